Background: an optimization exercise with open tools, aiming at small area, a short achievable clock period and few clock cycles per item. Do not read the settings as production practice. RTL that was checked went through simulation tests only; none was proved equivalent to the original. The runs stand in the order in which they began. Some may have run side by side, so a run need not build on the results above it, and the first need not be the original design. The series may have gaps, and a smaller design here may also do less where the tests do not look. Only the layout flow was run in runs 3 to 8 and 21; the RTL was not checked for function there.

==> flow/config.mk <==
export PLATFORM = sky130hd
export DESIGN_NAME = filter
export DESIGN_NICKNAME = filter
export VERILOG_FILES = /design/flow/design.v
export SDC_FILE = /design/flow/constraint.sdc
export NUM_CORES = 4
export LEC_CHECK = 0
export CAP_MARGIN = 20
export CORE_MARGIN = 2
export CORE_UTILIZATION = 40
export SLEW_MARGIN = 20
==> flow/constraint.sdc <==
create_clock -name core_clock -period 10.0 [get_ports {clock}]
set_input_delay 2.0000 -clock core_clock [delete_from_list [all_inputs] [get_ports {clock}]]
set_output_delay 2.0000 -clock core_clock [all_outputs]
set_load 0.01 [all_outputs]
==> flow/design.v <==
module filter(
        input clock,
        input reset,
        input start,
        output reg done,
        input  [15:0] data_in,
        output reg [15:0] data_out
    );
    reg signed [15:0] x0, x1, x2, x3, x4, x5, x6, x7;
    always @(posedge clock) begin
        if (reset) begin
            x0 <= 16'sd0; x1 <= 16'sd0; x2 <= 16'sd0; x3 <= 16'sd0;
            x4 <= 16'sd0; x5 <= 16'sd0; x6 <= 16'sd0; x7 <= 16'sd0;
        end else if (start) begin
            x0 <= data_in; x1 <= x0; x2 <= x1; x3 <= x2;
            x4 <= x3; x5 <= x4; x6 <= x5; x7 <= x6;
        end
    end
    wire signed [16:0] a = x0 + x7;
    wire signed [16:0] b = x1 + x6;
    wire signed [16:0] c = x2 + x5;
    wire signed [16:0] d = x3 + x4;
    wire signed [23:0] y = 2*a + 12*b + 42*c + 71*d;
    always @(posedge clock) begin
        if (reset) begin
            done <= 1'b0;
            data_out <= 16'd0;
        end else begin
            done <= start;
            data_out <= y[23:8];
        end
    end
endmodule
==> flow/run.sh <==
#!/bin/bash
# synth_recipe.tcl (not shown) runs the flow's synth.tcl, then flattens the netlist and writes it again
# the make line also repeats each setting of config.mk as NAME=value (left out here)
make -C /OpenROAD-flow-scripts/flow DESIGN_CONFIG=/design/flow/config.mk WORK_HOME=/design/flow/orfs CLKGATE_MAP_FILE= SYNTH_SCRIPT=/design/flow/synth_recipe.tcl finish
==> results of run 1 <==
[metal layers]
layer / routed length, um / vias up
met5: 0 / -
met4: 368 / 0
met3: 717 / 30
met2: 11870 / 105
met1: 15330 / 4546
li1: - / 4929
[through the flow]
stage	setup WS [ns]	util [%]
floorplan	1.862	-
CTS	1.021	44.65
finish	1.091	44.65
detailed placement	1.052	42.94
global route	0.4060	44.65
global placement	1.218	42.94
[layout make-up]
type                            count  area [um2]
Fill cell                        3219       18510
Multi-Input combinational cell   1061        9649
Sequential cell                   145        2903
Inverter                          236       885.9
Tap cell                          448       560.5
Clock buffer                       22       474.2
Timing Repair Buffer               37       364.1
Clock inverter                     10       98.84
[path summary, 6_finish.rpt]
check	startpoint	endpoint	slack, ns	depth (start not counted)
worst max-delay path	x2[1]$_SDFFE_PP0P_	data_out[15]$_SDFF_PP0_	1.09	36
worst min-delay path	x7[9]$_SDFFE_PP0P_	x7[9]$_SDFFE_PP0P_	0.50	2
worst max register to register	x2[1]$_SDFFE_PP0P_	data_out[15]$_SDFF_PP0_	1.09	36
worst min register to register	x7[9]$_SDFFE_PP0P_	x7[9]$_SDFFE_PP0P_	0.50	2
[logic make-up (layout without fill, tap and decap cells)]
logic type      count (synthesis)  count (layout)  synth area share [%]
fa+ha+maj                     316             316                 35.32
simple gates                  321             321                 10.28
mux                           128             128                 9.453
xor+xnor                       98              98                 6.536
buf+inv                       267             305                 7.394
compound gates                198             198                 9.600
flops                         145             145                 21.42
[Yosys cell counts, types with 2 or more instances]
library cell,instances
inv_1,236
ha_1,205
nor2_1,196
dfxtp_1,145
mux2i_1,128
fa_1,111
xnor2_1,69
a21oi_1,61
o21ai_0,37
nand2_1,33
xor2_1,27
nand3_1,26
a21o_1,23
nor3_1,20
clkbuf_1,19
buf_1,12
nor2b_1,11
o21bai_1,11
and3_1,10
o21a_1,8
nand2b_1,7
o21ai_1,7
o41ai_1,6
or3_1,6
a211oi_1,5
o211ai_1,5
o31ai_1,5
a41oi_1,4
o2111ai_1,4
a21boi_0,3
a31oi_1,3
nor3b_1,3
a2111oi_0,2
a211o_1,2
a22oi_1,2
o22ai_2,2
xnor3_1,2
[tightest hold or removal path, cell delays in order, from the launching register on]
cell and delay [ns]:
dfxtp_1 0.33, mux2i_1 0.07, nor2_1 0.07
[cell usage in the layout, fill, tap and decap left out, types with 6 or more instances in the layout]
| cell | count |
|---|---|
| a21o_1 | 23 |
| nor3_1 | 20 |
| clkdlybuf4s50_1 | 33 |
| nand3_1 | 26 |
| o41ai_1 | 6 |
| o21ai_0 | 37 |
| inv_1 | 236 |
| clkbuf_16 | 17 |
| o21bai_1 | 11 |
| nor2_1 | 196 |
| or3_1 | 6 |
| dfxtp_1 | 145 |
| xor2_1 | 27 |
| nand2_1 | 33 |
| ha_1 | 205 |
| fa_1 | 111 |
| nor2b_1 | 11 |
| and3_1 | 10 |
| o21a_1 | 8 |
| xnor2_1 | 69 |
| mux2i_1 | 128 |
| o21ai_1 | 7 |
| nand2b_1 | 7 |
| a21oi_1 | 61 |
[registers in the layout, indices dropped and copies added (netlist names)]
signal and flops:
x6 16, x1 16, done 1, x5 16, x4 16, x7 16, x0 16, x3 16
x2 16, data_out 16
==> results.sh, run 1 <==
export IMPL_status="complete, no violations"
export IMPL_period_minus_slack_ns=8.909
export IMPL_busiest_layer="met1"
export IMPL_synth_edf_count=0
export IMPL_placed_cells=1927
export IMPL_firstDrtPassIters=5
export IMPL_clk_pin_slew_worst_paths_ns=0.07
export IMPL_hpwlAfterDp_mm=22.73
export IMPL_cts_sinks=145
export IMPL_die_area_um2=35370
export IMPL_clock_fmax_ghz=0.1122
export IMPL_avgSynthCellArea_um2=9.202
export IMPL_hold_viol=0
export IMPL_place_area_um2=14360
export IMPL_nets=1833
export IMPL_drt_first_iter_violations=465
export IMPL_post_cts_buffers=0
export IMPL_tightest_slew_ns=1.005
export IMPL_fp_row_count=67
export IMPL_clock_tree_root_cell="clkbuf_16"
export IMPL_io_buffers=35
export IMPL_dr_total_vias=9610
export IMPL_yosysWarnings=1
export IMPL_required_ns=10.38
export IMPL_fin_area_um2=14940
export IMPL_cts_resized=0
export IMPL_cts_hold_buf=0
export IMPL_synth_async_reset_ratio_pct=0
export IMPL_worst_setup_path_start_kind="flip-flop"
export IMPL_finalSetupViolCount=0
export IMPL_antenna_cells=0
export IMPL_grt_max_degree=78
export IMPL_final_cells=1959
export IMPL_synth_cell_type_count=54
export IMPL_gp_congestion=0.8169
export IMPL_finalCritPeriodShare_pct=89.09
export IMPL_dieHeight_um=188.1
export IMPL_hold_slack_ns=0.4959
export IMPL_avgViaCountPerCell=4.906
export IMPL_synthFlopType="dfxtp_1"
export IMPL_antenna_found_initial=0
export IMPL_max_slew_margin_pct=33.01
export IMPL_cp_max_fo=5
export IMPL_drive_gt1_share_pct=2.912
export IMPL_cp_top_family="compound AO/OA/AOI/OAI gates"
export IMPL_grt_pass1_vias=9451
export IMPL_syn_area_um2=13550
export IMPL_die_w_um=188.1
export IMPL_wl_per_cell_um=14.44
export IMPL_grt_usage_pct=16.77
export IMPL_rsz0062_at_grt="no"
export IMPL_maxCapViolations=0
export IMPL_synth_top_cell_area_share_pct=21.42
export IMPL_clkLatencyLatePin_ns=0.44
export IMPL_setup_tns_ns=0
export IMPL_crit_slowest_cell="fa_1"
export IMPL_syn_to_final_growth_pct=10.19
export IMPL_cp_end_kind="flip-flop"
export IMPL_numCtsBuffers=17
export IMPL_io_pins=36
export IMPL_htreeDepth=4
export IMPL_overflow=0
export IMPL_ys_ff_latch=145
export IMPL_met3_usage_pct=2.227
export IMPL_core_um2=33450
export IMPL_yosys_area_top_type="dfxtp_1"
export IMPL_clockBufferDepth=2
export IMPL_drc=0
export IMPL_max_stage_delay_ns=0.54
export IMPL_hold_class="reg -> reg"
export IMPL_grt_first_pass_wirelength_mm=47.58
export IMPL_initial_core_util_pct=40.52
export IMPL_use_met2_pct=24.98
export IMPL_ys_top_cells_by_area="dfxtp_1 (21%), ha_1 (19%), fa_1 (16%)"
export IMPL_drv_slew=0
export IMPL_arrival_ns=9.29
export IMPL_cts_tree="done"
export IMPL_use_met1_pct=25.28
export IMPL_clock_skew_ns=0.01139
export IMPL_syn_inst=1473
export IMPL_crit_type="reg -> reg"
export IMPL_postRouteAntennaNets=0
export IMPL_critPathBufInv=4
export IMPL_seq_area_frac_synth_pct=21.42
export IMPL_routed_wl_mm=28.29
Testbench counts, summed over its fixed seeds: cycles 2,064, samples 2,048.
Power of run 1 is not shown: the default activity estimate is doubtful for this run.
==> run 2: changes to the inputs <==
==> flow/design.v (replaced) <==
module filter(
        input clock,
        input reset,
        input start,
        output reg done,
        input  [15:0] data_in,
        output reg [15:0] data_out
    );
    reg [15:0] h0, h1, h2, h3, h4, h5, h6;
    reg [23:0] p0;
    reg [23:0] p1;
    always @(posedge clock) begin
        if (reset) begin
            h0 <= 16'd0; h1 <= 16'd0; h2 <= 16'd0; h3 <= 16'd0;
            h4 <= 16'd0; h5 <= 16'd0; h6 <= 16'd0;
        end else if (start) begin
            h0 <= data_in; h1 <= h0; h2 <= h1; h3 <= h2;
            h4 <= h3; h5 <= h4; h6 <= h5;
        end
    end
    wire s0, c0;
    fa u0 (h0[2], h0[3], h1[0], s0, c0);
    wire s1, c1;
    fa u1 (h0[3], h0[4], h1[1], s1, c1);
    wire s2, c2;
    fa u2 (h1[3], h1[5], h2[0], s2, c2);
    wire s3, c3;
    ha u3 (h2[3], h3[0], s3, c3);
    wire s4, c4;
    fa u4 (h0[4], h0[5], h1[2], s4, c4);
    wire s5, c5;
    fa u5 (h1[4], h1[6], h2[1], s5, c5);
    wire s6, c6;
    fa u6 (h2[4], h3[1], h3[4], s6, c6);
    wire s7, c7;
    ha u7 (h4[2], h4[4], s7, c7);
    wire s8, c8;
    fa u8 (h0[5], h0[6], h1[3], s8, c8);
    wire s9, c9;
    fa u9 (h1[5], h1[7], h2[2], s9, c9);
    wire s10, c10;
    fa u10 (h2[5], h3[2], h3[5], s10, c10);
    wire s11, c11;
    fa u11 (h4[3], h4[5], h4[7], s11, c11);
    wire s12, c12;
    fa u12 (h0[6], h0[7], h1[4], s12, c12);
    wire s13, c13;
    fa u13 (h1[6], h1[8], h2[3], s13, c13);
    wire s14, c14;
    fa u14 (h2[6], h3[3], h3[6], s14, c14);
    wire s15, c15;
    fa u15 (h4[4], h4[6], h4[8], s15, c15);
    wire s16, c16;
    fa u16 (h0[7], h0[8], h1[5], s16, c16);
    wire s17, c17;
    fa u17 (h1[7], h1[9], h2[4], s17, c17);
    wire s18, c18;
    fa u18 (h2[7], h3[4], h3[7], s18, c18);
    wire s19, c19;
    fa u19 (h4[5], h4[7], h4[9], s19, c19);
    wire s20, c20;
    fa u20 (h0[8], h0[9], h1[10], s20, c20);
    wire s21, c21;
    fa u21 (h1[6], h1[8], h2[5], s21, c21);
    wire s22, c22;
    fa u22 (h2[8], h3[5], h3[8], s22, c22);
    wire s23, c23;
    fa u23 (h4[10], h4[6], h4[8], s23, c23);
    wire s24, c24;
    fa u24 (h0[10], h0[9], h1[11], s24, c24);
    wire s25, c25;
    fa u25 (h1[7], h1[9], h2[6], s25, c25);
    wire s26, c26;
    fa u26 (h2[9], h3[6], h3[9], s26, c26);
    wire s27, c27;
    fa u27 (h4[11], h4[7], h4[9], s27, c27);
    wire s28, c28;
    fa u28 (h0[10], h0[11], h1[10], s28, c28);
    wire s29, c29;
    fa u29 (h1[12], h1[8], h2[10], s29, c29);
    wire s30, c30;
    fa u30 (h2[7], h3[10], h3[7], s30, c30);
    wire s31, c31;
    fa u31 (h4[10], h4[12], h4[8], s31, c31);
    wire s32, c32;
    fa u32 (h0[11], h0[12], h1[11], s32, c32);
    wire s33, c33;
    fa u33 (h1[13], h1[9], h2[11], s33, c33);
    wire s34, c34;
    fa u34 (h2[8], h3[11], h3[8], s34, c34);
    wire s35, c35;
    fa u35 (h4[11], h4[13], h4[9], s35, c35);
    wire s36, c36;
    fa u36 (h0[12], h0[13], h1[10], s36, c36);
    wire s37, c37;
    fa u37 (h1[12], h1[14], h2[12], s37, c37);
    wire s38, c38;
    fa u38 (h2[15], h2[9], h3[12], s38, c38);
    wire s39, c39;
    fa u39 (h3[15], h3[9], h4[10], s39, c39);
    wire s40, c40;
    fa u40 (1'b1, h0[13], h0[14], s40, c40);
    wire s41, c41;
    fa u41 (h1[11], h1[13], h2[10], s41, c41);
    wire s42, c42;
    fa u42 (h2[13], h3[10], h3[13], s42, c42);
    wire s43, c43;
    ha u43 (h4[11], h4[13], s43, c43);
    wire s44, c44;
    fa u44 (1'b1, h0[14], h1[12], s44, c44);
    wire s45, c45;
    fa u45 (h1[14], h2[11], h2[14], s45, c45);
    wire s46, c46;
    fa u46 (h0[0], h0[1], h1[0], s46, c46);
    wire s47, c47;
    fa u47 (h1[2], h2[0], h3[0], s47, c47);
    wire s48, c48;
    fa u48 (h0[1], h0[2], h1[1], s48, c48);
    wire s49, c49;
    fa u49 (h1[3], h2[1], h3[1], s49, c49);
    wire s50, c50;
    fa u50 (h4[1], h4[3], h5[1], s50, c50);
    wire s51, c51;
    fa u51 (h1[2], h1[4], h2[2], s51, c51);
    wire s52, c52;
    fa u52 (h3[2], h4[0], h4[2], s52, c52);
    wire s53, c53;
    fa u53 (h4[4], h5[2], h5[3], s53, c53);
    wire s54, c54;
    ha u54 (h6[4], ~h2[5], s54, c54);
    wire s55, c55;
    fa u55 (h3[3], h4[1], h4[3], s55, c55);
    wire s56, c56;
    fa u56 (h4[5], h5[3], h5[4], s56, c56);
    wire s57, c57;
    fa u57 (h6[5], ~h2[6], ~h3[6], s57, c57);
    wire s58, c58;
    fa u58 (s3, c0, s1, s58, c58);
    wire s59, c59;
    fa u59 (h4[6], h5[4], h5[5], s59, c59);
    wire s60, c60;
    fa u60 (h6[6], ~h2[7], ~h3[7], s60, c60);
    wire s61, c61;
    fa u61 (c3, s7, c1, s61, c61);
    wire s62, c62;
    fa u62 (c2, s4, s5, s62, c62);
    wire s63, c63;
    fa u63 (h5[5], h5[6], h6[7], s63, c63);
    wire s64, c64;
    fa u64 (~h2[8], ~h3[8], c7, s64, c64);
    wire s65, c65;
    fa u65 (c4, c5, c6, s65, c65);
    wire s66, c66;
    fa u66 (s10, s11, s8, s66, c66);
    wire s67, c67;
    fa u67 (h5[6], h5[7], h6[8], s67, c67);
    wire s68, c68;
    fa u68 (~h2[9], ~h3[9], c10, s68, c68);
    wire s69, c69;
    fa u69 (c11, c8, c9, s69, c69);
    wire s70, c70;
    fa u70 (s12, s13, s14, s70, c70);
    wire s71, c71;
    fa u71 (h5[7], h5[8], h6[9], s71, c71);
    wire s72, c72;
    fa u72 (~h2[10], ~h3[10], c12, s72, c72);
    wire s73, c73;
    fa u73 (c13, c14, c15, s73, c73);
    wire s74, c74;
    fa u74 (s16, s17, s18, s74, c74);
    wire s75, c75;
    fa u75 (h5[8], h5[9], h6[10], s75, c75);
    wire s76, c76;
    fa u76 (~h2[11], ~h3[11], c16, s76, c76);
    wire s77, c77;
    fa u77 (c17, c18, c19, s77, c77);
    wire s78, c78;
    fa u78 (s20, s21, s22, s78, c78);
    wire s79, c79;
    fa u79 (h5[10], h5[9], h6[11], s79, c79);
    wire s80, c80;
    fa u80 (~h2[12], ~h3[12], c20, s80, c80);
    wire s81, c81;
    fa u81 (c21, c22, c23, s81, c81);
    wire s82, c82;
    fa u82 (s24, s25, s26, s82, c82);
    wire s83, c83;
    fa u83 (h5[10], h5[11], h6[12], s83, c83);
    wire s84, c84;
    fa u84 (~h2[13], ~h3[13], c24, s84, c84);
    wire s85, c85;
    fa u85 (c25, c26, c27, s85, c85);
    wire s86, c86;
    fa u86 (s28, s29, s30, s86, c86);
    wire s87, c87;
    fa u87 (h5[11], h5[12], h6[13], s87, c87);
    wire s88, c88;
    fa u88 (~h2[14], ~h3[14], c28, s88, c88);
    wire s89, c89;
    fa u89 (c29, c30, c31, s89, c89);
    wire s90, c90;
    fa u90 (s32, s33, s34, s90, c90);
    wire s91, c91;
    fa u91 (h4[12], h4[14], h5[12], s91, c91);
    wire s92, c92;
    fa u92 (h5[13], h6[14], c32, s92, c92);
    wire s93, c93;
    fa u93 (c33, c34, c35, s93, c93);
    wire s94, c94;
    fa u94 (s36, s37, s38, s94, c94);
    wire s95, c95;
    fa u95 (h5[13], h5[14], ~h1[15], s95, c95);
    wire s96, c96;
    fa u96 (~h4[15], ~h6[15], s43, s96, c96);
    wire s97, c97;
    fa u97 (c36, c37, c38, s97, c97);
    wire s98, c98;
    fa u98 (c39, s40, s41, s98, c98);
    wire s99, c99;
    fa u99 (h3[11], h3[14], h4[12], s99, c99);
    wire s100, c100;
    fa u100 (h4[14], h5[14], ~h0[15], s100, c100);
    wire s101, c101;
    fa u101 (~h5[15], c43, c40, s101, c101);
    wire s102, c102;
    fa u102 (c41, c42, s44, s102, c102);
    wire s103, c103;
    fa u103 (1'b1, h1[13], h2[12], s103, c103);
    wire s104, c104;
    fa u104 (h3[12], h4[13], ~h0[15], s104, c104);
    wire s105, c105;
    fa u105 (~h1[15], ~h2[15], ~h3[15], s105, c105);
    wire s106, c106;
    fa u106 (~h4[15], ~h5[15], c44, s106, c106);
    wire s107, c107;
    ha u107 (h0[0], h1[1], s107, c107);
    wire s108, c108;
    fa u108 (h4[0], h4[2], h5[0], s108, c108);
    wire s109, c109;
    fa u109 (h5[1], h6[2], ~h2[3], s109, c109);
    wire s110, c110;
    fa u110 (h5[2], h6[3], ~h2[4], s110, c110);
    wire s111, c111;
    fa u111 (~h3[4], c46, c47, s111, c111);
    wire s112, c112;
    ha u112 (s48, s49, s112, c112);
    wire s113, c113;
    fa u113 (~h3[5], s54, c48, s113, c113);
    wire s114, c114;
    fa u114 (c49, c50, s0, s114, c114);
    wire s115, c115;
    fa u115 (s51, s52, s53, s115, c115);
    wire s116, c116;
    fa u116 (c54, c51, c52, s116, c116);
    wire s117, c117;
    fa u117 (c53, s2, s55, s117, c117);
    wire s118, c118;
    fa u118 (s56, s57, s58, s118, c118);
    wire s119, c119;
    fa u119 (c55, c56, c57, s119, c119);
    wire s120, c120;
    fa u120 (s59, s6, s60, s120, c120);
    wire s121, c121;
    fa u121 (c58, s61, s62, s121, c121);
    wire s122, c122;
    fa u122 (c59, c60, s63, s122, c122);
    wire s123, c123;
    fa u123 (s9, s64, c61, s123, c123);
    wire s124, c124;
    fa u124 (c62, s65, s66, s124, c124);
    wire s125, c125;
    fa u125 (c63, s15, s67, s125, c125);
    wire s126, c126;
    fa u126 (c64, c65, c66, s126, c126);
    wire s127, c127;
    fa u127 (s68, s69, s70, s127, c127);
    wire s128, c128;
    fa u128 (c67, s19, s71, s128, c128);
    wire s129, c129;
    fa u129 (c68, c69, c70, s129, c129);
    wire s130, c130;
    fa u130 (s72, s73, s74, s130, c130);
    wire s131, c131;
    fa u131 (c71, s23, s75, s131, c131);
    wire s132, c132;
    fa u132 (c72, c73, c74, s132, c132);
    wire s133, c133;
    fa u133 (s76, s77, s78, s133, c133);
    wire s134, c134;
    fa u134 (c75, s27, s79, s134, c134);
    wire s135, c135;
    fa u135 (c76, c77, c78, s135, c135);
    wire s136, c136;
    fa u136 (s80, s81, s82, s136, c136);
    wire s137, c137;
    fa u137 (c79, s31, s83, s137, c137);
    wire s138, c138;
    fa u138 (c80, c81, c82, s138, c138);
    wire s139, c139;
    fa u139 (s84, s85, s86, s139, c139);
    wire s140, c140;
    fa u140 (c83, s35, s87, s140, c140);
    wire s141, c141;
    fa u141 (c84, c85, c86, s141, c141);
    wire s142, c142;
    fa u142 (s88, s89, s90, s142, c142);
    wire s143, c143;
    fa u143 (c87, s39, s91, s143, c143);
    wire s144, c144;
    fa u144 (c88, c89, c90, s144, c144);
    wire s145, c145;
    fa u145 (s92, s93, s94, s145, c145);
    wire s146, c146;
    fa u146 (c91, s42, s95, s146, c146);
    wire s147, c147;
    fa u147 (c92, c93, s96, s147, c147);
    wire s148, c148;
    fa u148 (c94, s97, s98, s148, c148);
    wire s149, c149;
    fa u149 (c95, s100, s45, s149, c149);
    wire s150, c150;
    fa u150 (s99, c96, c97, s150, c150);
    wire s151, c151;
    fa u151 (c98, s101, s102, s151, c151);
    wire s152, c152;
    fa u152 (c100, c45, c99, s152, c152);
    wire s153, c153;
    fa u153 (s103, s104, s105, s153, c153);
    wire s154, c154;
    fa u154 (c101, c102, s106, s154, c154);
    wire s155, c155;
    fa u155 (1'b1, h1[14], h2[13], s155, c155);
    wire s156, c156;
    fa u156 (h3[13], h4[14], c103, s156, c156);
    wire s157, c157;
    fa u157 (c104, c105, c106, s157, c157);
    wire s158, c158;
    fa u158 (1'b1, h2[14], h3[14], s158, c158);
    wire s159, c159;
    fa u159 (1'b1, h1[0], h4[0], s159, c159);
    wire s160, c160;
    fa u160 (h4[1], h5[0], h6[1], s160, c160);
    wire s161, c161;
    ha u161 (~h2[2], ~h3[2], s161, c161);
    wire s162, c162;
    fa u162 (~h3[3], c107, s108, s162, c162);
    wire s163, c163;
    fa u163 (s109, s46, s47, s163, c163);
    wire s164, c164;
    fa u164 (c108, c109, s110, s164, c164);
    wire s165, c165;
    fa u165 (s50, s112, s111, s165, c165);
    wire s166, c166;
    fa u166 (c110, c112, c111, s166, c166);
    wire s167, c167;
    fa u167 (s113, s114, s115, s167, c167);
    wire s168, c168;
    fa u168 (c113, c114, c115, s168, c168);
    wire s169, c169;
    fa u169 (s116, s117, s118, s169, c169);
    wire s170, c170;
    fa u170 (c116, c117, s119, s170, c170);
    wire s171, c171;
    fa u171 (s120, c118, s121, s171, c171);
    wire s172, c172;
    fa u172 (c119, c120, s122, s172, c172);
    wire s173, c173;
    fa u173 (s123, c121, s124, s173, c173);
    wire s174, c174;
    fa u174 (c122, s125, c123, s174, c174);
    wire s175, c175;
    fa u175 (c124, s126, s127, s175, c175);
    wire s176, c176;
    fa u176 (c125, s128, c126, s176, c176);
    wire s177, c177;
    fa u177 (c127, s129, s130, s177, c177);
    wire s178, c178;
    fa u178 (c128, s131, c129, s178, c178);
    wire s179, c179;
    fa u179 (c130, s132, s133, s179, c179);
    wire s180, c180;
    fa u180 (c131, s134, c132, s180, c180);
    wire s181, c181;
    fa u181 (c133, s135, s136, s181, c181);
    wire s182, c182;
    fa u182 (c134, s137, c135, s182, c182);
    wire s183, c183;
    fa u183 (c136, s138, s139, s183, c183);
    wire s184, c184;
    fa u184 (c137, s140, c138, s184, c184);
    wire s185, c185;
    fa u185 (c139, s141, s142, s185, c185);
    wire s186, c186;
    fa u186 (c140, s143, c141, s186, c186);
    wire s187, c187;
    fa u187 (c142, s144, s145, s187, c187);
    wire s188, c188;
    fa u188 (c143, s146, c144, s188, c188);
    wire s189, c189;
    fa u189 (s147, c145, s148, s189, c189);
    wire s190, c190;
    fa u190 (c146, s149, c147, s190, c190);
    wire s191, c191;
    fa u191 (s150, c148, s151, s191, c191);
    wire s192, c192;
    fa u192 (c149, s152, s153, s192, c192);
    wire s193, c193;
    fa u193 (c150, c151, s154, s193, c193);
    wire s194, c194;
    fa u194 (s155, c152, c153, s194, c194);
    wire s195, c195;
    fa u195 (s156, c154, s157, s195, c195);
    wire s196, c196;
    fa u196 (~h1[15], ~h4[15], c155, s196, c196);
    wire s197, c197;
    fa u197 (s158, c156, c157, s197, c197);
    wire s198, c198;
    fa u198 (1'b1, ~h2[15], ~h3[15], s198, c198);
    wire s199, c199;
    ha u199 (h6[0], ~h2[1], s199, c199);
    wire s200, c200;
    fa u200 (s107, s161, c159, s200, c200);
    wire s201, c201;
    fa u201 (c161, c160, s162, s201, c201);
    wire s202, c202;
    fa u202 (c162, c163, s164, s202, c202);
    wire s203, c203;
    fa u203 (c164, c165, s166, s203, c203);
    wire s204, c204;
    fa u204 (c166, c167, s168, s204, c204);
    wire s205, c205;
    fa u205 (c168, s170, c169, s205, c205);
    wire s206, c206;
    fa u206 (c170, s172, c171, s206, c206);
    wire s207, c207;
    fa u207 (c172, s174, c173, s207, c207);
    wire s208, c208;
    fa u208 (c174, s176, c175, s208, c208);
    wire s209, c209;
    fa u209 (c176, s178, c177, s209, c209);
    wire s210, c210;
    fa u210 (c178, s180, c179, s210, c210);
    wire s211, c211;
    fa u211 (c180, s182, c181, s211, c211);
    wire s212, c212;
    fa u212 (c182, s184, c183, s212, c212);
    wire s213, c213;
    fa u213 (c184, s186, c185, s213, c213);
    wire s214, c214;
    fa u214 (c186, s188, c187, s214, c214);
    wire s215, c215;
    fa u215 (c188, s190, c189, s215, c215);
    wire s216, c216;
    fa u216 (s192, c190, c191, s216, c216);
    wire s217, c217;
    fa u217 (c192, s194, c193, s217, c217);
    wire s218, c218;
    fa u218 (s196, c194, c195, s218, c218);
    wire s219, c219;
    fa u219 (c158, s198, c196, s219, c219);
    wire s220, c220;
    ha u220 (~h3[1], s199, s220, c220);
    wire s221, c221;
    fa u221 (c199, s160, s200, s221, c221);
    wire s222, c222;
    fa u222 (c200, s163, s201, s222, c222);
    wire s223, c223;
    fa u223 (c201, s165, s202, s223, c223);
    wire s224, c224;
    fa u224 (c202, s167, s203, s224, c224);
    wire s225, c225;
    fa u225 (c203, s204, s169, s225, c225);
    wire s226, c226;
    fa u226 (c204, s171, s205, s226, c226);
    wire s227, c227;
    fa u227 (s173, c205, s206, s227, c227);
    wire s228, c228;
    fa u228 (s175, c206, s207, s228, c228);
    wire s229, c229;
    fa u229 (s177, c207, s208, s229, c229);
    wire s230, c230;
    fa u230 (s179, c208, s209, s230, c230);
    wire s231, c231;
    fa u231 (s181, c209, s210, s231, c231);
    wire s232, c232;
    fa u232 (s183, c210, s211, s232, c232);
    wire s233, c233;
    fa u233 (s185, c211, s212, s233, c233);
    wire s234, c234;
    fa u234 (s187, c212, s213, s234, c234);
    wire s235, c235;
    fa u235 (s189, c213, s214, s235, c235);
    wire s236, c236;
    fa u236 (s191, c214, s215, s236, c236);
    wire s237, c237;
    fa u237 (s193, c215, s216, s237, c237);
    wire s238, c238;
    fa u238 (s195, c216, s217, s238, c238);
    wire s239, c239;
    fa u239 (s197, c217, s218, s239, c239);
    wire s240, c240;
    fa u240 (s219, c197, c218, s240, c240);
    wire s241, c241;
    fa u241 (1'b1, c198, c219, s241, c241);
    wire [23:0] pn0 = {c241, s241, c239, c238, c237, c236, c235, c234, c233, c232, c231, c230, c229, c228, c227, c226, c225, c224, c223, c222, c221, c220, s159, ~h2[0]};
    wire [23:0] pn1 = {1'b0, c240, s240, s239, s238, s237, s236, s235, s234, s233, s232, s231, s230, s229, s228, s227, s226, s225, s224, s223, s222, s221, s220, ~h3[0]};
    wire s242, c242;
    ha u242 (h0[0], p0[1], s242, c242);
    wire s243, c243;
    fa u243 (h0[1], p0[2], p1[2], s243, c243);
    wire s244, c244;
    fa u244 (h0[2], p0[3], p1[3], s244, c244);
    wire s245, c245;
    fa u245 (h0[3], p0[4], p1[4], s245, c245);
    wire s246, c246;
    fa u246 (h0[4], p0[5], p1[5], s246, c246);
    wire s247, c247;
    fa u247 (h0[5], p0[6], p1[6], s247, c247);
    wire s248, c248;
    fa u248 (h0[6], p0[7], p1[7], s248, c248);
    wire s249, c249;
    fa u249 (h0[7], p0[8], p1[8], s249, c249);
    wire s250, c250;
    fa u250 (h0[8], p0[9], p1[9], s250, c250);
    wire s251, c251;
    fa u251 (h0[9], p0[10], p1[10], s251, c251);
    wire s252, c252;
    fa u252 (h0[10], p0[11], p1[11], s252, c252);
    wire s253, c253;
    fa u253 (h0[11], p0[12], p1[12], s253, c253);
    wire s254, c254;
    fa u254 (h0[12], p0[13], p1[13], s254, c254);
    wire s255, c255;
    fa u255 (h0[13], p0[14], p1[14], s255, c255);
    wire s256, c256;
    fa u256 (h0[14], p0[15], p1[15], s256, c256);
    wire s257, c257;
    fa u257 (p0[16], p1[16], ~h0[15], s257, c257);
    wire s258, c258;
    ha u258 (p0[17], p1[17], s258, c258);
    wire s259, c259;
    ha u259 (p0[18], p1[18], s259, c259);
    wire s260, c260;
    ha u260 (p0[19], p1[19], s260, c260);
    wire s261, c261;
    ha u261 (p0[20], p1[20], s261, c261);
    wire s262, c262;
    ha u262 (p0[21], p1[21], s262, c262);
    wire s263, c263;
    ha u263 (p0[22], p1[22], s263, c263);
    wire [23:0] r0 = {p0[23], c262, c261, c260, c259, c258, s258, c256, c255, c254, c253, c252, c251, c250, c249, c248, c247, c246, c245, c244, c243, c242, p1[1], p0[0]};
    wire [23:0] r1 = {c263, s263, s262, s261, s260, s259, c257, s257, s256, s255, s254, s253, s252, s251, s250, s249, s248, s247, s246, s245, s244, s243, s242, p1[0]};
    wire [23:0] y = r0 + r1;
    always @(posedge clock) begin
        p0 <= pn0;
        p1 <= pn1;
    end
    always @(posedge clock) begin
        if (reset) begin
            done <= 1'b0;
            data_out <= 16'd0;
        end else begin
            done <= start;
            if (done)
                data_out <= y[23:8];
        end
    end
endmodule
module fa(input a, input b, input c, output s, output co);
    assign s  = a ^ b ^ c;
    assign co = (a & b) | (a & c) | (b & c);
endmodule
module ha(input a, input b, output s, output co);
    assign s  = a ^ b;
    assign co = a & b;
endmodule
--- a/flow/config.mk
+++ b/flow/config.mk
@@ -9,3 +9,4 @@
 export CORE_MARGIN = 2
 export CORE_UTILIZATION = 40
 export SLEW_MARGIN = 20
+export SYNTH_HIERARCHICAL = 1
==> run 2 against run 1 <==
  * Still clean
  * First-iteration DRC count grew 15%
  * Worst hold slack lost 0.025 ns
  * Non-clock buffer count stayed put
  * Register-to-register slack improved by 5.4 ns
  * Fmax up 150%
  * Design area fell by 12%
  * Final cell count fell by 31%
  * Via count down 29%
  * Clock skew up 0.0040 ns
  * Core utilization grew 0.77 points
  * Area after synthesis shrank 13%
  * Wire length is 11% lower
  * Critical path type is now reg -> out
  * Critical endpoint is now done
==> results.sh, run 2 <==
export IMPL_clkLatencyLatePin_ns=0.44
export IMPL_required_ns=8.00
export IMPL_hpwlAfterDp_mm=20.03
export IMPL_initial_core_util_pct=40.85
export IMPL_cts_sinks=176
export IMPL_mostFrequentLayoutCells="fa_1 (248), dfxtp_1 (176), nor2_1 (123)"
export IMPL_finalSetupViolCount=0
export IMPL_path_cells="clkdlybuf4s50_1"
export IMPL_hold_class="reg -> reg"
export IMPL_finalCritPeriodShare_pct=35.95
export IMPL_crit_slowest_cell="clkdlybuf4s50_1"
export IMPL_synth_top_cell_area_share_pct=42.01
export IMPL_cp_max_fo=12
export IMPL_clk_pin_slew_worst_paths_ns=0.07
export IMPL_avgViaCountPerCell=5.050
export IMPL_dr_total_vias=6787
export IMPL_grt_pass1_vias=7506
export IMPL_grt_usage_pct=18.01
export IMPL_period_minus_slack_ns=3.595
export IMPL_synth_async_reset_ratio_pct=0
export IMPL_setup_tns_ns=0
export IMPL_synth_cell_type_count=50
export IMPL_postRouteAntennaNets=0
export IMPL_nets=1253
export IMPL_crit_type="reg -> out"
export IMPL_top_register="p0"
export IMPL_firstDrtPassIters=7
export IMPL_post_cts_buffers=0
export IMPL_top_regs="p0 (24), p1 (23)"
export IMPL_busiest_layer="met2"
export IMPL_drt_first_iter_violations=534
export IMPL_fp_row_count=62
export IMPL_io_pins=36
export IMPL_routed_wl_mm=25.11
export IMPL_gp_congestion=0.8305
export IMPL_core_um2=28940
export IMPL_htreeDepth=4
export IMPL_cts_hold_buf=0
export IMPL_synthFlopType="dfxtp_1"
export IMPL_tightest_slew_ns=0.9084
export IMPL_cp_top_family="buffers and inverters"
export IMPL_ys_top_cells_by_area="fa_1 (42%), dfxtp_1 (30%), mux2i_1 (9.7%)"
export IMPL_clockBufferDepth=2
export IMPL_rsz0062_at_grt="no"
export IMPL_io_buffers=35
export IMPL_clock_fmax_ghz=0.2782
export IMPL_arrival_ns=1.59
export IMPL_syn_area_um2=11820
export IMPL_cp_end_kind="primary output"
export IMPL_hold_viol=0
export IMPL_clock_tree_root_cell="clkbuf_16"
export IMPL_yosys_area_top_type="fa_1"
export IMPL_syn_to_final_growth_pct=11.20
export IMPL_met3_usage_pct=3.247
export IMPL_dieHeight_um=175.9
export IMPL_cts_tree="done"
export IMPL_largest_reg_flops=24
export IMPL_max_stage_delay_ns=0.61
export IMPL_syn_inst=919
export IMPL_yosysWarnings=7
export IMPL_use_met2_pct=31.45
export IMPL_status="complete, no violations"
export IMPL_antenna_cells=0
export IMPL_ys_ff_latch=176
export IMPL_layout_commonest_cell="fa_1"
export IMPL_drv_slew=0
export IMPL_seq_area_frac_synth_pct=29.81
export IMPL_grt_first_pass_wirelength_mm=41.86
export IMPL_cts_resized=0
export IMPL_clock_skew_ns=0.01543
export IMPL_grt_max_degree=103
export IMPL_antenna_found_initial=0
export IMPL_maxCapViolations=0
export IMPL_synth_most_common_cell="fa_1"
export IMPL_numCtsBuffers=17
export IMPL_worst_setup_path_start_kind="flip-flop"
export IMPL_die_w_um=175.9
export IMPL_overflow=0
export IMPL_die_area_um2=30940
export IMPL_avgSynthCellArea_um2=12.86
export IMPL_wl_per_cell_um=18.68
export IMPL_synth_common_cells="fa_1 (248), dfxtp_1 (176), nor2_1 (123)"
export IMPL_use_met1_pct=23.34
export IMPL_drive_gt1_share_pct=4.583
export IMPL_drc=0
export IMPL_max_slew_margin_pct=39.44
export IMPL_synth_edf_count=0
export IMPL_critPathBufInv=1
[run 2: changes by cell type after synthesis, moves of 15 or more]
cell     change
a21oi_1     -43
ha_1       -167
nor3_1      -19
xor2_1      -25
nand3_1     -15
inv_1      -196
o21ai_0     -21
xnor2_1     -63
nor2_1      -73
fa_1       +137
dfxtp_1     +31
nand2_1     -15
a21o_1      -19
[run 2: final timing paths]
kind         slack, ns                        to  cells past startpoint                startpoint
max               6.41                      done                      1           done$_SDFF_PP0_
min               0.47  data_out[8]$_SDFFE_PP0P_                      1  data_out[8]$_SDFFE_PP0P_
max reg2reg       6.46            p1[16]$_DFF_P_                      6       h0[13]$_SDFFE_PP0P_
min reg2reg       0.47  data_out[8]$_SDFFE_PP0P_                      1  data_out[8]$_SDFFE_PP0P_
[run 2: layout make-up]
type,count,area [um2]
clock buffer,21,460.4
clock inverter,10,127.6
fill,2613,15790
inverter,40,150.1
multi-input combinational,676,8033
sequential,176,3523
tap,384,480.5
timing repair buffer,37,367.9
[run 2: routing by layer]
layer  share of wire, %  vias up
li1                   -     3092
met1                 43     3539
met2                 53      127
met3                3.1       29
met4                1.5        0
met5                  0        -
[run 2: modules after synthesis (local to each module, per instance)]
| module | cell area, um2 | times used | cells |
|---|---|---|---|
| filter | 6654 | 1 | 655 |
| ha | 12.51 | 16 | 1 |
| fa | 20.02 | 248 | 1 |
[run 2: through the flow]
step                utilization (%)  hold slack [ns]  cells  cell area, um2  setup slack, ns
floorplan                         -           0.4037    926           11850            6.715
global placement              43.38           0.4551   1313           12550            5.784
detailed placement            43.38           0.4580   1313           12550            5.761
CTS                           45.41           0.4737   1344           13140            6.223
global route                  45.42           0.4807   1344           13140            6.312
finish                        45.42           0.4705   1344           13140            6.405
[run 2: kinds of logic (layout without fill, tap and decap cells)]
group	after synthesis	after routing	synth area share, %
adders and majority gates	286	286	46.03
and+or+nand+nor	181	181	6.849
DFF	176	176	29.81
muxes	114	114	9.655
AOI/OAI and AO/OA	79	79	4.584
buffers and inverters	74	108	2.445
xor gates and xnor gates	8	8	0.5929
other	1	8	0.03173
Testbench counts for the RTL of run 2, summed over its fixed seeds: cycles 2,064, samples 2,048.
Power of run 2 is not shown: the default activity estimate is doubtful for this run.
==> run 3: changes to the inputs <==
--- a/flow/design.v
+++ b/flow/design.v
@@ -9,15 +9,19 @@
     reg [15:0] h0, h1, h2, h3, h4, h5, h6;
     reg [23:0] p0;
     reg [23:0] p1;
-    always @(posedge clock) begin
-        if (reset) begin
-            h0 <= 16'd0; h1 <= 16'd0; h2 <= 16'd0; h3 <= 16'd0;
-            h4 <= 16'd0; h5 <= 16'd0; h6 <= 16'd0;
-        end else if (start) begin
-            h0 <= data_in; h1 <= h0; h2 <= h1; h3 <= h2;
-            h4 <= h3; h5 <= h4; h6 <= h5;
+    wire ld   = start & ~reset;
+    wire hold = ~start & ~reset;
+    wire [111:0] hq = {h6, h5, h4, h3, h2, h1, h0};
+    wire [111:0] hn = {h5, h4, h3, h2, h1, h0, data_in};
+    wire [111:0] hd;
+    genvar gi;
+    generate
+        for (gi = 0; gi < 112; gi = gi + 1) begin : hsel
+            ao22 m (ld, hn[gi], hold, hq[gi], hd[gi]);
         end
-    end
+    endgenerate
+    always @(posedge clock)
+        {h6, h5, h4, h3, h2, h1, h0} <= hd;
     wire s0, c0;
     fa u0 (h0[2], h0[3], h1[0], s0, c0);
     wire s1, c1;
@@ -555,21 +559,28 @@
         p0 <= pn0;
         p1 <= pn1;
     end
-    always @(posedge clock) begin
-        if (reset) begin
-            done <= 1'b0;
-            data_out <= 16'd0;
-        end else begin
-            done <= start;
-            if (done)
-                data_out <= y[23:8];
+    reg dn;
+    wire ldo   = dn & ~reset;
+    wire holdo = ~dn & ~reset;
+    wire [15:0] od;
+    generate
+        for (gi = 0; gi < 16; gi = gi + 1) begin : osel
+            ao22 m (ldo, y[gi + 8], holdo, data_out[gi], od[gi]);
         end
+    endgenerate
+    always @(posedge clock) begin
+        done <= start & ~reset;
+        dn <= start & ~reset;
+        data_out <= od;
     end
 endmodule
 module fa(input a, input b, input c, output s, output co);
     assign s  = a ^ b ^ c;
     assign co = (a & b) | (a & c) | (b & c);
 endmodule
+module ao22(input a1, input a2, input b1, input b2, output y);
+    assign y = (a1 & a2) | (b1 & b2);
+endmodule
 module ha(input a, input b, output s, output co);
     assign s  = a ^ b;
     assign co = a & b;
==> run 3 against run 2 <==
  * Fmax decreased by 10%
  * Worst hold slack improved by 0.0040 ns
  * Wire length decreased by 6.5%
  * First-iteration DRC count shrank 30%
==> results.sh, run 3 <==
export IMPL_hold_slack_ns=0.4745
export IMPL_fillCellCount=2378
export IMPL_io_buffers=35
export IMPL_syn_inst=742
export IMPL_layout_commonest_cell="fa_1"
export IMPL_dr_total_vias=6126
export IMPL_synth_cell_type_count=40
export IMPL_arrival_ns=4.37
export IMPL_finalCritPeriodShare_pct=39.98
export IMPL_tightest_slew_ns=0.9789
export IMPL_syn_area_um2=10950
export IMPL_yosys_area_top_type="fa_1"
export IMPL_post_cts_buffers=0
export IMPL_avgSynthCellArea_um2=14.76
export IMPL_antenna_cells=0
export IMPL_fp_row_count=60
export IMPL_grt_max_degree=92
export IMPL_top_register="p0"
export IMPL_clockBufferDepth=2
export IMPL_hpwlAfterDp_mm=18.49
export IMPL_clock_skew_ns=0.01134
export IMPL_synth_common_cells="fa_1 (248), dfxtp_1 (176), a22o_1 (128)"
export IMPL_cts_hold_buf=0
export IMPL_clk_pin_slew_worst_paths_ns=0.07
export IMPL_grt_pass1_vias=6866
export IMPL_htreeDepth=4
export IMPL_syn_to_final_growth_pct=12.77
export IMPL_drc=0
export IMPL_die_w_um=169.5
export IMPL_die_area_um2=28720
export IMPL_hold_viol=0
export IMPL_seqCellArea_um2=3523
export IMPL_synthFlopType="dfxtp_1"
export IMPL_numCtsBuffers=17
export IMPL_firstDrtPassIters=5
export IMPL_yosysWarnings=7
export IMPL_gp_congestion=0.8373
export IMPL_placed_cells=1125
export IMPL_maxCapViolations=0
export IMPL_drt_first_iter_violations=374
export IMPL_ys_ff_latch=176
export IMPL_routed_wl_mm=23.48
export IMPL_timing_final_ws_setup_ns=6.002
export IMPL_setup_tns_ns=0
export IMPL_synth_edf_count=0
export IMPL_top_regs="p0 (24), p1 (23)"
export IMPL_final_cells=1157
export IMPL_clock_fmax_ghz=0.2501
export IMPL_initial_core_util_pct=40.64
export IMPL_wl_per_cell_um=20.30
export IMPL_cp_end_kind="flip-flop"
export IMPL_multi_input_area_um2=7312
export IMPL_overflow=0
export IMPL_postRouteAntennaNets=0
export IMPL_ys_top_cells_by_area="fa_1 (45%), dfxtp_1 (32%), a22o_1 (10%)"
export IMPL_cp_max_fo=88
export IMPL_period_minus_slack_ns=3.998
export IMPL_dp_slack_ns=5.660
export IMPL_clock_tree_root_cell="clkbuf_16"
export IMPL_synth_most_common_cell="fa_1"
export IMPL_mostFrequentLayoutCells="fa_1 (248), dfxtp_1 (176), a22o_1 (128)"
export IMPL_synth_top_cell_area_share_pct=45.33
export IMPL_worst_setup_path_start_kind="input pin"
export IMPL_rsz0062_at_grt="no"
export IMPL_grt_usage_pct=17.87
export IMPL_io_pins=36
export IMPL_antenna_found_initial=0
export IMPL_max_slew_margin_pct=34.74
export IMPL_core_um2=26950
export IMPL_dieHeight_um=169.5
export IMPL_grt_first_pass_wirelength_mm=38.24
export IMPL_status="complete, no violations"
export IMPL_crit_type="in -> reg"
export IMPL_clkLatencyLatePin_ns=0.44
export IMPL_largest_reg_flops=24
export IMPL_drive_gt1_share_pct=5.270
export IMPL_seq_area_frac_synth_pct=32.17
export IMPL_hold_class="reg -> reg"
export IMPL_finalSetupViolCount=0
export IMPL_synth_async_reset_ratio_pct=0
export IMPL_drv_slew=0
export IMPL_nets=1108
export IMPL_cts_sinks=176
export IMPL_cts_tree="done"
export IMPL_required_ns=10.38
export IMPL_cts_resized=0
export IMPL_avgViaCountPerCell=5.295
[run 3: changes by cell type in the layout (fill, tap and decap cells not counted), moves of 5 or more]
cell,previous run,this run
a22o_1,0,128
a32o_1,6,0
mux2i_1,114,1
nand2_1,18,9
nand2b_1,6,0
nand3_1,11,4
nor2_1,123,10
o21ai_0,16,7
o21bai_1,1,6
or3_1,6,0
xor2_1,2,7
[run 3: worst max-delay path: stages]
cell and delay [ns]:
clkdlybuf4s50_1 0.55, nor2b_4 0.61, buf_4 0.79, a22o_1 0.27
[run 3: final cells by class]
| class | instances | share of cell area, % |
|---|---|---|
| Clock buffer | 17 | 3.444 |
| Timing Repair Buffer | 37 | 2.958 |
| Multi-Input combinational cell | 530 | 59.20 |
| Sequential cell | 176 | 28.53 |
| Tap cell | 341 | 3.454 |
| Inverter | 41 | 1.246 |
| Clock inverter | 15 | 1.175 |
[run 3: routing by layer]
| metal | vias to the layer above | share of wire, % | global-route usage (%) | routed length (um) |
|---|---|---|---|---|
| li1 | 2731 | - | - | - |
| met1 | 3292 | 42 | 22.21 | 9825 |
| met2 | 79 | 54 | 31.71 | 12680 |
| met3 | 24 | 2.4 | 3.335 | 574 |
| met4 | 0 | 1.7 | 5.425 | 403 |
| met5 | - | 0 | 0 | 0 |
[run 3: path summary, 6_finish.rpt]
kind	from	endpoint	slack [ns]	cells after the start
worst max-delay path	reset	h3[9]$_DFF_P_	6.00	4
worst min-delay path	h3[0]$_DFF_P_	p1[0]$_DFF_P_	0.47	1
worst max register to register	h0[5]$_DFF_P_	p1[8]$_DFF_P_	6.35	6
worst min register to register	h3[0]$_DFF_P_	p1[0]$_DFF_P_	0.47	1
[run 3: metrics by stage]
| stage | cell area [um2] | utilization [%] |
|---|---|---|
| after floorplan | 10980 | - |
| after global placement | 11780 | 43.70 |
| after detailed placement | 11780 | 43.70 |
| after CTS | 12350 | 45.81 |
| after global routing | 12350 | 45.83 |
| final | 12350 | 45.83 |
[run 3: cells by family after synthesis]
logic type	count (synthesis)	share of synthesized area (%)
xor+xnor	14	1.120
other cells	1	0.03424
flops	176	32.17
simple gates	41	1.896
compound gates	180	13.53
fa+ha+maj	286	49.67
buf+inv	43	1.496
mux	1	0.09139
[run 3: per-module statistics from Yosys (local to each module, per instance)]
module	cells inside	area, um2	times used	flops+latches
ao22	1	8.758	128	0
filter	350	4667	1	176
fa	1	20.02	248	0
ha	1	12.51	16	0
Power of run 3 is not shown: the default activity estimate is doubtful for this run.
==> run 4: changes to the inputs <==
--- a/flow/design.v
+++ b/flow/design.v
@@ -9,6 +9,7 @@
     reg [15:0] h0, h1, h2, h3, h4, h5, h6;
     reg [23:0] p0;
     reg [23:0] p1;
+    reg [23:0] p2;
     wire ld   = start & ~reset;
     wire hold = ~start & ~reset;
     wire [111:0] hq = {h6, h5, h4, h3, h2, h1, h0};
@@ -462,102 +463,104 @@
     fa u218 (s196, c194, c195, s218, c218);
     wire s219, c219;
     fa u219 (c158, s198, c196, s219, c219);
+    wire [23:0] pn0 = {1'b0, 1'b1, s219, s197, s195, s193, s191, s189, s187, s185, s183, s181, s179, s177, s175, s173, c204, c203, c202, c201, c200, c199, ~h3[1], ~h2[0]};
+    wire [23:0] pn1 = {1'b0, c198, c197, c217, c216, c215, c214, c213, c212, c211, c210, c209, c208, c207, c206, c205, s171, s204, s167, s165, s163, s160, s199, ~h3[0]};
+    wire [23:0] pn2 = {1'b0, c219, c218, s218, s217, s216, s215, s214, s213, s212, s211, s210, s209, s208, s207, s206, s205, s169, s203, s202, s201, s200, s159, 1'b0};
     wire s220, c220;
-    ha u220 (~h3[1], s199, s220, c220);
+    ha u220 (h0[0], p0[1], s220, c220);
     wire s221, c221;
-    fa u221 (c199, s160, s200, s221, c221);
+    fa u221 (h0[1], p0[2], p1[2], s221, c221);
     wire s222, c222;
-    fa u222 (c200, s163, s201, s222, c222);
+    fa u222 (h0[2], p0[3], p1[3], s222, c222);
     wire s223, c223;
-    fa u223 (c201, s165, s202, s223, c223);
+    fa u223 (h0[3], p0[4], p1[4], s223, c223);
     wire s224, c224;
-    fa u224 (c202, s167, s203, s224, c224);
+    fa u224 (h0[4], p0[5], p1[5], s224, c224);
     wire s225, c225;
-    fa u225 (c203, s204, s169, s225, c225);
+    fa u225 (h0[5], p0[6], p1[6], s225, c225);
     wire s226, c226;
-    fa u226 (c204, s171, s205, s226, c226);
+    fa u226 (h0[6], p0[7], p1[7], s226, c226);
     wire s227, c227;
-    fa u227 (s173, c205, s206, s227, c227);
+    fa u227 (h0[7], p0[8], p1[8], s227, c227);
     wire s228, c228;
-    fa u228 (s175, c206, s207, s228, c228);
+    fa u228 (h0[8], p0[9], p1[9], s228, c228);
     wire s229, c229;
-    fa u229 (s177, c207, s208, s229, c229);
+    fa u229 (h0[9], p0[10], p1[10], s229, c229);
     wire s230, c230;
-    fa u230 (s179, c208, s209, s230, c230);
+    fa u230 (h0[10], p0[11], p1[11], s230, c230);
     wire s231, c231;
-    fa u231 (s181, c209, s210, s231, c231);
+    fa u231 (h0[11], p0[12], p1[12], s231, c231);
     wire s232, c232;
-    fa u232 (s183, c210, s211, s232, c232);
+    fa u232 (h0[12], p0[13], p1[13], s232, c232);
     wire s233, c233;
-    fa u233 (s185, c211, s212, s233, c233);
+    fa u233 (h0[13], p0[14], p1[14], s233, c233);
     wire s234, c234;
-    fa u234 (s187, c212, s213, s234, c234);
+    fa u234 (h0[14], p0[15], p1[15], s234, c234);
     wire s235, c235;
-    fa u235 (s189, c213, s214, s235, c235);
+    fa u235 (p0[16], p1[16], p2[16], s235, c235);
     wire s236, c236;
-    fa u236 (s191, c214, s215, s236, c236);
+    ha u236 (p0[17], p1[17], s236, c236);
     wire s237, c237;
-    fa u237 (s193, c215, s216, s237, c237);
+    ha u237 (p0[18], p1[18], s237, c237);
     wire s238, c238;
-    fa u238 (s195, c216, s217, s238, c238);
+    ha u238 (p0[19], p1[19], s238, c238);
     wire s239, c239;
-    fa u239 (s197, c217, s218, s239, c239);
+    ha u239 (p0[20], p1[20], s239, c239);
     wire s240, c240;
-    fa u240 (s219, c197, c218, s240, c240);
+    ha u240 (p0[21], p1[21], s240, c240);
     wire s241, c241;
-    fa u241 (1'b1, c198, c219, s241, c241);
-    wire [23:0] pn0 = {c241, s241, c239, c238, c237, c236, c235, c234, c233, c232, c231, c230, c229, c228, c227, c226, c225, c224, c223, c222, c221, c220, s159, ~h2[0]};
-    wire [23:0] pn1 = {1'b0, c240, s240, s239, s238, s237, s236, s235, s234, s233, s232, s231, s230, s229, s228, s227, s226, s225, s224, s223, s222, s221, s220, ~h3[0]};
+    ha u241 (p0[22], p1[22], s241, c241);
     wire s242, c242;
-    ha u242 (h0[0], p0[1], s242, c242);
+    ha u242 (p1[1], p2[1], s242, c242);
     wire s243, c243;
-    fa u243 (h0[1], p0[2], p1[2], s243, c243);
+    fa u243 (p2[2], c220, s221, s243, c243);
     wire s244, c244;
-    fa u244 (h0[2], p0[3], p1[3], s244, c244);
+    fa u244 (p2[3], c221, s222, s244, c244);
     wire s245, c245;
-    fa u245 (h0[3], p0[4], p1[4], s245, c245);
+    fa u245 (p2[4], c222, s223, s245, c245);
     wire s246, c246;
-    fa u246 (h0[4], p0[5], p1[5], s246, c246);
+    fa u246 (p2[5], c223, s224, s246, c246);
     wire s247, c247;
-    fa u247 (h0[5], p0[6], p1[6], s247, c247);
+    fa u247 (p2[6], c224, s225, s247, c247);
     wire s248, c248;
-    fa u248 (h0[6], p0[7], p1[7], s248, c248);
+    fa u248 (p2[7], c225, s226, s248, c248);
     wire s249, c249;
-    fa u249 (h0[7], p0[8], p1[8], s249, c249);
+    fa u249 (p2[8], c226, s227, s249, c249);
     wire s250, c250;
-    fa u250 (h0[8], p0[9], p1[9], s250, c250);
+    fa u250 (p2[9], c227, s228, s250, c250);
     wire s251, c251;
-    fa u251 (h0[9], p0[10], p1[10], s251, c251);
+    fa u251 (p2[10], c228, s229, s251, c251);
     wire s252, c252;
-    fa u252 (h0[10], p0[11], p1[11], s252, c252);
+    fa u252 (p2[11], c229, s230, s252, c252);
     wire s253, c253;
-    fa u253 (h0[11], p0[12], p1[12], s253, c253);
+    fa u253 (p2[12], c230, s231, s253, c253);
     wire s254, c254;
-    fa u254 (h0[12], p0[13], p1[13], s254, c254);
+    fa u254 (p2[13], c231, s232, s254, c254);
     wire s255, c255;
-    fa u255 (h0[13], p0[14], p1[14], s255, c255);
+    fa u255 (p2[14], c232, s233, s255, c255);
     wire s256, c256;
-    fa u256 (h0[14], p0[15], p1[15], s256, c256);
+    fa u256 (p2[15], c233, s234, s256, c256);
     wire s257, c257;
-    fa u257 (p0[16], p1[16], ~h0[15], s257, c257);
+    fa u257 (~h0[15], c234, s235, s257, c257);
     wire s258, c258;
-    ha u258 (p0[17], p1[17], s258, c258);
+    fa u258 (p2[17], s236, c235, s258, c258);
     wire s259, c259;
-    ha u259 (p0[18], p1[18], s259, c259);
+    fa u259 (p2[18], c236, s237, s259, c259);
     wire s260, c260;
-    ha u260 (p0[19], p1[19], s260, c260);
+    fa u260 (p2[19], c237, s238, s260, c260);
     wire s261, c261;
-    ha u261 (p0[20], p1[20], s261, c261);
+    fa u261 (p2[20], c238, s239, s261, c261);
     wire s262, c262;
-    ha u262 (p0[21], p1[21], s262, c262);
+    fa u262 (p2[21], c239, s240, s262, c262);
     wire s263, c263;
-    ha u263 (p0[22], p1[22], s263, c263);
-    wire [23:0] r0 = {p0[23], c262, c261, c260, c259, c258, s258, c256, c255, c254, c253, c252, c251, c250, c249, c248, c247, c246, c245, c244, c243, c242, p1[1], p0[0]};
-    wire [23:0] r1 = {c263, s263, s262, s261, s260, s259, c257, s257, s256, s255, s254, s253, s252, s251, s250, s249, s248, s247, s246, s245, s244, s243, s242, p1[0]};
+    fa u263 (p2[22], c240, s241, s263, c263);
+    wire [23:0] r0 = {c241, c262, c261, c260, c259, c258, c257, c256, c255, c254, c253, c252, c251, c250, c249, c248, c247, c246, c245, c244, c243, c242, s220, p0[0]};
+    wire [23:0] r1 = {c263, s263, s262, s261, s260, s259, s258, s257, s256, s255, s254, s253, s252, s251, s250, s249, s248, s247, s246, s245, s244, s243, s242, p1[0]};
     wire [23:0] y = r0 + r1;
     always @(posedge clock) begin
         p0 <= pn0;
         p1 <= pn1;
+        p2 <= pn2;
     end
     reg dn;
     wire ldo   = dn & ~reset;
==> run 4 against run 3 <==
  * Still clean on timing, DRC and antenna
  * Worst hold slack lost 0.024 ns
  * Flip-flop and latch count is 20 higher
  * Wire length increased by 5.2%
  * Critical path depth stayed put
  * Non-clock buffer count unchanged
  * Count of clock-buffer cells in the layout is 2 higher
  * Core utilization rose by 0.11 points
  * Setup slack improved by 0.0082 ns
  * Synthesized cell count increased by 2.7%
  * Design area is 3.6% higher
  * Critical endpoint is now h6[2]$_DFF_P_
  * Highest routed layer unchanged
==> results.sh, run 4 <==
export IMPL_r2r_cells=10
export IMPL_hold_class="reg -> reg"
export IMPL_clk_pin_slew_worst_paths_ns=0.07
export IMPL_yosys_area_top_type="fa_1"
export IMPL_crit_type="in -> reg"
export IMPL_yosysWarnings=7
export IMPL_cts_sinks=196
export IMPL_antenna_cells=0
export IMPL_crit_slowest_cell="buf_4"
export IMPL_max_stage_delay_ns=0.84
export IMPL_cts_tree="done"
export IMPL_layout_commonest_cell="fa_1"
export IMPL_hpwlAfterDp_mm=19.23
export IMPL_required_ns=10.38
export IMPL_top_register="p1"
export IMPL_tightest_slew_ns=0.9151
export IMPL_clkLatencyLatePin_ns=0.44
export IMPL_clock_fmax_ghz=0.2507
export IMPL_firstDrtPassIters=4
export IMPL_holdPathStages=1
export IMPL_path_cells="clkdlybuf4s50_1 > nor2b_4 > buf_4 > a22o_1"
export IMPL_avgViaCountPerCell=5.186
export IMPL_cp_max_fo=84
export IMPL_postRouteAntennaNets=0
export IMPL_ys_ff_latch=196
export IMPL_overflow=0
export IMPL_grt_max_degree=85
export IMPL_seq_area_frac_synth_pct=34.55
export IMPL_drv_slew=0
export IMPL_cp_end_kind="flip-flop"
export IMPL_drc=0
export IMPL_finalCritPeriodShare_pct=39.90
export IMPL_wl_per_cell_um=20.34
export IMPL_clock_tree_root_cell="clkbuf_16"
export IMPL_gp_congestion=0.8321
export IMPL_setup_tns_ns=0
export IMPL_dieHeight_um=172.5
export IMPL_die_w_um=172.5
export IMPL_syn_area_um2=11360
export IMPL_largest_reg_flops=23
export IMPL_top_regs="p1 (23), p0 (22), p2 (22)"
export IMPL_drive_gt1_share_pct=5.144
export IMPL_initial_core_util_pct=40.77
export IMPL_clockBufferDepth=2
export IMPL_htreeDepth=4
export IMPL_grt_usage_pct=17.71
export IMPL_clock_skew_ns=0.01159
export IMPL_synth_top_cell_area_share_pct=43.71
export IMPL_core_um2=27860
export IMPL_antenna_found_initial=0
export IMPL_status="complete, no violations"
export IMPL_finalSetupViolCount=0
export IMPL_routed_wl_mm=24.70
export IMPL_max_slew_margin_pct=38.99
export IMPL_avgSynthCellArea_um2=14.90
export IMPL_arrival_ns=4.37
export IMPL_drt_first_iter_violations=356
export IMPL_cts_resized=0
export IMPL_synth_cell_type_count=41
export IMPL_synthFlopType="dfxtp_1"
export IMPL_rsz0062_at_grt="no"
export IMPL_syn_inst=762
export IMPL_nets=1128
export IMPL_grt_first_pass_wirelength_mm=39.76
export IMPL_grt_pass1_vias=7099
export IMPL_synth_common_cells="fa_1 (248), dfxtp_1 (196), a22o_1 (128)"
export IMPL_worst_setup_path_start_kind="input pin"
export IMPL_fp_row_count=61
export IMPL_synth_edf_count=0
export IMPL_syn_to_final_growth_pct=12.69
export IMPL_hold_viol=0
export IMPL_cts_hold_buf=0
export IMPL_mostFrequentLayoutCells="fa_1 (248), dfxtp_1 (196), a22o_1 (128)"
export IMPL_numCtsBuffers=17
export IMPL_dr_total_vias=6296
export IMPL_die_area_um2=29760
export IMPL_synth_async_reset_ratio_pct=0
export IMPL_io_pins=36
export IMPL_period_minus_slack_ns=3.990
export IMPL_synth_most_common_cell="fa_1"
export IMPL_io_buffers=35
export IMPL_maxCapViolations=0
export IMPL_ys_top_cells_by_area="fa_1 (44%), dfxtp_1 (35%), a22o_1 (9.9%)"
export IMPL_post_cts_buffers=0
==> run 4: area by class of cell <==
cell class,instances,area (um2)
Fill cell,2466,15060
Timing Repair Buffer,37,365.4
Clock buffer,19,442.9
Sequential cell,196,3924
Multi-Input combinational cell,530,7316
Clock inverter,13,123.9
Inverter,41,153.9
Tap cell,378,473.0
==> run 4: final timing paths <==
path,slack (ns),start,endpoint
min,0.45,h3[0]$_DFF_P_,p1[0]$_DFF_P_
max reg2reg,6.23,h0[1]$_DFF_P_,data_out[14]$_DFF_P_
min reg2reg,0.45,h3[0]$_DFF_P_,p1[0]$_DFF_P_
max,6.01,reset,h6[2]$_DFF_P_
==> run 4: worst max-delay path: cells and delay by family <==
kind / cells / cell delay, ns
and+or+nand+nor: 1 / 0.66
AOI/OAI and AO/OA: 1 / 0.26
buffers and inverters: 2 / 1.40
==> run 4: cells by family (layout without fill, tap and decap cells) <==
| logic type | count (synthesis) | after routing | synth area share [%] |
|---|---|---|---|
| AOI/OAI and AO/OA | 180 | 180 | 13.08 |
| xor gates and xnor gates | 14 | 14 | 1.080 |
| adders and majority gates | 286 | 286 | 47.90 |
| buffers and inverters | 43 | 110 | 1.443 |
| DFF | 196 | 196 | 34.55 |
| muxes | 1 | 1 | 0.08814 |
| other | 1 | 8 | 0.03302 |
| and+or+nand+nor | 41 | 41 | 1.829 |
==> run 4: stage by stage <==
step | util [%] | setup WS (ns) | cell area, um2 | cells | hold WS [ns]
5_1_grt | 45.94 | 5.896 | 12800 | 1214 | 0.4705
3_3_place_gp | 43.89 | 5.609 | 12230 | 1182 | 0.4325
3_5_place_dp | 43.90 | 5.576 | 12230 | 1182 | 0.4320
6_report | 45.94 | 6.010 | 12800 | 1214 | 0.4503
2_1_floorplan | - | 3.710 | 11380 | 769 | 0.4049
4_1_cts | 45.93 | 6.049 | 12800 | 1214 | 0.4480
==> run 4: routing by layer <==
metal	track usage, %	up-vias	part of all wire, %
met2	30.97	102	53
met5	0	-	0
li1	-	2802	-
met3	3.161	26	2.8
met4	5.556	0	2.0
met1	22.35	3366	42
==> run 4: per-module statistics from Yosys (local to each module, per instance) <==
module	cells	flops+latches
ha	1	0
fa	1	0
filter	370	196
ao22	1	0
Power of run 4 is not shown: the default activity estimate is doubtful for this run.
==> run 5: changes to the inputs <==
==> flow/design.v: back to that of run 3 <==
==> flow/flow/run.sh (new file) <==
#!/bin/bash
# Standard ORFS layout (standard.sh), asking the timing repair for more
# setup margin than the 10 ns clock needs, so it optimises the achieved period.
set -euo pipefail
bash standard.sh SETUP_SLACK_MARGIN=6.5 finish > orfs_make.log 2>&1
==> flow/standard.sh (new file) <==
#!/bin/bash
# synth_recipe.tcl (not shown) runs the flow's synth.tcl, then flattens the netlist and writes it again
# the make line also repeats each setting of config.mk as NAME=value (left out here)
make -C /OpenROAD-flow-scripts/flow DESIGN_CONFIG=/design/flow/config.mk WORK_HOME=/design/flow/orfs CLKGATE_MAP_FILE= SYNTH_SCRIPT=/design/flow/synth_recipe.tcl "${@:-finish}"
removed: flow/run.sh
==> run 5 against run 4 <==
  * Still clean
  * Register-to-register slack improved by 0.32 ns
  * Final cell count shrank 4.5%
  * Setup slack better by 0.54 ns
  * Flip-flop and latch count decreased by 20
  * Critical path type is now reg -> reg
==> results.sh, run 5 <==
export IMPL_overflow=0
export IMPL_mostFrequentLayoutCells="fa_1 (248), dfxtp_1 (129), a22o_1 (128)"
export IMPL_period_minus_slack_ns=3.447
export IMPL_largest_reg_flops=24
export IMPL_postRouteAntennaNets=0
export IMPL_required_ns=10.30
export IMPL_layout_commonest_cell="fa_1"
export IMPL_hpwlAfterDp_mm=18.48
export IMPL_die_w_um=169.5
export IMPL_io_buffers=35
export IMPL_clockBufferDepth=2
export IMPL_syn_area_um2=10950
export IMPL_cp_end_kind="flip-flop"
export IMPL_rsz0062_at_grt="no"
export IMPL_avgViaCountPerCell=5.318
export IMPL_path_common_cell="fa_1"
export IMPL_drt_first_iter_violations=361
export IMPL_hold_viol=0
export IMPL_max_stage_delay_ns=0.59
export IMPL_cts_sinks=176
export IMPL_fp_row_count=60
export IMPL_numCtsBuffers=17
export IMPL_antenna_found_initial=0
export IMPL_grt_first_pass_wirelength_mm=38.63
export IMPL_ys_ff_latch=176
export IMPL_htreeDepth=4
export IMPL_maxCapViolations=0
export IMPL_drive_gt1_share_pct=11.25
export IMPL_setup_tns_ns=0
export IMPL_clock_skew_ns=0.01496
export IMPL_dieHeight_um=169.5
export IMPL_fillCellCount=2353
export IMPL_syn_to_final_growth_pct=14.30
export IMPL_cts_tree="done"
export IMPL_hold_slack_ns=0.4753
export IMPL_synthFlopType="dfxtp_1"
export IMPL_yosysWarnings=7
export IMPL_die_area_um2=28720
export IMPL_avgSynthCellArea_um2=14.76
export IMPL_firstDrtPassIters=4
export IMPL_clock_fmax_ghz=0.2901
export IMPL_status="complete, no violations"
export IMPL_drc=0
export IMPL_worst_setup_path_start_kind="flip-flop"
export IMPL_path_cells="fa_1 > fa_1 > fa_1 > fa_1 > fa_1 > fa_1"
export IMPL_wl_per_cell_um=20.67
export IMPL_critPathBufInv=0
export IMPL_grt_pass1_vias=6857
export IMPL_arrival_ns=3.75
export IMPL_grt_usage_pct=18.21
export IMPL_clock_tree_root_cell="clkbuf_16"
export IMPL_top_register="p0"
export IMPL_io_pins=36
export IMPL_post_cts_buffers=0
export IMPL_gp_congestion=0.8091
export IMPL_top_regs="p0 (24), p1 (23)"
export IMPL_synth_edf_count=0
export IMPL_crit_type="reg -> reg"
export IMPL_dr_total_vias=6163
export IMPL_cp_top_family="adder cells"
export IMPL_finalCritPeriodShare_pct=34.47
export IMPL_synth_top_cell_area_share_pct=45.33
export IMPL_max_slew_margin_pct=54.47
export IMPL_crit_slowest_cell="fa_1"
export IMPL_drv_slew=0
export IMPL_syn_inst=742
export IMPL_routed_wl_mm=23.95
export IMPL_clkLatencyLatePin_ns=0.44
export IMPL_clk_pin_slew_worst_paths_ns=0.07
export IMPL_synth_most_common_cell="fa_1"
export IMPL_nets=1110
export IMPL_core_um2=26950
export IMPL_seq_area_frac_synth_pct=32.17
export IMPL_finalSetupViolCount=0
export IMPL_tightest_slew_ns=0.6799
export IMPL_hold_class="reg -> reg"
export IMPL_synth_async_reset_ratio_pct=0
export IMPL_grt_max_degree=93
export IMPL_ys_top_cells_by_area="fa_1 (45%), dfxtp_1 (32%), a22o_1 (10%)"
export IMPL_antenna_cells=0
export IMPL_cp_max_fo=5
export IMPL_synth_common_cells="fa_1 (248), dfxtp_1 (176), a22o_1 (128)"
export IMPL_synth_cell_type_count=40
export IMPL_initial_core_util_pct=40.64
export IMPL_yosys_area_top_type="fa_1"
==> run 5: worst paths after layout <==
check,startpoint,end,slack [ns],cells after the start
max reg2reg,h0[6]$_DFF_P_,p1[10]$_DFF_P_,6.55,6
min reg2reg,data_out[10]$_DFF_P_,data_out[10]$_DFF_P_,0.48,1
max,h0[6]$_DFF_P_,p1[10]$_DFF_P_,6.55,6
min,data_out[10]$_DFF_P_,data_out[10]$_DFF_P_,0.48,1
==> run 5: logic make-up (layout without fill, tap and decap cells) <==
| kind of cell | after synthesis | after routing | share of synthesized area (%) |
|---|---|---|---|
| simple gates | 41 | 43 | 1.896 |
| other cells | 1 | 8 | 0.03424 |
| compound gates | 180 | 180 | 13.53 |
| fa+ha+maj | 286 | 286 | 49.67 |
| mux | 1 | 1 | 0.09139 |
| flops | 176 | 176 | 32.17 |
| xor+xnor | 14 | 14 | 1.120 |
| buf+inv | 43 | 110 | 1.496 |
==> run 5: Yosys stat by module (local to each module, per instance) <==
module / flip-flops and latches / area (um2) / cells / times used
filter: 176 / 4667 / 350 / 1
fa: 0 / 20.02 / 1 / 248
ha: 0 / 12.51 / 1 / 16
ao22: 0 / 8.758 / 1 / 128
==> run 5: final cells by class <==
cell class / count / area (um2) / area share, %
clock buffers: 18 / 439.2 / 3.508
flip-flops and latches: 176 / 3585 / 28.63
well taps: 341 / 426.7 / 3.408
multi-input cells: 532 / 7327 / 58.52
repair buffers: 37 / 390.4 / 3.118
inverters: 41 / 153.9 / 1.229
clock inverters: 14 / 197.7 / 1.579
==> run 5: layer usage <==
metal  vias to the layer above  track usage (%)  share of wire (%)
li1                       2736                -                  -
met1                      3305            22.51                 41
met2                        97            32.58                 54
met3                        25            3.148                3.1
met4                         0            5.648                1.9
met5                         -                0                  0
==> run 5: metrics by stage <==
step                std cells  worst slack, ns  utilization [%]  area [um2]
finish                   1159            6.553            46.45       12520
global route             1159            6.502            46.45       12520
CTS                      1159            6.503            46.27       12470
detailed placement       1125            5.688            43.70       11780
global placement         1125            5.710            43.70       11780
floorplan                 749            6.365                -       10990
==> run 5: repair_timing <==
| action | CTS | global route |
|---|---|---|
| gates resized for setup | 26 | 28 |
| hold buffers | 0 | 0 |
| pin swaps | 1 | 0 |
| gates cloned | 2 | 0 |
| endpoints found under the setup margin | 106 | 109 |
| hold endpoints to repair | 0 | 0 |
Power of run 5 is not shown: the default activity estimate is doubtful for this run.
==> run 6: changes to the inputs <==
==> flow/flow/run.sh (replaced) <==
#!/bin/bash
# Standard ORFS layout (standard.sh), asking the timing repair for more
# setup margin than the 10 ns clock needs, so it optimises the achieved period.
set -euo pipefail
bash standard.sh SETUP_SLACK_MARGIN=7.2 finish > orfs_make.log 2>&1
==> run 6 against run 5 <==
  * Critical endpoint is now p1[15]$_DFF_P_
  * Final cell count rose by 4.7%
  * Global-route usage rose by 1.4 points
  * Wire length is 10% higher
  * Area after synthesis is the same
  * Core utilization grew 4.2 points
  * Die area did not move
  * First-iteration DRC count increased by 18%
  * Critical path type unchanged
==> results.sh, run 6 <==
export IMPL_clock_tree_root_cell="clkbuf_16"
export IMPL_worst_setup_path_start_kind="flip-flop"
export IMPL_seqCellArea_um2=3725
export IMPL_antenna_cells=0
export IMPL_htreeDepth=4
export IMPL_dieHeight_um=169.5
export IMPL_hpwlAfterDp_mm=18.36
export IMPL_endpoint="p1[15]$_DFF_P_"
export IMPL_period_minus_slack_ns=3.424
export IMPL_cp_end_kind="flip-flop"
export IMPL_reg2reg_to="p1[15]$_DFF_P_"
export IMPL_top_regs="p0 (24), p1 (23)"
export IMPL_firstDrtPassIters=4
export IMPL_yosys_area_top_type="fa_1"
export IMPL_finalSetupViolCount=0
export IMPL_yosysWarnings=7
export IMPL_clkLatencyLatePin_ns=0.44
export IMPL_synthFlopType="dfxtp_1"
export IMPL_die_w_um=169.5
export IMPL_synth_cell_type_count=40
export IMPL_postRouteAntennaNets=0
export IMPL_clock_skew_ns=0.01380
export IMPL_cts_tree="done"
export IMPL_hold_viol=0
export IMPL_top_register="p0"
export IMPL_clk_pin_slew_worst_paths_ns=0.07
export IMPL_drt_first_iter_violations=425
export IMPL_tightest_slew_ns=0.6709
export IMPL_rsz0062_at_grt="yes"
export IMPL_utilization_pct=50.65
export IMPL_r2r_cells=6
export IMPL_reg2reg_slack_ns=6.58
export IMPL_crit_start="h3[8]$_DFF_P_"
export IMPL_layout_commonest_cell="fa_1"
export IMPL_overflow=0
export IMPL_wl_per_cell_um=21.76
export IMPL_io_buffers=35
export IMPL_die_area_um2=28720
export IMPL_ys_ff_latch=176
export IMPL_crit_type="reg -> reg"
export IMPL_io_pins=36
export IMPL_avgSynthCellArea_um2=14.76
export IMPL_ys_top_cells_by_area="fa_1 (45%), dfxtp_1 (32%), a22o_1 (10%)"
export IMPL_hold_class="reg -> reg"
export IMPL_arrival_ns=3.74
export IMPL_drive_gt1_share_pct=36.20
export IMPL_min_delay_start="h2[0]$_DFF_P_"
export IMPL_drv_slew=0
export IMPL_finalCritPeriodShare_pct=34.24
export IMPL_core_um2=26950
export IMPL_gp_congestion=0.8153
export IMPL_cts_sinks=176
export IMPL_multi_input_area_um2=7835
export IMPL_mostFrequentLayoutCells="fa_1 (170), a22o_1 (128), dfxtp_1 (93)"
export IMPL_avgViaCountPerCell=5.336
export IMPL_cp_max_fo=2
export IMPL_grt_usage_pct=19.64
export IMPL_grt_max_degree=71
export IMPL_synth_async_reset_ratio_pct=0
export IMPL_synth_top_cell_area_share_pct=45.33
export IMPL_syn_inst=742
export IMPL_worstReg2RegStart="h3[8]$_DFF_P_"
export IMPL_clock_fmax_ghz=0.2920
export IMPL_synth_common_cells="fa_1 (248), dfxtp_1 (176), a22o_1 (128)"
export IMPL_maxCapViolations=0
export IMPL_syn_to_final_growth_pct=24.64
export IMPL_synth_most_common_cell="fa_1"
export IMPL_grt_first_pass_wirelength_mm=41.50
export IMPL_setup_tns_ns=0
export IMPL_drc=0
export IMPL_synth_edf_count=0
export IMPL_largest_reg_flops=24
export IMPL_routed_wl_mm=26.42
export IMPL_fp_row_count=60
export IMPL_max_slew_margin_pct=55.07
export IMPL_seq_area_frac_synth_pct=32.17
export IMPL_fillCellCount=2224
export IMPL_antenna_found_initial=0
export IMPL_grt_pass1_vias=7190
export IMPL_syn_area_um2=10950
export IMPL_required_ns=10.32
export IMPL_numCtsBuffers=17
export IMPL_status="complete, no violations"
export IMPL_dr_total_vias=6478
export IMPL_clockBufferDepth=2
export IMPL_nets=1166
export IMPL_initial_core_util_pct=40.64
## run 6: cell counts after synthesis
No cell type changed its count.
## run 6: per-module statistics from Yosys, one instance, submodules excluded
module,copies in the design,cells,flip-flops and latches
fa,248,1,0
filter,1,350,176
ha,16,1,0
ao22,128,1,0
## run 6: area by class of cell
class / count / share of cell area [%]
Sequential cell: 176 / 27.28
Multi-Input combinational cell: 533 / 57.39
Timing Repair Buffer: 92 / 6.480
Clock inverter: 14 / 1.476
Tap cell: 341 / 3.125
Inverter: 41 / 1.127
Clock buffer: 17 / 3.116
## run 6: logic make-up (layout without fill, tap and decap cells)
logic type      Yosys count  in the layout  share of synthesized area (%)
mux                       1              1                        0.09139
fa+ha+maj               286            286                          49.67
xor+xnor                 14             14                          1.120
buf+inv                  43            164                          1.496
compound gates          180            180                          13.53
flops                   176            176                          32.17
simple gates             41             44                          1.896
other cells               1              8                        0.03424
## run 6: how the worst min path moves through the flow
stage,endpoint,cells past startpoint
floorplan,p1[0]$_DFF_P_,1
global placement,data_out[12]$_DFF_P_,1
detailed placement,data_out[12]$_DFF_P_,1
CTS,p0[0]$_DFF_P_,1
global route,p0[0]$_DFF_P_,1
finish,p0[0]$_DFF_P_,1
## run 6: critical path: stages (launching register included)
cell and delay [ns]:
dfxtp_4 0.36, fa_1 0.52, fa_1 0.59, fa_2 0.44, fa_2 0.37, fa_2 0.56, fa_2 0.45
## run 6: per-layer routing
layer,routed length [um],up-vias,track usage (%)
li1,-,2853,-
met1,10720,3465,24.56
met2,14170,127,34.69
met3,889,33,3.521
met4,637,0,6.169
met5,0,-,0
## run 6: repair_timing
action	in CTS	in global routing
hold buffers	0	0
pin swaps	49	29
gates resized for setup	317	51
hold endpoints to repair	0	0
gates cloned	4	0
buffers inserted	40	14
setup endpoints to repair	180	116
## run 6: metrics by stage
stage | instance area [um2] | cells | hold WS (ns) | setup slack [ns]
4_1_cts | 13330 | 1200 | 0.4610 | 6.593
2_1_floorplan | 11000 | 749 | 0.4049 | 6.365
3_3_place_gp | 11780 | 1125 | 0.4534 | 5.481
3_5_place_dp | 11780 | 1125 | 0.4524 | 5.464
5_1_grt | 13650 | 1214 | 0.4755 | 6.517
6_report | 13650 | 1214 | 0.4528 | 6.576
Power of run 6 is not shown: the default activity estimate is doubtful for this run.
==> run 7: changes to the inputs <==
==> flow/design.v (replaced) <==
module filter(
        input clock,
        input reset,
        input start,
        output reg done,
        input  [15:0] data_in,
        output reg [15:0] data_out
    );
    reg [15:0] h0, h1, h2, h3, h4, h5, h6;
    reg [23:0] p0;
    reg [23:0] p1;
    wire ld   = start & ~reset;
    wire hold = ~start & ~reset;
    wire [111:0] hq = {h6, h5, h4, h3, h2, h1, h0};
    wire [111:0] hn = {h5, h4, h3, h2, h1, h0, data_in};
    wire [111:0] hd;
    genvar gi;
    generate
        for (gi = 0; gi < 112; gi = gi + 1) begin : hsel
            ao22 m (ld, hn[gi], hold, hq[gi], hd[gi]);
        end
    endgenerate
    always @(posedge clock)
        {h6, h5, h4, h3, h2, h1, h0} <= hd;
    reg  [16:0] pc;    
    wire [16:0] pc_n = {h0[15], h0} + {h3[15], h3};
    wire [16:0] pc_d;
    generate
        for (gi = 0; gi < 17; gi = gi + 1) begin : pcsel
            ao22 m (ld, pc_n[gi], hold, pc[gi], pc_d[gi]);
        end
    endgenerate
    always @(posedge clock)
        pc <= pc_d;
    reg  [16:0] pd;    
    wire [16:0] pd_n = {h1[15], h1} + {h2[15], h2};
    wire [16:0] pd_d;
    generate
        for (gi = 0; gi < 17; gi = gi + 1) begin : pdsel
            ao22 m (ld, pd_n[gi], hold, pd[gi], pd_d[gi]);
        end
    endgenerate
    always @(posedge clock)
        pd <= pd_d;
    wire s0, c0;
    ha u0 (h0[2], h0[3], s0, c0);
    wire s1, c1;
    fa u1 (h0[3], h0[4], h5[3], s1, c1);
    wire s2, c2;
    ha u2 (h5[4], h6[5], s2, c2);
    wire s3, c3;
    fa u3 (h0[4], h0[5], h5[4], s3, c3);
    wire s4, c4;
    fa u4 (h5[5], h6[6], pc[2], s4, c4);
    wire s5, c5;
    fa u5 (h0[5], h0[6], h5[5], s5, c5);
    wire s6, c6;
    fa u6 (h5[6], h6[7], pc[3], s6, c6);
    wire s7, c7;
    fa u7 (h0[6], h0[7], h5[6], s7, c7);
    wire s8, c8;
    fa u8 (h5[7], h6[8], pc[4], s8, c8);
    wire s9, c9;
    fa u9 (h0[7], h0[8], h5[7], s9, c9);
    wire s10, c10;
    fa u10 (h5[8], h6[9], pc[5], s10, c10);
    wire s11, c11;
    fa u11 (h0[8], h0[9], h5[8], s11, c11);
    wire s12, c12;
    fa u12 (h5[9], h6[10], pc[10], s12, c12);
    wire s13, c13;
    fa u13 (h0[10], h0[9], h5[10], s13, c13);
    wire s14, c14;
    fa u14 (h5[9], h6[11], pc[11], s14, c14);
    wire s15, c15;
    fa u15 (h0[10], h0[11], h5[10], s15, c15);
    wire s16, c16;
    fa u16 (h5[11], h6[12], pc[10], s16, c16);
    wire s17, c17;
    fa u17 (h0[11], h0[12], h5[11], s17, c17);
    wire s18, c18;
    fa u18 (h5[12], h6[13], pc[11], s18, c18);
    wire s19, c19;
    fa u19 (h0[12], h0[13], h5[12], s19, c19);
    wire s20, c20;
    fa u20 (h5[13], h6[14], pc[10], s20, c20);
    wire s21, c21;
    fa u21 (1'b1, h0[13], h0[14], s21, c21);
    wire s22, c22;
    fa u22 (h5[13], h5[14], pc[11], s22, c22);
    wire s23, c23;
    ha u23 (pc[13], pc[15], s23, c23);
    wire s24, c24;
    fa u24 (1'b1, h0[14], h5[14], s24, c24);
    wire s25, c25;
    fa u25 (pc[12], pc[14], pd[11], s25, c25);
    wire s26, c26;
    fa u26 (h0[0], h0[1], h5[0], s26, c26);
    wire s27, c27;
    ha u27 (h5[1], h6[2], s27, c27);
    wire s28, c28;
    fa u28 (h0[1], h0[2], h5[1], s28, c28);
    wire s29, c29;
    fa u29 (h5[2], h6[3], pc[1], s29, c29);
    wire s30, c30;
    ha u30 (pc[3], pd[1], s30, c30);
    wire s31, c31;
    fa u31 (h5[2], h5[3], h6[4], s31, c31);
    wire s32, c32;
    fa u32 (pc[0], pc[2], pc[4], s32, c32);
    wire s33, c33;
    fa u33 (pd[2], ~pd[5], s0, s33, c33);
    wire s34, c34;
    fa u34 (pc[1], pc[3], pc[5], s34, c34);
    wire s35, c35;
    fa u35 (pd[0], pd[3], ~pd[6], s35, c35);
    wire s36, c36;
    fa u36 (c0, s2, s1, s36, c36);
    wire s37, c37;
    fa u37 (pc[4], pc[6], pd[1], s37, c37);
    wire s38, c38;
    fa u38 (pd[4], ~pd[7], c2, s38, c38);
    wire s39, c39;
    fa u39 (c1, s3, s4, s39, c39);
    wire s40, c40;
    fa u40 (pc[5], pc[7], pd[2], s40, c40);
    wire s41, c41;
    fa u41 (pd[5], ~pd[8], c3, s41, c41);
    wire s42, c42;
    fa u42 (c4, s5, s6, s42, c42);
    wire s43, c43;
    fa u43 (pc[6], pc[8], pd[3], s43, c43);
    wire s44, c44;
    fa u44 (pd[6], ~pd[9], c5, s44, c44);
    wire s45, c45;
    fa u45 (c6, s7, s8, s45, c45);
    wire s46, c46;
    fa u46 (pc[7], pc[9], pd[4], s46, c46);
    wire s47, c47;
    fa u47 (pd[7], ~pd[10], c7, s47, c47);
    wire s48, c48;
    fa u48 (c8, s10, s9, s48, c48);
    wire s49, c49;
    fa u49 (pc[6], pc[8], pd[5], s49, c49);
    wire s50, c50;
    fa u50 (pd[8], ~pd[11], c10, s50, c50);
    wire s51, c51;
    fa u51 (c9, s11, s12, s51, c51);
    wire s52, c52;
    fa u52 (pc[7], pc[9], pd[6], s52, c52);
    wire s53, c53;
    fa u53 (pd[9], ~pd[12], c11, s53, c53);
    wire s54, c54;
    fa u54 (c12, s13, s14, s54, c54);
    wire s55, c55;
    fa u55 (pc[12], pc[8], pd[10], s55, c55);
    wire s56, c56;
    fa u56 (pd[7], ~pd[13], c13, s56, c56);
    wire s57, c57;
    fa u57 (c14, s15, s16, s57, c57);
    wire s58, c58;
    fa u58 (pc[13], pc[9], pd[11], s58, c58);
    wire s59, c59;
    fa u59 (pd[8], ~pd[14], c15, s59, c59);
    wire s60, c60;
    fa u60 (c16, s17, s18, s60, c60);
    wire s61, c61;
    fa u61 (pc[12], pc[14], pd[12], s61, c61);
    wire s62, c62;
    fa u62 (pd[9], ~pd[15], c17, s62, c62);
    wire s63, c63;
    fa u63 (c18, s19, s20, s63, c63);
    wire s64, c64;
    fa u64 (pd[10], pd[13], pd[16], s64, c64);
    wire s65, c65;
    fa u65 (~h6[15], s23, c19, s65, c65);
    wire s66, c66;
    fa u66 (c20, s21, s22, s66, c66);
    wire s67, c67;
    fa u67 (pd[14], ~h0[15], ~h5[15], s67, c67);
    wire s68, c68;
    fa u68 (~pc[16], c23, c21, s68, c68);
    wire s69, c69;
    fa u69 (c22, s24, s25, s69, c69);
    wire s70, c70;
    fa u70 (1'b1, pc[13], pc[15], s70, c70);
    wire s71, c71;
    fa u71 (pd[12], pd[15], ~h0[15], s71, c71);
    wire s72, c72;
    fa u72 (~h5[15], c24, c25, s72, c72);
    wire s73, c73;
    fa u73 (1'b1, pc[14], pd[13], s73, c73);
    wire s74, c74;
    ha u74 (h0[0], h5[0], s74, c74);
    wire s75, c75;
    fa u75 (pc[0], pc[2], pd[0], s75, c75);
    wire s76, c76;
    ha u76 (~pd[3], s27, s76, c76);
    wire s77, c77;
    fa u77 (~pd[4], c27, s30, s77, c77);
    wire s78, c78;
    fa u78 (c26, s28, s29, s78, c78);
    wire s79, c79;
    fa u79 (c30, c28, c29, s79, c79);
    wire s80, c80;
    fa u80 (s31, s32, s33, s80, c80);
    wire s81, c81;
    fa u81 (c31, c32, s34, s81, c81);
    wire s82, c82;
    fa u82 (s35, c33, s36, s82, c82);
    wire s83, c83;
    fa u83 (c34, c35, s37, s83, c83);
    wire s84, c84;
    fa u84 (s38, c36, s39, s84, c84);
    wire s85, c85;
    fa u85 (c37, s40, c38, s85, c85);
    wire s86, c86;
    fa u86 (c39, s41, s42, s86, c86);
    wire s87, c87;
    fa u87 (c40, s43, c41, s87, c87);
    wire s88, c88;
    fa u88 (c42, s44, s45, s88, c88);
    wire s89, c89;
    fa u89 (c43, s46, c44, s89, c89);
    wire s90, c90;
    fa u90 (c45, s47, s48, s90, c90);
    wire s91, c91;
    fa u91 (c46, s49, c47, s91, c91);
    wire s92, c92;
    fa u92 (c48, s50, s51, s92, c92);
    wire s93, c93;
    fa u93 (c49, s52, c50, s93, c93);
    wire s94, c94;
    fa u94 (c51, s53, s54, s94, c94);
    wire s95, c95;
    fa u95 (c52, s55, c53, s95, c95);
    wire s96, c96;
    fa u96 (c54, s56, s57, s96, c96);
    wire s97, c97;
    fa u97 (c55, s58, c56, s97, c97);
    wire s98, c98;
    fa u98 (c57, s59, s60, s98, c98);
    wire s99, c99;
    fa u99 (c58, s61, c59, s99, c99);
    wire s100, c100;
    fa u100 (c60, s62, s63, s100, c100);
    wire s101, c101;
    fa u101 (c61, s64, c62, s101, c101);
    wire s102, c102;
    fa u102 (c63, s65, s66, s102, c102);
    wire s103, c103;
    fa u103 (c64, s67, c65, s103, c103);
    wire s104, c104;
    fa u104 (c66, s68, s69, s104, c104);
    wire s105, c105;
    fa u105 (c67, s70, s71, s105, c105);
    wire s106, c106;
    fa u106 (c68, c69, s72, s106, c106);
    wire s107, c107;
    fa u107 (~pc[16], ~pd[16], c70, s107, c107);
    wire s108, c108;
    fa u108 (c71, s73, c72, s108, c108);
    wire s109, c109;
    fa u109 (1'b1, pc[15], pd[14], s109, c109);
    wire s110, c110;
    ha u110 (h6[1], pc[1], s110, c110);
    wire s111, c111;
    fa u111 (c74, s26, s75, s111, c111);
    wire s112, c112;
    fa u112 (c75, c76, s77, s112, c112);
    wire s113, c113;
    fa u113 (c77, c78, s79, s113, c113);
    wire s114, c114;
    fa u114 (c79, s81, c80, s114, c114);
    wire s115, c115;
    fa u115 (c81, s83, c82, s115, c115);
    wire s116, c116;
    fa u116 (c83, s85, c84, s116, c116);
    wire s117, c117;
    fa u117 (c85, s87, c86, s117, c117);
    wire s118, c118;
    fa u118 (c87, s89, c88, s118, c118);
    wire s119, c119;
    fa u119 (c89, s91, c90, s119, c119);
    wire s120, c120;
    fa u120 (c91, s93, c92, s120, c120);
    wire s121, c121;
    fa u121 (c93, s95, c94, s121, c121);
    wire s122, c122;
    fa u122 (c95, s97, c96, s122, c122);
    wire s123, c123;
    fa u123 (c97, s99, c98, s123, c123);
    wire s124, c124;
    fa u124 (c99, s101, c100, s124, c124);
    wire s125, c125;
    fa u125 (c101, s103, c102, s125, c125);
    wire s126, c126;
    fa u126 (s105, c103, c104, s126, c126);
    wire s127, c127;
    fa u127 (c105, s107, c106, s127, c127);
    wire s128, c128;
    fa u128 (c73, s109, c107, s128, c128);
    wire s129, c129;
    fa u129 (1'b1, pd[15], ~pc[16], s129, c129);
    wire s130, c130;
    ha u130 (h6[0], pc[0], s130, c130);
    wire s131, c131;
    fa u131 (~pd[2], s110, s74, s131, c131);
    wire s132, c132;
    fa u132 (c110, s76, s111, s132, c132);
    wire s133, c133;
    fa u133 (c111, s78, s112, s133, c133);
    wire s134, c134;
    fa u134 (c112, s80, s113, s134, c134);
    wire s135, c135;
    fa u135 (c113, s82, s114, s135, c135);
    wire s136, c136;
    fa u136 (s84, c114, s115, s136, c136);
    wire s137, c137;
    fa u137 (s86, c115, s116, s137, c137);
    wire s138, c138;
    fa u138 (s88, c116, s117, s138, c138);
    wire s139, c139;
    fa u139 (s90, c117, s118, s139, c139);
    wire s140, c140;
    fa u140 (s92, c118, s119, s140, c140);
    wire s141, c141;
    fa u141 (s94, c119, s120, s141, c141);
    wire s142, c142;
    fa u142 (s96, c120, s121, s142, c142);
    wire s143, c143;
    fa u143 (s98, c121, s122, s143, c143);
    wire s144, c144;
    fa u144 (s100, c122, s123, s144, c144);
    wire s145, c145;
    fa u145 (s102, c123, s124, s145, c145);
    wire s146, c146;
    fa u146 (s104, c124, s125, s146, c146);
    wire s147, c147;
    fa u147 (s106, c125, s126, s147, c147);
    wire s148, c148;
    fa u148 (s108, c126, s127, s148, c148);
    wire s149, c149;
    fa u149 (c108, s128, c127, s149, c149);
    wire s150, c150;
    fa u150 (c109, s129, c128, s150, c150);
    wire s151, c151;
    fa u151 (1'b1, ~pd[16], c129, s151, c151);
    wire [23:0] pn0 = {c151, s151, s150, c148, c147, c146, c145, c144, c143, c142, c141, c140, c139, c138, c137, c136, c135, c134, c133, c132, c131, c130, ~pd[1], 1'b1};
    wire [23:0] pn1 = {1'b0, c150, c149, s149, s148, s147, s146, s145, s144, s143, s142, s141, s140, s139, s138, s137, s136, s135, s134, s133, s132, s131, s130, ~pd[0]};
    wire s152, c152;
    ha u152 (h0[0], p0[1], s152, c152);
    wire s153, c153;
    fa u153 (h0[1], p0[2], p1[2], s153, c153);
    wire s154, c154;
    fa u154 (h0[2], p0[3], p1[3], s154, c154);
    wire s155, c155;
    fa u155 (h0[3], p0[4], p1[4], s155, c155);
    wire s156, c156;
    fa u156 (h0[4], p0[5], p1[5], s156, c156);
    wire s157, c157;
    fa u157 (h0[5], p0[6], p1[6], s157, c157);
    wire s158, c158;
    fa u158 (h0[6], p0[7], p1[7], s158, c158);
    wire s159, c159;
    fa u159 (h0[7], p0[8], p1[8], s159, c159);
    wire s160, c160;
    fa u160 (h0[8], p0[9], p1[9], s160, c160);
    wire s161, c161;
    fa u161 (h0[9], p0[10], p1[10], s161, c161);
    wire s162, c162;
    fa u162 (h0[10], p0[11], p1[11], s162, c162);
    wire s163, c163;
    fa u163 (h0[11], p0[12], p1[12], s163, c163);
    wire s164, c164;
    fa u164 (h0[12], p0[13], p1[13], s164, c164);
    wire s165, c165;
    fa u165 (h0[13], p0[14], p1[14], s165, c165);
    wire s166, c166;
    fa u166 (h0[14], p0[15], p1[15], s166, c166);
    wire s167, c167;
    fa u167 (p0[16], p1[16], ~h0[15], s167, c167);
    wire s168, c168;
    ha u168 (p0[17], p1[17], s168, c168);
    wire s169, c169;
    ha u169 (p0[18], p1[18], s169, c169);
    wire s170, c170;
    ha u170 (p0[19], p1[19], s170, c170);
    wire s171, c171;
    ha u171 (p0[20], p1[20], s171, c171);
    wire s172, c172;
    ha u172 (p0[21], p1[21], s172, c172);
    wire s173, c173;
    ha u173 (p0[22], p1[22], s173, c173);
    wire [23:0] r0 = {p0[23], c172, c171, c170, c169, c168, s168, c166, c165, c164, c163, c162, c161, c160, c159, c158, c157, c156, c155, c154, c153, c152, p1[1], p0[0]};
    wire [23:0] r1 = {c173, s173, s172, s171, s170, s169, c167, s167, s166, s165, s164, s163, s162, s161, s160, s159, s158, s157, s156, s155, s154, s153, s152, p1[0]};
    wire [23:0] y = r0 + r1;
    always @(posedge clock) begin
        p0 <= pn0;
        p1 <= pn1;
    end
    reg dn;
    wire ldo   = dn & ~reset;
    wire holdo = ~dn & ~reset;
    wire [15:0] od;
    generate
        for (gi = 0; gi < 16; gi = gi + 1) begin : osel
            ao22 m (ldo, y[gi + 8], holdo, data_out[gi], od[gi]);
        end
    endgenerate
    always @(posedge clock) begin
        done <= start & ~reset;
        dn <= start & ~reset;
        data_out <= od;
    end
endmodule
module fa(input a, input b, input c, output s, output co);
    assign s  = a ^ b ^ c;
    assign co = (a & b) | (a & c) | (b & c);
endmodule
module ao22(input a1, input a2, input b1, input b2, output y);
    assign y = (a1 & a2) | (b1 & b2);
endmodule
module ha(input a, input b, output s, output co);
    assign s  = a ^ b;
    assign co = a & b;
endmodule
==> flow/flow/run.sh (replaced) <==
#!/bin/bash
# Standard ORFS layout (standard.sh) with two changes to how it is
# optimised: ports are buffered with a plain buffer instead of the default
# delay-buffer cell, and timing repair is asked for more setup margin than the
# 10 ns clock needs, so that it works on the achieved period.
set -euo pipefail
bash standard.sh SETUP_SLACK_MARGIN=6.8 "BUFFER_PORTS_ARGS=-buffer_cell sky130_fd_sc_hd__buf_2" finish > orfs_make.log 2>&1
==> run 7 against run 6 <==
  * Wire length fell by 11%
  * First-iteration DRC count rose by 8.0%
  * Final cell count rose by 12%
  * Fmax rose by 11%
  * Flip-flop and latch count rose by 33
  * Setup slack improved by 0.34 ns
  * Highest routed layer unchanged
  * Worst hold slack improved by 0.0099 ns
  * Die area rose by 4.4%
==> results.sh, run 7 <==
export IMPL_endpoint="h0[0]$_DFF_P_"
export IMPL_seqCellArea_um2=4214
export IMPL_drv_slew=0
export IMPL_max_slew_margin_pct=30.45
export IMPL_rsz0062_at_grt="no"
export IMPL_multi_input_area_um2=7177
export IMPL_grt_usage_pct=15.83
export IMPL_synth_cell_type_count=56
export IMPL_clockBufferDepth=3
export IMPL_setup_tns_ns=0
export IMPL_cp_top_family="buffers and inverters"
export IMPL_mostFrequentLayoutCells="dfxtp_1 (195), a22o_1 (163), fa_1 (160)"
export IMPL_fillCellCount=2494
export IMPL_io_buffers=35
export IMPL_synth_top_cell_area_share_pct=36.54
export IMPL_hold_slack_ns=0.4627
export IMPL_synth_common_cells="dfxtp_1 (209), a22o_1 (163), fa_1 (160)"
export IMPL_dr_total_vias=7190
export IMPL_seq_area_frac_synth_pct=36.54
export IMPL_nets=1217
export IMPL_arrival_ns=3.54
export IMPL_syn_to_final_growth_pct=15.35
export IMPL_htreeDepth=1
export IMPL_maxCapViolations=0
export IMPL_clock_tree_root_cell="clkbuf_16"
export IMPL_core_um2=28010
export IMPL_synthFlopType="dfxtp_1"
export IMPL_firstDrtPassIters=5
export IMPL_avgSynthCellArea_um2=12.75
export IMPL_syn_area_um2=11450
export IMPL_layout_commonest_cell="dfxtp_1"
export IMPL_hold_class="reg -> reg"
export IMPL_reg2reg_slack_ns=6.95
export IMPL_tightest_slew_ns=1.041
export IMPL_yosysWarnings=7
export IMPL_wl_per_cell_um=17.21
export IMPL_drive_gt1_share_pct=11.66
export IMPL_path_common_cell="buf_6"
export IMPL_worst_path_stages=5
export IMPL_status="complete, no violations"
export IMPL_io_pins=36
export IMPL_synth_async_reset_ratio_pct=0
export IMPL_syn_inst=898
export IMPL_max_stage_delay_ns=0.53
export IMPL_hold_viol=0
export IMPL_dieHeight_um=173.2
export IMPL_crit_type="in -> reg"
export IMPL_routed_wl_mm=23.47
export IMPL_hpwlAfterDp_mm=17.91
export IMPL_worst_setup_path_start_kind="input pin"
export IMPL_cp_end_kind="flip-flop"
export IMPL_clock_fmax_ghz=0.3242
export IMPL_place_area_um2=12160
export IMPL_antenna_found_initial=0
export IMPL_die_w_um=173.2
export IMPL_grt_pass1_vias=7428
export IMPL_antenna_cells=0
export IMPL_avgViaCountPerCell=5.271
export IMPL_required_ns=10.46
export IMPL_cts_tree="done"
export IMPL_ys_ff_latch=209
export IMPL_clkLatencyLatePin_ns=0.53
export IMPL_finalSetupViolCount=0
export IMPL_reg2reg_to="data_out[15]$_DFF_P_"
export IMPL_clock_skew_ns=0.02156
export IMPL_fin_area_um2=13210
export IMPL_grt_first_pass_wirelength_mm=38.79
export IMPL_path_cells="buf_2 > nor2b_4 > buf_6 > buf_6 > a22o_1"
export IMPL_period_minus_slack_ns=3.084
export IMPL_synth_edf_count=0
export IMPL_cts_sinks=209
export IMPL_crit_start="start"
export IMPL_clk_pin_slew_worst_paths_ns=0.06
export IMPL_synth_most_common_cell="dfxtp_1"
export IMPL_die_area_um2=30000
export IMPL_yosys_area_top_type="dfxtp_1"
export IMPL_r2r_cells=10
export IMPL_drc=0
export IMPL_drt_first_iter_violations=459
export IMPL_gp_congestion=0.8127
export IMPL_numCtsBuffers=24
export IMPL_critPathBufInv=3
export IMPL_finalCritPeriodShare_pct=30.84
export IMPL_initial_core_util_pct=40.88
export IMPL_crit_slowest_cell="buf_6"
export IMPL_ys_top_cells_by_area="dfxtp_1 (37%), fa_1 (28%), a22o_1 (12%)"
export IMPL_grt_max_degree=77
export IMPL_fp_row_count=61
export IMPL_overflow=0
export IMPL_postRouteAntennaNets=0
export IMPL_cp_max_fo=76
export IMPL_worstReg2RegStart="h0[7]$_DFF_P_"
export IMPL_cts_hold_buf=0
export IMPL_top_regs="p0 (23), p1 (23)"
## run 7: per-stage QoR
stage | utilization [%] | std cells | setup slack (ns)
3_3_place_gp | 43.40 | 1319 | 6.048
6_report | 47.16 | 1364 | 6.916
5_1_grt | 47.16 | 1364 | 6.805
3_5_place_dp | 43.40 | 1319 | 6.023
4_1_cts | 47.02 | 1363 | 6.797
2_1_floorplan | - | 904 | 5.977
## run 7: Yosys stat by module (local to each module, per instance)
module  copies in the design  flip-flops and latches  cells
filter                     1                     209    562
ha                        16                       0      1
ao22                     162                       0      1
fa                       158                       0      1
## run 7: worst min-delay path by stage
stage | start | end | slack (ns) | depth (start not counted)
2_1_floorplan | pd[1]$_DFF_P_ | p0[1]$_DFF_P_ | 0.39 | 1
3_3_place_gp | data_out[0]$_DFF_P_ | data_out[0]$_DFF_P_ | 0.45 | 1
3_5_place_dp | data_out[0]$_DFF_P_ | data_out[0]$_DFF_P_ | 0.45 | 1
4_1_cts | data_out[10]$_DFF_P_ | data_out[10]$_DFF_P_ | 0.47 | 1
5_1_grt | data_out[8]$_DFF_P_ | data_out[8]$_DFF_P_ | 0.48 | 1
6_report | data_out[6]$_DFF_P_ | data_out[6]$_DFF_P_ | 0.46 | 1
## run 7: what timing repair did
item | 4_1_cts | 5_1_grt
pin swaps | 0 | 1
setup buffers | 0 | 1
endpoints found under the setup margin | 79 | 83
gates cloned | 0 | 0
gates resized for setup | 12 | 14
## run 7: layout make-up
cell class              count  share of cell area (%)
multi-input cells         659                   54.33
flip-flops and latches    209                   31.90
clock buffers              25                   4.651
well taps                 378                   3.581
clock inverters            19                   2.842
repair buffers             40                   1.724
inverters                  34                  0.9662
## run 7: cell families after synthesis
logic type               after synthesis  share of synthesized area [%]
AO/OA/AOI/OAI                        287                          19.84
adder cells (fa/ha/maj)              230                          35.62
flip-flops                           209                          36.54
AND/OR/NAND/NOR                      102                          4.250
buffers and inverters                 36                          1.191
XOR/XNOR                              33                          2.524
other                                  1                        0.03275
## run 7: per-layer routing
| layer | vias up | routed length (um) | global-route usage (%) |
|---|---|---|---|
| met3 | 30 | 926 | 2.287 |
| li1 | 3465 | - | - |
| met2 | 131 | 10290 | 24.27 |
| met5 | - | 0 | 0 |
| met4 | 0 | 402 | 3.884 |
| met1 | 3564 | 11850 | 23.60 |
Power of run 7 is not shown: the default activity estimate is doubtful for this run.
==> run 8: changes to the inputs <==
==> flow/design.v: back to that of run 3 <==
==> run 8 against run 7 <==
  * Final cell count decreased by 13%
  * Flip-flop and latch count is 33 lower
  * Design area decreased by 2.7%
  * Count of clock-buffer cells in the layout down 7
  * Synthesized cell count decreased by 17%
  * Register-to-register slack worse by 0.32 ns
  * Setup slack got worse by 0.29 ns
  * Die area shrank 4.2%
==> results.sh, run 8 <==
export IMPL_initial_core_util_pct=40.64
export IMPL_arrival_ns=3.68
export IMPL_period_minus_slack_ns=3.374
export IMPL_tightest_slew_ns=0.7539
export IMPL_required_ns=10.31
export IMPL_synth_most_common_cell="fa_1"
export IMPL_synth_edf_count=0
export IMPL_synth_top_cell_area_share_pct=45.33
export IMPL_avgSynthCellArea_um2=14.76
export IMPL_reg2reg_slack_ns=6.63
export IMPL_io_pins=36
export IMPL_cts_tree="done"
export IMPL_syn_to_final_growth_pct=17.28
export IMPL_status="complete, no violations"
export IMPL_clockBufferDepth=2
export IMPL_cts_sinks=176
export IMPL_cts_hold_buf=0
export IMPL_holdPathStages=1
export IMPL_min_delay_start="h2[0]$_DFF_P_"
export IMPL_multi_input_area_um2=7503
export IMPL_ys_top_cells_by_area="fa_1 (45%), dfxtp_1 (32%), a22o_1 (10%)"
export IMPL_synthFlopType="dfxtp_1"
export IMPL_setup_tns_ns=0
export IMPL_crit_type="reg -> reg"
export IMPL_drc=0
export IMPL_synth_cell_type_count=40
export IMPL_maxCapViolations=0
export IMPL_core_um2=26950
export IMPL_die_w_um=169.5
export IMPL_worstReg2RegStart="h0[6]$_DFF_P_"
export IMPL_drt_first_iter_violations=398
export IMPL_dr_total_vias=6315
export IMPL_hold_viol=0
export IMPL_mostFrequentLayoutCells="fa_1 (189), a22o_1 (128), dfxtp_1 (112)"
export IMPL_syn_inst=742
export IMPL_fp_row_count=60
export IMPL_clock_tree_root_cell="clkbuf_16"
export IMPL_synth_async_reset_ratio_pct=0
export IMPL_hold_class="reg -> reg"
export IMPL_dieHeight_um=169.5
export IMPL_rsz0062_at_grt="yes"
export IMPL_postRouteAntennaNets=0
export IMPL_synth_common_cells="fa_1 (248), dfxtp_1 (176), a22o_1 (128)"
export IMPL_syn_area_um2=10950
export IMPL_clock_fmax_ghz=0.2964
export IMPL_reg2reg_to="p1[9]$_DFF_P_"
export IMPL_worst_setup_path_start_kind="flip-flop"
export IMPL_min_to="p0[0]$_DFF_P_"
export IMPL_avgViaCountPerCell=5.334
export IMPL_gp_congestion=0.8404
export IMPL_hpwlAfterDp_mm=18.45
export IMPL_top_register="p0"
export IMPL_seqCellArea_um2=3721
export IMPL_grt_max_degree=89
export IMPL_clock_skew_ns=0.01416
export IMPL_overflow=0
export IMPL_layout_commonest_cell="fa_1"
export IMPL_finalCritPeriodShare_pct=33.74
export IMPL_largest_reg_flops=24
export IMPL_htreeDepth=4
export IMPL_firstDrtPassIters=4
export IMPL_die_area_um2=28720
export IMPL_clkLatencyLatePin_ns=0.44
export IMPL_ys_ff_latch=176
export IMPL_numCtsBuffers=17
export IMPL_io_buffers=35
export IMPL_grt_usage_pct=18.30
export IMPL_antenna_found_initial=0
export IMPL_cp_end_kind="flip-flop"
export IMPL_clk_pin_slew_worst_paths_ns=0.08
export IMPL_yosys_area_top_type="fa_1"
export IMPL_antenna_cells=0
export IMPL_grt_pass1_vias=7071
export IMPL_nets=1135
export IMPL_max_slew_margin_pct=49.69
export IMPL_drive_gt1_share_pct=27.64
export IMPL_r2r_cells=6
export IMPL_drv_slew=0
export IMPL_wl_per_cell_um=20.83
export IMPL_yosysWarnings=7
export IMPL_routed_wl_mm=24.67
export IMPL_finalSetupViolCount=0
export IMPL_top_regs="p0 (24), p1 (23)"
export IMPL_cp_max_fo=4
export IMPL_fillCellCount=2316
export IMPL_seq_area_frac_synth_pct=32.17
export IMPL_grt_first_pass_wirelength_mm=39.09
run 8: stage by stage:
step	setup slack (ns)	cell area (um2)	instances	hold WS [ns]	utilization, %
6_report	6.626	12850	1184	0.4508	47.66
5_1_grt	6.548	12850	1184	0.4683	47.66
4_1_cts	6.607	12660	1173	0.4745	46.96
3_5_place_dp	6.077	11600	1125	0.4506	43.05
3_3_place_gp	6.094	11600	1125	0.4492	43.05
2_1_floorplan	6.365	10990	749	0.4049	-
run 8: worst max-delay path by stage:
stage,start,end,slack [ns],depth (start not counted)
after floorplan,start,h0[0]$_DFF_P_,6.36,2
after global placement,start,h6[3]$_DFF_P_,6.09,4
after detailed placement,start,h5[14]$_DFF_P_,6.08,4
after CTS,h1[4]$_DFF_P_,p1[10]$_DFF_P_,6.61,6
after global routing,h4[5]$_DFF_P_,p1[12]$_DFF_P_,6.55,7
final,h0[6]$_DFF_P_,p1[9]$_DFF_P_,6.63,6
run 8: final cells by class:
class,instances,share of cell area [%]
clock buffer,18,3.419
multi-input combinational,532,58.41
timing repair buffer,62,3.156
clock inverter,14,1.529
tap,341,3.321
sequential,176,28.97
inverter,41,1.198
run 8: critical path, cell delays in order (launching register included):
cell and delay [ns]:
dfxtp_4 0.38, fa_1 0.52, fa_1 0.55, fa_2 0.46
fa_2 0.35, fa_1 0.54, fa_2 0.45
run 8: per-module statistics from Yosys, one instance, submodules excluded:
module | flops+latches | cell area (um2) | copies in the design
ao22 | 0 | 8.758 | 128
filter | 176 | 4667 | 1
fa | 0 | 20.02 | 248
ha | 0 | 12.51 | 16
run 8: cell families (layout without fill, tap and decap cells):
group / after synthesis / count (layout) / synth area share, %
AO/OA/AOI/OAI: 180 / 180 / 13.53
XOR/XNOR: 14 / 14 / 1.120
adder cells (fa/ha/maj): 286 / 286 / 49.67
buffers and inverters: 43 / 135 / 1.496
flip-flops: 176 / 176 / 32.17
multiplexers: 1 / 1 / 0.09139
other: 1 / 8 / 0.03424
AND/OR/NAND/NOR: 41 / 43 / 1.896
run 8: timing repair:
action	4_1_cts	5_1_grt
cloned	0	2
setup buffers	16	9
setup endpoints to repair	117	117
pin swaps	25	25
resized for setup	142	38
run 8: layer usage:
layer | GRT usage [%] | wire length, um | up-vias
li1 | - | - | 2798
met1 | 23.08 | 10180 | 3370
met2 | 32.19 | 13110 | 120
met3 | 3.265 | 823 | 27
met4 | 5.537 | 554 | 0
met5 | 0 | 0 | -
Power of run 8 is not shown: the default activity estimate is doubtful for this run.
==> run 9: changes to the inputs <==
==> flow/design.v (replaced) <==
module filter(
        input clock,
        input reset,
        input start,
        output reg done,
        input  [15:0] data_in,
        output reg [15:0] data_out
    );
    reg [15:0] h0, h1, h2, h3, h4, h5, h6;
    reg [23:0] p0;
    reg [23:0] p1;
    wire [8:0] ld, hold;
    wire [111:0] hq = {h6, h5, h4, h3, h2, h1, h0};
    wire [111:0] hn = {h5, h4, h3, h2, h1, h0, data_in};
    wire [111:0] hd;
    genvar gi;
    generate
        for (gi = 0; gi < 9; gi = gi + 1) begin : sel
            selgen g (start, reset, ld[gi], hold[gi]);
        end
        for (gi = 0; gi < 112; gi = gi + 1) begin : hsel
            ao22 m (ld[gi / 16], hn[gi], hold[gi / 16], hq[gi], hd[gi]);
        end
    endgenerate
    always @(posedge clock)
        {h6, h5, h4, h3, h2, h1, h0} <= hd;
    reg  [16:0] pc;    
    wire [16:0] pc_n = {h0[15], h0} + {h3[15], h3};
    wire [16:0] pc_d;
    generate
        for (gi = 0; gi < 17; gi = gi + 1) begin : pcsel
            ao22 m (ld[7], pc_n[gi], hold[7], pc[gi], pc_d[gi]);
        end
    endgenerate
    always @(posedge clock)
        pc <= pc_d;
    reg  [16:0] pd;    
    wire [16:0] pd_n = {h1[15], h1} + {h2[15], h2};
    wire [16:0] pd_d;
    generate
        for (gi = 0; gi < 17; gi = gi + 1) begin : pdsel
            ao22 m (ld[8], pd_n[gi], hold[8], pd[gi], pd_d[gi]);
        end
    endgenerate
    always @(posedge clock)
        pd <= pd_d;
    wire s0, c0;
    ha u0 (h0[2], h0[3], s0, c0);
    wire s1, c1;
    fa u1 (h0[3], h0[4], h5[3], s1, c1);
    wire s2, c2;
    ha u2 (h5[4], h6[5], s2, c2);
    wire s3, c3;
    fa u3 (h0[4], h0[5], h5[4], s3, c3);
    wire s4, c4;
    fa u4 (h5[5], h6[6], pc[2], s4, c4);
    wire s5, c5;
    fa u5 (h0[5], h0[6], h5[5], s5, c5);
    wire s6, c6;
    fa u6 (h5[6], h6[7], pc[3], s6, c6);
    wire s7, c7;
    fa u7 (h0[6], h0[7], h5[6], s7, c7);
    wire s8, c8;
    fa u8 (h5[7], h6[8], pc[4], s8, c8);
    wire s9, c9;
    fa u9 (h0[7], h0[8], h5[7], s9, c9);
    wire s10, c10;
    fa u10 (h5[8], h6[9], pc[5], s10, c10);
    wire s11, c11;
    fa u11 (h0[8], h0[9], h5[8], s11, c11);
    wire s12, c12;
    fa u12 (h5[9], h6[10], pc[10], s12, c12);
    wire s13, c13;
    fa u13 (h0[10], h0[9], h5[10], s13, c13);
    wire s14, c14;
    fa u14 (h5[9], h6[11], pc[11], s14, c14);
    wire s15, c15;
    fa u15 (h0[10], h0[11], h5[10], s15, c15);
    wire s16, c16;
    fa u16 (h5[11], h6[12], pc[10], s16, c16);
    wire s17, c17;
    fa u17 (h0[11], h0[12], h5[11], s17, c17);
    wire s18, c18;
    fa u18 (h5[12], h6[13], pc[11], s18, c18);
    wire s19, c19;
    fa u19 (h0[12], h0[13], h5[12], s19, c19);
    wire s20, c20;
    fa u20 (h5[13], h6[14], pc[10], s20, c20);
    wire s21, c21;
    fa u21 (1'b1, h0[13], h0[14], s21, c21);
    wire s22, c22;
    fa u22 (h5[13], h5[14], pc[11], s22, c22);
    wire s23, c23;
    ha u23 (pc[13], pc[15], s23, c23);
    wire s24, c24;
    fa u24 (1'b1, h0[14], h5[14], s24, c24);
    wire s25, c25;
    fa u25 (pc[12], pc[14], pd[11], s25, c25);
    wire s26, c26;
    fa u26 (h0[0], h0[1], h5[0], s26, c26);
    wire s27, c27;
    ha u27 (h5[1], h6[2], s27, c27);
    wire s28, c28;
    fa u28 (h0[1], h0[2], h5[1], s28, c28);
    wire s29, c29;
    fa u29 (h5[2], h6[3], pc[1], s29, c29);
    wire s30, c30;
    ha u30 (pc[3], pd[1], s30, c30);
    wire s31, c31;
    fa u31 (h5[2], h5[3], h6[4], s31, c31);
    wire s32, c32;
    fa u32 (pc[0], pc[2], pc[4], s32, c32);
    wire s33, c33;
    fa u33 (pd[2], ~pd[5], s0, s33, c33);
    wire s34, c34;
    fa u34 (pc[1], pc[3], pc[5], s34, c34);
    wire s35, c35;
    fa u35 (pd[0], pd[3], ~pd[6], s35, c35);
    wire s36, c36;
    fa u36 (c0, s2, s1, s36, c36);
    wire s37, c37;
    fa u37 (pc[4], pc[6], pd[1], s37, c37);
    wire s38, c38;
    fa u38 (pd[4], ~pd[7], c2, s38, c38);
    wire s39, c39;
    fa u39 (c1, s3, s4, s39, c39);
    wire s40, c40;
    fa u40 (pc[5], pc[7], pd[2], s40, c40);
    wire s41, c41;
    fa u41 (pd[5], ~pd[8], c3, s41, c41);
    wire s42, c42;
    fa u42 (c4, s5, s6, s42, c42);
    wire s43, c43;
    fa u43 (pc[6], pc[8], pd[3], s43, c43);
    wire s44, c44;
    fa u44 (pd[6], ~pd[9], c5, s44, c44);
    wire s45, c45;
    fa u45 (c6, s7, s8, s45, c45);
    wire s46, c46;
    fa u46 (pc[7], pc[9], pd[4], s46, c46);
    wire s47, c47;
    fa u47 (pd[7], ~pd[10], c7, s47, c47);
    wire s48, c48;
    fa u48 (c8, s10, s9, s48, c48);
    wire s49, c49;
    fa u49 (pc[6], pc[8], pd[5], s49, c49);
    wire s50, c50;
    fa u50 (pd[8], ~pd[11], c10, s50, c50);
    wire s51, c51;
    fa u51 (c9, s11, s12, s51, c51);
    wire s52, c52;
    fa u52 (pc[7], pc[9], pd[6], s52, c52);
    wire s53, c53;
    fa u53 (pd[9], ~pd[12], c11, s53, c53);
    wire s54, c54;
    fa u54 (c12, s13, s14, s54, c54);
    wire s55, c55;
    fa u55 (pc[12], pc[8], pd[10], s55, c55);
    wire s56, c56;
    fa u56 (pd[7], ~pd[13], c13, s56, c56);
    wire s57, c57;
    fa u57 (c14, s15, s16, s57, c57);
    wire s58, c58;
    fa u58 (pc[13], pc[9], pd[11], s58, c58);
    wire s59, c59;
    fa u59 (pd[8], ~pd[14], c15, s59, c59);
    wire s60, c60;
    fa u60 (c16, s17, s18, s60, c60);
    wire s61, c61;
    fa u61 (pc[12], pc[14], pd[12], s61, c61);
    wire s62, c62;
    fa u62 (pd[9], ~pd[15], c17, s62, c62);
    wire s63, c63;
    fa u63 (c18, s19, s20, s63, c63);
    wire s64, c64;
    fa u64 (pd[10], pd[13], pd[16], s64, c64);
    wire s65, c65;
    fa u65 (~h6[15], s23, c19, s65, c65);
    wire s66, c66;
    fa u66 (c20, s21, s22, s66, c66);
    wire s67, c67;
    fa u67 (pd[14], ~h0[15], ~h5[15], s67, c67);
    wire s68, c68;
    fa u68 (~pc[16], c23, c21, s68, c68);
    wire s69, c69;
    fa u69 (c22, s24, s25, s69, c69);
    wire s70, c70;
    fa u70 (1'b1, pc[13], pc[15], s70, c70);
    wire s71, c71;
    fa u71 (pd[12], pd[15], ~h0[15], s71, c71);
    wire s72, c72;
    fa u72 (~h5[15], c24, c25, s72, c72);
    wire s73, c73;
    fa u73 (1'b1, pc[14], pd[13], s73, c73);
    wire s74, c74;
    ha u74 (h0[0], h5[0], s74, c74);
    wire s75, c75;
    fa u75 (pc[0], pc[2], pd[0], s75, c75);
    wire s76, c76;
    ha u76 (~pd[3], s27, s76, c76);
    wire s77, c77;
    fa u77 (~pd[4], c27, s30, s77, c77);
    wire s78, c78;
    fa u78 (c26, s28, s29, s78, c78);
    wire s79, c79;
    fa u79 (c30, c28, c29, s79, c79);
    wire s80, c80;
    fa u80 (s31, s32, s33, s80, c80);
    wire s81, c81;
    fa u81 (c31, c32, s34, s81, c81);
    wire s82, c82;
    fa u82 (s35, c33, s36, s82, c82);
    wire s83, c83;
    fa u83 (c34, c35, s37, s83, c83);
    wire s84, c84;
    fa u84 (s38, c36, s39, s84, c84);
    wire s85, c85;
    fa u85 (c37, s40, c38, s85, c85);
    wire s86, c86;
    fa u86 (c39, s41, s42, s86, c86);
    wire s87, c87;
    fa u87 (c40, s43, c41, s87, c87);
    wire s88, c88;
    fa u88 (c42, s44, s45, s88, c88);
    wire s89, c89;
    fa u89 (c43, s46, c44, s89, c89);
    wire s90, c90;
    fa u90 (c45, s47, s48, s90, c90);
    wire s91, c91;
    fa u91 (c46, s49, c47, s91, c91);
    wire s92, c92;
    fa u92 (c48, s50, s51, s92, c92);
    wire s93, c93;
    fa u93 (c49, s52, c50, s93, c93);
    wire s94, c94;
    fa u94 (c51, s53, s54, s94, c94);
    wire s95, c95;
    fa u95 (c52, s55, c53, s95, c95);
    wire s96, c96;
    fa u96 (c54, s56, s57, s96, c96);
    wire s97, c97;
    fa u97 (c55, s58, c56, s97, c97);
    wire s98, c98;
    fa u98 (c57, s59, s60, s98, c98);
    wire s99, c99;
    fa u99 (c58, s61, c59, s99, c99);
    wire s100, c100;
    fa u100 (c60, s62, s63, s100, c100);
    wire s101, c101;
    fa u101 (c61, s64, c62, s101, c101);
    wire s102, c102;
    fa u102 (c63, s65, s66, s102, c102);
    wire s103, c103;
    fa u103 (c64, s67, c65, s103, c103);
    wire s104, c104;
    fa u104 (c66, s68, s69, s104, c104);
    wire s105, c105;
    fa u105 (c67, s70, s71, s105, c105);
    wire s106, c106;
    fa u106 (c68, c69, s72, s106, c106);
    wire s107, c107;
    fa u107 (~pc[16], ~pd[16], c70, s107, c107);
    wire s108, c108;
    fa u108 (c71, s73, c72, s108, c108);
    wire s109, c109;
    fa u109 (1'b1, pc[15], pd[14], s109, c109);
    wire s110, c110;
    ha u110 (h6[1], pc[1], s110, c110);
    wire s111, c111;
    fa u111 (c74, s26, s75, s111, c111);
    wire s112, c112;
    fa u112 (c75, c76, s77, s112, c112);
    wire s113, c113;
    fa u113 (c77, c78, s79, s113, c113);
    wire s114, c114;
    fa u114 (c79, s81, c80, s114, c114);
    wire s115, c115;
    fa u115 (c81, s83, c82, s115, c115);
    wire s116, c116;
    fa u116 (c83, s85, c84, s116, c116);
    wire s117, c117;
    fa u117 (c85, s87, c86, s117, c117);
    wire s118, c118;
    fa u118 (c87, s89, c88, s118, c118);
    wire s119, c119;
    fa u119 (c89, s91, c90, s119, c119);
    wire s120, c120;
    fa u120 (c91, s93, c92, s120, c120);
    wire s121, c121;
    fa u121 (c93, s95, c94, s121, c121);
    wire s122, c122;
    fa u122 (c95, s97, c96, s122, c122);
    wire s123, c123;
    fa u123 (c97, s99, c98, s123, c123);
    wire s124, c124;
    fa u124 (c99, s101, c100, s124, c124);
    wire s125, c125;
    fa u125 (c101, s103, c102, s125, c125);
    wire s126, c126;
    fa u126 (s105, c103, c104, s126, c126);
    wire s127, c127;
    fa u127 (c105, s107, c106, s127, c127);
    wire s128, c128;
    fa u128 (c73, s109, c107, s128, c128);
    wire s129, c129;
    fa u129 (1'b1, pd[15], ~pc[16], s129, c129);
    wire s130, c130;
    ha u130 (h6[0], pc[0], s130, c130);
    wire s131, c131;
    fa u131 (~pd[2], s110, s74, s131, c131);
    wire s132, c132;
    fa u132 (c110, s76, s111, s132, c132);
    wire s133, c133;
    fa u133 (c111, s78, s112, s133, c133);
    wire s134, c134;
    fa u134 (c112, s80, s113, s134, c134);
    wire s135, c135;
    fa u135 (c113, s82, s114, s135, c135);
    wire s136, c136;
    fa u136 (s84, c114, s115, s136, c136);
    wire s137, c137;
    fa u137 (s86, c115, s116, s137, c137);
    wire s138, c138;
    fa u138 (s88, c116, s117, s138, c138);
    wire s139, c139;
    fa u139 (s90, c117, s118, s139, c139);
    wire s140, c140;
    fa u140 (s92, c118, s119, s140, c140);
    wire s141, c141;
    fa u141 (s94, c119, s120, s141, c141);
    wire s142, c142;
    fa u142 (s96, c120, s121, s142, c142);
    wire s143, c143;
    fa u143 (s98, c121, s122, s143, c143);
    wire s144, c144;
    fa u144 (s100, c122, s123, s144, c144);
    wire s145, c145;
    fa u145 (s102, c123, s124, s145, c145);
    wire s146, c146;
    fa u146 (s104, c124, s125, s146, c146);
    wire s147, c147;
    fa u147 (s106, c125, s126, s147, c147);
    wire s148, c148;
    fa u148 (s108, c126, s127, s148, c148);
    wire s149, c149;
    fa u149 (c108, s128, c127, s149, c149);
    wire s150, c150;
    fa u150 (c109, s129, c128, s150, c150);
    wire s151, c151;
    fa u151 (1'b1, ~pd[16], c129, s151, c151);
    wire [23:0] pn0 = {c151, s151, s150, c148, c147, c146, c145, c144, c143, c142, c141, c140, c139, c138, c137, c136, c135, c134, c133, c132, c131, c130, ~pd[1], 1'b1};
    wire [23:0] pn1 = {1'b0, c150, c149, s149, s148, s147, s146, s145, s144, s143, s142, s141, s140, s139, s138, s137, s136, s135, s134, s133, s132, s131, s130, ~pd[0]};
    wire s152, c152;
    ha u152 (h0[0], p0[1], s152, c152);
    wire s153, c153;
    fa u153 (h0[1], p0[2], p1[2], s153, c153);
    wire s154, c154;
    fa u154 (h0[2], p0[3], p1[3], s154, c154);
    wire s155, c155;
    fa u155 (h0[3], p0[4], p1[4], s155, c155);
    wire s156, c156;
    fa u156 (h0[4], p0[5], p1[5], s156, c156);
    wire s157, c157;
    fa u157 (h0[5], p0[6], p1[6], s157, c157);
    wire s158, c158;
    fa u158 (h0[6], p0[7], p1[7], s158, c158);
    wire s159, c159;
    fa u159 (h0[7], p0[8], p1[8], s159, c159);
    wire s160, c160;
    fa u160 (h0[8], p0[9], p1[9], s160, c160);
    wire s161, c161;
    fa u161 (h0[9], p0[10], p1[10], s161, c161);
    wire s162, c162;
    fa u162 (h0[10], p0[11], p1[11], s162, c162);
    wire s163, c163;
    fa u163 (h0[11], p0[12], p1[12], s163, c163);
    wire s164, c164;
    fa u164 (h0[12], p0[13], p1[13], s164, c164);
    wire s165, c165;
    fa u165 (h0[13], p0[14], p1[14], s165, c165);
    wire s166, c166;
    fa u166 (h0[14], p0[15], p1[15], s166, c166);
    wire s167, c167;
    fa u167 (p0[16], p1[16], ~h0[15], s167, c167);
    wire s168, c168;
    ha u168 (p0[17], p1[17], s168, c168);
    wire s169, c169;
    ha u169 (p0[18], p1[18], s169, c169);
    wire s170, c170;
    ha u170 (p0[19], p1[19], s170, c170);
    wire s171, c171;
    ha u171 (p0[20], p1[20], s171, c171);
    wire s172, c172;
    ha u172 (p0[21], p1[21], s172, c172);
    wire s173, c173;
    ha u173 (p0[22], p1[22], s173, c173);
    wire [23:0] r0 = {p0[23], c172, c171, c170, c169, c168, s168, c166, c165, c164, c163, c162, c161, c160, c159, c158, c157, c156, c155, c154, c153, c152, p1[1], p0[0]};
    wire [23:0] r1 = {c173, s173, s172, s171, s170, s169, c167, s167, s166, s165, s164, s163, s162, s161, s160, s159, s158, s157, s156, s155, s154, s153, s152, p1[0]};
    wire [23:0] y = r0 + r1;
    always @(posedge clock) begin
        p0 <= pn0;
        p1 <= pn1;
    end
    reg dn;
    wire ldo   = dn & ~reset;
    wire holdo = ~dn & ~reset;
    wire [15:0] od;
    generate
        for (gi = 0; gi < 16; gi = gi + 1) begin : osel
            ao22 m (ldo, y[gi + 8], holdo, data_out[gi], od[gi]);
        end
    endgenerate
    always @(posedge clock) begin
        done <= start & ~reset;
        dn <= start & ~reset;
        data_out <= od;
    end
endmodule
module fa(input a, input b, input c, output s, output co);
    assign s  = a ^ b ^ c;
    assign co = (a & b) | (a & c) | (b & c);
endmodule
module selgen(input start, input reset, output ld, output hold);
    assign ld   = start & ~reset;
    assign hold = ~start & ~reset;
endmodule
module ao22(input a1, input a2, input b1, input b2, output y);
    assign y = (a1 & a2) | (b1 & b2);
endmodule
module ha(input a, input b, output s, output co);
    assign s  = a ^ b;
    assign co = a & b;
endmodule
==> flow/flow/run.sh (replaced) <==
#!/bin/bash
# Standard ORFS layout (standard.sh) with two changes to how it is
# optimised: ports are buffered with a plain buffer instead of the default
# delay-buffer cell, and timing repair is asked for more setup margin than the
# 10 ns clock needs, so that it works on the achieved period.
set -euo pipefail
bash standard.sh SETUP_SLACK_MARGIN=7.1 "BUFFER_PORTS_ARGS=-buffer_cell sky130_fd_sc_hd__buf_2" finish > orfs_make.log 2>&1
==> run 9 against run 8 <==
  * Still clean
  * Final cell count up 19%
  * Via count up 20%
  * Critical path depth down 2
  * Critical path type is now in -> reg
  * Largest cell class unchanged
==> results.sh, run 9 <==
export IMPL_status="complete, no violations"
export IMPL_grt_pass1_vias=7861
export IMPL_core_um2=28780
export IMPL_hold_class="reg -> reg"
export IMPL_yosys_area_top_type="dfxtp_1"
export IMPL_cts_tree="done"
export IMPL_clock_fmax_ghz=0.3324
export IMPL_maxCapViolations=0
export IMPL_max_slew_margin_pct=48.03
export IMPL_drv_slew=0
export IMPL_wl_per_cell_um=18.67
export IMPL_clock_skew_ns=0.02179
export IMPL_synth_edf_count=0
export IMPL_hold_viol=0
export IMPL_grt_first_pass_wirelength_mm=42.91
export IMPL_dr_total_vias=7585
export IMPL_ys_ff_latch=209
export IMPL_avgSynthCellArea_um2=12.65
export IMPL_nets=1260
export IMPL_die_area_um2=30630
export IMPL_overflow=0
export IMPL_synth_common_cells="dfxtp_1 (209), a22o_1 (162), fa_1 (160)"
export IMPL_antenna_found_initial=0
export IMPL_grt_max_degree=22
export IMPL_cp_end_kind="flip-flop"
export IMPL_seq_area_frac_synth_pct=35.76
export IMPL_synth_top_cell_area_share_pct=35.76
export IMPL_ys_top_cells_by_area="dfxtp_1 (36%), fa_1 (27%), a22o_1 (12%)"
export IMPL_drive_gt1_share_pct=18.81
export IMPL_routed_wl_mm=26.32
export IMPL_clock_tree_root_cell="clkbuf_16"
export IMPL_hpwlAfterDp_mm=20.95
export IMPL_clockBufferDepth=3
export IMPL_synthFlopType="dfxtp_1"
export IMPL_tightest_slew_ns=0.7795
export IMPL_synth_async_reset_ratio_pct=0
export IMPL_synth_cell_type_count=53
export IMPL_io_buffers=35
export IMPL_top_regs="p0 (23), p1 (23)"
export IMPL_syn_inst=925
export IMPL_yosysWarnings=7
export IMPL_gp_congestion=0.8338
export IMPL_period_minus_slack_ns=3.009
export IMPL_grt_usage_pct=17.77
export IMPL_worst_setup_path_start_kind="input pin"
export IMPL_clkLatencyLatePin_ns=0.53
export IMPL_setup_tns_ns=0
export IMPL_dieHeight_um=175.0
export IMPL_numCtsBuffers=23
export IMPL_syn_area_um2=11700
export IMPL_utilization_pct=47.52
export IMPL_antenna_cells=0
export IMPL_placed_cells=1346
export IMPL_fp_row_count=62
export IMPL_cts_hold_buf=0
export IMPL_htreeDepth=1
export IMPL_clk_pin_slew_worst_paths_ns=0.06
export IMPL_synth_most_common_cell="dfxtp_1"
export IMPL_required_ns=10.40
export IMPL_rsz0062_at_grt="yes"
export IMPL_io_pins=36
export IMPL_drc=0
export IMPL_layout_commonest_cell="a22o_1"
export IMPL_die_w_um=175.0
export IMPL_arrival_ns=3.41
export IMPL_drt_first_iter_violations=479
export IMPL_postRouteAntennaNets=0
export IMPL_final_cells=1410
export IMPL_initial_core_util_pct=40.65
export IMPL_crit_type="in -> reg"
export IMPL_avgViaCountPerCell=5.379
export IMPL_finalSetupViolCount=0
export IMPL_cts_sinks=209
export IMPL_mostFrequentLayoutCells="a22o_1 (162), dfxtp_1 (161), fa_1 (147)"
export IMPL_finalCritPeriodShare_pct=30.09
export IMPL_firstDrtPassIters=5
export IMPL_syn_to_final_growth_pct=16.90
export IMPL_cp_max_fo=21
==> run 9: cell types whose count changed after synthesis, moves of 24 or more <==
cell / change
fa_1: -88
a22o_1: +34
dfxtp_1: +33
ha_1: +32
a21oi_1: +24
==> run 9: metrics by stage <==
step           setup WS, ns  cell area, um2  hold WS [ns]
3_5_place_dp          6.422           12370        0.4531
4_1_cts               6.974           13430        0.4713
3_3_place_gp          6.445           12370        0.4471
5_1_grt               6.951           13680        0.4808
6_report              6.991           13680        0.4683
2_1_floorplan         7.135           11720        0.3936
==> run 9: Yosys stat by module, one instance, submodules excluded <==
| module | cells | flops+latches |
|---|---|---|
| filter | 571 | 209 |
| fa | 1 | 0 |
| ha | 1 | 0 |
| selgen | 2 | 0 |
| ao22 | 1 | 0 |
==> run 9: repair_timing <==
item | in CTS | in global routing
cloned | 0 | 0
gates resized for setup | 57 | 52
setup buffers | 13 | 10
endpoints found under the setup margin | 175 | 127
pin swaps | 0 | 10
==> run 9: area by class of cell <==
cell class | instances | area [um2]
Fill cell | 2576 | 15100
Multi-Input combinational cell | 687 | 7523
Sequential cell | 209 | 4277
Clock buffer | 33 | 673.1
Timing Repair Buffer | 61 | 483.0
Tap cell | 384 | 480.5
Clock inverter | 7 | 131.4
Inverter | 29 | 108.9
==> run 9: cell families after synthesis <==
family | count (synthesis) | synth area share, %
compound gates | 294 | 19.59
fa+ha+maj | 230 | 34.86
flops | 209 | 35.76
simple gates | 113 | 5.368
xor+xnor | 41 | 3.069
buf+inv | 35 | 1.144
mux | 2 | 0.1711
other cells | 1 | 0.03205
==> run 9: layer usage <==
layer | track usage, % | vias to the layer above | wire length (um)
met4 | 4.826 | 0 | 550
li1 | - | 3599 | -
met5 | 0 | - | 0
met3 | 2.611 | 45 | 916
met2 | 27.87 | 134 | 11680
met1 | 25.74 | 3807 | 13170
==> run 9: worst paths after layout <==
check,to,startpoint,depth (start not counted),slack (ns)
max,h0[11]$_DFF_P_,reset,4,6.99
min,data_out[0]$_DFF_P_,data_out[0]$_DFF_P_,1,0.47
min reg2reg,data_out[0]$_DFF_P_,data_out[0]$_DFF_P_,1,0.47
max reg2reg,p1[17]$_DFF_P_,h0[13]$_DFF_P_,6,7.10
==> run 9: critical path, stage by stage <==
cell and delay (ns):
buf_2 0.59, nor2_1 0.28, buf_4 0.29, a22o_1 0.22
Testbench counts for the RTL of run 9, summed over its fixed seeds: cycles 2,064, samples 2,048.
Power of run 9 is not shown: the default activity estimate is doubtful for this run.
==> run 10: changes to the inputs <==
==> flow/flow/run.sh (replaced) <==
#!/bin/bash
# Standard ORFS layout (standard.sh) with two changes to how it is
# optimised: ports are buffered with a plain buffer instead of the default
# delay-buffer cell, and timing repair is asked for more setup margin than the
# 10 ns clock needs, so that it works on the achieved period.
set -euo pipefail
bash standard.sh SETUP_SLACK_MARGIN=6.8 "BUFFER_PORTS_ARGS=-buffer_cell sky130_fd_sc_hd__buf_2" finish > orfs_make.log 2>&1
==> run 10 against run 9 <==
  * Worst hold slack lost 0.0069 ns
  * Clock skew fell by 0.0016 ns
  * Synthesized cell count unchanged
  * Core utilization is 1.6 points lower
  * Critical path depth up 5
  * Critical endpoint is now data_out[15]$_DFF_P_
==> results.sh, run 10 <==
export IMPL_layout_commonest_cell="dfxtp_1"
export IMPL_synth_cell_type_count=53
export IMPL_max_slew_margin_pct=24.09
export IMPL_overflow=0
export IMPL_antenna_cells=0
export IMPL_holdPathStages=1
export IMPL_cp_end_kind="flip-flop"
export IMPL_routed_wl_mm=25.99
export IMPL_cts_hold_buf=0
export IMPL_reg2reg_to="data_out[15]$_DFF_P_"
export IMPL_status="complete, no violations"
export IMPL_drive_gt1_share_pct=10.07
export IMPL_yosysWarnings=7
export IMPL_fin_area_um2=13210
export IMPL_die_area_um2=30630
export IMPL_place_area_um2=12370
export IMPL_min_delay_start="data_out[7]$_DFF_P_"
export IMPL_finalCritPeriodShare_pct=30.98
export IMPL_gp_congestion=0.8338
export IMPL_drt_first_iter_violations=471
export IMPL_yosys_area_top_type="dfxtp_1"
export IMPL_tightest_slew_ns=1.134
export IMPL_clock_fmax_ghz=0.3228
export IMPL_cts_tree="done"
export IMPL_crit_type="reg -> reg"
export IMPL_clkLatencyLatePin_ns=0.53
export IMPL_drv_slew=0
export IMPL_period_minus_slack_ns=3.098
export IMPL_fillCellCount=2647
export IMPL_clk_pin_slew_worst_paths_ns=0.06
export IMPL_grt_max_degree=22
export IMPL_avgViaCountPerCell=5.373
export IMPL_critPathBufInv=0
export IMPL_mostFrequentLayoutCells="dfxtp_1 (201), a22o_1 (162), fa_1 (160)"
export IMPL_setup_tns_ns=0
export IMPL_clock_tree_root_cell="clkbuf_16"
export IMPL_syn_to_final_growth_pct=12.87
export IMPL_synth_common_cells="dfxtp_1 (209), a22o_1 (162), fa_1 (160)"
export IMPL_synth_edf_count=0
export IMPL_grt_pass1_vias=7789
export IMPL_synth_async_reset_ratio_pct=0
export IMPL_clock_skew_ns=0.02014
export IMPL_worst_setup_path_start_kind="flip-flop"
export IMPL_avgSynthCellArea_um2=12.65
export IMPL_postRouteAntennaNets=0
export IMPL_synth_most_common_cell="dfxtp_1"
export IMPL_cts_sinks=209
export IMPL_die_w_um=175.0
export IMPL_max_stage_delay_ns=0.62
export IMPL_initial_core_util_pct=40.65
export IMPL_cp_max_fo=7
export IMPL_use_met1_pct=25.70
export IMPL_worstReg2RegStart="h0[11]$_DFF_P_"
export IMPL_finalSetupViolCount=0
export IMPL_grt_first_pass_wirelength_mm=42.63
export IMPL_hold_class="reg -> reg"
export IMPL_grt_usage_pct=17.65
export IMPL_firstDrtPassIters=8
export IMPL_required_ns=10.40
export IMPL_min_to="data_out[7]$_DFF_P_"
export IMPL_rsz0062_at_grt="yes"
export IMPL_cp_top_family="adder cells"
export IMPL_clockBufferDepth=3
export IMPL_top_regs="p0 (23), p1 (23)"
export IMPL_io_buffers=35
export IMPL_path_cells="fa_1 > ha_1 > a21oi_1 > o21ai_0 > or3b_2 > a2bb2oi_1 > a31oi_1 > xnor2_1 > a22o_1"
export IMPL_htreeDepth=1
export IMPL_crit_slowest_cell="dfxtp_1"
export IMPL_hold_viol=0
export IMPL_syn_area_um2=11700
export IMPL_seq_area_frac_synth_pct=35.76
export IMPL_hold_slack_ns=0.4613
export IMPL_io_pins=36
export IMPL_use_met2_pct=27.45
export IMPL_wl_per_cell_um=18.74
export IMPL_core_um2=28780
export IMPL_synth_top_cell_area_share_pct=35.76
export IMPL_maxCapViolations=0
export IMPL_drc=0
export IMPL_post_cts_buffers=0
export IMPL_ys_top_cells_by_area="dfxtp_1 (36%), fa_1 (27%), a22o_1 (12%)"
export IMPL_crit_start="h0[11]$_DFF_P_"
export IMPL_utilization_pct=45.88
export IMPL_antenna_found_initial=0
export IMPL_hpwlAfterDp_mm=20.95
export IMPL_arrival_ns=3.50
export IMPL_met3_usage_pct=2.633
export IMPL_ys_ff_latch=209
export IMPL_nets=1237
export IMPL_reg2reg_slack_ns=6.90
export IMPL_dr_total_vias=7453
export IMPL_fp_row_count=62
export IMPL_busiest_layer="met2"
export IMPL_syn_inst=925
export IMPL_synthFlopType="dfxtp_1"
export IMPL_dieHeight_um=175.0
export IMPL_numCtsBuffers=23
export IMPL_r2r_cells=9
run 10: cell counts after synthesis:
No cell type changed its count.
run 10: worst reg2reg max path: stages (launching register included):
cell and delay (ns):
dfxtp_1 0.62, fa_1 0.48, ha_1 0.43, a21oi_1 0.11, o21ai_0 0.28, or3b_2 0.48
a2bb2oi_1 0.15, a31oi_1 0.07, xnor2_1 0.15, a22o_1 0.21
run 10: cell type report:
class | instances | area (um2) | share of cell area [%]
multi-input cells | 687 | 7417 | 56.17
flip-flops and latches | 209 | 4197 | 31.78
clock buffers | 33 | 673.1 | 5.098
well taps | 384 | 480.5 | 3.638
repair buffers | 38 | 197.7 | 1.497
clock inverters | 7 | 131.4 | 0.9949
inverters | 29 | 108.9 | 0.8243
run 10: kinds of logic after synthesis:
family          Yosys count  share of synthesized area (%)
mux                       2                         0.1711
fa+ha+maj               230                          34.86
xor+xnor                 41                          3.069
other cells               1                        0.03205
buf+inv                  35                          1.144
compound gates          294                          19.59
flops                   209                          35.76
simple gates            113                          5.368
run 10: repair_timing:
item	CTS	global route
cloned	0	0
endpoints found under the setup margin	10	14
resized for setup	2	8
run 10: stage by stage:
step,std cells,setup slack (ns)
finish,1387,6.902
global route,1387,6.731
CTS,1386,6.814
detailed placement,1346,6.422
global placement,1346,6.445
floorplan,931,7.135
run 10: how the worst max path moves through the flow:
stage,to,slack (ns),cells past startpoint
6_report,data_out[15]$_DFF_P_,6.90,9
4_1_cts,data_out[14]$_DFF_P_,6.81,9
2_1_floorplan,data_out[0]$_DFF_P_,7.14,2
5_1_grt,data_out[15]$_DFF_P_,6.73,9
3_3_place_gp,pc[15]$_DFF_P_,6.44,3
3_5_place_dp,h1[15]$_DFF_P_,6.42,3
run 10: routing by layer:
metal / share of wire (%) / up-vias
li1: - / 3550
met1: 50 / 3720
met2: 44 / 139
met3: 3.9 / 44
met4: 2.2 / 0
met5: 0 / -
run 10: per-module statistics from Yosys, one instance, submodules excluded:
| module | times used | flip-flops and latches | cells inside |
|---|---|---|---|
| filter | 1 | 209 | 571 |
| ao22 | 162 | 0 | 1 |
| fa | 158 | 0 | 1 |
| ha | 16 | 0 | 1 |
| selgen | 9 | 0 | 2 |
Power of run 10 is not shown: the default activity estimate is doubtful for this run.
==> run 11: changes to the inputs <==
==> flow/flow/run.sh (replaced) <==
#!/bin/bash
# Standard ORFS layout (standard.sh) with changes only to how it is
# optimised: ports are buffered with a plain buffer instead of the default
# delay-buffer cell, and timing repair is asked for more setup margin than the
# 10 ns clock needs, so that it works on the achieved period.
set -euo pipefail
bash standard.sh SETUP_SLACK_MARGIN=7.1 "BUFFER_PORTS_ARGS=-buffer_cell sky130_fd_sc_hd__buf_4" "MATCH_CELL_FOOTPRINT=0" finish > orfs_make.log 2>&1
==> run 11 against run 10 <==
  * Still clean on timing, DRC and antenna
  * Final cell count is 1.5% higher
  * Die area stayed put
  * Wire length is 4.3% higher
  * Design area is 3.9% higher
  * Core utilization is 1.8 points higher
  * Clock skew is 0.0088 ns lower
  * Largest cell class unchanged
==> results.sh, run 11 <==
export IMPL_status="complete, no violations"
export IMPL_min_delay_start="h4[10]$_DFF_P_"
export IMPL_synth_async_reset_ratio_pct=0
export IMPL_io_pins=36
export IMPL_cp_max_fo=3
export IMPL_grt_first_pass_wirelength_mm=43.56
export IMPL_hpwlAfterDp_mm=21.50
export IMPL_clockBufferDepth=3
export IMPL_reg2reg_slack_ns=7.14
export IMPL_max_slew_margin_pct=33.86
export IMPL_fillCellCount=2558
export IMPL_overflow=0
export IMPL_routed_wl_mm=27.10
export IMPL_clock_fmax_ghz=0.3394
export IMPL_setup_tns_ns=0
export IMPL_firstDrtPassIters=5
export IMPL_cts_tree="done"
export IMPL_crit_type="reg -> out"
export IMPL_worst_setup_path_start_kind="flip-flop"
export IMPL_synth_top_cell_area_share_pct=35.76
export IMPL_fp_row_count=62
export IMPL_synthFlopType="dfxtp_1"
export IMPL_drc=0
export IMPL_cts_sinks=209
export IMPL_tightest_slew_ns=0.9884
export IMPL_drive_gt1_share_pct=19.73
export IMPL_clock_skew_ns=0.01138
export IMPL_dr_total_vias=7552
export IMPL_holdPathStages=1
export IMPL_min_to="h4[10]$_DFF_P_"
export IMPL_avgViaCountPerCell=5.364
export IMPL_maxCapViolations=0
export IMPL_dieHeight_um=175.0
export IMPL_cp_top_family="flip-flops"
export IMPL_required_ns=8.00
export IMPL_arrival_ns=0.95
export IMPL_gp_congestion=0.8799
export IMPL_htreeDepth=1
export IMPL_mostFrequentLayoutCells="a22o_1 (162), dfxtp_1 (159), fa_1 (150)"
export IMPL_path_cells="buf_6"
export IMPL_antenna_cells=0
export IMPL_max_stage_delay_ns=0.34
export IMPL_die_w_um=175.0
export IMPL_grt_usage_pct=18.02
export IMPL_clk_pin_slew_worst_paths_ns=0.06
export IMPL_yosysWarnings=7
export IMPL_hold_viol=0
export IMPL_io_buffers=35
export IMPL_avgSynthCellArea_um2=12.65
export IMPL_yosys_area_top_type="dfxtp_1"
export IMPL_period_minus_slack_ns=2.946
export IMPL_reg2reg_to="p1[15]$_DFF_P_"
export IMPL_cp_end_kind="primary output"
export IMPL_clkLatencyLatePin_ns=0.51
export IMPL_grt_pass1_vias=7920
export IMPL_r2r_cells=5
export IMPL_synth_common_cells="dfxtp_1 (209), a22o_1 (162), fa_1 (160)"
export IMPL_wl_per_cell_um=19.25
export IMPL_synth_edf_count=0
export IMPL_clock_tree_root_cell="clkbuf_16"
export IMPL_critPathBufInv=1
export IMPL_finalCritPeriodShare_pct=29.46
export IMPL_ys_top_cells_by_area="dfxtp_1 (36%), fa_1 (27%), a22o_1 (12%)"
export IMPL_crit_slowest_cell="dfxtp_2"
export IMPL_drv_slew=0
export IMPL_syn_to_final_growth_pct=17.25
export IMPL_ys_ff_latch=209
export IMPL_seq_area_frac_synth_pct=35.76
export IMPL_grt_max_degree=22
export IMPL_postRouteAntennaNets=0
export IMPL_synth_cell_type_count=53
export IMPL_core_um2=28780
export IMPL_finalSetupViolCount=0
export IMPL_antenna_found_initial=0
export IMPL_die_area_um2=30630
export IMPL_rsz0062_at_grt="yes"
export IMPL_numCtsBuffers=23
export IMPL_worstReg2RegStart="h0[12]$_DFF_P_"
export IMPL_synth_most_common_cell="dfxtp_1"
export IMPL_nets=1261
export IMPL_syn_area_um2=11700
export IMPL_drt_first_iter_violations=570
export IMPL_hold_class="reg -> reg"
export IMPL_top_regs="p0 (23), p1 (23)"
export IMPL_syn_inst=925
export IMPL_layout_commonest_cell="a22o_1"
export IMPL_initial_core_util_pct=40.65
## run 11: layout make-up
| cell class | instances | area, um2 | share of cell area, % |
|---|---|---|---|
| clock buffer | 29 | 648.1 | 4.725 |
| sequential | 209 | 4279 | 31.19 |
| multi-input combinational | 687 | 7571 | 55.19 |
| inverter | 29 | 108.9 | 0.7935 |
| tap | 384 | 480.5 | 3.502 |
| timing repair buffer | 62 | 529.3 | 3.858 |
| clock inverter | 8 | 101.3 | 0.7388 |
## run 11: timing repair
| item | in CTS | in global routing |
|---|---|---|
| hold buffers | 0 | 0 |
| setup endpoints to repair | 108 | 68 |
| gates resized for setup | 74 | 47 |
| pin swaps | 1 | 10 |
| buffers inserted | 15 | 10 |
## run 11: logic make-up (layout without fill, tap and decap cells)
group / count (synthesis) / count (layout) / synth area share (%)
adders and majority gates: 230 / 230 / 34.86
and+or+nand+nor: 113 / 113 / 5.368
buffers and inverters: 35 / 128 / 1.144
muxes: 2 / 2 / 0.1711
other: 1 / 7 / 0.03205
xor gates and xnor gates: 41 / 41 / 3.069
DFF: 209 / 209 / 35.76
AOI/OAI and AO/OA: 294 / 294 / 19.59
## run 11: modules after synthesis (local to each module, per instance)
| module | area (um2) | flip-flops and latches | cells | times used |
|---|---|---|---|---|
| ao22 | 8.758 | 0 | 1 | 162 |
| fa | 20.02 | 0 | 1 | 158 |
| filter | 6760 | 209 | 571 | 1 |
| ha | 12.51 | 0 | 1 | 16 |
| selgen | 17.52 | 0 | 2 | 9 |
## run 11: per-layer routing
metal  wire length (um)  track usage (%)  up-vias
li1                   -                -     3599
met1              13500            26.19     3767
met2              12090            28.38      153
met3               1055            2.698       33
met4                457            4.271        0
met5                  0                0        -
## run 11: how the worst max path moves through the flow
stage               slack (ns)                 from                   to  cells past startpoint
finish                    7.05           dn$_DFF_P_                 done                      1
global route              7.02  data_out[3]$_DFF_P_          data_out[3]                      1
detailed placement        6.52                reset       h6[15]$_DFF_P_                      3
global placement          6.48                reset       h1[14]$_DFF_P_                      3
CTS                       7.03           dn$_DFF_P_                 done                      1
floorplan                 7.14                reset  data_out[0]$_DFF_P_                      2
## run 11: through the flow
| step | area, um2 | hold WS (ns) | setup slack, ns | std cells | util, % |
|---|---|---|---|---|---|
| finish | 13720 | 0.4707 | 7.054 | 1408 | 47.67 |
| global route | 13720 | 0.4795 | 7.021 | 1408 | 47.67 |
| CTS | 13510 | 0.4734 | 7.034 | 1398 | 46.96 |
| detailed placement | 12460 | 0.4578 | 6.518 | 1346 | 43.29 |
| global placement | 12460 | 0.4534 | 6.479 | 1346 | 43.28 |
| floorplan | 11720 | 0.3936 | 7.135 | 931 | - |
Power of run 11 is not shown: the default activity estimate is doubtful for this run.
==> run 12: changes to the inputs <==
==> flow/flow/run.sh (replaced) <==
#!/bin/bash
# Standard ORFS layout (standard.sh) with changes only to how it is
# optimised: ports are buffered with a plain buffer instead of the default
# delay-buffer cell, and timing repair is asked for more setup margin than the
# 10 ns clock needs, so that it works on the achieved period.
set -euo pipefail
bash standard.sh SETUP_SLACK_MARGIN=7.1 "BUFFER_PORTS_ARGS=-buffer_cell sky130_fd_sc_hd__buf_4" finish > orfs_make.log 2>&1
--- a/flow/config.mk
+++ b/flow/config.mk
@@ -8,5 +8,7 @@
 export CAP_MARGIN = 20
 export CORE_MARGIN = 2
 export CORE_UTILIZATION = 40
+export CTS_CLUSTER_DIAMETER = 60
+export CTS_CLUSTER_SIZE = 40
 export SLEW_MARGIN = 20
 export SYNTH_HIERARCHICAL = 1
==> run 12 against run 11 <==
  * Still clean on timing, DRC and antenna
  * Via count is essentially flat
  * Register-to-register slack lost 0.06 ns
  * Synthesized cell count is the same
  * Design area shrank 0.72%
  * Die area is the same
  * Sequential share of layout area grew 0.28 points
  * Global-route usage shrank 0.078 points
  * Critical path depth is the same
  * Count of clock-buffer cells in the layout shrank 11
  * Core utilization shrank 0.34 points
  * Largest cell class unchanged
  * Highest routed layer unchanged
==> results.sh, run 12 <==
export IMPL_io_pins=36
export IMPL_hold_slack_ns=0.4785
export IMPL_fp_row_count=62
export IMPL_finalCritPeriodShare_pct=29.64
export IMPL_hpwlAfterDp_mm=21.50
export IMPL_clock_tree_root_cell="clkbuf_16"
export IMPL_critPathBufInv=1
export IMPL_seq_area_frac_synth_pct=35.76
export IMPL_required_ns=8.00
export IMPL_firstDrtPassIters=5
export IMPL_clkLatencyLatePin_ns=0.50
export IMPL_grt_pass1_vias=7879
export IMPL_clock_skew_ns=0.03500
export IMPL_nets=1259
export IMPL_grt_usage_pct=17.94
export IMPL_cp_end_kind="primary output"
export IMPL_synth_cell_type_count=53
export IMPL_synth_most_common_cell="dfxtp_1"
export IMPL_yosys_area_top_type="dfxtp_1"
export IMPL_status="complete, no violations"
export IMPL_routed_wl_mm=26.94
export IMPL_crit_slowest_cell="dfxtp_2"
export IMPL_antenna_cells=0
export IMPL_drt_first_iter_violations=524
export IMPL_overflow=0
export IMPL_clockBufferDepth=3
export IMPL_avgSynthCellArea_um2=12.65
export IMPL_synth_common_cells="dfxtp_1 (209), a22o_1 (162), fa_1 (160)"
export IMPL_drv_slew=0
export IMPL_placed_cells=1346
export IMPL_yosysWarnings=7
export IMPL_io_buffers=35
export IMPL_die_w_um=175.0
export IMPL_gp_congestion=0.8799
export IMPL_top_regs="p0 (23), p1 (23)"
export IMPL_drc=0
export IMPL_grt_first_pass_wirelength_mm=43.35
export IMPL_synth_edf_count=0
export IMPL_period_minus_slack_ns=2.964
export IMPL_hold_viol=0
export IMPL_wl_per_cell_um=19.19
export IMPL_finalSetupViolCount=0
export IMPL_syn_to_final_growth_pct=16.40
export IMPL_syn_area_um2=11700
export IMPL_clk_pin_slew_worst_paths_ns=0.09
export IMPL_grt_max_degree=26
export IMPL_htreeDepth=1
export IMPL_layout_commonest_cell="a22o_1"
export IMPL_cts_sinks=209
export IMPL_crit_type="reg -> out"
export IMPL_initial_core_util_pct=40.65
export IMPL_dp_slack_ns=6.518
export IMPL_max_stage_delay_ns=0.36
export IMPL_core_um2=28780
export IMPL_cp_max_fo=3
export IMPL_ys_top_cells_by_area="dfxtp_1 (36%), fa_1 (27%), a22o_1 (12%)"
export IMPL_arrival_ns=0.96
export IMPL_hold_class="reg -> reg"
export IMPL_dr_total_vias=7553
export IMPL_worst_setup_path_start_kind="flip-flop"
export IMPL_clock_fmax_ghz=0.3373
export IMPL_rsz0062_at_grt="yes"
export IMPL_cts_tree="done"
export IMPL_setup_tns_ns=0
export IMPL_max_slew_margin_pct=49.81
export IMPL_synthFlopType="dfxtp_1"
export IMPL_synth_top_cell_area_share_pct=35.76
export IMPL_timing_final_ws_setup_ns=7.036
export IMPL_drive_gt1_share_pct=20.00
export IMPL_avgViaCountPerCell=5.380
export IMPL_syn_inst=925
export IMPL_final_cells=1404
export IMPL_dieHeight_um=175.0
export IMPL_die_area_um2=30630
export IMPL_ys_ff_latch=209
export IMPL_mostFrequentLayoutCells="a22o_1 (162), dfxtp_1 (157), fa_1 (148)"
export IMPL_numCtsBuffers=16
export IMPL_cp_top_family="flip-flops"
export IMPL_antenna_found_initial=0
export IMPL_path_cells="buf_6"
export IMPL_postRouteAntennaNets=0
export IMPL_tightest_slew_ns=0.7521
export IMPL_cts_hold_buf=0
export IMPL_synth_async_reset_ratio_pct=0
export IMPL_maxCapViolations=0
## run 12: per-stage QoR
step | utilization [%] | instance area [um2]
floorplan | - | 11720
global placement | 43.28 | 12460
detailed placement | 43.29 | 12460
CTS | 46.45 | 13370
global route | 47.32 | 13620
finish | 47.32 | 13620
## run 12: layout make-up
class / instances / area [um2]
clock buffer: 18 / 439.2
clock inverter: 10 / 123.9
fill: 2557 / 15160
inverter: 29 / 108.9
multi-input combinational: 687 / 7589
sequential: 209 / 4287
tap: 384 / 480.5
timing repair buffer: 67 / 591.8
## run 12: Yosys stat by module, one instance, submodules excluded
module / cells inside / area (um2) / flip-flops and latches / copies in the design
ao22: 1 / 8.758 / 0 / 162
fa: 1 / 20.02 / 0 / 158
ha: 1 / 12.51 / 0 / 16
filter: 571 / 6760 / 209 / 1
selgen: 2 / 17.52 / 0 / 9
## run 12: path summary, 6_finish.rpt
path / slack (ns) / cells past startpoint / endpoint / from
max: 7.04 / 1 / done / dn$_DFF_P_
min reg2reg: 0.48 / 1 / h4[10]$_DFF_P_ / h4[10]$_DFF_P_
min: 0.48 / 1 / h4[10]$_DFF_P_ / h4[10]$_DFF_P_
max reg2reg: 7.08 / 6 / p1[7]$_DFF_P_ / h0[4]$_DFF_P_
## run 12: per-layer routing
layer  wire (um)  track usage, %
met2       12020           28.34
met5           0               0
met3        1201           2.154
met4         476           4.444
met1       13240           26.27
## run 12: repair_timing
action                                  4_1_cts  5_1_grt
gates resized for setup                      78       51
pin swaps                                     1       11
buffers inserted                             17       13
endpoints found under the setup margin      116       88
## run 12: kinds of logic (layout without fill, tap and decap cells)
| logic type | after synthesis | in the layout | synth area share, % |
|---|---|---|---|
| other cells | 1 | 7 | 0.03205 |
| simple gates | 113 | 113 | 5.368 |
| xor+xnor | 41 | 41 | 3.069 |
| buf+inv | 35 | 124 | 1.144 |
| mux | 2 | 2 | 0.1711 |
| flops | 209 | 209 | 35.76 |
| fa+ha+maj | 230 | 230 | 34.86 |
| compound gates | 294 | 294 | 19.59 |
Power of run 12 is not shown: the default activity estimate is doubtful for this run.
==> run 13: changes to the inputs <==
--- a/flow/config.mk
+++ b/flow/config.mk
@@ -8,7 +8,5 @@
 export CAP_MARGIN = 20
 export CORE_MARGIN = 2
 export CORE_UTILIZATION = 40
-export CTS_CLUSTER_DIAMETER = 60
-export CTS_CLUSTER_SIZE = 40
 export SLEW_MARGIN = 20
 export SYNTH_HIERARCHICAL = 1
==> run 13 against run 12 <==
  * Clock skew shrank 0.024 ns
  * Wire length grew 0.58%
  * Core utilization grew 0.34 points
  * Synthesized cell count is the same
  * Count of clock-buffer cells in the layout grew 11
  * First-iteration DRC count grew 8.8%
  * Fmax grew 0.62%
==> results.sh, run 13 <==
export IMPL_max_stage_delay_ns=0.34
export IMPL_crit_slowest_cell="dfxtp_2"
export IMPL_postRouteAntennaNets=0
export IMPL_antenna_cells=0
export IMPL_seq_area_frac_synth_pct=35.76
export IMPL_io_pins=36
export IMPL_core_um2=28780
export IMPL_yosysWarnings=7
export IMPL_grt_first_pass_wirelength_mm=43.56
export IMPL_dr_total_vias=7552
export IMPL_clock_tree_root_cell="clkbuf_16"
export IMPL_synth_edf_count=0
export IMPL_cp_top_family="flip-flops"
export IMPL_hold_class="reg -> reg"
export IMPL_use_met1_pct=26.19
export IMPL_clkLatencyLatePin_ns=0.51
export IMPL_cts_hold_buf=0
export IMPL_cts_tree="done"
export IMPL_cts_sinks=209
export IMPL_htreeDepth=1
export IMPL_clockBufferDepth=3
export IMPL_hpwlAfterDp_mm=21.50
export IMPL_avgViaCountPerCell=5.364
export IMPL_utilization_pct=47.67
export IMPL_antenna_found_initial=0
export IMPL_required_ns=8.00
export IMPL_grt_pass1_vias=7920
export IMPL_die_area_um2=30630
export IMPL_clock_skew_ns=0.01138
export IMPL_fillCellCount=2558
export IMPL_dieHeight_um=175.0
export IMPL_top_regs="p0 (23), p1 (23)"
export IMPL_use_met2_pct=28.38
export IMPL_timing_final_ws_setup_ns=7.054
export IMPL_synth_most_common_cell="dfxtp_1"
export IMPL_gp_congestion=0.8799
export IMPL_overflow=0
export IMPL_cp_end_kind="primary output"
export IMPL_ys_ff_latch=209
export IMPL_period_minus_slack_ns=2.946
export IMPL_fp_row_count=62
export IMPL_wl_per_cell_um=19.25
export IMPL_critPathBufInv=1
export IMPL_maxCapViolations=0
export IMPL_mostFrequentLayoutCells="a22o_1 (162), dfxtp_1 (159), fa_1 (150)"
export IMPL_finalSetupViolCount=0
export IMPL_synth_cell_type_count=53
export IMPL_synth_async_reset_ratio_pct=0
export IMPL_syn_area_um2=11700
export IMPL_io_buffers=35
export IMPL_die_w_um=175.0
export IMPL_max_slew_margin_pct=33.86
export IMPL_drive_gt1_share_pct=19.73
export IMPL_routed_wl_mm=27.10
export IMPL_status="complete, no violations"
export IMPL_tightest_slew_ns=0.9884
export IMPL_drt_first_iter_violations=570
export IMPL_layout_commonest_cell="a22o_1"
export IMPL_grt_max_degree=22
export IMPL_numCtsBuffers=23
export IMPL_avgSynthCellArea_um2=12.65
export IMPL_synth_common_cells="dfxtp_1 (209), a22o_1 (162), fa_1 (160)"
export IMPL_arrival_ns=0.95
export IMPL_syn_to_final_growth_pct=17.25
export IMPL_fin_area_um2=13720
export IMPL_synthFlopType="dfxtp_1"
export IMPL_busiest_layer="met2"
export IMPL_worst_setup_path_start_kind="flip-flop"
export IMPL_firstDrtPassIters=5
export IMPL_met3_usage_pct=2.698
export IMPL_finalCritPeriodShare_pct=29.46
export IMPL_syn_inst=925
export IMPL_path_cells="buf_6"
export IMPL_cp_max_fo=3
export IMPL_place_area_um2=12460
export IMPL_setup_tns_ns=0
export IMPL_drc=0
export IMPL_ys_top_cells_by_area="dfxtp_1 (36%), fa_1 (27%), a22o_1 (12%)"
export IMPL_drv_slew=0
export IMPL_grt_usage_pct=18.02
export IMPL_rsz0062_at_grt="yes"
export IMPL_initial_core_util_pct=40.65
export IMPL_clk_pin_slew_worst_paths_ns=0.06
export IMPL_crit_type="reg -> out"
export IMPL_hold_viol=0
export IMPL_dp_slack_ns=6.518
export IMPL_nets=1261
export IMPL_yosys_area_top_type="dfxtp_1"
export IMPL_clock_fmax_ghz=0.3394
export IMPL_synth_top_cell_area_share_pct=35.76
==> run 13: cell types whose count changed in the layout (fill, tap and decap cells not counted), moves of 2 or more <==
cell	delta
buf_12	-2
buf_4	-3
clkbuf_16	+6
clkbuf_8	+4
dfxtp_1	+2
dfxtp_4	-2
fa_1	+2
fa_2	-2
inv_8	-4
==> run 13: routing by layer <==
layer	vias up	share of wire, %
met5	-	0
met3	33	3.9
met2	153	45
met1	3767	50
met4	0	1.7
li1	3599	-
==> run 13: cell type report <==
cell class	instances	area (um2)	share of cell area, %
inverters	29	108.9	0.7935
clock buffers	29	648.1	4.725
well taps	384	480.5	3.502
repair buffers	62	529.3	3.858
multi-input cells	687	7571	55.19
flip-flops and latches	209	4279	31.19
clock inverters	8	101.3	0.7388
==> run 13: Yosys stat by module (local to each module, per instance) <==
module  area (um2)  flip-flops and latches
filter        6760                     209
ha           12.51                       0
fa           20.02                       0
ao22         8.758                       0
selgen       17.52                       0
==> run 13: cells by family after synthesis <==
family	synth area share [%]
buffers and inverters	1.144
other	0.03205
XOR/XNOR	3.069
AO/OA/AOI/OAI	19.59
adder cells (fa/ha/maj)	34.86
multiplexers	0.1711
AND/OR/NAND/NOR	5.368
flip-flops	35.76
==> run 13: stage by stage <==
step / hold slack (ns) / instances
floorplan: 0.3936 / 931
global placement: 0.4534 / 1346
global route: 0.4795 / 1408
CTS: 0.4734 / 1398
finish: 0.4707 / 1408
detailed placement: 0.4578 / 1346
==> run 13: final timing paths <==
check | from | endpoint | slack, ns | depth (start not counted)
setup / recovery | dn$_DFF_P_ | done | 7.05 | 1
hold / removal | h4[10]$_DFF_P_ | h4[10]$_DFF_P_ | 0.47 | 1
setup reg to reg | h0[12]$_DFF_P_ | p1[15]$_DFF_P_ | 7.14 | 5
hold reg to reg | h4[10]$_DFF_P_ | h4[10]$_DFF_P_ | 0.47 | 1
==> run 13: timing repair <==
action	in CTS	in global routing
pin swaps	1	10
buffers inserted	15	10
gates resized for setup	74	47
setup endpoints to repair	108	68
Power of run 13 is not shown: the default activity estimate is doubtful for this run.
==> run 14: changes to the inputs <==
--- a/flow/config.mk
+++ b/flow/config.mk
@@ -8,5 +8,7 @@
 export CAP_MARGIN = 20
 export CORE_MARGIN = 2
 export CORE_UTILIZATION = 40
+export CTS_CLUSTER_DIAMETER = 100
+export CTS_CLUSTER_SIZE = 24
 export SLEW_MARGIN = 20
 export SYNTH_HIERARCHICAL = 1
==> run 14 against run 13 <==
  * Design area decreased by 3.1%
  * Setup slack improved by 0.021 ns
  * Highest routed layer unchanged
  * Via count about the same
  * Still clean
  * Final cell count decreased by 1.5%
  * Largest cell class unchanged
  * Critical path type unchanged
  * Wire length decreased by 1.0%
  * Die area unchanged
  * Flip-flop and latch count unchanged
==> results.sh, run 14 <==
export IMPL_status="complete, no violations"
export IMPL_finalCritPeriodShare_pct=29.26
export IMPL_arrival_ns=0.93
export IMPL_crit_slowest_cell="dfxtp_2"
export IMPL_cp_top_family="flip-flops"
export IMPL_path_cells="buf_6"
export IMPL_io_pins=36
export IMPL_dr_total_vias=7556
export IMPL_synth_common_cells="dfxtp_1 (209), a22o_1 (162), fa_1 (160)"
export IMPL_cp_max_fo=3
export IMPL_clock_tree_root_cell="clkbuf_16"
export IMPL_grt_max_degree=25
export IMPL_clkLatencyLatePin_ns=0.48
export IMPL_drc=0
export IMPL_synth_async_reset_ratio_pct=0
export IMPL_avgSynthCellArea_um2=12.65
export IMPL_avgViaCountPerCell=5.448
export IMPL_grt_pass1_vias=7798
export IMPL_top_regs="p0 (23), p1 (23)"
export IMPL_required_ns=8.00
export IMPL_hold_slack_ns=0.4790
export IMPL_synth_top_cell_area_share_pct=35.76
export IMPL_antenna_found_initial=0
export IMPL_mostFrequentLayoutCells="a22o_1 (162), dfxtp_1 (158), fa_1 (151)"
export IMPL_clock_fmax_ghz=0.3418
export IMPL_placed_cells=1346
export IMPL_ys_ff_latch=209
export IMPL_yosysWarnings=7
export IMPL_htreeDepth=1
export IMPL_setup_tns_ns=0
export IMPL_fillCellCount=2597
export IMPL_critPathBufInv=1
export IMPL_die_w_um=175.0
export IMPL_drv_slew=0
export IMPL_hold_class="reg -> reg"
export IMPL_cts_tree="done"
export IMPL_grt_usage_pct=17.87
export IMPL_cts_hold_buf=0
export IMPL_clk_pin_slew_worst_paths_ns=0.09
export IMPL_crit_type="reg -> out"
export IMPL_drive_gt1_share_pct=17.75
export IMPL_seqCellArea_um2=4283
export IMPL_overflow=0
export IMPL_numCtsBuffers=12
export IMPL_nets=1251
export IMPL_tightest_slew_ns=0.7604
export IMPL_io_buffers=35
export IMPL_yosys_area_top_type="dfxtp_1"
export IMPL_clock_skew_ns=0.01429
export IMPL_layout_commonest_cell="a22o_1"
export IMPL_utilization_pct=46.20
export IMPL_maxCapViolations=0
export IMPL_die_area_um2=30630
export IMPL_hpwlAfterDp_mm=21.50
export IMPL_synth_edf_count=0
export IMPL_max_stage_delay_ns=0.36
export IMPL_hold_viol=0
export IMPL_cp_end_kind="primary output"
export IMPL_rsz0062_at_grt="yes"
export IMPL_synthFlopType="dfxtp_1"
export IMPL_period_minus_slack_ns=2.926
export IMPL_syn_to_final_growth_pct=13.66
export IMPL_synth_most_common_cell="dfxtp_1"
export IMPL_initial_core_util_pct=40.65
export IMPL_finalSetupViolCount=0
export IMPL_max_slew_margin_pct=49.25
export IMPL_postRouteAntennaNets=0
export IMPL_seq_area_frac_synth_pct=35.76
export IMPL_syn_area_um2=11700
export IMPL_dieHeight_um=175.0
export IMPL_clockBufferDepth=3
export IMPL_routed_wl_mm=26.82
export IMPL_final_cells=1387
export IMPL_grt_first_pass_wirelength_mm=43.15
export IMPL_wl_per_cell_um=19.34
export IMPL_cts_sinks=209
export IMPL_fp_row_count=62
export IMPL_synth_cell_type_count=53
export IMPL_core_um2=28780
export IMPL_drt_first_iter_violations=462
export IMPL_syn_inst=925
export IMPL_gp_congestion=0.8799
export IMPL_worst_setup_path_start_kind="flip-flop"
export IMPL_antenna_cells=0
export IMPL_ys_top_cells_by_area="dfxtp_1 (36%), fa_1 (27%), a22o_1 (12%)"
export IMPL_multi_input_area_um2=7528
export IMPL_firstDrtPassIters=5
-- run 14: cell counts after synthesis --
Identical to the previous run, type by type.
-- run 14: worst paths after layout --
kind	startpoint	end	slack [ns]	cells past startpoint
max	dn$_DFF_P_	done	7.07	1
min	data_out[14]$_DFF_P_	data_out[14]$_DFF_P_	0.48	1
max reg2reg	pc[3]$_DFF_P_	p1[9]$_DFF_P_	7.15	5
min reg2reg	data_out[14]$_DFF_P_	data_out[14]$_DFF_P_	0.48	1
-- run 14: layout make-up --
type                            instances  share of cell area, %
Timing Repair Buffer                   63                  4.036
Inverter                               29                 0.8186
Multi-Input combinational cell        687                  56.61
Tap cell                              384                  3.613
Clock inverter                          2                 0.2635
Sequential cell                       209                  32.21
Clock buffer                           13                  2.446
-- run 14: per-module statistics from Yosys (local to each module, per instance) --
module  cells inside  cell area, um2  flops+latches  copies in the design
ao22               1           8.758              0                   162
fa                 1           20.02              0                   158
filter           571            6760            209                     1
ha                 1           12.51              0                    16
selgen             2           17.52              0                     9
-- run 14: cells by family after synthesis --
family | Yosys count | synth area share (%)
flops | 209 | 35.76
mux | 2 | 0.1711
simple gates | 113 | 5.368
xor+xnor | 41 | 3.069
fa+ha+maj | 230 | 34.86
other cells | 1 | 0.03205
compound gates | 294 | 19.59
buf+inv | 35 | 1.144
-- run 14: what timing repair did --
action / CTS / global route
buffers inserted: 13 / 13
setup endpoints to repair: 144 / 70
pin swaps: 1 / 12
gates resized for setup: 70 / 42
-- run 14: per-layer routing --
metal	global-route usage [%]	share of wire [%]	up-vias
met3	2.306	3.8	42
met5	0	0	-
li1	-	-	3560
met1	26.06	50	3789
met2	28.39	45	165
met4	4.097	2.0	0
-- run 14: per-stage QoR --
| step | worst slack, ns | cell area [um2] |
|---|---|---|
| 2_1_floorplan | 7.135 | 11720 |
| 3_3_place_gp | 6.479 | 12460 |
| 5_1_grt | 7.032 | 13300 |
| 6_report | 7.074 | 13300 |
| 4_1_cts | 7.051 | 13090 |
| 3_5_place_dp | 6.518 | 12460 |
Power of run 14 is not shown: the default activity estimate is doubtful for this run.
==> run 15: changes to the inputs <==
--- a/flow/config.mk
+++ b/flow/config.mk
@@ -9,6 +9,6 @@
 export CORE_MARGIN = 2
 export CORE_UTILIZATION = 40
 export CTS_CLUSTER_DIAMETER = 100
-export CTS_CLUSTER_SIZE = 24
+export CTS_CLUSTER_SIZE = 20
 export SLEW_MARGIN = 20
 export SYNTH_HIERARCHICAL = 1
==> run 15 against run 14 <==
  * Still clean
  * Final cell count grew 0.14%
  * Synthesized cell count is the same
  * Clock skew grew 0.012 ns
  * Critical path type unchanged
  * Critical endpoint unchanged
  * Largest cell class unchanged
==> results.sh, run 15 <==
export IMPL_synth_async_reset_ratio_pct=0
export IMPL_clock_tree_root_cell="clkbuf_16"
export IMPL_grt_first_pass_wirelength_mm=43.17
export IMPL_r2r_cells=5
export IMPL_cp_top_family="flip-flops"
export IMPL_routed_wl_mm=26.84
export IMPL_syn_inst=925
export IMPL_avgSynthCellArea_um2=12.65
export IMPL_place_area_um2=12460
export IMPL_syn_to_final_growth_pct=14.44
export IMPL_syn_area_um2=11700
export IMPL_setup_tns_ns=0
export IMPL_cp_max_fo=3
export IMPL_use_met1_pct=26.24
export IMPL_crit_slowest_cell="dfxtp_2"
export IMPL_path_cells="buf_6"
export IMPL_clock_skew_ns=0.02608
export IMPL_initial_core_util_pct=40.65
export IMPL_status="complete, no violations"
export IMPL_tightest_slew_ns=0.7437
export IMPL_cts_tree="done"
export IMPL_numCtsBuffers=14
export IMPL_hold_class="reg -> reg"
export IMPL_dp_slack_ns=6.518
export IMPL_antenna_found_initial=0
export IMPL_hpwlAfterDp_mm=21.50
export IMPL_crit_type="reg -> out"
export IMPL_drt_first_iter_violations=565
export IMPL_finalCritPeriodShare_pct=29.47
export IMPL_gp_congestion=0.8799
export IMPL_synth_simple_area_share_pct=5.368
export IMPL_wl_per_cell_um=19.32
export IMPL_dr_total_vias=7529
export IMPL_drv_slew=0
export IMPL_required_ns=8.00
export IMPL_clkLatencyLatePin_ns=0.49
export IMPL_clock_fmax_ghz=0.3394
export IMPL_period_minus_slack_ns=2.947
export IMPL_synth_most_common_cell="dfxtp_1"
export IMPL_max_slew_margin_pct=50.37
export IMPL_fin_area_um2=13390
export IMPL_timing_final_ws_setup_ns=7.053
export IMPL_nets=1254
export IMPL_synth_area_mux_share_pct=0.1711
export IMPL_layout_commonest_cell="a22o_1"
export IMPL_postRouteAntennaNets=0
export IMPL_max_stage_delay_ns=0.36
export IMPL_yosysWarnings=7
export IMPL_core_um2=28780
export IMPL_top_regs="p0 (23), p1 (23)"
export IMPL_crit_start="dn$_DFF_P_"
export IMPL_met3_usage_pct=2.154
export IMPL_use_met2_pct=28.26
export IMPL_synth_edf_count=0
export IMPL_avgViaCountPerCell=5.420
export IMPL_finalSetupViolCount=0
export IMPL_holdPathStages=1
export IMPL_synth_compound_area_share_pct=19.59
export IMPL_antenna_cells=0
export IMPL_synthFlopType="dfxtp_1"
export IMPL_seq_area_frac_synth_pct=35.76
export IMPL_ys_top_cells_by_area="dfxtp_1 (36%), fa_1 (27%), a22o_1 (12%)"
export IMPL_io_pins=36
export IMPL_die_area_um2=30630
export IMPL_min_delay_start="h4[10]$_DFF_P_"
export IMPL_drive_gt1_share_pct=18.91
export IMPL_maxCapViolations=0
export IMPL_grt_pass1_vias=7744
export IMPL_cts_sinks=209
export IMPL_cp_end_kind="primary output"
export IMPL_dieHeight_um=175.0
export IMPL_worstReg2RegStart="h0[12]$_DFF_P_"
export IMPL_ys_ff_latch=209
export IMPL_synth_fa_ha_area_share_pct=34.86
export IMPL_overflow=0
export IMPL_arrival_ns=0.95
export IMPL_hold_viol=0
export IMPL_yosys_area_share_xor_xnor_pct=3.069
export IMPL_clockBufferDepth=3
export IMPL_synth_cell_type_count=53
export IMPL_mostFrequentLayoutCells="a22o_1 (162), dfxtp_1 (156), fa_1 (148)"
export IMPL_synth_common_cells="dfxtp_1 (209), a22o_1 (162), fa_1 (160)"
export IMPL_grt_usage_pct=17.86
export IMPL_worst_path_stages=1
export IMPL_fp_row_count=62
export IMPL_rsz0062_at_grt="yes"
export IMPL_synth_top_family_by_area="adder cells"
export IMPL_io_buffers=35
export IMPL_worst_setup_path_start_kind="flip-flop"
export IMPL_yosys_area_top_type="dfxtp_1"
export IMPL_grt_max_degree=22
export IMPL_busiest_layer="met2"
export IMPL_die_w_um=175.0
export IMPL_clk_pin_slew_worst_paths_ns=0.08
export IMPL_critPathBufInv=1
export IMPL_synth_top_cell_area_share_pct=35.76
export IMPL_htreeDepth=1
export IMPL_firstDrtPassIters=6
export IMPL_drc=0
[run 15: routing by layer]
| layer | vias up | part of all wire [%] |
|---|---|---|
| met5 | - | 0 |
| met4 | 0 | 1.9 |
| met3 | 34 | 4.2 |
| met2 | 172 | 45 |
| met1 | 3764 | 49 |
| li1 | 3559 | - |
[run 15: repair_timing]
item / in CTS / in global routing
hold buffers: 0 / 0
pin swaps: 1 / 13
setup buffers: 15 / 12
endpoints found under the setup margin: 136 / 69
gates resized for setup: 78 / 53
[run 15: cell type report]
type | count | area (um2)
inverters | 29 | 108.9
multi-input cells | 687 | 7582
clock inverters | 2 | 32.53
flip-flops and latches | 209 | 4290
well taps | 384 | 480.5
clock buffers | 14 | 350.3
repair buffers | 64 | 544.3
fillers | 2570 | 15390
[run 15: final timing paths]
path                          to  slack (ns)
hold reg to reg   h4[10]$_DFF_P_        0.48
hold / removal    h4[10]$_DFF_P_        0.48
setup / recovery            done        7.05
setup reg to reg  p1[15]$_DFF_P_        7.14
[run 15: Yosys stat by module (local to each module, per instance)]
module / cells / area, um2 / flip-flops and latches
ao22: 1 / 8.758 / 0
ha: 1 / 12.51 / 0
selgen: 2 / 17.52 / 0
fa: 1 / 20.02 / 0
filter: 571 / 6760 / 209
[run 15: cell families (layout without fill, tap and decap cells)]
logic type                 after synthesis  count (layout)
AOI/OAI and AO/OA                      294             294
adders and majority gates              230             230
DFF                                    209             209
and+or+nand+nor                        113             113
xor gates and xnor gates                41              41
buffers and inverters                   35             109
muxes                                    2               2
other                                    1               7
[run 15: per-stage QoR]
stage          util [%]  hold WS, ns  instances
3_5_place_dp      43.29       0.4578       1346
2_1_floorplan         -       0.3936        931
5_1_grt           46.52       0.4876       1389
4_1_cts           45.71       0.4803       1377
3_3_place_gp      43.28       0.4534       1346
6_report          46.52       0.4789       1389
Power of run 15 is not shown: the default activity estimate is doubtful for this run.
==> run 16: changes to the inputs <==
--- a/flow/config.mk
+++ b/flow/config.mk
@@ -9,6 +9,6 @@
 export CORE_MARGIN = 2
 export CORE_UTILIZATION = 40
 export CTS_CLUSTER_DIAMETER = 100
-export CTS_CLUSTER_SIZE = 20
+export CTS_CLUSTER_SIZE = 28
 export SLEW_MARGIN = 20
 export SYNTH_HIERARCHICAL = 1
==> run 16 against run 15 <==
  * Flip-flop and latch count stayed put
  * Largest cell class unchanged
  * Critical path type unchanged
  * Worst hold slack better by 0.0014 ns
  * Die area did not move
  * Still clean on timing, DRC and antenna
==> results.sh, run 16 <==
export IMPL_status="complete, no violations"
export IMPL_worst_path_stages=1
export IMPL_nets=1253
export IMPL_grt_pass1_vias=7733
export IMPL_clockBufferDepth=3
export IMPL_setup_tns_ns=0
export IMPL_drv_slew=0
export IMPL_grt_usage_pct=17.74
export IMPL_core_um2=28780
export IMPL_dieHeight_um=175.0
export IMPL_drc=0
export IMPL_arrival_ns=0.93
export IMPL_synthFlopType="dfxtp_1"
export IMPL_grt_max_degree=29
export IMPL_crit_type="reg -> out"
export IMPL_dp_slack_ns=6.518
export IMPL_worst_setup_path_start_kind="flip-flop"
export IMPL_cts_sinks=209
export IMPL_hold_class="reg -> reg"
export IMPL_synth_cell_type_count=53
export IMPL_top_regs="p0 (23), p1 (23)"
export IMPL_synth_simple_area_share_pct=5.368
export IMPL_cts_tree="done"
export IMPL_yosysWarnings=7
export IMPL_fillCellCount=2596
export IMPL_gp_congestion=0.8799
export IMPL_mostFrequentLayoutCells="a22o_1 (162), dfxtp_1 (162), fa_1 (153)"
export IMPL_ys_ff_latch=209
export IMPL_tightest_slew_ns=0.7889
export IMPL_finalSetupViolCount=0
export IMPL_synth_top_family_by_area="adder cells"
export IMPL_syn_to_final_growth_pct=13.37
export IMPL_clkLatencyLatePin_ns=0.47
export IMPL_hold_slack_ns=0.4802
export IMPL_timing_final_ws_setup_ns=7.071
export IMPL_antenna_found_initial=0
export IMPL_synth_compound_area_share_pct=19.59
export IMPL_endpoint="done"
export IMPL_drt_first_iter_violations=543
export IMPL_maxCapViolations=0
export IMPL_crit_start="dn$_DFF_P_"
export IMPL_wl_per_cell_um=19.29
export IMPL_initial_core_util_pct=40.65
export IMPL_die_w_um=175.0
export IMPL_max_stage_delay_ns=0.36
export IMPL_rsz0062_at_grt="yes"
export IMPL_io_buffers=35
export IMPL_max_slew_margin_pct=47.35
export IMPL_hpwlAfterDp_mm=21.50
export IMPL_firstDrtPassIters=5
export IMPL_avgSynthCellArea_um2=12.65
export IMPL_synth_edf_count=0
export IMPL_synth_top_cell_area_share_pct=35.76
export IMPL_postRouteAntennaNets=0
export IMPL_finalCritPeriodShare_pct=29.29
export IMPL_drive_gt1_share_pct=17.41
export IMPL_antenna_cells=0
export IMPL_r2r_cells=6
export IMPL_critPathBufInv=1
export IMPL_worstReg2RegStart="h0[4]$_DFF_P_"
export IMPL_clock_fmax_ghz=0.3414
export IMPL_clock_tree_root_cell="clkbuf_16"
export IMPL_path_cells="buf_6"
export IMPL_synth_async_reset_ratio_pct=0
export IMPL_reg2reg_slack_ns=7.10
export IMPL_crit_slowest_cell="dfxtp_2"
export IMPL_synth_common_cells="dfxtp_1 (209), a22o_1 (162), fa_1 (160)"
export IMPL_cp_end_kind="primary output"
export IMPL_clk_pin_slew_worst_paths_ns=0.10
export IMPL_period_minus_slack_ns=2.930
export IMPL_grt_first_pass_wirelength_mm=42.83
export IMPL_hold_viol=0
export IMPL_avgViaCountPerCell=5.434
export IMPL_cp_top_family="flip-flops"
export IMPL_required_ns=8.00
export IMPL_yosys_area_top_type="dfxtp_1"
export IMPL_ys_top_cells_by_area="dfxtp_1 (36%), fa_1 (27%), a22o_1 (12%)"
export IMPL_syn_area_um2=11700
export IMPL_dr_total_vias=7548
export IMPL_seq_area_frac_synth_pct=35.76
export IMPL_die_area_um2=30630
export IMPL_yosys_area_share_xor_xnor_pct=3.069
export IMPL_synth_fa_ha_area_share_pct=34.86
export IMPL_routed_wl_mm=26.79
export IMPL_synth_area_mux_share_pct=0.1711
export IMPL_syn_inst=925
export IMPL_cp_max_fo=3
export IMPL_htreeDepth=1
export IMPL_clock_skew_ns=0.01547
export IMPL_overflow=0
export IMPL_io_pins=36
export IMPL_reg2reg_to="p1[9]$_DFF_P_"
export IMPL_synth_most_common_cell="dfxtp_1"
export IMPL_fp_row_count=62
export IMPL_numCtsBuffers=11
run 16: changes by cell type in the layout (fill, tap and decap cells not counted), moves of 3 or more:
cell | before | now
fa_1 | 148 | 153
dfxtp_2 | 37 | 33
fa_2 | 12 | 7
buf_4 | 47 | 50
dfxtp_1 | 156 | 162
clkbuf_16 | 14 | 11
run 16: how the worst min path moves through the flow:
| stage | startpoint | cells after the start | slack (ns) | to |
|---|---|---|---|---|
| 4_1_cts | data_out[13]$_DFF_P_ | 1 | 0.48 | data_out[13]$_DFF_P_ |
| 2_1_floorplan | pd[1]$_DFF_P_ | 1 | 0.39 | p0[1]$_DFF_P_ |
| 5_1_grt | h4[10]$_DFF_P_ | 1 | 0.49 | h4[10]$_DFF_P_ |
| 3_3_place_gp | h4[10]$_DFF_P_ | 1 | 0.45 | h4[10]$_DFF_P_ |
| 3_5_place_dp | data_out[0]$_DFF_P_ | 1 | 0.46 | data_out[0]$_DFF_P_ |
| 6_report | data_out[14]$_DFF_P_ | 1 | 0.48 | data_out[14]$_DFF_P_ |
run 16: kinds of logic (layout without fill, tap and decap cells):
group                    Yosys count  count (layout)
AO/OA/AOI/OAI                    294             294
XOR/XNOR                          41              41
adder cells (fa/ha/maj)          230             230
buffers and inverters             35             109
flip-flops                       209             209
multiplexers                       2               2
other                              1               7
AND/OR/NAND/NOR                  113             113
run 16: cell type report:
class | instances | area [um2] | area share [%]
clock inverter | 1 | 16.27 | 0.1226
timing repair buffer | 66 | 555.5 | 4.188
tap | 384 | 480.5 | 3.622
inverter | 29 | 108.9 | 0.8207
sequential | 209 | 4278 | 32.25
multi-input combinational | 687 | 7522 | 56.71
clock buffer | 13 | 302.8 | 2.283
run 16: repair_timing:
item,CTS,global route
buffers inserted,13,16
hold buffers,0,0
pin swaps,1,8
setup endpoints to repair,143,70
gates resized for setup,68,38
run 16: layer usage:
metal  up-vias  global-route usage, %  wire [um]
li1       3554                      -          -
met1      3825                  26.30      13480
met2       138                  28.03      11970
met3        31                  1.849        877
met4         0                  3.993        471
met5         -                      0          0
run 16: per-module statistics from Yosys (local to each module, per instance):
module / copies in the design / cells / cell area (um2) / flip-flops and latches
fa: 158 / 1 / 20.02 / 0
ha: 16 / 1 / 12.51 / 0
selgen: 9 / 2 / 17.52 / 0
ao22: 162 / 1 / 8.758 / 0
filter: 1 / 571 / 6760 / 209
run 16: per-stage QoR:
stage / std cells / utilization (%) / instance area [um2]
2_1_floorplan: 931 / - / 11720
6_report: 1389 / 46.09 / 13260
3_3_place_gp: 1346 / 43.28 / 12460
3_5_place_dp: 1346 / 43.29 / 12460
4_1_cts: 1373 / 45.34 / 13050
5_1_grt: 1389 / 46.09 / 13260
Power of run 16 is not shown: the default activity estimate is doubtful for this run.
==> run 17: changes to the inputs <==
--- a/flow/config.mk
+++ b/flow/config.mk
@@ -7,8 +7,8 @@
 export LEC_CHECK = 0
 export CAP_MARGIN = 20
 export CORE_MARGIN = 2
-export CORE_UTILIZATION = 40
+export CORE_UTILIZATION = 60
 export CTS_CLUSTER_DIAMETER = 100
-export CTS_CLUSTER_SIZE = 28
+export CTS_CLUSTER_SIZE = 24
 export SLEW_MARGIN = 20
 export SYNTH_HIERARCHICAL = 1
==> run 17 against run 16 <==
  * Critical path type unchanged
  * Design area fell by 0.80%
  * Core utilization up 22 points
  * Fmax increased by 0.30%
  * Still clean
  * Wire length up 0.29%
  * Setup slack better by 0.0088 ns
  * Critical path depth did not move
==> results.sh, run 17 <==
export IMPL_avgViaCountPerCell=6.080
export IMPL_grt_pass1_vias=8018
export IMPL_cp_top_family="flip-flops"
export IMPL_clock_skew_ns=0.009773
export IMPL_io_pins=36
export IMPL_tightest_slew_ns=0.7886
export IMPL_gp_congestion=0.8973
export IMPL_syn_area_um2=11700
export IMPL_numCtsBuffers=12
export IMPL_crit_slowest_cell="dfxtp_2"
export IMPL_ys_top_cells_by_area="dfxtp_1 (36%), fa_1 (27%), a22o_1 (12%)"
export IMPL_grt_first_pass_wirelength_mm=42.66
export IMPL_clkLatencyLatePin_ns=0.47
export IMPL_fp_row_count=51
export IMPL_synth_async_reset_ratio_pct=0
export IMPL_clockBufferDepth=3
export IMPL_htreeDepth=1
export IMPL_synth_edf_count=0
export IMPL_overflow=0
export IMPL_grt_max_degree=25
export IMPL_syn_inst=925
export IMPL_max_slew_margin_pct=47.37
export IMPL_cts_hold_buf=0
export IMPL_synth_common_cells="dfxtp_1 (209), a22o_1 (162), fa_1 (160)"
export IMPL_synthFlopType="dfxtp_1"
export IMPL_clk_pin_slew_worst_paths_ns=0.09
export IMPL_ys_ff_latch=209
export IMPL_top_regs="p0 (23), p1 (23)"
export IMPL_firstDrtPassIters=4
export IMPL_avgSynthCellArea_um2=12.65
export IMPL_drc=0
export IMPL_rsz0062_at_grt="yes"
export IMPL_postRouteAntennaNets=0
export IMPL_arrival_ns=0.92
export IMPL_layout_commonest_cell="a22o_1"
export IMPL_max_stage_delay_ns=0.34
export IMPL_drv_slew=0
export IMPL_critPathBufInv=1
export IMPL_synth_cell_type_count=53
export IMPL_die_w_um=143.6
export IMPL_cp_max_fo=2
export IMPL_cp_end_kind="primary output"
export IMPL_finalCritPeriodShare_pct=29.21
export IMPL_dieHeight_um=143.6
export IMPL_io_buffers=35
export IMPL_clock_tree_root_cell="clkbuf_16"
export IMPL_seq_area_frac_synth_pct=35.76
export IMPL_yosysWarnings=7
export IMPL_cts_sinks=209
export IMPL_syn_to_final_growth_pct=12.46
export IMPL_grt_usage_pct=26.88
export IMPL_period_minus_slack_ns=2.921
export IMPL_hold_class="reg -> reg"
export IMPL_clock_fmax_ghz=0.3424
export IMPL_hold_viol=0
export IMPL_drive_gt1_share_pct=18.22
export IMPL_path_cells="buf_6"
export IMPL_core_um2=19270
export IMPL_cts_tree="done"
export IMPL_yosys_area_top_type="dfxtp_1"
export IMPL_status="complete, no violations"
export IMPL_hpwlAfterDp_mm=21.38
export IMPL_dr_total_vias=7685
export IMPL_required_ns=8.00
export IMPL_drt_first_iter_violations=421
export IMPL_initial_core_util_pct=60.71
export IMPL_mostFrequentLayoutCells="a22o_1 (162), dfxtp_1 (157), fa_1 (149)"
export IMPL_nets=1247
export IMPL_worst_setup_path_start_kind="flip-flop"
export IMPL_routed_wl_mm=26.87
export IMPL_wl_per_cell_um=21.26
export IMPL_antenna_found_initial=0
export IMPL_antenna_cells=0
export IMPL_crit_type="reg -> out"
export IMPL_synth_top_cell_area_share_pct=35.76
export IMPL_setup_tns_ns=0
export IMPL_die_area_um2=20630
export IMPL_finalSetupViolCount=0
export IMPL_maxCapViolations=0
export IMPL_synth_most_common_cell="dfxtp_1"
==> run 17: through the flow <==
step | worst slack [ns] | cells | hold WS, ns | util (%) | instance area, um2
after CTS | 7.058 | 1252 | 0.4785 | 66.94 | 12900
after global routing | 7.054 | 1264 | 0.4993 | 68.28 | 13160
final | 7.079 | 1264 | 0.4763 | 68.28 | 13160
after floorplan | 7.135 | 931 | 0.3936 | - | 11720
after global placement | 6.485 | 1226 | 0.4529 | 63.82 | 12300
after detailed placement | 6.489 | 1226 | 0.4592 | 63.85 | 12300
==> run 17: modules after synthesis (local to each module, per instance) <==
module,times used,flops+latches
fa,158,0
selgen,9,0
ao22,162,0
filter,1,209
ha,16,0
==> run 17: final cells by class <==
class                   count  area, um2
multi-input cells         687       7594
clock buffers              14      329.1
fillers                  1434       6113
repair buffers             59      506.7
flip-flops and latches    209       4279
inverters                  29      108.9
well taps                 265      331.6
clock inverters             1      8.758
==> run 17: final timing paths <==
path         cells past startpoint  slack, ns                 start              endpoint
min reg2reg                      1       0.48  data_out[12]$_DFF_P_  data_out[12]$_DFF_P_
min                              1       0.48  data_out[12]$_DFF_P_  data_out[12]$_DFF_P_
max reg2reg                      5       7.15         h0[8]$_DFF_P_        p1[12]$_DFF_P_
max                              1       7.08            dn$_DFF_P_                  done
==> run 17: cell families after synthesis <==
| logic type | Yosys count | synth area share (%) |
|---|---|---|
| muxes | 2 | 0.1711 |
| xor gates and xnor gates | 41 | 3.069 |
| other | 1 | 0.03205 |
| adders and majority gates | 230 | 34.86 |
| DFF | 209 | 35.76 |
| and+or+nand+nor | 113 | 5.368 |
| AOI/OAI and AO/OA | 294 | 19.59 |
| buffers and inverters | 35 | 1.144 |
==> run 17: routing by layer <==
metal | share of wire [%] | vias to the layer above | track usage, %
met1 | 46 | 3915 | 38.34
met3 | 4.8 | 36 | 2.766
met4 | 1.8 | 0 | 6.760
met2 | 48 | 188 | 44.54
li1 | - | 3546 | -
met5 | 0 | - | 0
==> run 17: repair_timing <==
action | 4_1_cts | 5_1_grt
hold endpoints to repair | 0 | 0
setup buffers | 11 | 12
resized for setup | 70 | 57
endpoints found under the setup margin | 128 | 67
pin swaps | 2 | 6
Power of run 17 is not shown: the default activity estimate is doubtful for this run.
==> run 18: changes to the inputs <==
==> flow/flow/run.sh (replaced) <==
#!/bin/bash
# Standard ORFS layout (standard.sh) with changes only to how it is
# optimised: ports are buffered with a plain buffer instead of the default
# delay-buffer cell, and timing repair is asked for more setup margin than the
# 10 ns clock needs, so that it works on the achieved period.
set -euo pipefail
bash standard.sh SETUP_SLACK_MARGIN=7.25 "BUFFER_PORTS_ARGS=-buffer_cell sky130_fd_sc_hd__buf_4" finish > orfs_make.log 2>&1
--- a/flow/config.mk
+++ b/flow/config.mk
@@ -7,7 +7,7 @@
 export LEC_CHECK = 0
 export CAP_MARGIN = 20
 export CORE_MARGIN = 2
-export CORE_UTILIZATION = 60
+export CORE_UTILIZATION = 40
 export CTS_CLUSTER_DIAMETER = 100
 export CTS_CLUSTER_SIZE = 24
 export SLEW_MARGIN = 20
==> run 18 against run 17 <==
  * Global-route usage shrank 9.3 points
  * Wire length shrank 2.9%
  * Count of clock-buffer cells in the layout shrank 1
  * Area after synthesis is the same
==> results.sh, run 18 <==
export IMPL_status="complete, no violations"
export IMPL_numCtsBuffers=12
export IMPL_ys_top_cells_by_area="dfxtp_1 (36%), fa_1 (27%), a22o_1 (12%)"
export IMPL_wl_per_cell_um=18.70
export IMPL_firstDrtPassIters=6
export IMPL_max_stage_delay_ns=0.33
export IMPL_grt_usage_pct=17.58
export IMPL_clock_fmax_ghz=0.3429
export IMPL_ys_ff_latch=209
export IMPL_synth_cell_type_count=53
export IMPL_avgSynthCellArea_um2=12.65
export IMPL_synth_common_cells="dfxtp_1 (209), a22o_1 (162), fa_1 (160)"
export IMPL_clock_tree_root_cell="clkbuf_16"
export IMPL_top_regs="p0 (23), p1 (23)"
export IMPL_dieHeight_um=175.0
export IMPL_drc=0
export IMPL_clkLatencyLatePin_ns=0.47
export IMPL_hold_class="reg -> reg"
export IMPL_crit_type="reg -> out"
export IMPL_cp_end_kind="primary output"
export IMPL_drv_slew=0
export IMPL_synth_top_cell_area_share_pct=35.76
export IMPL_fin_area_um2=13600
export IMPL_synth_edf_count=0
export IMPL_seq_area_frac_synth_pct=35.76
export IMPL_drt_first_iter_violations=529
export IMPL_syn_inst=925
export IMPL_synth_most_common_cell="dfxtp_1"
export IMPL_synth_async_reset_ratio_pct=0
export IMPL_htreeDepth=1
export IMPL_cp_max_fo=2
export IMPL_overflow=0
export IMPL_final_cells=1395
export IMPL_cp_top_family="flip-flops"
export IMPL_maxCapViolations=0
export IMPL_tightest_slew_ns=0.6848
export IMPL_grt_pass1_vias=7828
export IMPL_path_cells="buf_6"
export IMPL_synthFlopType="dfxtp_1"
export IMPL_max_slew_margin_pct=54.30
export IMPL_nets=1260
export IMPL_rsz0062_at_grt="yes"
export IMPL_grt_max_degree=25
export IMPL_hold_viol=0
export IMPL_arrival_ns=0.92
export IMPL_clockBufferDepth=3
export IMPL_mostFrequentLayoutCells="a22o_1 (162), dfxtp_1 (157), fa_1 (121)"
export IMPL_dr_total_vias=7466
export IMPL_antenna_found_initial=0
export IMPL_placed_cells=1344
export IMPL_finalSetupViolCount=0
export IMPL_cts_sinks=209
export IMPL_die_area_um2=30630
export IMPL_avgViaCountPerCell=5.352
export IMPL_setup_tns_ns=0
export IMPL_gp_congestion=0.8585
export IMPL_finalCritPeriodShare_pct=29.16
export IMPL_layout_commonest_cell="a22o_1"
export IMPL_io_pins=36
export IMPL_yosys_area_top_type="dfxtp_1"
export IMPL_initial_core_util_pct=40.65
export IMPL_required_ns=8.00
export IMPL_hpwlAfterDp_mm=20.97
export IMPL_syn_area_um2=11700
export IMPL_hold_slack_ns=0.4746
export IMPL_die_w_um=175.0
export IMPL_period_minus_slack_ns=2.916
export IMPL_yosysWarnings=7
export IMPL_antenna_cells=0
export IMPL_core_um2=28780
export IMPL_crit_slowest_cell="dfxtp_2"
export IMPL_grt_first_pass_wirelength_mm=42.56
export IMPL_syn_to_final_growth_pct=16.23
export IMPL_place_area_um2=12480
export IMPL_clk_pin_slew_worst_paths_ns=0.09
export IMPL_worst_setup_path_start_kind="flip-flop"
export IMPL_postRouteAntennaNets=0
export IMPL_routed_wl_mm=26.08
export IMPL_clock_skew_ns=0.01508
export IMPL_io_buffers=35
export IMPL_cts_tree="done"
export IMPL_critPathBufInv=1
export IMPL_fp_row_count=62
export IMPL_drive_gt1_share_pct=22.85
==> run 18: cell counts after synthesis <==
No cell type changed its count.
==> run 18: layer usage <==
layer	share of wire, %	GRT usage (%)	wire, um
met2	45	27.88	11650
met5	0	0	0
met1	50	25.92	12970
met3	3.6	1.915	949
met4	1.9	4.063	507
==> run 18: final timing paths <==
kind | depth (start not counted) | startpoint | end | slack, ns
hold / removal | 1 | data_out[7]$_DFF_P_ | data_out[7]$_DFF_P_ | 0.47
setup reg to reg | 5 | h0[10]$_DFF_P_ | p1[14]$_DFF_P_ | 7.16
hold reg to reg | 1 | data_out[7]$_DFF_P_ | data_out[7]$_DFF_P_ | 0.47
setup / recovery | 1 | data_out[14]$_DFF_P_ | data_out[14] | 7.08
==> run 18: cell type report <==
type                            instances  area [um2]
Clock buffer                           13       325.3
Clock inverter                          1       8.758
Fill cell                            2575       15180
Inverter                               29       108.9
Multi-Input combinational cell        687        7775
Sequential cell                       209        4297
Tap cell                              384       480.5
Timing Repair Buffer                   72       604.3
==> run 18: repair_timing <==
item                       CTS  global route
buffers inserted            31             6
hold endpoints to repair     0             0
gates resized for setup    128            34
setup endpoints to repair   65           105
pin swaps                   16            12
cloned                       0             0
hold buffers                 0             0
==> run 18: kinds of logic after synthesis <==
group | share of synthesized area (%)
other cells | 0.03205
buf+inv | 1.144
flops | 35.76
xor+xnor | 3.069
simple gates | 5.368
compound gates | 19.59
mux | 0.1711
fa+ha+maj | 34.86
==> run 18: Yosys stat by module (local to each module, per instance) <==
module / cells / times used
filter: 571 / 1
fa: 1 / 158
selgen: 2 / 9
ha: 1 / 16
ao22: 1 / 162
==> run 18: stage by stage <==
step	utilization, %	setup WS (ns)
after floorplan	-	7.262
after global placement	43.37	6.788
after detailed placement	43.37	6.753
after CTS	46.59	7.071
after global routing	47.25	7.051
final	47.25	7.084
Power of run 18 is not shown: the default activity estimate is doubtful for this run.
==> run 19: changes to the inputs <==
==> flow/flow/run.sh (replaced) <==
#!/bin/bash
# Standard ORFS layout (standard.sh) with changes only to how it is
# optimised: ports are buffered with a plain buffer instead of the default
# delay-buffer cell, and timing repair is asked for more setup margin than the
# 10 ns clock needs, so that it works on the achieved period.
set -euo pipefail
bash standard.sh SETUP_SLACK_MARGIN=6.95 "BUFFER_PORTS_ARGS=-buffer_cell sky130_fd_sc_hd__buf_4" finish > orfs_make.log 2>&1
--- a/flow/config.mk
+++ b/flow/config.mk
@@ -7,7 +7,7 @@
 export LEC_CHECK = 0
 export CAP_MARGIN = 20
 export CORE_MARGIN = 2
-export CORE_UTILIZATION = 40
+export CORE_UTILIZATION = 60
 export CTS_CLUSTER_DIAMETER = 100
 export CTS_CLUSTER_SIZE = 24
 export SLEW_MARGIN = 20
==> run 19 against run 18 <==
  * Flip-flop and latch count unchanged
  * First-iteration DRC count down 9.8%
  * Non-clock buffer count shrank 35
  * Sequential share of layout area up 1.5 points
  * Critical path type is now in -> reg
  * Largest cell class unchanged
==> results.sh, run 19 <==
export IMPL_status="complete, no violations"
export IMPL_crit_type="in -> reg"
export IMPL_r2r_cells=5
export IMPL_reg2reg_to="p1[12]$_DFF_P_"
export IMPL_numCtsBuffers=12
export IMPL_htreeDepth=1
export IMPL_synth_top_cell_area_share_pct=35.76
export IMPL_cts_tree="done"
export IMPL_avgViaCountPerCell=6.091
export IMPL_routed_wl_mm=26.29
export IMPL_dieHeight_um=143.6
export IMPL_fp_row_count=51
export IMPL_hpwlAfterDp_mm=21.38
export IMPL_worst_setup_path_start_kind="input pin"
export IMPL_die_area_um2=20630
export IMPL_min_to="data_out[12]$_DFF_P_"
export IMPL_drv_slew=0
export IMPL_synth_simple_area_share_pct=5.368
export IMPL_cts_sinks=209
export IMPL_grt_first_pass_wirelength_mm=42.43
export IMPL_overflow=0
export IMPL_avgSynthCellArea_um2=12.65
export IMPL_yosys_area_share_xor_xnor_pct=3.069
export IMPL_finalCritPeriodShare_pct=29.56
export IMPL_wl_per_cell_um=21.17
export IMPL_layout_commonest_cell="dfxtp_1"
export IMPL_synthFlopType="dfxtp_1"
export IMPL_holdPathStages=1
export IMPL_postRouteAntennaNets=0
export IMPL_grt_pass1_vias=7964
export IMPL_synth_cell_type_count=53
export IMPL_synth_top_family_by_area="adder cells"
export IMPL_rsz0062_at_grt="yes"
export IMPL_required_ns=10.42
export IMPL_drc=0
export IMPL_syn_area_um2=11700
export IMPL_clock_fmax_ghz=0.3383
export IMPL_gp_congestion=0.8973
export IMPL_syn_to_final_growth_pct=8.962
export IMPL_drt_first_iter_violations=477
export IMPL_period_minus_slack_ns=2.956
export IMPL_synth_edf_count=0
export IMPL_grt_max_degree=25
export IMPL_min_delay_start="data_out[12]$_DFF_P_"
export IMPL_fillCellCount=1480
export IMPL_drive_gt1_share_pct=10.03
export IMPL_maxCapViolations=0
export IMPL_initial_core_util_pct=60.71
export IMPL_synth_fa_ha_area_share_pct=34.86
export IMPL_grt_usage_pct=26.74
export IMPL_top_regs="p0 (23), p1 (23)"
export IMPL_cts_hold_buf=0
export IMPL_clockBufferDepth=3
export IMPL_cp_max_fo=21
export IMPL_tightest_slew_ns=1.074
export IMPL_io_pins=36
export IMPL_clock_tree_root_cell="clkbuf_16"
export IMPL_hold_viol=0
export IMPL_die_w_um=143.6
export IMPL_firstDrtPassIters=5
export IMPL_setup_tns_ns=0
export IMPL_arrival_ns=3.37
export IMPL_dr_total_vias=7565
export IMPL_syn_inst=925
export IMPL_clkLatencyLatePin_ns=0.47
export IMPL_synth_most_common_cell="dfxtp_1"
export IMPL_core_um2=19270
export IMPL_worstReg2RegStart="h0[9]$_DFF_P_"
export IMPL_max_slew_margin_pct=28.14
export IMPL_reg2reg_slack_ns=7.05
export IMPL_seq_area_frac_synth_pct=35.76
export IMPL_synth_async_reset_ratio_pct=0
export IMPL_seqCellArea_um2=4215
export IMPL_synth_compound_area_share_pct=19.59
export IMPL_nets=1225
export IMPL_antenna_cells=0
export IMPL_synth_common_cells="dfxtp_1 (209), a22o_1 (162), fa_1 (160)"
export IMPL_io_buffers=35
export IMPL_ys_ff_latch=209
export IMPL_mostFrequentLayoutCells="dfxtp_1 (194), a22o_1 (162), fa_1 (160)"
export IMPL_multi_input_area_um2=7477
export IMPL_ys_top_cells_by_area="dfxtp_1 (36%), fa_1 (27%), a22o_1 (12%)"
export IMPL_hold_class="reg -> reg"
export IMPL_clock_skew_ns=0.009410
export IMPL_yosysWarnings=7
export IMPL_finalSetupViolCount=0
export IMPL_antenna_found_initial=0
export IMPL_cp_end_kind="flip-flop"
export IMPL_clk_pin_slew_worst_paths_ns=0.09
export IMPL_synth_area_mux_share_pct=0.1711
export IMPL_yosys_area_top_type="dfxtp_1"
==> run 19: layout make-up <==
cell class                 count  share of cell area (%)
tap                          265                   2.601
sequential                   209                   33.06
inverter                      29                  0.8539
clock buffer                  14                   2.581
multi-input combinational    687                   58.65
clock inverter                 1                 0.06870
timing repair buffer          37                   2.179
==> run 19: worst max-delay path, cell delays in order <==
cell and delay (ns):
buf_4 0.24, nor2_1 0.86, a22o_1 0.25
==> run 19: how the worst max path moves through the flow <==
stage / startpoint / to / slack, ns / cells after the start
2_1_floorplan: reset / data_out[0]$_DFF_P_ / 7.14 / 2
3_3_place_gp: reset / h0[0]$_DFF_P_ / 6.49 / 3
3_5_place_dp: reset / pd[15]$_DFF_P_ / 6.49 / 3
4_1_cts: h0[1]$_DFF_P_ / data_out[15]$_DFF_P_ / 6.96 / 9
5_1_grt: h0[11]$_DFF_P_ / data_out[15]$_DFF_P_ / 6.93 / 9
6_report: reset / h1[1]$_DFF_P_ / 7.04 / 3
==> run 19: cells by family after synthesis <==
family / Yosys count
XOR/XNOR: 41
flip-flops: 209
AND/OR/NAND/NOR: 113
adder cells (fa/ha/maj): 230
multiplexers: 2
buffers and inverters: 35
other: 1
AO/OA/AOI/OAI: 294
==> run 19: per-stage QoR <==
step	hold WS [ns]	std cells	setup slack [ns]	instance area [um2]	util (%)
finish	0.4757	1242	7.044	12750	66.15
global route	0.4917	1242	6.935	12750	66.15
CTS	0.4805	1241	6.962	12680	65.78
detailed placement	0.4592	1226	6.489	12300	63.85
global placement	0.4529	1226	6.485	12300	63.82
floorplan	0.3936	931	7.135	11720	-
==> run 19: routing by layer <==
metal / part of all wire, % / global-route usage, %
met1: 47 / 38.26
met2: 47 / 44.14
met3: 4.4 / 2.766
met4: 2.0 / 6.760
met5: 0 / 0
==> run 19: modules after synthesis, one instance, submodules excluded <==
module	cells inside	flip-flops and latches	cell area, um2	times used
fa	1	0	20.02	158
selgen	2	0	17.52	9
ha	1	0	12.51	16
ao22	1	0	8.758	162
filter	571	209	6760	1
==> run 19: repair_timing <==
item | 4_1_cts | 5_1_grt
buffers inserted | 0 | 1
resized for setup | 16 | 16
pin swaps | 0 | 1
endpoints found under the setup margin | 25 | 11
Power of run 19 is not shown: the default activity estimate is doubtful for this run.
==> run 20: changes to the inputs <==
==> flow/flow/run.sh (replaced) <==
#!/bin/bash
# Standard ORFS layout (standard.sh) with changes only to how it is
# optimised: ports are buffered with a plain buffer instead of the default
# delay-buffer cell, and timing repair is asked for more setup margin than the
# 10 ns clock needs, so that it works on the achieved period.
set -euo pipefail
bash standard.sh SETUP_SLACK_MARGIN=7.05 "BUFFER_PORTS_ARGS=-buffer_cell sky130_fd_sc_hd__buf_4" finish > orfs_make.log 2>&1
==> run 20 against run 19 <==
  * Still clean on timing, DRC and antenna
  * Sequential share of layout area shrank 0.22 points
  * Wire length grew 1.1%
  * Global-route usage is essentially flat
  * Register-to-register slack gained 0.05 ns
  * Die area is the same
  * Synthesized cell count is the same
  * Critical path type is now reg -> out
  * Largest cell class unchanged
==> results.sh, run 20 <==
export IMPL_die_area_um2=20630
export IMPL_final_cells=1249
export IMPL_setup_tns_ns=0
export IMPL_overflow=0
export IMPL_dr_total_vias=7601
export IMPL_path_cells="buf_6"
export IMPL_cp_max_fo=2
export IMPL_hpwlAfterDp_mm=21.38
export IMPL_hold_viol=0
export IMPL_cts_sinks=209
export IMPL_worst_setup_path_start_kind="flip-flop"
export IMPL_initial_core_util_pct=60.71
export IMPL_drv_slew=0
export IMPL_yosysWarnings=7
export IMPL_critPathBufInv=1
export IMPL_ys_ff_latch=209
export IMPL_drt_first_iter_violations=443
export IMPL_htreeDepth=1
export IMPL_clock_fmax_ghz=0.3426
export IMPL_die_w_um=143.6
export IMPL_antenna_found_initial=0
export IMPL_drc=0
export IMPL_rsz0062_at_grt="yes"
export IMPL_tightest_slew_ns=0.7770
export IMPL_maxCapViolations=0
export IMPL_synth_most_common_cell="dfxtp_1"
export IMPL_clock_skew_ns=0.008169
export IMPL_placed_cells=1226
export IMPL_hold_slack_ns=0.4763
export IMPL_synth_cell_type_count=53
export IMPL_avgViaCountPerCell=6.086
export IMPL_cts_tree="done"
export IMPL_top_regs="p0 (23), p1 (23)"
export IMPL_finalSetupViolCount=0
export IMPL_crit_slowest_cell="dfxtp_2"
export IMPL_max_stage_delay_ns=0.34
export IMPL_syn_inst=925
export IMPL_grt_first_pass_wirelength_mm=42.46
export IMPL_syn_area_um2=11700
export IMPL_nets=1232
export IMPL_antenna_cells=0
export IMPL_synth_async_reset_ratio_pct=0
export IMPL_max_slew_margin_pct=48.15
export IMPL_core_um2=19270
export IMPL_holdPathStages=1
export IMPL_clock_tree_root_cell="clkbuf_16"
export IMPL_fp_row_count=51
export IMPL_fin_area_um2=12970
export IMPL_numCtsBuffers=12
export IMPL_hold_class="reg -> reg"
export IMPL_drive_gt1_share_pct=14.43
export IMPL_io_pins=36
export IMPL_synth_edf_count=0
export IMPL_clk_pin_slew_worst_paths_ns=0.09
export IMPL_synthFlopType="dfxtp_1"
export IMPL_grt_pass1_vias=7974
export IMPL_crit_type="reg -> out"
export IMPL_arrival_ns=0.92
export IMPL_postRouteAntennaNets=0
export IMPL_clockBufferDepth=3
export IMPL_r2r_cells=5
export IMPL_seq_area_frac_synth_pct=35.76
export IMPL_cp_end_kind="primary output"
export IMPL_clkLatencyLatePin_ns=0.47
export IMPL_gp_congestion=0.8973
export IMPL_mostFrequentLayoutCells="dfxtp_1 (170), a22o_1 (162), fa_1 (158)"
export IMPL_dieHeight_um=143.6
export IMPL_io_buffers=35
export IMPL_synth_top_cell_area_share_pct=35.76
export IMPL_cp_top_family="flip-flops"
export IMPL_synth_common_cells="dfxtp_1 (209), a22o_1 (162), fa_1 (160)"
export IMPL_firstDrtPassIters=5
export IMPL_worst_path_stages=1
export IMPL_place_area_um2=12300
export IMPL_syn_to_final_growth_pct=10.88
export IMPL_grt_usage_pct=26.77
export IMPL_wl_per_cell_um=21.28
export IMPL_period_minus_slack_ns=2.919
export IMPL_yosys_area_top_type="dfxtp_1"
export IMPL_routed_wl_mm=26.58
export IMPL_avgSynthCellArea_um2=12.65
export IMPL_finalCritPeriodShare_pct=29.19
export IMPL_cts_hold_buf=0
export IMPL_reg2reg_slack_ns=7.10
export IMPL_layout_commonest_cell="dfxtp_1"
export IMPL_ys_top_cells_by_area="dfxtp_1 (36%), fa_1 (27%), a22o_1 (12%)"
export IMPL_required_ns=8.00
export IMPL_grt_max_degree=25
export IMPL_status="complete, no violations"
==> run 20: repair_timing <==
action,CTS,global route
resized for setup,38,61
buffers inserted,5,3
pin swaps,1,4
setup endpoints to repair,95,91
==> run 20: per-layer routing <==
layer / track usage (%) / vias up / wire, um
met3: 2.766 / 40 / 1179
met5: 0 / - / 0
met2: 44.19 / 188 / 12550
met4: 6.760 / 0 / 522
li1: - / 3516 / -
met1: 38.30 / 3857 / 12330
==> run 20: worst paths after layout <==
check / from / to
max: data_out[3]$_DFF_P_ / data_out[3]
min: data_out[12]$_DFF_P_ / data_out[12]$_DFF_P_
max reg2reg: h0[8]$_DFF_P_ / p1[12]$_DFF_P_
min reg2reg: data_out[12]$_DFF_P_ / data_out[12]$_DFF_P_
==> run 20: Yosys stat by module (local to each module, per instance) <==
module	cells inside	area [um2]
ao22	1	8.758
fa	1	20.02
filter	571	6760
ha	1	12.51
selgen	2	17.52
==> run 20: cell families (layout without fill, tap and decap cells) <==
kind of cell,after synthesis,count (layout),share of synthesized area (%)
compound gates,294,294,19.59
fa+ha+maj,230,230,34.86
flops,209,209,35.76
simple gates,113,113,5.368
xor+xnor,41,41,3.069
buf+inv,35,88,1.144
mux,2,2,0.1711
other cells,1,7,0.03205
==> run 20: through the flow <==
stage / setup WS, ns / utilization [%]
after global routing: 7.032 / 67.32
after CTS: 7.051 / 66.26
after detailed placement: 6.489 / 63.85
after floorplan: 7.135 / -
after global placement: 6.485 / 63.82
final: 7.081 / 67.32
==> run 20: layout make-up <==
| cell class | instances | area (um2) |
|---|---|---|
| clock buffer | 14 | 329.1 |
| clock inverter | 1 | 8.758 |
| fill | 1449 | 6299 |
| inverter | 29 | 108.9 |
| multi-input combinational | 687 | 7540 |
| sequential | 209 | 4260 |
| tap | 265 | 331.6 |
| timing repair buffer | 44 | 394.1 |
Power of run 20 is not shown: the default activity estimate is doubtful for this run.
==> run 21: changes to the inputs <==
--- a/flow/design.v
+++ b/flow/design.v
@@ -25,7 +25,125 @@
     always @(posedge clock)
         {h6, h5, h4, h3, h2, h1, h0} <= hd;
     reg  [16:0] pc;    
-    wire [16:0] pc_n = {h0[15], h0} + {h3[15], h3};
+    wire pca_g0, pca_p0;
+    ha pca_h0 (h0[0], h3[0], pca_p0, pca_g0);
+    wire pca_g1, pca_p1;
+    ha pca_h1 (h0[1], h3[1], pca_p1, pca_g1);
+    wire pca_g2, pca_p2;
+    ha pca_h2 (h0[2], h3[2], pca_p2, pca_g2);
+    wire pca_g3, pca_p3;
+    ha pca_h3 (h0[3], h3[3], pca_p3, pca_g3);
+    wire pca_g4, pca_p4;
+    ha pca_h4 (h0[4], h3[4], pca_p4, pca_g4);
+    wire pca_g5, pca_p5;
+    ha pca_h5 (h0[5], h3[5], pca_p5, pca_g5);
+    wire pca_g6, pca_p6;
+    ha pca_h6 (h0[6], h3[6], pca_p6, pca_g6);
+    wire pca_g7, pca_p7;
+    ha pca_h7 (h0[7], h3[7], pca_p7, pca_g7);
+    wire pca_g8, pca_p8;
+    ha pca_h8 (h0[8], h3[8], pca_p8, pca_g8);
+    wire pca_g9, pca_p9;
+    ha pca_h9 (h0[9], h3[9], pca_p9, pca_g9);
+    wire pca_g10, pca_p10;
+    ha pca_h10 (h0[10], h3[10], pca_p10, pca_g10);
+    wire pca_g11, pca_p11;
+    ha pca_h11 (h0[11], h3[11], pca_p11, pca_g11);
+    wire pca_g12, pca_p12;
+    ha pca_h12 (h0[12], h3[12], pca_p12, pca_g12);
+    wire pca_g13, pca_p13;
+    ha pca_h13 (h0[13], h3[13], pca_p13, pca_g13);
+    wire pca_g14, pca_p14;
+    ha pca_h14 (h0[14], h3[14], pca_p14, pca_g14);
+    wire pca_g15, pca_p15;
+    ha pca_h15 (h0[15], h3[15], pca_p15, pca_g15);
+    wire pca_g16, pca_p16;
+    ha pca_h16 (h0[15], h3[15], pca_p16, pca_g16);
+    wire pca_G0;
+    gc pca_c0 (pca_g1, pca_p1, pca_g0, pca_G0);
+    wire pca_G1, pca_P1;
+    pgc pca_c1 (pca_g3, pca_p3, pca_g2, pca_p2, pca_G1, pca_P1);
+    wire pca_G2, pca_P2;
+    pgc pca_c2 (pca_g5, pca_p5, pca_g4, pca_p4, pca_G2, pca_P2);
+    wire pca_G3, pca_P3;
+    pgc pca_c3 (pca_g7, pca_p7, pca_g6, pca_p6, pca_G3, pca_P3);
+    wire pca_G4, pca_P4;
+    pgc pca_c4 (pca_g9, pca_p9, pca_g8, pca_p8, pca_G4, pca_P4);
+    wire pca_G5, pca_P5;
+    pgc pca_c5 (pca_g11, pca_p11, pca_g10, pca_p10, pca_G5, pca_P5);
+    wire pca_G6, pca_P6;
+    pgc pca_c6 (pca_g13, pca_p13, pca_g12, pca_p12, pca_G6, pca_P6);
+    wire pca_G7, pca_P7;
+    pgc pca_c7 (pca_g15, pca_p15, pca_g14, pca_p14, pca_G7, pca_P7);
+    wire pca_G8;
+    gc pca_c8 (pca_G1, pca_P1, pca_G0, pca_G8);
+    wire pca_G9, pca_P9;
+    pgc pca_c9 (pca_G3, pca_P3, pca_G2, pca_P2, pca_G9, pca_P9);
+    wire pca_G10, pca_P10;
+    pgc pca_c10 (pca_G5, pca_P5, pca_G4, pca_P4, pca_G10, pca_P10);
+    wire pca_G11, pca_P11;
+    pgc pca_c11 (pca_G7, pca_P7, pca_G6, pca_P6, pca_G11, pca_P11);
+    wire pca_G12;
+    gc pca_c12 (pca_G9, pca_P9, pca_G8, pca_G12);
+    wire pca_G13, pca_P13;
+    pgc pca_c13 (pca_G11, pca_P11, pca_G10, pca_P10, pca_G13, pca_P13);
+    wire pca_G14;
+    gc pca_c14 (pca_G13, pca_P13, pca_G12, pca_G14);
+    wire pca_G15;
+    gc pca_c15 (pca_G10, pca_P10, pca_G12, pca_G15);
+    wire pca_G16;
+    gc pca_c16 (pca_G2, pca_P2, pca_G8, pca_G16);
+    wire pca_G17;
+    gc pca_c17 (pca_G4, pca_P4, pca_G12, pca_G17);
+    wire pca_G18;
+    gc pca_c18 (pca_G6, pca_P6, pca_G15, pca_G18);
+    wire pca_G19;
+    gc pca_c19 (pca_g2, pca_p2, pca_G0, pca_G19);
+    wire pca_G20;
+    gc pca_c20 (pca_g4, pca_p4, pca_G8, pca_G20);
+    wire pca_G21;
+    gc pca_c21 (pca_g6, pca_p6, pca_G16, pca_G21);
+    wire pca_G22;
+    gc pca_c22 (pca_g8, pca_p8, pca_G12, pca_G22);
+    wire pca_G23;
+    gc pca_c23 (pca_g10, pca_p10, pca_G17, pca_G23);
+    wire pca_G24;
+    gc pca_c24 (pca_g12, pca_p12, pca_G15, pca_G24);
+    wire pca_G25;
+    gc pca_c25 (pca_g14, pca_p14, pca_G18, pca_G25);
+    wire pca_s1;
+    xo pca_x1 (pca_p1, pca_g0, pca_s1);
+    wire pca_s2;
+    xo pca_x2 (pca_p2, pca_G0, pca_s2);
+    wire pca_s3;
+    xo pca_x3 (pca_p3, pca_G19, pca_s3);
+    wire pca_s4;
+    xo pca_x4 (pca_p4, pca_G8, pca_s4);
+    wire pca_s5;
+    xo pca_x5 (pca_p5, pca_G20, pca_s5);
+    wire pca_s6;
+    xo pca_x6 (pca_p6, pca_G16, pca_s6);
+    wire pca_s7;
+    xo pca_x7 (pca_p7, pca_G21, pca_s7);
+    wire pca_s8;
+    xo pca_x8 (pca_p8, pca_G12, pca_s8);
+    wire pca_s9;
+    xo pca_x9 (pca_p9, pca_G22, pca_s9);
+    wire pca_s10;
+    xo pca_x10 (pca_p10, pca_G17, pca_s10);
+    wire pca_s11;
+    xo pca_x11 (pca_p11, pca_G23, pca_s11);
+    wire pca_s12;
+    xo pca_x12 (pca_p12, pca_G15, pca_s12);
+    wire pca_s13;
+    xo pca_x13 (pca_p13, pca_G24, pca_s13);
+    wire pca_s14;
+    xo pca_x14 (pca_p14, pca_G18, pca_s14);
+    wire pca_s15;
+    xo pca_x15 (pca_p15, pca_G25, pca_s15);
+    wire pca_s16;
+    xo pca_x16 (pca_p16, pca_G14, pca_s16);
+    wire [16:0] pc_n = {pca_s16, pca_s15, pca_s14, pca_s13, pca_s12, pca_s11, pca_s10, pca_s9, pca_s8, pca_s7, pca_s6, pca_s5, pca_s4, pca_s3, pca_s2, pca_s1, pca_p0};
     wire [16:0] pc_d;
     generate
         for (gi = 0; gi < 17; gi = gi + 1) begin : pcsel
@@ -35,7 +153,125 @@
     always @(posedge clock)
         pc <= pc_d;
     reg  [16:0] pd;    
-    wire [16:0] pd_n = {h1[15], h1} + {h2[15], h2};
+    wire pda_g0, pda_p0;
+    ha pda_h0 (h1[0], h2[0], pda_p0, pda_g0);
+    wire pda_g1, pda_p1;
+    ha pda_h1 (h1[1], h2[1], pda_p1, pda_g1);
+    wire pda_g2, pda_p2;
+    ha pda_h2 (h1[2], h2[2], pda_p2, pda_g2);
+    wire pda_g3, pda_p3;
+    ha pda_h3 (h1[3], h2[3], pda_p3, pda_g3);
+    wire pda_g4, pda_p4;
+    ha pda_h4 (h1[4], h2[4], pda_p4, pda_g4);
+    wire pda_g5, pda_p5;
+    ha pda_h5 (h1[5], h2[5], pda_p5, pda_g5);
+    wire pda_g6, pda_p6;
+    ha pda_h6 (h1[6], h2[6], pda_p6, pda_g6);
+    wire pda_g7, pda_p7;
+    ha pda_h7 (h1[7], h2[7], pda_p7, pda_g7);
+    wire pda_g8, pda_p8;
+    ha pda_h8 (h1[8], h2[8], pda_p8, pda_g8);
+    wire pda_g9, pda_p9;
+    ha pda_h9 (h1[9], h2[9], pda_p9, pda_g9);
+    wire pda_g10, pda_p10;
+    ha pda_h10 (h1[10], h2[10], pda_p10, pda_g10);
+    wire pda_g11, pda_p11;
+    ha pda_h11 (h1[11], h2[11], pda_p11, pda_g11);
+    wire pda_g12, pda_p12;
+    ha pda_h12 (h1[12], h2[12], pda_p12, pda_g12);
+    wire pda_g13, pda_p13;
+    ha pda_h13 (h1[13], h2[13], pda_p13, pda_g13);
+    wire pda_g14, pda_p14;
+    ha pda_h14 (h1[14], h2[14], pda_p14, pda_g14);
+    wire pda_g15, pda_p15;
+    ha pda_h15 (h1[15], h2[15], pda_p15, pda_g15);
+    wire pda_g16, pda_p16;
+    ha pda_h16 (h1[15], h2[15], pda_p16, pda_g16);
+    wire pda_G0;
+    gc pda_c0 (pda_g1, pda_p1, pda_g0, pda_G0);
+    wire pda_G1, pda_P1;
+    pgc pda_c1 (pda_g3, pda_p3, pda_g2, pda_p2, pda_G1, pda_P1);
+    wire pda_G2, pda_P2;
+    pgc pda_c2 (pda_g5, pda_p5, pda_g4, pda_p4, pda_G2, pda_P2);
+    wire pda_G3, pda_P3;
+    pgc pda_c3 (pda_g7, pda_p7, pda_g6, pda_p6, pda_G3, pda_P3);
+    wire pda_G4, pda_P4;
+    pgc pda_c4 (pda_g9, pda_p9, pda_g8, pda_p8, pda_G4, pda_P4);
+    wire pda_G5, pda_P5;
+    pgc pda_c5 (pda_g11, pda_p11, pda_g10, pda_p10, pda_G5, pda_P5);
+    wire pda_G6, pda_P6;
+    pgc pda_c6 (pda_g13, pda_p13, pda_g12, pda_p12, pda_G6, pda_P6);
+    wire pda_G7, pda_P7;
+    pgc pda_c7 (pda_g15, pda_p15, pda_g14, pda_p14, pda_G7, pda_P7);
+    wire pda_G8;
+    gc pda_c8 (pda_G1, pda_P1, pda_G0, pda_G8);
+    wire pda_G9, pda_P9;
+    pgc pda_c9 (pda_G3, pda_P3, pda_G2, pda_P2, pda_G9, pda_P9);
+    wire pda_G10, pda_P10;
+    pgc pda_c10 (pda_G5, pda_P5, pda_G4, pda_P4, pda_G10, pda_P10);
+    wire pda_G11, pda_P11;
+    pgc pda_c11 (pda_G7, pda_P7, pda_G6, pda_P6, pda_G11, pda_P11);
+    wire pda_G12;
+    gc pda_c12 (pda_G9, pda_P9, pda_G8, pda_G12);
+    wire pda_G13, pda_P13;
+    pgc pda_c13 (pda_G11, pda_P11, pda_G10, pda_P10, pda_G13, pda_P13);
+    wire pda_G14;
+    gc pda_c14 (pda_G13, pda_P13, pda_G12, pda_G14);
+    wire pda_G15;
+    gc pda_c15 (pda_G10, pda_P10, pda_G12, pda_G15);
+    wire pda_G16;
+    gc pda_c16 (pda_G2, pda_P2, pda_G8, pda_G16);
+    wire pda_G17;
+    gc pda_c17 (pda_G4, pda_P4, pda_G12, pda_G17);
+    wire pda_G18;
+    gc pda_c18 (pda_G6, pda_P6, pda_G15, pda_G18);
+    wire pda_G19;
+    gc pda_c19 (pda_g2, pda_p2, pda_G0, pda_G19);
+    wire pda_G20;
+    gc pda_c20 (pda_g4, pda_p4, pda_G8, pda_G20);
+    wire pda_G21;
+    gc pda_c21 (pda_g6, pda_p6, pda_G16, pda_G21);
+    wire pda_G22;
+    gc pda_c22 (pda_g8, pda_p8, pda_G12, pda_G22);
+    wire pda_G23;
+    gc pda_c23 (pda_g10, pda_p10, pda_G17, pda_G23);
+    wire pda_G24;
+    gc pda_c24 (pda_g12, pda_p12, pda_G15, pda_G24);
+    wire pda_G25;
+    gc pda_c25 (pda_g14, pda_p14, pda_G18, pda_G25);
+    wire pda_s1;
+    xo pda_x1 (pda_p1, pda_g0, pda_s1);
+    wire pda_s2;
+    xo pda_x2 (pda_p2, pda_G0, pda_s2);
+    wire pda_s3;
+    xo pda_x3 (pda_p3, pda_G19, pda_s3);
+    wire pda_s4;
+    xo pda_x4 (pda_p4, pda_G8, pda_s4);
+    wire pda_s5;
+    xo pda_x5 (pda_p5, pda_G20, pda_s5);
+    wire pda_s6;
+    xo pda_x6 (pda_p6, pda_G16, pda_s6);
+    wire pda_s7;
+    xo pda_x7 (pda_p7, pda_G21, pda_s7);
+    wire pda_s8;
+    xo pda_x8 (pda_p8, pda_G12, pda_s8);
+    wire pda_s9;
+    xo pda_x9 (pda_p9, pda_G22, pda_s9);
+    wire pda_s10;
+    xo pda_x10 (pda_p10, pda_G17, pda_s10);
+    wire pda_s11;
+    xo pda_x11 (pda_p11, pda_G23, pda_s11);
+    wire pda_s12;
+    xo pda_x12 (pda_p12, pda_G15, pda_s12);
+    wire pda_s13;
+    xo pda_x13 (pda_p13, pda_G24, pda_s13);
+    wire pda_s14;
+    xo pda_x14 (pda_p14, pda_G18, pda_s14);
+    wire pda_s15;
+    xo pda_x15 (pda_p15, pda_G25, pda_s15);
+    wire pda_s16;
+    xo pda_x16 (pda_p16, pda_G14, pda_s16);
+    wire [16:0] pd_n = {pda_s16, pda_s15, pda_s14, pda_s13, pda_s12, pda_s11, pda_s10, pda_s9, pda_s8, pda_s7, pda_s6, pda_s5, pda_s4, pda_s3, pda_s2, pda_s1, pda_p0};
     wire [16:0] pd_d;
     generate
         for (gi = 0; gi < 17; gi = gi + 1) begin : pdsel
@@ -424,6 +660,16 @@
     assign ld   = start & ~reset;
     assign hold = ~start & ~reset;
 endmodule
+module gc(input g1, input p1, input g0, output g);
+    assign g = g1 | (p1 & g0);
+endmodule
+module pgc(input g1, input p1, input g0, input p0, output g, output p);
+    assign g = g1 | (p1 & g0);
+    assign p = p1 & p0;
+endmodule
+module xo(input a, input b, output y);
+    assign y = a ^ b;
+endmodule
 module ao22(input a1, input a2, input b1, input b2, output y);
     assign y = (a1 & a2) | (b1 & b2);
 endmodule
==> flow/flow/run.sh (replaced) <==
#!/bin/bash
# Standard ORFS layout (standard.sh) with changes only to how it is
# optimised: ports are buffered with a plain buffer instead of the default
# delay-buffer cell, and timing repair is asked for more setup margin than the
# 10 ns clock needs, so that it works on the achieved period.
set -euo pipefail
bash standard.sh SETUP_SLACK_MARGIN=7.1 "BUFFER_PORTS_ARGS=-buffer_cell sky130_fd_sc_hd__buf_4" finish > orfs_make.log 2>&1
==> run 21 against run 20 <==
  * Still clean
  * Core utilization up 0.68 points
  * Synthesized cell count down 5.7%
  * Non-clock buffer count up 7
  * Design area down 1.6%
  * Fmax down 1.2%
  * Wire length down 6.3%
==> results.sh, run 21 <==
export IMPL_status="complete, no violations"
export IMPL_antenna_found_initial=0
export IMPL_grt_pass1_vias=7769
export IMPL_max_slew_margin_pct=29.39
export IMPL_dieHeight_um=142.5
export IMPL_cp_max_fo=21
export IMPL_avgSynthCellArea_um2=13.20
export IMPL_clockBufferDepth=3
export IMPL_tightest_slew_ns=1.055
export IMPL_cp_end_kind="flip-flop"
export IMPL_io_pins=36
export IMPL_r2r_cells=5
export IMPL_syn_inst=872
export IMPL_period_minus_slack_ns=2.955
export IMPL_grt_usage_pct=25.62
export IMPL_antenna_cells=0
export IMPL_synth_edf_count=0
export IMPL_layout_commonest_cell="dfxtp_1"
export IMPL_cts_sinks=209
export IMPL_clock_tree_root_cell="clkbuf_16"
export IMPL_avgViaCountPerCell=6.115
export IMPL_worst_path_stages=3
export IMPL_cts_tree="done"
export IMPL_die_area_um2=20310
export IMPL_crit_slowest_cell="nor2_1"
export IMPL_postRouteAntennaNets=0
export IMPL_ys_ff_latch=209
export IMPL_grt_max_degree=25
export IMPL_drv_slew=0
export IMPL_drive_gt1_share_pct=16.31
export IMPL_dr_total_vias=7167
export IMPL_io_buffers=35
export IMPL_firstDrtPassIters=5
export IMPL_ys_top_cells_by_area="dfxtp_1 (36%), fa_1 (27%), a22o_1 (12%)"
export IMPL_rsz0062_at_grt="yes"
export IMPL_initial_core_util_pct=61.33
export IMPL_grt_first_pass_wirelength_mm=40.39
export IMPL_overflow=0
export IMPL_clk_pin_slew_worst_paths_ns=0.09
export IMPL_wl_per_cell_um=21.26
export IMPL_busiest_layer="met2"
export IMPL_required_ns=10.40
export IMPL_seq_area_frac_synth_pct=36.35
export IMPL_clock_skew_ns=0.02426
export IMPL_drc=0
export IMPL_fp_row_count=50
export IMPL_numCtsBuffers=12
export IMPL_nets=1187
export IMPL_maxCapViolations=0
export IMPL_use_met2_pct=43.35
export IMPL_synth_async_reset_ratio_pct=0
export IMPL_yosysWarnings=7
export IMPL_drt_first_iter_violations=353
export IMPL_htreeDepth=1
export IMPL_yosys_area_top_type="dfxtp_1"
export IMPL_path_cells="buf_4 > nor2_1 > a22o_1"
export IMPL_clkLatencyLatePin_ns=0.48
export IMPL_synth_common_cells="dfxtp_1 (209), a22o_1 (162), fa_1 (158)"
export IMPL_max_stage_delay_ns=0.85
export IMPL_core_um2=18770
export IMPL_synth_most_common_cell="dfxtp_1"
export IMPL_clock_fmax_ghz=0.3384
export IMPL_top_regs="p0 (23), p1 (23)"
export IMPL_holdPathStages=1
export IMPL_cp_top_family="simple AND/OR/NAND/NOR gates"
export IMPL_critPathBufInv=1
export IMPL_finalCritPeriodShare_pct=29.55
export IMPL_syn_area_um2=11510
export IMPL_fillCellCount=1401
export IMPL_hpwlAfterDp_mm=20.17
export IMPL_worst_setup_path_start_kind="input pin"
export IMPL_routed_wl_mm=24.91
export IMPL_finalSetupViolCount=0
export IMPL_use_met1_pct=35.71
export IMPL_setup_tns_ns=0
export IMPL_synthFlopType="dfxtp_1"
export IMPL_mostFrequentLayoutCells="dfxtp_1 (163), a22o_1 (162), fa_1 (150)"
export IMPL_arrival_ns=3.36
export IMPL_met3_usage_pct=3.331
export IMPL_synth_top_cell_area_share_pct=36.35
export IMPL_gp_congestion=0.8874
export IMPL_die_w_um=142.5
export IMPL_crit_type="in -> reg"
export IMPL_synth_cell_type_count=43
export IMPL_hold_class="reg -> reg"
export IMPL_syn_to_final_growth_pct=10.87
export IMPL_hold_viol=0
[run 21: logic make-up after synthesis]
group	count (synthesis)	share of synthesized area, %
AOI/OAI and AO/OA	276	19.34
and+or+nand+nor	82	4.544
other	1	0.03258
xor gates and xnor gates	46	3.500
buffers and inverters	28	0.9239
DFF	209	36.35
adders and majority gates	230	35.31
[run 21: layer usage]
metal  wire (um)  vias up  share of wire, %
li1            -     3319                 -
met3        1078       35               4.3
met2       11750      165                47
met1       11690     3648                47
met4         392        0               1.6
met5           0        -                 0
[run 21: final timing paths]
kind / from / to / slack [ns]
min: data_out[0]$_DFF_P_ / data_out[0]$_DFF_P_ / 0.47
max reg2reg: pc[2]$_DFF_P_ / p1[8]$_DFF_P_ / 7.10
max: reset / h5[4]$_DFF_P_ / 7.05
min reg2reg: data_out[0]$_DFF_P_ / data_out[0]$_DFF_P_ / 0.47
[run 21: cell type report]
cell class,count,area [um2],area share (%)
inverter,23,90.09,0.7060
timing repair buffer,51,446.7,3.500
sequential,209,4274,33.49
multi-input combinational,641,7323,57.39
clock buffer,13,325.3,2.549
clock inverter,1,8.758,0.06863
tap,234,292.8,2.294
[run 21: repair_timing]
| item | in CTS | in global routing |
|---|---|---|
| hold buffers | 0 | 0 |
| pin swaps | 0 | 1 |
| endpoints found under the setup margin | 137 | 100 |
| gates resized for setup | 62 | 36 |
| buffers inserted | 7 | 8 |
[run 21: metrics by stage]
stage | hold WS (ns) | instance area [um2] | setup WS (ns) | cells | util (%)
6_report | 0.4730 | 12760 | 7.045 | 1172 | 67.99
5_1_grt | 0.4858 | 12760 | 6.959 | 1172 | 67.99
4_1_cts | 0.4799 | 12600 | 7.046 | 1163 | 67.15
3_5_place_dp | 0.4562 | 12070 | 6.504 | 1142 | 64.33
3_3_place_gp | 0.4527 | 12070 | 6.455 | 1142 | 64.30
2_1_floorplan | 0.3936 | 11530 | 7.135 | 878 | -
[run 21: worst reg2reg max path: cells and delay by family, from the launching register on]
family                   cells  cell delay, ns
adder cells (fa/ha/maj)      5            2.28
flip-flops                   1            0.51
[run 21: modules after synthesis, one instance, submodules excluded]
module,area [um2],times used,cells
ao22,8.758,162,1
fa,20.02,158,1
filter,5336,1,378
gc,7.507,30,1
ha,12.51,50,1
pgc,13.76,22,2
selgen,17.52,9,2
xo,8.758,32,1
Power of run 21 is not shown: the default activity estimate is doubtful for this run.
==> run 22: changes to the inputs <==
==> flow/design.v (replaced) <==
module filter(
        input clock,
        input reset,
        input start,
        output reg done,
        input  [15:0] data_in,
        output reg [15:0] data_out
    );
    reg [15:0] h0, h1, h2, h3, h4, h5, h6;
    reg [23:0] p0, p1;
    genvar gi;
    wire [8:0] ld, hold;
    wire [111:0] hq = {h6, h5, h4, h3, h2, h1, h0};
    wire [111:0] hn = {h5, h4, h3, h2, h1, h0, data_in};
    wire [111:0] hd;
    generate
        for (gi = 0; gi < 9; gi = gi + 1) begin : sel
            selgen g (start, reset, ld[gi], hold[gi]);
        end
        for (gi = 0; gi < 112; gi = gi + 1) begin : hsel
            ao22 m (ld[gi / 16], hn[gi], hold[gi / 16], hq[gi], hd[gi]);
        end
    endgenerate
    always @(posedge clock)
        {h6, h5, h4, h3, h2, h1, h0} <= hd;
    reg  [16:0] pc;    
    wire pca_1, pca_2;
    ha pca_1_c (h0[0], h3[0], pca_1, pca_2);
    wire pca_3, pca_4;
    ha pca_3_c (h0[1], h3[1], pca_3, pca_4);
    wire pca_5, pca_6;
    ha pca_5_c (h0[2], h3[2], pca_5, pca_6);
    wire pca_7, pca_8;
    ha pca_7_c (h0[3], h3[3], pca_7, pca_8);
    wire pca_9, pca_10;
    ha pca_9_c (h0[4], h3[4], pca_9, pca_10);
    wire pca_11, pca_12;
    ha pca_11_c (h0[5], h3[5], pca_11, pca_12);
    wire pca_13, pca_14;
    ha pca_13_c (h0[6], h3[6], pca_13, pca_14);
    wire pca_15, pca_16;
    ha pca_15_c (h0[7], h3[7], pca_15, pca_16);
    wire pca_17, pca_18;
    ha pca_17_c (h0[8], h3[8], pca_17, pca_18);
    wire pca_19, pca_20;
    ha pca_19_c (h0[9], h3[9], pca_19, pca_20);
    wire pca_21, pca_22;
    ha pca_21_c (h0[10], h3[10], pca_21, pca_22);
    wire pca_23, pca_24;
    ha pca_23_c (h0[11], h3[11], pca_23, pca_24);
    wire pca_25, pca_26;
    ha pca_25_c (h0[12], h3[12], pca_25, pca_26);
    wire pca_27, pca_28;
    ha pca_27_c (h0[13], h3[13], pca_27, pca_28);
    wire pca_29, pca_30;
    ha pca_29_c (h0[14], h3[14], pca_29, pca_30);
    wire pca_31, pca_32;
    ha pca_31_c (h0[15], h3[15], pca_31, pca_32);
    wire pca_33, pca_34;
    ha pca_33_c (h0[15], h3[15], pca_33, pca_34);
    wire pca_35;
    gc pca_35_c (pca_4, pca_3, pca_2, pca_35);
    wire pca_36;
    gc pca_36_c (pca_8, pca_7, pca_6, pca_36);
    wire pca_37;
    an pca_37_c (pca_7, pca_5, pca_37);
    wire pca_38;
    gc pca_38_c (pca_12, pca_11, pca_10, pca_38);
    wire pca_39;
    an pca_39_c (pca_11, pca_9, pca_39);
    wire pca_40;
    gc pca_40_c (pca_16, pca_15, pca_14, pca_40);
    wire pca_41;
    an pca_41_c (pca_15, pca_13, pca_41);
    wire pca_42;
    gc pca_42_c (pca_20, pca_19, pca_18, pca_42);
    wire pca_43;
    an pca_43_c (pca_19, pca_17, pca_43);
    wire pca_44;
    gc pca_44_c (pca_24, pca_23, pca_22, pca_44);
    wire pca_45;
    an pca_45_c (pca_23, pca_21, pca_45);
    wire pca_46;
    gc pca_46_c (pca_28, pca_27, pca_26, pca_46);
    wire pca_47;
    an pca_47_c (pca_27, pca_25, pca_47);
    wire pca_48;
    gc pca_48_c (pca_32, pca_31, pca_30, pca_48);
    wire pca_49;
    an pca_49_c (pca_31, pca_29, pca_49);
    wire pca_50;
    gc pca_50_c (pca_36, pca_37, pca_35, pca_50);
    wire pca_51;
    gc pca_51_c (pca_40, pca_41, pca_38, pca_51);
    wire pca_52;
    an pca_52_c (pca_41, pca_39, pca_52);
    wire pca_53;
    gc pca_53_c (pca_44, pca_45, pca_42, pca_53);
    wire pca_54;
    an pca_54_c (pca_45, pca_43, pca_54);
    wire pca_55;
    gc pca_55_c (pca_48, pca_49, pca_46, pca_55);
    wire pca_56;
    an pca_56_c (pca_49, pca_47, pca_56);
    wire pca_57;
    gc pca_57_c (pca_51, pca_52, pca_50, pca_57);
    wire pca_58;
    gc pca_58_c (pca_55, pca_56, pca_53, pca_58);
    wire pca_59;
    an pca_59_c (pca_56, pca_54, pca_59);
    wire pca_60;
    gc pca_60_c (pca_58, pca_59, pca_57, pca_60);
    wire pca_61;
    gc pca_61_c (pca_53, pca_54, pca_57, pca_61);
    wire pca_62;
    gc pca_62_c (pca_38, pca_39, pca_50, pca_62);
    wire pca_63;
    gc pca_63_c (pca_42, pca_43, pca_57, pca_63);
    wire pca_64;
    gc pca_64_c (pca_46, pca_47, pca_61, pca_64);
    wire pca_65;
    gc pca_65_c (pca_6, pca_5, pca_35, pca_65);
    wire pca_66;
    gc pca_66_c (pca_10, pca_9, pca_50, pca_66);
    wire pca_67;
    gc pca_67_c (pca_14, pca_13, pca_62, pca_67);
    wire pca_68;
    gc pca_68_c (pca_18, pca_17, pca_57, pca_68);
    wire pca_69;
    gc pca_69_c (pca_22, pca_21, pca_63, pca_69);
    wire pca_70;
    gc pca_70_c (pca_26, pca_25, pca_61, pca_70);
    wire pca_71;
    gc pca_71_c (pca_30, pca_29, pca_64, pca_71);
    wire pca_72;
    xo pca_72_c (pca_3, pca_2, pca_72);
    wire pca_73;
    xo pca_73_c (pca_5, pca_35, pca_73);
    wire pca_74;
    xo pca_74_c (pca_7, pca_65, pca_74);
    wire pca_75;
    xo pca_75_c (pca_9, pca_50, pca_75);
    wire pca_76;
    xo pca_76_c (pca_11, pca_66, pca_76);
    wire pca_77;
    xo pca_77_c (pca_13, pca_62, pca_77);
    wire pca_78;
    xo pca_78_c (pca_15, pca_67, pca_78);
    wire pca_79;
    xo pca_79_c (pca_17, pca_57, pca_79);
    wire pca_80;
    xo pca_80_c (pca_19, pca_68, pca_80);
    wire pca_81;
    xo pca_81_c (pca_21, pca_63, pca_81);
    wire pca_82;
    xo pca_82_c (pca_23, pca_69, pca_82);
    wire pca_83;
    xo pca_83_c (pca_25, pca_61, pca_83);
    wire pca_84;
    xo pca_84_c (pca_27, pca_70, pca_84);
    wire pca_85;
    xo pca_85_c (pca_29, pca_64, pca_85);
    wire pca_86;
    xo pca_86_c (pca_31, pca_71, pca_86);
    wire pca_87;
    xo pca_87_c (pca_33, pca_60, pca_87);
    wire [16:0] pc_n = {pca_87, pca_86, pca_85, pca_84, pca_83, pca_82, pca_81, pca_80, pca_79, pca_78, pca_77, pca_76, pca_75, pca_74, pca_73, pca_72, pca_1};
    wire [16:0] pc_d;
    generate
        for (gi = 0; gi < 17; gi = gi + 1) begin : pcsel
            ao22 m (ld[7], pc_n[gi], hold[7], pc[gi], pc_d[gi]);
        end
    endgenerate
    always @(posedge clock)
        pc <= pc_d;
    reg  [16:0] pd;    
    wire pda_1, pda_2;
    ha pda_1_c (h1[0], h2[0], pda_1, pda_2);
    wire pda_3, pda_4;
    ha pda_3_c (h1[1], h2[1], pda_3, pda_4);
    wire pda_5, pda_6;
    ha pda_5_c (h1[2], h2[2], pda_5, pda_6);
    wire pda_7, pda_8;
    ha pda_7_c (h1[3], h2[3], pda_7, pda_8);
    wire pda_9, pda_10;
    ha pda_9_c (h1[4], h2[4], pda_9, pda_10);
    wire pda_11, pda_12;
    ha pda_11_c (h1[5], h2[5], pda_11, pda_12);
    wire pda_13, pda_14;
    ha pda_13_c (h1[6], h2[6], pda_13, pda_14);
    wire pda_15, pda_16;
    ha pda_15_c (h1[7], h2[7], pda_15, pda_16);
    wire pda_17, pda_18;
    ha pda_17_c (h1[8], h2[8], pda_17, pda_18);
    wire pda_19, pda_20;
    ha pda_19_c (h1[9], h2[9], pda_19, pda_20);
    wire pda_21, pda_22;
    ha pda_21_c (h1[10], h2[10], pda_21, pda_22);
    wire pda_23, pda_24;
    ha pda_23_c (h1[11], h2[11], pda_23, pda_24);
    wire pda_25, pda_26;
    ha pda_25_c (h1[12], h2[12], pda_25, pda_26);
    wire pda_27, pda_28;
    ha pda_27_c (h1[13], h2[13], pda_27, pda_28);
    wire pda_29, pda_30;
    ha pda_29_c (h1[14], h2[14], pda_29, pda_30);
    wire pda_31, pda_32;
    ha pda_31_c (h1[15], h2[15], pda_31, pda_32);
    wire pda_33, pda_34;
    ha pda_33_c (h1[15], h2[15], pda_33, pda_34);
    wire pda_35;
    gc pda_35_c (pda_4, pda_3, pda_2, pda_35);
    wire pda_36;
    gc pda_36_c (pda_8, pda_7, pda_6, pda_36);
    wire pda_37;
    an pda_37_c (pda_7, pda_5, pda_37);
    wire pda_38;
    gc pda_38_c (pda_12, pda_11, pda_10, pda_38);
    wire pda_39;
    an pda_39_c (pda_11, pda_9, pda_39);
    wire pda_40;
    gc pda_40_c (pda_16, pda_15, pda_14, pda_40);
    wire pda_41;
    an pda_41_c (pda_15, pda_13, pda_41);
    wire pda_42;
    gc pda_42_c (pda_20, pda_19, pda_18, pda_42);
    wire pda_43;
    an pda_43_c (pda_19, pda_17, pda_43);
    wire pda_44;
    gc pda_44_c (pda_24, pda_23, pda_22, pda_44);
    wire pda_45;
    an pda_45_c (pda_23, pda_21, pda_45);
    wire pda_46;
    gc pda_46_c (pda_28, pda_27, pda_26, pda_46);
    wire pda_47;
    an pda_47_c (pda_27, pda_25, pda_47);
    wire pda_48;
    gc pda_48_c (pda_32, pda_31, pda_30, pda_48);
    wire pda_49;
    an pda_49_c (pda_31, pda_29, pda_49);
    wire pda_50;
    gc pda_50_c (pda_36, pda_37, pda_35, pda_50);
    wire pda_51;
    gc pda_51_c (pda_40, pda_41, pda_38, pda_51);
    wire pda_52;
    an pda_52_c (pda_41, pda_39, pda_52);
    wire pda_53;
    gc pda_53_c (pda_44, pda_45, pda_42, pda_53);
    wire pda_54;
    an pda_54_c (pda_45, pda_43, pda_54);
    wire pda_55;
    gc pda_55_c (pda_48, pda_49, pda_46, pda_55);
    wire pda_56;
    an pda_56_c (pda_49, pda_47, pda_56);
    wire pda_57;
    gc pda_57_c (pda_51, pda_52, pda_50, pda_57);
    wire pda_58;
    gc pda_58_c (pda_55, pda_56, pda_53, pda_58);
    wire pda_59;
    an pda_59_c (pda_56, pda_54, pda_59);
    wire pda_60;
    gc pda_60_c (pda_58, pda_59, pda_57, pda_60);
    wire pda_61;
    gc pda_61_c (pda_53, pda_54, pda_57, pda_61);
    wire pda_62;
    gc pda_62_c (pda_38, pda_39, pda_50, pda_62);
    wire pda_63;
    gc pda_63_c (pda_42, pda_43, pda_57, pda_63);
    wire pda_64;
    gc pda_64_c (pda_46, pda_47, pda_61, pda_64);
    wire pda_65;
    gc pda_65_c (pda_6, pda_5, pda_35, pda_65);
    wire pda_66;
    gc pda_66_c (pda_10, pda_9, pda_50, pda_66);
    wire pda_67;
    gc pda_67_c (pda_14, pda_13, pda_62, pda_67);
    wire pda_68;
    gc pda_68_c (pda_18, pda_17, pda_57, pda_68);
    wire pda_69;
    gc pda_69_c (pda_22, pda_21, pda_63, pda_69);
    wire pda_70;
    gc pda_70_c (pda_26, pda_25, pda_61, pda_70);
    wire pda_71;
    gc pda_71_c (pda_30, pda_29, pda_64, pda_71);
    wire pda_72;
    xo pda_72_c (pda_3, pda_2, pda_72);
    wire pda_73;
    xo pda_73_c (pda_5, pda_35, pda_73);
    wire pda_74;
    xo pda_74_c (pda_7, pda_65, pda_74);
    wire pda_75;
    xo pda_75_c (pda_9, pda_50, pda_75);
    wire pda_76;
    xo pda_76_c (pda_11, pda_66, pda_76);
    wire pda_77;
    xo pda_77_c (pda_13, pda_62, pda_77);
    wire pda_78;
    xo pda_78_c (pda_15, pda_67, pda_78);
    wire pda_79;
    xo pda_79_c (pda_17, pda_57, pda_79);
    wire pda_80;
    xo pda_80_c (pda_19, pda_68, pda_80);
    wire pda_81;
    xo pda_81_c (pda_21, pda_63, pda_81);
    wire pda_82;
    xo pda_82_c (pda_23, pda_69, pda_82);
    wire pda_83;
    xo pda_83_c (pda_25, pda_61, pda_83);
    wire pda_84;
    xo pda_84_c (pda_27, pda_70, pda_84);
    wire pda_85;
    xo pda_85_c (pda_29, pda_64, pda_85);
    wire pda_86;
    xo pda_86_c (pda_31, pda_71, pda_86);
    wire pda_87;
    xo pda_87_c (pda_33, pda_60, pda_87);
    wire [16:0] pd_n = {pda_87, pda_86, pda_85, pda_84, pda_83, pda_82, pda_81, pda_80, pda_79, pda_78, pda_77, pda_76, pda_75, pda_74, pda_73, pda_72, pda_1};
    wire [16:0] pd_d;
    generate
        for (gi = 0; gi < 17; gi = gi + 1) begin : pdsel
            ao22 m (ld[8], pd_n[gi], hold[8], pd[gi], pd_d[gi]);
        end
    endgenerate
    always @(posedge clock)
        pd <= pd_d;
    wire s0, c0;
    ha u0 (h0[2], h0[3], s0, c0);
    wire s1, c1;
    fa u1 (h0[3], h0[4], h5[3], s1, c1);
    wire s2, c2;
    ha u2 (h5[4], pc[1], s2, c2);
    wire s3, c3;
    fa u3 (h0[4], h0[5], h5[4], s3, c3);
    wire s4, c4;
    fa u4 (h5[5], pc[2], pc[4], s4, c4);
    wire s5, c5;
    fa u5 (h0[5], h0[6], h5[5], s5, c5);
    wire s6, c6;
    fa u6 (h5[6], pc[3], pc[5], s6, c6);
    wire s7, c7;
    fa u7 (h0[6], h0[7], h5[6], s7, c7);
    wire s8, c8;
    fa u8 (h5[7], pc[4], pc[6], s8, c8);
    wire s9, c9;
    fa u9 (h0[7], h0[8], h5[7], s9, c9);
    wire s10, c10;
    fa u10 (h5[8], pc[5], pc[7], s10, c10);
    wire s11, c11;
    fa u11 (h0[8], h0[9], h5[8], s11, c11);
    wire s12, c12;
    fa u12 (h5[9], pc[6], pc[8], s12, c12);
    wire s13, c13;
    fa u13 (h0[9], h0[10], h5[9], s13, c13);
    wire s14, c14;
    fa u14 (h5[10], pc[7], pc[9], s14, c14);
    wire s15, c15;
    fa u15 (h0[10], h0[11], h5[10], s15, c15);
    wire s16, c16;
    fa u16 (h5[11], pc[8], pc[10], s16, c16);
    wire s17, c17;
    fa u17 (h0[11], h0[12], h5[11], s17, c17);
    wire s18, c18;
    fa u18 (h5[12], pc[9], pc[11], s18, c18);
    wire s19, c19;
    fa u19 (h0[12], h0[13], h5[12], s19, c19);
    wire s20, c20;
    fa u20 (h5[13], pc[10], pc[12], s20, c20);
    wire s21, c21;
    fa1 u21 (h0[13], h0[14], s21, c21);
    wire s22, c22;
    fa u22 (h5[13], h5[14], pc[11], s22, c22);
    wire s23, c23;
    ha u23 (pc[13], pc[15], s23, c23);
    wire s24, c24;
    fa1 u24 (h0[14], ~h0[15], s24, c24);
    wire s25, c25;
    fa u25 (h5[14], ~h5[15], pc[12], s25, c25);
    wire s26, c26;
    fa u26 (h0[0], h0[1], h5[0], s26, c26);
    wire s27, c27;
    ha u27 (h5[1], pc[0], s27, c27);
    wire s28, c28;
    fa u28 (h0[1], h0[2], h5[1], s28, c28);
    wire s29, c29;
    fa u29 (h5[2], pc[1], pc[3], s29, c29);
    wire s30, c30;
    ha u30 (pd[1], ~pd[4], s30, c30);
    wire s31, c31;
    fa u31 (h5[2], h5[3], pc[0], s31, c31);
    wire s32, c32;
    fa u32 (pc[2], pc[4], pd[2], s32, c32);
    wire s33, c33;
    fa u33 (~pd[5], h6[4], s0, s33, c33);
    wire s34, c34;
    fa u34 (pc[3], pc[5], pd[0], s34, c34);
    wire s35, c35;
    fa u35 (pd[3], ~pd[6], h6[5], s35, c35);
    wire s36, c36;
    fa u36 (c0, s2, s1, s36, c36);
    wire s37, c37;
    fa u37 (pc[6], pd[1], pd[4], s37, c37);
    wire s38, c38;
    fa u38 (~pd[7], h6[6], c2, s38, c38);
    wire s39, c39;
    fa u39 (c1, s3, s4, s39, c39);
    wire s40, c40;
    fa u40 (pc[7], pd[2], pd[5], s40, c40);
    wire s41, c41;
    fa u41 (~pd[8], h6[7], c3, s41, c41);
    wire s42, c42;
    fa u42 (c4, s5, s6, s42, c42);
    wire s43, c43;
    fa u43 (pc[8], pd[3], pd[6], s43, c43);
    wire s44, c44;
    fa u44 (~pd[9], h6[8], c5, s44, c44);
    wire s45, c45;
    fa u45 (c6, s7, s8, s45, c45);
    wire s46, c46;
    fa u46 (pc[9], pd[4], pd[7], s46, c46);
    wire s47, c47;
    fa u47 (~pd[10], h6[9], c7, s47, c47);
    wire s48, c48;
    fa u48 (c8, s9, s10, s48, c48);
    wire s49, c49;
    fa u49 (pc[10], pd[5], pd[8], s49, c49);
    wire s50, c50;
    fa u50 (~pd[11], h6[10], c9, s50, c50);
    wire s51, c51;
    fa u51 (c10, s11, s12, s51, c51);
    wire s52, c52;
    fa u52 (pc[11], pd[6], pd[9], s52, c52);
    wire s53, c53;
    fa u53 (~pd[12], h6[11], c11, s53, c53);
    wire s54, c54;
    fa u54 (c12, s13, s14, s54, c54);
    wire s55, c55;
    fa u55 (pc[12], pd[7], pd[10], s55, c55);
    wire s56, c56;
    fa u56 (~pd[13], h6[12], c13, s56, c56);
    wire s57, c57;
    fa u57 (c14, s15, s16, s57, c57);
    wire s58, c58;
    fa u58 (pc[13], pd[8], pd[11], s58, c58);
    wire s59, c59;
    fa u59 (~pd[14], h6[13], c15, s59, c59);
    wire s60, c60;
    fa u60 (c16, s17, s18, s60, c60);
    wire s61, c61;
    fa u61 (pc[14], pd[9], pd[12], s61, c61);
    wire s62, c62;
    fa u62 (~pd[15], h6[14], c17, s62, c62);
    wire s63, c63;
    fa u63 (c18, s19, s20, s63, c63);
    wire s64, c64;
    fa u64 (pd[10], pd[13], pd[16], s64, c64);
    wire s65, c65;
    fa u65 (~h6[15], s21, s23, s65, c65);
    wire s66, c66;
    fa u66 (c19, c20, s22, s66, c66);
    wire s67, c67;
    fa u67 (pc[14], ~pc[16], pd[11], s67, c67);
    wire s68, c68;
    fa u68 (pd[14], c21, c23, s68, c68);
    wire s69, c69;
    fa u69 (s24, c22, s25, s69, c69);
    wire s70, c70;
    fa1 u70 (~h0[15], ~h5[15], s70, c70);
    wire s71, c71;
    fa u71 (pc[13], pc[15], pd[12], s71, c71);
    wire s72, c72;
    fa u72 (pd[15], c24, c25, s72, c72);
    wire s73, c73;
    fa1 u73 (pc[14], ~pc[16], s73, c73);
    wire s74, c74;
    ha u74 (h0[0], h5[0], s74, c74);
    wire s75, c75;
    fa u75 (pc[2], pd[0], ~pd[3], s75, c75);
    wire s76, c76;
    ha u76 (h6[2], s27, s76, c76);
    wire s77, c77;
    fa u77 (h6[3], c27, s30, s77, c77);
    wire s78, c78;
    fa u78 (c26, s28, s29, s78, c78);
    wire s79, c79;
    fa u79 (c30, c28, c29, s79, c79);
    wire s80, c80;
    fa u80 (s31, s32, s33, s80, c80);
    wire s81, c81;
    fa u81 (c31, c32, s34, s81, c81);
    wire s82, c82;
    fa u82 (s35, c33, s36, s82, c82);
    wire s83, c83;
    fa u83 (c34, c35, s37, s83, c83);
    wire s84, c84;
    fa u84 (s38, c36, s39, s84, c84);
    wire s85, c85;
    fa u85 (c37, s40, c38, s85, c85);
    wire s86, c86;
    fa u86 (c39, s41, s42, s86, c86);
    wire s87, c87;
    fa u87 (c40, s43, c41, s87, c87);
    wire s88, c88;
    fa u88 (c42, s44, s45, s88, c88);
    wire s89, c89;
    fa u89 (c43, s46, c44, s89, c89);
    wire s90, c90;
    fa u90 (c45, s47, s48, s90, c90);
    wire s91, c91;
    fa u91 (c46, s49, c47, s91, c91);
    wire s92, c92;
    fa u92 (c48, s50, s51, s92, c92);
    wire s93, c93;
    fa u93 (c49, s52, c50, s93, c93);
    wire s94, c94;
    fa u94 (c51, s53, s54, s94, c94);
    wire s95, c95;
    fa u95 (c52, s55, c53, s95, c95);
    wire s96, c96;
    fa u96 (c54, s56, s57, s96, c96);
    wire s97, c97;
    fa u97 (c55, s58, c56, s97, c97);
    wire s98, c98;
    fa u98 (c57, s59, s60, s98, c98);
    wire s99, c99;
    fa u99 (c58, s61, c59, s99, c99);
    wire s100, c100;
    fa u100 (c60, s62, s63, s100, c100);
    wire s101, c101;
    fa u101 (c61, s64, c62, s101, c101);
    wire s102, c102;
    fa u102 (s65, c63, s66, s102, c102);
    wire s103, c103;
    fa u103 (c64, s67, c65, s103, c103);
    wire s104, c104;
    fa u104 (s68, c66, s69, s104, c104);
    wire s105, c105;
    fa u105 (s70, c67, s71, s105, c105);
    wire s106, c106;
    fa u106 (c68, c69, s72, s106, c106);
    wire s107, c107;
    fa u107 (pd[13], ~pd[16], c70, s107, c107);
    wire s108, c108;
    fa u108 (s73, c71, c72, s108, c108);
    wire s109, c109;
    fa1 u109 (pc[15], pd[14], s109, c109);
    wire s110, c110;
    ha u110 (pc[1], ~pd[2], s110, c110);
    wire s111, c111;
    fa u111 (c74, s75, s26, s111, c111);
    wire s112, c112;
    fa u112 (c75, c76, s77, s112, c112);
    wire s113, c113;
    fa u113 (c77, c78, s79, s113, c113);
    wire s114, c114;
    fa u114 (c79, s81, c80, s114, c114);
    wire s115, c115;
    fa u115 (c81, s83, c82, s115, c115);
    wire s116, c116;
    fa u116 (c83, s85, c84, s116, c116);
    wire s117, c117;
    fa u117 (c85, s87, c86, s117, c117);
    wire s118, c118;
    fa u118 (c87, s89, c88, s118, c118);
    wire s119, c119;
    fa u119 (c89, s91, c90, s119, c119);
    wire s120, c120;
    fa u120 (c91, s93, c92, s120, c120);
    wire s121, c121;
    fa u121 (c93, s95, c94, s121, c121);
    wire s122, c122;
    fa u122 (c95, s97, c96, s122, c122);
    wire s123, c123;
    fa u123 (c97, s99, c98, s123, c123);
    wire s124, c124;
    fa u124 (c99, s101, c100, s124, c124);
    wire s125, c125;
    fa u125 (c101, s103, c102, s125, c125);
    wire s126, c126;
    fa u126 (s105, c103, c104, s126, c126);
    wire s127, c127;
    fa u127 (s107, c105, c106, s127, c127);
    wire s128, c128;
    fa u128 (s109, c73, c107, s128, c128);
    wire s129, c129;
    fa1 u129 (~pc[16], pd[15], s129, c129);
    wire s130, c130;
    ha u130 (pc[0], ~pd[1], s130, c130);
    wire s131, c131;
    fa u131 (h6[1], s110, s74, s131, c131);
    wire s132, c132;
    fa u132 (c110, s76, s111, s132, c132);
    wire s133, c133;
    fa u133 (c111, s78, s112, s133, c133);
    wire s134, c134;
    fa u134 (c112, s80, s113, s134, c134);
    wire s135, c135;
    fa u135 (c113, s82, s114, s135, c135);
    wire s136, c136;
    fa u136 (s84, c114, s115, s136, c136);
    wire s137, c137;
    fa u137 (s86, c115, s116, s137, c137);
    wire s138, c138;
    fa u138 (s88, c116, s117, s138, c138);
    wire s139, c139;
    fa u139 (s90, c117, s118, s139, c139);
    wire s140, c140;
    fa u140 (s92, c118, s119, s140, c140);
    wire s141, c141;
    fa u141 (s94, c119, s120, s141, c141);
    wire s142, c142;
    fa u142 (s96, c120, s121, s142, c142);
    wire s143, c143;
    fa u143 (s98, c121, s122, s143, c143);
    wire s144, c144;
    fa u144 (s100, c122, s123, s144, c144);
    wire s145, c145;
    fa u145 (s102, c123, s124, s145, c145);
    wire s146, c146;
    fa u146 (s104, c124, s125, s146, c146);
    wire s147, c147;
    fa u147 (s106, c125, s126, s147, c147);
    wire s148, c148;
    fa u148 (s108, c126, s127, s148, c148);
    wire s149, c149;
    fa u149 (s128, c108, c127, s149, c149);
    wire s150, c150;
    fa u150 (s129, c109, c128, s150, c150);
    wire s151, c151;
    fa1 u151 (~pd[16], c129, s151, c151);
    always @(posedge clock) begin
        p0[1] <= h6[0];
        p0[2] <= c130;
        p0[3] <= c131;
        p0[4] <= c132;
        p0[5] <= c133;
        p0[6] <= c134;
        p0[7] <= c135;
        p0[8] <= c136;
        p0[9] <= c137;
        p0[10] <= c138;
        p0[11] <= c139;
        p0[12] <= c140;
        p0[13] <= c141;
        p0[14] <= c142;
        p0[15] <= c143;
        p0[16] <= c144;
        p0[17] <= c145;
        p0[18] <= c146;
        p0[19] <= c147;
        p0[20] <= c148;
        p0[21] <= s150;
        p0[22] <= s151;
        p0[23] <= c151;
        p1[0] <= ~pd[0];
        p1[1] <= s130;
        p1[2] <= s131;
        p1[3] <= s132;
        p1[4] <= s133;
        p1[5] <= s134;
        p1[6] <= s135;
        p1[7] <= s136;
        p1[8] <= s137;
        p1[9] <= s138;
        p1[10] <= s139;
        p1[11] <= s140;
        p1[12] <= s141;
        p1[13] <= s142;
        p1[14] <= s143;
        p1[15] <= s144;
        p1[16] <= s145;
        p1[17] <= s146;
        p1[18] <= s147;
        p1[19] <= s148;
        p1[20] <= s149;
        p1[21] <= c149;
        p1[22] <= c150;
    end
    wire s152, c152;
    ha u152 (p0[1], p1[1], s152, c152);
    wire s153, c153;
    fa u153 (p0[2], p1[2], h0[1], s153, c153);
    wire s154, c154;
    fa u154 (p0[3], p1[3], h0[2], s154, c154);
    wire s155, c155;
    fa u155 (p0[4], p1[4], h0[3], s155, c155);
    wire s156, c156;
    fa u156 (p0[5], p1[5], h0[4], s156, c156);
    wire s157, c157;
    fa u157 (p0[6], p1[6], h0[5], s157, c157);
    wire s158, c158;
    fa u158 (p0[7], p1[7], h0[6], s158, c158);
    wire s159, c159;
    fa u159 (p0[8], p1[8], h0[7], s159, c159);
    wire s160, c160;
    fa u160 (p0[9], p1[9], h0[8], s160, c160);
    wire s161, c161;
    fa u161 (p0[10], p1[10], h0[9], s161, c161);
    wire s162, c162;
    fa u162 (p0[11], p1[11], h0[10], s162, c162);
    wire s163, c163;
    fa u163 (p0[12], p1[12], h0[11], s163, c163);
    wire s164, c164;
    fa u164 (p0[13], p1[13], h0[12], s164, c164);
    wire s165, c165;
    fa u165 (p0[14], p1[14], h0[13], s165, c165);
    wire s166, c166;
    fa u166 (p0[15], p1[15], h0[14], s166, c166);
    wire s167, c167;
    fa u167 (p0[16], p1[16], ~h0[15], s167, c167);
    wire s168, c168;
    ha u168 (p0[17], p1[17], s168, c168);
    wire s169, c169;
    ha u169 (p0[18], p1[18], s169, c169);
    wire s170, c170;
    ha u170 (p0[19], p1[19], s170, c170);
    wire s171, c171;
    ha u171 (p0[20], p1[20], s171, c171);
    wire s172, c172;
    ha u172 (p0[21], p1[21], s172, c172);
    wire s173, c173;
    ha u173 (p0[22], p1[22], s173, c173);
    wire fy_1, fy_2;
    ha fy_1_c (h0[0], s152, fy_1, fy_2);
    wire fy_3, fy_4;
    ha fy_3_c (c152, s153, fy_3, fy_4);
    wire fy_5, fy_6;
    ha fy_5_c (c153, s154, fy_5, fy_6);
    wire fy_7, fy_8;
    ha fy_7_c (c154, s155, fy_7, fy_8);
    wire fy_9, fy_10;
    ha fy_9_c (c155, s156, fy_9, fy_10);
    wire fy_11, fy_12;
    ha fy_11_c (c156, s157, fy_11, fy_12);
    wire fy_13, fy_14;
    ha fy_13_c (c157, s158, fy_13, fy_14);
    wire fy_15, fy_16;
    ha fy_15_c (c158, s159, fy_15, fy_16);
    wire fy_17, fy_18;
    ha fy_17_c (c159, s160, fy_17, fy_18);
    wire fy_19, fy_20;
    ha fy_19_c (c160, s161, fy_19, fy_20);
    wire fy_21, fy_22;
    ha fy_21_c (c161, s162, fy_21, fy_22);
    wire fy_23, fy_24;
    ha fy_23_c (c162, s163, fy_23, fy_24);
    wire fy_25, fy_26;
    ha fy_25_c (c163, s164, fy_25, fy_26);
    wire fy_27, fy_28;
    ha fy_27_c (c164, s165, fy_27, fy_28);
    wire fy_29, fy_30;
    ha fy_29_c (c165, s166, fy_29, fy_30);
    wire fy_31, fy_32;
    ha fy_31_c (c166, s167, fy_31, fy_32);
    wire fy_33, fy_34;
    ha fy_33_c (s168, c167, fy_33, fy_34);
    wire fy_35, fy_36;
    ha fy_35_c (c168, s169, fy_35, fy_36);
    wire fy_37, fy_38;
    ha fy_37_c (c169, s170, fy_37, fy_38);
    wire fy_39, fy_40;
    ha fy_39_c (c170, s171, fy_39, fy_40);
    wire fy_41, fy_42;
    ha fy_41_c (c171, s172, fy_41, fy_42);
    wire fy_43, fy_44;
    ha fy_43_c (c172, s173, fy_43, fy_44);
    wire fy_45, fy_46;
    ha fy_45_c (p0[23], c173, fy_45, fy_46);
    wire fy_47;
    gc fy_47_c (fy_2, fy_1, p1[0], fy_47);
    wire fy_48;
    gc fy_48_c (fy_6, fy_5, fy_4, fy_48);
    wire fy_49;
    an fy_49_c (fy_5, fy_3, fy_49);
    wire fy_50;
    gc fy_50_c (fy_10, fy_9, fy_8, fy_50);
    wire fy_51;
    an fy_51_c (fy_9, fy_7, fy_51);
    wire fy_52;
    gc fy_52_c (fy_14, fy_13, fy_12, fy_52);
    wire fy_53;
    an fy_53_c (fy_13, fy_11, fy_53);
    wire fy_54;
    gc fy_54_c (fy_18, fy_17, fy_16, fy_54);
    wire fy_55;
    an fy_55_c (fy_17, fy_15, fy_55);
    wire fy_56;
    gc fy_56_c (fy_22, fy_21, fy_20, fy_56);
    wire fy_57;
    an fy_57_c (fy_21, fy_19, fy_57);
    wire fy_58;
    gc fy_58_c (fy_26, fy_25, fy_24, fy_58);
    wire fy_59;
    an fy_59_c (fy_25, fy_23, fy_59);
    wire fy_60;
    gc fy_60_c (fy_30, fy_29, fy_28, fy_60);
    wire fy_61;
    an fy_61_c (fy_29, fy_27, fy_61);
    wire fy_62;
    gc fy_62_c (fy_34, fy_33, fy_32, fy_62);
    wire fy_63;
    an fy_63_c (fy_33, fy_31, fy_63);
    wire fy_64;
    gc fy_64_c (fy_38, fy_37, fy_36, fy_64);
    wire fy_65;
    an fy_65_c (fy_37, fy_35, fy_65);
    wire fy_66;
    gc fy_66_c (fy_42, fy_41, fy_40, fy_66);
    wire fy_67;
    an fy_67_c (fy_41, fy_39, fy_67);
    wire fy_68;
    gc fy_68_c (fy_48, fy_49, fy_47, fy_68);
    wire fy_69;
    gc fy_69_c (fy_52, fy_53, fy_50, fy_69);
    wire fy_70;
    an fy_70_c (fy_53, fy_51, fy_70);
    wire fy_71;
    gc fy_71_c (fy_20, fy_19, fy_54, fy_71);
    wire fy_72;
    an fy_72_c (fy_19, fy_55, fy_72);
    wire fy_73;
    gc fy_73_c (fy_56, fy_57, fy_54, fy_73);
    wire fy_74;
    an fy_74_c (fy_57, fy_55, fy_74);
    wire fy_75;
    gc fy_75_c (fy_28, fy_27, fy_58, fy_75);
    wire fy_76;
    an fy_76_c (fy_27, fy_59, fy_76);
    wire fy_77;
    gc fy_77_c (fy_60, fy_61, fy_58, fy_77);
    wire fy_78;
    an fy_78_c (fy_61, fy_59, fy_78);
    wire fy_79;
    gc fy_79_c (fy_36, fy_35, fy_62, fy_79);
    wire fy_80;
    an fy_80_c (fy_35, fy_63, fy_80);
    wire fy_81;
    gc fy_81_c (fy_64, fy_65, fy_62, fy_81);
    wire fy_82;
    an fy_82_c (fy_65, fy_63, fy_82);
    wire fy_83;
    gc fy_83_c (fy_44, fy_43, fy_66, fy_83);
    wire fy_84;
    an fy_84_c (fy_43, fy_67, fy_84);
    wire fy_85;
    gc fy_85_c (fy_69, fy_70, fy_68, fy_85);
    wire fy_86;
    gc fy_86_c (fy_24, fy_23, fy_73, fy_86);
    wire fy_87;
    an fy_87_c (fy_23, fy_74, fy_87);
    wire fy_88;
    gc fy_88_c (fy_58, fy_59, fy_73, fy_88);
    wire fy_89;
    an fy_89_c (fy_59, fy_74, fy_89);
    wire fy_90;
    gc fy_90_c (fy_75, fy_76, fy_73, fy_90);
    wire fy_91;
    an fy_91_c (fy_76, fy_74, fy_91);
    wire fy_92;
    gc fy_92_c (fy_77, fy_78, fy_73, fy_92);
    wire fy_93;
    an fy_93_c (fy_78, fy_74, fy_93);
    wire fy_94;
    gc fy_94_c (fy_40, fy_39, fy_81, fy_94);
    wire fy_95;
    an fy_95_c (fy_39, fy_82, fy_95);
    wire fy_96;
    gc fy_96_c (fy_66, fy_67, fy_81, fy_96);
    wire fy_97;
    an fy_97_c (fy_67, fy_82, fy_97);
    wire fy_98;
    gc fy_98_c (fy_83, fy_84, fy_81, fy_98);
    wire fy_99;
    an fy_99_c (fy_84, fy_82, fy_99);
    wire fy_100;
    gc fy_100_c (fy_16, fy_15, fy_85, fy_100);
    wire fy_101;
    gc fy_101_c (fy_54, fy_55, fy_85, fy_101);
    wire fy_102;
    gc fy_102_c (fy_71, fy_72, fy_85, fy_102);
    wire fy_103;
    gc fy_103_c (fy_73, fy_74, fy_85, fy_103);
    wire fy_104;
    gc fy_104_c (fy_86, fy_87, fy_85, fy_104);
    wire fy_105;
    gc fy_105_c (fy_88, fy_89, fy_85, fy_105);
    wire fy_106;
    gc fy_106_c (fy_90, fy_91, fy_85, fy_106);
    wire fy_107;
    gc fy_107_c (fy_92, fy_93, fy_85, fy_107);
    wire fy_108;
    gc fy_108_c (fy_32, fy_31, fy_107, fy_108);
    wire fy_109;
    gc fy_109_c (fy_62, fy_63, fy_107, fy_109);
    wire fy_110;
    gc fy_110_c (fy_79, fy_80, fy_107, fy_110);
    wire fy_111;
    gc fy_111_c (fy_81, fy_82, fy_107, fy_111);
    wire fy_112;
    gc fy_112_c (fy_94, fy_95, fy_107, fy_112);
    wire fy_113;
    gc fy_113_c (fy_96, fy_97, fy_107, fy_113);
    wire fy_114;
    gc fy_114_c (fy_98, fy_99, fy_107, fy_114);
    wire fy_115;
    xo fy_115_c (fy_15, fy_85, fy_115);
    wire fy_116;
    xo fy_116_c (fy_17, fy_100, fy_116);
    wire fy_117;
    xo fy_117_c (fy_19, fy_101, fy_117);
    wire fy_118;
    xo fy_118_c (fy_21, fy_102, fy_118);
    wire fy_119;
    xo fy_119_c (fy_23, fy_103, fy_119);
    wire fy_120;
    xo fy_120_c (fy_25, fy_104, fy_120);
    wire fy_121;
    xo fy_121_c (fy_27, fy_105, fy_121);
    wire fy_122;
    xo fy_122_c (fy_29, fy_106, fy_122);
    wire fy_123;
    xo fy_123_c (fy_31, fy_107, fy_123);
    wire fy_124;
    xo fy_124_c (fy_33, fy_108, fy_124);
    wire fy_125;
    xo fy_125_c (fy_35, fy_109, fy_125);
    wire fy_126;
    xo fy_126_c (fy_37, fy_110, fy_126);
    wire fy_127;
    xo fy_127_c (fy_39, fy_111, fy_127);
    wire fy_128;
    xo fy_128_c (fy_41, fy_112, fy_128);
    wire fy_129;
    xo fy_129_c (fy_43, fy_113, fy_129);
    wire fy_130;
    xo fy_130_c (fy_45, fy_114, fy_130);
    wire [15:0] y = {fy_130, fy_129, fy_128, fy_127, fy_126, fy_125, fy_124, fy_123, fy_122, fy_121, fy_120, fy_119, fy_118, fy_117, fy_116, fy_115};
    reg dn;
    wire ldo   = dn & ~reset;
    wire holdo = ~dn & ~reset;
    wire [15:0] od;
    generate
        for (gi = 0; gi < 16; gi = gi + 1) begin : osel
            ao22 m (ldo, y[gi], holdo, data_out[gi], od[gi]);
        end
    endgenerate
    always @(posedge clock) begin
        done <= start & ~reset;
        dn <= start & ~reset;
        data_out <= od;
    end
endmodule
module fa(input a, input b, input c, output s, output co);
    assign s  = a ^ b ^ c;
    assign co = (a & b) | (a & c) | (b & c);
endmodule
module fa1(input a, input b, output s, output co);
    assign s  = ~(a ^ b);
    assign co = a | b;
endmodule
module ha(input a, input b, output s, output co);
    assign s  = a ^ b;
    assign co = a & b;
endmodule
module gc(input g1, input p1, input g0, output g);
    assign g = g1 | (p1 & g0);
endmodule
module an(input a, input b, output y);
    assign y = a & b;
endmodule
module orr(input a, input b, output y);
    assign y = a | b;
endmodule
module xo(input a, input b, output y);
    assign y = a ^ b;
endmodule
module ao22(input a1, input a2, input b1, input b2, output y);
    assign y = (a1 & a2) | (b1 & b2);
endmodule
module selgen(input start, input reset, output ld, output hold);
    assign ld   = start & ~reset;
    assign hold = ~start & ~reset;
endmodule
==> flow/flow/run.sh (replaced) <==
#!/bin/bash
# Standard ORFS layout (standard.sh) with changes only to how it is
# optimised: ports are buffered with a plain buffer instead of the default
# delay-buffer cell, and timing repair is asked for more setup margin than the
# 10 ns clock needs, so that it works on the achieved period.
set -euo pipefail
bash standard.sh SETUP_SLACK_MARGIN=6.95 "BUFFER_PORTS_ARGS=-buffer_cell sky130_fd_sc_hd__buf_4" finish > orfs_make.log 2>&1
==> run 22 against run 21 <==
  * Synthesized cell count shrank 1.1%
  * Final cell count shrank 1.8%
  * Sequential share of layout area increased by 0.52 points
==> results.sh, run 22 <==
export IMPL_cts_sinks=209
export IMPL_clockBufferDepth=3
export IMPL_overflow=0
export IMPL_seq_area_frac_synth_pct=36.66
export IMPL_syn_inst=862
export IMPL_arrival_ns=0.99
export IMPL_top_regs="p0 (23), p1 (23)"
export IMPL_avgSynthCellArea_um2=13.24
export IMPL_synthFlopType="dfxtp_1"
export IMPL_period_minus_slack_ns=2.987
export IMPL_rsz0062_at_grt="no"
export IMPL_syn_to_final_growth_pct=8.420
export IMPL_firstDrtPassIters=4
export IMPL_dieHeight_um=141.9
export IMPL_numCtsBuffers=12
export IMPL_grt_first_pass_wirelength_mm=40.82
export IMPL_grt_max_degree=25
export IMPL_antenna_found_initial=0
export IMPL_drive_gt1_share_pct=9.051
export IMPL_hpwlAfterDp_mm=19.65
export IMPL_clock_fmax_ghz=0.3348
export IMPL_path_cells="buf_4"
export IMPL_grt_usage_pct=26.51
export IMPL_cp_end_kind="primary output"
export IMPL_die_area_um2=20140
export IMPL_synth_top_cell_area_share_pct=36.66
export IMPL_grt_pass1_vias=7576
export IMPL_synth_cell_type_count=11
export IMPL_clkLatencyLatePin_ns=0.47
export IMPL_max_stage_delay_ns=0.38
export IMPL_finalCritPeriodShare_pct=29.87
export IMPL_clk_pin_slew_worst_paths_ns=0.09
export IMPL_cp_top_family="flip-flops"
export IMPL_hold_class="reg -> reg"
export IMPL_maxCapViolations=0
export IMPL_syn_area_um2=11410
export IMPL_synth_edf_count=0
export IMPL_core_um2=18710
export IMPL_drv_slew=0
export IMPL_drc=0
export IMPL_mostFrequentLayoutCells="dfxtp_1 (195), a22o_1 (162), fa_1 (151)"
export IMPL_antenna_cells=0
export IMPL_synth_most_common_cell="dfxtp_1"
export IMPL_ys_top_cells_by_area="dfxtp_1 (37%), fa_1 (26%), a22o_1 (12%)"
export IMPL_avgViaCountPerCell=5.992
export IMPL_nets=1165
export IMPL_crit_slowest_cell="dfxtp_1"
export IMPL_critPathBufInv=1
export IMPL_status="complete, no violations"
export IMPL_utilization_pct=66.15
export IMPL_tightest_slew_ns=1.094
export IMPL_cp_max_fo=3
export IMPL_fp_row_count=50
export IMPL_finalSetupViolCount=0
export IMPL_required_ns=8.00
export IMPL_clock_tree_root_cell="clkbuf_16"
export IMPL_layout_commonest_cell="dfxtp_1"
export IMPL_die_w_um=141.9
export IMPL_yosys_area_top_type="dfxtp_1"
export IMPL_wl_per_cell_um=21.84
export IMPL_postRouteAntennaNets=0
export IMPL_io_buffers=35
export IMPL_clock_skew_ns=0.01100
export IMPL_cts_tree="done"
export IMPL_drt_first_iter_violations=287
export IMPL_htreeDepth=1
export IMPL_yosysWarnings=7
export IMPL_synth_common_cells="dfxtp_1 (209), a22o_1 (162), fa_1 (151)"
export IMPL_ys_ff_latch=209
export IMPL_io_pins=36
export IMPL_crit_type="reg -> out"
export IMPL_gp_congestion=0.8344
export IMPL_hold_viol=0
export IMPL_worst_setup_path_start_kind="flip-flop"
export IMPL_dr_total_vias=6897
export IMPL_reg2reg_slack_ns=7.02
export IMPL_routed_wl_mm=25.13
export IMPL_initial_core_util_pct=61.01
export IMPL_max_slew_margin_pct=26.80
export IMPL_setup_tns_ns=0
export IMPL_synth_async_reset_ratio_pct=0
-- run 22: area by class of cell --
cell class,count,area [um2]
flip-flops and latches,209,4209
clock inverters,2,10.01
fillers,1420,6332
multi-input cells,604,7056
repair buffers,39,292.8
clock buffers,14,329.1
well taps,234,292.8
inverters,49,183.9
-- run 22: worst reg2reg max path, stage by stage, from the launching register on --
cell	delay [ns]
dfxtp_2	0.56
fa_1	0.51
fa_1	0.49
fa_1	0.39
fa_1	0.51
fa_1	0.41
-- run 22: what timing repair did --
action	CTS	global route
endpoints found under the setup margin	40	12
pin swaps	0	0
resized for setup	13	7
endpoints found under the hold margin	0	0
buffers inserted	0	0
hold buffers	0	0
-- run 22: metal layers --
layer | global-route usage, % | up-vias | share of wire (%)
met1 | 33.79 | 3546 | 43
met4 | 10.95 | 0 | 4.5
met3 | 3.172 | 48 | 3.5
met2 | 46.19 | 124 | 49
li1 | - | 3179 | -
met5 | 0 | - | 0
-- run 22: cell families after synthesis --
| kind of cell | after synthesis | synth area share [%] |
|---|---|---|
| XOR/XNOR | 48 | 3.684 |
| buffers and inverters | 49 | 1.612 |
| adder cells (fa/ha/maj) | 231 | 35.26 |
| flip-flops | 209 | 36.66 |
| AO/OA/AOI/OAI | 257 | 18.68 |
| AND/OR/NAND/NOR | 68 | 4.100 |
-- run 22: stage by stage --
| stage | cell area, um2 | hold WS, ns | worst slack, ns | instances |
|---|---|---|---|---|
| 2_1_floorplan | 11410 | 0.3317 | 7.135 | 862 |
| 3_3_place_gp | 11980 | 0.4109 | 6.435 | 1132 |
| 3_5_place_dp | 12000 | 0.4146 | 6.445 | 1135 |
| 4_1_cts | 12360 | 0.4336 | 6.954 | 1151 |
| 5_1_grt | 12370 | 0.4287 | 6.957 | 1151 |
| 6_report | 12370 | 0.4188 | 7.013 | 1151 |
-- run 22: modules after synthesis, one instance, submodules excluded --
module	copies in the design	cell area, um2	cells inside
selgen	9	17.52	2
xo	48	8.758	1
gc	95	7.507	1
fa	151	20.02	1
ha	73	12.51	1
ao22	162	8.758	1
fa1	7	27.53	5
filter	1	4279	233
an	47	6.256	1
-- run 22: final timing paths --
| path | start | end | depth (start not counted) |
|---|---|---|---|
| hold / removal | h6[0]$_DFF_P_ | p0[1]$_DFF_P_ | 0 |
| setup reg to reg | h0[11]$_DFF_P_ | p1[14]$_DFF_P_ | 5 |
| setup / recovery | dn$_DFF_P_ | done | 1 |
| hold reg to reg | h6[0]$_DFF_P_ | p0[1]$_DFF_P_ | 0 |
Testbench counts for the RTL of run 22, summed over its fixed seeds: cycles 2,064, samples 2,048.
Power of run 22 is not shown: the default activity estimate is doubtful for this run.
==> run 23: changes to the inputs <==
==> flow/flow/run.sh (replaced) <==
#!/bin/bash
# Standard ORFS layout (standard.sh) with changes only to how it is
# optimised: ports are buffered with a plain buffer instead of the default
# delay-buffer cell, and timing repair is asked for more setup margin than the
# 10 ns clock needs, so that it works on the achieved period.
set -euo pipefail
bash standard.sh SETUP_SLACK_MARGIN=7.05 "BUFFER_PORTS_ARGS=-buffer_cell sky130_fd_sc_hd__buf_4" finish > orfs_make.log 2>&1
==> run 23 against run 22 <==
  * Still clean on timing, DRC and antenna
  * Area after synthesis unchanged
  * Setup slack better by 0.062 ns
  * Clock skew up 0.0016 ns
  * Die area unchanged
  * Register-to-register slack better by 0.09 ns
  * Sequential share of layout area down 0.088 points
  * Count of clock-buffer cells in the layout unchanged
  * Global-route usage about the same
  * Highest routed layer unchanged
==> results.sh, run 23 <==
export IMPL_clk_pin_slew_worst_paths_ns=0.09
export IMPL_hpwlAfterDp_mm=19.65
export IMPL_synth_edf_count=0
export IMPL_met3_usage_pct=3.172
export IMPL_holdPathStages=0
export IMPL_dp_slack_ns=6.445
export IMPL_dieHeight_um=141.9
export IMPL_clock_skew_ns=0.01260
export IMPL_routed_wl_mm=25.23
export IMPL_yosys_area_share_xor_xnor_pct=3.684
export IMPL_r2r_cells=5
export IMPL_firstDrtPassIters=4
export IMPL_min_delay_start="h6[0]$_DFF_P_"
export IMPL_dr_total_vias=6925
export IMPL_overflow=0
export IMPL_grt_max_degree=25
export IMPL_path_cells="buf_4"
export IMPL_cp_top_family="flip-flops"
export IMPL_grt_usage_pct=26.55
export IMPL_hold_viol=0
export IMPL_drc=0
export IMPL_status="complete, no violations"
export IMPL_synth_top_cell_area_share_pct=36.66
export IMPL_cp_end_kind="primary output"
export IMPL_cts_hold_buf=0
export IMPL_yosysWarnings=7
export IMPL_grt_first_pass_wirelength_mm=40.87
export IMPL_busiest_layer="met2"
export IMPL_synth_cell_type_count=11
export IMPL_synth_area_mux_share_pct=0
export IMPL_syn_area_um2=11410
export IMPL_antenna_found_initial=0
export IMPL_antenna_cells=0
export IMPL_max_slew_margin_pct=46.10
export IMPL_postRouteAntennaNets=0
export IMPL_crit_type="reg -> out"
export IMPL_clkLatencyLatePin_ns=0.47
export IMPL_setup_tns_ns=0
export IMPL_synth_top_family_by_area="adder cells"
export IMPL_clock_fmax_ghz=0.3420
export IMPL_finalSetupViolCount=0
export IMPL_numCtsBuffers=12
export IMPL_seq_area_frac_synth_pct=36.66
export IMPL_initial_core_util_pct=61.01
export IMPL_synthFlopType="dfxtp_1"
export IMPL_synth_async_reset_ratio_pct=0
export IMPL_synth_fa_ha_area_share_pct=35.26
export IMPL_worstReg2RegStart="h0[10]$_DFF_P_"
export IMPL_ys_ff_latch=209
export IMPL_synth_compound_area_share_pct=18.68
export IMPL_hold_slack_ns=0.4226
export IMPL_synth_most_common_cell="dfxtp_1"
export IMPL_maxCapViolations=0
export IMPL_io_pins=36
export IMPL_top_regs="p0 (23), p1 (23)"
export IMPL_die_area_um2=20140
export IMPL_clock_tree_root_cell="clkbuf_16"
export IMPL_gp_congestion=0.8344
export IMPL_core_um2=18710
export IMPL_syn_to_final_growth_pct=10.35
export IMPL_avgSynthCellArea_um2=13.24
export IMPL_yosys_area_top_type="dfxtp_1"
export IMPL_drive_gt1_share_pct=14.02
export IMPL_drt_first_iter_violations=321
export IMPL_use_met1_pct=33.92
export IMPL_period_minus_slack_ns=2.924
export IMPL_hold_class="reg -> reg"
export IMPL_use_met2_pct=46.17
export IMPL_drv_slew=0
export IMPL_timing_final_ws_setup_ns=7.076
export IMPL_avgViaCountPerCell=5.965
export IMPL_mostFrequentLayoutCells="a22o_1 (162), dfxtp_1 (162), fa_1 (151)"
export IMPL_required_ns=8.00
export IMPL_min_to="p0[1]$_DFF_P_"
export IMPL_wl_per_cell_um=21.73
export IMPL_synth_simple_area_share_pct=4.100
export IMPL_grt_pass1_vias=7597
export IMPL_htreeDepth=1
export IMPL_reg2reg_slack_ns=7.11
export IMPL_max_stage_delay_ns=0.33
export IMPL_crit_slowest_cell="dfxtp_2"
export IMPL_reg2reg_to="p1[13]$_DFF_P_"
export IMPL_fp_row_count=50
export IMPL_rsz0062_at_grt="yes"
export IMPL_fillCellCount=1410
export IMPL_arrival_ns=0.92
export IMPL_ys_top_cells_by_area="dfxtp_1 (37%), fa_1 (26%), a22o_1 (12%)"
export IMPL_die_w_um=141.9
export IMPL_io_buffers=35
export IMPL_synth_common_cells="dfxtp_1 (209), a22o_1 (162), fa_1 (151)"
export IMPL_syn_inst=862
export IMPL_clockBufferDepth=3
export IMPL_finalCritPeriodShare_pct=29.24
export IMPL_tightest_slew_ns=0.8076
export IMPL_critPathBufInv=1
export IMPL_worst_setup_path_start_kind="flip-flop"
export IMPL_cp_max_fo=2
export IMPL_nets=1175
export IMPL_cts_sinks=209
export IMPL_cts_tree="done"
==> run 23: cell counts after synthesis <==
Identical to the previous run, type by type.
==> run 23: through the flow <==
step                util (%)  area [um2]  instances
floorplan                  -       11410        862
global placement       64.02       11980       1132
detailed placement     64.15       12000       1135
CTS                    66.66       12470       1160
global route           67.32       12590       1161
finish                 67.32       12590       1161
==> run 23: how the worst max path moves through the flow <==
| stage | start | end | slack, ns | depth (start not counted) |
|---|---|---|---|---|
| CTS | h0[1]$_DFF_P_ | data_out[12]$_DFF_P_ | 6.98 | 9 |
| detailed placement | reset | pc[16]$_DFF_P_ | 6.45 | 3 |
| finish | data_out[12]$_DFF_P_ | data_out[12] | 7.08 | 1 |
| floorplan | reset | data_out[0]$_DFF_P_ | 7.14 | 2 |
| global placement | reset | data_out[7]$_DFF_P_ | 6.43 | 3 |
| global route | h0[10]$_DFF_P_ | p1[13]$_DFF_P_ | 7.01 | 5 |
==> run 23: final cells by class <==
type | instances | area [um2] | area share (%)
multi-input cells | 604 | 7064 | 56.10
flip-flops and latches | 209 | 4273 | 33.93
repair buffers | 49 | 440.4 | 3.497
clock buffers | 14 | 329.1 | 2.613
well taps | 234 | 292.8 | 2.325
inverters | 49 | 183.9 | 1.461
clock inverters | 2 | 10.01 | 0.07948
==> run 23: cell families (layout without fill, tap and decap cells) <==
logic type	count (synthesis)	after routing
simple gates	68	68
flops	209	209
buf+inv	49	114
xor+xnor	48	48
compound gates	257	257
fa+ha+maj	231	231
==> run 23: modules after synthesis (local to each module, per instance) <==
module | flops+latches | cells
filter | 209 | 233
fa1 | 0 | 5
fa | 0 | 1
selgen | 0 | 2
ha | 0 | 1
ao22 | 0 | 1
xo | 0 | 1
gc | 0 | 1
an | 0 | 1
==> run 23: what timing repair did <==
item	CTS	global route
pin swaps	0	1
setup buffers	9	1
endpoints found under the setup margin	82	87
resized for setup	37	46
==> run 23: per-layer routing <==
layer	up-vias	share of wire, %
li1	3197	-
met1	3554	43
met2	129	50
met3	45	3.1
met4	0	4.4
met5	-	0
Power of run 23 is not shown: the default activity estimate is doubtful for this run.
==> run 24: changes to the inputs <==
--- a/flow/config.mk
+++ b/flow/config.mk
@@ -7,7 +7,7 @@
 export LEC_CHECK = 0
 export CAP_MARGIN = 20
 export CORE_MARGIN = 2
-export CORE_UTILIZATION = 60
+export CORE_UTILIZATION = 70
 export CTS_CLUSTER_DIAMETER = 100
 export CTS_CLUSTER_SIZE = 24
 export SLEW_MARGIN = 20
==> run 24 against run 23 <==
  * Design area shrank 0.63%
  * Setup slack worse by 0.045 ns
  * Sequential share of layout area grew 0.24 points
  * Worst hold slack got worse by 0.057 ns
  * Flip-flop and latch count did not move
  * Critical path depth did not move
  * Non-clock buffer count fell by 6
  * First-iteration DRC count grew 45%
  * Register-to-register slack barely moved
  * Core utilization rose by 11 points
  * Synthesized cell count unchanged
  * Critical endpoint is now done
  * Highest routed layer unchanged
==> results.sh, run 24 <==
export IMPL_mostFrequentLayoutCells="a22o_1 (162), dfxtp_1 (159), fa_1 (149)"
export IMPL_crit_slowest_cell="dfxtp_4"
export IMPL_clock_tree_root_cell="clkbuf_16"
export IMPL_grt_max_degree=25
export IMPL_layout_commonest_cell="a22o_1"
export IMPL_required_ns=8.00
export IMPL_finalSetupViolCount=0
export IMPL_syn_to_final_growth_pct=9.659
export IMPL_cts_tree="done"
export IMPL_antenna_cells=0
export IMPL_seq_area_frac_synth_pct=36.66
export IMPL_rsz0062_at_grt="yes"
export IMPL_cp_top_family="flip-flops"
export IMPL_initial_core_util_pct=71.84
export IMPL_max_slew_margin_pct=45.79
export IMPL_arrival_ns=0.97
export IMPL_crit_type="reg -> out"
export IMPL_avgViaCountPerCell=6.195
export IMPL_core_um2=15890
export IMPL_cp_end_kind="primary output"
export IMPL_cp_max_fo=3
export IMPL_path_cells="buf_6"
export IMPL_cts_sinks=209
export IMPL_syn_inst=862
export IMPL_syn_area_um2=11410
export IMPL_max_stage_delay_ns=0.37
export IMPL_postRouteAntennaNets=0
export IMPL_die_w_um=131.7
export IMPL_yosys_area_top_type="dfxtp_1"
export IMPL_avgSynthCellArea_um2=13.24
export IMPL_clkLatencyLatePin_ns=0.47
export IMPL_finalCritPeriodShare_pct=29.69
export IMPL_clock_skew_ns=0.01087
export IMPL_grt_usage_pct=28.88
export IMPL_worst_setup_path_start_kind="flip-flop"
export IMPL_overflow=0
export IMPL_cts_hold_buf=0
export IMPL_critPathBufInv=1
export IMPL_synth_top_cell_area_share_pct=36.66
export IMPL_ys_top_cells_by_area="dfxtp_1 (37%), fa_1 (26%), a22o_1 (12%)"
export IMPL_nets=1169
export IMPL_clock_fmax_ghz=0.3368
export IMPL_clk_pin_slew_worst_paths_ns=0.09
export IMPL_synth_common_cells="dfxtp_1 (209), a22o_1 (162), fa_1 (151)"
export IMPL_synth_cell_type_count=11
export IMPL_status="complete, no violations"
export IMPL_setup_tns_ns=0
export IMPL_numCtsBuffers=12
export IMPL_die_area_um2=17340
export IMPL_drt_first_iter_violations=465
export IMPL_yosysWarnings=7
export IMPL_synth_most_common_cell="dfxtp_1"
export IMPL_clockBufferDepth=3
export IMPL_drc=0
export IMPL_wl_per_cell_um=21.43
export IMPL_fp_row_count=46
export IMPL_synthFlopType="dfxtp_1"
export IMPL_top_regs="p0 (23), p1 (23)"
export IMPL_drv_slew=0
export IMPL_htreeDepth=1
export IMPL_dieHeight_um=131.7
export IMPL_routed_wl_mm=24.33
export IMPL_hpwlAfterDp_mm=19.64
export IMPL_dr_total_vias=7031
export IMPL_ys_ff_latch=209
export IMPL_maxCapViolations=0
export IMPL_hold_class="reg -> reg"
export IMPL_firstDrtPassIters=5
export IMPL_io_pins=36
export IMPL_grt_pass1_vias=7411
export IMPL_tightest_slew_ns=0.8095
export IMPL_synth_edf_count=0
export IMPL_fillCellCount=964
export IMPL_io_buffers=35
export IMPL_hold_viol=0
export IMPL_gp_congestion=0.8982
export IMPL_period_minus_slack_ns=2.969
export IMPL_drive_gt1_share_pct=14.25
export IMPL_synth_async_reset_ratio_pct=0
export IMPL_antenna_found_initial=0
export IMPL_grt_first_pass_wirelength_mm=39.30
run 24: cell counts after synthesis:
No cell type changed its count.
run 24: path summary, 6_finish.rpt:
kind                  start        endpoint  slack (ns)  cells past startpoint
min reg2reg   h6[0]$_DFF_P_   p0[1]$_DFF_P_        0.37                      0
max              dn$_DFF_P_            done        7.03                      1
max reg2reg  h5[14]$_DFF_P_  p1[17]$_DFF_P_        7.10                      5
min           h6[0]$_DFF_P_   p0[1]$_DFF_P_        0.37                      0
run 24: routing by layer:
| metal | GRT usage, % | wire length (um) |
|---|---|---|
| met5 | 0 | 0 |
| met4 | 6.944 | 488 |
| met3 | 3.202 | 1306 |
| met2 | 48.28 | 11750 |
| met1 | 40.99 | 10780 |
run 24: repair_timing:
action / in CTS / in global routing
pin swaps: 0 / 1
hold endpoints to repair: 0 / 0
endpoints found under the setup margin: 74 / 84
resized for setup: 28 / 59
setup buffers: 0 / 8
run 24: through the flow:
stage / instances / hold WS (ns) / util [%] / worst slack, ns / instance area [um2]
2_1_floorplan: 862 / 0.3317 / - / 7.135 / 11410
3_3_place_gp: 1113 / 0.3478 / 75.20 / 6.452 / 11950
3_5_place_dp: 1113 / 0.3556 / 75.21 / 6.438 / 11950
4_1_cts: 1127 / 0.3650 / 77.58 / 7.003 / 12320
5_1_grt: 1135 / 0.3903 / 78.78 / 7.008 / 12510
6_report: 1135 / 0.3658 / 78.78 / 7.031 / 12510
run 24: area by class of cell:
class / instances / area [um2] / share of cell area, %
clock inverters: 1 / 8.758 / 0.06999
flip-flops and latches: 209 / 4277 / 34.17
inverters: 49 / 183.9 / 1.470
clock buffers: 13 / 325.3 / 2.599
multi-input cells: 604 / 7078 / 56.56
well taps: 216 / 270.3 / 2.160
repair buffers: 43 / 371.6 / 2.969
run 24: cells by family (layout without fill, tap and decap cells):
logic type | after synthesis | after routing | synth area share [%]
AOI/OAI and AO/OA | 257 | 257 | 18.68
adders and majority gates | 231 | 231 | 35.26
DFF | 209 | 209 | 36.66
and+or+nand+nor | 68 | 68 | 4.100
buffers and inverters | 49 | 106 | 1.612
xor gates and xnor gates | 48 | 48 | 3.684
run 24: per-module statistics from Yosys (local to each module, per instance):
module  times used  cells  area (um2)
gc              95      1       7.507
fa1              7      5       27.53
fa             151      1       20.02
ha              73      1       12.51
an              47      1       6.256
selgen           9      2       17.52
xo              48      1       8.758
ao22           162      1       8.758
filter           1    233        4279
Power of run 24 is not shown: the default activity estimate is doubtful for this run.
==> run 25: changes to the inputs <==
==> flow/flow/run.sh (replaced) <==
#!/bin/bash
# Standard ORFS layout (standard.sh) with changes only to how it is
# optimised: ports are buffered with a plain buffer instead of the default
# delay-buffer cell, and timing repair is asked for more setup margin than the
# 10 ns clock needs, so that it works on the achieved period.
set -euo pipefail
bash standard.sh SETUP_SLACK_MARGIN=7.0 "BUFFER_PORTS_ARGS=-buffer_cell sky130_fd_sc_hd__buf_4" finish > orfs_make.log 2>&1
--- a/flow/config.mk
+++ b/flow/config.mk
@@ -7,8 +7,9 @@
 export LEC_CHECK = 0
 export CAP_MARGIN = 20
 export CORE_MARGIN = 2
-export CORE_UTILIZATION = 70
+export CORE_UTILIZATION = 60
+export CTS_BUF_LIST = sky130_fd_sc_hd__clkbuf_8
 export CTS_CLUSTER_DIAMETER = 100
-export CTS_CLUSTER_SIZE = 24
+export CTS_CLUSTER_SIZE = 16
 export SLEW_MARGIN = 20
 export SYNTH_HIERARCHICAL = 1
==> run 25 against run 24 <==
  * Count of clock-buffer cells in the layout up 4
  * Die area rose by 16%
  * Flip-flop and latch count did not move
  * First-iteration DRC count decreased by 48%
  * Via count decreased by 1.5%
  * Worst hold slack gained 0.058 ns
  * Register-to-register slack is essentially flat
  * Largest cell class unchanged
==> results.sh, run 25 <==
export IMPL_postRouteAntennaNets=0
export IMPL_overflow=0
export IMPL_layout_commonest_cell="dfxtp_1"
export IMPL_clock_tree_root_cell="clkbuf_8"
export IMPL_synth_cell_type_count=11
export IMPL_synth_top_cell_area_share_pct=36.66
export IMPL_seq_area_frac_synth_pct=36.66
export IMPL_clock_skew_ns=0.02766
export IMPL_crit_type="in -> reg"
export IMPL_yosysWarnings=7
export IMPL_tightest_slew_ns=1.125
export IMPL_clk_pin_slew_worst_paths_ns=0.10
export IMPL_clkLatencyLatePin_ns=0.49
export IMPL_grt_pass1_vias=7603
export IMPL_synth_most_common_cell="dfxtp_1"
export IMPL_seqCellArea_um2=4249
export IMPL_firstDrtPassIters=5
export IMPL_syn_area_um2=11410
export IMPL_hpwlAfterDp_mm=19.65
export IMPL_ys_top_cells_by_area="dfxtp_1 (37%), fa_1 (26%), a22o_1 (12%)"
export IMPL_nets=1175
export IMPL_hold_viol=0
export IMPL_finalSetupViolCount=0
export IMPL_cts_sinks=209
export IMPL_die_area_um2=20140
export IMPL_htreeDepth=1
export IMPL_yosys_area_top_type="dfxtp_1"
export IMPL_synth_async_reset_ratio_pct=0
export IMPL_max_slew_margin_pct=24.72
export IMPL_mostFrequentLayoutCells="dfxtp_1 (175), a22o_1 (162), fa_1 (151)"
export IMPL_syn_to_final_growth_pct=8.716
export IMPL_period_minus_slack_ns=2.964
export IMPL_drc=0
export IMPL_grt_first_pass_wirelength_mm=40.65
export IMPL_rsz0062_at_grt="yes"
export IMPL_maxCapViolations=0
export IMPL_syn_inst=862
export IMPL_worst_setup_path_start_kind="input pin"
export IMPL_dieHeight_um=141.9
export IMPL_hold_slack_ns=0.4235
export IMPL_gp_congestion=0.8344
export IMPL_finalCritPeriodShare_pct=29.64
export IMPL_avgSynthCellArea_um2=13.24
export IMPL_io_pins=36
export IMPL_cts_hold_buf=0
export IMPL_fp_row_count=50
export IMPL_top_regs="p0 (23), p1 (23)"
export IMPL_synth_common_cells="dfxtp_1 (209), a22o_1 (162), fa_1 (151)"
export IMPL_cp_end_kind="flip-flop"
export IMPL_multi_input_area_um2=7056
export IMPL_fillCellCount=1427
export IMPL_grt_max_degree=22
export IMPL_clockBufferDepth=3
export IMPL_drt_first_iter_violations=243
export IMPL_drv_slew=0
export IMPL_initial_core_util_pct=61.01
export IMPL_clock_fmax_ghz=0.3374
export IMPL_routed_wl_mm=25.07
export IMPL_drive_gt1_share_pct=12.00
export IMPL_cp_max_fo=21
export IMPL_status="complete, no violations"
export IMPL_ys_ff_latch=209
export IMPL_antenna_found_initial=0
export IMPL_avgViaCountPerCell=5.977
export IMPL_wl_per_cell_um=21.63
export IMPL_die_w_um=141.9
export IMPL_dr_total_vias=6927
export IMPL_core_um2=18710
export IMPL_cts_tree="done"
export IMPL_antenna_cells=0
export IMPL_numCtsBuffers=17
export IMPL_io_buffers=35
export IMPL_hold_class="reg -> reg"
export IMPL_grt_usage_pct=26.44
export IMPL_synthFlopType="dfxtp_1"
export IMPL_required_ns=10.43
export IMPL_synth_edf_count=0
export IMPL_arrival_ns=3.40
export IMPL_setup_tns_ns=0
run 25: cell counts after synthesis:
Identical to the previous run, type by type.
run 25: path summary, 6_finish.rpt:
| path | from | to | slack (ns) | cells past startpoint |
|---|---|---|---|---|
| max | reset | h3[14]$_DFF_P_ | 7.04 | 3 |
| min | h6[0]$_DFF_P_ | p0[1]$_DFF_P_ | 0.42 | 0 |
| max reg2reg | h0[5]$_DFF_P_ | p1[9]$_DFF_P_ | 7.09 | 5 |
| min reg2reg | h6[0]$_DFF_P_ | p0[1]$_DFF_P_ | 0.42 | 0 |
run 25: repair_timing:
action | in CTS | in global routing
hold endpoints to repair | 0 | 0
endpoints found under the setup margin | 52 | 34
buffers inserted | 1 | 4
resized for setup | 23 | 35
gates cloned | 0 | 0
run 25: cells by family (layout without fill, tap and decap cells):
kind of cell               count (synthesis)  in the layout  share of synthesized area [%]
AOI/OAI and AO/OA                        257            257                          18.68
xor gates and xnor gates                  48             48                          3.684
adders and majority gates                231            231                          35.26
buffers and inverters                     49            112                          1.612
DFF                                      209            209                          36.66
and+or+nand+nor                           68             68                          4.100
run 25: area by class of cell:
cell class / count / area share [%]
Multi-Input combinational cell: 604 / 56.87
Sequential cell: 209 / 34.25
Timing Repair Buffer: 44 / 2.995
Tap cell: 234 / 2.360
Clock buffer: 17 / 1.886
Inverter: 49 / 1.482
Clock inverter: 2 / 0.1614
run 25: per-layer routing:
layer | routed length [um] | global-route usage [%] | part of all wire, % | up-vias
li1 | - | - | - | 3193
met1 | 10810 | 33.57 | 43 | 3554
met2 | 12160 | 45.32 | 49 | 124
met3 | 842 | 3.814 | 3.4 | 56
met4 | 1255 | 11.74 | 5.0 | 0
met5 | 0 | 0 | 0 | -
run 25: stage by stage:
stage / util, % / cells / area [um2] / setup slack [ns]
2_1_floorplan: - / 862 / 11410 / 7.135
3_3_place_gp: 64.02 / 1132 / 11980 / 6.435
3_5_place_dp: 64.15 / 1135 / 12000 / 6.445
4_1_cts: 65.73 / 1155 / 12290 / 7.001
5_1_grt: 66.33 / 1159 / 12410 / 6.980
6_report: 66.33 / 1159 / 12410 / 7.036
run 25: Yosys stat by module, one instance, submodules excluded:
module | area [um2] | times used | flip-flops and latches
selgen | 17.52 | 9 | 0
an | 6.256 | 47 | 0
xo | 8.758 | 48 | 0
fa | 20.02 | 151 | 0
gc | 7.507 | 95 | 0
filter | 4279 | 1 | 209
ha | 12.51 | 73 | 0
ao22 | 8.758 | 162 | 0
fa1 | 27.53 | 7 | 0
run 25: worst max-delay path, cell delays in order:
cell    delay (ns)
buf_4         0.24
nor2_1        0.89
a22o_1        0.26
Power of run 25 is not shown: the default activity estimate is doubtful for this run.
==> run 26: changes to the inputs <==
--- a/flow/config.mk
+++ b/flow/config.mk
@@ -8,8 +8,8 @@
 export CAP_MARGIN = 20
 export CORE_MARGIN = 2
 export CORE_UTILIZATION = 60
-export CTS_BUF_LIST = sky130_fd_sc_hd__clkbuf_8
+export CTS_BUF_LIST = sky130_fd_sc_hd__clkbuf_8 sky130_fd_sc_hd__clkbuf_16
 export CTS_CLUSTER_DIAMETER = 100
-export CTS_CLUSTER_SIZE = 16
+export CTS_CLUSTER_SIZE = 24
 export SLEW_MARGIN = 20
 export SYNTH_HIERARCHICAL = 1
==> run 26 against run 25 <==
  * Design area hardly changed
  * Synthesized cell count stayed put
  * Fmax grew 0.52%
  * Flip-flop and latch count unchanged
  * Core utilization about the same
  * Critical path type is now reg -> out
  * Die area unchanged
  * Via count up 0.17%
  * First-iteration DRC count rose by 7.4%
  * Worst hold slack worse by 0.0063 ns
==> results.sh, run 26 <==
export IMPL_status="complete, no violations"
export IMPL_drc=0
export IMPL_top_regs="p0 (23), p1 (23)"
export IMPL_placed_cells=1135
export IMPL_mostFrequentLayoutCells="dfxtp_1 (190), a22o_1 (162), fa_1 (151)"
export IMPL_synth_common_cells="dfxtp_1 (209), a22o_1 (162), fa_1 (151)"
export IMPL_maxCapViolations=0
export IMPL_tightest_slew_ns=0.7895
export IMPL_hpwlAfterDp_mm=19.65
export IMPL_synth_async_reset_ratio_pct=0
export IMPL_initial_core_util_pct=61.01
export IMPL_arrival_ns=0.95
export IMPL_finalCritPeriodShare_pct=29.48
export IMPL_path_cells="buf_4"
export IMPL_avgSynthCellArea_um2=13.24
export IMPL_utilization_pct=66.31
export IMPL_syn_to_final_growth_pct=8.694
export IMPL_hold_class="reg -> reg"
export IMPL_drv_slew=0
export IMPL_syn_inst=862
export IMPL_period_minus_slack_ns=2.948
export IMPL_hold_viol=0
export IMPL_clkLatencyLatePin_ns=0.47
export IMPL_cts_sinks=209
export IMPL_reg2reg_slack_ns=7.09
export IMPL_overflow=0
export IMPL_endpoint="done"
export IMPL_yosys_area_top_type="dfxtp_1"
export IMPL_dr_total_vias=6939
export IMPL_io_buffers=35
export IMPL_max_stage_delay_ns=0.34
export IMPL_synth_edf_count=0
export IMPL_grt_first_pass_wirelength_mm=40.82
export IMPL_worst_setup_path_start_kind="flip-flop"
export IMPL_clock_skew_ns=0.01188
export IMPL_required_ns=8.00
export IMPL_grt_max_degree=25
export IMPL_firstDrtPassIters=4
export IMPL_setup_tns_ns=0
export IMPL_finalSetupViolCount=0
export IMPL_post_cts_buffers=0
export IMPL_seqCellArea_um2=4233
export IMPL_die_area_um2=20140
export IMPL_critPathBufInv=1
export IMPL_clockBufferDepth=3
export IMPL_dieHeight_um=141.9
export IMPL_antenna_cells=0
export IMPL_r2r_cells=8
export IMPL_holdPathStages=0
export IMPL_clock_tree_root_cell="clkbuf_16"
export IMPL_numCtsBuffers=12
export IMPL_yosysWarnings=7
export IMPL_postRouteAntennaNets=0
export IMPL_ys_ff_latch=209
export IMPL_fillCellCount=1425
export IMPL_rsz0062_at_grt="no"
export IMPL_ys_top_cells_by_area="dfxtp_1 (37%), fa_1 (26%), a22o_1 (12%)"
export IMPL_multi_input_area_um2=7063
export IMPL_clk_pin_slew_worst_paths_ns=0.09
export IMPL_max_slew_margin_pct=47.31
export IMPL_final_cells=1151
export IMPL_synth_cell_type_count=11
export IMPL_drt_first_iter_violations=261
export IMPL_cp_top_family="flip-flops"
export IMPL_clock_fmax_ghz=0.3392
export IMPL_hold_slack_ns=0.4172
export IMPL_die_w_um=141.9
export IMPL_wl_per_cell_um=21.85
export IMPL_avgViaCountPerCell=6.029
export IMPL_syn_area_um2=11410
export IMPL_routed_wl_mm=25.15
export IMPL_htreeDepth=1
export IMPL_grt_pass1_vias=7576
export IMPL_cp_max_fo=3
export IMPL_grt_usage_pct=26.51
export IMPL_reg2reg_to="p1[19]$_DFF_P_"
export IMPL_crit_slowest_cell="dfxtp_2"
export IMPL_nets=1165
export IMPL_synthFlopType="dfxtp_1"
export IMPL_worstReg2RegStart="h0[15]$_DFF_P_"
export IMPL_gp_congestion=0.8344
export IMPL_crit_type="reg -> out"
export IMPL_drive_gt1_share_pct=9.924
export IMPL_cts_tree="done"
export IMPL_antenna_found_initial=0
export IMPL_seq_area_frac_synth_pct=36.66
export IMPL_synth_most_common_cell="dfxtp_1"
export IMPL_layout_commonest_cell="dfxtp_1"
export IMPL_worst_path_stages=1
export IMPL_io_pins=36
export IMPL_cp_end_kind="primary output"
export IMPL_core_um2=18710
export IMPL_fp_row_count=50
export IMPL_synth_top_cell_area_share_pct=36.66
export IMPL_crit_start="dn$_DFF_P_"
run 26: worst register-to-register path, cell delays in order, from the launching register on:
cell and delay (ns):
dfxtp_1 0.41, inv_2 0.16, inv_1 0.06, ha_1 0.27, inv_1 0.06, fa_1 0.46, fa_1 0.44, fa_1 0.53
fa_1 0.41
run 26: Yosys stat by module, one instance, submodules excluded:
module / area [um2] / flip-flops and latches / copies in the design / cells
filter: 4279 / 209 / 1 / 233
fa1: 27.53 / 0 / 7 / 5
fa: 20.02 / 0 / 151 / 1
selgen: 17.52 / 0 / 9 / 2
ha: 12.51 / 0 / 73 / 1
ao22: 8.758 / 0 / 162 / 1
xo: 8.758 / 0 / 48 / 1
gc: 7.507 / 0 / 95 / 1
an: 6.256 / 0 / 47 / 1
run 26: cells by family after synthesis:
group	count (synthesis)	synth area share [%]
buf+inv	49	1.612
flops	209	36.66
fa+ha+maj	231	35.26
compound gates	257	18.68
simple gates	68	4.100
xor+xnor	48	3.684
run 26: metrics by stage:
| stage | cell area [um2] | setup slack (ns) |
|---|---|---|
| after floorplan | 11410 | 7.135 |
| after CTS | 12370 | 7.000 |
| after global routing | 12400 | 6.998 |
| final | 12400 | 7.052 |
| after global placement | 11980 | 6.435 |
| after detailed placement | 12000 | 6.445 |
run 26: layout make-up:
class / instances / share of cell area (%)
Timing Repair Buffer: 39 / 2.360
Sequential cell: 209 / 34.12
Clock inverter: 3 / 0.1110
Multi-Input combinational cell: 604 / 56.94
Tap cell: 234 / 2.360
Inverter: 49 / 1.483
Clock buffer: 13 / 2.623
run 26: how the worst min path moves through the flow:
stage / start / endpoint / slack, ns
2_1_floorplan: h6[0]$_DFF_P_ / p0[1]$_DFF_P_ / 0.33
3_3_place_gp: h6[0]$_DFF_P_ / p0[1]$_DFF_P_ / 0.41
3_5_place_dp: h6[0]$_DFF_P_ / p0[1]$_DFF_P_ / 0.41
4_1_cts: h6[0]$_DFF_P_ / p0[1]$_DFF_P_ / 0.43
5_1_grt: h6[0]$_DFF_P_ / p0[1]$_DFF_P_ / 0.43
6_report: h6[0]$_DFF_P_ / p0[1]$_DFF_P_ / 0.42
run 26: timing repair:
action | 4_1_cts | 5_1_grt
endpoints found under the hold margin | 0 | 0
hold buffers | 0 | 0
setup endpoints to repair | 66 | 39
resized for setup | 18 | 18
gates cloned | 0 | 0
run 26: routing by layer:
metal  global-route usage (%)  wire length [um]  vias up
li1                         -                 -     3183
met1                    33.79             10650     3560
met2                    46.19             12410      143
met3                    3.172               923       53
met4                    10.95              1173        0
met5                        0                 0        -
Power of run 26 is not shown: the default activity estimate is doubtful for this run.
==> run 27: changes to the inputs <==
==> flow/flow/run.sh (replaced) <==
#!/bin/bash
# Standard ORFS layout (standard.sh) with changes only to how it is
# optimised: ports are buffered with a plain buffer instead of the default
# delay-buffer cell, and timing repair is asked for more setup margin than the
# 10 ns clock needs, so that it works on the achieved period.
set -euo pipefail
bash standard.sh SETUP_SLACK_MARGIN=7.0 "BUFFER_PORTS_ARGS=-buffer_cell sky130_fd_sc_hd__buf_4" "CTS_ARGS=-sink_clustering_enable -repair_clock_nets -sink_clustering_size 24 -sink_clustering_max_diameter 100 -distance_between_buffers 1000 -branching_point_buffers_distance 1000" finish > orfs_make.log 2>&1
--- a/flow/config.mk
+++ b/flow/config.mk
@@ -8,8 +8,5 @@
 export CAP_MARGIN = 20
 export CORE_MARGIN = 2
 export CORE_UTILIZATION = 60
-export CTS_BUF_LIST = sky130_fd_sc_hd__clkbuf_8 sky130_fd_sc_hd__clkbuf_16
-export CTS_CLUSTER_DIAMETER = 100
-export CTS_CLUSTER_SIZE = 24
 export SLEW_MARGIN = 20
 export SYNTH_HIERARCHICAL = 1
==> run 27 against run 26 <==
  * Fmax barely moved
  * Design area unchanged
  * Worst hold slack got worse by 0.00077 ns
  * Critical path depth is the same
  * Core utilization is the same
  * Final cell count unchanged
  * Global-route usage unchanged
  * Register-to-register slack about the same
  * Non-clock buffer count unchanged
==> results.sh, run 27 <==
export IMPL_period_minus_slack_ns=2.949
export IMPL_layout_commonest_cell="dfxtp_1"
export IMPL_max_stage_delay_ns=0.34
export IMPL_path_cells="buf_4"
export IMPL_finalSetupViolCount=0
export IMPL_cp_top_family="flip-flops"
export IMPL_fillCellCount=1425
export IMPL_fp_row_count=50
export IMPL_required_ns=8.00
export IMPL_yosysWarnings=7
export IMPL_cp_max_fo=3
export IMPL_hpwlAfterDp_mm=19.65
export IMPL_die_area_um2=20140
export IMPL_post_cts_buffers=0
export IMPL_clock_skew_ns=0.01094
export IMPL_routed_wl_mm=25.17
export IMPL_gp_congestion=0.8344
export IMPL_die_w_um=141.9
export IMPL_seq_area_frac_synth_pct=36.66
export IMPL_io_pins=36
export IMPL_synthFlopType="dfxtp_1"
export IMPL_grt_first_pass_wirelength_mm=40.82
export IMPL_drt_first_iter_violations=261
export IMPL_dr_total_vias=6945
export IMPL_dieHeight_um=141.9
export IMPL_avgSynthCellArea_um2=13.24
export IMPL_syn_area_um2=11410
export IMPL_firstDrtPassIters=4
export IMPL_synth_top_cell_area_share_pct=36.66
export IMPL_crit_start="dn$_DFF_P_"
export IMPL_clock_tree_root_cell="clkbuf_16"
export IMPL_crit_type="reg -> out"
export IMPL_finalCritPeriodShare_pct=29.49
export IMPL_synth_cell_type_count=11
export IMPL_final_cells=1151
export IMPL_synth_common_cells="dfxtp_1 (209), a22o_1 (162), fa_1 (151)"
export IMPL_worst_setup_path_start_kind="flip-flop"
export IMPL_tightest_slew_ns=0.7860
export IMPL_clock_fmax_ghz=0.3391
export IMPL_cts_tree="done"
export IMPL_ys_top_cells_by_area="dfxtp_1 (37%), fa_1 (26%), a22o_1 (12%)"
export IMPL_synth_async_reset_ratio_pct=0
export IMPL_min_delay_start="h6[0]$_DFF_P_"
export IMPL_worstReg2RegStart="h0[5]$_DFF_P_"
export IMPL_core_um2=18710
export IMPL_hold_viol=0
export IMPL_antenna_cells=0
export IMPL_numCtsBuffers=12
export IMPL_reg2reg_slack_ns=7.09
export IMPL_drc=0
export IMPL_placed_cells=1135
export IMPL_arrival_ns=0.95
export IMPL_max_slew_margin_pct=47.54
export IMPL_clkLatencyLatePin_ns=0.47
export IMPL_synth_edf_count=0
export IMPL_cp_end_kind="primary output"
export IMPL_clk_pin_slew_worst_paths_ns=0.09
export IMPL_wl_per_cell_um=21.87
export IMPL_postRouteAntennaNets=0
export IMPL_yosys_area_top_type="dfxtp_1"
export IMPL_hold_class="reg -> reg"
export IMPL_drv_slew=0
export IMPL_grt_pass1_vias=7576
export IMPL_top_regs="p0 (23), p1 (23)"
export IMPL_maxCapViolations=0
export IMPL_antenna_found_initial=0
export IMPL_critPathBufInv=1
export IMPL_avgViaCountPerCell=6.034
export IMPL_grt_max_degree=25
export IMPL_grt_usage_pct=26.51
export IMPL_crit_slowest_cell="dfxtp_2"
export IMPL_drive_gt1_share_pct=9.924
export IMPL_rsz0062_at_grt="no"
export IMPL_htreeDepth=1
export IMPL_nets=1165
export IMPL_clockBufferDepth=3
export IMPL_cts_hold_buf=0
export IMPL_initial_core_util_pct=61.01
export IMPL_syn_inst=862
export IMPL_cts_sinks=209
export IMPL_syn_to_final_growth_pct=8.694
export IMPL_setup_tns_ns=0
export IMPL_synth_most_common_cell="dfxtp_1"
export IMPL_mostFrequentLayoutCells="dfxtp_1 (190), a22o_1 (162), fa_1 (151)"
export IMPL_overflow=0
export IMPL_status="complete, no violations"
export IMPL_ys_ff_latch=209
export IMPL_io_buffers=35
-- run 27: cell types whose count changed in the layout (fill, tap and decap cells not counted) --
cell / before / now
clkbuf_1: 0 / 1
inv_1: 49 / 48
-- run 27: final cells by class --
type	instances	area, um2	share of cell area, %
Multi-Input combinational cell	604	7063	56.94
Sequential cell	209	4233	34.12
Clock buffer	14	329.1	2.653
Timing Repair Buffer	39	292.8	2.360
Tap cell	234	292.8	2.360
Inverter	49	183.9	1.483
Clock inverter	2	10.01	0.08069
-- run 27: path summary, 6_finish.rpt --
check | to | depth (start not counted)
worst min-delay path | p0[1]$_DFF_P_ | 0
worst max register to register | p1[9]$_DFF_P_ | 5
worst max-delay path | done | 1
worst min register to register | p0[1]$_DFF_P_ | 0
-- run 27: modules after synthesis (local to each module, per instance) --
| module | copies in the design | cell area [um2] | cells inside |
|---|---|---|---|
| gc | 95 | 7.507 | 1 |
| selgen | 9 | 17.52 | 2 |
| fa | 151 | 20.02 | 1 |
| xo | 48 | 8.758 | 1 |
| filter | 1 | 4279 | 233 |
| ao22 | 162 | 8.758 | 1 |
| fa1 | 7 | 27.53 | 5 |
| an | 47 | 6.256 | 1 |
| ha | 73 | 12.51 | 1 |
-- run 27: per-layer routing --
| metal | part of all wire, % | global-route usage, % | vias to the layer above | wire length [um] |
|---|---|---|---|---|
| met1 | 42 | 33.79 | 3557 | 10610 |
| met2 | 49 | 46.19 | 152 | 12430 |
| li1 | - | - | 3183 | - |
| met4 | 4.6 | 10.95 | 0 | 1167 |
| met3 | 3.8 | 3.172 | 53 | 967 |
| met5 | 0 | 0 | - | 0 |
-- run 27: stage by stage --
step | hold WS (ns) | util, % | instance area [um2] | worst slack [ns]
after global routing | 0.4287 | 66.31 | 12400 | 6.998
after CTS | 0.4336 | 66.11 | 12370 | 7.000
after detailed placement | 0.4146 | 64.15 | 12000 | 6.445
after floorplan | 0.3317 | - | 11410 | 7.135
after global placement | 0.4109 | 64.02 | 11980 | 6.435
final | 0.4165 | 66.31 | 12400 | 7.051
-- run 27: timing repair --
action,CTS,global route
endpoints found under the setup margin,66,39
resized for setup,18,18
gates cloned,0,0
pin swaps,0,0
-- run 27: cells by family (layout without fill, tap and decap cells) --
group | Yosys count | count (layout) | synth area share (%)
AO/OA/AOI/OAI | 257 | 257 | 18.68
adder cells (fa/ha/maj) | 231 | 231 | 35.26
flip-flops | 209 | 209 | 36.66
AND/OR/NAND/NOR | 68 | 68 | 4.100
buffers and inverters | 49 | 104 | 1.612
XOR/XNOR | 48 | 48 | 3.684
-- run 27: worst register-to-register path, stage by stage, from the launching register on --
cell and delay [ns]:
dfxtp_2 0.49, fa_1 0.49, fa_1 0.45, fa_1 0.45, fa_1 0.51, fa_1 0.41
Power of run 27 is not shown: the default activity estimate is doubtful for this run.
==> run 28: changes to the inputs <==
==> flow/flow/run.sh (replaced) <==
#!/bin/bash
# Standard ORFS layout (standard.sh) with changes only to how it is
# optimised: ports are buffered with a plain buffer instead of the default
# delay-buffer cell, and timing repair is asked for more setup margin than the
# 10 ns clock needs, so that it works on the achieved period.
set -euo pipefail
bash standard.sh SETUP_SLACK_MARGIN=7.0 "BUFFER_PORTS_ARGS=-buffer_cell sky130_fd_sc_hd__buf_4" finish > orfs_make.log 2>&1
--- a/flow/config.mk
+++ b/flow/config.mk
@@ -8,5 +8,7 @@
 export CAP_MARGIN = 20
 export CORE_MARGIN = 2
 export CORE_UTILIZATION = 60
+export CTS_CLUSTER_DIAMETER = 100
+export CTS_CLUSTER_SIZE = 30
 export SLEW_MARGIN = 20
 export SYNTH_HIERARCHICAL = 1
==> run 28 against run 27 <==
  * Global-route usage about the same
  * Final cell count about the same
  * Via count down 0.27%
  * Design area down 0.20%
  * Fmax down 0.70%
  * Area after synthesis unchanged
  * Setup slack worse by 0.021 ns
  * First-iteration DRC count up 13%
  * Clock skew up 0.011 ns
  * Non-clock buffer count unchanged
  * Critical path depth unchanged
  * Critical endpoint unchanged
  * Largest cell class unchanged
==> results.sh, run 28 <==
export IMPL_status="complete, no violations"
export IMPL_yosys_area_top_type="dfxtp_1"
export IMPL_fillCellCount=1426
export IMPL_post_cts_buffers=0
export IMPL_syn_inst=862
export IMPL_hold_class="reg -> reg"
export IMPL_finalSetupViolCount=0
export IMPL_worst_path_stages=1
export IMPL_maxCapViolations=0
export IMPL_drt_first_iter_violations=295
export IMPL_holdPathStages=0
export IMPL_clock_tree_root_cell="clkbuf_16"
export IMPL_endpoint="done"
export IMPL_gp_congestion=0.8344
export IMPL_grt_first_pass_wirelength_mm=40.88
export IMPL_dr_total_vias=6926
export IMPL_timing_final_ws_setup_ns=7.030
export IMPL_critPathBufInv=1
export IMPL_clock_fmax_ghz=0.3367
export IMPL_syn_to_final_growth_pct=8.475
export IMPL_max_stage_delay_ns=0.35
export IMPL_synth_top_cell_area_share_pct=36.66
export IMPL_mostFrequentLayoutCells="dfxtp_1 (188), a22o_1 (162), fa_1 (151)"
export IMPL_arrival_ns=0.97
export IMPL_cp_max_fo=3
export IMPL_worst_setup_path_start_kind="flip-flop"
export IMPL_antenna_found_initial=0
export IMPL_io_pins=36
export IMPL_ys_ff_latch=209
export IMPL_rsz0062_at_grt="yes"
export IMPL_dp_slack_ns=6.445
export IMPL_clock_skew_ns=0.02207
export IMPL_crit_start="dn$_DFF_P_"
export IMPL_grt_usage_pct=26.48
export IMPL_reg2reg_to="p1[18]$_DFF_P_"
export IMPL_path_cells="buf_4"
export IMPL_cts_tree="done"
export IMPL_seq_area_frac_synth_pct=36.66
export IMPL_max_slew_margin_pct=30.88
export IMPL_cp_end_kind="primary output"
export IMPL_clockBufferDepth=3
export IMPL_synthFlopType="dfxtp_1"
export IMPL_dieHeight_um=141.9
export IMPL_initial_core_util_pct=61.01
export IMPL_utilization_pct=66.18
export IMPL_avgViaCountPerCell=6.023
export IMPL_grt_max_degree=31
export IMPL_worstReg2RegStart="pc[12]$_DFF_P_"
export IMPL_routed_wl_mm=25.22
export IMPL_reg2reg_slack_ns=7.08
export IMPL_synth_async_reset_ratio_pct=0
export IMPL_avgSynthCellArea_um2=13.24
export IMPL_finalCritPeriodShare_pct=29.70
export IMPL_r2r_cells=5
export IMPL_die_w_um=141.9
export IMPL_cts_sinks=209
export IMPL_firstDrtPassIters=5
export IMPL_nets=1164
export IMPL_synth_most_common_cell="dfxtp_1"
export IMPL_core_um2=18710
export IMPL_die_area_um2=20140
export IMPL_ys_top_cells_by_area="dfxtp_1 (37%), fa_1 (26%), a22o_1 (12%)"
export IMPL_period_minus_slack_ns=2.970
export IMPL_synth_cell_type_count=11
export IMPL_top_regs="p0 (23), p1 (23)"
export IMPL_fin_area_um2=12380
export IMPL_overflow=0
export IMPL_syn_area_um2=11410
export IMPL_grt_pass1_vias=7575
export IMPL_htreeDepth=1
export IMPL_postRouteAntennaNets=0
export IMPL_drive_gt1_share_pct=10.04
export IMPL_crit_type="reg -> out"
export IMPL_hpwlAfterDp_mm=19.65
export IMPL_clkLatencyLatePin_ns=0.48
export IMPL_crit_slowest_cell="dfxtp_2"
export IMPL_place_area_um2=12000
export IMPL_io_buffers=35
export IMPL_yosysWarnings=7
export IMPL_antenna_cells=0
export IMPL_synth_common_cells="dfxtp_1 (209), a22o_1 (162), fa_1 (151)"
export IMPL_drc=0
export IMPL_fp_row_count=50
export IMPL_hold_viol=0
export IMPL_tightest_slew_ns=1.033
export IMPL_drv_slew=0
export IMPL_required_ns=8.00
export IMPL_layout_commonest_cell="dfxtp_1"
export IMPL_clk_pin_slew_worst_paths_ns=0.12
export IMPL_cp_top_family="flip-flops"
export IMPL_numCtsBuffers=11
export IMPL_synth_edf_count=0
export IMPL_setup_tns_ns=0
export IMPL_wl_per_cell_um=21.93
==> run 28: cell counts after synthesis <==
No cell type changed its count.
==> run 28: Yosys stat by module (local to each module, per instance) <==
module  cell area (um2)  cells inside  flops+latches
an                6.256             1              0
xo                8.758             1              0
fa                20.02             1              0
selgen            17.52             2              0
ao22              8.758             1              0
gc                7.507             1              0
filter             4279           233            209
fa1               27.53             5              0
ha                12.51             1              0
==> run 28: worst min path at each step <==
stage / endpoint / slack [ns] / from
5_1_grt: p0[1]$_DFF_P_ / 0.43 / h6[0]$_DFF_P_
3_3_place_gp: p0[1]$_DFF_P_ / 0.41 / h6[0]$_DFF_P_
2_1_floorplan: p0[1]$_DFF_P_ / 0.33 / h6[0]$_DFF_P_
4_1_cts: p0[1]$_DFF_P_ / 0.44 / h6[0]$_DFF_P_
6_report: p0[1]$_DFF_P_ / 0.43 / h6[0]$_DFF_P_
3_5_place_dp: p0[1]$_DFF_P_ / 0.41 / h6[0]$_DFF_P_
==> run 28: cells by family (layout without fill, tap and decap cells) <==
kind of cell             count (synthesis)  count (layout)  share of synthesized area [%]
AO/OA/AOI/OAI                          257             257                          18.68
XOR/XNOR                                48              48                          3.684
adder cells (fa/ha/maj)                231             231                          35.26
buffers and inverters                   49             103                          1.612
flip-flops                             209             209                          36.66
AND/OR/NAND/NOR                         68              68                          4.100
==> run 28: cell type report <==
| type | count | area, um2 | share of cell area, % |
|---|---|---|---|
| multi-input combinational | 604 | 7061 | 57.03 |
| sequential | 209 | 4233 | 34.19 |
| timing repair buffer | 39 | 292.8 | 2.365 |
| tap | 234 | 292.8 | 2.365 |
| clock buffer | 11 | 275.3 | 2.224 |
| inverter | 49 | 183.9 | 1.486 |
| clock inverter | 4 | 41.29 | 0.3335 |
==> run 28: metrics by stage <==
stage / std cells / hold slack [ns]
after floorplan: 862 / 0.3317
after global placement: 1132 / 0.4109
after detailed placement: 1135 / 0.4146
after CTS: 1150 / 0.4351
after global routing: 1150 / 0.4282
final: 1150 / 0.4322
==> run 28: timing repair <==
item / CTS / global route
hold endpoints to repair: 0 / 0
hold buffers: 0 / 0
endpoints found under the setup margin: 68 / 35
gates resized for setup: 16 / 18
pin swaps: 0 / 0
==> run 28: layer usage <==
layer	vias up	GRT usage, %	wire length [um]
met1	3547	33.74	10820
met5	-	0	0
met4	0	10.53	1179
met2	141	46.47	12290
met3	54	3.004	934
li1	3184	-	-
Power of run 28 is not shown: the default activity estimate is doubtful for this run.
==> run 29: changes to the inputs <==
--- a/flow/config.mk
+++ b/flow/config.mk
@@ -7,8 +7,8 @@
 export LEC_CHECK = 0
 export CAP_MARGIN = 20
 export CORE_MARGIN = 2
-export CORE_UTILIZATION = 60
+export CORE_UTILIZATION = 55
 export CTS_CLUSTER_DIAMETER = 100
-export CTS_CLUSTER_SIZE = 30
+export CTS_CLUSTER_SIZE = 24
 export SLEW_MARGIN = 20
 export SYNTH_HIERARCHICAL = 1
==> run 29 against run 28 <==
  * Still clean on timing, DRC and antenna
  * First-iteration DRC count up 12%
  * Fmax about the same
  * Via count fell by 1.4%
  * Register-to-register slack about the same
  * Non-clock buffer count up 1
  * Setup slack improved by 0.0027 ns
  * Area after synthesis stayed put
  * Worst hold slack got worse by 0.070 ns
  * Critical endpoint is now data_out[0]$_DFF_P_
==> results.sh, run 29 <==
export IMPL_status="complete, no violations"
export IMPL_drc=0
export IMPL_rsz0062_at_grt="yes"
export IMPL_grt_pass1_vias=7663
export IMPL_mostFrequentLayoutCells="dfxtp_1 (189), a22o_1 (162), fa_1 (151)"
export IMPL_reg2reg_slack_ns=7.08
export IMPL_gp_congestion=0.8350
export IMPL_dp_slack_ns=6.485
export IMPL_overflow=0
export IMPL_synth_common_cells="dfxtp_1 (209), a22o_1 (162), fa_1 (151)"
export IMPL_drv_slew=0
export IMPL_antenna_cells=0
export IMPL_nets=1166
export IMPL_numCtsBuffers=12
export IMPL_initial_core_util_pct=56.22
export IMPL_top_regs="p0 (23), p1 (23)"
export IMPL_period_minus_slack_ns=2.967
export IMPL_arrival_ns=3.38
export IMPL_clock_fmax_ghz=0.3370
export IMPL_place_area_um2=12050
export IMPL_setup_tns_ns=0
export IMPL_maxCapViolations=0
export IMPL_final_cells=1187
export IMPL_finalCritPeriodShare_pct=29.67
export IMPL_cts_tree="done"
export IMPL_synth_async_reset_ratio_pct=0
export IMPL_cts_hold_buf=0
export IMPL_yosysWarnings=7
export IMPL_antenna_found_initial=0
export IMPL_fin_area_um2=12470
export IMPL_clock_skew_ns=0.01115
export IMPL_fp_row_count=52
export IMPL_fillCellCount=1679
export IMPL_cp_max_fo=21
export IMPL_syn_inst=862
export IMPL_routed_wl_mm=25.21
export IMPL_tightest_slew_ns=1.081
export IMPL_hold_viol=0
export IMPL_synthFlopType="dfxtp_1"
export IMPL_avgSynthCellArea_um2=13.24
export IMPL_core_um2=20300
export IMPL_synth_top_cell_area_share_pct=36.66
export IMPL_syn_to_final_growth_pct=9.287
export IMPL_syn_area_um2=11410
export IMPL_clock_tree_root_cell="clkbuf_16"
export IMPL_synth_edf_count=0
export IMPL_grt_usage_pct=24.63
export IMPL_htreeDepth=1
export IMPL_hpwlAfterDp_mm=19.90
export IMPL_postRouteAntennaNets=0
export IMPL_crit_type="in -> reg"
export IMPL_drt_first_iter_violations=331
export IMPL_required_ns=10.41
export IMPL_die_area_um2=21920
export IMPL_avgViaCountPerCell=5.756
export IMPL_synth_cell_type_count=11
export IMPL_grt_first_pass_wirelength_mm=41.57
export IMPL_io_buffers=35
export IMPL_synth_most_common_cell="dfxtp_1"
export IMPL_grt_max_degree=25
export IMPL_worst_setup_path_start_kind="input pin"
export IMPL_clk_pin_slew_worst_paths_ns=0.09
export IMPL_yosys_area_top_type="dfxtp_1"
export IMPL_layout_commonest_cell="dfxtp_1"
export IMPL_timing_final_ws_setup_ns=7.033
export IMPL_ys_top_cells_by_area="dfxtp_1 (37%), fa_1 (26%), a22o_1 (12%)"
export IMPL_seq_area_frac_synth_pct=36.66
export IMPL_die_w_um=148.0
export IMPL_cp_end_kind="flip-flop"
export IMPL_wl_per_cell_um=21.24
export IMPL_finalSetupViolCount=0
export IMPL_dieHeight_um=148.0
export IMPL_drive_gt1_share_pct=10.03
export IMPL_clockBufferDepth=3
export IMPL_hold_class="reg -> reg"
export IMPL_ys_ff_latch=209
export IMPL_io_pins=36
export IMPL_clkLatencyLatePin_ns=0.47
export IMPL_firstDrtPassIters=4
export IMPL_cts_sinks=209
export IMPL_dr_total_vias=6832
export IMPL_placed_cells=1171
export IMPL_max_slew_margin_pct=27.68
[run 29: cell type report]
| cell class | count | area, um2 | share of cell area (%) |
|---|---|---|---|
| Multi-Input combinational cell | 604 | 7061 | 56.61 |
| Sequential cell | 209 | 4229 | 33.91 |
| Tap cell | 270 | 337.8 | 2.709 |
| Clock buffer | 13 | 325.3 | 2.608 |
| Timing Repair Buffer | 40 | 300.3 | 2.408 |
| Inverter | 49 | 183.9 | 1.475 |
| Clock inverter | 2 | 35.03 | 0.2809 |
[run 29: cell families after synthesis]
kind of cell / Yosys count / synth area share, %
compound gates: 257 / 18.68
xor+xnor: 48 / 3.684
fa+ha+maj: 231 / 35.26
buf+inv: 49 / 1.612
flops: 209 / 36.66
simple gates: 68 / 4.100
[run 29: path summary, 6_finish.rpt]
check,depth (start not counted),start,end
worst max register to register,5,pc[12]$_DFF_P_,p1[18]$_DFF_P_
worst min register to register,0,h6[0]$_DFF_P_,p0[1]$_DFF_P_
worst max-delay path,3,reset,data_out[0]$_DFF_P_
worst min-delay path,0,h6[0]$_DFF_P_,p0[1]$_DFF_P_
[run 29: Yosys stat by module, one instance, submodules excluded]
module / flip-flops and latches / area (um2) / cells inside / copies in the design
selgen: 0 / 17.52 / 2 / 9
filter: 209 / 4279 / 233 / 1
gc: 0 / 7.507 / 1 / 95
fa: 0 / 20.02 / 1 / 151
an: 0 / 6.256 / 1 / 47
xo: 0 / 8.758 / 1 / 48
ha: 0 / 12.51 / 1 / 73
fa1: 0 / 27.53 / 5 / 7
ao22: 0 / 8.758 / 1 / 162
[run 29: through the flow]
stage          hold slack [ns]  util, %
2_1_floorplan           0.3317        -
3_3_place_gp            0.3509    59.33
3_5_place_dp            0.3504    59.35
4_1_cts                 0.3642    61.23
5_1_grt                 0.3736    61.44
6_report                0.3624    61.44
[run 29: timing repair]
action | in CTS | in global routing
gates cloned | 0 | 0
resized for setup | 15 | 17
buffers inserted | 0 | 1
endpoints found under the setup margin | 53 | 41
[run 29: per-layer routing]
| metal | wire (um) | GRT usage [%] | vias up |
|---|---|---|---|
| met4 | 652 | 5.762 | 0 |
| met5 | 0 | 0 | - |
| met2 | 12180 | 42.41 | 117 |
| met1 | 11260 | 33.35 | 3512 |
| li1 | - | - | 3172 |
| met3 | 1121 | 3.333 | 31 |
[run 29: critical path, stage by stage]
cell and delay, ns:
buf_4 0.24, nor2_1 0.87, a22o_1 0.26
Power of run 29 is not shown: the default activity estimate is doubtful for this run.
==> run 30: changes to the inputs <==
--- a/flow/config.mk
+++ b/flow/config.mk
@@ -7,7 +7,7 @@
 export LEC_CHECK = 0
 export CAP_MARGIN = 20
 export CORE_MARGIN = 2
-export CORE_UTILIZATION = 55
+export CORE_UTILIZATION = 60
 export CTS_CLUSTER_DIAMETER = 100
 export CTS_CLUSTER_SIZE = 24
 export SLEW_MARGIN = 20
==> run 30 against run 29 <==
  * First-iteration DRC count fell by 21%
  * Fmax rose by 0.61%
  * Still clean on timing, DRC and antenna
  * Final cell count fell by 3.0%
  * Clock skew barely moved
  * Via count rose by 1.7%
  * Count of clock-buffer cells in the layout rose by 1
  * Setup slack improved by 0.018 ns
  * Critical path depth fell by 2
  * Non-clock buffer count fell by 1
  * Sequential share of layout area rose by 0.22 points
  * Global-route usage rose by 1.9 points
==> results.sh, run 30 <==
export IMPL_status="complete, no violations"
export IMPL_synth_async_reset_ratio_pct=0
export IMPL_hpwlAfterDp_mm=19.65
export IMPL_antenna_found_initial=0
export IMPL_grt_pass1_vias=7576
export IMPL_numCtsBuffers=12
export IMPL_grt_usage_pct=26.51
export IMPL_worst_setup_path_start_kind="flip-flop"
export IMPL_reg2reg_to="p1[9]$_DFF_P_"
export IMPL_syn_area_um2=11410
export IMPL_synth_edf_count=0
export IMPL_syn_to_final_growth_pct=8.694
export IMPL_tightest_slew_ns=0.7860
export IMPL_reg2reg_slack_ns=7.09
export IMPL_postRouteAntennaNets=0
export IMPL_cts_sinks=209
export IMPL_yosys_area_top_type="dfxtp_1"
export IMPL_gp_congestion=0.8344
export IMPL_crit_start="dn$_DFF_P_"
export IMPL_drc=0
export IMPL_ys_top_cells_by_area="dfxtp_1 (37%), fa_1 (26%), a22o_1 (12%)"
export IMPL_io_buffers=35
export IMPL_die_w_um=141.9
export IMPL_cp_end_kind="primary output"
export IMPL_finalSetupViolCount=0
export IMPL_routed_wl_mm=25.17
export IMPL_mostFrequentLayoutCells="dfxtp_1 (190), a22o_1 (162), fa_1 (151)"
export IMPL_clockBufferDepth=3
export IMPL_antenna_cells=0
export IMPL_firstDrtPassIters=4
export IMPL_critPathBufInv=1
export IMPL_drive_gt1_share_pct=9.924
export IMPL_cts_tree="done"
export IMPL_synth_top_cell_area_share_pct=36.66
export IMPL_synth_common_cells="dfxtp_1 (209), a22o_1 (162), fa_1 (151)"
export IMPL_min_to="p0[1]$_DFF_P_"
export IMPL_dp_slack_ns=6.445
export IMPL_rsz0062_at_grt="no"
export IMPL_required_ns=8.00
export IMPL_timing_final_ws_setup_ns=7.051
export IMPL_nets=1165
export IMPL_final_cells=1151
export IMPL_avgViaCountPerCell=6.034
export IMPL_core_um2=18710
export IMPL_synth_cell_type_count=11
export IMPL_fp_row_count=50
export IMPL_r2r_cells=5
export IMPL_clock_tree_root_cell="clkbuf_16"
export IMPL_clk_pin_slew_worst_paths_ns=0.09
export IMPL_synth_most_common_cell="dfxtp_1"
export IMPL_dr_total_vias=6945
export IMPL_arrival_ns=0.95
export IMPL_wl_per_cell_um=21.87
export IMPL_die_area_um2=20140
export IMPL_overflow=0
export IMPL_initial_core_util_pct=61.01
export IMPL_ys_ff_latch=209
export IMPL_drv_slew=0
export IMPL_hold_class="reg -> reg"
export IMPL_drt_first_iter_violations=261
export IMPL_finalCritPeriodShare_pct=29.49
export IMPL_max_slew_margin_pct=47.54
export IMPL_io_pins=36
export IMPL_top_regs="p0 (23), p1 (23)"
export IMPL_dieHeight_um=141.9
export IMPL_htreeDepth=1
export IMPL_yosysWarnings=7
export IMPL_period_minus_slack_ns=2.949
export IMPL_hold_slack_ns=0.4165
export IMPL_clock_fmax_ghz=0.3391
export IMPL_holdPathStages=0
export IMPL_seq_area_frac_synth_pct=36.66
export IMPL_min_delay_start="h6[0]$_DFF_P_"
export IMPL_setup_tns_ns=0
export IMPL_clkLatencyLatePin_ns=0.47
export IMPL_hold_viol=0
export IMPL_worstReg2RegStart="h0[5]$_DFF_P_"
export IMPL_grt_first_pass_wirelength_mm=40.82
export IMPL_grt_max_degree=25
export IMPL_synthFlopType="dfxtp_1"
export IMPL_placed_cells=1135
export IMPL_path_cells="buf_4"
export IMPL_max_stage_delay_ns=0.34
export IMPL_crit_type="reg -> out"
export IMPL_avgSynthCellArea_um2=13.24
export IMPL_cp_max_fo=3
export IMPL_clock_skew_ns=0.01094
export IMPL_syn_inst=862
export IMPL_layout_commonest_cell="dfxtp_1"
export IMPL_cp_top_family="flip-flops"
export IMPL_crit_slowest_cell="dfxtp_2"
export IMPL_maxCapViolations=0
## run 30: cell types whose count changed in the layout (fill, tap and decap cells not counted), sizes merged
cell    before  now
bufinv       1    0
clkinv       1    2
buf         40   39
clkbuf      13   14
## run 30: per-stage QoR
stage / utilization (%) / area [um2]
6_report: 66.31 / 12400
5_1_grt: 66.31 / 12400
4_1_cts: 66.11 / 12370
3_5_place_dp: 64.15 / 12000
3_3_place_gp: 64.02 / 11980
2_1_floorplan: - / 11410
## run 30: layer usage
| layer | GRT usage, % | routed length [um] |
|---|---|---|
| met4 | 10.95 | 1167 |
| met1 | 33.79 | 10610 |
| met5 | 0 | 0 |
| met2 | 46.19 | 12430 |
| met3 | 3.172 | 967 |
## run 30: Yosys stat by module, one instance, submodules excluded
module	cells	flops+latches	area (um2)	times used
filter	233	209	4279	1
ao22	1	0	8.758	162
an	1	0	6.256	47
fa	1	0	20.02	151
gc	1	0	7.507	95
xo	1	0	8.758	48
fa1	5	0	27.53	7
selgen	2	0	17.52	9
ha	1	0	12.51	73
## run 30: what timing repair did
action | in CTS | in global routing
endpoints found under the setup margin | 66 | 39
buffers inserted | 0 | 0
hold buffers | 0 | 0
gates resized for setup | 18 | 18
## run 30: layout make-up
class / instances / area [um2]
Multi-Input combinational cell: 604 / 7063
Fill cell: 1425 / 6301
Sequential cell: 209 / 4233
Clock buffer: 14 / 329.1
Timing Repair Buffer: 39 / 292.8
Tap cell: 234 / 292.8
Inverter: 49 / 183.9
Clock inverter: 2 / 10.01
## run 30: worst max-delay path by stage
stage,end,depth (start not counted)
after global routing,p1[13]$_DFF_P_,5
after CTS,p1[15]$_DFF_P_,5
after floorplan,data_out[0]$_DFF_P_,2
after detailed placement,pc[16]$_DFF_P_,3
after global placement,data_out[7]$_DFF_P_,3
final,done,1
## run 30: cells by family (layout without fill, tap and decap cells)
| kind of cell | after synthesis | count (layout) | synth area share (%) |
|---|---|---|---|
| fa+ha+maj | 231 | 231 | 35.26 |
| flops | 209 | 209 | 36.66 |
| compound gates | 257 | 257 | 18.68 |
| xor+xnor | 48 | 48 | 3.684 |
| buf+inv | 49 | 104 | 1.612 |
| simple gates | 68 | 68 | 4.100 |
Power of run 30 is not shown: the default activity estimate is doubtful for this run.
==> run 31: changes to the inputs <==
--- a/flow/config.mk
+++ b/flow/config.mk
@@ -10,5 +10,6 @@
 export CORE_UTILIZATION = 60
 export CTS_CLUSTER_DIAMETER = 100
 export CTS_CLUSTER_SIZE = 24
+export GPL_TIMING_DRIVEN = 1
 export SLEW_MARGIN = 20
 export SYNTH_HIERARCHICAL = 1
==> run 31 against run 30 <==
  * Clock skew unchanged
  * Design area stayed put
  * Critical path depth stayed put
  * Setup slack is the same
  * Via count is the same
  * Critical path type unchanged
  * Wire length did not move
  * Final cell count unchanged
  * Still clean
  * Fmax is the same
  * Worst hold slack is the same
  * Synthesized cell count unchanged
  * Largest cell class unchanged
  * Area after synthesis unchanged
==> results.sh, run 31 <==
export IMPL_avgSynthCellArea_um2=13.24
export IMPL_max_stage_delay_ns=0.34
export IMPL_cp_max_fo=3
export IMPL_crit_slowest_cell="dfxtp_2"
export IMPL_tightest_slew_ns=0.7860
export IMPL_synth_async_reset_ratio_pct=0
export IMPL_seq_area_frac_synth_pct=36.66
export IMPL_hold_slack_ns=0.4165
export IMPL_antenna_found_initial=0
export IMPL_fp_row_count=50
export IMPL_finalSetupViolCount=0
export IMPL_wl_met1_mm=10.61
export IMPL_synth_common_cells="dfxtp_1 (209), a22o_1 (162), fa_1 (151)"
export IMPL_dieHeight_um=141.9
export IMPL_die_w_um=141.9
export IMPL_crit_type="reg -> out"
export IMPL_grt_usage_pct=26.51
export IMPL_yosys_area_top_type="dfxtp_1"
export IMPL_max_slew_margin_pct=47.54
export IMPL_rsz0062_at_grt="no"
export IMPL_top_regs="p0 (23), p1 (23)"
export IMPL_top_layer_used="met4"
export IMPL_post_cts_buffers=0
export IMPL_dr_total_vias=6945
export IMPL_cp_end_kind="primary output"
export IMPL_postRouteAntennaNets=0
export IMPL_ys_ff_latch=209
export IMPL_htreeDepth=1
export IMPL_initial_core_util_pct=61.01
export IMPL_grt_max_degree=25
export IMPL_hold_viol=0
export IMPL_clock_tree_root_cell="clkbuf_16"
export IMPL_clockBufferDepth=3
export IMPL_critPathBufInv=1
export IMPL_hold_class="reg -> reg"
export IMPL_wl_met3_um=967
export IMPL_io_buffers=35
export IMPL_setup_tns_ns=0
export IMPL_overflow=0
export IMPL_dr_wl_met2_mm=12.43
export IMPL_cp_top_family="flip-flops"
export IMPL_grt_first_pass_wirelength_mm=40.82
export IMPL_cts_sinks=209
export IMPL_synth_cell_type_count=11
export IMPL_antenna_cells=0
export IMPL_routed_wl_mm=25.17
export IMPL_period_minus_slack_ns=2.949
export IMPL_layout_commonest_cell="dfxtp_1"
export IMPL_gp_congestion=0.8344
export IMPL_die_area_um2=20140
export IMPL_cts_resized=18
export IMPL_worst_setup_path_start_kind="flip-flop"
export IMPL_arrival_ns=0.95
export IMPL_nets=1165
export IMPL_clock_fmax_ghz=0.3391
export IMPL_clkLatencyLatePin_ns=0.47
export IMPL_core_um2=18710
export IMPL_hpwlAfterDp_mm=19.65
export IMPL_synth_edf_count=0
export IMPL_grt_pass1_vias=7576
export IMPL_mostFrequentLayoutCells="dfxtp_1 (190), a22o_1 (162), fa_1 (151)"
export IMPL_maxCapViolations=0
export IMPL_syn_to_final_growth_pct=8.694
export IMPL_drc=0
export IMPL_firstDrtPassIters=4
export IMPL_path_cells="buf_4"
export IMPL_syn_area_um2=11410
export IMPL_synthFlopType="dfxtp_1"
export IMPL_clk_pin_slew_worst_paths_ns=0.09
export IMPL_ys_top_cells_by_area="dfxtp_1 (37%), fa_1 (26%), a22o_1 (12%)"
export IMPL_drv_slew=0
export IMPL_status="complete, no violations"
export IMPL_cts_tree="done"
export IMPL_yosysWarnings=7
export IMPL_syn_inst=862
export IMPL_clock_skew_ns=0.01094
export IMPL_required_ns=8.00
export IMPL_io_pins=36
export IMPL_drive_gt1_share_pct=9.924
export IMPL_cts_hold_buf=0
export IMPL_avgViaCountPerCell=6.034
export IMPL_drt_first_iter_violations=261
export IMPL_synth_top_cell_area_share_pct=36.66
export IMPL_wl_per_cell_um=21.87
export IMPL_synth_most_common_cell="dfxtp_1"
export IMPL_finalCritPeriodShare_pct=29.49
export IMPL_numCtsBuffers=12
## run 31: cell counts after synthesis
No cell type changed its count.
## run 31: worst paths after layout
path	from	endpoint	slack (ns)	cells after the start
max reg2reg	h0[5]$_DFF_P_	p1[9]$_DFF_P_	7.09	5
max	dn$_DFF_P_	done	7.05	1
min reg2reg	h6[0]$_DFF_P_	p0[1]$_DFF_P_	0.42	0
min	h6[0]$_DFF_P_	p0[1]$_DFF_P_	0.42	0
## run 31: modules after synthesis (local to each module, per instance), excerpt
module  cells  flops+latches  area, um2
xo          1              0      8.758
filter    233            209       4279
ha          1              0      12.51
an          1              0      6.256
fa          1              0      20.02
gc          1              0      7.507
ao22        1              0      8.758
selgen      2              0      17.52
## run 31: area by class of cell
cell class	instances	area (um2)
clock buffers	14	329.1
clock inverters	2	10.01
fillers	1425	6301
inverters	49	183.9
multi-input cells	604	7063
flip-flops and latches	209	4233
well taps	234	292.8
repair buffers	39	292.8
## run 31: routing by layer
metal	track usage, %	vias up
li1	-	3183
met3	3.172	53
met5	0	-
met1	33.79	3557
met4	10.95	0
met2	46.19	152
## run 31: cell families (layout without fill, tap and decap cells)
group,count (synthesis),in the layout,share of synthesized area [%]
and+or+nand+nor,68,68,4.100
DFF,209,209,36.66
xor gates and xnor gates,48,48,3.684
buffers and inverters,49,104,1.612
adders and majority gates,231,231,35.26
AOI/OAI and AO/OA,257,257,18.68
## run 31: metrics by stage
stage | std cells | area (um2) | worst slack (ns) | utilization [%]
finish | 1151 | 12400 | 7.051 | 66.31
global route | 1151 | 12400 | 6.998 | 66.31
CTS | 1151 | 12370 | 7.000 | 66.11
detailed placement | 1135 | 12000 | 6.445 | 64.15
global placement | 1132 | 11980 | 6.435 | 64.02
floorplan | 862 | 11410 | 7.135 | -
Power of run 31 is not shown: the default activity estimate is doubtful for this run.
==> run 32: changes to the inputs <==
--- a/flow/config.mk
+++ b/flow/config.mk
@@ -10,6 +10,6 @@
 export CORE_UTILIZATION = 60
 export CTS_CLUSTER_DIAMETER = 100
 export CTS_CLUSTER_SIZE = 24
-export GPL_TIMING_DRIVEN = 1
+export PLACE_DENSITY = 0.8
 export SLEW_MARGIN = 20
 export SYNTH_HIERARCHICAL = 1
==> run 32 against run 31 <==
  * Design area hardly changed
  * Clock skew up 0.0075 ns
  * Fmax is 0.31% lower
  * Count of clock-buffer cells in the layout decreased by 1
  * Register-to-register slack barely moved
  * Global-route usage shrank 1.9 points
  * Final cell count is 0.26% lower
  * First-iteration DRC count increased by 29%
  * Sequential share of layout area down 0.061 points
  * Critical path type unchanged
  * Largest cell class unchanged
==> results.sh, run 32 <==
export IMPL_fillCellCount=1368
export IMPL_cp_max_fo=2
export IMPL_setup_tns_ns=0
export IMPL_gp_congestion=0.8881
export IMPL_clock_skew_ns=0.01847
export IMPL_period_minus_slack_ns=2.958
export IMPL_top_regs="p0 (23), p1 (23)"
export IMPL_syn_inst=862
export IMPL_ys_ff_latch=209
export IMPL_nets=1163
export IMPL_path_cells="buf_4"
export IMPL_dr_total_vias=6913
export IMPL_drt_first_iter_violations=337
export IMPL_grt_max_degree=25
export IMPL_synth_cell_type_count=11
export IMPL_hold_viol=0
export IMPL_placed_cells=1132
export IMPL_fp_row_count=50
export IMPL_worst_path_stages=1
export IMPL_crit_start="data_out[14]$_DFF_P_"
export IMPL_cts_sinks=209
export IMPL_yosysWarnings=7
export IMPL_syn_to_final_growth_pct=8.728
export IMPL_rsz0062_at_grt="yes"
export IMPL_clock_tree_root_cell="clkbuf_16"
export IMPL_r2r_cells=5
export IMPL_cp_end_kind="primary output"
export IMPL_wl_per_cell_um=20.19
export IMPL_layout_commonest_cell="dfxtp_1"
export IMPL_worst_setup_path_start_kind="flip-flop"
export IMPL_synthFlopType="dfxtp_1"
export IMPL_antenna_cells=0
export IMPL_cts_tree="done"
export IMPL_seq_area_frac_synth_pct=36.66
export IMPL_die_w_um=141.9
export IMPL_reg2reg_to="p1[15]$_DFF_P_"
export IMPL_arrival_ns=0.96
export IMPL_antenna_found_initial=0
export IMPL_numCtsBuffers=12
export IMPL_mostFrequentLayoutCells="dfxtp_1 (189), a22o_1 (162), fa_1 (151)"
export IMPL_synth_edf_count=0
export IMPL_synth_common_cells="dfxtp_1 (209), a22o_1 (162), fa_1 (151)"
export IMPL_routed_wl_mm=23.18
export IMPL_max_stage_delay_ns=0.34
export IMPL_synth_top_cell_area_share_pct=36.66
export IMPL_htreeDepth=1
export IMPL_status="complete, no violations"
export IMPL_maxCapViolations=0
export IMPL_required_ns=8.00
export IMPL_final_cells=1148
export IMPL_critPathBufInv=1
export IMPL_multi_input_area_um2=7067
export IMPL_finalSetupViolCount=0
export IMPL_crit_slowest_cell="dfxtp_2"
export IMPL_drc=0
export IMPL_worstReg2RegStart="pc[9]$_DFF_P_"
export IMPL_hpwlAfterDp_mm=18.24
export IMPL_clkLatencyLatePin_ns=0.48
export IMPL_io_pins=36
export IMPL_seqCellArea_um2=4227
export IMPL_clockBufferDepth=3
export IMPL_grt_usage_pct=24.62
export IMPL_drv_slew=0
export IMPL_crit_type="reg -> out"
export IMPL_ys_top_cells_by_area="dfxtp_1 (37%), fa_1 (26%), a22o_1 (12%)"
export IMPL_dieHeight_um=141.9
export IMPL_clock_fmax_ghz=0.3381
export IMPL_avgViaCountPerCell=6.022
export IMPL_finalCritPeriodShare_pct=29.58
export IMPL_synth_most_common_cell="dfxtp_1"
export IMPL_syn_area_um2=11410
export IMPL_max_slew_margin_pct=33.18
export IMPL_grt_pass1_vias=7236
export IMPL_initial_core_util_pct=61.01
export IMPL_overflow=0
export IMPL_tightest_slew_ns=0.9986
export IMPL_avgSynthCellArea_um2=13.24
export IMPL_postRouteAntennaNets=0
export IMPL_hold_class="reg -> reg"
export IMPL_endpoint="data_out[14]"
export IMPL_place_area_um2=11980
export IMPL_firstDrtPassIters=5
export IMPL_io_buffers=35
export IMPL_drive_gt1_share_pct=9.847
export IMPL_synth_async_reset_ratio_pct=0
export IMPL_core_um2=18710
export IMPL_fin_area_um2=12410
export IMPL_die_area_um2=20140
export IMPL_reg2reg_slack_ns=7.08
export IMPL_cp_top_family="flip-flops"
export IMPL_yosys_area_top_type="dfxtp_1"
export IMPL_grt_first_pass_wirelength_mm=38.50
export IMPL_clk_pin_slew_worst_paths_ns=0.10
run 32: timing repair:
action	4_1_cts	5_1_grt
endpoints found under the setup margin	28	33
buffers inserted	0	1
gates resized for setup	14	15
hold buffers	0	0
run 32: Yosys stat by module, one instance, submodules excluded:
| module | area, um2 | times used | cells | flip-flops and latches |
|---|---|---|---|---|
| gc | 7.507 | 95 | 1 | 0 |
| selgen | 17.52 | 9 | 2 | 0 |
| ao22 | 8.758 | 162 | 1 | 0 |
| filter | 4279 | 1 | 233 | 209 |
| fa | 20.02 | 151 | 1 | 0 |
| xo | 8.758 | 48 | 1 | 0 |
| fa1 | 27.53 | 7 | 5 | 0 |
| ha | 12.51 | 73 | 1 | 0 |
| an | 6.256 | 47 | 1 | 0 |
run 32: per-layer routing:
metal / global-route usage (%) / up-vias / routed length [um]
li1: - / 3175 / -
met1: 35.47 / 3575 / 10840
met2: 40.27 / 141 / 10850
met3: 3.780 / 22 / 1215
met4: 4.842 / 0 / 271
met5: 0 / - / 0
run 32: layout make-up:
type | instances | share of cell area [%]
Clock buffer | 13 | 2.622
Timing Repair Buffer | 37 | 2.239
Clock inverter | 2 | 0.2823
Sequential cell | 209 | 34.06
Inverter | 49 | 1.482
Multi-Input combinational cell | 604 | 56.95
Tap cell | 234 | 2.360
run 32: metrics by stage:
step / hold WS (ns) / setup WS [ns] / util (%)
finish: 0.3674 / 7.042 / 66.33
detailed placement: 0.3492 / 6.540 / 64.05
floorplan: 0.3317 / 7.135 / -
global route: 0.3744 / 6.996 / 66.33
global placement: 0.3474 / 6.432 / 64.02
CTS: 0.3665 / 7.001 / 66.07
run 32: cells by family after synthesis:
group	count (synthesis)	share of synthesized area, %
AOI/OAI and AO/OA	257	18.68
adders and majority gates	231	35.26
DFF	209	36.66
and+or+nand+nor	68	4.100
buffers and inverters	49	1.612
xor gates and xnor gates	48	3.684
run 32: worst register-to-register path: stages, from the launching register on:
cell and delay, ns:
dfxtp_1 0.51, fa_1 0.49, fa_1 0.48, fa_1 0.41
fa_1 0.51, fa_1 0.42
run 32: worst min path at each step:
stage	start	endpoint	slack, ns	cells past startpoint
after global routing	h6[0]$_DFF_P_	p0[1]$_DFF_P_	0.37	0
after floorplan	h6[0]$_DFF_P_	p0[1]$_DFF_P_	0.33	0
final	h6[0]$_DFF_P_	p0[1]$_DFF_P_	0.37	0
after global placement	h6[0]$_DFF_P_	p0[1]$_DFF_P_	0.35	0
after CTS	h6[0]$_DFF_P_	p0[1]$_DFF_P_	0.37	0
after detailed placement	h6[0]$_DFF_P_	p0[1]$_DFF_P_	0.35	0
Power of run 32 is not shown: the default activity estimate is doubtful for this run.

==> separate check: timing with driven ports <==
Ports are ideal in the flow. The routed layouts listed here were re-timed in OpenROAD. Step 1 assumes that a clkbuf_16 drives the clock port and a buf_2 every other input. Step 2 also shifts input and output timing later by t, the mid clock arrival at the registers, as if the neighbouring blocks saw the same clock. Three values: ideal ports, drivers, drivers and shift; two values: the first two.
run | t, ns | slack for setup (ns) | hold WS [ns]
run 1 | 0.490 | 1.091 / 1.091 / 1.091 | 0.496 / 0.496 / 0.496
run 2 | 0.476 | 6.405 / 6.358 / 6.043 | 0.471 / 0.471 / 0.471
run 3 | 0.482 | 6.002 / 6.032 / 5.550 | 0.474 / 0.474 / 0.474
run 4 | 0.481 | 6.010 / 6.036 / 5.555 | 0.450 / 0.450 / 0.450
run 5 | 0.483 | 6.553 / 6.553 / 6.111 | 0.475 / 0.475 / 0.475
run 6 | 0.489 | 6.576 / 6.576 / 6.576 | 0.453 / 0.453 / 0.453
run 7 | 0.568 | 6.916 / 6.932 / 6.364 | 0.463 / 0.463 / 0.463
run 8 | 0.479 | 6.626 / 6.626 / 6.445 | 0.451 / 0.451 / 0.451
run 9 | 0.569 | 6.991 / 6.979 / 6.446 | 0.468 / 0.468 / 0.468
run 10 | 0.571 | 6.902 / 6.902 / 6.365 | 0.461 / 0.461 / 0.461
run 11 | 0.553 | 7.054 / 7.004 / 6.632 | 0.471 / 0.471 / 0.471
run 12 | 0.534 | 7.036 / 6.985 / 6.789 | 0.478 / 0.478 / 0.478
run 13 | 0.553 | 7.054 / 7.004 / 6.632 | 0.471 / 0.471 / 0.471
run 14 | 0.520 | 7.074 / 7.024 / 6.780 | 0.479 / 0.479 / 0.479
run 15 | 0.529 | 7.053 / 7.002 / 6.767 | 0.479 / 0.479 / 0.479
run 16 | 0.514 | 7.070 / 7.020 / 6.763 | 0.480 / 0.480 / 0.480
run 17 | 0.518 | 7.079 / 7.030 / 6.764 | 0.476 / 0.476 / 0.476
run 18 | 0.514 | 7.084 / 7.033 / 6.814 | 0.475 / 0.475 / 0.475
run 19 | 0.519 | 7.044 / 6.999 / 6.550 | 0.476 / 0.476 / 0.476
run 20 | 0.519 | 7.081 / 7.032 / 6.765 | 0.476 / 0.476 / 0.476
run 21 | 0.514 | 7.045 / 7.026 / 6.556 | 0.473 / 0.473 / 0.473
run 22 | 0.509 | 7.013 / 6.970 / 6.541 | 0.419 / 0.419 / 0.419
run 23 | 0.509 | 7.076 / 7.032 / 6.758 | 0.423 / 0.423 / 0.423
run 24 | 0.516 | 7.031 / 6.985 / 6.706 | 0.366 / 0.366 / 0.366
run 25 | 0.523 | 7.036 / 7.000 / 6.535 | 0.423 / 0.423 / 0.423
run 26 | 0.508 | 7.052 / 7.008 / 6.761 | 0.417 / 0.417 / 0.417
run 27 | 0.508 | 7.051 / 7.008 / 6.759 | 0.416 / 0.416 / 0.416
run 28 | 0.510 | 7.030 / 6.986 / 6.602 | 0.432 / 0.432 / 0.432
run 29 | 0.511 | 7.033 / 6.991 / 6.549 | 0.362 / 0.362 / 0.362
run 30 | 0.508 | 7.051 / 7.008 / 6.759 | 0.416 / 0.416 / 0.416
run 31 | 0.508 | 7.051 / 7.008 / 6.759 | 0.416 / 0.416 / 0.416
run 32 | 0.512 | 7.042 / 6.997 / 6.625 | 0.367 / 0.367 / 0.367
After both steps every run listed still meets setup and hold. For run 7, which loses most, drivers alone change the setup slack by +0.016 ns; drivers and shift together by -0.552 ns.
